This design comes from an exercise in tuning for small area and a short achievable clock period on the open sky130 flow, not from production work. At most, simulation tests tie the RTL to the original design; equivalence was not proved. The runs stand in the order in which they began. Some may have run side by side, so a run need not build on the results above it, and the first need not be the original design. Some runs may be left out. An edit can pass the tests and still lose a function that they never use. Only the layout flow was run in runs 1 to 8, 14 to 16, 18, 20 to 32, 34 to 37, 41, 43 and 44; the RTL was not checked for function there. Power figures rest on the tool's default switching activity, not on a simulated workload.

==> design.v <==
module tod_core #(parameter TIME_WIDTH_SUB_NS=20, TIME_WIDTH_NS=32, TIME_WIDTH_SEC=48) (
    input clk,
    input rst_n,
    input set_init_time,  
    input set_offset_time,  
    input plus_offset_time,  
    input wire [TIME_WIDTH_SUB_NS-1:0] init_time_sub_ns,
    input wire [TIME_WIDTH_NS-1:0] init_time_ns,
    input wire [TIME_WIDTH_SEC-1:0] init_time_sec,
    input wire [TIME_WIDTH_SUB_NS-1:0] offset_time_sub_ns,
    input wire [TIME_WIDTH_NS-1:0] offset_time_ns,  
    input wire [TIME_WIDTH_SUB_NS-1:0] incr_time_sub_ns,
    input wire [TIME_WIDTH_NS-1:0] incr_time_ns,
    output reg [TIME_WIDTH_SUB_NS-1:0] time_sub_ns,
    output reg [TIME_WIDTH_NS-1:0] time_ns,
    output reg [TIME_WIDTH_SEC-1:0] time_sec
);
localparam W = TIME_WIDTH_SUB_NS + TIME_WIDTH_NS;    
localparam LW = TIME_WIDTH_SUB_NS + 9;                 
localparam HW = W - LW;                                
localparam [HW-1:0] KP = 23'd1953125;                  
localparam [HW-1:0] KM = -23'd1953125;
wire minus = set_offset_time & ~plus_offset_time;
wire [W-1:0] a = {time_ns, time_sub_ns};
wire [W-1:0] b = {incr_time_ns, incr_time_sub_ns};
wire [W-1:0] c = {W{set_offset_time}} & ({offset_time_ns, offset_time_sub_ns} ^ {W{minus}});
wire [W-1:0] x = a ^ b ^ c;
wire [W-1:0] y = {(a[W-2:0] & b[W-2:0]) | (a[W-2:0] & c[W-2:0]) | (b[W-2:0] & c[W-2:0]), 1'b0};
wire [LW-1:0] lo;
wire c9;
tod_add_lo u_lo (.a(x[LW-1:0]), .b(y[LW-1:0]), .cin(minus), .s(lo), .cout(c9));
wire [HW-1:0] xu = x[W-1:LW];
wire [HW-1:0] yu = y[W-1:LW];
wire [HW-1:0] xp = xu ^ yu ^ KP;
wire [HW-1:0] yp = {(xu[HW-2:0] & yu[HW-2:0]) | (xu[HW-2:0] & KP[HW-2:0]) | (yu[HW-2:0] & KP[HW-2:0]), 1'b0};
wire [HW-1:0] xm = xu ^ yu ^ KM;
wire [HW-1:0] ym = {(xu[HW-2:0] & yu[HW-2:0]) | (xu[HW-2:0] & KM[HW-2:0]) | (yu[HW-2:0] & KM[HW-2:0]), 1'b0};
wire [HW-1:0] u0, up, um;
wire co0, cop, com;
tod_add_hi u_h0 (.a(xu), .b(yu), .cin(c9), .s(u0), .cout(co0));
tod_add_hi u_hp (.a(xp), .b(yp), .cin(c9), .s(up), .cout(cop));
tod_add_hi u_hm (.a(xm), .b(ym), .cin(c9), .s(um), .cout(com));
wire sec_dec = u0[HW-1];                  
wire sec_adv = ~um[HW-1] & ~sec_dec;      
wire [HW-1:0] ns_hi = sec_dec ? up : (sec_adv ? um : u0);
wire [TIME_WIDTH_SEC-1:0] ones, zeros;
assign ones[0] = 1'b1;
assign zeros[0] = 1'b1;
genvar k;
generate for (k = 1; k < TIME_WIDTH_SEC; k = k + 1) begin : g_pre
    assign ones[k] = ones[k-1] & time_sec[k-1];
    assign zeros[k] = zeros[k-1] & ~time_sec[k-1];
end endgenerate
wire [TIME_WIDTH_SEC-1:0] sec_nxt = time_sec ^ (({TIME_WIDTH_SEC{sec_adv}} & ones) | ({TIME_WIDTH_SEC{sec_dec}} & zeros));
always @(posedge clk or negedge rst_n) begin
    if (!rst_n) begin
        time_sub_ns <= {TIME_WIDTH_SUB_NS{1'b0}};
        time_ns <= {TIME_WIDTH_NS{1'b0}};
        time_sec <= {TIME_WIDTH_SEC{1'b0}};
    end
    else if (set_init_time) begin
        time_sub_ns <= init_time_sub_ns;
        time_ns <= init_time_ns;
        time_sec <= init_time_sec;
    end
    else begin
        time_sub_ns <= lo[TIME_WIDTH_SUB_NS-1:0];
        time_ns <= {ns_hi, lo[LW-1:TIME_WIDTH_SUB_NS]};
        time_sec <= sec_nxt;
    end
end
endmodule
module tod_add_lo (input [28:0] a, input [28:0] b, input cin, output [28:0] s, output cout);
wire [29:0] g0 = {a & b, cin};
wire [29:0] p0 = {a ^ b, 1'b0};
wire g1_1 = g0[1] | (p0[1] & g0[0]);
wire p1_1 = p0[1] & p0[0];
wire g1_3 = g0[3] | (p0[3] & g0[2]);
wire p1_3 = p0[3] & p0[2];
wire g1_5 = g0[5] | (p0[5] & g0[4]);
wire p1_5 = p0[5] & p0[4];
wire g1_7 = g0[7] | (p0[7] & g0[6]);
wire p1_7 = p0[7] & p0[6];
wire g1_9 = g0[9] | (p0[9] & g0[8]);
wire p1_9 = p0[9] & p0[8];
wire g1_11 = g0[11] | (p0[11] & g0[10]);
wire p1_11 = p0[11] & p0[10];
wire g1_13 = g0[13] | (p0[13] & g0[12]);
wire p1_13 = p0[13] & p0[12];
wire g1_15 = g0[15] | (p0[15] & g0[14]);
wire p1_15 = p0[15] & p0[14];
wire g1_17 = g0[17] | (p0[17] & g0[16]);
wire p1_17 = p0[17] & p0[16];
wire g1_19 = g0[19] | (p0[19] & g0[18]);
wire p1_19 = p0[19] & p0[18];
wire g1_21 = g0[21] | (p0[21] & g0[20]);
wire p1_21 = p0[21] & p0[20];
wire g1_23 = g0[23] | (p0[23] & g0[22]);
wire p1_23 = p0[23] & p0[22];
wire g1_25 = g0[25] | (p0[25] & g0[24]);
wire p1_25 = p0[25] & p0[24];
wire g1_27 = g0[27] | (p0[27] & g0[26]);
wire p1_27 = p0[27] & p0[26];
wire g1_29 = g0[29] | (p0[29] & g0[28]);
wire p1_29 = p0[29] & p0[28];
wire g2_2 = g0[2] | (p0[2] & g1_1);
wire p2_2 = p0[2] & p1_1;
wire g2_3 = g1_3 | (p1_3 & g1_1);
wire p2_3 = p1_3 & p1_1;
wire g2_6 = g0[6] | (p0[6] & g1_5);
wire p2_6 = p0[6] & p1_5;
wire g2_7 = g1_7 | (p1_7 & g1_5);
wire p2_7 = p1_7 & p1_5;
wire g2_10 = g0[10] | (p0[10] & g1_9);
wire p2_10 = p0[10] & p1_9;
wire g2_11 = g1_11 | (p1_11 & g1_9);
wire p2_11 = p1_11 & p1_9;
wire g2_14 = g0[14] | (p0[14] & g1_13);
wire p2_14 = p0[14] & p1_13;
wire g2_15 = g1_15 | (p1_15 & g1_13);
wire p2_15 = p1_15 & p1_13;
wire g2_18 = g0[18] | (p0[18] & g1_17);
wire p2_18 = p0[18] & p1_17;
wire g2_19 = g1_19 | (p1_19 & g1_17);
wire p2_19 = p1_19 & p1_17;
wire g2_22 = g0[22] | (p0[22] & g1_21);
wire p2_22 = p0[22] & p1_21;
wire g2_23 = g1_23 | (p1_23 & g1_21);
wire p2_23 = p1_23 & p1_21;
wire g2_26 = g0[26] | (p0[26] & g1_25);
wire p2_26 = p0[26] & p1_25;
wire g2_27 = g1_27 | (p1_27 & g1_25);
wire p2_27 = p1_27 & p1_25;
wire g3_4 = g0[4] | (p0[4] & g2_3);
wire p3_4 = p0[4] & p2_3;
wire g3_5 = g1_5 | (p1_5 & g2_3);
wire p3_5 = p1_5 & p2_3;
wire g3_6 = g2_6 | (p2_6 & g2_3);
wire p3_6 = p2_6 & p2_3;
wire g3_7 = g2_7 | (p2_7 & g2_3);
wire p3_7 = p2_7 & p2_3;
wire g3_12 = g0[12] | (p0[12] & g2_11);
wire p3_12 = p0[12] & p2_11;
wire g3_13 = g1_13 | (p1_13 & g2_11);
wire p3_13 = p1_13 & p2_11;
wire g3_14 = g2_14 | (p2_14 & g2_11);
wire p3_14 = p2_14 & p2_11;
wire g3_15 = g2_15 | (p2_15 & g2_11);
wire p3_15 = p2_15 & p2_11;
wire g3_20 = g0[20] | (p0[20] & g2_19);
wire p3_20 = p0[20] & p2_19;
wire g3_21 = g1_21 | (p1_21 & g2_19);
wire p3_21 = p1_21 & p2_19;
wire g3_22 = g2_22 | (p2_22 & g2_19);
wire p3_22 = p2_22 & p2_19;
wire g3_23 = g2_23 | (p2_23 & g2_19);
wire p3_23 = p2_23 & p2_19;
wire g3_28 = g0[28] | (p0[28] & g2_27);
wire p3_28 = p0[28] & p2_27;
wire g3_29 = g1_29 | (p1_29 & g2_27);
wire p3_29 = p1_29 & p2_27;
wire g4_8 = g0[8] | (p0[8] & g3_7);
wire p4_8 = p0[8] & p3_7;
wire g4_9 = g1_9 | (p1_9 & g3_7);
wire p4_9 = p1_9 & p3_7;
wire g4_10 = g2_10 | (p2_10 & g3_7);
wire p4_10 = p2_10 & p3_7;
wire g4_11 = g2_11 | (p2_11 & g3_7);
wire p4_11 = p2_11 & p3_7;
wire g4_12 = g3_12 | (p3_12 & g3_7);
wire p4_12 = p3_12 & p3_7;
wire g4_13 = g3_13 | (p3_13 & g3_7);
wire p4_13 = p3_13 & p3_7;
wire g4_14 = g3_14 | (p3_14 & g3_7);
wire p4_14 = p3_14 & p3_7;
wire g4_15 = g3_15 | (p3_15 & g3_7);
wire p4_15 = p3_15 & p3_7;
wire g4_24 = g0[24] | (p0[24] & g3_23);
wire p4_24 = p0[24] & p3_23;
wire g4_25 = g1_25 | (p1_25 & g3_23);
wire p4_25 = p1_25 & p3_23;
wire g4_26 = g2_26 | (p2_26 & g3_23);
wire p4_26 = p2_26 & p3_23;
wire g4_27 = g2_27 | (p2_27 & g3_23);
wire p4_27 = p2_27 & p3_23;
wire g4_28 = g3_28 | (p3_28 & g3_23);
wire p4_28 = p3_28 & p3_23;
wire g4_29 = g3_29 | (p3_29 & g3_23);
wire p4_29 = p3_29 & p3_23;
wire g5_16 = g0[16] | (p0[16] & g4_15);
wire p5_16 = p0[16] & p4_15;
wire g5_17 = g1_17 | (p1_17 & g4_15);
wire p5_17 = p1_17 & p4_15;
wire g5_18 = g2_18 | (p2_18 & g4_15);
wire p5_18 = p2_18 & p4_15;
wire g5_19 = g2_19 | (p2_19 & g4_15);
wire p5_19 = p2_19 & p4_15;
wire g5_20 = g3_20 | (p3_20 & g4_15);
wire p5_20 = p3_20 & p4_15;
wire g5_21 = g3_21 | (p3_21 & g4_15);
wire p5_21 = p3_21 & p4_15;
wire g5_22 = g3_22 | (p3_22 & g4_15);
wire p5_22 = p3_22 & p4_15;
wire g5_23 = g3_23 | (p3_23 & g4_15);
wire p5_23 = p3_23 & p4_15;
wire g5_24 = g4_24 | (p4_24 & g4_15);
wire p5_24 = p4_24 & p4_15;
wire g5_25 = g4_25 | (p4_25 & g4_15);
wire p5_25 = p4_25 & p4_15;
wire g5_26 = g4_26 | (p4_26 & g4_15);
wire p5_26 = p4_26 & p4_15;
wire g5_27 = g4_27 | (p4_27 & g4_15);
wire p5_27 = p4_27 & p4_15;
wire g5_28 = g4_28 | (p4_28 & g4_15);
wire p5_28 = p4_28 & p4_15;
wire g5_29 = g4_29 | (p4_29 & g4_15);
wire p5_29 = p4_29 & p4_15;
wire [29:0] cy;
assign cy[0] = g0[0];
assign cy[1] = g1_1;
assign cy[2] = g2_2;
assign cy[3] = g2_3;
assign cy[4] = g3_4;
assign cy[5] = g3_5;
assign cy[6] = g3_6;
assign cy[7] = g3_7;
assign cy[8] = g4_8;
assign cy[9] = g4_9;
assign cy[10] = g4_10;
assign cy[11] = g4_11;
assign cy[12] = g4_12;
assign cy[13] = g4_13;
assign cy[14] = g4_14;
assign cy[15] = g4_15;
assign cy[16] = g5_16;
assign cy[17] = g5_17;
assign cy[18] = g5_18;
assign cy[19] = g5_19;
assign cy[20] = g5_20;
assign cy[21] = g5_21;
assign cy[22] = g5_22;
assign cy[23] = g5_23;
assign cy[24] = g5_24;
assign cy[25] = g5_25;
assign cy[26] = g5_26;
assign cy[27] = g5_27;
assign cy[28] = g5_28;
assign cy[29] = g5_29;
assign s = p0[29:1] ^ cy[28:0];
assign cout = cy[29];
endmodule
module tod_add_hi (input [22:0] a, input [22:0] b, input cin, output [22:0] s, output cout);
wire [23:0] g0 = {a & b, cin};
wire [23:0] p0 = {a ^ b, 1'b0};
wire g1_1 = g0[1] | (p0[1] & g0[0]);
wire p1_1 = p0[1] & p0[0];
wire g1_3 = g0[3] | (p0[3] & g0[2]);
wire p1_3 = p0[3] & p0[2];
wire g1_5 = g0[5] | (p0[5] & g0[4]);
wire p1_5 = p0[5] & p0[4];
wire g1_7 = g0[7] | (p0[7] & g0[6]);
wire p1_7 = p0[7] & p0[6];
wire g1_9 = g0[9] | (p0[9] & g0[8]);
wire p1_9 = p0[9] & p0[8];
wire g1_11 = g0[11] | (p0[11] & g0[10]);
wire p1_11 = p0[11] & p0[10];
wire g1_13 = g0[13] | (p0[13] & g0[12]);
wire p1_13 = p0[13] & p0[12];
wire g1_15 = g0[15] | (p0[15] & g0[14]);
wire p1_15 = p0[15] & p0[14];
wire g1_17 = g0[17] | (p0[17] & g0[16]);
wire p1_17 = p0[17] & p0[16];
wire g1_19 = g0[19] | (p0[19] & g0[18]);
wire p1_19 = p0[19] & p0[18];
wire g1_21 = g0[21] | (p0[21] & g0[20]);
wire p1_21 = p0[21] & p0[20];
wire g1_23 = g0[23] | (p0[23] & g0[22]);
wire p1_23 = p0[23] & p0[22];
wire g2_2 = g0[2] | (p0[2] & g1_1);
wire p2_2 = p0[2] & p1_1;
wire g2_3 = g1_3 | (p1_3 & g1_1);
wire p2_3 = p1_3 & p1_1;
wire g2_6 = g0[6] | (p0[6] & g1_5);
wire p2_6 = p0[6] & p1_5;
wire g2_7 = g1_7 | (p1_7 & g1_5);
wire p2_7 = p1_7 & p1_5;
wire g2_10 = g0[10] | (p0[10] & g1_9);
wire p2_10 = p0[10] & p1_9;
wire g2_11 = g1_11 | (p1_11 & g1_9);
wire p2_11 = p1_11 & p1_9;
wire g2_14 = g0[14] | (p0[14] & g1_13);
wire p2_14 = p0[14] & p1_13;
wire g2_15 = g1_15 | (p1_15 & g1_13);
wire p2_15 = p1_15 & p1_13;
wire g2_18 = g0[18] | (p0[18] & g1_17);
wire p2_18 = p0[18] & p1_17;
wire g2_19 = g1_19 | (p1_19 & g1_17);
wire p2_19 = p1_19 & p1_17;
wire g2_22 = g0[22] | (p0[22] & g1_21);
wire p2_22 = p0[22] & p1_21;
wire g2_23 = g1_23 | (p1_23 & g1_21);
wire p2_23 = p1_23 & p1_21;
wire g3_4 = g0[4] | (p0[4] & g2_3);
wire p3_4 = p0[4] & p2_3;
wire g3_5 = g1_5 | (p1_5 & g2_3);
wire p3_5 = p1_5 & p2_3;
wire g3_6 = g2_6 | (p2_6 & g2_3);
wire p3_6 = p2_6 & p2_3;
wire g3_7 = g2_7 | (p2_7 & g2_3);
wire p3_7 = p2_7 & p2_3;
wire g3_12 = g0[12] | (p0[12] & g2_11);
wire p3_12 = p0[12] & p2_11;
wire g3_13 = g1_13 | (p1_13 & g2_11);
wire p3_13 = p1_13 & p2_11;
wire g3_14 = g2_14 | (p2_14 & g2_11);
wire p3_14 = p2_14 & p2_11;
wire g3_15 = g2_15 | (p2_15 & g2_11);
wire p3_15 = p2_15 & p2_11;
wire g3_20 = g0[20] | (p0[20] & g2_19);
wire p3_20 = p0[20] & p2_19;
wire g3_21 = g1_21 | (p1_21 & g2_19);
wire p3_21 = p1_21 & p2_19;
wire g3_22 = g2_22 | (p2_22 & g2_19);
wire p3_22 = p2_22 & p2_19;
wire g3_23 = g2_23 | (p2_23 & g2_19);
wire p3_23 = p2_23 & p2_19;
wire g4_8 = g0[8] | (p0[8] & g3_7);
wire p4_8 = p0[8] & p3_7;
wire g4_9 = g1_9 | (p1_9 & g3_7);
wire p4_9 = p1_9 & p3_7;
wire g4_10 = g2_10 | (p2_10 & g3_7);
wire p4_10 = p2_10 & p3_7;
wire g4_11 = g2_11 | (p2_11 & g3_7);
wire p4_11 = p2_11 & p3_7;
wire g4_12 = g3_12 | (p3_12 & g3_7);
wire p4_12 = p3_12 & p3_7;
wire g4_13 = g3_13 | (p3_13 & g3_7);
wire p4_13 = p3_13 & p3_7;
wire g4_14 = g3_14 | (p3_14 & g3_7);
wire p4_14 = p3_14 & p3_7;
wire g4_15 = g3_15 | (p3_15 & g3_7);
wire p4_15 = p3_15 & p3_7;
wire g5_16 = g0[16] | (p0[16] & g4_15);
wire p5_16 = p0[16] & p4_15;
wire g5_17 = g1_17 | (p1_17 & g4_15);
wire p5_17 = p1_17 & p4_15;
wire g5_18 = g2_18 | (p2_18 & g4_15);
wire p5_18 = p2_18 & p4_15;
wire g5_19 = g2_19 | (p2_19 & g4_15);
wire p5_19 = p2_19 & p4_15;
wire g5_20 = g3_20 | (p3_20 & g4_15);
wire p5_20 = p3_20 & p4_15;
wire g5_21 = g3_21 | (p3_21 & g4_15);
wire p5_21 = p3_21 & p4_15;
wire g5_22 = g3_22 | (p3_22 & g4_15);
wire p5_22 = p3_22 & p4_15;
wire g5_23 = g3_23 | (p3_23 & g4_15);
wire p5_23 = p3_23 & p4_15;
wire [23:0] cy;
assign cy[0] = g0[0];
assign cy[1] = g1_1;
assign cy[2] = g2_2;
assign cy[3] = g2_3;
assign cy[4] = g3_4;
assign cy[5] = g3_5;
assign cy[6] = g3_6;
assign cy[7] = g3_7;
assign cy[8] = g4_8;
assign cy[9] = g4_9;
assign cy[10] = g4_10;
assign cy[11] = g4_11;
assign cy[12] = g4_12;
assign cy[13] = g4_13;
assign cy[14] = g4_14;
assign cy[15] = g4_15;
assign cy[16] = g5_16;
assign cy[17] = g5_17;
assign cy[18] = g5_18;
assign cy[19] = g5_19;
assign cy[20] = g5_20;
assign cy[21] = g5_21;
assign cy[22] = g5_22;
assign cy[23] = g5_23;
assign s = p0[23:1] ^ cy[22:0];
assign cout = cy[23];
endmodule
==> run.sh <==
#!/bin/bash
# synth_recipe.tcl (not shown) runs the flow's synth.tcl, then flattens the netlist and writes it again
# the make line also repeats each setting of config.mk as NAME=value (left out here)
make -C /OpenROAD-flow-scripts/flow DESIGN_CONFIG=/design/flow/config.mk WORK_HOME=/design/flow/orfs CLKGATE_MAP_FILE= SYNTH_SCRIPT=/design/flow/synth_recipe.tcl finish
==> config.mk <==
export PLATFORM = sky130hd
export DESIGN_NAME = tod_core
export DESIGN_NICKNAME = tod_core
export VERILOG_FILES = /design/flow/design.v
export SDC_FILE = /design/flow/constraint.sdc
export NUM_CORES = 4
export LEC_CHECK = 0
export CAP_MARGIN = 20
export CORE_MARGIN = 2
export CORE_UTILIZATION = 40
export SLEW_MARGIN = 20
==> constraint.sdc <==
create_clock -name core_clock -period 18.0 [get_ports {clk}]
set_input_delay 3.6000 -clock core_clock [delete_from_list [all_inputs] [get_ports {clk}]]
set_output_delay 3.6000 -clock core_clock [all_outputs]
set_load 0.01 [all_outputs]
==> results of run 1 <==
## Yosys cell counts (3+ instances only)
master / number / share of area (%)
o21bai_1: 4 / 0.25
nor2b_1: 10 / 0.51
and3_1: 13 / 0.67
o41ai_1: 3 / 0.22
fa_1: 78 / 13
nor3_1: 34 / 1.4
a211o_1: 3 / 0.22
or3_1: 12 / 0.61
nor3b_1: 5 / 0.31
o21ai_0: 97 / 4.0
a211oi_1: 18 / 1.1
a32oi_1: 3 / 0.22
nand4_1: 14 / 0.72
nand2_1: 167 / 5.1
nor4_2: 3 / 0.31
or4_4: 3 / 0.28
buf_1: 6 / 0.18
a21o_1: 20 / 1.2
xnor2_1: 100 / 7.2
a31o_2: 3 / 0.22
nand2b_1: 10 / 0.51
buf_6: 3 / 0.28
a22oi_1: 4 / 0.25
mux2_2: 7 / 0.65
and2_1: 7 / 0.36
ha_1: 116 / 12
nand3_1: 15 / 0.61
a41oi_1: 6 / 0.43
buf_2: 5 / 0.20
xor2_1: 64 / 4.6
nor2_1: 63 / 1.9
a21oi_1: 54 / 2.2
o31ai_1: 7 / 0.43
or4_1: 8 / 0.49
inv_1: 269 / 8.3
clkbuf_1: 38 / 1.2
a31oi_1: 16 / 0.82
and4_1: 6 / 0.43
nor4_1: 15 / 0.77
o211ai_1: 8 / 0.49
o21a_1: 21 / 1.3
dfrtp_1: 100 / 20
mux2i_1: 7 / 0.57
## cell families (layout without fill, tap and decap cells)
logic type               count (synthesis)  count (layout)  synth area share [%]
AO/OA/AOI/OAI                          296             296                  15.6
AND/OR/NAND/NOR                        395             395                  16.0
flip-flops                             100             100                  20.5
adder cells (fa/ha/maj)                194             194                  24.7
other                                    0               5                     0
buffers and inverters                  321             600                  10.1
multiplexers                            14              14                  1.22
XOR/XNOR                               165             165                  11.9
## area by class of cell
type | instances | area [sq um] | share of cell area (%)
diodes | 5 | 12.5 | 0.0786
clock buffers | 9 | 225 | 1.41
clock inverters | 7 | 67.6 | 0.424
inverters | 269 | 1010 | 6.34
multi-input cells | 1064 | 8490 | 53.3
flip-flops and latches | 100 | 2500 | 15.7
well taps | 390 | 488 | 3.06
repair buffers | 315 | 3130 | 19.6
## layer usage
layer  vias up  track usage, %  routed length (microns)
li1       5430               -                        -
met1      5183            30.3                    16100
met2       281            42.1                    17900
met3        48            3.97                     2020
met4         2            6.37                      844
met5         -               0                       13
## layout by cell type, fill, tap and decap left out, types with 14 or more instances in the layout
cell             count
xor2_1              64
clkdlybuf4s50_1    304
fa_1                78
a31oi_1             16
o21ai_0             97
nor2_1              63
a21oi_1             54
o21a_1              21
inv_1              269
nor4_1              15
a21o_1              20
nand3_1             15
nand4_1             14
xnor2_1            100
dfrtp_1            100
ha_1               116
nor3_1              34
nand2_1            167
a211oi_1            18
## worst max-delay path, stage by stage
cell and delay, ns:
buf_4 0.68, xnor2_1 0.20, nand2_1 0.09, fa_1 0.55
inv_1 0.05, ha_1 0.28, a211oi_1 0.09, o21ai_0 0.40
a41o_1 0.35, a21oi_1 0.14, o41ai_1 0.44, nor4_1 0.11
o41ai_1 0.64, o21a_1 0.22, o21ai_0 0.13, nor2b_1 0.18
fa_1 0.44, nand3b_1 0.24, a311oi_2 0.43, a31o_2 0.27
a21oi_2 0.11, or3_1 0.42, and3_1 0.22, buf_4 0.28
nor4_1 0.65, nand3_1 0.18, and3_1 0.24, o31ai_2 0.21
## flip-flops by register name, summed over array words and instances (netlist names)
register and count:
time_ns 32, time_sub_ns 20, time_sec 48
## worst min path at each step
stage,from,to,cells past startpoint
after floorplan,time_sec[47]$_DFF_PN0_,time_sec[47]$_DFF_PN0_,2
after global placement,time_sec[47]$_DFF_PN0_,time_sec[47]$_DFF_PN0_,2
after detailed placement,time_sec[47]$_DFF_PN0_,time_sec[47]$_DFF_PN0_,2
after CTS,time_sec[47]$_DFF_PN0_,time_sec[47]$_DFF_PN0_,2
after global routing,time_sec[47]$_DFF_PN0_,time_sec[47]$_DFF_PN0_,2
final,time_sec[47]$_DFF_PN0_,time_sec[47]$_DFF_PN0_,2
## metrics by stage
step | worst slack [ns] | area, sq um
after floorplan | 7.44 | 12200
after global placement | 6.09 | 15600
after detailed placement | 6.03 | 15600
after CTS | 6.38 | 15900
after global routing | 5.60 | 15900
final | 6.38 | 15900
==> impl_results.rst, run 1 <==
.. list-table::
   :header-rows: 1

   * - Metric
     - Value
   * - Via count of the first global-routing pass
     - 11400
   * - Post-synth EDFFs
     - 0
   * - Post-CTS Hold Buffers
     - 0
   * - Critical path start-end classification
     - in2reg
   * - Final estimated routing congestion in global placement
     - 0.901
   * - Resize count post-CTS
     - 0
   * - I/O pin count
     - 309
   * - Number of post-CTS setup repair buffers
     - 0
   * - Clock transition time at the flip-flop clock pins of the worst setup and hold paths
     - 0.08 ns
   * - Maximum clock insertion buffer count
     - 2
   * - Number of standard cells after synthesis
     - 1485
   * - Number of standard cells in the layout, taps in and fillers out
     - 2159
   * - Share of post-route cells with drive strength above 1
     - 3.17%
   * - RSZ-0062 raised after global routing
     - no
   * - Final hold vios
     - 0
   * - Transition time at the pin with the least slew margin
     - 0.919 ns
   * - Max-slew violation count
     - 0
   * - Post-placement cell count
     - 2138
   * - Area of the die
     - 31900 sq um
   * - Worst reg2reg path depth
     - 26
   * - Highest fanout seen on the critical path
     - 53
   * - Share of the core filled with cells in the final layout
     - 53.3%
   * - Req. time, crit path
     - 18.28 ns
   * - GRT Resource Usage Total
     - 23.9%
   * - Layout-stage area growth over the synthesis result
     - 30.4%
   * - Worst R2R Start
     - time_sub_ns[1]$_DFF_PN0_
   * - Final TNS setup
     - 0 ns
   * - Layout fillers
     - 2865
   * - End of the worst register-to-register path
     - time_sec[44]$_DFF_PN0_
   * - Number of distinct library cells after synthesis
     - 74
   * - Number of max-capacitance violations reported
     - 0
   * - Capturing element of the worst setup path
     - time_sec[44]$_DFF_PN0_
   * - Antenna violations before repair
     - 7
   * - Floorplan row count
     - 63
   * - Area of the mapped netlist
     - 12200 sq um
   * - Count of routing violations after the opening detailed-route iteration
     - 509
   * - Wire length of the first global-routing pass
     - 59600 microns
   * - # H-tree levels
     - 3
   * - Highest attainable clock frequency
     - 0.0861 GHz
   * - Fraction of synthesis flops using an asynchronous set or reset pin
     - 100%
   * - Number of warnings issued by yosys
     - 1
   * - Sequential cell area fraction in the yosys report
     - 20.5%
   * - Count of antenna-violating nets left after detailed routing
     - 0
   * - Average wire per cell in the routed design
     - 17.1 microns
   * - Clock root cell
     - clkbuf_16
   * - Avg Cell Area, Syn
     - 8.22 sq um
   * - Total clock buffers created by CTS
     - 9
   * - Run status
     - no timing/DRC/antenna violations
   * - Worst Setup SP
     - plus_offset_time
   * - Min-Delay Path Class
     - reg2reg
   * - Layout net count
     - 2162
   * - Flop and latch count out of synthesis
     - 100
   * - Critical path arrival
     - 11.90 ns
   * - Minimum setup slack among reg-to-reg paths
     - 10.15 ns
   * - Sum of net half-perimeters after detailed placement
     - 29100 microns
   * - Initial Utilization
     - 40.9%
   * - Drt first pass iters
     - 4
   * - Routed Wire Length
     - 36900 microns
   * - Global route overflow
     - 0
   * - Clock tree sinks
     - 100
   * - Die X
     - 179 microns
   * - Largest net degree at the start of global routing
     - 70
   * - Hold slack final
     - 0.620 ns
   * - Relative slew slack
     - 38.7%
   * - Count of buffers from port buffering
     - 308
   * - Finish-stage setup viols
     - 0
   * - Startpoint kind of the worst setup timing path
     - primary input
   * - Worst-Skew Late Latency
     - 0.37 ns
   * - Endpoint class of the critical path
     - flop
   * - Via density
     - 5.07
   * - Time the worst path needs with I/O delays and setup
     - 11.62 ns
   * - Routed via count
     - 10900
   * - Primary flip-flop cell chosen by synthesis mapping
     - dfrtp_1
   * - Y dimension of the die
     - 179 microns
   * - Worst Clk Skew
     - 0.0140 ns
   * - Part of the cycle the worst path needs
     - 64.6%
   * - Clock tree from TritonCTS
     - yes
   * - Core Area
     - 29900 sq um
   * - Remaining design rule violation count
     - 0
Power of run 1 is not shown: the default activity estimate is doubtful for this run.
==> inputs of run 2 (changes only) <==
--- a/design.v
+++ b/design.v
@@ -18,40 +18,31 @@
 localparam W = TIME_WIDTH_SUB_NS + TIME_WIDTH_NS;    
 localparam LW = TIME_WIDTH_SUB_NS + 9;                 
 localparam HW = W - LW;                                
-localparam [HW-1:0] KP = 23'd1953125;                  
-localparam [HW-1:0] KM = -23'd1953125;
+localparam SW = TIME_WIDTH_SEC;
 wire minus = set_offset_time & ~plus_offset_time;
-wire [W-1:0] a = {time_ns, time_sub_ns};
-wire [W-1:0] b = {incr_time_ns, incr_time_sub_ns};
-wire [W-1:0] c = {W{set_offset_time}} & ({offset_time_ns, offset_time_sub_ns} ^ {W{minus}});
-wire [W-1:0] x = a ^ b ^ c;
-wire [W-1:0] y = {(a[W-2:0] & b[W-2:0]) | (a[W-2:0] & c[W-2:0]) | (b[W-2:0] & c[W-2:0]), 1'b0};
+wire [W-1:0] x, y;
+tod_csa #(.W(W)) u_csa (
+    .a({time_ns, time_sub_ns}), .b({incr_time_ns, incr_time_sub_ns}),
+    .o({offset_time_ns, offset_time_sub_ns}), .en(set_offset_time), .neg(minus),
+    .x(x), .y(y));
 wire [LW-1:0] lo;
 wire c9;
 tod_add_lo u_lo (.a(x[LW-1:0]), .b(y[LW-1:0]), .cin(minus), .s(lo), .cout(c9));
-wire [HW-1:0] xu = x[W-1:LW];
-wire [HW-1:0] yu = y[W-1:LW];
-wire [HW-1:0] xp = xu ^ yu ^ KP;
-wire [HW-1:0] yp = {(xu[HW-2:0] & yu[HW-2:0]) | (xu[HW-2:0] & KP[HW-2:0]) | (yu[HW-2:0] & KP[HW-2:0]), 1'b0};
-wire [HW-1:0] xm = xu ^ yu ^ KM;
-wire [HW-1:0] ym = {(xu[HW-2:0] & yu[HW-2:0]) | (xu[HW-2:0] & KM[HW-2:0]) | (yu[HW-2:0] & KM[HW-2:0]), 1'b0};
+wire [HW-1:0] xp, yp, xm, ym;
+tod_kcsa #(.W(HW), .K(23'd1953125)) u_kp (.x(x[W-1:LW]), .y(y[W-1:LW]), .s(xp), .c(yp));
+tod_kcsa #(.W(HW), .K(-23'd1953125)) u_km (.x(x[W-1:LW]), .y(y[W-1:LW]), .s(xm), .c(ym));
 wire [HW-1:0] u0, up, um;
 wire co0, cop, com;
-tod_add_hi u_h0 (.a(xu), .b(yu), .cin(c9), .s(u0), .cout(co0));
+tod_add_hi u_h0 (.a(x[W-1:LW]), .b(y[W-1:LW]), .cin(c9), .s(u0), .cout(co0));
 tod_add_hi u_hp (.a(xp), .b(yp), .cin(c9), .s(up), .cout(cop));
 tod_add_hi u_hm (.a(xm), .b(ym), .cin(c9), .s(um), .cout(com));
-wire sec_dec = u0[HW-1];                  
-wire sec_adv = ~um[HW-1] & ~sec_dec;      
-wire [HW-1:0] ns_hi = sec_dec ? up : (sec_adv ? um : u0);
-wire [TIME_WIDTH_SEC-1:0] ones, zeros;
-assign ones[0] = 1'b1;
-assign zeros[0] = 1'b1;
-genvar k;
-generate for (k = 1; k < TIME_WIDTH_SEC; k = k + 1) begin : g_pre
-    assign ones[k] = ones[k-1] & time_sec[k-1];
-    assign zeros[k] = zeros[k-1] & ~time_sec[k-1];
-end endgenerate
-wire [TIME_WIDTH_SEC-1:0] sec_nxt = time_sec ^ (({TIME_WIDTH_SEC{sec_adv}} & ones) | ({TIME_WIDTH_SEC{sec_dec}} & zeros));
+wire [SW-1:0] ones, zeros;
+tod_secpre #(.W(SW)) u_pre (.v(time_sec), .ones(ones), .zeros(zeros));
+wire [HW-1:0] ns_hi_nxt;
+wire [SW-1:0] sec_nxt;
+tod_nxt #(.HW(HW), .SW(SW)) u_nxt (
+    .u0(u0), .up(up), .um(um), .sec(time_sec), .ones(ones), .zeros(zeros),
+    .ns_hi(ns_hi_nxt), .sec_nxt(sec_nxt));
 always @(posedge clk or negedge rst_n) begin
     if (!rst_n) begin
         time_sub_ns <= {TIME_WIDTH_SUB_NS{1'b0}};
@@ -65,11 +56,41 @@
     end
     else begin
         time_sub_ns <= lo[TIME_WIDTH_SUB_NS-1:0];
-        time_ns <= {ns_hi, lo[LW-1:TIME_WIDTH_SUB_NS]};
+        time_ns <= {ns_hi_nxt, lo[LW-1:TIME_WIDTH_SUB_NS]};
         time_sec <= sec_nxt;
     end
 end
 endmodule
+module tod_csa #(parameter W = 52) (
+    input [W-1:0] a, input [W-1:0] b, input [W-1:0] o, input en, input neg,
+    output [W-1:0] x, output [W-1:0] y);
+wire [W-1:0] c = {W{en}} & (o ^ {W{neg}});
+assign x = a ^ b ^ c;
+assign y = {(a[W-2:0] & b[W-2:0]) | (a[W-2:0] & c[W-2:0]) | (b[W-2:0] & c[W-2:0]), 1'b0};
+endmodule
+module tod_kcsa #(parameter W = 23, parameter [W-1:0] K = 0) (
+    input [W-1:0] x, input [W-1:0] y, output [W-1:0] s, output [W-1:0] c);
+assign s = x ^ y ^ K;
+assign c = {(x[W-2:0] & y[W-2:0]) | (x[W-2:0] & K[W-2:0]) | (y[W-2:0] & K[W-2:0]), 1'b0};
+endmodule
+module tod_secpre #(parameter W = 48) (input [W-1:0] v, output [W-1:0] ones, output [W-1:0] zeros);
+genvar k;
+assign ones[0] = 1'b1;
+assign zeros[0] = 1'b1;
+generate for (k = 1; k < W; k = k + 1) begin : g_pre
+    assign ones[k] = &v[k-1:0];
+    assign zeros[k] = ~|v[k-1:0];
+end endgenerate
+endmodule
+module tod_nxt #(parameter HW = 23, parameter SW = 48) (
+    input [HW-1:0] u0, input [HW-1:0] up, input [HW-1:0] um,
+    input [SW-1:0] sec, input [SW-1:0] ones, input [SW-1:0] zeros,
+    output [HW-1:0] ns_hi, output [SW-1:0] sec_nxt);
+wire dec = u0[HW-1];                
+wire adv = ~um[HW-1] & ~dec;        
+assign ns_hi = dec ? up : (adv ? um : u0);
+assign sec_nxt = sec ^ (({SW{adv}} & ones) | ({SW{dec}} & zeros));
+endmodule
 module tod_add_lo (input [28:0] a, input [28:0] b, input cin, output [28:0] s, output cout);
 wire [29:0] g0 = {a & b, cin};
 wire [29:0] p0 = {a ^ b, 1'b0};
@@ -250,8 +271,8 @@
 assign cout = cy[29];
 endmodule
 module tod_add_hi (input [22:0] a, input [22:0] b, input cin, output [22:0] s, output cout);
-wire [23:0] g0 = {a & b, cin};
-wire [23:0] p0 = {a ^ b, 1'b0};
+wire [22:0] g0 = a & b;
+wire [22:0] p0 = a ^ b;
 wire g1_1 = g0[1] | (p0[1] & g0[0]);
 wire p1_1 = p0[1] & p0[0];
 wire g1_3 = g0[3] | (p0[3] & g0[2]);
@@ -274,8 +295,6 @@
 wire p1_19 = p0[19] & p0[18];
 wire g1_21 = g0[21] | (p0[21] & g0[20]);
 wire p1_21 = p0[21] & p0[20];
-wire g1_23 = g0[23] | (p0[23] & g0[22]);
-wire p1_23 = p0[23] & p0[22];
 wire g2_2 = g0[2] | (p0[2] & g1_1);
 wire p2_2 = p0[2] & p1_1;
 wire g2_3 = g1_3 | (p1_3 & g1_1);
@@ -298,8 +317,6 @@
 wire p2_19 = p1_19 & p1_17;
 wire g2_22 = g0[22] | (p0[22] & g1_21);
 wire p2_22 = p0[22] & p1_21;
-wire g2_23 = g1_23 | (p1_23 & g1_21);
-wire p2_23 = p1_23 & p1_21;
 wire g3_4 = g0[4] | (p0[4] & g2_3);
 wire p3_4 = p0[4] & p2_3;
 wire g3_5 = g1_5 | (p1_5 & g2_3);
@@ -322,8 +339,6 @@
 wire p3_21 = p1_21 & p2_19;
 wire g3_22 = g2_22 | (p2_22 & g2_19);
 wire p3_22 = p2_22 & p2_19;
-wire g3_23 = g2_23 | (p2_23 & g2_19);
-wire p3_23 = p2_23 & p2_19;
 wire g4_8 = g0[8] | (p0[8] & g3_7);
 wire p4_8 = p0[8] & p3_7;
 wire g4_9 = g1_9 | (p1_9 & g3_7);
@@ -354,33 +369,31 @@
 wire p5_21 = p3_21 & p4_15;
 wire g5_22 = g3_22 | (p3_22 & g4_15);
 wire p5_22 = p3_22 & p4_15;
-wire g5_23 = g3_23 | (p3_23 & g4_15);
-wire p5_23 = p3_23 & p4_15;
 wire [23:0] cy;
-assign cy[0] = g0[0];
-assign cy[1] = g1_1;
-assign cy[2] = g2_2;
-assign cy[3] = g2_3;
-assign cy[4] = g3_4;
-assign cy[5] = g3_5;
-assign cy[6] = g3_6;
-assign cy[7] = g3_7;
-assign cy[8] = g4_8;
-assign cy[9] = g4_9;
-assign cy[10] = g4_10;
-assign cy[11] = g4_11;
-assign cy[12] = g4_12;
-assign cy[13] = g4_13;
-assign cy[14] = g4_14;
-assign cy[15] = g4_15;
-assign cy[16] = g5_16;
-assign cy[17] = g5_17;
-assign cy[18] = g5_18;
-assign cy[19] = g5_19;
-assign cy[20] = g5_20;
-assign cy[21] = g5_21;
-assign cy[22] = g5_22;
-assign cy[23] = g5_23;
-assign s = p0[23:1] ^ cy[22:0];
+assign cy[0] = cin;
+assign cy[1] = g0[0] | (p0[0] & cin);
+assign cy[2] = g1_1 | (p1_1 & cin);
+assign cy[3] = g2_2 | (p2_2 & cin);
+assign cy[4] = g2_3 | (p2_3 & cin);
+assign cy[5] = g3_4 | (p3_4 & cin);
+assign cy[6] = g3_5 | (p3_5 & cin);
+assign cy[7] = g3_6 | (p3_6 & cin);
+assign cy[8] = g3_7 | (p3_7 & cin);
+assign cy[9] = g4_8 | (p4_8 & cin);
+assign cy[10] = g4_9 | (p4_9 & cin);
+assign cy[11] = g4_10 | (p4_10 & cin);
+assign cy[12] = g4_11 | (p4_11 & cin);
+assign cy[13] = g4_12 | (p4_12 & cin);
+assign cy[14] = g4_13 | (p4_13 & cin);
+assign cy[15] = g4_14 | (p4_14 & cin);
+assign cy[16] = g4_15 | (p4_15 & cin);
+assign cy[17] = g5_16 | (p5_16 & cin);
+assign cy[18] = g5_17 | (p5_17 & cin);
+assign cy[19] = g5_18 | (p5_18 & cin);
+assign cy[20] = g5_19 | (p5_19 & cin);
+assign cy[21] = g5_20 | (p5_20 & cin);
+assign cy[22] = g5_21 | (p5_21 & cin);
+assign cy[23] = g5_22 | (p5_22 & cin);
+assign s = p0 ^ cy[22:0];
 assign cout = cy[23];
 endmodule
--- a/config.mk
+++ b/config.mk
@@ -9,3 +9,4 @@
 export CORE_MARGIN = 2
 export CORE_UTILIZATION = 40
 export SLEW_MARGIN = 20
+export SYNTH_HIERARCHICAL = 1
==> run 2 against run 1 <==
Still clean; via count is 25% higher; worst setup slack lost 0.81 ns; maximum frequency fell by 6.5%; routed wire length increased by 19%; register-to-register slack better by 0.42 ns; worst hold slack improved by 0.22 ns; utilization decreased by 4.3 points; critical path depth shrank 1; synthesized cell count rose by 25%.
==> impl_results.rst, run 2 <==
.. list-table::
   :header-rows: 1

   * - Metric
     - Value
   * - Run status
     - no timing/DRC/antenna violations
   * - Number of standard cells after synthesis
     - 1853 (+25%)
   * - RSZ-0062 raised after global routing
     - no
   * - Final TNS setup
     - 0 ns (unchanged)
   * - Clock tree from TritonCTS
     - yes
   * - Crit. path cell count
     - 27 (-3.6%)
   * - Critical path arrival
     - 12.69 ns (+0.79 ns)
   * - Finish-stage setup viols
     - 0 (unchanged)
   * - Wire length the detailed router placed on met1
     - 19700 microns (+22%)
   * - Via density
     - 5.22 (+3.0%)
   * - Relative slew slack
     - 27.0% (-12 points)
   * - Sum of net half-perimeters after detailed placement
     - 34000 microns (+17%)
   * - Clock root cell
     - clkbuf_16
   * - Drt first pass iters
     - 5 (+1)
   * - # H-tree levels
     - 3 (unchanged)
   * - Via count of the first global-routing pass
     - 13600 (+19%)
   * - Clock tree sinks
     - 100 (unchanged)
   * - End of the worst register-to-register path
     - time_sec[6]$_DFF_PN0_
   * - Hold-critical path endpoint
     - time_sec[47]$_DFF_PN0_
   * - Highest fanout seen on the critical path
     - 113 (+110%)
   * - Register bank with the most flops
     - time_sec
   * - Worst reg2reg path depth
     - 22 (-15%)
   * - Commonest cells after routing, fill and taps aside
     - 350 x inv_1, 305 x clkdlybuf4s50_1, 141 x ha_1
   * - Total clock buffers created by CTS
     - 9 (unchanged)
   * - Layout net count
     - 2508 (+16%)
   * - Highest attainable clock frequency
     - 0.0804 GHz (-6.5%)
   * - Transition time at the pin with the least slew margin
     - 1.09 ns (+0.176 ns)
   * - Antenna violations before repair
     - 3 (-4)
   * - Floorplan row count
     - 73 (+16%)
   * - Die X
     - 204 microns (+14%)
   * - Number of max-capacitance violations reported
     - 0 (unchanged)
   * - Initial Utilization
     - 40.3% (-0.57 points)
   * - Min-Delay Path Class
     - reg2reg
   * - Maximum clock insertion buffer count
     - 2 (unchanged)
   * - Resize count post-CTS
     - 0 (unchanged)
   * - Minimum setup slack among reg-to-reg paths
     - 10.57 ns (+0.42 ns)
   * - Final hold vios
     - 0 (unchanged)
   * - GRT Resource Usage Total
     - 21.3% (-2.6 points)
   * - Time the worst path needs with I/O delays and setup
     - 12.43 ns (+0.810 ns)
   * - Max-slew violation count
     - 0 (unchanged)
   * - Core Area
     - 39500 sq um (+32%)
   * - Critical path start-end classification
     - in2reg
   * - Slowest stage cell, crit path
     - buf_4
   * - Wire length of the first global-routing pass
     - 71300 microns (+20%)
   * - Endpoint class of the critical path
     - flop
   * - Average wire per cell in the routed design
     - 16.7 microns (-2.6%)
   * - Worst Clk Skew
     - 0.0166 ns (+0.00265 ns)
   * - Worst R2R Start
     - time_ns[0]$_DFF_PN0_
   * - Leading cell type in the layout, fill and taps excluded
     - inv_1
   * - Clock transition time at the flip-flop clock pins of the worst setup and hold paths
     - 0.08 ns (about the same)
   * - Global route overflow
     - 0 (unchanged)
   * - Final estimated routing congestion in global placement
     - 0.865 (-4.0%)
   * - Count of routing violations after the opening detailed-route iteration
     - 738 (+45%)
   * - Highest Signal Layer
     - met5
   * - Req. time, crit path
     - 18.26 ns (-0.02 ns)
   * - Number of buffers and inverters on the critical path
     - 6 (+3)
   * - Routed length on met3
     - 2280 microns (+13%)
   * - Worst-Skew Late Latency
     - 0.39 ns (+0.02 ns)
   * - Avg Cell Area, Syn
     - 8.60 sq um (+4.6%)
   * - Gate family responsible for the most delay along the worst path
     - compound AO/OA/AOI/OAI gates
   * - Startpoint kind of the worst setup timing path
     - primary input
   * - Area of the mapped netlist
     - 15900 sq um (+31%)
   * - Layout-stage area growth over the synthesis result
     - 21.5%
   * - Post-CTS Hold Buffers
     - 0 (unchanged)
   * - Routed Wire Length
     - 43800 microns (+19%)
   * - Y dimension of the die
     - 204 microns (+14%)
   * - Number of warnings issued by yosys
     - 7 (+6)
   * - Largest net degree at the start of global routing
     - 114 (+63%)
   * - Share of post-route cells with drive strength above 1
     - 9.89% (+6.7 points)
   * - Registers with the highest flip-flop counts
     - time_sec x48, time_ns x32, time_sub_ns x20
   * - Routed via count
     - 13700 (+25%)
[run 2: worst max path at each step]
stage / startpoint / end / slack, ns
floorplan: set_offset_time / time_sec[7]$_DFF_PN0_ / 9.33
global placement: set_offset_time / time_sec[3]$_DFF_PN0_ / 5.58
detailed placement: set_offset_time / time_sec[5]$_DFF_PN0_ / 5.24
CTS: set_offset_time / time_sec[3]$_DFF_PN0_ / 5.64
global route: set_offset_time / time_sec[8]$_DFF_PN0_ / 4.79
finish: set_offset_time / time_sec[6]$_DFF_PN0_ / 5.57
[run 2: cell type report]
cell class | instances | area [sq um]
fillers | 3758 | 20200
clock buffers | 11 | 243
flip-flops and latches | 100 | 2500
well taps | 525 | 657
diodes | 2 | 5.00
clock inverters | 4 | 48.8
inverters | 350 | 1310
multi-input cells | 1323 | 11500
repair buffers | 315 | 3130
[run 2: layer usage]
metal  vias up  GRT usage, %
met5         -             0
met2       300          36.2
met4         2          5.03
met1      6535          27.7
met3        41          4.23
li1       6850             -
[run 2: worst min-delay path: cells and delay by family (launching register included)]
kind / cells / cell delay (ns)
compound gates: 2 / 0.27
flops: 1 / 0.39
mux: 1 / 0.16
[run 2: stage by stage]
stage / hold WS, ns / instance area, sq um / setup slack [ns] / utilization [%] / cells
final: 0.844 / 19400 / 5.57 / 49.0 / 2630
after global routing: 0.895 / 19400 / 4.79 / 49.0 / 2630
after CTS: 0.855 / 19400 / 5.64 / 49.0 / 2628
after detailed placement: 0.835 / 19100 / 5.24 / 48.2 / 2613
after global placement: 0.797 / 19100 / 5.58 / 48.2 / 2613
after floorplan: 0.831 / 15900 / 9.33 / - / 1854
Power of run 2 is not shown: the default activity estimate is doubtful for this run.
==> inputs of run 3 (changes only) <==
==> flow/run.sh (new file) <==
#!/bin/bash
# The standard layout, with the port buffers made from the smallest buffer cell
# instead of the one buffer_ports picks by default. Each step's output goes to a log here.
set -euo pipefail
bash standard.sh "BUFFER_PORTS_ARGS=-buffer_cell sky130_fd_sc_hd__buf_1" finish > standard.log 2>&1
==> standard.sh (new file) <==
#!/bin/bash
# synth_recipe.tcl (not shown) runs the flow's synth.tcl, then flattens the netlist and writes it again
# the make line also repeats each setting of config.mk as NAME=value (left out here)
make -C /OpenROAD-flow-scripts/flow DESIGN_CONFIG=/design/flow/config.mk WORK_HOME=/design/flow/orfs CLKGATE_MAP_FILE= SYNTH_SCRIPT=/design/flow/synth_recipe.tcl "${@:-finish}"
removed: run.sh
==> run 3 against run 2 <==
Flip-flop and latch count did not move; still clean on timing, DRC and antenna; critical endpoint is now time_sec[9]$_DFF_PN0_; global-route usage is 0.66 points lower; worst setup slack gained 0.50 ns; sequential share of layout area is 1.4 points higher; critical path depth shrank 1; design area decreased by 9.9%; die area unchanged.
==> impl_results.rst, run 3 <==
.. list-table::
   :header-rows: 1

   * - Metric
     - Value
   * - Number of flip-flops under the largest register name
     - 48
   * - Transition time at the pin with the least slew margin
     - 1.04 ns (-0.0596 ns)
   * - Largest net degree at the start of global routing
     - 117 (+2.6%)
   * - Resize count post-CTS
     - 0 (unchanged)
   * - Remaining design rule violation count
     - 0
   * - Time the worst path needs with I/O delays and setup
     - 11.93 ns (-0.496 ns)
   * - Avg Cell Area, Syn
     - 8.60 sq um (unchanged)
   * - Area of the mapped netlist
     - 15900 sq um (unchanged)
   * - Maximum clock insertion buffer count
     - 2 (unchanged)
   * - Layout-stage area growth over the synthesis result
     - 9.54%
   * - Leading cell type in the layout, fill and taps excluded
     - inv_1
   * - Wire length of the first global-routing pass
     - 68500 microns (-3.8%)
   * - Number of buffers and inverters on the critical path
     - 5 (-1)
   * - Final hold vios
     - 0 (unchanged)
   * - Routed via count
     - 13800 (+0.41%)
   * - Commonest cells after routing, fill and taps aside
     - 350 x inv_1, 305 x buf_1, 141 x ha_1
   * - Total clock buffers created by CTS
     - 9 (unchanged)
   * - Clock tree sinks
     - 100 (unchanged)
   * - Registers with the highest flip-flop counts
     - time_sec x48, time_ns x32, time_sub_ns x20
   * - Worst Clk Skew
     - 0.0127 ns (-0.00395 ns)
   * - Relative slew slack
     - 31.0% (+4.0 points)
   * - Post-CTS Hold Buffers
     - 0 (unchanged)
   * - Count of buffers from port buffering
     - 308
   * - Area of the die
     - 41500 sq um
   * - Y dimension of the die
     - 204 microns (unchanged)
   * - I/O pin count
     - 309
   * - Highest attainable clock frequency
     - 0.0838 GHz (+4.2%)
   * - Number of post-CTS setup repair buffers
     - 0
   * - Gate family responsible for the most delay along the worst path
     - compound AO/OA/AOI/OAI gates
   * - Slowest stage cell, crit path
     - buf_4
   * - Highest fanout seen on the critical path
     - 116 (+2.7%)
   * - Startpoint kind of the worst setup timing path
     - primary input
   * - Worst-Skew Late Latency
     - 0.40 ns (about the same)
   * - Routed Wire Length
     - 43000 microns (-1.8%)
   * - Drt first pass iters
     - 5 (unchanged)
   * - Global route overflow
     - 0 (unchanged)
   * - Die X
     - 204 microns (unchanged)
   * - Critical path start-end classification
     - in2reg
   * - RSZ-0062 raised after global routing
     - no
   * - Sum of net half-perimeters after detailed placement
     - 33500 microns (-1.4%)
   * - Via density
     - 5.24 (+0.41%)
   * - Cell repeated most along the worst path
     - a21oi_1
   * - Critical path arrival
     - 12.22 ns (-0.47 ns)
   * - Antenna violations before repair
     - 2 (-1)
   * - Average wire per cell in the routed design
     - 16.4 microns (-1.8%)
   * - Number of standard cells after synthesis
     - 1853 (unchanged)
   * - Req. time, crit path
     - 18.28 ns (+0.02 ns)
   * - Final TNS setup
     - 0 ns (unchanged)
   * - Via count of the first global-routing pass
     - 13500 (-0.63%)
   * - Run status
     - no timing/DRC/antenna violations
   * - Part of the cycle the worst path needs
     - 66.3%
   * - Clock transition time at the flip-flop clock pins of the worst setup and hold paths
     - 0.08 ns (about the same)
   * - Max-slew violation count
     - 0 (unchanged)
   * - Clock tree from TritonCTS
     - yes
   * - Share of post-route cells with drive strength above 1
     - 9.98% (+0.086 points)
   * - Max stage delay on crit path
     - 0.86 ns
   * - Min-Delay Path Class
     - reg2reg
   * - Core Area
     - 39500 sq um (unchanged)
   * - Minimum setup slack among reg-to-reg paths
     - 11.01 ns (+0.44 ns)
   * - Final estimated routing congestion in global placement
     - 0.840 (-2.9%)
   * - Layout net count
     - 2509 (+0.040%)
   * - Finish-stage setup viols
     - 0 (unchanged)
   * - Count of routing violations after the opening detailed-route iteration
     - 701 (-5.0%)
   * - Diodes inserted
     - 0 (-2)
   * - Clock root cell
     - clkbuf_16
   * - GRT Resource Usage Total
     - 20.6% (-0.66 points)
   * - Endpoint class of the critical path
     - flop
   * - Initial Utilization
     - 40.3% (unchanged)
   * - Floorplan row count
     - 73 (unchanged)
   * - Number of max-capacitance violations reported
     - 0 (unchanged)
   * - # H-tree levels
     - 3 (unchanged)
   * - Count of antenna-violating nets left after detailed routing
     - 0
   * - Register bank with the most flops
     - time_sec
   * - Number of warnings issued by yosys
     - 7 (unchanged)
[run 3: changes by cell type in the layout (fill, tap and decap cells not counted), moves of 2 or more]
cell             delta
buf_1             +305
clkbuf_4            +2
clkdlybuf4s50_1   -305
diode_2             -2
clkinvlp_4          +2
[run 3: metrics by stage]
step	hold slack [ns]	instances	instance area, sq um	util (%)	worst slack (ns)
after floorplan	0.831	1854	15900	-	9.33
after global placement	0.817	2614	17200	43.4	5.86
after detailed placement	0.834	2614	17200	43.4	5.72
after CTS	0.855	2630	17500	44.1	6.13
after global routing	0.891	2630	17500	44.1	5.58
final	0.852	2630	17500	44.1	6.07
[run 3: per-layer routing]
| metal | share of wire [%] | global-route usage [%] | routed length, microns |
|---|---|---|---|
| met4 | 2.8 | 7.53 | 1210 |
| met2 | 48 | 34.8 | 20500 |
| met5 | 0.030 | 0 | 13 |
| met1 | 45 | 25.5 | 19200 |
| met3 | 5.0 | 4.87 | 2160 |
[run 3: area by class of cell]
cell class,instances,area [sq um]
fill,4011,22100
multi-input combinational,1323,11500
sequential,100,2500
inverter,350,1310
timing repair buffer,316,1220
tap,525,657
clock buffer,10,229
clock inverter,6,63.8
[run 3: worst paths after layout]
kind                                           start  depth (start not counted)                  endpoint
max                                  set_offset_time                         26     time_sec[9]$_DFF_PN0_
min                           time_sec[47]$_DFF_PN0_                          3    time_sec[47]$_DFF_PN0_
max reg2reg                time_sub_ns[16]$_DFF_PN0_                         21     time_sec[9]$_DFF_PN0_
min reg2reg                   time_sec[47]$_DFF_PN0_                          3    time_sec[47]$_DFF_PN0_
max in group asynchronous                      rst_n                          2    time_sec[27]$_DFF_PN0_
min in group asynchronous                      rst_n                          1  time_sub_ns[7]$_DFF_PN0_
[run 3: tightest hold or removal path: stages, from the launching register on]
cell	delay, ns
dfrtp_1	0.39
a21oi_1	0.06
a211oi_2	0.21
mux2_4	0.15
Power of run 3 is not shown: the default activity estimate is doubtful for this run.
==> inputs of run 4 (changes only) <==
==> flow/run.sh (replaced) <==
#!/bin/bash
# The standard layout, with the port buffers made from the smallest buffer cell
# instead of the one buffer_ports picks by default. Each step's output goes to a log here.
set -euo pipefail
bash standard.sh "BUFFER_PORTS_ARGS=-buffer_cell sky130_fd_sc_hd__buf_1" SETUP_SLACK_MARGIN=11 finish > standard.log 2>&1
==> run 4 against run 3 <==
Synthesized area stayed put; register-to-register slack improved by 1.8 ns; maximum frequency rose by 36%; sequential share of layout area decreased by 2.2 points; utilization increased by 8.2 points; clock skew is 0.0055 ns higher; worst hold slack better by 0.028 ns; worst setup slack improved by 3.2 ns; critical path depth up 6; routed wire length up 29%; cell count grew 4.3%; largest cell class unchanged.
==> impl_results.rst, run 4 <==
.. list-table::
   :header-rows: 1

   * - Metric
     - Value
   * - # H-tree levels
     - 3 (unchanged)
   * - Initial Utilization
     - 40.3% (unchanged)
   * - Critical path start-end classification
     - in2reg
   * - Placed Instance Area
     - 17500 sq um (+1.7%)
   * - Via density
     - 5.52 (+5.3%)
   * - Maximum clock insertion buffer count
     - 2 (unchanged)
   * - Worst R2R Start
     - time_sub_ns[6]$_DFF_PN0_
   * - Total clock buffers created by CTS
     - 9 (unchanged)
   * - Worst Clk Skew
     - 0.0182 ns (+0.00554 ns)
   * - Register bank with the most flops
     - time_sec
   * - Layout net count
     - 2620 (+4.4%)
   * - Leading cell type in the layout, fill and taps excluded
     - inv_1
   * - Part of the cycle the worst path needs
     - 48.7% (-18 points)
   * - Wire length of the first global-routing pass
     - 83700 microns (+22%)
   * - Number of standard cells in the layout, taps in and fillers out
     - 2743 (+4.3%)
   * - Post-placement cell count
     - 2614 (unchanged)
   * - Worst-Skew Late Latency
     - 0.41 ns (about the same)
   * - Highest fanout seen on the critical path
     - 8 (-93%)
   * - Y dimension of the die
     - 204 microns (unchanged)
   * - Clock tree from TritonCTS
     - yes
   * - Max-slew violation count
     - 0 (unchanged)
   * - Final hold vios
     - 0 (unchanged)
   * - Area of the mapped netlist
     - 15900 sq um (unchanged)
   * - Max stage delay on crit path
     - 0.53 ns (-0.33 ns)
   * - Drt first pass iters
     - 6 (+1)
   * - Share of post-route cells with drive strength above 1
     - 21.4% (+11 points)
   * - Time the worst path needs with I/O delays and setup
     - 8.77 ns (-3.16 ns)
   * - Finish-stage setup viols
     - 0 (unchanged)
   * - Routed via count
     - 15100 (+9.8%)
   * - Slowest stage cell, crit path
     - fa_1
   * - Clock tree sinks
     - 100 (unchanged)
   * - End of the worst register-to-register path
     - time_sec[2]$_DFF_PN0_
   * - Die X
     - 204 microns (unchanged)
   * - Area of the die
     - 41500 sq um (unchanged)
   * - Post-CTS Hold Buffers
     - 0 (unchanged)
   * - Registers with the highest flip-flop counts
     - time_sec x48, time_ns x32, time_sub_ns x20
   * - Minimum setup slack among reg-to-reg paths
     - 12.86 ns (+1.85 ns)
   * - Count of buffers from port buffering
     - 308 (unchanged)
   * - Worst Setup SP
     - set_offset_time
   * - Antenna violations before repair
     - 6 (+4)
   * - Min-Delay Path Class
     - reg2reg
   * - Count of antenna-violating nets left after detailed routing
     - 0 (unchanged)
   * - Routed Wire Length
     - 55700 microns (+29%)
   * - Endpoint class of the critical path
     - flop
   * - Final estimated routing congestion in global placement
     - 0.906 (+7.8%)
   * - Average wire per cell in the routed design
     - 20.3 microns (+24%)
   * - Transition time at the pin with the least slew margin
     - 1.10 ns (+0.0633 ns)
   * - Via count of the first global-routing pass
     - 15200 (+12%)
   * - Number of max-capacitance violations reported
     - 0 (unchanged)
   * - Req. time, crit path
     - 18.29 ns (about the same)
   * - Total non-filler cell area in the finished layout
     - 20700 sq um (+19%)
   * - Cell repeated most along the worst path
     - buf_12
   * - Run status
     - no timing/DRC/antenna violations
   * - Final TNS setup
     - 0 ns (unchanged)
   * - Clock transition time at the flip-flop clock pins of the worst setup and hold paths
     - 0.08 ns (about the same)
   * - Startpoint kind of the worst setup timing path
     - primary input
   * - GRT Resource Usage Total
     - 26.2% (+5.5 points)
   * - Clock root cell
     - clkbuf_16
   * - Count of routing violations after the opening detailed-route iteration
     - 849 (+21%)
   * - Layout-stage area growth over the synthesis result
     - 29.9%
   * - Number of flip-flops under the largest register name
     - 48 (unchanged)
   * - Number of standard cells after synthesis
     - 1853 (unchanged)
   * - Layout fillers
     - 3630 (-9.5%)
   * - Core Area
     - 39500 sq um (unchanged)
   * - Commonest cells after routing, fill and taps aside
     - 347 x inv_1, 305 x buf_1, 129 x ha_1
   * - Largest net degree at the start of global routing
     - 52 (-56%)
   * - Avg Cell Area, Syn
     - 8.60 sq um (unchanged)
   * - Worst reg2reg path depth
     - 24 (+14%)
   * - Remaining design rule violation count
     - 0 (unchanged)
   * - Share of the core filled with cells in the final layout
     - 52.3% (+8.2 points)
   * - Floorplan row count
     - 73 (unchanged)
run 4: metrics by stage:
stage	setup WS [ns]	hold slack (ns)
finish	9.23	0.880
floorplan	9.71	0.832
detailed placement	5.61	0.832
CTS	9.26	0.864
global route	9.05	0.911
global placement	5.84	0.799
run 4: per-layer routing:
metal / share of wire [%] / wire length, microns / track usage (%)
met5: 0.070 / 39 / 0
met4: 4.0 / 2240 / 11.4
met3: 6.9 / 3870 / 6.01
met2: 48 / 26500 / 43.9
met1: 41 / 23100 / 32.0
run 4: what timing repair did:
| item | 4_1_cts | 5_1_grt |
|---|---|---|
| gates cloned | 31 | 8 |
| pin swaps | 65 | 59 |
| gates resized for setup | 170 | 82 |
| setup endpoints to repair | 99 | 83 |
| buffers inserted | 59 | 13 |
run 4: how the worst min path moves through the flow:
| stage | from | endpoint |
|---|---|---|
| after floorplan | time_sec[47]$_DFF_PN0_ | time_sec[47]$_DFF_PN0_ |
| after global placement | time_sec[47]$_DFF_PN0_ | time_sec[47]$_DFF_PN0_ |
| after detailed placement | time_sec[47]$_DFF_PN0_ | time_sec[47]$_DFF_PN0_ |
| after CTS | time_sec[47]$_DFF_PN0_ | time_sec[47]$_DFF_PN0_ |
| after global routing | time_sec[47]$_DFF_PN0_ | time_sec[47]$_DFF_PN0_ |
| final | time_sec[47]$_DFF_PN0_ | time_sec[47]$_DFF_PN0_ |
run 4: critical path, delay by kind of cell:
family | cells | cell delay [ns]
compound gates | 13 | 2.07
buf+inv | 11 | 1.42
fa+ha+maj | 2 | 0.80
simple gates | 4 | 0.68
mux | 1 | 0.28
xor+xnor | 1 | 0.15
run 4: layout make-up:
type                    count  area [sq um]  share of cell area (%)
diodes                      3          7.51                  0.0363
clock buffers              11           253                    1.22
clock inverters             4          31.3                   0.151
inverters                 350          1310                    6.35
multi-input cells        1325         12900                    62.2
flip-flops and latches    100          2500                    12.1
well taps                 525           657                    3.17
repair buffers            425          3060                    14.8
Power of run 4 is not shown: default switching activity piles up to over one toggle a cycle in this logic, so the estimate is an artifact.
==> inputs of run 5 (changes only) <==
==> flow/run.sh (replaced) <==
#!/bin/bash
# The standard layout, with the port buffers made from the smallest buffer cell
# instead of the one buffer_ports picks by default. Each step's output goes to a log here.
set -euo pipefail
bash standard.sh "BUFFER_PORTS_ARGS=-buffer_cell sky130_fd_sc_hd__buf_1" SETUP_SLACK_MARGIN=8 finish > standard.log 2>&1
==> run 5 against run 4 <==
Via count down 8.0%; design area shrank 15%; utilization down 7.8 points; critical path depth shrank 6; global-route usage down 5.4 points; synthesized cell count is the same; non-clock buffer count decreased by 104; critical endpoint is now time_sec[24]$_DFF_PN0_.
==> impl_results.rst, run 5 <==
.. list-table::
   :header-rows: 1

   * - Metric
     - Value
   * - Run status
     - no timing/DRC/antenna violations
   * - Area of the mapped netlist
     - 15900 sq um (unchanged)
   * - Number of max-capacitance violations reported
     - 0 (unchanged)
   * - Total clock buffers created by CTS
     - 9 (unchanged)
   * - Wire length the detailed router placed on met1
     - 19900 microns (-14%)
   * - Count of routing violations after the opening detailed-route iteration
     - 771 (-9.2%)
   * - Worst-Skew Late Latency
     - 0.40 ns (about the same)
   * - Highest fanout seen on the critical path
     - 53 (+45)
   * - Routed wire length on met2
     - 21200 microns (-20%)
   * - Via density
     - 5.28 (-4.3%)
   * - Final estimated routing congestion in global placement
     - 0.840 (-7.2%)
   * - Antenna violations before repair
     - 2 (-4)
   * - Hold-critical path endpoint
     - time_sec[47]$_DFF_PN0_
   * - Endpoint class of the critical path
     - flop
   * - Startpoint kind of the worst setup timing path
     - primary input
   * - Worst Clk Skew
     - 0.0110 ns (-0.00723 ns)
   * - Met2 Use GR
     - 35.0% (-8.9 points)
   * - Maximum clock insertion buffer count
     - 2 (unchanged)
   * - Minimum setup slack among reg-to-reg paths
     - 12.31 ns (-0.55 ns)
   * - Drt first pass iters
     - 5 (-1)
   * - Y dimension of the die
     - 204 microns (unchanged)
   * - Routed length on met3
     - 2210 microns (-43%)
   * - Area occupied by registers
     - 2500 sq um (unchanged)
   * - Floorplan row count
     - 73 (unchanged)
   * - Remaining design rule violation count
     - 0 (unchanged)
   * - Met1 track utilization from global routing
     - 25.9% (-6.1 points)
   * - Finish-stage setup viols
     - 0 (unchanged)
   * - Req. time, crit path
     - 18.33 ns (+0.04 ns)
   * - Clock tree from TritonCTS
     - yes
   * - Routed Wire Length
     - 44500 microns (-20%)
   * - Busiest layer in global routing
     - met2
   * - Core Area
     - 39500 sq um (unchanged)
   * - Area of the die
     - 41500 sq um (unchanged)
   * - Layout net count
     - 2515 (-4.0%)
   * - Critical path start-end classification
     - in2reg
   * - Hold path startpoint
     - time_sec[47]$_DFF_PN0_
   * - Avg Cell Area, Syn
     - 8.60 sq um (unchanged)
   * - Transition time at the pin with the least slew margin
     - 0.979 ns (-0.120 ns)
   * - GRT Resource Usage Total
     - 20.8% (-5.4 points)
   * - Part of the cycle the worst path needs
     - 53.6% (+4.9 points)
   * - Leading cell type in the layout, fill and taps excluded
     - inv_1
   * - Routed via count
     - 13900 (-8.0%)
   * - Clock root cell
     - clkbuf_16
   * - Largest net degree at the start of global routing
     - 117 (+130%)
   * - Die X
     - 204 microns (unchanged)
   * - Count of buffers from port buffering
     - 308 (unchanged)
   * - Min-Delay Path Class
     - reg2reg
   * - # H-tree levels
     - 3 (unchanged)
   * - Register bank with the most flops
     - time_sec
   * - Number of standard cells after synthesis
     - 1853 (unchanged)
   * - Wire length of the first global-routing pass
     - 69000 microns (-18%)
   * - Count of antenna-violating nets left after detailed routing
     - 0 (unchanged)
   * - Final TNS setup
     - 0 ns (unchanged)
   * - Clock transition time at the flip-flop clock pins of the worst setup and hold paths
     - 0.08 ns (about the same)
   * - Layout fillers
     - 3994 (+10%)
   * - End of the worst register-to-register path
     - time_sec[24]$_DFF_PN0_
   * - Layout-stage area growth over the synthesis result
     - 10.6%
   * - Worst R2R Start
     - time_sub_ns[16]$_DFF_PN0_
   * - Share of post-route cells with drive strength above 1
     - 10.5% (-11 points)
   * - Worst reg2reg path depth
     - 21 (-13%)
   * - Clock tree sinks
     - 100 (unchanged)
   * - Average wire per cell in the routed design
     - 16.9 microns (-17%)
   * - Time the worst path needs with I/O delays and setup
     - 9.65 ns (+0.881 ns)
   * - Max-slew violation count
     - 0 (unchanged)
   * - Highest Signal Layer
     - met5
   * - Global routing met3 resource utilization
     - 4.83% (-1.2 points)
   * - Registers with the highest flip-flop counts
     - time_sec x48, time_ns x32, time_sub_ns x20
   * - Number of flip-flops under the largest register name
     - 48 (unchanged)
   * - Commonest cells after routing, fill and taps aside
     - 350 x inv_1, 305 x buf_1, 141 x ha_1
   * - Multi-input combinational cell area
     - 11500 sq um (-11%)
   * - Highest attainable clock frequency
     - 0.104 GHz
run 5: final cells by class:
type / count / share of cell area (%)
Clock buffer: 10 / 1.30
Clock inverter: 6 / 0.362
Inverter: 350 / 7.45
Multi-Input combinational cell: 1324 / 65.3
Sequential cell: 100 / 14.2
Tap cell: 525 / 3.73
Timing Repair Buffer: 321 / 7.66
run 5: worst max-delay path, stage by stage:
cell and delay (ns):
clkbuf_2 0.11, buf_12 0.25, nor2b_4 0.26, buf_12 0.27
xor2_1 0.17, nand2_1 0.08, fa_1 0.50, inv_1 0.05
ha_1 0.35, a21oi_1 0.18, o21ai_0 0.20, a211oi_1 0.44
o21ai_0 0.16, a21oi_1 0.18, o31ai_2 0.10, a21o_1 0.26
a21oi_1 0.25, o21bai_2 0.14, o21ai_1 0.32, a21oi_1 0.17
o31ai_1 0.49, a31oi_4 0.21, clkbuf_16 0.26, or3b_1 0.43
a211oi_2 0.24, mux2_4 0.18
run 5: per-stage QoR:
stage,util [%],area (sq um),setup WS [ns],hold slack (ns),instances
floorplan,-,15900,9.33,0.831,1854
global placement,43.4,17200,5.86,0.817,2614
detailed placement,43.4,17200,5.72,0.834,2614
CTS,44.3,17500,8.01,0.855,2634
global route,44.6,17600,7.95,0.891,2636
finish,44.6,17600,8.35,0.849,2636
run 5: worst max-delay path by stage:
stage / start / to / slack [ns] / depth (start not counted)
2_1_floorplan: set_offset_time / time_sec[7]$_DFF_PN0_ / 9.33 / 26
3_3_place_gp: set_offset_time / time_sec[13]$_DFF_PN0_ / 5.86 / 26
5_1_grt: set_offset_time / time_sec[31]$_DFF_PN0_ / 7.95 / 26
4_1_cts: set_offset_time / time_sec[28]$_DFF_PN0_ / 8.01 / 26
3_5_place_dp: set_offset_time / time_sec[24]$_DFF_PN0_ / 5.72 / 26
6_report: set_offset_time / time_sec[24]$_DFF_PN0_ / 8.35 / 26
run 5: timing repair:
item / CTS / global route
setup endpoints to repair: 71 / 71
buffers inserted: 3 / 0
cloned: 1 / 2
hold buffers: 0 / 0
resized for setup: 11 / 20
Power of run 5 is not shown: the default activity estimate is doubtful for this run.
==> inputs of run 6 (changes only) <==
==> design.v: back to that of run 1 <==
==> flow/run.sh (replaced) <==
#!/bin/bash
# The standard layout (standard.sh), with two changes to how it is made:
# - the port buffers use the smallest buffer cell instead of buffer_ports' default;
# - repair_timing works towards a setup slack of 8 ns at the design's clock period.
# The output of every step goes to standard.log here (ORFS's own per-step logs stay in orfs/logs).
set -euo pipefail
bash standard.sh "BUFFER_PORTS_ARGS=-buffer_cell sky130_fd_sc_hd__buf_1" SETUP_SLACK_MARGIN=8 finish > standard.log 2>&1
--- a/config.mk
+++ b/config.mk
@@ -9,4 +9,3 @@
 export CORE_MARGIN = 2
 export CORE_UTILIZATION = 40
 export SLEW_MARGIN = 20
-export SYNTH_HIERARCHICAL = 1
==> run 6 against run 5 <==
Routed wire length fell by 18%; first-iteration DRC count decreased by 24%; critical path depth increased by 3; worst hold slack got worse by 0.19 ns; sequential share of layout area rose by 3.0 points; worst setup slack lost 0.099 ns; critical path type unchanged; critical endpoint is now time_sec[8]$_DFF_PN0_.
==> impl_results.rst, run 6 <==
.. list-table::
   :header-rows: 1

   * - Metric
     - Value
   * - Run status
     - no timing/DRC/antenna violations
   * - Wire length the detailed router placed on met1
     - 16700 microns (-16%)
   * - Largest net degree at the start of global routing
     - 79 (-32%)
   * - Maximum clock insertion buffer count
     - 2 (unchanged)
   * - Final estimated routing congestion in global placement
     - 0.866 (+3.1%)
   * - Time the worst path needs with I/O delays and setup
     - 9.75 ns (+0.0987 ns)
   * - Total clock buffers created by CTS
     - 9 (unchanged)
   * - Layout-stage area growth over the synthesis result
     - 19.3%
   * - Number of max-capacitance violations reported
     - 0 (unchanged)
   * - Via density
     - 5.12 (-3.1%)
   * - Layout fillers
     - 3018 (-24%)
   * - # H-tree levels
     - 3 (unchanged)
   * - Drt first pass iters
     - 5 (unchanged)
   * - Remaining design rule violation count
     - 0 (unchanged)
   * - Leading cell type in the layout, fill and taps excluded
     - buf_1
   * - Highest fanout seen on the critical path
     - 17 (-68%)
   * - Min-Delay Path Class
     - reg2reg
   * - Clock root cell
     - clkbuf_16
   * - Gate family responsible for the most delay along the worst path
     - compound AO/OA/AOI/OAI gates
   * - Slowest stage cell, crit path
     - fa_2
   * - Clock tree from TritonCTS
     - yes
   * - Number of flip-flops under the largest register name
     - 48 (unchanged)
   * - Transition time at the pin with the least slew margin
     - 0.899 ns (-0.0799 ns)
   * - Commonest cells after routing, fill and taps aside
     - 304 x buf_1, 269 x inv_1, 167 x nand2_1
   * - Number of buffers and inverters on the critical path
     - 4 (-1)
   * - Resize count post-CTS
     - 27 (+16)
   * - Max stage delay on crit path
     - 0.52 ns (+0.02 ns)
   * - Registers with the highest flip-flop counts
     - time_sec x48, time_ns x32, time_sub_ns x20
   * - Count of antenna-violating nets left after detailed routing
     - 0 (unchanged)
   * - Post-CTS Hold Buffers
     - 0 (unchanged)
   * - Layout net count
     - 2187 (-13%)
   * - Routed wire length on met2
     - 17400 microns (-18%)
   * - Req. time, crit path
     - 18.30 ns (-0.03 ns)
   * - Part of the cycle the worst path needs
     - 54.2% (+0.55 points)
   * - Routed length on met3
     - 1740 microns (-21%)
   * - Multi-input combinational cell area
     - 8710 sq um (-24%)
   * - Area occupied by registers
     - 2500 sq um (unchanged)
   * - Highest Signal Layer
     - met4
   * - Startpoint kind of the worst setup timing path
     - primary input
   * - Minimum setup slack among reg-to-reg paths
     - 11.72 ns (-0.59 ns)
   * - Wire length of the first global-routing pass
     - 56500 microns (-18%)
   * - Routed via count
     - 11200 (-20%)
   * - Number of post-CTS setup repair buffers
     - 8 (+5)
   * - Y dimension of the die
     - 179 microns (-12%)
   * - Cells taking the most area after synthesis
     - dfrtp_1 20%, fa_1 13%, ha_1 12%
   * - Area of the die
     - 31900 sq um (-23%)
   * - Share of post-route cells with drive strength above 1
     - 6.04% (-4.5 points)
   * - Sum of net half-perimeters after detailed placement
     - 28300 microns
   * - Final TNS setup
     - 0 ns (unchanged)
   * - Number of standard cells after synthesis
     - 1485 (-20%)
   * - Cell repeated most along the worst path
     - a21oi_4
   * - Core Area
     - 29900 sq um (-24%)
   * - Register bank with the most flops
     - time_sec
   * - Clock transition time at the flip-flop clock pins of the worst setup and hold paths
     - 0.08 ns (about the same)
   * - Avg Cell Area, Syn
     - 8.22 sq um (-4.4%)
   * - Routed Wire Length
     - 36600 microns (-18%)
   * - Finish-stage setup viols
     - 0 (unchanged)
   * - Worst-Skew Late Latency
     - 0.37 ns (-0.03 ns)
   * - Count of routing violations after the opening detailed-route iteration
     - 585 (-24%)
   * - Antenna violations before repair
     - 0 (-2)
   * - Clock tree sinks
     - 100 (unchanged)
   * - Floorplan row count
     - 63 (-14%)
   * - Die X
     - 179 microns (-12%)
   * - Highest attainable clock frequency
     - 0.103 GHz (-1.0%)
   * - GRT Resource Usage Total
     - 22.5% (+1.7 points)
   * - Endpoint class of the critical path
     - flop
   * - Count of buffers from port buffering
     - 308 (unchanged)
   * - Area of the mapped netlist
     - 12200 sq um (-23%)
   * - Critical path start-end classification
     - in2reg
   * - Worst Clk Skew
     - 0.00977 ns (-0.00123 ns)
   * - Average wire per cell in the routed design
     - 16.8 microns (-0.57%)
==> run 6: worst min-delay path: stages (launching register included) <==
cell,delay (ns)
dfrtp_1,0.40
xor2_1,0.09
o21ai_1,0.12
==> run 6: logic make-up (layout without fill, tap and decap cells) <==
logic type	count (synthesis)	in the layout	share of synthesized area, %
simple gates	395	396	16.0
buf+inv	321	624	10.1
compound gates	296	296	15.6
fa+ha+maj	194	194	24.7
xor+xnor	165	165	11.9
flops	100	100	20.5
mux	14	14	1.22
other cells	0	1	0
==> run 6: layout make-up <==
cell class                      instances  share of cell area [%]
Sequential cell                       100                    17.2
Clock inverter                          6                   0.567
Multi-Input combinational cell       1065                    59.8
Clock buffer                           10                    1.64
Antenna cell                            1                  0.0172
Timing Repair Buffer                  339                    10.5
Tap cell                              390                    3.35
Inverter                              269                    6.93
==> run 6: final timing paths <==
| path | startpoint | endpoint | cells past startpoint |
|---|---|---|---|
| worst max-delay path | plus_offset_time | time_sec[8]$_DFF_PN0_ | 29 |
| worst min-delay path | time_sec[29]$_DFF_PN0_ | time_sec[29]$_DFF_PN0_ | 2 |
| worst max register to register | time_sub_ns[2]$_DFF_PN0_ | time_sec[8]$_DFF_PN0_ | 26 |
| worst min register to register | time_sec[29]$_DFF_PN0_ | time_sec[29]$_DFF_PN0_ | 2 |
| max in group asynchronous | rst_n | time_ns[20]$_DFF_PN0_ | 2 |
| min in group asynchronous | rst_n | time_ns[1]$_DFF_PN0_ | 1 |
==> run 6: per-layer routing <==
layer  vias up  GRT usage [%]
li1       5498              -
met1      5319           30.0
met2       299           38.2
met3        43           2.93
met4         0           6.54
met5         -              0
==> run 6: through the flow <==
stage | utilization (%) | instances | worst slack (ns) | instance area, sq um | hold WS, ns
after floorplan | - | 1485 | 8.04 | 12200 | 0.624
after global placement | 46.0 | 2140 | 6.18 | 13700 | 0.595
after detailed placement | 46.0 | 2140 | 6.08 | 13700 | 0.640
after CTS | 47.9 | 2165 | 8.08 | 14300 | 0.657
after global routing | 48.7 | 2179 | 7.95 | 14600 | 0.710
final | 48.7 | 2180 | 8.25 | 14600 | 0.658
Power of run 6 is not shown: the default activity estimate is doubtful for this run.
==> inputs of run 7 (changes only) <==
--- a/config.mk
+++ b/config.mk
@@ -7,5 +7,5 @@
 export LEC_CHECK = 0
 export CAP_MARGIN = 20
 export CORE_MARGIN = 2
-export CORE_UTILIZATION = 40
+export CORE_UTILIZATION = 60
 export SLEW_MARGIN = 20
==> run 7 against run 6 <==
Still clean; first-iteration DRC count is 11% lower; maximum frequency is 0.14% lower; design area is 2.7% lower; routed wire length is 7.0% lower; non-clock buffer count is 12 lower; register-to-register slack worse by 0.25 ns; worst hold slack worse by 0.0096 ns; global-route usage is 8.9 points higher; sequential share of layout area is 0.47 points higher; utilization is 22 points higher; clock skew is 0.0033 ns higher; flip-flop and latch count stayed put; highest routed layer is now met5.
==> impl_results.rst, run 7 <==
.. list-table::
   :header-rows: 1

   * - Metric
     - Value
   * - Run status
     - no timing/DRC/antenna violations
   * - GRT Resource Usage Total
     - 31.5% (+8.9 points)
   * - Highest fanout seen on the critical path
     - 36 (+19)
   * - Clock tree sinks
     - 100 (unchanged)
   * - Register bank with the most flops
     - time_sec
   * - Main combinational cell family by area after synthesis
     - adder cells
   * - Area of the mapped netlist
     - 12200 sq um (unchanged)
   * - Drt first pass iters
     - 4 (-1)
   * - Startpoint kind of the worst setup timing path
     - primary input
   * - Maximum clock insertion buffer count
     - 2 (unchanged)
   * - Avg Cell Area, Syn
     - 8.22 sq um (unchanged)
   * - Time the worst path needs with I/O delays and setup
     - 9.76 ns (+0.0135 ns)
   * - Basic-gate share of the synthesized area counting and, or, nand and nor cells
     - 16.0% (unchanged)
   * - Via density
     - 5.48 (+7.0%)
   * - Y dimension of the die
     - 147 microns (-18%)
   * - Hold slack final
     - 0.648 ns (-0.00955 ns)
   * - Fraction of synthesized cell area in xor and xnor cells
     - 11.9% (unchanged)
   * - Share of post-route cells with drive strength above 1
     - 4.90% (-1.1 points)
   * - Min-Delay Path Class
     - reg2reg
   * - Commonest cells after routing, fill and taps aside
     - 304 x buf_1, 269 x inv_1, 167 x nand2_1
   * - Share of cell area taken by muxes after synthesis
     - 1.22% (unchanged)
   * - Clock tree from TritonCTS
     - yes
   * - Sum of net half-perimeters after detailed placement
     - 25400 microns (-10%)
   * - Average wire per cell in the routed design
     - 16.6 microns (-0.87%)
   * - Worst-Skew Late Latency
     - 0.37 ns (about the same)
   * - Layout fillers
     - 1755 (-42%)
   * - Clock root cell
     - clkbuf_16
   * - Highest attainable clock frequency
     - 0.102 GHz (-0.14%)
   * - Number of max-capacitance violations reported
     - 0 (unchanged)
   * - Diodes inserted
     - 0 (-1)
   * - Placed Instance Area
     - 13600 sq um (-1.3%)
   * - Req. time, crit path
     - 18.25 ns (-0.05 ns)
   * - Total non-filler cell area in the finished layout
     - 14200 sq um (-2.7%)
   * - Antenna violations before repair
     - 1 (+1)
   * - Layout net count
     - 2174 (-0.59%)
   * - Finish-stage setup viols
     - 0 (unchanged)
   * - Final TNS setup
     - 0 ns (unchanged)
   * - Remaining design rule violation count
     - 0 (unchanged)
   * - Count of buffers from port buffering
     - 308 (unchanged)
   * - Worst Setup SP
     - set_offset_time
   * - Routed Wire Length
     - 34000 microns (-7.0%)
   * - Synth Area in Compound Gates
     - 15.6% (unchanged)
   * - Hold path startpoint
     - time_sec[32]$_DFF_PN0_
   * - Die X
     - 147 microns (-18%)
   * - Share of synthesized cell area in full adder, half adder and majority cells
     - 24.7% (unchanged)
   * - Layout-stage area growth over the synthesis result
     - 16.1%
   * - Count of antenna-violating nets left after detailed routing
     - 0 (unchanged)
   * - Transition time at the pin with the least slew margin
     - 0.995 ns (+0.0963 ns)
   * - Final estimated routing congestion in global placement
     - 0.864 (-0.23%)
run 7: cell counts after synthesis:
No cell type changed its count.
run 7: stage by stage:
step,worst slack [ns],instances
global route,8.01,2046
floorplan,8.04,1485
detailed placement,6.28,2017
global placement,6.46,2017
finish,8.24,2046
CTS,7.95,2041
run 7: critical path: stages:
cell and delay (ns):
clkbuf_4 0.19, buf_12 0.17, nand2_1 0.08, fa_1 0.48, inv_1 0.04, ha_1 0.31
o21ai_0 0.13, o21ai_1 0.20, a41o_1 0.26, a21oi_2 0.10, o41ai_2 0.30, nor4_2 0.09
o41ai_2 0.41, o21a_1 0.24, o21ai_1 0.11, nor2b_1 0.18, fa_2 0.41, nand3b_1 0.22
a311oi_2 0.31, a31o_2 0.26, a21oi_2 0.11, or3_4 0.42, and3_2 0.24, buf_12 0.20
and2_4 0.20, and2_1 0.15, or4_1 0.46, o211a_1 0.12
run 7: what timing repair did:
item / CTS / global route
gates cloned: 2 / 2
endpoints found under the setup margin: 71 / 66
hold endpoints to repair: 0 / 0
setup buffers: 6 / 3
resized for setup: 16 / 22
pin swaps: 7 / 9
run 7: final timing paths:
kind | depth (start not counted) | slack (ns) | end
hold reg to reg | 2 | 0.65 | time_sec[32]$_DFF_PN0_
max in group asynchronous | 2 | 13.42 | time_sec[41]$_DFF_PN0_
setup / recovery | 28 | 8.24 | time_sec[43]$_DFF_PN0_
hold / removal | 2 | 0.65 | time_sec[32]$_DFF_PN0_
setup reg to reg | 26 | 11.47 | time_sec[43]$_DFF_PN0_
min in group asynchronous | 1 | 3.27 | time_ns[19]$_DFF_PN0_
run 7: area by class of cell:
type                            instances  area (sq um)  area share [%]
Clock buffer                            9           225            1.59
Sequential cell                       100          2500            17.7
Inverter                              269          1010            7.12
Tap cell                              270           338            2.38
Timing Repair Buffer                  327          1430            10.1
Multi-Input combinational cell       1064          8610            60.7
Clock inverter                          7          67.6           0.477
run 7: layer usage:
layer  routed length (microns)  track usage (%)  part of all wire [%]  up-vias
met3                      2080             4.47                   6.1       57
met2                     16300             53.6                    48      360
met5                        12                0                 0.035        -
met1                     14800             41.8                    44     5329
met4                       871             9.56                   2.6        2
li1                          -                -                     -     5461
Power of run 7 is not shown: the default activity estimate is doubtful for this run.
==> inputs of run 8 (changes only) <==
==> flow/run.sh (replaced) <==
#!/bin/bash
# The standard layout (standard.sh), with three changes to how it is made:
# - synthesis maps the logic with flow/abc.script (an area-oriented ABC script; see flow/synth.tcl);
# - the port buffers use the smallest buffer cell instead of buffer_ports' default;
# - repair_timing works towards a setup slack of 8 ns at the design's clock period.
# The output of every step goes to standard.log here (ORFS's own per-step logs stay in orfs/logs).
set -euo pipefail
export FLOW_ABC_SCRIPT=$PWD/flow/abc.script
bash standard.sh SYNTH_SCRIPT=$PWD/flow/synth.tcl "BUFFER_PORTS_ARGS=-buffer_cell sky130_fd_sc_hd__buf_1" SETUP_SLACK_MARGIN=8 finish > standard.log 2>&1
==> flow/abc.script (new file) <==
&get -n
&st
&dch
&nf -a
&put
==> flow/synth.tcl (new file) <==
# synth_recipe.tcl (the standard synthesis) with one change: ABC maps with
# flow/abc.script in place of ORFS's abc_speed.script. Everything else,
# including the register names and cells, is as in the standard synthesis.
proc synth {args} { yosys synth -nofsm -noshare {*}$args }
proc abc {args} {
  set i [lsearch -exact $args -script]
  if { $i >= 0 } {
    set args [lreplace $args [expr {$i + 1}] [expr {$i + 1}] $::env(FLOW_ABC_SCRIPT)]
  }
  yosys abc {*}$args
}
source $::env(SCRIPTS_DIR)/synth.tcl
# left out here: clear keep_hierarchy, flatten, clean up, hide names made inside functions, write 1_2_yosys.v
--- a/config.mk
+++ b/config.mk
@@ -7,5 +7,5 @@
 export LEC_CHECK = 0
 export CAP_MARGIN = 20
 export CORE_MARGIN = 2
-export CORE_UTILIZATION = 60
+export CORE_UTILIZATION = 40
 export SLEW_MARGIN = 20
==> run 8 against run 7 <==
Largest cell class unchanged; flip-flop and latch count unchanged; worst hold slack worse by 0.033 ns; first-iteration DRC count up 1.2%; worst setup slack worse by 0.062 ns; synthesized area down 6.7%; highest routed layer is now met4; sequential share of layout area down 0.22 points; utilization down 19 points; register-to-register slack about the same; clock skew up 0.0063 ns; cell count up 5.1%; synthesized cell count down 6.3%; die area up 39%.
==> impl_results.rst, run 8 <==
.. list-table::
   :header-rows: 1

   * - Metric
     - Value
   * - Via density
     - 5.04 (-8.0%)
   * - Maximum clock insertion buffer count
     - 2 (unchanged)
   * - Antenna violations before repair
     - 0 (-1)
   * - Layout-stage area growth over the synthesis result
     - 26.1%
   * - Routed Wire Length
     - 35400 microns (+4.0%)
   * - Clock tree sinks
     - 100 (unchanged)
   * - Clock transition time at the flip-flop clock pins of the worst setup and hold paths
     - 0.08 ns
   * - RSZ-0062 raised after global routing
     - yes
   * - Cell repeated most along the worst path
     - nand2_2
   * - Y dimension of the die
     - 173 microns (+18%)
   * - Count of buffers from port buffering
     - 308 (unchanged)
   * - Multi-input combinational cell area
     - 8290 sq um (-3.7%)
   * - Clock root cell
     - clkbuf_16
   * - Max stage delay on crit path
     - 0.51 ns (+0.03 ns)
   * - Area of the die
     - 29800 sq um
   * - Share of post-route cells with drive strength above 1
     - 7.33% (+2.4 points)
   * - Slowest stage cell, crit path
     - fa_1
   * - Final estimated routing congestion in global placement
     - 0.868 (+0.43%)
   * - Worst Setup SP
     - set_offset_time
   * - Req. time, crit path
     - 18.27 ns (+0.02 ns)
   * - Count of antenna-violating nets left after detailed routing
     - 0 (unchanged)
   * - Clock tree from TritonCTS
     - yes
   * - Area of the mapped netlist
     - 11400 sq um (-6.7%)
   * - Diodes inserted
     - 0 (unchanged)
   * - Registers with the highest flip-flop counts
     - time_sec x48, time_ns x32, time_sub_ns x20
   * - Worst-Skew Late Latency
     - 0.37 ns (about the same)
   * - Sum of net half-perimeters after detailed placement
     - 25700 microns (+0.90%)
   * - Met1 track utilization from global routing
     - 31.2% (-11 points)
   * - Routed via count
     - 10800
   * - Layout fillers
     - 2792 (+59%)
   * - Post-synth top area share
     - 22.0%
   * - Total clock buffers created by CTS
     - 9
   * - Global routing met3 resource utilization
     - 2.02% (-2.4 points)
   * - Register bank with the most flops
     - time_sec
   * - Transition time at the pin with the least slew margin
     - 0.895 ns (-0.100 ns)
   * - Commonest cells after routing, fill and taps aside
     - 304 x buf_1, 270 x clkinv_1, 180 x nand2_1
   * - GRT Resource Usage Total
     - 23.3% (-8.2 points)
   * - Time the worst path needs with I/O delays and setup
     - 9.83 ns (+0.0623 ns)
   * - Met2 Use GR
     - 40.2% (-13 points)
   * - Average wire per cell in the routed design
     - 16.4 microns (-1.1%)
   * - Highest Signal Layer
     - met4
   * - Number of flip-flops under the largest register name
     - 48
   * - Post-CTS Hold Buffers
     - 0
   * - Number of max-capacitance violations reported
     - 0 (unchanged)
   * - Busiest layer in global routing
     - met2
   * - Min-Delay Path Class
     - reg2reg
   * - Remaining design rule violation count
     - 0 (unchanged)
   * - Critical path start-end classification
     - in2reg
   * - Relative slew slack
     - 39.9%
   * - Part of the cycle the worst path needs
     - 54.6%
   * - Startpoint kind of the worst setup timing path
     - primary input
   * - Layout net count
     - 2171 (-0.14%)
   * - Highest attainable clock frequency
     - 0.102 GHz (-0.63%)
   * - Wire length the detailed router placed on met1
     - 16000 microns (+8.0%)
   * - Number of buffers and inverters on the critical path
     - 5 (+1)
   * - Flop and latch count out of synthesis
     - 100
   * - Routed wire length on met2
     - 17100 microns (+4.9%)
   * - Drt first pass iters
     - 5 (+1)
   * - Highest fanout seen on the critical path
     - 14 (-61%)
   * - Hold path startpoint
     - time_sec[47]$_DFF_PN0_
   * - Avg Cell Area, Syn
     - 8.19 sq um (-0.44%)
   * - Largest net degree at the start of global routing
     - 93
   * - Routed length on met3
     - 1510 microns (-27%)
   * - Die X
     - 173 microns (+18%)
   * - Finish-stage setup viols
     - 0 (unchanged)
   * - Run status
     - no timing/DRC/antenna violations
   * - Final TNS setup
     - 0 ns (unchanged)
   * - Area occupied by registers
     - 2500 sq um (unchanged)
   * - Gate family responsible for the most delay along the worst path
     - simple AND/OR/NAND/NOR gates
   * - Worst Clk Skew
     - 0.0194 ns
   * - Max-slew violation count
     - 0
[run 8: changes by cell type in the layout (fill, tap and decap cells not counted), moves of 18 or more]
cell and delta:
o21ai_0 +23, buf_4 +34, o21a_1 -18, inv_1 -269, clkinv_1 +270, xor2_1 -23
a21oi_1 +22, nor2_1 -18, xnor2_1 +22
[run 8: timing repair]
item,in CTS,in global routing
endpoints found under the setup margin,71,61
gates cloned,5,2
pin swaps,20,39
gates resized for setup,39,38
setup buffers,23,20
[run 8: per-stage QoR]
stage	area [sq um]	setup WS, ns	cells	hold WS, ns	utilization (%)
final	14400	8.17	2151	0.616	51.4
after global routing	14400	7.88	2151	0.645	51.4
after CTS	13900	8.00	2129	0.580	49.9
after detailed placement	13200	5.81	2085	0.565	47.1
after global placement	13200	6.05	2085	0.561	47.1
after floorplan	11500	7.97	1391	0.585	-
[run 8: worst paths after layout]
check / end / slack, ns / depth (start not counted)
min in group asynchronous: time_sub_ns[19]$_DFF_PN0_ / 3.19 / 1
worst max-delay path: time_sec[45]$_DFF_PN0_ / 8.17 / 35
worst min register to register: time_sec[47]$_DFF_PN0_ / 0.62 / 2
worst min-delay path: time_sec[47]$_DFF_PN0_ / 0.62 / 2
max in group asynchronous: time_sec[45]$_DFF_PN0_ / 13.69 / 2
worst max register to register: time_sec[45]$_DFF_PN0_ / 11.46 / 33
[run 8: cell families (layout without fill, tap and decap cells)]
| logic type | Yosys count | after routing | synth area share (%) |
|---|---|---|---|
| AO/OA/AOI/OAI | 289 | 289 | 14.6 |
| multiplexers | 4 | 4 | 0.385 |
| flip-flops | 100 | 100 | 22.0 |
| adder cells (fa/ha/maj) | 194 | 194 | 26.5 |
| AND/OR/NAND/NOR | 359 | 361 | 14.4 |
| XOR/XNOR | 170 | 170 | 13.1 |
| buffers and inverters | 275 | 655 | 9.07 |
[run 8: layout make-up]
cell class	count	area share, %
Clock buffer	10	1.60
Clock inverter	6	0.357
Inverter	275	7.21
Multi-Input combinational cell	1018	57.7
Sequential cell	100	17.4
Tap cell	378	3.30
Timing Repair Buffer	364	12.4
Power of run 8 is not shown: the default activity estimate is doubtful for this run.
## Run 9: large edit since run 8, in outline
design.v: 386 -> 316 lines; modules unchanged: 1
  tod_add_lo: edited, 179 -> 139 lines, not shown
  tod_add_hi: edited, 135 -> 105 lines, not shown
==> run 9 against run 8 <==
Via count increased by 1.1%; die area increased by 3.7%; cell count increased by 1.3%; synthesized area increased by 3.8%; clock-buffer cell count unchanged; global-route usage decreased by 0.34 points; worst setup slack improved by 0.46 ns; register-to-register slack improved by 1.1 ns; first-iteration DRC count decreased by 8.4%; flip-flop and latch count unchanged; non-clock buffer count decreased by 46; utilization decreased by 3.4 points; critical path type unchanged; largest cell class unchanged.
==> impl_results.rst, run 9 <==
.. list-table::
   :header-rows: 1

   * - Metric
     - Value
   * - Minimum setup slack among reg-to-reg paths
     - 12.55 ns (+1.09 ns)
   * - Average wire per cell in the routed design
     - 16.0 microns (-3.0%)
   * - Run status
     - no timing/DRC/antenna violations
   * - Maximum clock insertion buffer count
     - 2 (unchanged)
   * - Wire length the detailed router placed on met1
     - 15500 microns (-3.1%)
   * - Post-synth EDFFs
     - 0
   * - Transition time at the pin with the least slew margin
     - 1.06 ns (+0.168 ns)
   * - Max stage delay on crit path
     - 0.80 ns (+0.29 ns)
   * - Area of the mapped netlist
     - 11800 sq um (+3.8%)
   * - Relative slew slack
     - 29.2% (-11 points)
   * - Clock tree sinks
     - 100 (unchanged)
   * - Min-Delay Path Class
     - reg2reg
   * - Register bank with the most flops
     - time_sec
   * - Clock transition time at the flip-flop clock pins of the worst setup and hold paths
     - 0.08 ns (about the same)
   * - RSZ-0062 raised after global routing
     - no
   * - Area of the die
     - 30900 sq um (+3.7%)
   * - # H-tree levels
     - 3
   * - Y dimension of the die
     - 176 microns (+1.8%)
   * - Layout fillers
     - 2991 (+7.1%)
   * - Count of buffers from port buffering
     - 308 (unchanged)
   * - Max-slew violation count
     - 0 (unchanged)
   * - Flop and latch count out of synthesis
     - 100 (unchanged)
   * - Routed via count
     - 11000 (+1.1%)
   * - Count of antenna-violating nets left after detailed routing
     - 0 (unchanged)
   * - Die X
     - 176 microns (+1.8%)
   * - Number of flip-flops under the largest register name
     - 48 (unchanged)
   * - Highest attainable clock frequency
     - 0.107 GHz (+4.9%)
   * - Number of standard cells in the layout, taps in and fillers out
     - 2180 (+1.3%)
   * - Registers with the highest flip-flop counts
     - time_sec x48, time_ns x32, time_sub_ns x20
   * - Post-placement cell count
     - 2163 (+3.7%)
   * - Layout-stage area growth over the synthesis result
     - 17.1%
   * - Number of max-capacitance violations reported
     - 0 (unchanged)
   * - Number of instances on the worst hold path
     - 2 (unchanged)
   * - Remaining design rule violation count
     - 0 (unchanged)
   * - Final estimated routing congestion in global placement
     - 0.876 (+0.91%)
   * - Post-CTS Hold Buffers
     - 0 (unchanged)
   * - Multi-input combinational cell area
     - 8260 sq um (-0.27%)
   * - Finish-stage setup viols
     - 0 (unchanged)
   * - Slowest stage cell, crit path
     - clkbuf_4
   * - Req. time, crit path
     - 18.21 ns (-0.06 ns)
   * - Total clock buffers created by CTS
     - 9 (unchanged)
   * - Cells taking the most area after synthesis
     - dfrtp_1 21%, fa_1 13%, ha_1 12%
   * - Worst-Skew Late Latency
     - 0.36 ns (about the same)
   * - PnR worst setup slack
     - 8.63 ns (+0.459 ns)
   * - Routed Wire Length
     - 34800 microns (-1.7%)
   * - Startpoint kind of the worst setup timing path
     - primary input
   * - Sum of net half-perimeters after detailed placement
     - 27600 microns (+7.4%)
   * - Post-synth top area share
     - 21.2% (-0.80 points)
   * - Worst Clk Skew
     - 0.0131 ns (-0.00634 ns)
   * - Via density
     - 5.03 (-0.23%)
   * - Final TNS setup
     - 0 ns (unchanged)
   * - Largest net degree at the start of global routing
     - 102 (+9.7%)
   * - Antenna violations before repair
     - 2 (+2)
   * - Highest Signal Layer
     - met5
   * - Routed wire length on met2
     - 16200 microns (-5.0%)
   * - Hold path startpoint
     - time_sec[46]$_DFF_PN0_
   * - Resize count post-CTS
     - 0 (-100%)
   * - Clock root cell
     - clkbuf_16
   * - Critical path start-end classification
     - in2reg
   * - Share of post-route cells with drive strength above 1
     - 1.73% (-5.6 points)
   * - Highest fanout seen on the critical path
     - 54 (+40)
   * - Drt first pass iters
     - 5 (unchanged)
   * - Number of buffers and inverters on the critical path
     - 3 (-2)
   * - Worst reg2reg path depth
     - 16 (-52%)
   * - Area occupied by registers
     - 2500 sq um (unchanged)
   * - GRT Resource Usage Total
     - 22.9% (-0.34 points)
   * - Commonest cells after routing, fill and taps aside
     - 304 x buf_1, 281 x clkinv_1, 197 x nand2_1
   * - Hold-critical path endpoint
     - time_sec[46]$_DFF_PN0_
   * - Fraction of synthesis flops using an asynchronous set or reset pin
     - 100%
   * - Part of the cycle the worst path needs
     - 52.0% (-2.6 points)
   * - Layout net count
     - 2191 (+0.92%)
[run 9: cell count changes in the layout (fill, tap and decap cells not counted), sizes merged, moves of 8 or more]
cell,change
xnor2,+11
nor2b,+9
o21ai,-8
xor2,-14
nand2,+11
a21oi,+24
mux2,+13
buf,-42
clkinv,+10
[run 9: kinds of logic (layout without fill, tap and decap cells)]
group / count (synthesis) / after routing / synth area share [%]
AND/OR/NAND/NOR: 388 / 388 / 15.0
AO/OA/AOI/OAI: 314 / 314 / 15.6
buffers and inverters: 281 / 615 / 8.93
adder cells (fa/ha/maj): 192 / 192 / 25.2
XOR/XNOR: 167 / 167 / 12.4
flip-flops: 100 / 100 / 21.2
multiplexers: 19 / 19 / 1.78
other: 0 / 1 / 0
[run 9: worst max path at each step]
stage	from	end	slack, ns	cells after the start
global placement	plus_offset_time	time_ns[26]$_DFF_PN0_	8.28	19
floorplan	offset_time_ns[20]	time_ns[27]$_DFF_PN0_	9.90	17
finish	plus_offset_time	time_ns[10]$_DFF_PN0_	8.63	18
detailed placement	plus_offset_time	time_ns[26]$_DFF_PN0_	8.19	19
CTS	plus_offset_time	time_ns[26]$_DFF_PN0_	8.55	19
global route	plus_offset_time	time_ns[27]$_DFF_PN0_	8.12	20
[run 9: metrics by stage]
stage | cell area (sq um) | hold WS [ns]
4_1_cts | 13800 | 0.641
5_1_grt | 13800 | 0.661
3_3_place_gp | 13500 | 0.613
6_report | 13800 | 0.646
2_1_floorplan | 11800 | 0.618
3_5_place_dp | 13500 | 0.623
[run 9: area by class of cell]
cell class                      count  share of cell area [%]
Antenna cell                        1                  0.0181
Clock buffer                       10                    1.66
Clock inverter                      6                   0.407
Inverter                          281                    7.63
Multi-Input combinational cell   1080                    59.7
Sequential cell                   100                    18.1
Tap cell                          384                    3.47
Timing Repair Buffer              318                    8.99
[run 9: metal layers]
layer / vias up / GRT usage (%)
met2: 332 / 39.1
met5: - / 0
met1: 5116 / 29.8
met4: 2 / 4.72
met3: 33 / 5.26
li1: 5477 / -
Power of run 9 is not shown: the default activity estimate is doubtful for this run.
==> inputs of run 10 (changes only) <==
--- a/flow/run.sh
+++ b/flow/run.sh
@@ -1,6 +1,6 @@
 #!/bin/bash
 # The standard layout (standard.sh), with three changes to how it is made:
-# - synthesis maps the logic with flow/abc.script (an area-oriented ABC script; see flow/synth.tcl);
+# - synthesis maps all logic with flow/abc.script, an area-oriented ABC script (see flow/synth.tcl);
 # - the port buffers use the smallest buffer cell instead of buffer_ports' default;
 # - repair_timing works towards a setup slack of 8 ns at the design's clock period.
 # The output of every step goes to standard.log here (ORFS's own per-step logs stay in orfs/logs).
==> flow/synth.tcl (replaced) <==
# synth_recipe.tcl (the standard synthesis) with two changes: ABC maps with
# flow/abc.script in place of ORFS's abc_speed.script, and full and half adders
# are not extracted into fa/ha cells first (ABC maps that logic with the rest).
# Everything else, including the register names and cells, is as in the
# standard synthesis.
proc synth {args} { yosys synth -nofsm -noshare {*}$args }
proc extract_fa {args} { }
proc abc {args} {
  set i [lsearch -exact $args -script]
  if { $i >= 0 } {
    set args [lreplace $args [expr {$i + 1}] [expr {$i + 1}] $::env(FLOW_ABC_SCRIPT)]
  }
  yosys abc {*}$args
}
source $::env(SCRIPTS_DIR)/synth.tcl
# left out here: clear keep_hierarchy, flatten, clean up, hide names made inside functions, write 1_2_yosys.v
==> run 10 against run 9 <==
Utilization is 0.060 points lower; via count is 8.7% higher; maximum frequency is 2.0% lower; critical path type unchanged; non-clock buffer count stayed put; sequential share of layout area is 0.83 points higher; flip-flop and latch count stayed put; critical endpoint is now time_sec[17]$_DFF_PN0_; worst setup slack worse by 0.19 ns; first-iteration DRC count is 30% higher; critical path depth is 3 higher; routed wire length is 2.7% higher; still clean; register-to-register slack worse by 1.2 ns; cell count is 1.9% higher.
==> impl_results.rst, run 10 <==
.. list-table::
   :header-rows: 1

   * - Metric
     - Value
   * - Run status
     - no timing/DRC/antenna violations
   * - Transition time at the pin with the least slew margin
     - 0.880 ns (-0.183 ns)
   * - Area of the mapped netlist
     - 11100 sq um (-5.7%)
   * - Slowest stage cell, crit path
     - buf_4
   * - Remaining design rule violation count
     - 0 (unchanged)
   * - Maximum clock insertion buffer count
     - 2 (unchanged)
   * - Wire length the detailed router placed on met1
     - 16200 microns (+4.5%)
   * - Via density
     - 5.36 (+6.6%)
   * - Register bank with the most flops
     - time_sec
   * - Layout fillers
     - 2888 (-3.4%)
   * - Hold slack final
     - 0.593 ns (-0.0528 ns)
   * - GRT Resource Usage Total
     - 23.9% (+0.95 points)
   * - Startpoint kind of the worst setup timing path
     - primary input
   * - Registers with the highest flip-flop counts
     - time_sec x48, time_ns x32, time_sub_ns x20
   * - Clock tree sinks
     - 100 (unchanged)
   * - Count of buffers from port buffering
     - 308 (unchanged)
   * - Highest attainable clock frequency
     - 0.105 GHz (-2.0%)
   * - Number of max-capacitance violations reported
     - 0 (unchanged)
   * - Commonest cells after routing, fill and taps aside
     - 304 x buf_1, 223 x nand2_1, 217 x xnor2_1
   * - Largest net degree at the start of global routing
     - 93 (-8.8%)
   * - Average wire per cell in the routed design
     - 16.1 microns (+0.74%)
   * - Final TNS setup
     - 0 ns (unchanged)
   * - Part of the cycle the worst path needs
     - 53.1% (+1.1 points)
   * - Sum of net half-perimeters after detailed placement
     - 27000 microns (-2.2%)
   * - Routed Wire Length
     - 35700 microns (+2.7%)
   * - Die X
     - 171 microns (-2.8%)
   * - Max stage delay on crit path
     - 0.44 ns (-0.36 ns)
   * - Worst-Skew Late Latency
     - 0.38 ns (+0.02 ns)
   * - Min-Delay Path Class
     - reg2reg
   * - Post-synth EDFFs
     - 0 (unchanged)
   * - Post-synth top area share
     - 22.5% (+1.3 points)
   * - Area of the die
     - 29200 sq um (-5.6%)
   * - Number of flip-flops under the largest register name
     - 48 (unchanged)
   * - Highest Signal Layer
     - met5
   * - Layout net count
     - 2047 (-6.6%)
   * - Total clock buffers created by CTS
     - 9 (unchanged)
   * - Y dimension of the die
     - 171 microns (-2.8%)
   * - Count of antenna-violating nets left after detailed routing
     - 0 (unchanged)
   * - Final estimated routing congestion in global placement
     - 0.881 (+0.64%)
   * - # H-tree levels
     - 3 (unchanged)
   * - Antenna violations before repair
     - 3 (+1)
   * - Req. time, crit path
     - 18.26 ns (+0.05 ns)
   * - Max-slew violation count
     - 0 (unchanged)
   * - Worst Clk Skew
     - 0.0153 ns (+0.00219 ns)
   * - Highest fanout seen on the critical path
     - 53 (-1.9%)
   * - Routed via count
     - 11900 (+8.7%)
   * - Clock transition time at the flip-flop clock pins of the worst setup and hold paths
     - 0.09 ns (about the same)
   * - Finish-stage setup viols
     - 0 (unchanged)
   * - Drt first pass iters
     - 5 (unchanged)
[run 10: final cells by class]
type / instances / area (sq um) / area share [%]
multi-input combinational: 1365 / 8510 / 64.4
sequential: 100 / 2500 / 18.9
clock inverter: 7 / 87.6 / 0.662
antenna: 1 / 2.50 / 0.0189
clock buffer: 9 / 225 / 1.70
timing repair buffer: 318 / 1260 / 9.51
tap: 378 / 473 / 3.58
inverter: 44 / 165 / 1.25
[run 10: through the flow]
stage	area, sq um	std cells	worst slack, ns
floorplan	11100	1509	8.22
global placement	12900	2205	7.60
detailed placement	12900	2205	7.43
CTS	13200	2221	8.05
global route	13200	2221	7.99
finish	13200	2222	8.44
[run 10: what timing repair did]
item                       4_1_cts  5_1_grt
hold buffers                     0        0
gates resized for setup          1        6
gates cloned                     0        0
setup endpoints to repair       24       68
[run 10: per-layer routing]
| layer | track usage (%) | vias to the layer above |
|---|---|---|
| met5 | 0 | - |
| li1 | - | 5990 |
| met2 | 40.6 | 400 |
| met3 | 5.78 | 38 |
| met1 | 30.5 | 5478 |
| met4 | 5.67 | 4 |
[run 10: cell families after synthesis]
kind of cell / Yosys count / share of synthesized area, %
AO/OA/AOI/OAI: 423 / 22.9
buffers and inverters: 44 / 1.48
AND/OR/NAND/NOR: 597 / 25.7
adder cells (fa/ha/maj): 20 / 1.80
XOR/XNOR: 321 / 25.2
flip-flops: 100 / 22.5
multiplexers: 4 / 0.393
[run 10: tightest hold or removal path, cell delays in order, from the launching register on]
cell and delay [ns]:
dfrtp_1 0.38, xnor2_1 0.12, o21ai_0 0.06
[run 10: final timing paths]
kind / from / to / slack, ns / cells past startpoint
max in group asynchronous: rst_n / time_ns[11]$_DFF_PN0_ / 13.44 / 2
min in group asynchronous: rst_n / time_sec[44]$_DFF_PN0_ / 3.27 / 1
hold / removal: time_sec[47]$_DFF_PN0_ / time_sec[47]$_DFF_PN0_ / 0.59 / 2
setup reg to reg: time_sec[0]$_DFF_PN0_ / time_sec[47]$_DFF_PN0_ / 11.39 / 18
setup / recovery: set_offset_time / time_sec[17]$_DFF_PN0_ / 8.44 / 21
hold reg to reg: time_sec[47]$_DFF_PN0_ / time_sec[47]$_DFF_PN0_ / 0.59 / 2
Power of run 10 is not shown: the default activity estimate is doubtful for this run.
==> inputs of run 11 (changes only) <==
==> flow/run.sh (replaced) <==
#!/bin/bash
# The standard layout (standard.sh), with three changes to how it is made:
# - synthesis maps all logic with flow/abc.script, an area-oriented ABC script (see flow/synth.tcl);
# - the port buffers use the smallest buffer cell instead of buffer_ports' default;
# - repair_timing works towards a setup slack of 11 ns at the design's clock period.
# The output of every step goes to standard.log here (ORFS's own per-step logs stay in orfs/logs).
set -euo pipefail
export FLOW_ABC_SCRIPT=$PWD/flow/abc.script
bash standard.sh SYNTH_SCRIPT=$PWD/flow/synth.tcl "BUFFER_PORTS_ARGS=-buffer_cell sky130_fd_sc_hd__buf_1" SETUP_SLACK_MARGIN=11 finish > standard.log 2>&1
==> run 11 against run 10 <==
Highest routed layer is now met4; via count increased by 6.9%; utilization is 9.9 points higher; largest cell class unchanged; critical path depth rose by 2; worst setup slack improved by 1.8 ns; still clean on timing, DRC and antenna; maximum frequency increased by 24%.
==> impl_results.rst, run 11 <==
.. list-table::
   :header-rows: 1

   * - Metric
     - Value
   * - Hold path startpoint
     - time_sec[27]$_DFF_PN0_
   * - End of the worst register-to-register path
     - time_sec[47]$_DFF_PN0_
   * - Startpoint kind of the worst setup timing path
     - primary input
   * - Initial Utilization
     - 40.3%
   * - Flop and latch count out of synthesis
     - 100
   * - Average wire per cell in the routed design
     - 18.3 microns (+14%)
   * - Clock transition time at the flip-flop clock pins of the worst setup and hold paths
     - 0.09 ns (about the same)
   * - Count of antenna-violating nets left after detailed routing
     - 0 (unchanged)
   * - Layout net count
     - 2151 (+5.1%)
   * - Highest Signal Layer
     - met4
   * - Highest attainable clock frequency
     - 0.129 GHz (+24%)
   * - Routed via count
     - 12700 (+6.9%)
   * - Post-synth top area share
     - 22.5% (unchanged)
   * - Multi-input combinational cell area
     - 10000 sq um (+18%)
   * - Top cell types by occurrence after synthesis
     - 223 x nand2_1, 219 x xnor2_1, 162 x o21ai_0
   * - Worst-Skew Late Latency
     - 0.37 ns (about the same)
   * - Run status
     - no timing/DRC/antenna violations
   * - Global routing met3 resource utilization
     - 5.81% (+0.023 points)
   * - Min-Delay Path Class
     - reg2reg
   * - Sum of net half-perimeters after detailed placement
     - 26900 microns (-0.19%)
   * - Y dimension of the die
     - 171 microns (unchanged)
   * - Post-placement cell count
     - 2202 (-0.14%)
   * - Die X
     - 171 microns (unchanged)
   * - Largest net degree at the start of global routing
     - 101 (+8.6%)
   * - Layout fillers
     - 2577 (-11%)
   * - Count of buffers from port buffering
     - 308 (unchanged)
   * - Clock tree sinks
     - 100 (unchanged)
   * - Endpoint class of the critical path
     - flop
   * - Area of the die
     - 29200 sq um (unchanged)
   * - Register bank with the most flops
     - time_sec
   * - # H-tree levels
     - 3 (unchanged)
   * - Final TNS setup
     - 0 ns (unchanged)
   * - Met2 Use GR
     - 47.3% (+6.7 points)
   * - Antenna violations before repair
     - 1 (-2)
   * - Busiest layer in global routing
     - met2
   * - Highest fanout seen on the critical path
     - 7 (-87%)
   * - Minimum setup slack among reg-to-reg paths
     - 10.59 ns (-0.80 ns)
   * - Count of routing violations after the opening detailed-route iteration
     - 651
   * - Req. time, crit path
     - 18.25 ns (about the same)
   * - Area occupied by registers
     - 2500 sq um (unchanged)
   * - Max-slew violation count
     - 0 (unchanged)
   * - Worst R2R Start
     - time_sec[0]$_DFF_PN0_
   * - Post-synth EDFFs
     - 0 (unchanged)
   * - Time the worst path needs with I/O delays and setup
     - 7.73 ns
   * - Routed Wire Length
     - 42500 microns (+19%)
   * - Commonest cells after routing, fill and taps aside
     - 304 x buf_1, 213 x nand2_1, 190 x xnor2_1
   * - Part of the cycle the worst path needs
     - 43.0% (-10 points)
   * - Number of flip-flops under the largest register name
     - 48 (unchanged)
   * - GRT Resource Usage Total
     - 28.2% (+4.3 points)
   * - Layout-stage area growth over the synthesis result
     - 43.4%
   * - Post-CTS Hold Buffers
     - 0 (unchanged)
   * - Met1 track utilization from global routing
     - 35.5% (+5.0 points)
   * - Total clock buffers created by CTS
     - 9 (unchanged)
   * - Worst Clk Skew
     - 0.0142 ns (-0.00108 ns)
   * - Registers with the highest flip-flop counts
     - time_sec x48, time_ns x32, time_sub_ns x20
   * - Number of max-capacitance violations reported
     - 0 (unchanged)
   * - Worst reg2reg path depth
     - 18 (unchanged)
   * - Maximum clock insertion buffer count
     - 2 (unchanged)
   * - Finish-stage setup viols
     - 0 (unchanged)
   * - Via density
     - 5.47 (+2.1%)
   * - Remaining design rule violation count
     - 0 (unchanged)
   * - Transition time at the pin with the least slew margin
     - 1.02 ns (+0.137 ns)
   * - Number of standard cells in the layout, taps in and fillers out
     - 2327 (+4.7%)
   * - Final estimated routing congestion in global placement
     - 0.914 (+3.7%)
   * - Drt first pass iters
     - 5 (unchanged)
   * - Area of the mapped netlist
     - 11100 sq um (unchanged)
   * - Cells taking the most area after synthesis
     - dfrtp_1 22%, xnor2_1 17%, xor2_1 8.0%
   * - Routed wire length on met2
     - 19800 microns
   * - Capturing element of the worst setup path
     - time_sec[17]$_DFF_PN0_
   * - Worst Setup SP
     - plus_offset_time
   * - Wire length the detailed router placed on met1
     - 18200 microns (+13%)
run 11: worst min-delay path by stage:
stage                     cells past startpoint                endpoint
after detailed placement                      2  time_sec[27]$_DFF_PN0_
final                                         2  time_sec[27]$_DFF_PN0_
after floorplan                               2  time_sec[47]$_DFF_PN0_
after global placement                        2  time_sec[27]$_DFF_PN0_
after global routing                          2  time_sec[30]$_DFF_PN0_
after CTS                                     2  time_sec[47]$_DFF_PN0_
run 11: kinds of logic after synthesis:
kind of cell | share of synthesized area [%]
AOI/OAI and AO/OA | 22.9
DFF | 22.5
buffers and inverters | 1.48
muxes | 0.393
adders and majority gates | 1.80
xor gates and xnor gates | 25.2
and+or+nand+nor | 25.7
run 11: metrics by stage:
stage	setup slack, ns	hold WS [ns]	area, sq um	utilization, %
after floorplan	10.07	0.607	11300	-
after global placement	7.97	0.592	13000	47.0
after detailed placement	7.89	0.596	13000	47.0
after CTS	10.36	0.614	15100	54.5
after global routing	10.12	0.660	16000	57.8
final	10.27	0.622	16000	57.8
run 11: what timing repair did:
| action | 4_1_cts | 5_1_grt |
|---|---|---|
| cloned | 22 | 1 |
| pin swaps | 60 | 58 |
| endpoints found under the setup margin | 85 | 75 |
| buffers inserted | 57 | 27 |
| resized for setup | 200 | 160 |
run 11: cell type report:
class                      count  share of cell area [%]
antenna                        2                  0.0313
clock buffer                   9                    1.41
clock inverter                 7                   0.658
inverter                      44                    1.07
multi-input combinational   1376                    62.8
sequential                   100                    15.7
tap                          378                    2.96
timing repair buffer         411                    15.4
run 11: critical path, stage by stage:
cell	delay [ns]
clkbuf_16	0.14
buf_16	0.15
buf_12	0.15
xor2_4	0.16
o31a_1	0.26
or3_4	0.36
and2_4	0.18
a32o_2	0.28
a22oi_2	0.20
nand2_1	0.12
a211oi_2	0.22
nor2_1	0.09
nor4_2	0.26
o31ai_4	0.13
a31o_4	0.30
xnor2_4	0.18
buf_12	0.18
buf_12	0.14
or3_4	0.34
nor2_4	0.11
a21oi_2	0.04
xnor2_1	0.12
mux2_4	0.25
Power of run 11 is not shown: the default activity estimate is doubtful for this run.
==> inputs of run 12 (changes only) <==
==> flow/run.sh (replaced) <==
#!/bin/bash
# The standard layout (standard.sh), with three changes to how it is made:
# - synthesis maps all logic with flow/abc.script, an area-oriented ABC script (see flow/synth.tcl);
# - the port buffers use the smallest buffer cell instead of buffer_ports' default;
# - repair_timing works towards a setup slack of 10 ns at the design's clock period.
# The output of every step goes to standard.log here (ORFS's own per-step logs stay in orfs/logs).
set -euo pipefail
export FLOW_ABC_SCRIPT=$PWD/flow/abc.script
bash standard.sh SYNTH_SCRIPT=$PWD/flow/synth.tcl "BUFFER_PORTS_ARGS=-buffer_cell sky130_fd_sc_hd__buf_1" SETUP_SLACK_MARGIN=10 finish > standard.log 2>&1
==> run 12 against run 11 <==
Clock skew is 0.0042 ns lower; synthesized area stayed put; design area is 13% lower; cell count is 3.5% lower; worst hold slack worse by 0.012 ns; first-iteration DRC count is 17% lower; global-route usage is 3.0 points lower; utilization is 7.4 points lower; worst setup slack worse by 0.12 ns; register-to-register slack better by 0.80 ns; via count is 5.1% lower; maximum frequency is 1.5% lower.
==> impl_results.rst, run 12 <==
.. list-table::
   :header-rows: 1

   * - Metric
     - Value
   * - Min-Delay Path Class
     - reg2reg
   * - Number of buffers and inverters on the critical path
     - 4 (-1)
   * - Max stage delay on crit path
     - 0.38 ns (+0.02 ns)
   * - Worst-Skew Late Latency
     - 0.37 ns (about the same)
   * - Count of antenna-violating nets left after detailed routing
     - 0 (unchanged)
   * - Layout-stage area growth over the synthesis result
     - 25.0%
   * - Routed via count
     - 12100 (-5.1%)
   * - Hold path startpoint
     - time_sec[47]$_DFF_PN0_
   * - Number of instances on the worst hold path
     - 2 (unchanged)
   * - GRT Resource Usage Total
     - 25.2% (-3.0 points)
   * - Via density
     - 5.38 (-1.7%)
   * - Remaining design rule violation count
     - 0 (unchanged)
   * - # H-tree levels
     - 3 (unchanged)
   * - Placed Instance Area
     - 12900 sq um (-0.42%)
   * - Area of the die
     - 29200 sq um (unchanged)
   * - Antenna violations before repair
     - 2 (+1)
   * - End of the worst register-to-register path
     - time_sec[47]$_DFF_PN0_
   * - Worst R2R Start
     - time_sec[0]$_DFF_PN0_
   * - Cells taking the most area after synthesis
     - dfrtp_1 22%, xnor2_1 17%, xor2_1 8.0%
   * - Initial Utilization
     - 40.3% (unchanged)
   * - Time the worst path needs with I/O delays and setup
     - 7.85 ns (+0.117 ns)
   * - Slowest stage cell, crit path
     - maj3_1
   * - Flop and latch count out of synthesis
     - 100 (unchanged)
   * - Y dimension of the die
     - 171 microns (unchanged)
   * - Drt first pass iters
     - 7 (+2)
   * - Run status
     - no timing/DRC/antenna violations
   * - Part of the cycle the worst path needs
     - 43.6% (+0.65 points)
   * - Area of the mapped netlist
     - 11100 sq um (unchanged)
   * - Layout net count
     - 2071 (-3.7%)
   * - Cell repeated most along the worst path
     - buf_12
   * - Total non-filler cell area in the finished layout
     - 13900 sq um (-13%)
   * - Worst Clk Skew
     - 0.00994 ns (-0.00423 ns)
   * - Post-synth top area share
     - 22.5% (unchanged)
   * - Commonest cells after routing, fill and taps aside
     - 304 x buf_1, 221 x nand2_1, 213 x xnor2_1
   * - Minimum setup slack among reg-to-reg paths
     - 11.39 ns (+0.80 ns)
   * - Count of routing violations after the opening detailed-route iteration
     - 538 (-17%)
   * - Finish-stage setup viols
     - 0 (unchanged)
   * - Routed Wire Length
     - 37600 microns (-12%)
   * - Largest net degree at the start of global routing
     - 103 (+2.0%)
   * - Number of max-capacitance violations reported
     - 0 (unchanged)
   * - Average wire per cell in the routed design
     - 16.7 microns (-8.4%)
   * - Gate family responsible for the most delay along the worst path
     - compound AO/OA/AOI/OAI gates
   * - Count of buffers from port buffering
     - 308 (unchanged)
   * - Clock transition time at the flip-flop clock pins of the worst setup and hold paths
     - 0.08 ns (about the same)
   * - Top cell types by occurrence after synthesis
     - 223 x nand2_1, 219 x xnor2_1, 162 x o21ai_0
   * - Startpoint kind of the worst setup timing path
     - primary input
   * - Transition time at the pin with the least slew margin
     - 0.933 ns (-0.0838 ns)
   * - Worst Setup SP
     - plus_offset_time
   * - Post-synth EDFFs
     - 0 (unchanged)
## run 12: cell types whose count changed in the layout (fill, tap and decap cells not counted), sizes merged
| cell | previous run | this run |
|---|---|---|
| clkinvlp | 1 | 2 |
| bufinv | 2 | 0 |
| buf | 402 | 330 |
| and2 | 44 | 40 |
| diode | 2 | 1 |
| nand2 | 226 | 223 |
| a31oi | 36 | 35 |
| bufbuf | 3 | 4 |
## run 12: how the worst max path moves through the flow
stage,end,cells after the start
finish,time_sec[17]$_DFF_PN0_,22
global route,time_sec[17]$_DFF_PN0_,22
CTS,time_ns[21]$_DFF_PN0_,20
detailed placement,time_sec[47]$_DFF_PN0_,20
global placement,time_sec[47]$_DFF_PN0_,21
floorplan,time_sec[17]$_DFF_PN0_,17
## run 12: layer usage
| metal | vias to the layer above | part of all wire, % | global-route usage, % |
|---|---|---|---|
| met2 | 312 | 46 | 42.1 |
| met3 | 66 | 6.1 | 4.44 |
| met1 | 5655 | 44 | 32.8 |
| met4 | 2 | 3.2 | 8.84 |
| li1 | 6047 | - | - |
| met5 | - | 0.035 | 0 |
## run 12: logic make-up after synthesis
group,after synthesis,share of synthesized area [%]
AO/OA/AOI/OAI,423,22.9
XOR/XNOR,321,25.2
adder cells (fa/ha/maj),20,1.80
buffers and inverters,44,1.48
flip-flops,100,22.5
multiplexers,4,0.393
AND/OR/NAND/NOR,597,25.7
## run 12: cell type report
cell class	instances	area (sq um)
repair buffers	339	1660
fillers	2847	13700
inverters	44	168
multi-input cells	1368	8830
well taps	378	473
flip-flops and latches	100	2500
clock buffers	10	229
diodes	1	2.50
clock inverters	6	52.6
## run 12: per-stage QoR
stage               util [%]  instances  setup WS (ns)  hold WS, ns
global placement        46.8       2203           8.05        0.600
floorplan                  -       1509          10.00        0.607
finish                  50.4       2246          10.15        0.610
CTS                     49.6       2235          10.00        0.608
global route            50.4       2246           9.98        0.626
detailed placement      46.8       2203           7.91        0.601
## run 12: what timing repair did
item | in CTS | in global routing
gates resized for setup | 46 | 33
gates cloned | 8 | 2
endpoints found under the setup margin | 71 | 70
pin swaps | 5 | 10
buffers inserted | 8 | 8
Power of run 12 is not shown: the default activity estimate is doubtful for this run.
==> inputs of run 13 (changes only) <==
--- a/config.mk
+++ b/config.mk
@@ -7,5 +7,5 @@
 export LEC_CHECK = 0
 export CAP_MARGIN = 20
 export CORE_MARGIN = 2
-export CORE_UTILIZATION = 40
+export CORE_UTILIZATION = 60
 export SLEW_MARGIN = 20
==> run 13 against run 12 <==
First-iteration DRC count rose by 55%; register-to-register slack worse by 0.10 ns; still clean; critical path type unchanged; cell count shrank 6.9%; worst setup slack got worse by 0.074 ns.
==> impl_results.rst, run 13 <==
.. list-table::
   :header-rows: 1

   * - Metric
     - Value
   * - Startpoint kind of the worst setup timing path
     - primary input
   * - Total non-filler cell area in the finished layout
     - 13500 sq um (-3.0%)
   * - Largest net degree at the start of global routing
     - 95 (-7.8%)
   * - Number of instances on the worst hold path
     - 2 (unchanged)
   * - Most used standard cell by instance count after synthesis
     - nand2_1
   * - PnR worst setup slack
     - 10.08 ns (-0.0743 ns)
   * - Primary flip-flop cell chosen by synthesis mapping
     - dfrtp_1
   * - Met2 Use GR
     - 57.3% (+15 points)
   * - # H-tree levels
     - 3 (unchanged)
   * - Routed via count
     - 12300 (+2.2%)
   * - Highest Signal Layer
     - met4
   * - Area of the mapped netlist
     - 11100 sq um (unchanged)
   * - Pre-CTS setup slack
     - 8.28 ns (+0.371 ns)
   * - Count of routing violations after the opening detailed-route iteration
     - 834 (+55%)
   * - Layout net count
     - 2065 (-0.29%)
   * - Avg Cell Area, Syn
     - 7.38 sq um
   * - Initial Utilization
     - 61.6% (+21 points)
   * - Routed wire length on met2
     - 16500 microns (-5.1%)
   * - Post-synth EDFFs
     - 0 (unchanged)
   * - Routed length on met3
     - 3120 microns (+37%)
   * - Sum of net half-perimeters after detailed placement
     - 24300 microns
   * - Min-Delay Path Class
     - reg2reg
   * - Time the worst path needs with I/O delays and setup
     - 7.92 ns (+0.0743 ns)
   * - Finish-stage setup viols
     - 0 (unchanged)
   * - Y dimension of the die
     - 140 microns (-18%)
   * - Routed Wire Length
     - 35900 microns (-4.4%)
   * - Worst Clk Skew
     - 0.00968 ns (-0.000258 ns)
   * - Die X
     - 140 microns
   * - Post-placement cell count
     - 2052 (-6.9%)
   * - Count of antenna-violating nets left after detailed routing
     - 0 (unchanged)
   * - Transition time at the pin with the least slew margin
     - 1.04 ns (+0.112 ns)
   * - Clock tree sinks
     - 100
   * - Max-slew violation count
     - 0
   * - Run status
     - no timing/DRC/antenna violations
   * - Total clock buffers created by CTS
     - 9
   * - Antenna violations before repair
     - 1 (-1)
   * - Count of buffers from port buffering
     - 308 (unchanged)
   * - Remaining design rule violation count
     - 0 (unchanged)
   * - Average wire per cell in the routed design
     - 17.2 microns (+2.6%)
   * - Commonest cells after routing, fill and taps aside
     - 304 x buf_1, 219 x nand2_1, 214 x xnor2_1
   * - Part of the cycle the worst path needs
     - 44.0% (+0.41 points)
   * - Global route overflow
     - 0
   * - Endpoint class of the critical path
     - flop
   * - Share of the core filled with cells in the final layout
     - 74.7% (+24 points)
   * - Number of distinct library cells after synthesis
     - 52
   * - Number of max-capacitance violations reported
     - 0 (unchanged)
   * - Fraction of synthesis flops using an asynchronous set or reset pin
     - 100%
   * - Layout-stage area growth over the synthesis result
     - 21.3%
   * - Req. time, crit path
     - 18.22 ns
   * - Worst-Skew Late Latency
     - 0.37 ns (about the same)
   * - Placed Instance Area
     - 12700 sq um (-1.6%)
   * - Hold slack final
     - 0.593 ns (-0.0177 ns)
   * - Final estimated routing congestion in global placement
     - 0.925
   * - Drt first pass iters
     - 5 (-2)
   * - Critical path arrival
     - 8.15 ns
   * - Flop and latch count out of synthesis
     - 100 (unchanged)
   * - Met1 track utilization from global routing
     - 43.4% (+11 points)
   * - I/O pin count
     - 309
   * - Post-synth top area share
     - 22.5% (unchanged)
   * - Busiest layer in global routing
     - met2
   * - Via density
     - 5.90 (+9.7%)
   * - Area of the die
     - 19700 sq um (-33%)
   * - Maximum clock insertion buffer count
     - 2
   * - Wire length the detailed router placed on met1
     - 14900 microns (-10%)
   * - Number of flip-flops under the largest register name
     - 48
   * - Number of standard cells in the layout, taps in and fillers out
     - 2092 (-6.9%)
   * - GRT Resource Usage Total
     - 34.3% (+9.1 points)
   * - Clock transition time at the flip-flop clock pins of the worst setup and hold paths
     - 0.08 ns (about the same)
   * - Cells taking the most area after synthesis
     - dfrtp_1 22%, xnor2_1 17%, xor2_1 8.0%
   * - Top cell types by occurrence after synthesis
     - 223 x nand2_1, 219 x xnor2_1, 162 x o21ai_0
   * - Global routing met3 resource utilization
     - 7.21% (+2.8 points)
==> run 13: cells by family (layout without fill, tap and decap cells) <==
kind of cell | count (synthesis) | after routing | share of synthesized area [%]
flops | 100 | 100 | 22.5
fa+ha+maj | 20 | 20 | 1.80
buf+inv | 44 | 392 | 1.48
xor+xnor | 321 | 321 | 25.2
compound gates | 423 | 424 | 22.9
simple gates | 597 | 600 | 25.7
mux | 4 | 4 | 0.393
other cells | 0 | 2 | 0
==> run 13: layout make-up <==
type | instances | area [sq um]
Clock buffer | 10 | 239
Antenna cell | 2 | 5.00
Tap cell | 229 | 287
Inverter | 44 | 168
Multi-Input combinational cell | 1369 | 8780
Timing Repair Buffer | 332 | 1480
Clock inverter | 6 | 46.3
Sequential cell | 100 | 2500
Fill cell | 1550 | 4580
==> run 13: repair_timing <==
action | CTS | global route
endpoints found under the setup margin | 71 | 70
cloned | 4 | 5
resized for setup | 22 | 39
setup buffers | 4 | 9
hold buffers | 0 | 0
pin swaps | 4 | 5
hold endpoints to repair | 0 | 0
==> run 13: final timing paths <==
check	startpoint	endpoint	slack [ns]
max	plus_offset_time	time_sec[47]$_DFF_PN0_	10.08
min	time_sec[47]$_DFF_PN0_	time_sec[47]$_DFF_PN0_	0.59
max reg2reg	time_sec[0]$_DFF_PN0_	time_sec[47]$_DFF_PN0_	11.29
min reg2reg	time_sec[47]$_DFF_PN0_	time_sec[47]$_DFF_PN0_	0.59
max in group asynchronous	rst_n	time_sec[37]$_DFF_PN0_	13.43
min in group asynchronous	rst_n	time_sub_ns[18]$_DFF_PN0_	3.25
==> run 13: worst max-delay path, stage by stage <==
cell and delay [ns]:
clkbuf_16 0.19, xor2_1 0.20, o31a_1 0.33, or3_1 0.42, nand2_2 0.17, xnor2_1 0.14, a31oi_1 0.27, o221ai_1 0.21
a311o_1 0.42, a21boi_0 0.30, o22ai_1 0.12, o21bai_2 0.26, a31oi_1 0.26, xnor2_2 0.15, buf_4 0.20, nand2_4 0.24
o31ai_1 0.39, xnor2_1 0.16, o21ai_0 0.08
Power of run 13 is not shown: the default activity estimate is doubtful for this run.
==> inputs of run 14 (changes only) <==
--- a/design.v
+++ b/design.v
@@ -234,83 +234,105 @@
 wire p1_19 = p0[19] & p0[18];
 wire g1_21 = g0[21] | (p0[21] & g0[20]);
 wire p1_21 = p0[21] & p0[20];
+wire g2_2 = g0[2] | (p0[2] & g1_1);
+wire p2_2 = p0[2] & p1_1;
 wire g2_3 = g1_3 | (p1_3 & g1_1);
 wire p2_3 = p1_3 & p1_1;
+wire g2_6 = g0[6] | (p0[6] & g1_5);
+wire p2_6 = p0[6] & p1_5;
 wire g2_7 = g1_7 | (p1_7 & g1_5);
 wire p2_7 = p1_7 & p1_5;
+wire g2_10 = g0[10] | (p0[10] & g1_9);
+wire p2_10 = p0[10] & p1_9;
 wire g2_11 = g1_11 | (p1_11 & g1_9);
 wire p2_11 = p1_11 & p1_9;
+wire g2_14 = g0[14] | (p0[14] & g1_13);
+wire p2_14 = p0[14] & p1_13;
 wire g2_15 = g1_15 | (p1_15 & g1_13);
 wire p2_15 = p1_15 & p1_13;
+wire g2_18 = g0[18] | (p0[18] & g1_17);
+wire p2_18 = p0[18] & p1_17;
 wire g2_19 = g1_19 | (p1_19 & g1_17);
 wire p2_19 = p1_19 & p1_17;
+wire g2_22 = g0[22] | (p0[22] & g1_21);
+wire p2_22 = p0[22] & p1_21;
+wire g3_4 = g0[4] | (p0[4] & g2_3);
+wire p3_4 = p0[4] & p2_3;
+wire g3_5 = g1_5 | (p1_5 & g2_3);
+wire p3_5 = p1_5 & p2_3;
+wire g3_6 = g2_6 | (p2_6 & g2_3);
+wire p3_6 = p2_6 & p2_3;
 wire g3_7 = g2_7 | (p2_7 & g2_3);
 wire p3_7 = p2_7 & p2_3;
+wire g3_12 = g0[12] | (p0[12] & g2_11);
+wire p3_12 = p0[12] & p2_11;
+wire g3_13 = g1_13 | (p1_13 & g2_11);
+wire p3_13 = p1_13 & p2_11;
+wire g3_14 = g2_14 | (p2_14 & g2_11);
+wire p3_14 = p2_14 & p2_11;
 wire g3_15 = g2_15 | (p2_15 & g2_11);
 wire p3_15 = p2_15 & p2_11;
+wire g3_20 = g0[20] | (p0[20] & g2_19);
+wire p3_20 = p0[20] & p2_19;
+wire g3_21 = g1_21 | (p1_21 & g2_19);
+wire p3_21 = p1_21 & p2_19;
+wire g3_22 = g2_22 | (p2_22 & g2_19);
+wire p3_22 = p2_22 & p2_19;
+wire g4_8 = g0[8] | (p0[8] & g3_7);
+wire p4_8 = p0[8] & p3_7;
+wire g4_9 = g1_9 | (p1_9 & g3_7);
+wire p4_9 = p1_9 & p3_7;
+wire g4_10 = g2_10 | (p2_10 & g3_7);
+wire p4_10 = p2_10 & p3_7;
+wire g4_11 = g2_11 | (p2_11 & g3_7);
+wire p4_11 = p2_11 & p3_7;
+wire g4_12 = g3_12 | (p3_12 & g3_7);
+wire p4_12 = p3_12 & p3_7;
+wire g4_13 = g3_13 | (p3_13 & g3_7);
+wire p4_13 = p3_13 & p3_7;
+wire g4_14 = g3_14 | (p3_14 & g3_7);
+wire p4_14 = p3_14 & p3_7;
 wire g4_15 = g3_15 | (p3_15 & g3_7);
 wire p4_15 = p3_15 & p3_7;
-wire g5_11 = g2_11 | (p2_11 & g3_7);
-wire p5_11 = p2_11 & p3_7;
+wire g5_16 = g0[16] | (p0[16] & g4_15);
+wire p5_16 = p0[16] & p4_15;
+wire g5_17 = g1_17 | (p1_17 & g4_15);
+wire p5_17 = p1_17 & p4_15;
+wire g5_18 = g2_18 | (p2_18 & g4_15);
+wire p5_18 = p2_18 & p4_15;
 wire g5_19 = g2_19 | (p2_19 & g4_15);
 wire p5_19 = p2_19 & p4_15;
-wire g6_5 = g1_5 | (p1_5 & g2_3);
-wire p6_5 = p1_5 & p2_3;
-wire g6_9 = g1_9 | (p1_9 & g3_7);
-wire p6_9 = p1_9 & p3_7;
-wire g6_13 = g1_13 | (p1_13 & g5_11);
-wire p6_13 = p1_13 & p5_11;
-wire g6_17 = g1_17 | (p1_17 & g4_15);
-wire p6_17 = p1_17 & p4_15;
-wire g6_21 = g1_21 | (p1_21 & g5_19);
-wire p6_21 = p1_21 & p5_19;
-wire g7_2 = g0[2] | (p0[2] & g1_1);
-wire p7_2 = p0[2] & p1_1;
-wire g7_4 = g0[4] | (p0[4] & g2_3);
-wire p7_4 = p0[4] & p2_3;
-wire g7_6 = g0[6] | (p0[6] & g6_5);
-wire p7_6 = p0[6] & p6_5;
-wire g7_8 = g0[8] | (p0[8] & g3_7);
-wire p7_8 = p0[8] & p3_7;
-wire g7_10 = g0[10] | (p0[10] & g6_9);
-wire p7_10 = p0[10] & p6_9;
-wire g7_12 = g0[12] | (p0[12] & g5_11);
-wire p7_12 = p0[12] & p5_11;
-wire g7_14 = g0[14] | (p0[14] & g6_13);
-wire p7_14 = p0[14] & p6_13;
-wire g7_16 = g0[16] | (p0[16] & g4_15);
-wire p7_16 = p0[16] & p4_15;
-wire g7_18 = g0[18] | (p0[18] & g6_17);
-wire p7_18 = p0[18] & p6_17;
-wire g7_20 = g0[20] | (p0[20] & g5_19);
-wire p7_20 = p0[20] & p5_19;
-wire g7_22 = g0[22] | (p0[22] & g6_21);
-wire p7_22 = p0[22] & p6_21;
+wire g5_20 = g3_20 | (p3_20 & g4_15);
+wire p5_20 = p3_20 & p4_15;
+wire g5_21 = g3_21 | (p3_21 & g4_15);
+wire p5_21 = p3_21 & p4_15;
+wire g5_22 = g3_22 | (p3_22 & g4_15);
+wire p5_22 = p3_22 & p4_15;
 wire [23:0] cy;
 assign cy[0] = cin;
 assign cy[1] = g0[0] | (p0[0] & cin);
 assign cy[2] = g1_1 | (p1_1 & cin);
-assign cy[3] = g7_2 | (p7_2 & cin);
+assign cy[3] = g2_2 | (p2_2 & cin);
 assign cy[4] = g2_3 | (p2_3 & cin);
-assign cy[5] = g7_4 | (p7_4 & cin);
-assign cy[6] = g6_5 | (p6_5 & cin);
-assign cy[7] = g7_6 | (p7_6 & cin);
+assign cy[5] = g3_4 | (p3_4 & cin);
+assign cy[6] = g3_5 | (p3_5 & cin);
+assign cy[7] = g3_6 | (p3_6 & cin);
 assign cy[8] = g3_7 | (p3_7 & cin);
-assign cy[9] = g7_8 | (p7_8 & cin);
-assign cy[10] = g6_9 | (p6_9 & cin);
-assign cy[11] = g7_10 | (p7_10 & cin);
-assign cy[12] = g5_11 | (p5_11 & cin);
-assign cy[13] = g7_12 | (p7_12 & cin);
-assign cy[14] = g6_13 | (p6_13 & cin);
-assign cy[15] = g7_14 | (p7_14 & cin);
+assign cy[9] = g4_8 | (p4_8 & cin);
+assign cy[10] = g4_9 | (p4_9 & cin);
+assign cy[11] = g4_10 | (p4_10 & cin);
+assign cy[12] = g4_11 | (p4_11 & cin);
+assign cy[13] = g4_12 | (p4_12 & cin);
+assign cy[14] = g4_13 | (p4_13 & cin);
+assign cy[15] = g4_14 | (p4_14 & cin);
 assign cy[16] = g4_15 | (p4_15 & cin);
-assign cy[17] = g7_16 | (p7_16 & cin);
-assign cy[18] = g6_17 | (p6_17 & cin);
-assign cy[19] = g7_18 | (p7_18 & cin);
+assign cy[17] = g5_16 | (p5_16 & cin);
+assign cy[18] = g5_17 | (p5_17 & cin);
+assign cy[19] = g5_18 | (p5_18 & cin);
 assign cy[20] = g5_19 | (p5_19 & cin);
-assign cy[21] = g7_20 | (p7_20 & cin);
-assign cy[22] = g6_21 | (p6_21 & cin);
-assign cy[23] = g7_22 | (p7_22 & cin);
+assign cy[21] = g5_20 | (p5_20 & cin);
+assign cy[22] = g5_21 | (p5_21 & cin);
+assign cy[23] = g5_22 | (p5_22 & cin);
 assign s = p0 ^ cy[22:0];
 assign cout = cy[23];
 endmodule
--- a/config.mk
+++ b/config.mk
@@ -7,5 +7,5 @@
 export LEC_CHECK = 0
 export CAP_MARGIN = 20
 export CORE_MARGIN = 2
-export CORE_UTILIZATION = 60
+export CORE_UTILIZATION = 40
 export SLEW_MARGIN = 20
==> run 14 against run 13 <==
Maximum frequency rose by 2.3%; routed wire length rose by 1.3%; worst hold slack improved by 0.032 ns.
==> impl_results.rst, run 14 <==
.. list-table::
   :header-rows: 1

   * - Metric
     - Value
   * - Run status
     - no timing/DRC/antenna violations
   * - Endpoint class of the critical path
     - flop
   * - Max stage delay on crit path
     - 0.43 ns (about the same)
   * - Slowest stage cell, crit path
     - a2111o_1
   * - Post-synth EDFFs
     - 0 (unchanged)
   * - Number of standard cells in the layout, taps in and fillers out
     - 2180 (+4.2%)
   * - Number of flip-flops under the largest register name
     - 48 (unchanged)
   * - Clock tree sinks
     - 100 (unchanged)
   * - Routed via count
     - 11700 (-5.2%)
   * - Transition time at the pin with the least slew margin
     - 1.03 ns (-0.00994 ns)
   * - Global route overflow
     - 0 (unchanged)
   * - Max-slew violation count
     - 0 (unchanged)
   * - Share of cell area taken by muxes after synthesis
     - 0.0915% (-0.30 points)
   * - Main combinational cell family by area after synthesis
     - XOR/XNOR gates
   * - Global routing met3 resource utilization
     - 5.13% (-2.1 points)
   * - Worst-Skew Late Latency
     - 0.37 ns (about the same)
   * - Antenna violations before repair
     - 4 (+3)
   * - I/O pin count
     - 309 (unchanged)
   * - Count of antenna-violating nets left after detailed routing
     - 0 (unchanged)
   * - Layout net count
     - 2040 (-1.2%)
   * - # H-tree levels
     - 3 (unchanged)
   * - Met1 track utilization from global routing
     - 32.1% (-11 points)
   * - Total clock buffers created by CTS
     - 9 (unchanged)
   * - Most used standard cell by instance count after synthesis
     - xnor2_1
   * - Post-placement cell count
     - 2147 (+4.6%)
   * - Finish-stage setup viols
     - 0 (unchanged)
   * - Synth Area in Compound Gates
     - 22.3% (-0.56 points)
   * - Largest net degree at the start of global routing
     - 97 (+2.1%)
   * - Fraction of synthesis flops using an asynchronous set or reset pin
     - 100% (unchanged)
   * - Worst R2R Start
     - time_sec[0]$_DFF_PN0_
   * - PnR worst setup slack
     - 10.25 ns (+0.175 ns)
   * - Area of the die
     - 28700 sq um (+46%)
   * - GRT Resource Usage Total
     - 24.9% (-9.3 points)
   * - Share of synthesized cell area in full adder, half adder and majority cells
     - 1.01% (-0.79 points)
   * - Flop and latch count out of synthesis
     - 100 (unchanged)
   * - Avg Cell Area, Syn
     - 7.34 sq um (-0.60%)
   * - Y dimension of the die
     - 169 microns (+21%)
   * - Average wire per cell in the routed design
     - 16.7 microns (-2.8%)
   * - Cell-by-cell trace of the critical path
     - clkbuf_8 -> buf_16 -> xnor2_1 -> nand2_1 -> xnor2_2 -> xor2_1 -> or2_0 -> o22ai_1 -> a2111o_1 -> a31o_2 -> a31o_4 -> a31oi_4 -> o21a_4 -> o21ai_4 -> xnor2_4 -> buf_12 -> nand2b_4 -> or3_1 -> o21ai_0 -> xnor2_1 -> o21ai_0
   * - Die X
     - 169 microns (+21%)
   * - Critical path arrival
     - 7.96 ns (-0.19 ns)
   * - Layout fillers
     - 2742 (+77%)
   * - Share of the core filled with cells in the final layout
     - 49.8% (-25 points)
   * - Routed Wire Length
     - 36400 microns (+1.3%)
   * - Number of buffers and inverters on the critical path
     - 3 (+1)
   * - Sum of net half-perimeters after detailed placement
     - 26400 microns (+8.9%)
   * - Maximum clock insertion buffer count
     - 2 (unchanged)
   * - Fraction of synthesized cell area in xor and xnor cells
     - 27.0% (+1.7 points)
   * - Busiest layer in global routing
     - met2
-- run 14: cell count changes after synthesis, moves of 10 or more --
| cell | previous run | this run |
|---|---|---|
| a31oi_1 | 35 | 25 |
| and2_0 | 37 | 23 |
| nor2_1 | 116 | 164 |
| o21ai_0 | 162 | 151 |
| xnor2_1 | 219 | 233 |
-- run 14: cells by family (layout without fill, tap and decap cells) --
group           Yosys count  after routing
buf+inv                  36            379
other cells               0              3
compound gates          402            403
fa+ha+maj                11             11
flops                   100            100
xor+xnor                337            337
simple gates            604            605
mux                       1              1
-- run 14: path summary, 6_finish.rpt --
check | slack (ns) | cells past startpoint | endpoint
hold reg to reg | 0.63 | 2 | time_sec[41]$_DFF_PN0_
min in group asynchronous | 3.28 | 1 | time_sec[12]$_DFF_PN0_
hold / removal | 0.63 | 2 | time_sec[41]$_DFF_PN0_
max in group asynchronous | 13.46 | 2 | time_ns[23]$_DFF_PN0_
setup reg to reg | 12.55 | 18 | time_sec[47]$_DFF_PN0_
setup / recovery | 10.25 | 21 | time_sec[41]$_DFF_PN0_
-- run 14: through the flow --
step | instance area [sq um] | hold slack [ns]
after floorplan | 11000 | 0.611
after global placement | 12600 | 0.581
after detailed placement | 12600 | 0.592
after CTS | 13200 | 0.618
after global routing | 13400 | 0.669
final | 13400 | 0.625
-- run 14: layer usage --
metal	vias up	routed length, microns
li1	5923	-
met4	2	891
met3	58	2500
met2	374	16700
met1	5344	16300
met5	-	18
-- run 14: layout make-up --
cell class,instances,area (sq um),share of cell area (%)
clock buffer,10,239,1.78
clock inverter,6,53.8,0.402
multi-input combinational,1357,8550,63.8
sequential,100,2500,18.7
tap,341,427,3.19
inverter,36,136,1.02
antenna,3,7.51,0.0561
timing repair buffer,327,1480,11.0
-- run 14: timing repair --
item | 4_1_cts | 5_1_grt
endpoints found under the setup margin | 71 | 70
gates resized for setup | 31 | 29
buffers inserted | 1 | 7
pin swaps | 1 | 8
cloned | 4 | 2
hold buffers | 0 | 0
-- run 14: worst reg2reg max path, delay by kind of cell (launching register included) --
| kind | cells | cell delay (ns) |
|---|---|---|
| compound gates | 2 | 0.23 |
| xor+xnor | 1 | 0.16 |
| simple gates | 15 | 4.37 |
| flops | 1 | 0.55 |
Power of run 14 is not shown: the default activity estimate is doubtful for this run.
==> inputs of run 15 (changes only) <==
--- a/design.v
+++ b/design.v
@@ -48,8 +48,8 @@
 assign zeros[0] = 1'b1;
 genvar k;
 generate for (k = 1; k < TIME_WIDTH_SEC; k = k + 1) begin : g_pre
-    assign ones[k] = ones[k-1] & time_sec[k-1];
-    assign zeros[k] = zeros[k-1] & ~time_sec[k-1];
+    assign ones[k] = &time_sec[k-1:0];
+    assign zeros[k] = ~|time_sec[k-1:0];
 end endgenerate
 wire [TIME_WIDTH_SEC-1:0] sec_nxt = time_sec ^ (({TIME_WIDTH_SEC{sec_adv}} & ones) | ({TIME_WIDTH_SEC{sec_dec}} & zeros));
 always @(posedge clk or negedge rst_n) begin
==> run 15 against run 14 <==
Worst hold slack lost 0.023 ns; clock-buffer cell count grew 1; critical path type unchanged; highest routed layer unchanged; clock skew shrank 0.0037 ns.
==> impl_results.rst, run 15 <==
.. list-table::
   :header-rows: 1

   * - Metric
     - Value
   * - Run status
     - no timing/DRC/antenna violations
   * - Layout fillers
     - 2991 (+9.1%)
   * - Antenna violations before repair
     - 7 (+3)
   * - Met1 track utilization from global routing
     - 34.4% (+2.3 points)
   * - Slowest stage cell, crit path
     - or4_1
   * - Global routing met3 resource utilization
     - 6.65% (+1.5 points)
   * - Most area-hungry cell class in the final design
     - multi-input combinational cells
   * - Transition time at the pin with the least slew margin
     - 1.03 ns (-0.00224 ns)
   * - Busiest layer in global routing
     - met2
   * - Routed length on met3
     - 3650 microns (+46%)
   * - Post-synth EDFFs
     - 0 (unchanged)
   * - Area occupied by registers
     - 2500 sq um (unchanged)
   * - Die X
     - 176 microns (+3.8%)
   * - Multi-input combinational cell area
     - 9730 sq um (+14%)
   * - Max stage delay on crit path
     - 0.51 ns (+0.08 ns)
   * - Most used standard cell by instance count after synthesis
     - xnor2_1
   * - Wire length the detailed router placed on met1
     - 18400 microns (+13%)
   * - Routed via count
     - 13300 (+14%)
   * - Routed wire length on met2
     - 19100 microns (+14%)
   * - GRT Resource Usage Total
     - 26.2% (+1.3 points)
   * - Number of ordinary inverters in the final layout
     - 24 (-33%)
   * - Number of standard cells in the layout, taps in and fillers out
     - 2332 (+7.0%)
   * - Avg Cell Area, Syn
     - 7.43 sq um (+1.3%)
   * - Proportion of final cell area spent on non-clock buffers
     - 11.7% (+0.66 points)
   * - # H-tree levels
     - 3 (unchanged)
   * - Critical path arrival
     - 8.07 ns (+0.11 ns)
   * - Clock buffer count in the final layout
     - 11 (+1)
   * - Average wire per cell in the routed design
     - 18.0 microns (+7.7%)
   * - Max-slew violation count
     - 0 (unchanged)
   * - Sequential portion of the cell area
     - 16.8% (-1.9 points)
   * - Number of sequential cells
     - 100 (unchanged)
   * - Inserted tap cell count
     - 384 (+13%)
   * - Sum of net half-perimeters after detailed placement
     - 29400 microns (+11%)
   * - Finish-stage setup viols
     - 0 (unchanged)
   * - Share of cell area taken by multi-input logic gates
     - 65.5% (+1.6 points)
   * - Multi-Input Combinational
     - 1463 (+7.8%)
   * - Global route overflow
     - 0 (unchanged)
   * - Clock tree sinks
     - 100 (unchanged)
   * - Number of buffers and inverters on the critical path
     - 4 (+1)
   * - Post-placement cell count
     - 2290 (+6.7%)
   * - Cell-by-cell trace of the critical path
     - clkbuf_16 -> buf_16 -> xnor2_2 -> and3_1 -> nor3_2 -> maj3_1 -> a31oi_1 -> o21ai_2 -> a311o_2 -> a311o_1 -> a211oi_4 -> o31a_4 -> o21ai_4 -> xnor2_4 -> buf_12 -> buf_12 -> or4_1 -> a31o_1 -> o22a_1
   * - Layout net count
     - 2151 (+5.4%)
   * - Total clock buffers created by CTS
     - 9 (unchanged)
   * - Area fraction of clock buffers and clock inverters
     - 2.13% (-0.057 points)
   * - Routed Wire Length
     - 41900 microns (+15%)
   * - Maximum clock insertion buffer count
     - 2 (unchanged)
   * - Area of the die
     - 30900 sq um (+7.7%)
   * - I/O pin count
     - 309 (unchanged)
   * - Y dimension of the die
     - 176 microns (+3.8%)
-- run 15: cell count changes in the layout (fill, tap and decap cells not counted), moves of 24 or more --
| cell | before | now |
|---|---|---|
| or2_0 | 19 | 43 |
| nand2_1 | 223 | 165 |
| o21ai_0 | 142 | 115 |
| nor2_1 | 163 | 129 |
| xnor2_1 | 227 | 181 |
| o22a_1 | 9 | 34 |
| nor3_1 | 25 | 56 |
| a31o_1 | 3 | 32 |
-- run 15: logic make-up after synthesis --
group / Yosys count / synth area share (%)
simple gates: 659 / 27.8
compound gates: 506 / 27.9
xor+xnor: 279 / 20.7
flops: 100 / 21.2
buf+inv: 24 / 0.764
fa+ha+maj: 17 / 1.44
mux: 2 / 0.191
-- run 15: repair_timing --
item	in CTS	in global routing
setup endpoints to repair	71	71
resized for setup	57	49
pin swaps	9	11
cloned	5	1
buffers inserted	11	8
-- run 15: worst register-to-register path: stages (launching register included) --
cell,delay [ns]
dfrtp_1,0.50
or4_1,0.63
or4_1,0.44
or2_0,0.34
or4_1,0.56
or3_1,0.42
nand2b_1,0.22
or4_1,0.46
or3_1,0.41
or4b_1,0.57
or4_1,0.61
or4_1,0.62
or3_1,0.40
or3_1,0.34
a31o_1,0.22
o22a_1,0.15
-- run 15: per-stage QoR --
step | hold slack, ns | util (%) | area [sq um] | setup WS (ns)
2_1_floorplan | 0.606 | - | 12000 | 9.83
3_3_place_gp | 0.570 | 47.6 | 13700 | 7.85
3_5_place_dp | 0.580 | 47.6 | 13700 | 7.62
4_1_cts | 0.591 | 50.5 | 14600 | 10.00
5_1_grt | 0.651 | 51.5 | 14900 | 9.98
6_report | 0.602 | 51.5 | 14900 | 10.20
-- run 15: final timing paths --
kind,slack (ns),cells after the start,end,start
min in group asynchronous,3.23,1,time_sub_ns[3]$_DFF_PN0_,rst_n
max reg2reg,11.02,15,time_sec[45]$_DFF_PN0_,time_sec[1]$_DFF_PN0_
min,0.60,2,time_sec[19]$_DFF_PN0_,time_sec[19]$_DFF_PN0_
max,10.20,19,time_sec[18]$_DFF_PN0_,plus_offset_time
min reg2reg,0.60,2,time_sec[19]$_DFF_PN0_,time_sec[19]$_DFF_PN0_
max in group asynchronous,13.41,2,time_sec[35]$_DFF_PN0_,rst_n
Power of run 15 is not shown: the default activity estimate is doubtful for this run.
==> inputs of run 16 (changes only) <==
--- a/design.v
+++ b/design.v
@@ -48,8 +48,8 @@
 assign zeros[0] = 1'b1;
 genvar k;
 generate for (k = 1; k < TIME_WIDTH_SEC; k = k + 1) begin : g_pre
-    assign ones[k] = &time_sec[k-1:0];
-    assign zeros[k] = ~|time_sec[k-1:0];
+    assign ones[k] = ones[k-1] & time_sec[k-1];
+    assign zeros[k] = zeros[k-1] & ~time_sec[k-1];
 end endgenerate
 wire [TIME_WIDTH_SEC-1:0] sec_nxt = time_sec ^ (({TIME_WIDTH_SEC{sec_adv}} & ones) | ({TIME_WIDTH_SEC{sec_dec}} & zeros));
 always @(posedge clk or negedge rst_n) begin
==> flow/abc.script (replaced) <==
strash
dch
amap
==> run 16 against run 15 <==
Sequential share of layout area shrank 0.13 points; non-clock buffer count grew 137; synthesized area shrank 14%; clock-buffer cell count shrank 2; critical path depth grew 39; first-iteration DRC count grew 30%; cell count grew 4.6%; maximum frequency shrank 28%.
==> impl_results.rst, run 16 <==
.. list-table::
   :header-rows: 1

   * - Metric
     - Value
   * - Basic-gate share of the synthesized area counting and, or, nand and nor cells
     - 29.6% (+1.9 points)
   * - Multi-Input Combinational
     - 1372 (-6.2%)
   * - Worst-Skew Late Latency
     - 0.37 ns
   * - Commonest cells after routing, fill and taps aside
     - 313 x nor2_1, 303 x buf_1, 236 x nand2_1
   * - Global route overflow
     - 0 (unchanged)
   * - Run status
     - no timing/DRC/antenna violations
   * - Slowest stage cell, crit path
     - o211ai_1
   * - GRT Resource Usage Total
     - 31.8% (+5.7 points)
   * - Fraction of synthesized cell area in xor and xnor cells
     - 0.0859% (-21 points)
   * - Clock transition time at the flip-flop clock pins of the worst setup and hold paths
     - 0.09 ns
   * - Area occupied by registers
     - 2500 sq um (about the same)
   * - Total clock buffers created by CTS
     - 9 (unchanged)
   * - Clock buffer count in the final layout
     - 9 (-2)
   * - Final estimated routing congestion in global placement
     - 0.941
   * - Layout fillers
     - 2325 (-22%)
   * - Die X
     - 164 microns (-6.9%)
   * - Maximum clock insertion buffer count
     - 2 (unchanged)
   * - Number of distinct library cells after synthesis
     - 37
   * - Share of cell area taken by multi-input logic gates
     - 54.8% (-11 points)
   * - Most used standard cell by instance count after synthesis
     - nor2_1
   * - Placed Instance Area
     - 11900 sq um (-13%)
   * - Sum of net half-perimeters after detailed placement
     - 27000 microns (-8.2%)
   * - Number of post-CTS setup repair buffers
     - 138 (+127)
   * - Transition time at the pin with the least slew margin
     - 1.12 ns (+0.0848 ns)
   * - Finish-stage setup viols
     - 0 (unchanged)
   * - Routed Wire Length
     - 45400 microns (+8.4%)
   * - Most area-hungry cell class in the final design
     - multi-input combinational cells
   * - Clock tree sinks
     - 100 (unchanged)
   * - Proportion of final cell area spent on non-clock buffers
     - 18.9% (+7.2 points)
   * - Flop and latch count out of synthesis
     - 100
   * - Sequential portion of the cell area
     - 16.7% (-0.13 points)
   * - Primary flip-flop cell chosen by synthesis mapping
     - dfrtp_1
   * - Resize count post-CTS
     - 120 (+110%)
   * - Startpoint kind of the worst setup timing path
     - primary input
   * - Antenna violations before repair
     - 2 (-5)
   * - Via count of the first global-routing pass
     - 13000
   * - Max stage delay on crit path
     - 0.38 ns (-0.13 ns)
   * - Post-CTS Hold Buffers
     - 0
   * - Share of cell area taken by muxes after synthesis
     - 0% (-0.19 points)
   * - Average wire per cell in the routed design
     - 18.6 microns (+3.6%)
   * - Number of warnings issued by yosys
     - 1
   * - Fraction of synthesis flops using an asynchronous set or reset pin
     - 100%
   * - Initial Utilization
     - 40.6%
   * - Routed via count
     - 14200 (+6.7%)
   * - Relative slew slack
     - 25.5%
   * - Part of the cycle the worst path needs
     - 59.8%
   * - Main combinational cell family by area after synthesis
     - compound AO/OA/AOI/OAI gates
   * - Number of sequential cells
     - 100 (unchanged)
   * - Layout net count
     - 2311 (+7.4%)
   * - Avg Cell Area, Syn
     - 6.36 sq um (-14%)
   * - Area of the die
     - 26800 sq um (-13%)
   * - Share of synthesized cell area in full adder, half adder and majority cells
     - 0% (-1.4 points)
   * - Area fraction of clock buffers and clock inverters
     - 2.16% (+0.032 points)
   * - Clock root cell
     - clkbuf_16
   * - Total non-filler cell area in the finished layout
     - 15000 sq um (+0.83%)
   * - Req. time, crit path
     - 18.26 ns
   * - Multi-input combinational cell area
     - 8210 sq um (-16%)
   * - Number of ordinary inverters in the final layout
     - 138 (+480%)
   * - Synth Area in Compound Gates
     - 41.0% (+13 points)
   * - Y dimension of the die
     - 164 microns (-6.9%)
   * - I/O pin count
     - 309 (unchanged)
   * - Critical path arrival
     - 11.03 ns (+2.96 ns)
   * - Endpoint class of the critical path
     - flop
   * - Inserted tap cell count
     - 330 (-14%)
   * - Max-slew violation count
     - 0 (unchanged)
   * - Count of buffers from port buffering
     - 308
   * - Share of post-route cells with drive strength above 1
     - 16.3%
   * - Share of the core filled with cells in the final layout
     - 59.7% (+8.2 points)
   * - Post-synth EDFFs
     - 0 (unchanged)
   * - # H-tree levels
     - 3 (unchanged)
   * - Number of standard cells after synthesis
     - 1602
==> run 16: cell types whose count changed after synthesis, moves of 41 or more <==
cell	previous run	this run
xor2_1	79	0
o21ai_0	132	235
nor2_1	131	327
o32a_1	1	47
nand2_1	170	239
xnor2_1	200	1
nor3_1	63	22
nand3_1	49	6
clkinv_1	24	130
==> run 16: final timing paths <==
kind | startpoint | endpoint | slack, ns | cells after the start
worst min-delay path | time_sec[47]$_DFF_PN0_ | time_sec[47]$_DFF_PN0_ | 0.57 | 3
worst min register to register | time_sec[47]$_DFF_PN0_ | time_sec[47]$_DFF_PN0_ | 0.57 | 3
min in group asynchronous | rst_n | time_sec[41]$_DFF_PN0_ | 3.35 | 1
max in group asynchronous | rst_n | time_sub_ns[18]$_DFF_PN0_ | 13.41 | 2
worst max register to register | time_sec[0]$_DFF_PN0_ | time_sec[46]$_DFF_PN0_ | 7.71 | 29
worst max-delay path | plus_offset_time | time_sub_ns[6]$_DFF_PN0_ | 7.23 | 58
==> run 16: stage by stage <==
stage	hold slack, ns	setup WS (ns)	cells
2_1_floorplan	0.597	7.18	1602
3_3_place_gp	0.560	5.72	2245
3_5_place_dp	0.581	5.53	2245
4_1_cts	0.584	8.13	2412
5_1_grt	0.633	7.06	2437
6_report	0.570	7.23	2439
==> run 16: worst max-delay path: cells and delay by family <==
kind / cells / cell delay, ns
buffers and inverters: 43 / 5.39
AND/OR/NAND/NOR: 5 / 0.72
AO/OA/AOI/OAI: 10 / 1.29
==> run 16: cell families after synthesis <==
kind of cell	Yosys count
AO/OA/AOI/OAI	657
XOR/XNOR	1
buffers and inverters	130
flip-flops	100
AND/OR/NAND/NOR	714
==> run 16: metal layers <==
layer	GRT usage [%]	routed length [microns]	vias up	part of all wire [%]
li1	-	-	6944	-
met1	38.3	18000	6397	40
met4	13.8	2010	2	4.4
met5	0	13	-	0.029
met2	53.4	20600	695	45
met3	8.43	4800	177	11
==> run 16: report_power, final <==
group | internal [mW] | leakage [nW] | switching, mW
clock network | 0.123 | 0.156 | 0.106
logic | 0.888 | 4.11 | 1.32
registers | 0.285 | 1.15 | 0.0657
total | 1.30 | 5.42 | 1.49
==> inputs of run 17 (changes only) <==
==> design.v: back to that of run 9 <==
==> flow/run.sh (replaced) <==
#!/bin/bash
# The standard layout (standard.sh), with three changes to how it is made:
# - synthesis maps all logic with flow/abc.script, an area-oriented ABC script (see flow/synth.tcl);
# - the port buffers use the smallest buffer cell instead of buffer_ports' default;
# - repair_timing works towards a setup slack of 10.5 ns at the design's clock period.
# The output of every step goes to standard.log here (ORFS's own per-step logs stay in orfs/logs).
set -euo pipefail
export FLOW_ABC_SCRIPT=$PWD/flow/abc.script
bash standard.sh SYNTH_SCRIPT=$PWD/flow/synth.tcl "BUFFER_PORTS_ARGS=-buffer_cell sky130_fd_sc_hd__buf_1" SETUP_SLACK_MARGIN=10.5 finish > standard.log 2>&1
==> flow/abc.script (replaced) <==
&get -n
&st
&dch
&nf -a
&put
==> run 17 against run 16 <==
Synthesized area grew 9.3%; maximum frequency increased by 42%; still clean on timing, DRC and antenna; utilization down 4.1 points; register-to-register slack gained 3.2 ns; design area is 2.4% higher; die area rose by 9.0%.
==> impl_results.rst, run 17 <==
.. list-table::
   :header-rows: 1

   * - Metric
     - Value
   * - Run status
     - no timing/DRC/antenna violations
   * - Y dimension of the die
     - 171 microns (+4.4%)
   * - Post-synth top area share
     - 22.5%
   * - Commonest cells after routing, fill and taps aside
     - 304 x buf_1, 215 x nand2_1, 183 x xnor2_1
   * - Wire length the detailed router placed on met1
     - 17800 microns (-0.91%)
   * - Routed Wire Length
     - 41300 microns (-9.0%)
   * - Post-synth EDFFs
     - 0 (unchanged)
   * - I/O pin count
     - 309 (unchanged)
   * - Highest Signal Layer
     - met4
   * - Fraction of synthesis flops using an asynchronous set or reset pin
     - 100% (unchanged)
   * - Number of standard cells after synthesis
     - 1509 (-5.8%)
   * - Max-slew violation count
     - 0 (unchanged)
   * - Count of buffers from port buffering
     - 308 (unchanged)
   * - Number of buffers and inverters on the critical path
     - 3 (-93%)
   * - Area of the die
     - 29200 sq um (+9.0%)
   * - Clock tree sinks
     - 100 (unchanged)
   * - Gate family responsible for the most delay along the worst path
     - compound AO/OA/AOI/OAI gates
   * - Busiest layer in global routing
     - met2
   * - Crit. path cell count
     - 21 (-64%)
   * - Sum of net half-perimeters after detailed placement
     - 25800 microns (-4.3%)
   * - # H-tree levels
     - 3 (unchanged)
   * - Routed wire length on met2
     - 19200 microns (-6.8%)
   * - Critical path arrival
     - 7.87 ns (-3.16 ns)
   * - Relative slew slack
     - 38.8% (+13 points)
   * - Part of the cycle the worst path needs
     - 42.3% (-18 points)
   * - Share of the core filled with cells in the final layout
     - 55.6% (-4.1 points)
   * - Pre-CTS setup slack
     - 8.23 ns (+2.70 ns)
   * - Finish-stage setup viols
     - 0 (unchanged)
   * - Via density
     - 5.45
   * - Max stage delay on crit path
     - 0.38 ns (about the same)
   * - Total clock buffers created by CTS
     - 9 (unchanged)
   * - Final estimated routing congestion in global placement
     - 0.850 (-9.6%)
   * - Initial Utilization
     - 40.3% (-0.29 points)
   * - Layout net count
     - 2118 (-8.4%)
   * - Transition time at the pin with the least slew margin
     - 0.918 ns (-0.199 ns)
   * - Number of instances on the worst hold path
     - 2 (-1)
   * - Die X
     - 171 microns (+4.4%)
   * - GRT Resource Usage Total
     - 26.8% (-5.0 points)
   * - Worst-Skew Late Latency
     - 0.37 ns (about the same)
   * - Clock tree from TritonCTS
     - yes
   * - Clock transition time at the flip-flop clock pins of the worst setup and hold paths
     - 0.08 ns (about the same)
   * - Met2 Use GR
     - 45.1% (-8.3 points)
   * - PnR worst setup slack
     - 10.39 ns (+3.16 ns)
   * - Endpoint class of the critical path
     - flop
   * - Maximum clock insertion buffer count
     - 2 (unchanged)
   * - Flop and latch count out of synthesis
     - 100 (unchanged)
   * - Share of post-route cells with drive strength above 1
     - 14.8% (-1.5 points)
   * - Critical path start-end classification
     - in2reg
   * - Worst reg2reg path depth
     - 18 (-38%)
   * - Highest attainable clock frequency
     - 0.131 GHz
   * - Avg Cell Area, Syn
     - 7.38 sq um (+16%)
   * - Global routing met3 resource utilization
     - 5.57% (-2.9 points)
   * - Global route overflow
     - 0 (unchanged)
   * - Clock root cell
     - clkbuf_16
   * - Slowest stage cell, crit path
     - or3_4
   * - Startpoint kind of the worst setup timing path
     - primary input
   * - Sequential cell area fraction in the yosys report
     - 22.5%
   * - Antenna violations before repair
     - 4 (+2)
   * - Number of warnings issued by yosys
     - 1 (unchanged)
   * - Count of antenna-violating nets left after detailed routing
     - 0
   * - Post-CTS Hold Buffers
     - 0 (unchanged)
   * - Routed via count
     - 12500 (-12%)
   * - Req. time, crit path
     - 18.26 ns (about the same)
   * - Via count of the first global-routing pass
     - 11800 (-9.5%)
   * - Most used standard cell by instance count after synthesis
     - nand2_1
   * - Routed length on met3
     - 2950 microns (-38%)
   * - Average wire per cell in the routed design
     - 18.0 microns (-3.3%)
   * - Met1 track utilization from global routing
     - 33.7% (-4.6 points)
   * - Primary flip-flop cell chosen by synthesis mapping
     - dfrtp_1
   * - Minimum setup slack among reg-to-reg paths
     - 10.95 ns (+3.24 ns)
   * - Number of distinct library cells after synthesis
     - 52 (+41%)
==> run 17: metrics by stage <==
step | hold slack (ns) | instances | area [sq um]
finish | 0.590 | 2296 | 15400
global placement | 0.569 | 2202 | 13000
detailed placement | 0.584 | 2202 | 13000
CTS | 0.597 | 2263 | 14400
global route | 0.597 | 2296 | 15400
floorplan | 0.607 | 1509 | 11300
==> run 17: final timing paths <==
kind                                             start                      to
worst min-delay path            time_sec[47]$_DFF_PN0_  time_sec[47]$_DFF_PN0_
worst max-delay path                  plus_offset_time  time_sec[17]$_DFF_PN0_
min in group asynchronous                        rst_n    time_ns[1]$_DFF_PN0_
worst min register to register  time_sec[47]$_DFF_PN0_  time_sec[47]$_DFF_PN0_
worst max register to register   time_sec[0]$_DFF_PN0_  time_sec[47]$_DFF_PN0_
max in group asynchronous                        rst_n   time_ns[17]$_DFF_PN0_
==> run 17: cell families (layout without fill, tap and decap cells) <==
kind of cell	count (synthesis)	after routing	share of synthesized area (%)
simple gates	597	604	25.7
mux	4	4	0.393
other cells	0	4	0
compound gates	423	424	22.9
flops	100	100	22.5
xor+xnor	321	321	25.2
buf+inv	44	441	1.48
fa+ha+maj	20	20	1.80
==> run 17: worst register-to-register path: stages (launching register included) <==
cell and delay, ns:
dfrtp_1 0.53, or3_1 0.46, nand4bb_1 0.26, nor4b_1 0.52
and4b_1 0.31, nand4bb_1 0.17, or4b_1 0.55, or4_1 0.54
or4_1 0.47, nor3_1 0.25, nand2b_1 0.16, or4_1 0.49
or4_1 0.57, or4_1 0.51, or3_1 0.38, or4_4 0.43
o31ai_2 0.08, xnor2_1 0.15, o21ai_1 0.07
==> run 17: repair_timing <==
item                       CTS  global route
gates cloned                15             4
setup buffers               30            25
pin swaps                   34            43
setup endpoints to repair   74            70
gates resized for setup    126           140
==> run 17: layout make-up <==
class | instances | area, sq um
sequential | 100 | 2500
clock buffer | 9 | 225
fill | 2723 | 12300
timing repair buffer | 381 | 2130
multi-input combinational | 1373 | 9720
inverter | 44 | 170
tap | 378 | 473
clock inverter | 7 | 130
antenna | 4 | 10.0
Power of run 17 is not shown: the default activity estimate is doubtful for this run.
==> inputs of run 18 (changes only) <==
==> design.v: back to that of run 14 <==
==> flow/run.sh (replaced) <==
#!/bin/bash
# The standard layout (standard.sh), with three changes to how it is made:
# - synthesis maps all logic with flow/abc.script, an area-oriented ABC script (see flow/synth.tcl);
# - the port buffers use the smallest buffer cell instead of buffer_ports' default;
# - repair_timing works towards a setup slack of 10 ns at the design's clock period.
# The output of every step goes to standard.log here (ORFS's own per-step logs stay in orfs/logs).
set -euo pipefail
export FLOW_ABC_SCRIPT=$PWD/flow/abc.script
bash standard.sh SYNTH_SCRIPT=$PWD/flow/synth.tcl "BUFFER_PORTS_ARGS=-buffer_cell sky130_fd_sc_hd__buf_1" SETUP_SLACK_MARGIN=10 finish > standard.log 2>&1
==> flow/abc.script (replaced) <==
strash
&get -n
&fraig -x
&put
scorr
dc2
strash
&get -n
&dch -f
&nf
&put
==> run 18 against run 17 <==
Clock skew grew 0.0029 ns; worst setup slack lost 8.4 ns; register-to-register slack lost 6.1 ns; critical endpoint is now time_sec[47]$_DFF_PN0_.
==> impl_results.rst, run 18 <==
.. list-table::
   :header-rows: 1

   * - Metric
     - Value
   * - Run status
     - no timing/DRC/antenna violations
   * - Clock tree sinks
     - 100 (unchanged)
   * - Post-synth top area share
     - 24.1% (+1.7 points)
   * - Y dimension of the die
     - 165 microns (-3.5%)
   * - Avg Cell Area, Syn
     - 7.20 sq um (-2.4%)
   * - Primary flip-flop cell chosen by synthesis mapping
     - dfrtp_1
   * - RSZ-0062 raised after global routing
     - yes
   * - Placed Instance Area
     - 12400 sq um (-4.3%)
   * - Endpoint class of the critical path
     - flop
   * - Max stage delay on crit path
     - 0.35 ns (-0.03 ns)
   * - Total clock buffers created by CTS
     - 9 (unchanged)
   * - Critical path start-end classification
     - in2reg
   * - Internal cell power
     - 1.44 mW
   * - Number of instances on the worst hold path
     - 2 (unchanged)
   * - Count of buffers from port buffering
     - 308 (unchanged)
   * - Slowest stage cell, crit path
     - maj3_2
   * - Power dissipated in sequential cells
     - 0.393 mW
   * - Via count of the first global-routing pass
     - 10900 (-7.7%)
   * - Most used standard cell by instance count after synthesis
     - nand2_1
   * - Share of post-route cells with drive strength above 1
     - 15.7% (+0.92 points)
   * - Crit. path cell count
     - 54 (+160%)
   * - Clock transition time at the flip-flop clock pins of the worst setup and hold paths
     - 0.09 ns (about the same)
   * - Layout net count
     - 2089 (-1.4%)
   * - Post-CTS Hold Buffers
     - 0 (unchanged)
   * - Number of post-CTS setup repair buffers
     - 66 (+120%)
   * - Finish-stage setup viols
     - 0 (unchanged)
   * - Routed via count
     - 11400 (-8.8%)
   * - Sequential cell area fraction in the yosys report
     - 24.1% (+1.7 points)
   * - Startpoint kind of the worst setup timing path
     - primary input
   * - GRT Resource Usage Total
     - 24.6% (-2.2 points)
   * - Layout-stage area growth over the synthesis result
     - 39.2%
   * - Via density
     - 5.14 (-5.6%)
   * - Critical path arrival
     - 16.34 ns (+8.47 ns)
   * - Global route overflow
     - 0 (unchanged)
   * - Final estimated routing congestion in global placement
     - 0.874 (+2.7%)
   * - Area of the die
     - 27200 sq um (-6.8%)
   * - Sum of net half-perimeters after detailed placement
     - 24600 microns (-4.7%)
   * - Worst-Skew Late Latency
     - 0.36 ns (about the same)
   * - I/O pin count
     - 309 (unchanged)
   * - Number of standard cells after synthesis
     - 1439 (-4.6%)
   * - Clock root cell
     - clkbuf_16
   * - Worst reg2reg path depth
     - 53 (+35)
   * - Total non-filler cell area in the finished layout
     - 14400 sq um (-6.1%)
   * - # H-tree levels
     - 3 (unchanged)
   * - Number of buffers and inverters on the critical path
     - 1 (-2)
   * - Flop and latch count out of synthesis
     - 100 (unchanged)
   * - Routed Wire Length
     - 34900 microns (-16%)
   * - Part of the cycle the worst path needs
     - 89.2% (+47 points)
   * - Relative slew slack
     - 33.1% (-5.7 points)
   * - Clock tree from TritonCTS
     - yes
   * - Pre-CTS setup slack
     - 0.282 ns (-7.94 ns)
   * - Number of distinct library cells after synthesis
     - 56 (+7.7%)
   * - Initial Utilization
     - 40.9% (+0.61 points)
   * - Remaining design rule violation count
     - 0
   * - Commonest cells after routing, fill and taps aside
     - 302 x buf_1, 290 x nand2_1, 218 x xnor2_1
   * - Max-slew violation count
     - 0 (unchanged)
   * - Post-synth EDFFs
     - 0 (unchanged)
   * - Highest attainable clock frequency
     - 0.0623 GHz (-53%)
   * - PnR worst setup slack
     - 1.95 ns (-8.44 ns)
   * - Average wire per cell in the routed design
     - 15.7 microns (-13%)
   * - Die X
     - 165 microns (-3.5%)
   * - Req. time, crit path
     - 18.29 ns (+0.03 ns)
   * - Clk power
     - 0.216 mW
   * - Fraction of synthesis flops using an asynchronous set or reset pin
     - 100% (unchanged)
   * - Largest area contributor in the netlist
     - dfrtp_1
   * - Antenna violations before repair
     - 2 (-2)
   * - Gate family responsible for the most delay along the worst path
     - compound AO/OA/AOI/OAI gates
   * - Number of warnings issued by yosys
     - 1 (unchanged)
   * - Count of antenna-violating nets left after detailed routing
     - 0 (unchanged)
   * - Transition time at the pin with the least slew margin
     - 1.00 ns (+0.0845 ns)
   * - Cells taking the most area after synthesis
     - dfrtp_1 24%, xnor2_1 20%, nand2_1 11%
-- run 18: cell count changes after synthesis, sizes merged, moves of 16 or more --
cell / change
a21oi: -32
a31oi: -25
and3: -19
clkinv: +25
nand2: +79
nor2: +59
o21ai: -49
or3: -16
xor2: -60
-- run 18: area by class of cell --
cell class	count	area, sq um
Fill cell	2443	10900
Sequential cell	100	2500
Tap cell	330	413
Clock buffer	10	229
Clock inverter	6	77.6
Inverter	69	259
Multi-Input combinational cell	1272	8750
Timing Repair Buffer	428	2190
Antenna cell	3	7.51
-- run 18: metrics by stage --
step	hold WS, ns	power [mW]	util (%)	instances
2_1_floorplan	0.595	1.78	-	1439
3_3_place_gp	0.563	2.17	49.0	2082
3_5_place_dp	0.568	2.18	49.0	2082
4_1_cts	0.583	2.64	53.7	2165
5_1_grt	0.613	3.11	56.9	2215
6_report	0.587	2.87	57.0	2218
-- run 18: metal layers --
| metal | up-vias | GRT usage, % | share of wire [%] |
|---|---|---|---|
| li1 | 5775 | - | - |
| met5 | - | 0 | 0 |
| met3 | 56 | 4.50 | 5.7 |
| met4 | 0 | 7.94 | 2.6 |
| met1 | 5289 | 31.7 | 44 |
| met2 | 288 | 41.6 | 48 |
-- run 18: final timing paths --
path / end / slack [ns] / startpoint
setup / recovery: time_sec[47]$_DFF_PN0_ / 1.95 / plus_offset_time
hold / removal: time_sec[47]$_DFF_PN0_ / 0.59 / time_sec[47]$_DFF_PN0_
setup reg to reg: time_sec[47]$_DFF_PN0_ / 4.81 / time_sub_ns[0]$_DFF_PN0_
hold reg to reg: time_sec[47]$_DFF_PN0_ / 0.59 / time_sec[47]$_DFF_PN0_
max in group asynchronous: time_sec[45]$_DFF_PN0_ / 13.42 / rst_n
min in group asynchronous: time_sec[12]$_DFF_PN0_ / 3.38 / rst_n
-- run 18: cell families after synthesis --
group | after synthesis | share of synthesized area, %
multiplexers | 18 | 1.92
flip-flops | 100 | 24.1
AND/OR/NAND/NOR | 661 | 28.4
adder cells (fa/ha/maj) | 16 | 1.55
XOR/XNOR | 274 | 23.3
buffers and inverters | 69 | 2.50
AO/OA/AOI/OAI | 301 | 18.2
==> inputs of run 19 (changes only) <==
==> design.v: back to that of run 9 <==
==> flow/run.sh (replaced) <==
#!/bin/bash
# The standard layout (standard.sh), with three changes to how it is made:
# - synthesis maps all logic with flow/abc.script, an area-oriented ABC script (see flow/synth.tcl);
# - the port buffers use the smallest buffer cell instead of buffer_ports' default;
# - repair_timing works towards a setup slack of 9.5 ns at the design's clock period.
# The output of every step goes to standard.log here (ORFS's own per-step logs stay in orfs/logs).
set -euo pipefail
export FLOW_ABC_SCRIPT=$PWD/flow/abc.script
bash standard.sh SYNTH_SCRIPT=$PWD/flow/synth.tcl "BUFFER_PORTS_ARGS=-buffer_cell sky130_fd_sc_hd__buf_1" SETUP_SLACK_MARGIN=9.5 finish > standard.log 2>&1
==> flow/abc.script (replaced) <==
&get -n
&st
&dch
&nf -a
&put
==> run 19 against run 18 <==
Via count grew 4.8%; worst setup slack gained 7.8 ns; synthesized area grew 7.5%; critical path type unchanged; critical endpoint is now time_sec[17]$_DFF_PN0_.
==> impl_results.rst, run 19 <==
.. list-table::
   :header-rows: 1

   * - Metric
     - Value
   * - Run status
     - no timing/DRC/antenna violations
   * - Transition time at the pin with the least slew margin
     - 0.912 ns (-0.0905 ns)
   * - Via density
     - 5.35 (+4.0%)
   * - Highest attainable clock frequency
     - 0.121 GHz (+95%)
   * - Die X
     - 171 microns (+3.6%)
   * - Share of cell area taken by muxes after synthesis
     - 0.393% (-1.5 points)
   * - Y dimension of the die
     - 171 microns (+3.6%)
   * - Clock transition time at the flip-flop clock pins of the worst setup and hold paths
     - 0.08 ns (about the same)
   * - Initial Utilization
     - 40.3% (-0.61 points)
   * - Max-slew violation count
     - 0 (unchanged)
   * - Total clock buffers created by CTS
     - 9 (unchanged)
   * - Post-synth top area share
     - 22.5% (-1.7 points)
   * - Synth Area in Compound Gates
     - 22.9% (+4.6 points)
   * - Number of standard cells after synthesis
     - 1509 (+4.9%)
   * - Clock tree sinks
     - 100 (unchanged)
   * - Layout fillers
     - 2902 (+19%)
   * - Antenna violations before repair
     - 7 (+5)
   * - Global route overflow
     - 0 (unchanged)
   * - Slowest stage cell, crit path
     - or3_1
   * - Clock root cell
     - clkbuf_16
   * - Area of the die
     - 29200 sq um (+7.3%)
   * - RSZ-0062 raised after global routing
     - no
   * - Commonest cells after routing, fill and taps aside
     - 304 x buf_1, 221 x nand2_1, 217 x xnor2_1
   * - Sum of net half-perimeters after detailed placement
     - 26100 microns (+6.1%)
   * - Routed via count
     - 12000 (+4.8%)
   * - Endpoint class of the critical path
     - flop
   * - Max stage delay on crit path
     - 0.40 ns (+0.05 ns)
   * - Finish-stage setup viols
     - 0 (unchanged)
   * - Flop and latch count out of synthesis
     - 100 (unchanged)
   * - Share of synthesized cell area in full adder, half adder and majority cells
     - 1.80% (+0.25 points)
   * - Routed Wire Length
     - 36400 microns (+4.3%)
   * - Most used standard cell by instance count after synthesis
     - nand2_1
   * - # H-tree levels
     - 3 (unchanged)
   * - Clock tree from TritonCTS
     - yes
   * - Count of antenna-violating nets left after detailed routing
     - 0 (unchanged)
   * - Count of buffers from port buffering
     - 308 (unchanged)
   * - Worst-Skew Late Latency
     - 0.37 ns (about the same)
   * - Layout-stage area growth over the synthesis result
     - 21.2%
   * - I/O pin count
     - 309 (unchanged)
   * - Critical path arrival
     - 8.49 ns (-7.85 ns)
   * - Multi-input combinational cell area
     - 8610 sq um (-1.6%)
   * - Critical path start-end classification
     - in2reg
   * - Average wire per cell in the routed design
     - 16.3 microns (+3.5%)
   * - Fraction of synthesis flops using an asynchronous set or reset pin
     - 100% (unchanged)
   * - Avg Cell Area, Syn
     - 7.38 sq um (+2.5%)
   * - Main combinational cell family by area after synthesis
     - simple AND/OR/NAND/NOR gates
   * - Via count of the first global-routing pass
     - 11300 (+3.8%)
   * - Pre-CTS setup slack
     - 7.46 ns (+7.18 ns)
   * - Post-CTS Hold Buffers
     - 0 (unchanged)
-- run 19: cell count changes after synthesis, moves of 16 or more --
| cell | change |
|---|---|
| xor2_1 | +60 |
| a31oi_1 | +25 |
| nor2_1 | -59 |
| clkinv_1 | -25 |
| a21oi_1 | +32 |
| nand2_1 | -79 |
| o21ai_0 | +49 |
| or3_1 | +16 |
| and3_1 | +19 |
-- run 19: routing by layer --
layer / vias to the layer above / GRT usage [%] / part of all wire, %
met1: 5459 / 31.8 / 45
met2: 415 / 39.4 / 44
li1: 6023 / - / -
met3: 54 / 6.18 / 9.0
met4: 4 / 6.30 / 1.7
met5: - / 0 / 0.074
-- run 19: final timing paths --
kind	startpoint	end	slack [ns]	cells past startpoint
worst max-delay path	set_offset_time	time_sec[17]$_DFF_PN0_	9.75	21
worst min-delay path	time_sec[33]$_DFF_PN0_	time_sec[33]$_DFF_PN0_	0.63	2
worst max register to register	time_sec[0]$_DFF_PN0_	time_sec[47]$_DFF_PN0_	11.31	18
worst min register to register	time_sec[33]$_DFF_PN0_	time_sec[33]$_DFF_PN0_	0.63	2
max in group asynchronous	rst_n	time_sub_ns[19]$_DFF_PN0_	13.45	2
min in group asynchronous	rst_n	time_sec[11]$_DFF_PN0_	3.35	1
-- run 19: area by class of cell --
| class | count | area share [%] |
|---|---|---|
| multi-input combinational | 1366 | 63.8 |
| clock inverter | 7 | 0.732 |
| tap | 378 | 3.50 |
| clock buffer | 9 | 1.67 |
| inverter | 44 | 1.23 |
| sequential | 100 | 18.5 |
| timing repair buffer | 326 | 10.4 |
| antenna | 5 | 0.0927 |
-- run 19: critical path, delay by kind of cell --
kind / cells / cell delay, ns
multiplexers: 1 / 0.30
adder cells (fa/ha/maj): 1 / 0.40
XOR/XNOR: 2 / 0.26
buffers and inverters: 4 / 0.97
AO/OA/AOI/OAI: 9 / 1.83
AND/OR/NAND/NOR: 4 / 1.06
-- run 19: through the flow --
step                      hold WS [ns]  utilization, %  instances  instance area, sq um
after floorplan                  0.607               -       1509                 11200
after global placement           0.610            46.6       2202                 12900
after detailed placement         0.623            46.6       2202                 12900
after CTS                        0.641            48.4       2223                 13400
after global routing             0.669            48.8       2231                 13500
final                            0.635            48.9       2235                 13500
Power of run 19 is not shown: the default activity estimate is doubtful for this run.
==> inputs of run 20 (changes only) <==
==> design.v: back to that of run 14 <==
==> flow/run.sh (replaced) <==
#!/bin/bash
# The standard layout (standard.sh), with three changes to how it is made:
# - synthesis maps all logic with flow/abc.script, an area-oriented ABC script (see flow/synth.tcl);
# - the port buffers use the smallest buffer cell instead of buffer_ports' default;
# - repair_timing works towards a setup slack of 10 ns at the design's clock period.
# The output of every step goes to standard.log here (ORFS's own per-step logs stay in orfs/logs).
set -euo pipefail
export FLOW_ABC_SCRIPT=$PWD/flow/abc.script
bash standard.sh SYNTH_SCRIPT=$PWD/flow/synth.tcl "BUFFER_PORTS_ARGS=-buffer_cell sky130_fd_sc_hd__buf_1" SETUP_SLACK_MARGIN=10 finish > standard.log 2>&1
==> flow/abc.script (replaced) <==
&get -n
&st
&dch
&nf
&st
&syn2
&if -g -K 6
&synch2
&nf
&st
&syn2
&if -g -K 6
&synch2
&nf
&st
&syn2
&if -g -K 6
&synch2
&nf
&st
&syn2
&if -g -K 6
&synch2
&nf
&st
&syn2
&if -g -K 6
&synch2
&nf
&put
buffer -c
topo
stime -c
upsize -c
dnsize -c
==> run 20 against run 19 <==
Sequential share of layout area shrank 4.9 points; cell count is 28% higher; non-clock buffer count grew 54; clock-buffer cell count is 1 higher; global-route usage grew 3.9 points; critical path type unchanged.
==> impl_results.rst, run 20 <==
.. list-table::
   :header-rows: 1

   * - Metric
     - Value
   * - Run status
     - no timing/DRC/antenna violations
   * - Crit. path cell count
     - 19 (-9.5%)
   * - Startpoint kind of the worst setup timing path
     - primary input
   * - Count of buffers from port buffering
     - 308 (unchanged)
   * - Total clock buffers created by CTS
     - 9 (unchanged)
   * - Die X
     - 197 microns (+15%)
   * - Clock tree sinks
     - 100 (unchanged)
   * - Finish-stage setup viols
     - 0 (unchanged)
   * - Post-placement cell count
     - 2786 (+27%)
   * - End of the worst register-to-register path
     - time_ns[11]$_DFF_PN0_
   * - Y dimension of the die
     - 197 microns (+15%)
   * - Worst R2R Start
     - time_ns[4]$_DFF_PN0_
   * - Number of standard cells in the layout, taps in and fillers out
     - 2869 (+28%)
   * - Busiest layer in global routing
     - met2
   * - Clock root cell
     - clkbuf_16
   * - Placed Instance Area
     - 16200 sq um (+26%)
   * - Max stage delay on crit path
     - 0.63 ns (+0.23 ns)
   * - Avg Cell Area, Syn
     - 7.08 sq um (-4.0%)
   * - Multi-input combinational cell area
     - 12800 sq um (+49%)
   * - Capturing element of the worst setup path
     - time_ns[11]$_DFF_PN0_
   * - Highest attainable clock frequency
     - 0.125 GHz (+3.4%)
   * - Worst-Skew Late Latency
     - 0.39 ns (+0.02 ns)
   * - Number of flip-flops under the largest register name
     - 48
   * - Number of buffers and inverters on the critical path
     - 3 (-1)
   * - Flop and latch count out of synthesis
     - 100 (unchanged)
   * - Clock tree from TritonCTS
     - yes
   * - Most used standard cell by instance count after synthesis
     - nand2_1
   * - Drt first pass iters
     - 6
   * - Transition time at the pin with the least slew margin
     - 1.33 ns (+0.413 ns)
   * - Slowest stage cell, crit path
     - o41a_4
   * - Post-synth top area share
     - 16.8% (-5.6 points)
   * - Layout fillers
     - 3685 (+27%)
   * - Area of the die
     - 38700 sq um (+33%)
   * - Wire length of the first global-routing pass
     - 86500 microns
   * - Post-CTS Hold Buffers
     - 0 (unchanged)
   * - Count of antenna-violating nets left after detailed routing
     - 0 (unchanged)
   * - Number of standard cells after synthesis
     - 2097 (+39%)
   * - RSZ-0062 raised after global routing
     - yes
   * - Clock transition time at the flip-flop clock pins of the worst setup and hold paths
     - 0.09 ns (about the same)
   * - Commonest cells after routing, fill and taps aside
     - 304 x buf_1, 293 x nand2_1, 186 x nor2_1
   * - Average wire per cell in the routed design
     - 20.3 microns (+24%)
   * - Fraction of synthesis flops using an asynchronous set or reset pin
     - 100% (unchanged)
   * - Global routing met3 resource utilization
     - 4.04% (-2.1 points)
   * - Critical path arrival
     - 8.25 ns (-0.24 ns)
   * - Met2 Use GR
     - 45.7% (+6.3 points)
   * - Max-slew violation count
     - 0 (unchanged)
   * - Minimum setup slack among reg-to-reg paths
     - 13.08 ns (+1.77 ns)
   * - Layout-stage area growth over the synthesis result
     - 23.6%
   * - Met1 track utilization from global routing
     - 37.7% (+5.9 points)
   * - Share of the core filled with cells in the final layout
     - 50.1% (+1.3 points)
   * - Antenna violations before repair
     - 3 (-4)
   * - Via density
     - 6.04 (+13%)
   * - Final hold vios
     - 0
   * - Routed via count
     - 17300 (+45%)
   * - # H-tree levels
     - 3 (unchanged)
   * - Sum of net half-perimeters after detailed placement
     - 40500 microns (+55%)
   * - Final estimated routing congestion in global placement
     - 0.926
   * - Worst Setup SP
     - plus_offset_time
   * - Via count of the first global-routing pass
     - 16000 (+42%)
   * - Initial Utilization
     - 40.6% (+0.26 points)
   * - Worst reg2reg path depth
     - 17 (-1)
   * - Min-Delay Path Class
     - reg2reg
   * - Gate family responsible for the most delay along the worst path
     - compound AO/OA/AOI/OAI gates
   * - Routed Wire Length
     - 58100 microns (+60%)
   * - Global route overflow
     - 0 (unchanged)
   * - Cells taking the most area after synthesis
     - dfrtp_1 17%, xnor2_1 11%, nand2_1 7.6%
   * - Critical path start-end classification
     - in2reg
   * - Endpoint class of the critical path
     - flop
   * - Total non-filler cell area in the finished layout
     - 18400 sq um (+36%)
   * - Relative slew slack
     - 11.3%
   * - I/O pin count
     - 309 (unchanged)
==> run 20: repair_timing <==
item,in CTS,in global routing
gates cloned,7,6
hold endpoints to repair,0,0
setup buffers,19,33
setup endpoints to repair,71,67
gates resized for setup,76,136
pin swaps,19,53
==> run 20: layout make-up <==
cell class	instances	area share, %
Clock inverter	6	0.348
Inverter	31	0.675
Multi-Input combinational cell	1872	69.8
Antenna cell	2	0.0273
Clock buffer	10	1.30
Sequential cell	100	13.6
Tap cell	468	3.19
Timing Repair Buffer	380	11.0
==> run 20: worst min-delay path by stage <==
stage,start,to,depth (start not counted)
2_1_floorplan,time_sec[47]$_DFF_PN0_,time_sec[47]$_DFF_PN0_,2
3_3_place_gp,time_sec[47]$_DFF_PN0_,time_sec[47]$_DFF_PN0_,2
3_5_place_dp,time_sec[47]$_DFF_PN0_,time_sec[47]$_DFF_PN0_,2
4_1_cts,time_sec[47]$_DFF_PN0_,time_sec[47]$_DFF_PN0_,2
5_1_grt,time_sec[15]$_DFF_PN0_,time_sec[15]$_DFF_PN0_,2
6_report,time_sec[16]$_DFF_PN0_,time_sec[16]$_DFF_PN0_,2
==> run 20: kinds of logic (layout without fill, tap and decap cells) <==
| group | after synthesis | after routing | synth area share [%] |
|---|---|---|---|
| adder cells (fa/ha/maj) | 31 | 31 | 2.12 |
| buffers and inverters | 129 | 427 | 4.06 |
| XOR/XNOR | 267 | 269 | 16.1 |
| flip-flops | 100 | 100 | 16.8 |
| AO/OA/AOI/OAI | 657 | 658 | 30.0 |
| multiplexers | 35 | 35 | 2.46 |
| other | 0 | 2 | 0 |
| AND/OR/NAND/NOR | 878 | 879 | 28.4 |
==> run 20: metrics by stage <==
| stage | hold WS [ns] | worst slack (ns) |
|---|---|---|
| finish | 0.629 | 10.03 |
| global placement | 0.601 | 8.11 |
| detailed placement | 0.620 | 7.97 |
| CTS | 0.638 | 10.01 |
| global route | 0.658 | 9.86 |
| floorplan | 0.620 | 10.19 |
==> run 20: routing by layer <==
metal  up-vias  wire (microns)
met5         -              13
met3        91            4550
met1      8195           24700
li1       8295               -
met4         2            1730
met2       748           27100
Power of run 20 is not shown: the default activity estimate is doubtful for this run.
==> inputs of run 21 (changes only) <==
==> flow/abc.script (replaced) <==
&get -n
&st
&syn2
&dch
&nf -a
&put
==> run 21 against run 20 <==
Worst setup slack got worse by 1.4 ns; maximum frequency down 15%; sequential share of layout area rose by 2.7 points; die area decreased by 26%; global-route usage is 3.3 points lower; first-iteration DRC count fell by 56%; routed wire length down 36%; synthesized area decreased by 27%; critical path type unchanged; critical endpoint is now time_sec[47]$_DFF_PN0_; largest cell class unchanged.
==> impl_results.rst, run 21 <==
.. list-table::
   :header-rows: 1

   * - Metric
     - Value
   * - Crit. path cell count
     - 28 (+9)
   * - Clock tree from TritonCTS
     - yes
   * - Hold path startpoint
     - time_sec[47]$_DFF_PN0_
   * - Proportion of final cell area spent on non-clock buffers
     - 15.2% (+4.2 points)
   * - Layout fillers
     - 2597 (-30%)
   * - Multi-Input Combinational
     - 1373 (-27%)
   * - Number of flip-flops under the largest register name
     - 48 (unchanged)
   * - Drt first pass iters
     - 5 (-1)
   * - Total clock buffers created by CTS
     - 9 (unchanged)
   * - Number of standard cells after synthesis
     - 1493 (-29%)
   * - Routed via count
     - 12100 (-30%)
   * - Worst-Skew Late Latency
     - 0.37 ns (-0.02 ns)
   * - Relative slew slack
     - 35.6% (+24 points)
   * - Clock tree sinks
     - 100 (unchanged)
   * - Highest attainable clock frequency
     - 0.106 GHz (-15%)
   * - Flop and latch count out of synthesis
     - 100 (unchanged)
   * - Critical path arrival
     - 9.71 ns (+1.46 ns)
   * - Hold slack final
     - 0.591 ns (-0.0380 ns)
   * - Area fraction of clock buffers and clock inverters
     - 1.87% (+0.22 points)
   * - PnR worst setup slack
     - 8.58 ns (-1.44 ns)
   * - Final estimated routing congestion in global placement
     - 0.882 (-4.7%)
   * - Placed Instance Area
     - 12700 sq um (-22%)
   * - Gate family responsible for the most delay along the worst path
     - simple AND/OR/NAND/NOR gates
   * - Antenna violations before repair
     - 1 (-2)
   * - Max stage delay on crit path
     - 0.41 ns (-0.22 ns)
   * - Initial Utilization
     - 40.5% (-0.076 points)
   * - Layout-stage area growth over the synthesis result
     - 40.8%
   * - Number of instances on the worst hold path
     - 2 (unchanged)
   * - Number of ordinary inverters in the final layout
     - 20 (-35%)
   * - Wire length of the first global-routing pass
     - 56600 microns (-35%)
   * - Worst R2R Start
     - time_sub_ns[15]$_DFF_PN0_
   * - Critical path start-end classification
     - in2reg
   * - Count of antenna-violating nets left after detailed routing
     - 0 (unchanged)
   * - Clock transition time at the flip-flop clock pins of the worst setup and hold paths
     - 0.08 ns (about the same)
   * - Finish-stage setup viols
     - 0 (unchanged)
   * - Multi-input combinational cell area
     - 9660 sq um (-25%)
   * - Routed Wire Length
     - 37300 microns (-36%)
   * - Number of sequential cells
     - 100 (unchanged)
   * - Post-placement cell count
     - 2150 (-23%)
   * - Share of the core filled with cells in the final layout
     - 57.0% (+6.9 points)
   * - Most used standard cell by instance count after synthesis
     - nand2_1
   * - Die X
     - 169 microns (-14%)
   * - Global route overflow
     - 0 (unchanged)
   * - Via density
     - 5.33 (-12%)
   * - RSZ-0062 raised after global routing
     - yes
   * - Slowest stage cell, crit path
     - nor4_4
   * - Via count of the first global-routing pass
     - 11300 (-30%)
   * - Fraction of synthesis flops using an asynchronous set or reset pin
     - 100% (unchanged)
   * - Avg Cell Area, Syn
     - 7.27 sq um (+2.6%)
   * - Sum of net half-perimeters after detailed placement
     - 25700 microns (-37%)
   * - Count of buffers from port buffering
     - 308 (unchanged)
   * - Commonest cells after routing, fill and taps aside
     - 304 x buf_1, 261 x nand2_1, 191 x nor2_1
   * - Share of cell area taken by multi-input logic gates
     - 63.2% (-6.6 points)
   * - Inserted tap cell count
     - 341 (-27%)
   * - Area of the die
     - 28500 sq um (-26%)
   * - Max-slew violation count
     - 0 (unchanged)
   * - Number of standard cells in the layout, taps in and fillers out
     - 2269 (-21%)
   * - Post-synth top area share
     - 23.1% (+6.2 points)
   * - Y dimension of the die
     - 169 microns (-14%)
   * - Pre-CTS setup slack
     - 6.58 ns (-1.40 ns)
   * - Sequential portion of the cell area
     - 16.4% (+2.7 points)
   * - Average wire per cell in the routed design
     - 16.5 microns (-19%)
   * - Startpoint kind of the worst setup timing path
     - primary input
   * - Run status
     - no timing/DRC/antenna violations
   * - Number of buffers and inverters on the critical path
     - 4 (+1)
   * - # H-tree levels
     - 3 (unchanged)
   * - Clock buffer count in the final layout
     - 9 (-1)
   * - I/O pin count
     - 309 (unchanged)
   * - Clock root cell
     - clkbuf_16
   * - Total non-filler cell area in the finished layout
     - 15300 sq um (-17%)
   * - Endpoint class of the critical path
     - flop
## run 21: changes by cell type after synthesis, sizes merged, moves of 20 or more
cell / previous run / this run
o21ai: 203 / 132
nand2: 304 / 280
clkbuf: 55 / 0
buf: 43 / 0
nor3: 64 / 24
a31oi: 42 / 11
or2: 40 / 15
clkinv: 0 / 20
nand3: 64 / 22
xor2: 82 / 119
and2: 55 / 22
inv: 31 / 0
and3: 33 / 9
## run 21: tightest hold or removal path, stage by stage, from the launching register on
cell,delay (ns)
dfrtp_1,0.40
o21ai_0,0.08
a31oi_1,0.08
## run 21: path summary, 6_finish.rpt
kind / endpoint / slack, ns
max in group asynchronous: time_sec[0]$_DFF_PN0_ / 13.47
min in group asynchronous: time_sec[39]$_DFF_PN0_ / 3.40
worst max-delay path: time_sec[47]$_DFF_PN0_ / 8.58
worst max register to register: time_sec[47]$_DFF_PN0_ / 11.60
worst min register to register: time_sec[47]$_DFF_PN0_ / 0.59
worst min-delay path: time_sec[47]$_DFF_PN0_ / 0.59
## run 21: logic make-up (layout without fill, tap and decap cells)
| logic type | after synthesis | in the layout | synth area share (%) |
|---|---|---|---|
| AO/OA/AOI/OAI | 346 | 346 | 19.1 |
| other | 0 | 1 | 0 |
| AND/OR/NAND/NOR | 659 | 659 | 26.8 |
| buffers and inverters | 20 | 454 | 0.692 |
| multiplexers | 19 | 19 | 1.87 |
| XOR/XNOR | 322 | 322 | 26.0 |
| adder cells (fa/ha/maj) | 27 | 27 | 2.49 |
| flip-flops | 100 | 100 | 23.1 |
## run 21: timing repair
| action | 4_1_cts | 5_1_grt |
|---|---|---|
| cloned | 5 | 1 |
| pin swaps | 54 | 103 |
| hold buffers | 0 | 0 |
| hold endpoints to repair | 0 | 0 |
| setup endpoints to repair | 71 | 65 |
| resized for setup | 135 | 183 |
| buffers inserted | 47 | 50 |
## run 21: layer usage
layer / part of all wire [%] / GRT usage (%) / vias up
met2: 49 / 43.1 / 305
met4: 2.1 / 6.93 / 0
met3: 4.1 / 2.50 / 43
met1: 45 / 32.5 / 5697
met5: 0 / 0 / -
li1: - / - / 6056
Power of run 21 is not shown: the default activity estimate is doubtful for this run.
==> inputs of run 22 (changes only) <==
--- a/design.v
+++ b/design.v
@@ -31,18 +31,17 @@
 tod_add_lo u_lo (.a(x[LW-1:0]), .b(y[LW-1:0]), .cin(minus), .s(lo), .cout(c9));
 wire [HW-1:0] xu = x[W-1:LW];
 wire [HW-1:0] yu = y[W-1:LW];
-wire [HW-1:0] xp = xu ^ yu ^ KP;
-wire [HW-1:0] yp = {(xu[HW-2:0] & yu[HW-2:0]) | (xu[HW-2:0] & KP[HW-2:0]) | (yu[HW-2:0] & KP[HW-2:0]), 1'b0};
-wire [HW-1:0] xm = xu ^ yu ^ KM;
-wire [HW-1:0] ym = {(xu[HW-2:0] & yu[HW-2:0]) | (xu[HW-2:0] & KM[HW-2:0]) | (yu[HW-2:0] & KM[HW-2:0]), 1'b0};
-wire [HW-1:0] u0, up, um;
-wire co0, cop, com;
+wire low = minus & ({1'b0, time_ns[31:28]} + {1'b0, incr_time_ns[31:28]} <= {1'b0, offset_time_ns[31:28]});
+wire [HW-1:0] ks = low ? KP : KM;         
+wire [HW-1:0] xk = xu ^ yu ^ ks;
+wire [HW-1:0] yk = {(xu[HW-2:0] & yu[HW-2:0]) | (xu[HW-2:0] & ks[HW-2:0]) | (yu[HW-2:0] & ks[HW-2:0]), 1'b0};
+wire [HW-1:0] u0, uk;
+wire co0, cok;
 tod_add_hi u_h0 (.a(xu), .b(yu), .cin(c9), .s(u0), .cout(co0));
-tod_add_hi u_hp (.a(xp), .b(yp), .cin(c9), .s(up), .cout(cop));
-tod_add_hi u_hm (.a(xm), .b(ym), .cin(c9), .s(um), .cout(com));
-wire sec_dec = u0[HW-1];                  
-wire sec_adv = ~um[HW-1] & ~sec_dec;      
-wire [HW-1:0] ns_hi = sec_dec ? up : (sec_adv ? um : u0);
+tod_add_hi u_hk (.a(xk), .b(yk), .cin(c9), .s(uk), .cout(cok));
+wire sec_dec = low & u0[HW-1];            
+wire sec_adv = ~low & ~uk[HW-1];          
+wire [HW-1:0] ns_hi = (sec_dec | sec_adv) ? uk : u0;
 wire [TIME_WIDTH_SEC-1:0] ones, zeros;
 assign ones[0] = 1'b1;
 assign zeros[0] = 1'b1;
==> flow/abc.script (replaced) <==
&get -n
&st
&dch
&nf -a
&put
==> run 22 against run 21 <==
Critical path type unchanged; worst setup slack better by 1.5 ns; maximum frequency up 19%; global-route usage down 0.97 points; utilization down 4.4 points; synthesized cell count down 3.8%; non-clock buffer count down 85; via count down 5.5%; design area down 10%; routed wire length down 5.5%; cell count down 6.0%.
==> impl_results.rst, run 22 <==
.. list-table::
   :header-rows: 1

   * - Metric
     - Value
   * - Fraction of synthesis flops using an asynchronous set or reset pin
     - 100% (unchanged)
   * - Global route overflow
     - 0 (unchanged)
   * - Multi-input combinational cell area
     - 8760 sq um (-9.3%)
   * - Number of sequential cells
     - 100 (unchanged)
   * - Routed Wire Length
     - 35300 microns (-5.5%)
   * - Wire length of the first global-routing pass
     - 54400 microns (-3.8%)
   * - Core Area
     - 26100 sq um
   * - Proportion of final cell area spent on non-clock buffers
     - 11.7% (-3.5 points)
   * - Sum of net half-perimeters after detailed placement
     - 24600 microns (-4.0%)
   * - Multi-Input Combinational
     - 1312 (-4.4%)
   * - GRT Resource Usage Total
     - 23.8%
   * - Count of antenna-violating nets left after detailed routing
     - 0 (unchanged)
   * - Layout-stage area growth over the synthesis result
     - 29.4%
   * - Via count of the first global-routing pass
     - 10800 (-4.2%)
   * - Number of max-capacitance violations reported
     - 0
   * - Post-synth top area share
     - 23.6% (+0.55 points)
   * - Placed Instance Area
     - 12500 sq um (-1.3%)
   * - Number of instances on the worst hold path
     - 2 (unchanged)
   * - Commonest cells after routing, fill and taps aside
     - 302 x buf_1, 242 x nand2_1, 231 x xnor2_1
   * - Die X
     - 167 microns (-1.1%)
   * - Antenna violations before repair
     - 6 (+5)
   * - Drt first pass iters
     - 5 (unchanged)
   * - Finish-stage setup viols
     - 0 (unchanged)
   * - Clock buffer count in the final layout
     - 9 (unchanged)
   * - Area of the die
     - 27800 sq um (-2.3%)
   * - Max stage delay on crit path
     - 0.57 ns (+0.16 ns)
   * - Number of standard cells after synthesis
     - 1437 (-3.8%)
   * - Floorplan row count
     - 59
   * - Final estimated routing congestion in global placement
     - 0.828 (-6.2%)
   * - Routed via count
     - 11400 (-5.5%)
   * - Number of buffers and inverters on the critical path
     - 4 (unchanged)
   * - I/O pin count
     - 309 (unchanged)
   * - Run status
     - no timing/DRC/antenna violations
   * - Area fraction of clock buffers and clock inverters
     - 2.13% (+0.26 points)
   * - Most used standard cell by instance count after synthesis
     - xnor2_1
   * - Max-slew violation count
     - 0 (unchanged)
   * - Inserted tap cell count
     - 335 (-1.8%)
   * - Number of flip-flops under the largest register name
     - 48 (unchanged)
   * - Average wire per cell in the routed design
     - 16.6 microns (+0.62%)
   * - Via density
     - 5.36 (+0.55%)
   * - Endpoint class of the critical path
     - flop
   * - Total clock buffers created by CTS
     - 9 (unchanged)
   * - Share of cell area taken by multi-input logic gates
     - 63.9% (+0.66 points)
   * - Layout fillers
     - 2589 (-0.31%)
   * - Avg Cell Area, Syn
     - 7.38 sq um (+1.5%)
   * - Layout net count
     - 1998
   * - Highest attainable clock frequency
     - 0.126 GHz (+19%)
   * - Crit. path cell count
     - 21 (-25%)
   * - Count of buffers from port buffering
     - 308 (unchanged)
   * - Worst-Skew Late Latency
     - 0.36 ns (about the same)
   * - Initial Utilization
     - 40.7% (+0.18 points)
   * - Clock root cell
     - clkbuf_16
   * - Gate family responsible for the most delay along the worst path
     - simple AND/OR/NAND/NOR gates
   * - Diodes inserted
     - 3
   * - # H-tree levels
     - 3 (unchanged)
   * - Critical path start-end classification
     - in2reg
   * - RSZ-0062 raised after global routing
     - yes
   * - Startpoint kind of the worst setup timing path
     - primary input
   * - Number of ordinary inverters in the final layout
     - 32 (+60%)
   * - Clock tree from TritonCTS
     - yes
   * - Clock transition time at the flip-flop clock pins of the worst setup and hold paths
     - 0.09 ns (about the same)
   * - Sequential portion of the cell area
     - 18.2% (+1.9 points)
   * - Total non-filler cell area in the finished layout
     - 13700 sq um (-10%)
   * - Flop and latch count out of synthesis
     - 100 (unchanged)
   * - Relative slew slack
     - 36.1% (+0.45 points)
   * - Slowest stage cell, crit path
     - or4b_4
   * - Post-CTS Hold Buffers
     - 0 (unchanged)
   * - Y dimension of the die
     - 167 microns (-1.1%)
   * - Clock tree sinks
     - 100 (unchanged)
   * - Leading cell type in the layout, fill and taps excluded
     - buf_1
   * - Critical path arrival
     - 8.12 ns (-1.59 ns)
[run 22: cell count changes after synthesis, moves of 14 or more]
cell | previous run | this run
a21oi_1 | 99 | 80
maj3_1 | 27 | 13
nand2_1 | 280 | 245
nor2_1 | 205 | 135
o21a_1 | 7 | 28
o21ai_0 | 132 | 152
o32ai_1 | 0 | 18
xnor2_1 | 203 | 247
xor2_1 | 119 | 75
[run 22: timing repair]
action | in CTS | in global routing
endpoints found under the setup margin | 70 | 69
pin swaps | 3 | 23
hold endpoints to repair | 0 | 0
setup buffers | 8 | 6
gates cloned | 5 | 7
resized for setup | 32 | 76
[run 22: metal layers]
layer | GRT usage [%] | wire length [microns] | share of wire, %
met3 | 5.73 | 2570 | 7.3
met4 | 4.91 | 452 | 1.3
met5 | 0 | 57 | 0.16
met2 | 38.6 | 15900 | 45
met1 | 32.2 | 16300 | 46
[run 22: cells by family after synthesis]
family / after synthesis / synth area share (%)
AOI/OAI and AO/OA: 377 / 21.6
DFF: 100 / 23.6
muxes: 3 / 0.307
adders and majority gates: 13 / 1.23
buffers and inverters: 32 / 1.13
and+or+nand+nor: 590 / 25.5
xor gates and xnor gates: 322 / 26.6
[run 22: through the flow]
stage               hold slack [ns]  worst slack [ns]  util (%)  instances
finish                        0.607             10.09      52.6       2132
CTS                           0.589              9.99      50.5       2116
global route                  0.608              9.92      52.6       2131
detailed placement            0.578              8.45      48.1       2087
floorplan                     0.614              9.05         -       1437
global placement              0.575              8.55      48.1       2087
[run 22: worst paths after layout]
check / from / end / slack (ns)
worst max register to register: time_sec[0]$_DFF_PN0_ / time_sec[47]$_DFF_PN0_ / 10.72
worst min-delay path: time_sec[9]$_DFF_PN0_ / time_sec[9]$_DFF_PN0_ / 0.61
worst max-delay path: incr_time_ns[28] / time_sec[21]$_DFF_PN0_ / 10.09
min in group asynchronous: rst_n / time_ns[8]$_DFF_PN0_ / 3.41
max in group asynchronous: rst_n / time_sub_ns[0]$_DFF_PN0_ / 13.41
worst min register to register: time_sec[9]$_DFF_PN0_ / time_sec[9]$_DFF_PN0_ / 0.61
Power of run 22 is not shown: the default activity estimate is doubtful for this run.
--- run 23: outline of the changes from run 22 ---
design.v: 337 -> 355 lines; modules unchanged: 1
  tod_add_lo: edited, 139 -> 179 lines, not shown
  tod_add_hi: edited, 127 -> 105 lines, not shown
==> flow/abc.script (replaced) <==
&get -n
&st
&dch -f
&nf -a
&put
==> run 23 against run 22 <==
Non-clock buffer count grew 17; via count grew 3.0%; still clean; critical path depth shrank 1; die area decreased by 1.0%; flip-flop and latch count is the same; maximum frequency increased by 1.0%; worst setup slack better by 0.081 ns; design area is 1.6% lower.
==> impl_results.rst, run 23 <==
.. list-table::
   :header-rows: 1

   * - Metric
     - Value
   * - Global route overflow
     - 0 (unchanged)
   * - Proportion of final cell area spent on non-clock buffers
     - 12.6% (+0.93 points)
   * - Layout net count
     - 2021 (+1.2%)
   * - Number of standard cells after synthesis
     - 1444 (+0.49%)
   * - Busiest layer in global routing
     - met2
   * - Clock root cell
     - clkbuf_16
   * - Count of buffers from port buffering
     - 308 (unchanged)
   * - Number of sequential cells
     - 100 (unchanged)
   * - Area fraction of clock buffers and clock inverters
     - 2.08% (-0.048 points)
   * - Fraction of synthesis flops using an asynchronous set or reset pin
     - 100% (unchanged)
   * - Drt first pass iters
     - 5 (unchanged)
   * - Initial Utilization
     - 40.5% (-0.19 points)
   * - Worst-Skew Late Latency
     - 0.36 ns (about the same)
   * - Number of ordinary inverters in the final layout
     - 33 (+3.1%)
   * - Inserted tap cell count
     - 335 (unchanged)
   * - # H-tree levels
     - 3 (unchanged)
   * - Max stage delay on crit path
     - 0.43 ns (-0.14 ns)
   * - Clock tree from TritonCTS
     - yes
   * - Core Area
     - 25900 sq um (-0.57%)
   * - Multi-Input Combinational
     - 1317 (+0.38%)
   * - Routed via count
     - 11800 (+3.0%)
   * - Commonest cells after routing, fill and taps aside
     - 302 x buf_1, 252 x nand2_1, 185 x xnor2_1
   * - Via density
     - 5.47 (+2.0%)
   * - Floorplan row count
     - 59 (unchanged)
   * - Highest Signal Layer
     - met4
   * - Leading cell type in the layout, fill and taps excluded
     - buf_1
   * - Routed wire length on met2
     - 17000 microns (+7.2%)
   * - Clock transition time at the flip-flop clock pins of the worst setup and hold paths
     - 0.09 ns (about the same)
   * - Number of flip-flops under the largest register name
     - 48 (unchanged)
   * - Count of antenna-violating nets left after detailed routing
     - 0 (unchanged)
   * - Highest fanout seen on the critical path
     - 13
   * - Req. time, crit path
     - 18.20 ns
   * - Sequential portion of the cell area
     - 18.5% (+0.30 points)
   * - Endpoint class of the critical path
     - flop
   * - Antenna violations before repair
     - 1 (-5)
   * - Max-slew violation count
     - 0 (unchanged)
   * - Routed length on met3
     - 2310 microns (-10%)
   * - Clock tree sinks
     - 100 (unchanged)
   * - Run status
     - no timing/DRC/antenna violations
   * - Highest attainable clock frequency
     - 0.128 GHz (+1.0%)
   * - Flop and latch count out of synthesis
     - 100 (unchanged)
   * - Y dimension of the die
     - 166 microns (-0.51%)
   * - Maximum clock insertion buffer count
     - 2
   * - Finish-stage setup viols
     - 0 (unchanged)
   * - Critical path start-end classification
     - in2reg
   * - Number of max-capacitance violations reported
     - 0 (unchanged)
   * - Wire length of the first global-routing pass
     - 55600 microns (+2.1%)
   * - Sum of net half-perimeters after detailed placement
     - 25400 microns (+3.3%)
   * - Die X
     - 166 microns (-0.51%)
   * - GRT Resource Usage Total
     - 24.6% (+0.84 points)
   * - RSZ-0062 raised after global routing
     - yes
   * - Via count of the first global-routing pass
     - 10800 (+0.44%)
   * - Most used standard cell by instance count after synthesis
     - nand2_1
   * - Diodes inserted
     - 0 (-3)
   * - Average wire per cell in the routed design
     - 17.0 microns (+2.6%)
   * - Global routing met3 resource utilization
     - 5.12% (-0.60 points)
   * - Share of cell area taken by multi-input logic gates
     - 62.7% (-1.1 points)
   * - Slowest stage cell, crit path
     - a311oi_2
   * - Critical path arrival
     - 8.03 ns (-0.09 ns)
   * - Post-CTS Hold Buffers
     - 0 (unchanged)
   * - Startpoint kind of the worst setup timing path
     - primary input
   * - Wire length the detailed router placed on met1
     - 16500 microns (+0.63%)
   * - Met1 track utilization from global routing
     - 32.6% (+0.45 points)
   * - Avg Cell Area, Syn
     - 7.26 sq um (-1.5%)
   * - Area of the mapped netlist
     - 10500 sq um
   * - I/O pin count
     - 309 (unchanged)
   * - Layout fillers
     - 2642 (+2.0%)
   * - Final estimated routing congestion in global placement
     - 0.855 (+3.3%)
   * - Met2 Use GR
     - 40.1% (+1.5 points)
   * - Routed Wire Length
     - 36600 microns (+3.6%)
   * - Multi-input combinational cell area
     - 8470 sq um (-3.4%)
## run 23: cell types whose count changed in the layout (fill, tap and decap cells not counted), moves of 13 or more
cell	previous run	this run
xnor2_1	231	185
nor2b_1	11	24
a31oi_1	11	28
o21ai_1	52	10
buf_4	11	29
o21ai_0	97	160
## run 23: logic make-up after synthesis
family	count (synthesis)	share of synthesized area, %
muxes	1	0.0954
DFF	100	23.9
xor gates and xnor gates	280	23.4
buffers and inverters	33	1.18
and+or+nand+nor	619	27.6
AOI/OAI and AO/OA	399	22.8
adders and majority gates	12	1.15
## run 23: stage by stage
step	hold WS [ns]	cells	util [%]	worst slack, ns	area [sq um]
global placement	0.575	2093	47.1	8.13	12200
floorplan	0.607	1444	-	10.02	10600
global route	0.643	2152	52.1	9.88	13500
finish	0.600	2152	52.1	10.17	13500
detailed placement	0.583	2093	47.1	7.79	12200
CTS	0.601	2138	50.1	10.01	13000
## run 23: final timing paths
check / startpoint / to / slack [ns] / depth (start not counted)
worst min-delay path: time_sec[47]$_DFF_PN0_ / time_sec[47]$_DFF_PN0_ / 0.60 / 2
worst max-delay path: incr_time_ns[29] / time_sec[20]$_DFF_PN0_ / 10.17 / 20
max in group asynchronous: rst_n / time_ns[8]$_DFF_PN0_ / 13.49 / 2
min in group asynchronous: rst_n / time_sec[19]$_DFF_PN0_ / 3.38 / 1
worst max register to register: time_sec[0]$_DFF_PN0_ / time_sec[47]$_DFF_PN0_ / 10.75 / 18
worst min register to register: time_sec[47]$_DFF_PN0_ / time_sec[47]$_DFF_PN0_ / 0.60 / 2
## run 23: worst max-delay path: cells and delay by family
| kind | cells | cell delay, ns |
|---|---|---|
| AND/OR/NAND/NOR | 5 | 1.07 |
| buffers and inverters | 2 | 0.34 |
| XOR/XNOR | 3 | 0.53 |
| AO/OA/AOI/OAI | 10 | 2.49 |
## run 23: timing repair
| action | 4_1_cts | 5_1_grt |
|---|---|---|
| gates cloned | 6 | 5 |
| setup endpoints to repair | 71 | 70 |
| endpoints found under the hold margin | 0 | 0 |
| gates resized for setup | 48 | 71 |
| pin swaps | 15 | 19 |
| setup buffers | 23 | 9 |
Power of run 23 is not shown: the default activity estimate is doubtful for this run.
==> inputs of run 24 (changes only) <==
==> design.v: back to that of run 22 <==
==> run 24 against run 23 <==
Cell count did not move; global-route usage fell by 0.36 points; via count fell by 1.2%; maximum frequency rose by 1.1%; critical path type unchanged; routed wire length fell by 0.49%; register-to-register slack improved by 0.36 ns; sequential share of layout area rose by 0.22 points; still clean on timing, DRC and antenna; flip-flop and latch count did not move; first-iteration DRC count rose by 21%.
==> impl_results.rst, run 24 <==
.. list-table::
   :header-rows: 1

   * - Metric
     - Value
   * - Run status
     - no timing/DRC/antenna violations
   * - Worst-Skew Late Latency
     - 0.37 ns (about the same)
   * - Most used standard cell by instance count after synthesis
     - nand2_1
   * - Y dimension of the die
     - 167 microns (+0.64%)
   * - Hold path startpoint
     - time_sec[40]$_DFF_PN0_
   * - Maximum clock insertion buffer count
     - 2 (unchanged)
   * - Highest fanout seen on the critical path
     - 20 (+7)
   * - Avg Cell Area, Syn
     - 7.30 sq um (+0.55%)
   * - Clock root cell
     - clkbuf_16
   * - Routed via count
     - 11600 (-1.2%)
   * - Basic-gate share of the synthesized area counting and, or, nand and nor cells
     - 27.2% (-0.40 points)
   * - Core Area
     - 26100 sq um (+0.57%)
   * - Via density
     - 5.41 (-1.2%)
   * - Worst reg2reg path depth
     - 18 (unchanged)
   * - Number of buffers and inverters on the critical path
     - 3 (+1)
   * - Minimum setup slack among reg-to-reg paths
     - 11.11 ns (+0.36 ns)
   * - Pre-CTS setup slack
     - 8.08 ns (+0.295 ns)
   * - Share of cell area taken by muxes after synthesis
     - 0.200% (+0.10 points)
   * - Flop and latch count out of synthesis
     - 100 (unchanged)
   * - Main combinational cell family by area after synthesis
     - simple AND/OR/NAND/NOR gates
   * - Share of synthesized cell area in full adder, half adder and majority cells
     - 0.848% (-0.30 points)
   * - Number of standard cells after synthesis
     - 1455 (+0.76%)
   * - # H-tree levels
     - 3 (unchanged)
   * - Final estimated routing congestion in global placement
     - 0.889 (+4.0%)
   * - Req. time, crit path
     - 18.23 ns (+0.03 ns)
   * - Initial Utilization
     - 40.8% (+0.30 points)
   * - Total non-filler cell area in the finished layout
     - 13300 sq um (-1.2%)
   * - Floorplan row count
     - 59 (unchanged)
   * - Clock tree sinks
     - 100 (unchanged)
   * - Clock tree from TritonCTS
     - yes
   * - Worst Setup SP
     - plus_offset_time
   * - Highest attainable clock frequency
     - 0.129 GHz (+1.1%)
   * - Hold-critical path endpoint
     - time_sec[40]$_DFF_PN0_
   * - Count of buffers from port buffering
     - 308 (unchanged)
   * - Fraction of synthesis flops using an asynchronous set or reset pin
     - 100% (unchanged)
   * - Drt first pass iters
     - 5 (unchanged)
   * - Leading cell type in the layout, fill and taps excluded
     - buf_1
   * - Antenna violations before repair
     - 4 (+3)
   * - Count of antenna-violating nets left after detailed routing
     - 0 (unchanged)
   * - Layout net count
     - 2019 (-0.099%)
   * - Gate family responsible for the most delay along the worst path
     - compound AO/OA/AOI/OAI gates
   * - Commonest cells after routing, fill and taps aside
     - 302 x buf_1, 262 x nand2_1, 217 x xnor2_1
   * - Endpoint class of the critical path
     - flop
   * - Routed Wire Length
     - 36400 microns (-0.49%)
   * - Die X
     - 167 microns (+0.64%)
   * - Fraction of synthesized cell area in xor and xnor cells
     - 24.3% (+0.93 points)
   * - Slowest stage cell, crit path
     - or2_2
   * - Global route overflow
     - 0 (unchanged)
   * - Average wire per cell in the routed design
     - 16.9 microns (-0.49%)
## run 24: cell types whose count changed in the layout (fill, tap and decap cells not counted), sizes merged, moves of 10 or more
| cell | previous run | this run |
|---|---|---|
| xnor2 | 206 | 229 |
| o32ai | 1 | 22 |
| nor2 | 126 | 110 |
| buf | 344 | 331 |
| a31oi | 33 | 23 |
| nand2 | 257 | 267 |
| nand2b | 31 | 41 |
## run 24: worst min-delay path: stages (launching register included)
cell and delay, ns:
dfrtp_1 0.39, xnor2_1 0.12, o21ai_0 0.07
## run 24: routing by layer
| layer | wire (microns) | vias to the layer above | share of wire, % | global-route usage, % |
|---|---|---|---|---|
| li1 | - | 5863 | - | - |
| met1 | 15700 | 5395 | 43 | 30.4 |
| met2 | 17300 | 333 | 48 | 41.3 |
| met3 | 2650 | 44 | 7.3 | 6.25 |
| met4 | 721 | 4 | 2.0 | 6.41 |
| met5 | 27 | - | 0.074 | 0 |
## run 24: logic make-up (layout without fill, tap and decap cells)
| family | Yosys count | in the layout |
|---|---|---|
| AOI/OAI and AO/OA | 397 | 397 |
| other | 0 | 2 |
| and+or+nand+nor | 617 | 625 |
| adders and majority gates | 9 | 9 |
| xor gates and xnor gates | 295 | 295 |
| DFF | 100 | 100 |
| buffers and inverters | 35 | 387 |
| muxes | 2 | 2 |
## run 24: repair_timing
| action | 4_1_cts | 5_1_grt |
|---|---|---|
| buffers inserted | 11 | 10 |
| pin swaps | 7 | 10 |
| gates cloned | 5 | 5 |
| resized for setup | 32 | 62 |
| endpoints found under the setup margin | 71 | 70 |
## run 24: area by class of cell
| cell class | count | area (sq um) |
|---|---|---|
| clock buffers | 9 | 225 |
| repair buffers | 336 | 1500 |
| inverters | 35 | 135 |
| clock inverters | 7 | 76.3 |
| multi-input cells | 1328 | 8470 |
| well taps | 335 | 419 |
| diodes | 2 | 5.00 |
| flip-flops and latches | 100 | 2500 |
| fillers | 2665 | 12700 |
## run 24: per-stage QoR
stage | util, % | std cells | hold WS (ns)
floorplan | - | 1455 | 0.614
global placement | 47.2 | 2103 | 0.588
detailed placement | 47.2 | 2103 | 0.602
CTS | 49.4 | 2135 | 0.618
global route | 51.2 | 2151 | 0.641
finish | 51.2 | 2152 | 0.616
Power of run 24 is not shown: the default activity estimate is doubtful for this run.
==> inputs of run 25 (changes only) <==
--- a/design.v
+++ b/design.v
@@ -31,17 +31,18 @@
 tod_add_lo u_lo (.a(x[LW-1:0]), .b(y[LW-1:0]), .cin(minus), .s(lo), .cout(c9));
 wire [HW-1:0] xu = x[W-1:LW];
 wire [HW-1:0] yu = y[W-1:LW];
-wire low = minus & ({1'b0, time_ns[31:28]} + {1'b0, incr_time_ns[31:28]} <= {1'b0, offset_time_ns[31:28]});
-wire [HW-1:0] ks = low ? KP : KM;         
-wire [HW-1:0] xk = xu ^ yu ^ ks;
-wire [HW-1:0] yk = {(xu[HW-2:0] & yu[HW-2:0]) | (xu[HW-2:0] & ks[HW-2:0]) | (yu[HW-2:0] & ks[HW-2:0]), 1'b0};
-wire [HW-1:0] u0, uk;
-wire co0, cok;
+wire [HW-1:0] xp = xu ^ yu ^ KP;
+wire [HW-1:0] yp = {(xu[HW-2:0] & yu[HW-2:0]) | (xu[HW-2:0] & KP[HW-2:0]) | (yu[HW-2:0] & KP[HW-2:0]), 1'b0};
+wire [HW-1:0] xm = xu ^ yu ^ KM;
+wire [HW-1:0] ym = {(xu[HW-2:0] & yu[HW-2:0]) | (xu[HW-2:0] & KM[HW-2:0]) | (yu[HW-2:0] & KM[HW-2:0]), 1'b0};
+wire [HW-1:0] u0, up, um;
+wire co0, cop, com;
 tod_add_hi u_h0 (.a(xu), .b(yu), .cin(c9), .s(u0), .cout(co0));
-tod_add_hi u_hk (.a(xk), .b(yk), .cin(c9), .s(uk), .cout(cok));
-wire sec_dec = low & u0[HW-1];            
-wire sec_adv = ~low & ~uk[HW-1];          
-wire [HW-1:0] ns_hi = (sec_dec | sec_adv) ? uk : u0;
+tod_add_hi u_hp (.a(xp), .b(yp), .cin(c9), .s(up), .cout(cop));
+tod_add_hi u_hm (.a(xm), .b(ym), .cin(c9), .s(um), .cout(com));
+wire sec_dec = u0[HW-1];                  
+wire sec_adv = ~um[HW-1] & ~sec_dec;      
+wire [HW-1:0] ns_hi = sec_dec ? up : (sec_adv ? um : u0);
 wire [TIME_WIDTH_SEC-1:0] ones, zeros;
 assign ones[0] = 1'b1;
 assign zeros[0] = 1'b1;
@@ -50,21 +51,24 @@
     assign ones[k] = ones[k-1] & time_sec[k-1];
     assign zeros[k] = zeros[k-1] & ~time_sec[k-1];
 end endgenerate
-wire [TIME_WIDTH_SEC-1:0] sec_nxt = time_sec ^ (({TIME_WIDTH_SEC{sec_adv}} & ones) | ({TIME_WIDTH_SEC{sec_dec}} & zeros));
+wire ld = set_init_time;
+wire adv_n = sec_adv & ~ld;
+wire dec_n = sec_dec & ~ld;
+wire [TIME_WIDTH_SEC-1:0] sec_q = ld ? init_time_sec : time_sec;
+wire [TIME_WIDTH_SEC-1:0] sec_nxt = sec_q ^ (({TIME_WIDTH_SEC{adv_n}} & ones) | ({TIME_WIDTH_SEC{dec_n}} & zeros));
+wire use_p = sec_dec & ~ld;
+wire use_m = sec_adv & ~ld;
+wire use_0 = ~sec_dec & ~sec_adv & ~ld;
+wire [HW-1:0] ns_hi_nxt = ({HW{use_p}} & up) | ({HW{use_m}} & um) | ({HW{use_0}} & u0) | ({HW{ld}} & init_time_ns[TIME_WIDTH_NS-1:9]);
 always @(posedge clk or negedge rst_n) begin
     if (!rst_n) begin
         time_sub_ns <= {TIME_WIDTH_SUB_NS{1'b0}};
         time_ns <= {TIME_WIDTH_NS{1'b0}};
         time_sec <= {TIME_WIDTH_SEC{1'b0}};
     end
-    else if (set_init_time) begin
-        time_sub_ns <= init_time_sub_ns;
-        time_ns <= init_time_ns;
-        time_sec <= init_time_sec;
-    end
     else begin
-        time_sub_ns <= lo[TIME_WIDTH_SUB_NS-1:0];
-        time_ns <= {ns_hi, lo[LW-1:TIME_WIDTH_SUB_NS]};
+        time_sub_ns <= ld ? init_time_sub_ns : lo[TIME_WIDTH_SUB_NS-1:0];
+        time_ns <= {ns_hi_nxt, ld ? init_time_ns[8:0] : lo[LW-1:TIME_WIDTH_SUB_NS]};
         time_sec <= sec_nxt;
     end
 end
==> flow/abc.script (replaced) <==
&get -n
&st
&dch
&nf -a
&put
--- a/config.mk
+++ b/config.mk
@@ -8,4 +8,5 @@
 export CAP_MARGIN = 20
 export CORE_MARGIN = 2
 export CORE_UTILIZATION = 40
+export CTS_BUF_LIST = sky130_fd_sc_hd__clkbuf_4 sky130_fd_sc_hd__clkbuf_8
 export SLEW_MARGIN = 20
==> run 25 against run 24 <==
Non-clock buffer count decreased by 6; worst hold slack improved by 0.0062 ns; flip-flop and latch count unchanged; still clean.
==> impl_results.rst, run 25 <==
.. list-table::
   :header-rows: 1

   * - Metric
     - Value
   * - Share of synthesized cell area in full adder, half adder and majority cells
     - 1.72% (+0.88 points)
   * - Primary flip-flop cell chosen by synthesis mapping
     - dfrtp_1
   * - Flop and latch count out of synthesis
     - 100 (unchanged)
   * - Endpoint class of the critical path
     - flop
   * - Standby leakage power
     - 4.87 nW
   * - Transition time at the pin with the least slew margin
     - 0.823 ns
   * - Remaining design rule violation count
     - 0
   * - Floorplan row count
     - 60 (+1.7%)
   * - Fraction of synthesized cell area in xor and xnor cells
     - 25.6% (+1.3 points)
   * - Highest fanout seen on the critical path
     - 14 (-30%)
   * - Maximum clock insertion buffer count
     - 2 (unchanged)
   * - Hold path startpoint
     - time_sec[47]$_DFF_PN0_
   * - Pre-CTS setup slack
     - 8.46 ns (+0.373 ns)
   * - Relative slew slack
     - 45.1%
   * - Cell repeated most along the worst path
     - a21oi_1
   * - Critical path arrival
     - 8.03 ns
   * - Commonest cells after routing, fill and taps aside
     - 304 x buf_1, 203 x xnor2_1, 188 x nand2_1
   * - Most used standard cell by instance count after synthesis
     - xnor2_1
   * - Number of max-capacitance violations reported
     - 0
   * - Core Area
     - 27000 sq um (+3.7%)
   * - Y dimension of the die
     - 170 microns (+1.9%)
   * - Leading cell type in the layout, fill and taps excluded
     - buf_1
   * - Basic-gate share of the synthesized area counting and, or, nand and nor cells
     - 24.5% (-2.7 points)
   * - RSZ-0062 raised after global routing
     - no
   * - Count of antenna-violating nets left after detailed routing
     - 0 (unchanged)
   * - Req. time, crit path
     - 18.28 ns (+0.05 ns)
   * - Share of post-route cells with drive strength above 1
     - 3.99%
   * - Final hold vios
     - 0
   * - Die X
     - 170 microns (+1.9%)
   * - Global route overflow
     - 0 (unchanged)
   * - Via density
     - 5.47 (+1.2%)
   * - Clock tree sinks
     - 100 (unchanged)
   * - Largest area contributor in the netlist
     - dfrtp_1
   * - Initial Utilization
     - 40.8% (+0.059 points)
   * - Worst reg2reg path depth
     - 17 (-1)
   * - Final TNS setup
     - 0 ns
   * - Time the worst path needs with I/O delays and setup
     - 7.76 ns
   * - Critical path start-end classification
     - in2reg
   * - Share of cell area taken by muxes after synthesis
     - 4.45% (+4.3 points)
   * - Total non-filler cell area in the finished layout
     - 13300 sq um (-0.44%)
   * - Largest net degree at the start of global routing
     - 95
   * - Routed Wire Length
     - 36100 microns (-0.95%)
   * - Worst-Skew Late Latency
     - 0.40 ns (+0.03 ns)
   * - Clock root cell
     - clkbuf_8
   * - Routed via count
     - 11600 (-0.15%)
   * - Sequential cell area fraction in the yosys report
     - 22.7%
   * - Highest attainable clock frequency
     - 0.129 GHz (-0.19%)
   * - Layout net count
     - 1985 (-1.7%)
   * - Slowest stage cell, crit path
     - a21oi_1
   * - Main combinational cell family by area after synthesis
     - XOR/XNOR gates
   * - Worst Setup SP
     - plus_offset_time
   * - Number of standard cells in the layout, taps in and fillers out
     - 2123 (-1.3%)
   * - Average wire per cell in the routed design
     - 17.0 microns (+0.40%)
   * - Run status
     - no timing/DRC/antenna violations
   * - # H-tree levels
     - 3 (unchanged)
   * - Cell-by-cell trace of the critical path
     - clkbuf_4 -> buf_16 -> xnor2_1 -> nand3_1 -> and3b_1 -> maj3_1 -> a21oi_1 -> o21a_1 -> o21a_1 -> o21ai_2 -> a21oi_1 -> o31ai_2 -> buf_2 -> a21oi_1 -> clkinv_1 -> a21oi_1 -> xor2_1 -> o22ai_1 -> a221o_1
   * - Avg Cell Area, Syn
     - 7.70 sq um (+5.5%)
   * - Antenna violations before repair
     - 3 (-1)
   * - GRT Resource Usage Total
     - 23.8%
   * - Worst Clk Skew
     - 0.0166 ns
   * - Post-placement cell count
     - 2092 (-0.52%)
   * - Count of buffers from port buffering
     - 308 (unchanged)
   * - Number of standard cells after synthesis
     - 1433 (-1.5%)
   * - Fraction of synthesis flops using an asynchronous set or reset pin
     - 100% (unchanged)
   * - Drt first pass iters
     - 6 (+1)
   * - Placed Instance Area
     - 12700 sq um
   * - Post-synth top area share
     - 22.7%
   * - I/O pin count
     - 309
   * - Clock tree from TritonCTS
     - yes
   * - Top cell types by occurrence after synthesis
     - 207 x xnor2_1, 191 x nand2_1, 129 x nor2_1
   * - Final estimated routing congestion in global placement
     - 0.893 (+0.44%)
run 25: metrics by stage:
step                total power, mW  hold slack (ns)  utilization [%]
floorplan                      1.88            0.637                -
global placement               2.34            0.598             47.1
detailed placement             2.36            0.600             47.1
CTS                            2.58            0.630             48.3
global route                   2.92            0.668             49.1
finish                         2.67            0.622             49.1
run 25: cell families (layout without fill, tap and decap cells):
group / count (synthesis) / after routing
AO/OA/AOI/OAI: 342 / 342
adder cells (fa/ha/maj): 19 / 19
other: 0 / 1
multiplexers: 49 / 49
buffers and inverters: 36 / 382
AND/OR/NAND/NOR: 564 / 566
flip-flops: 100 / 100
XOR/XNOR: 323 / 323
run 25: final cells by class:
class | instances | area, sq um
Fill cell | 2786 | 13800
Antenna cell | 1 | 2.50
Sequential cell | 100 | 2500
Timing Repair Buffer | 330 | 1420
Multi-Input combinational cell | 1299 | 8580
Clock buffer | 10 | 131
Clock inverter | 6 | 72.6
Inverter | 36 | 139
Tap cell | 341 | 427
run 25: timing repair:
item,CTS,global route
pin swaps,1,6
buffers inserted,4,5
cloned,1,4
resized for setup,18,31
setup endpoints to repair,71,70
hold buffers,0,0
run 25: path summary, 6_finish.rpt:
path                                             to  slack, ns
min in group asynchronous    time_sec[39]$_DFF_PN0_       3.25
max                           time_ns[19]$_DFF_PN0_      10.24
min reg2reg                  time_sec[47]$_DFF_PN0_       0.62
max in group asynchronous  time_sub_ns[0]$_DFF_PN0_      13.44
min                          time_sec[47]$_DFF_PN0_       0.62
max reg2reg                  time_sec[47]$_DFF_PN0_      11.24
run 25: layer usage:
layer	share of wire, %	track usage [%]
met1	44	29.1
met2	47	41.8
met3	7.8	5.77
met4	1.4	5.98
met5	0.036	0
run 25: critical path, delay by kind of cell:
family / cells / cell delay (ns)
adders and majority gates: 1 / 0.40
buffers and inverters: 4 / 0.81
AOI/OAI and AO/OA: 10 / 2.47
and+or+nand+nor: 2 / 0.34
xor gates and xnor gates: 2 / 0.41
run 25: power by group:
group	internal [mW]	switching, mW
sequential	0.307	0.0891
clock	0.0675	0.0958
combinational	0.850	1.27
==> inputs of run 26 (changes only) <==
--- a/design.v
+++ b/design.v
@@ -51,24 +51,21 @@
     assign ones[k] = ones[k-1] & time_sec[k-1];
     assign zeros[k] = zeros[k-1] & ~time_sec[k-1];
 end endgenerate
-wire ld = set_init_time;
-wire adv_n = sec_adv & ~ld;
-wire dec_n = sec_dec & ~ld;
-wire [TIME_WIDTH_SEC-1:0] sec_q = ld ? init_time_sec : time_sec;
-wire [TIME_WIDTH_SEC-1:0] sec_nxt = sec_q ^ (({TIME_WIDTH_SEC{adv_n}} & ones) | ({TIME_WIDTH_SEC{dec_n}} & zeros));
-wire use_p = sec_dec & ~ld;
-wire use_m = sec_adv & ~ld;
-wire use_0 = ~sec_dec & ~sec_adv & ~ld;
-wire [HW-1:0] ns_hi_nxt = ({HW{use_p}} & up) | ({HW{use_m}} & um) | ({HW{use_0}} & u0) | ({HW{ld}} & init_time_ns[TIME_WIDTH_NS-1:9]);
+wire [TIME_WIDTH_SEC-1:0] sec_nxt = time_sec ^ (({TIME_WIDTH_SEC{sec_adv}} & ones) | ({TIME_WIDTH_SEC{sec_dec}} & zeros));
 always @(posedge clk or negedge rst_n) begin
     if (!rst_n) begin
         time_sub_ns <= {TIME_WIDTH_SUB_NS{1'b0}};
         time_ns <= {TIME_WIDTH_NS{1'b0}};
         time_sec <= {TIME_WIDTH_SEC{1'b0}};
     end
+    else if (set_init_time) begin
+        time_sub_ns <= init_time_sub_ns;
+        time_ns <= init_time_ns;
+        time_sec <= init_time_sec;
+    end
     else begin
-        time_sub_ns <= ld ? init_time_sub_ns : lo[TIME_WIDTH_SUB_NS-1:0];
-        time_ns <= {ns_hi_nxt, ld ? init_time_ns[8:0] : lo[LW-1:TIME_WIDTH_SUB_NS]};
+        time_sub_ns <= lo[TIME_WIDTH_SUB_NS-1:0];
+        time_ns <= {ns_hi, lo[LW-1:TIME_WIDTH_SUB_NS]};
         time_sec <= sec_nxt;
     end
 end
--- a/config.mk
+++ b/config.mk
@@ -7,6 +7,6 @@
 export LEC_CHECK = 0
 export CAP_MARGIN = 20
 export CORE_MARGIN = 2
-export CORE_UTILIZATION = 40
+export CORE_UTILIZATION = 55
 export CTS_BUF_LIST = sky130_fd_sc_hd__clkbuf_4 sky130_fd_sc_hd__clkbuf_8
 export SLEW_MARGIN = 20
==> run 26 against run 25 <==
Still clean on timing, DRC and antenna; sequential share of layout area increased by 0.33 points; via count increased by 1.2%; clock skew increased by 0.00080 ns; synthesized cell count increased by 4.0%; critical path depth unchanged; global-route usage increased by 6.9 points; die area decreased by 27%; first-iteration DRC count increased by 32%.
==> impl_results.rst, run 26 <==
.. list-table::
   :header-rows: 1

   * - Metric
     - Value
   * - Run status
     - no timing/DRC/antenna violations
   * - Post-placement cell count
     - 2072 (-0.96%)
   * - Hold slack final
     - 0.610 ns (-0.0121 ns)
   * - Clock tree from TritonCTS
     - yes
   * - Most used standard cell by instance count after synthesis
     - xnor2_1
   * - Routed via count
     - 11800 (+1.2%)
   * - Highest attainable clock frequency
     - 0.130 GHz (+0.90%)
   * - Global route overflow
     - 0 (unchanged)
   * - Drt first pass iters
     - 5 (-1)
   * - Number of buffers and inverters on the critical path
     - 3 (-1)
   * - Clock root cell
     - clkbuf_8
   * - End of the worst register-to-register path
     - time_sec[47]$_DFF_PN0_
   * - Leading cell type in the layout, fill and taps excluded
     - buf_1
   * - Commonest cells after routing, fill and taps aside
     - 304 x buf_1, 230 x xnor2_1, 224 x nand2_1
   * - Die X
     - 145 microns (-15%)
   * - Remaining design rule violation count
     - 0 (unchanged)
   * - Top cell types by occurrence after synthesis
     - 233 x xnor2_1, 225 x nand2_1, 164 x nor2_1
   * - Cell-by-cell trace of the critical path
     - clkbuf_2 -> buf_12 -> nand2_1 -> xnor2_1 -> xor2_1 -> o31a_1 -> nor3_1 -> a2111o_1 -> a31o_2 -> a31o_2 -> a31oi_4 -> o21a_2 -> o21ai_4 -> xnor2_4 -> buf_8 -> or3_1 -> o21ai_0 -> xnor2_1 -> o21ai_0
   * - Layout fillers
     - 1810 (-35%)
   * - Fraction of synthesis flops using an asynchronous set or reset pin
     - 100% (unchanged)
   * - Post-synth top area share
     - 22.9% (+0.21 points)
   * - Via density
     - 5.61 (+2.5%)
   * - # H-tree levels
     - 3 (unchanged)
   * - Minimum setup slack among reg-to-reg paths
     - 12.32 ns (+1.08 ns)
   * - Highest fanout seen on the critical path
     - 42 (+28)
   * - Total non-filler cell area in the finished layout
     - 13000 sq um (-1.7%)
   * - Critical path start-end classification
     - in2reg
   * - Worst reg2reg path depth
     - 18 (+1)
   * - Worst-Skew Late Latency
     - 0.40 ns (about the same)
   * - Placed Instance Area
     - 12600 sq um (-1.3%)
   * - Count of antenna-violating nets left after detailed routing
     - 0 (unchanged)
   * - Relative slew slack
     - 29.5% (-16 points)
   * - Critical path arrival
     - 7.93 ns (-0.10 ns)
   * - Transition time at the pin with the least slew margin
     - 1.05 ns (+0.227 ns)
   * - Req. time, crit path
     - 18.24 ns (-0.04 ns)
   * - Flop and latch count out of synthesis
     - 100 (unchanged)
   * - Diodes inserted
     - 0 (-1)
   * - Layout net count
     - 2037 (+2.6%)
   * - Clock tree sinks
     - 100 (unchanged)
   * - Fraction of synthesized cell area in xor and xnor cells
     - 27.0% (+1.4 points)
   * - Final estimated routing congestion in global placement
     - 0.910 (+1.9%)
   * - Worst Setup SP
     - set_offset_time
   * - Routed Wire Length
     - 33200 microns (-8.0%)
   * - Initial Utilization
     - 56.2% (+15 points)
   * - Share of post-route cells with drive strength above 1
     - 3.22% (-0.77 points)
   * - Worst Clk Skew
     - 0.0174 ns (+0.000798 ns)
   * - Main combinational cell family by area after synthesis
     - XOR/XNOR gates
   * - Final TNS setup
     - 0 ns (unchanged)
   * - Share of the core filled with cells in the final layout
     - 67.0% (+18 points)
==> run 26: changes by cell type in the layout (fill, tap and decap cells not counted), moves of 9 or more <==
cell,before,now
a221oi_1,11,2
nand2_1,188,224
o22a_1,0,9
and2_0,36,23
nor2_1,128,163
a32oi_1,10,1
o21ai_0,87,143
mux2i_1,48,1
xnor2_1,203,230
xor2_1,114,102
a21oi_1,74,88
==> run 26: worst min-delay path: stages, from the launching register on <==
cell	delay (ns)
dfrtp_1	0.37
xor2_1	0.07
o21ai_0	0.14
==> run 26: how the worst min path moves through the flow <==
stage / start / endpoint / cells past startpoint
floorplan: time_sec[47]$_DFF_PN0_ / time_sec[47]$_DFF_PN0_ / 2
global placement: time_sec[47]$_DFF_PN0_ / time_sec[47]$_DFF_PN0_ / 2
detailed placement: time_sec[47]$_DFF_PN0_ / time_sec[47]$_DFF_PN0_ / 2
CTS: time_sec[47]$_DFF_PN0_ / time_sec[47]$_DFF_PN0_ / 2
global route: time_sec[47]$_DFF_PN0_ / time_sec[47]$_DFF_PN0_ / 2
finish: time_sec[47]$_DFF_PN0_ / time_sec[47]$_DFF_PN0_ / 2
==> run 26: cell type report <==
cell class	instances	area, sq um	share of cell area (%)
inverter	36	138	1.06
tap	265	332	2.54
timing repair buffer	325	1390	10.7
multi-input combinational	1356	8460	64.8
clock buffer	9	124	0.950
clock inverter	7	98.8	0.758
sequential	100	2500	19.2
==> run 26: logic make-up after synthesis <==
group,count (synthesis)
flops,100
buf+inv,36
simple gates,604
xor+xnor,337
compound gates,402
fa+ha+maj,11
mux,1
==> run 26: routing by layer <==
metal | vias to the layer above | global-route usage [%] | wire length (microns)
met2 | 398 | 52.7 | 15600
met3 | 41 | 5.19 | 2530
met5 | - | 0 | 0
met4 | 0 | 8.96 | 648
met1 | 5433 | 39.6 | 14400
li1 | 5895 | - | -
==> run 26: timing repair <==
| item | 4_1_cts | 5_1_grt |
|---|---|---|
| hold endpoints to repair | 0 | 0 |
| hold buffers | 0 | 0 |
| gates resized for setup | 22 | 20 |
| endpoints found under the setup margin | 71 | 69 |
| pin swaps | 3 | 2 |
| buffers inserted | 5 | 2 |
| gates cloned | 2 | 1 |
Power of run 26 is not shown: the default activity estimate is doubtful for this run.
==> run 27: too many edits to list; what changed since run 26 <==
design.v: 338 -> 317 lines; modules unchanged: 1
  tod_core: edited, 72 -> 73 lines, not shown
  tod_add_hi: edited, 127 -> 105 lines, not shown
==> flow/abc.script (replaced) <==
&get -n
&st
&dch -f
&nf -a
&put
==> run 27 against run 26 <==
Routed wire length down 1.3%; synthesized cell count shrank 9.5%; first-iteration DRC count increased by 0.30%; global-route usage fell by 0.21 points; clock skew about the same; die area shrank 3.2%.
==> impl_results.rst, run 27 <==
.. list-table::
   :header-rows: 1

   * - Metric
     - Value
   * - Routed via count
     - 11100 (-5.5%)
   * - Hold slack final
     - 0.634 ns (+0.0248 ns)
   * - Highest attainable clock frequency
     - 0.129 GHz (-0.79%)
   * - Highest fanout seen on the critical path
     - 21 (-50%)
   * - Highest Signal Layer
     - met4
   * - Critical path arrival
     - 8.04 ns (+0.11 ns)
   * - Met2 Use GR
     - 50.1% (-2.6 points)
   * - Number of instances on the worst hold path
     - 2 (unchanged)
   * - Cell-by-cell trace of the critical path
     - clkbuf_8 -> xnor2_1 -> a21oi_1 -> nand3b_1 -> maj3_1 -> o21ai_0 -> a21o_1 -> a31oi_2 -> o21ai_1 -> a21oi_2 -> o31a_1 -> o41ai_2 -> xnor2_1 -> nand2_1 -> nor2_1 -> buf_4 -> a32oi_1 -> xor2_1
   * - Most used standard cell by instance count after synthesis
     - xnor2_1
   * - Clock tree sinks
     - 100 (unchanged)
   * - Routed Wire Length
     - 32700 microns (-1.3%)
   * - Req. time, crit path
     - 18.29 ns (+0.05 ns)
   * - Clock tree from TritonCTS
     - yes
   * - Transition time at the pin with the least slew margin
     - 0.981 ns (-0.0689 ns)
   * - Number of buffers and inverters on the critical path
     - 2 (-1)
   * - Drt first pass iters
     - 5 (unchanged)
   * - Main combinational cell family by area after synthesis
     - XOR/XNOR gates
   * - Run status
     - no timing/DRC/antenna violations
   * - Layout net count
     - 1898 (-6.8%)
   * - Die X
     - 143 microns (-1.6%)
   * - Relative slew slack
     - 34.6% (+5.1 points)
   * - Global route overflow
     - 0 (unchanged)
   * - Routed wire length on met2
     - 15100 microns (-3.4%)
   * - Top cell types by occurrence after synthesis
     - 214 x xnor2_1, 194 x nand2_1, 107 x nor2_1
   * - Layout fillers
     - 1703 (-5.9%)
   * - Resize count post-CTS
     - 23 (+4.5%)
   * - Flop and latch count out of synthesis
     - 100 (unchanged)
   * - Critical path start-end classification
     - in2reg
   * - Fraction of synthesized cell area in xor and xnor cells
     - 25.2% (-1.7 points)
   * - Remaining design rule violation count
     - 0 (unchanged)
   * - Met1 track utilization from global routing
     - 41.0% (+1.4 points)
   * - Post-synth EDFFs
     - 0
   * - Global routing met3 resource utilization
     - 4.43% (-0.76 points)
   * - Fraction of synthesis flops using an asynchronous set or reset pin
     - 100% (unchanged)
   * - # H-tree levels
     - 3 (unchanged)
   * - Worst Setup SP
     - plus_offset_time
   * - Busiest layer in global routing
     - met2
   * - Count of antenna-violating nets left after detailed routing
     - 0 (unchanged)
   * - Clock root cell
     - clkbuf_8
   * - Number of post-CTS setup repair buffers
     - 1 (-4)
   * - Post-CTS Hold Buffers
     - 0 (unchanged)
   * - End of the worst register-to-register path
     - time_sec[47]$_DFF_PN0_
   * - Leading cell type in the layout, fill and taps excluded
     - buf_1
   * - Routed length on met3
     - 2380 microns (-5.8%)
   * - Share of post-route cells with drive strength above 1
     - 5.02% (+1.8 points)
   * - Worst Clk Skew
     - 0.0169 ns (-0.000469 ns)
   * - Via density
     - 5.76 (+2.7%)
   * - Post-synth top area share
     - 23.7% (+0.79 points)
run 27: cell types whose count changed after synthesis, moves of 13 or more:
cell,change
o22ai_1,-14
a21oi_1,-26
nor2_1,-57
a22oi_1,+23
a21o_1,-13
xor2_1,-16
xnor2_1,-19
mux2i_1,+47
o21ai_0,-54
nand2_1,-31
run 27: worst min-delay path, delay by kind of cell (launching register included):
family	cells	cell delay (ns)
muxes	1	0.08
xor gates and xnor gates	1	0.16
DFF	1	0.37
run 27: final cells by class:
cell class	count	area [sq um]	share of cell area, %
antenna	3	7.51	0.0585
clock buffer	10	138	1.07
inverter	27	106	0.828
timing repair buffer	325	1420	11.0
tap	234	293	2.28
sequential	100	2500	19.5
multi-input combinational	1226	8310	64.7
clock inverter	6	63.8	0.497
run 27: kinds of logic (layout without fill, tap and decap cells):
| logic type | count (synthesis) | count (layout) |
|---|---|---|
| AO/OA/AOI/OAI | 322 | 324 |
| buffers and inverters | 27 | 368 |
| multiplexers | 48 | 48 |
| XOR/XNOR | 303 | 303 |
| other | 0 | 3 |
| adder cells (fa/ha/maj) | 21 | 21 |
| flip-flops | 100 | 100 |
| AND/OR/NAND/NOR | 528 | 530 |
run 27: per-stage QoR:
stage          std cells  utilization [%]  total power [mW]  cell area (sq um)
2_1_floorplan       1349                -              1.73              10600
3_3_place_gp        1899             64.7              2.10              12100
3_5_place_dp        1899             64.7              2.13              12100
4_1_cts             1918             66.6              2.32              12500
5_1_grt             1930             68.4              2.63              12800
6_report            1931             68.4              2.43              12800
run 27: worst min path at each step:
stage	from	endpoint	slack, ns
6_report	time_sec[47]$_DFF_PN0_	time_sec[47]$_DFF_PN0_	0.63
5_1_grt	time_sec[47]$_DFF_PN0_	time_sec[47]$_DFF_PN0_	0.69
4_1_cts	time_sec[47]$_DFF_PN0_	time_sec[47]$_DFF_PN0_	0.63
3_5_place_dp	time_sec[47]$_DFF_PN0_	time_sec[47]$_DFF_PN0_	0.60
3_3_place_gp	time_sec[47]$_DFF_PN0_	time_sec[47]$_DFF_PN0_	0.59
2_1_floorplan	time_sec[47]$_DFF_PN0_	time_sec[47]$_DFF_PN0_	0.64
==> inputs of run 28 (changes only) <==
--- a/design.v
+++ b/design.v
@@ -235,83 +235,105 @@
 wire p1_19 = p0[19] & p0[18];
 wire g1_21 = g0[21] | (p0[21] & g0[20]);
 wire p1_21 = p0[21] & p0[20];
+wire g2_2 = g0[2] | (p0[2] & g1_1);
+wire p2_2 = p0[2] & p1_1;
 wire g2_3 = g1_3 | (p1_3 & g1_1);
 wire p2_3 = p1_3 & p1_1;
+wire g2_6 = g0[6] | (p0[6] & g1_5);
+wire p2_6 = p0[6] & p1_5;
 wire g2_7 = g1_7 | (p1_7 & g1_5);
 wire p2_7 = p1_7 & p1_5;
+wire g2_10 = g0[10] | (p0[10] & g1_9);
+wire p2_10 = p0[10] & p1_9;
 wire g2_11 = g1_11 | (p1_11 & g1_9);
 wire p2_11 = p1_11 & p1_9;
+wire g2_14 = g0[14] | (p0[14] & g1_13);
+wire p2_14 = p0[14] & p1_13;
 wire g2_15 = g1_15 | (p1_15 & g1_13);
 wire p2_15 = p1_15 & p1_13;
+wire g2_18 = g0[18] | (p0[18] & g1_17);
+wire p2_18 = p0[18] & p1_17;
 wire g2_19 = g1_19 | (p1_19 & g1_17);
 wire p2_19 = p1_19 & p1_17;
+wire g2_22 = g0[22] | (p0[22] & g1_21);
+wire p2_22 = p0[22] & p1_21;
+wire g3_4 = g0[4] | (p0[4] & g2_3);
+wire p3_4 = p0[4] & p2_3;
+wire g3_5 = g1_5 | (p1_5 & g2_3);
+wire p3_5 = p1_5 & p2_3;
+wire g3_6 = g2_6 | (p2_6 & g2_3);
+wire p3_6 = p2_6 & p2_3;
 wire g3_7 = g2_7 | (p2_7 & g2_3);
 wire p3_7 = p2_7 & p2_3;
+wire g3_12 = g0[12] | (p0[12] & g2_11);
+wire p3_12 = p0[12] & p2_11;
+wire g3_13 = g1_13 | (p1_13 & g2_11);
+wire p3_13 = p1_13 & p2_11;
+wire g3_14 = g2_14 | (p2_14 & g2_11);
+wire p3_14 = p2_14 & p2_11;
 wire g3_15 = g2_15 | (p2_15 & g2_11);
 wire p3_15 = p2_15 & p2_11;
+wire g3_20 = g0[20] | (p0[20] & g2_19);
+wire p3_20 = p0[20] & p2_19;
+wire g3_21 = g1_21 | (p1_21 & g2_19);
+wire p3_21 = p1_21 & p2_19;
+wire g3_22 = g2_22 | (p2_22 & g2_19);
+wire p3_22 = p2_22 & p2_19;
+wire g4_8 = g0[8] | (p0[8] & g3_7);
+wire p4_8 = p0[8] & p3_7;
+wire g4_9 = g1_9 | (p1_9 & g3_7);
+wire p4_9 = p1_9 & p3_7;
+wire g4_10 = g2_10 | (p2_10 & g3_7);
+wire p4_10 = p2_10 & p3_7;
+wire g4_11 = g2_11 | (p2_11 & g3_7);
+wire p4_11 = p2_11 & p3_7;
+wire g4_12 = g3_12 | (p3_12 & g3_7);
+wire p4_12 = p3_12 & p3_7;
+wire g4_13 = g3_13 | (p3_13 & g3_7);
+wire p4_13 = p3_13 & p3_7;
+wire g4_14 = g3_14 | (p3_14 & g3_7);
+wire p4_14 = p3_14 & p3_7;
 wire g4_15 = g3_15 | (p3_15 & g3_7);
 wire p4_15 = p3_15 & p3_7;
-wire g5_11 = g2_11 | (p2_11 & g3_7);
-wire p5_11 = p2_11 & p3_7;
+wire g5_16 = g0[16] | (p0[16] & g4_15);
+wire p5_16 = p0[16] & p4_15;
+wire g5_17 = g1_17 | (p1_17 & g4_15);
+wire p5_17 = p1_17 & p4_15;
+wire g5_18 = g2_18 | (p2_18 & g4_15);
+wire p5_18 = p2_18 & p4_15;
 wire g5_19 = g2_19 | (p2_19 & g4_15);
 wire p5_19 = p2_19 & p4_15;
-wire g6_5 = g1_5 | (p1_5 & g2_3);
-wire p6_5 = p1_5 & p2_3;
-wire g6_9 = g1_9 | (p1_9 & g3_7);
-wire p6_9 = p1_9 & p3_7;
-wire g6_13 = g1_13 | (p1_13 & g5_11);
-wire p6_13 = p1_13 & p5_11;
-wire g6_17 = g1_17 | (p1_17 & g4_15);
-wire p6_17 = p1_17 & p4_15;
-wire g6_21 = g1_21 | (p1_21 & g5_19);
-wire p6_21 = p1_21 & p5_19;
-wire g7_2 = g0[2] | (p0[2] & g1_1);
-wire p7_2 = p0[2] & p1_1;
-wire g7_4 = g0[4] | (p0[4] & g2_3);
-wire p7_4 = p0[4] & p2_3;
-wire g7_6 = g0[6] | (p0[6] & g6_5);
-wire p7_6 = p0[6] & p6_5;
-wire g7_8 = g0[8] | (p0[8] & g3_7);
-wire p7_8 = p0[8] & p3_7;
-wire g7_10 = g0[10] | (p0[10] & g6_9);
-wire p7_10 = p0[10] & p6_9;
-wire g7_12 = g0[12] | (p0[12] & g5_11);
-wire p7_12 = p0[12] & p5_11;
-wire g7_14 = g0[14] | (p0[14] & g6_13);
-wire p7_14 = p0[14] & p6_13;
-wire g7_16 = g0[16] | (p0[16] & g4_15);
-wire p7_16 = p0[16] & p4_15;
-wire g7_18 = g0[18] | (p0[18] & g6_17);
-wire p7_18 = p0[18] & p6_17;
-wire g7_20 = g0[20] | (p0[20] & g5_19);
-wire p7_20 = p0[20] & p5_19;
-wire g7_22 = g0[22] | (p0[22] & g6_21);
-wire p7_22 = p0[22] & p6_21;
+wire g5_20 = g3_20 | (p3_20 & g4_15);
+wire p5_20 = p3_20 & p4_15;
+wire g5_21 = g3_21 | (p3_21 & g4_15);
+wire p5_21 = p3_21 & p4_15;
+wire g5_22 = g3_22 | (p3_22 & g4_15);
+wire p5_22 = p3_22 & p4_15;
 wire [23:0] cy;
 assign cy[0] = cin;
 assign cy[1] = g0[0] | (p0[0] & cin);
 assign cy[2] = g1_1 | (p1_1 & cin);
-assign cy[3] = g7_2 | (p7_2 & cin);
+assign cy[3] = g2_2 | (p2_2 & cin);
 assign cy[4] = g2_3 | (p2_3 & cin);
-assign cy[5] = g7_4 | (p7_4 & cin);
-assign cy[6] = g6_5 | (p6_5 & cin);
-assign cy[7] = g7_6 | (p7_6 & cin);
+assign cy[5] = g3_4 | (p3_4 & cin);
+assign cy[6] = g3_5 | (p3_5 & cin);
+assign cy[7] = g3_6 | (p3_6 & cin);
 assign cy[8] = g3_7 | (p3_7 & cin);
-assign cy[9] = g7_8 | (p7_8 & cin);
-assign cy[10] = g6_9 | (p6_9 & cin);
-assign cy[11] = g7_10 | (p7_10 & cin);
-assign cy[12] = g5_11 | (p5_11 & cin);
-assign cy[13] = g7_12 | (p7_12 & cin);
-assign cy[14] = g6_13 | (p6_13 & cin);
-assign cy[15] = g7_14 | (p7_14 & cin);
+assign cy[9] = g4_8 | (p4_8 & cin);
+assign cy[10] = g4_9 | (p4_9 & cin);
+assign cy[11] = g4_10 | (p4_10 & cin);
+assign cy[12] = g4_11 | (p4_11 & cin);
+assign cy[13] = g4_12 | (p4_12 & cin);
+assign cy[14] = g4_13 | (p4_13 & cin);
+assign cy[15] = g4_14 | (p4_14 & cin);
 assign cy[16] = g4_15 | (p4_15 & cin);
-assign cy[17] = g7_16 | (p7_16 & cin);
-assign cy[18] = g6_17 | (p6_17 & cin);
-assign cy[19] = g7_18 | (p7_18 & cin);
+assign cy[17] = g5_16 | (p5_16 & cin);
+assign cy[18] = g5_17 | (p5_17 & cin);
+assign cy[19] = g5_18 | (p5_18 & cin);
 assign cy[20] = g5_19 | (p5_19 & cin);
-assign cy[21] = g7_20 | (p7_20 & cin);
-assign cy[22] = g6_21 | (p6_21 & cin);
-assign cy[23] = g7_22 | (p7_22 & cin);
+assign cy[21] = g5_20 | (p5_20 & cin);
+assign cy[22] = g5_21 | (p5_21 & cin);
+assign cy[23] = g5_22 | (p5_22 & cin);
 assign s = p0 ^ cy[22:0];
 assign cout = cy[23];
 endmodule
==> run 28 against run 27 <==
Still clean on timing, DRC and antenna; maximum frequency decreased by 0.48%; die area increased by 0.30%; non-clock buffer count is 1 lower; largest cell class unchanged; highest routed layer unchanged.
==> impl_results.rst, run 28 <==
.. list-table::
   :header-rows: 1

   * - Metric
     - Value
   * - Area of the die
     - 20400 sq um
   * - Count of buffers from port buffering
     - 308
   * - Hold-critical path endpoint
     - time_sec[39]$_DFF_PN0_
   * - Core Area
     - 18800 sq um
   * - Wire length of the first global-routing pass
     - 46900 microns
   * - Critical path start-end classification
     - in2reg
   * - Number of instances on the worst hold path
     - 2 (unchanged)
   * - Most used standard cell by instance count after synthesis
     - nand2_1
   * - Routed via count
     - 10900 (-1.5%)
   * - Highest attainable clock frequency
     - 0.128 GHz (-0.48%)
   * - I/O pin count
     - 309
   * - Layout fillers
     - 1736 (+1.9%)
   * - Count of antenna-violating nets left after detailed routing
     - 0 (unchanged)
   * - Req. time, crit path
     - 18.29 ns (about the same)
   * - Post-synth EDFFs
     - 0 (unchanged)
   * - Post-synth top area share
     - 23.6% (-0.073 points)
   * - End of the worst register-to-register path
     - time_sec[46]$_DFF_PN0_
   * - Busiest layer in global routing
     - met2
   * - Top cell types by occurrence after synthesis
     - 179 x nand2_1, 171 x xnor2_1, 111 x o21ai_0
   * - Die X
     - 143 microns (+0.15%)
   * - Worst Clk Skew
     - 0.0178 ns (+0.000893 ns)
   * - Global routing met3 resource utilization
     - 4.80% (+0.37 points)
   * - Area occupied by registers
     - 2500 sq um (unchanged)
   * - Highest fanout seen on the critical path
     - 27 (+29%)
   * - Layout net count
     - 1911 (+0.68%)
   * - Highest Signal Layer
     - met4
   * - Clock tree from TritonCTS
     - yes
   * - Leading cell type in the layout, fill and taps excluded
     - buf_1
   * - Multi-input combinational cell area
     - 8270 sq um (-0.47%)
   * - # H-tree levels
     - 3 (unchanged)
   * - Routed wire length on met2
     - 14500 microns (-3.6%)
   * - Hold path startpoint
     - time_sec[39]$_DFF_PN0_
   * - Clock transition time at the flip-flop clock pins of the worst setup and hold paths
     - 0.12 ns
   * - Met1 track utilization from global routing
     - 35.7% (-5.3 points)
   * - Share of post-route cells with drive strength above 1
     - 4.16% (-0.86 points)
   * - Layout-stage area growth over the synthesis result
     - 20.4%
   * - Via density
     - 5.57 (-3.3%)
   * - Worst reg2reg path depth
     - 17
   * - Wire length the detailed router placed on met1
     - 13200 microns
   * - Commonest cells after routing, fill and taps aside
     - 304 x buf_1, 178 x nand2_1, 166 x xnor2_1
   * - Clock tree sinks
     - 100 (unchanged)
   * - Remaining design rule violation count
     - 0 (unchanged)
   * - Drt first pass iters
     - 5 (unchanged)
   * - Count of routing violations after the opening detailed-route iteration
     - 606
   * - Fraction of synthesis flops using an asynchronous set or reset pin
     - 100% (unchanged)
   * - Routed length on met3
     - 2000 microns (-16%)
   * - Post-CTS Hold Buffers
     - 0 (unchanged)
   * - Clock root cell
     - clkbuf_8
   * - Startpoint kind of the worst setup timing path
     - primary input
   * - Transition time at the pin with the least slew margin
     - 0.899 ns (-0.0820 ns)
   * - Pwr Density
     - 180 nW/um^2
   * - Worst Setup SP
     - plus_offset_time
   * - Relative slew slack
     - 40.1% (+5.5 points)
   * - Number of max-capacitance violations reported
     - 0
   * - Final hold vios
     - 0
   * - Min-Delay Path Class
     - reg2reg
   * - Largest area contributor in the netlist
     - dfrtp_1
   * - Routed Wire Length
     - 30200 microns (-7.9%)
   * - Run status
     - no timing/DRC/antenna violations
   * - Diodes inserted
     - 0 (-3)
   * - Endpoint class of the critical path
     - flop
   * - Flop and latch count out of synthesis
     - 100 (unchanged)
   * - Critical path arrival
     - 8.07 ns (+0.03 ns)
   * - Number of standard cells after synthesis
     - 1365
   * - Total clock buffers created by CTS
     - 9
   * - Capturing element of the worst setup path
     - time_sec[15]$_DFF_PN0_
   * - Global route overflow
     - 0 (unchanged)
   * - Met2 Use GR
     - 49.9% (-0.23 points)
   * - Hold slack final
     - 0.627 ns (-0.00756 ns)
   * - Antenna violations before repair
     - 0
   * - Worst R2R Start
     - time_sec[0]$_DFF_PN0_
run 28: what timing repair did:
| action | 4_1_cts | 5_1_grt |
|---|---|---|
| resized for setup | 20 | 18 |
| setup buffers | 1 | 6 |
| gates cloned | 2 | 1 |
| endpoints found under the setup margin | 71 | 70 |
| endpoints found under the hold margin | 0 | 0 |
| pin swaps | 2 | 6 |
run 28: worst max-delay path, stage by stage:
cell,delay (ns)
clkbuf_4,0.16
buf_16,0.21
xnor2_2,0.21
a21oi_1,0.11
nand3b_1,0.21
maj3_1,0.41
maj3_1,0.44
o21ai_2,0.24
a21oi_2,0.15
o21ai_2,0.19
a21oi_1,0.15
o31a_4,0.46
o311ai_4,0.34
xnor2_2,0.22
nor2_4,0.24
nand2_4,0.16
nor3_1,0.29
a41oi_2,0.07
xor2_1,0.18
run 28: cell families after synthesis:
group                    Yosys count  share of synthesized area [%]
AND/OR/NAND/NOR                  545                           25.7
AO/OA/AOI/OAI                    353                           20.8
flip-flops                       100                           23.6
XOR/XNOR                         280                           23.3
adder cells (fa/ha/maj)           11                           1.04
multiplexers                      49                           4.62
buffers and inverters             27                          0.956
run 28: through the flow:
stage | util [%] | cell area (sq um) | setup slack, ns | cells | power (mW)
final | 67.8 | 12800 | 10.21 | 1967 | 2.30
after global routing | 67.8 | 12800 | 9.96 | 1967 | 2.51
after CTS | 67.0 | 12600 | 9.98 | 1960 | 2.23
after detailed placement | 65.2 | 12300 | 8.48 | 1941 | 2.04
after global placement | 65.2 | 12300 | 8.62 | 1941 | 2.02
after floorplan | - | 10700 | 10.00 | 1365 | 1.65
run 28: layout make-up:
class,instances,area share (%)
Timing Repair Buffer,324,10.8
Multi-Input combinational cell,1240,64.8
Clock buffer,10,1.08
Clock inverter,6,0.402
Sequential cell,100,19.6
Inverter,27,0.793
Tap cell,260,2.55
run 28: power breakdown:
part           switching [mW]  internal [mW]  leakage (nW)
sequential             0.0870          0.306          1.18
combinational            1.04          0.720          3.52
clock                  0.0952         0.0566        0.0943
==> inputs of run 29 (changes only) <==
==> design.v: back to that of run 14 <==
==> flow/abc.script (replaced) <==
&get -n
&st
&dch
&nf -a
&put
--- a/config.mk
+++ b/config.mk
@@ -9,4 +9,5 @@
 export CORE_MARGIN = 2
 export CORE_UTILIZATION = 55
 export CTS_BUF_LIST = sky130_fd_sc_hd__clkbuf_4 sky130_fd_sc_hd__clkbuf_8
+export PLACE_DENSITY = 0.75
 export SLEW_MARGIN = 20
==> run 29 against run 28 <==
Still clean on timing, DRC and antenna; critical path depth increased by 1; sequential share of layout area decreased by 0.37 points; utilization decreased by 0.92 points; synthesized area increased by 3.1%; first-iteration DRC count increased by 23%; flip-flop and latch count unchanged; global-route usage increased by 3.3 points; non-clock buffer count increased by 2; worst hold slack got worse by 0.014 ns.
==> impl_results.rst, run 29 <==
.. list-table::
   :header-rows: 1

   * - Metric
     - Value
   * - Run status
     - no timing/DRC/antenna violations
   * - Slowest stage cell, crit path
     - a211oi_2
   * - Highest Signal Layer
     - met5
   * - Busiest layer in global routing
     - met2
   * - Clock tree from TritonCTS
     - yes
   * - Layout-stage area growth over the synthesis result
     - 19.1%
   * - Number of standard cells in the layout, taps in and fillers out
     - 2098 (+6.7%)
   * - Via density
     - 5.70 (+2.5%)
   * - Global routing met3 resource utilization
     - 6.35% (+1.6 points)
   * - Highest attainable clock frequency
     - 0.129 GHz (+0.47%)
   * - # H-tree levels
     - 3 (unchanged)
   * - Clock tree sinks
     - 100 (unchanged)
   * - Wire length the detailed router placed on met1
     - 14500 microns (+10%)
   * - Core Area
     - 19500 sq um (+3.4%)
   * - Number of buffers and inverters on the critical path
     - 2 (unchanged)
   * - Gate family responsible for the most delay along the worst path
     - compound AO/OA/AOI/OAI gates
   * - Count of buffers from port buffering
     - 308 (unchanged)
   * - Routed via count
     - 12000 (+9.3%)
   * - Transition time at the pin with the least slew margin
     - 0.989 ns (+0.0904 ns)
   * - Largest area contributor in the netlist
     - dfrtp_1
   * - Basic-gate share of the synthesized area counting and, or, nand and nor cells
     - 25.5% (-0.23 points)
   * - Routed Wire Length
     - 34300 microns (+14%)
   * - Antenna violations before repair
     - 1 (+1)
   * - Share of post-route cells with drive strength above 1
     - 3.11% (-1.0 points)
   * - Post-synth EDFFs
     - 0 (unchanged)
   * - Met2 Use GR
     - 54.2% (+4.3 points)
   * - Share of the core filled with cells in the final layout
     - 66.9% (-0.92 points)
   * - Cell-by-cell trace of the critical path
     - buf_12 -> buf_16 -> xnor2_1 -> nand2_1 -> xnor2_1 -> xor2_2 -> o31a_1 -> nor3_1 -> a2111o_1 -> a31o_2 -> a31o_2 -> a31oi_4 -> o21ai_4 -> a211oi_2 -> nor4_2 -> or2_0 -> maj3_1 -> xnor2_1 -> o22ai_1 -> o22a_1
   * - Wire length of the first global-routing pass
     - 55200 microns (+18%)
   * - Count of routing violations after the opening detailed-route iteration
     - 743 (+23%)
   * - Die X
     - 145 microns (+1.5%)
   * - Highest fanout seen on the critical path
     - 21 (-22%)
   * - Synth Area in Compound Gates
     - 22.3% (+1.5 points)
   * - Routed wire length on met2
     - 16000 microns (+11%)
   * - Req. time, crit path
     - 18.29 ns (about the same)
   * - Startpoint kind of the worst setup timing path
     - primary input
   * - Global route overflow
     - 0 (unchanged)
   * - Drt first pass iters
     - 6 (+1)
   * - Count of antenna-violating nets left after detailed routing
     - 0 (unchanged)
   * - Layout net count
     - 2038 (+6.6%)
   * - Total clock buffers created by CTS
     - 9 (unchanged)
   * - Share of synthesized cell area in full adder, half adder and majority cells
     - 1.01% (-0.031 points)
   * - Post-placement cell count
     - 2073 (+6.8%)
   * - Critical path arrival
     - 8.04 ns (-0.03 ns)
   * - Post-synth top area share
     - 22.9% (-0.72 points)
   * - Endpoint class of the critical path
     - flop
   * - Number of standard cells after synthesis
     - 1491 (+9.2%)
   * - Min-Delay Path Class
     - reg2reg
   * - Fraction of synthesis flops using an asynchronous set or reset pin
     - 100% (unchanged)
-- run 29: cell types whose count changed after synthesis, sizes merged, moves of 13 or more --
cell	change
nor2	+69
xnor2	+62
mux2i	-48
nand2	+46
o21ai	+40
a22oi	-30
and3	-18
a21oi	+15
and2	-15
o22ai	+14
or2	-13
or3	-13
-- run 29: path summary, 6_finish.rpt --
kind	from	endpoint	slack, ns	cells past startpoint
hold reg to reg	time_sec[47]$_DFF_PN0_	time_sec[47]$_DFF_PN0_	0.61	2
setup reg to reg	time_sec[0]$_DFF_PN0_	time_sec[47]$_DFF_PN0_	12.46	18
hold / removal	time_sec[47]$_DFF_PN0_	time_sec[47]$_DFF_PN0_	0.61	2
setup / recovery	plus_offset_time	time_ns[20]$_DFF_PN0_	10.25	20
min in group asynchronous	rst_n	time_sub_ns[9]$_DFF_PN0_	3.23	1
max in group asynchronous	rst_n	time_sec[19]$_DFF_PN0_	13.47	2
-- run 29: timing repair --
action,4_1_cts,5_1_grt
gates resized for setup,29,12
setup endpoints to repair,71,69
hold endpoints to repair,0,0
pin swaps,2,6
gates cloned,2,1
buffers inserted,0,7
hold buffers,0,0
-- run 29: through the flow --
step / setup slack (ns) / area (sq um)
after floorplan: 10.09 / 11000
after global placement: 8.43 / 12600
after detailed placement: 8.20 / 12600
after CTS: 10.04 / 12900
after global routing: 9.98 / 13000
final: 10.25 / 13000
-- run 29: logic make-up (layout without fill, tap and decap cells) --
kind of cell / after synthesis / in the layout
xor+xnor: 337 / 337
buf+inv: 36 / 377
flops: 100 / 100
mux: 1 / 1
compound gates: 402 / 402
fa+ha+maj: 11 / 11
simple gates: 604 / 605
-- run 29: layout make-up --
type,count,area [sq um]
clock inverters,5,60.1
repair buffers,326,1420
well taps,265,332
fillers,1809,6440
inverters,36,135
multi-input cells,1356,8440
flip-flops and latches,100,2500
clock buffers,10,138
-- run 29: tightest hold or removal path, cell delays in order (launching register included) --
cell	delay [ns]
dfrtp_1	0.38
xor2_1	0.07
o21ai_0	0.14
Power of run 29 is not shown: the default activity estimate is doubtful for this run.
==> inputs of run 30 (changes only) <==
--- a/flow/run.sh
+++ b/flow/run.sh
@@ -6,4 +6,4 @@
 # The output of every step goes to standard.log here (ORFS's own per-step logs stay in orfs/logs).
 set -euo pipefail
 export FLOW_ABC_SCRIPT=$PWD/flow/abc.script
-bash standard.sh SYNTH_SCRIPT=$PWD/flow/synth.tcl "BUFFER_PORTS_ARGS=-buffer_cell sky130_fd_sc_hd__buf_1" SETUP_SLACK_MARGIN=10 finish > standard.log 2>&1
+bash standard.sh SYNTH_SCRIPT=$PWD/flow/synth.tcl "BUFFER_PORTS_ARGS=-buffer_cell sky130_fd_sc_hd__buf_1" SETUP_SLACK_MARGIN=10 "REMOVE_ABC_BUFFERS=1" finish > standard.log 2>&1
--- a/config.mk
+++ b/config.mk
@@ -9,5 +9,4 @@
 export CORE_MARGIN = 2
 export CORE_UTILIZATION = 55
 export CTS_BUF_LIST = sky130_fd_sc_hd__clkbuf_4 sky130_fd_sc_hd__clkbuf_8
-export PLACE_DENSITY = 0.75
 export SLEW_MARGIN = 20
==> run 30 against run 29 <==
Clock skew up 0.0048 ns; non-clock buffer count rose by 5; utilization grew 1.4 points; worst setup slack worse by 0.081 ns; largest cell class unchanged; design area up 2.1%; cell count rose by 0.33%; critical path depth unchanged; routed wire length increased by 1.2%; maximum frequency decreased by 1.0%; synthesized cell count unchanged; register-to-register slack got worse by 0.05 ns; global-route usage decreased by 0.59 points.
==> impl_results.rst, run 30 <==
.. list-table::
   :header-rows: 1

   * - Metric
     - Value
   * - Min-Delay Path Class
     - reg2reg
   * - # H-tree levels
     - 3 (unchanged)
   * - Average wire per cell in the routed design
     - 16.5 microns
   * - Layout fillers
     - 1779 (-1.7%)
   * - Share of post-route cells with drive strength above 1
     - 4.18% (+1.1 points)
   * - Count of routing violations after the opening detailed-route iteration
     - 754 (+1.5%)
   * - Via count of the first global-routing pass
     - 11200
   * - Post-synth top area share
     - 22.9% (unchanged)
   * - Non-clock buffer count
     - 331 (+1.5%)
   * - Multi-input combinational cell area
     - 8540 sq um (+1.1%)
   * - Highest Signal Layer
     - met4
   * - Routed length on met3
     - 3080 microns
   * - Wire length the detailed router placed on met1
     - 14800 microns (+1.9%)
   * - Minimum setup slack among reg-to-reg paths
     - 12.41 ns (-0.05 ns)
   * - Primary flip-flop cell chosen by synthesis mapping
     - dfrtp_1
   * - Count of buffers from port buffering
     - 308 (unchanged)
   * - Highest attainable clock frequency
     - 0.128 GHz (-1.0%)
   * - Clock tree from TritonCTS
     - yes
   * - Routed Wire Length
     - 34800 microns (+1.2%)
   * - Sequential portion of the cell area
     - 18.8% (-0.39 points)
   * - Time the worst path needs with I/O delays and setup
     - 7.83 ns
   * - End of the worst register-to-register path
     - time_sec[47]$_DFF_PN0_
   * - Post-synth EDFFs
     - 0 (unchanged)
   * - Drt first pass iters
     - 6 (unchanged)
   * - Multi-Input Combinational
     - 1357 (+0.074%)
   * - Floorplan row count
     - 51
   * - Via density
     - 5.65 (-1.0%)
   * - Highest fanout seen on the critical path
     - 14 (-33%)
   * - Worst reg2reg path depth
     - 18 (unchanged)
   * - Proportion of final cell area spent on non-clock buffers
     - 11.4% (+0.51 points)
   * - Endpoint class of the critical path
     - flop
   * - Area fraction of clock buffers and clock inverters
     - 2.05% (+0.53 points)
   * - Antenna violations before repair
     - 0 (-1)
   * - Worst R2R Start
     - time_sec[0]$_DFF_PN0_
   * - Fraction of synthesis flops using an asynchronous set or reset pin
     - 100% (unchanged)
   * - Clock buffer count in the final layout
     - 12 (+2)
   * - Register bank with the most flops
     - time_sec
   * - Run status
     - no timing/DRC/antenna violations
   * - Most area-hungry cell class in the final design
     - multi-input combinational cells
   * - Final hold vios
     - 0
   * - Initial Utilization
     - 56.2%
   * - Req. time, crit path
     - 18.27 ns (-0.02 ns)
   * - Area occupied by registers
     - 2500 sq um (unchanged)
   * - Number of standard cells after synthesis
     - 1491 (unchanged)
   * - Core Area
     - 19500 sq um (unchanged)
   * - Inserted tap cell count
     - 265 (unchanged)
   * - Transition time at the pin with the least slew margin
     - 0.909 ns (-0.0804 ns)
   * - Final TNS setup
     - 0 ns
   * - Critical path arrival
     - 8.10 ns (+0.06 ns)
   * - Number of instances on the worst hold path
     - 2 (unchanged)
   * - Hold-critical path endpoint
     - time_sec[47]$_DFF_PN0_
   * - Routed wire length on met2
     - 16200 microns (+0.80%)
   * - Wire length of the first global-routing pass
     - 54400 microns (-1.5%)
   * - Largest area contributor in the netlist
     - dfrtp_1
   * - Critical path start-end classification
     - in2reg
   * - Final estimated routing congestion in global placement
     - 0.923
   * - Post-CTS Hold Buffers
     - 0 (unchanged)
   * - Startpoint kind of the worst setup timing path
     - primary input
   * - Largest net degree at the start of global routing
     - 104
   * - Total clock buffers created by CTS
     - 9 (unchanged)
   * - Count of antenna-violating nets left after detailed routing
     - 0 (unchanged)
   * - Routed via count
     - 11900 (-0.67%)
   * - Clock tree sinks
     - 100 (unchanged)
   * - Hold path startpoint
     - time_sec[47]$_DFF_PN0_
   * - Share of cell area taken by multi-input logic gates
     - 64.2% (-0.61 points)
   * - Layout-stage area growth over the synthesis result
     - 21.6%
   * - Layout net count
     - 2044 (+0.29%)
   * - Number of sequential cells
     - 100 (unchanged)
   * - Global route overflow
     - 0 (unchanged)
   * - Die X
     - 145 microns (unchanged)
   * - Number of ordinary inverters in the final layout
     - 36 (unchanged)
run 30: cell counts after synthesis:
No cell type changed its count.
run 30: critical path: stages:
cell and delay, ns:
clkbuf_4 0.19, buf_16 0.20, xnor2_1 0.14, nand2_1 0.13, xnor2_2 0.20, xor2_1 0.24
or2_0 0.18, o22ai_1 0.14, a2111o_1 0.44, a31o_2 0.28, a31o_2 0.26, a31oi_4 0.21
o21ai_2 0.11, buf_4 0.18, a21boi_0 0.66, nor2_1 0.13, a21o_1 0.23, xnor2_1 0.14
nor2_1 0.06, o32a_1 0.34
run 30: kinds of logic after synthesis:
logic type	synth area share, %
buffers and inverters	1.24
adder cells (fa/ha/maj)	1.01
AND/OR/NAND/NOR	25.5
multiplexers	0.0915
XOR/XNOR	27.0
flip-flops	22.9
AO/OA/AOI/OAI	22.3
run 30: metal layers:
metal | global-route usage [%] | vias up
met5 | 0 | -
met4 | 8.71 | 0
met3 | 6.57 | 53
met2 | 52.4 | 449
met1 | 40.4 | 5467
li1 | - | 5919
run 30: timing repair:
item                                   CTS  global route
cloned                                   3             5
resized for setup                       30            31
setup endpoints to repair               71            69
endpoints found under the hold margin    0             0
pin swaps                                3             4
setup buffers                            2             7
run 30: worst max-delay path by stage:
stage	startpoint	end
5_1_grt	plus_offset_time	time_ns[24]$_DFF_PN0_
6_report	plus_offset_time	time_ns[19]$_DFF_PN0_
3_5_place_dp	set_offset_time	time_ns[17]$_DFF_PN0_
3_3_place_gp	set_offset_time	time_ns[17]$_DFF_PN0_
4_1_cts	plus_offset_time	time_sec[26]$_DFF_PN0_
2_1_floorplan	offset_time_sub_ns[9]	time_sec[26]$_DFF_PN0_
run 30: stage by stage:
step | util [%] | cells | area, sq um | worst slack [ns] | hold slack [ns]
finish | 68.3 | 2105 | 13300 | 10.17 | 0.609
global route | 68.3 | 2105 | 13300 | 9.90 | 0.658
CTS | 66.8 | 2093 | 13000 | 10.00 | 0.609
detailed placement | 64.3 | 2072 | 12500 | 7.99 | 0.580
global placement | 64.3 | 2072 | 12500 | 8.18 | 0.573
floorplan | - | 1491 | 10900 | 8.48 | 0.611
Power of run 30 is not shown: the default activity estimate is doubtful for this run.
==> run 31: too many edits to list; what changed since run 30 <==
design.v: 338 -> 316 lines; modules unchanged: 1
  tod_core: edited, 72 -> 72 lines, not shown
  tod_add_hi: edited, 127 -> 105 lines, not shown
==> flow/run.sh (replaced) <==
#!/bin/bash
# The standard layout (standard.sh), with three changes to how it is made:
# - synthesis maps all logic with flow/abc.script, an area-oriented ABC script (see flow/synth.tcl);
# - the port buffers use the smallest buffer cell instead of buffer_ports' default;
# - repair_timing works towards a setup slack of 9.8 ns at the design's clock period.
# The output of every step goes to standard.log here (ORFS's own per-step logs stay in orfs/logs).
set -euo pipefail
export FLOW_ABC_SCRIPT=$PWD/flow/abc.script
bash standard.sh SYNTH_SCRIPT=$PWD/flow/synth.tcl "BUFFER_PORTS_ARGS=-buffer_cell sky130_fd_sc_hd__buf_1" SETUP_SLACK_MARGIN=9.8 finish > standard.log 2>&1
==> flow/abc.script (replaced) <==
&get -n
&st
&dch -f
&nf -a
&put
==> run 31 against run 30 <==
Synthesized area shrank 3.3%; first-iteration DRC count decreased by 28%; clock-buffer cell count down 1; synthesized cell count fell by 9.5%; die area fell by 3.2%; design area is 5.5% lower; cell count shrank 8.7%; register-to-register slack got worse by 1.9 ns; global-route usage fell by 2.5 points; worst setup slack lost 0.094 ns; via count down 9.6%; non-clock buffer count is 10 lower; largest cell class unchanged.
==> impl_results.rst, run 31 <==
.. list-table::
   :header-rows: 1

   * - Metric
     - Value
   * - Run status
     - no timing/DRC/antenna violations
   * - Highest fanout seen on the critical path
     - 27 (+13)
   * - Min-Delay Path Class
     - reg2reg
   * - Largest net degree at the start of global routing
     - 69 (-34%)
   * - Worst reg2reg path depth
     - 17 (-1)
   * - Count of antenna-violating nets left after detailed routing
     - 0 (unchanged)
   * - Sequential cell area fraction in the yosys report
     - 23.7%
   * - Startpoint kind of the worst setup timing path
     - primary input
   * - Number of standard cells in the layout, taps in and fillers out
     - 1922 (-8.7%)
   * - Layout-stage area growth over the synthesis result
     - 18.8%
   * - Hold-critical path endpoint
     - time_sec[39]$_DFF_PN0_
   * - Hold path startpoint
     - time_sec[39]$_DFF_PN0_
   * - Highest attainable clock frequency
     - 0.126 GHz (-1.2%)
   * - Final TNS setup
     - 0 ns (unchanged)
   * - Via density
     - 5.59 (-0.97%)
   * - Clock tree sinks
     - 100 (unchanged)
   * - Clock transition time at the flip-flop clock pins of the worst setup and hold paths
     - 0.11 ns
   * - Global route overflow
     - 0 (unchanged)
   * - Cells taking the most area after synthesis
     - dfrtp_1 24%, xnor2_1 18%, xor2_1 7.3%
   * - Drt first pass iters
     - 5 (-1)
   * - Wire length of the first global-routing pass
     - 47300 microns (-13%)
   * - Total clock buffers created by CTS
     - 9 (unchanged)
   * - Clock tree from TritonCTS
     - yes
   * - Hold slack final
     - 0.624 ns (+0.0155 ns)
   * - Core Area
     - 18800 sq um (-3.6%)
   * - Via count of the first global-routing pass
     - 10000 (-11%)
   * - Number of instances on the worst hold path
     - 2 (unchanged)
   * - Share of post-route cells with drive strength above 1
     - 3.32% (-0.87 points)
   * - Placed Instance Area
     - 12100 sq um (-3.0%)
   * - PnR worst setup slack
     - 10.08 ns (-0.0944 ns)
   * - Minimum setup slack among reg-to-reg paths
     - 10.53 ns (-1.88 ns)
   * - Worst Setup SP
     - plus_offset_time
   * - # H-tree levels
     - 3 (unchanged)
   * - Count of routing violations after the opening detailed-route iteration
     - 541 (-28%)
   * - Count of buffers from port buffering
     - 308 (unchanged)
   * - Antenna violations before repair
     - 0 (unchanged)
   * - Layout fillers
     - 1707 (-4.0%)
   * - Final estimated routing congestion in global placement
     - 0.862 (-6.6%)
   * - Largest area contributor in the netlist
     - dfrtp_1
   * - Primary flip-flop cell chosen by synthesis mapping
     - dfrtp_1
   * - Switching portion of total power
     - 52.6%
   * - Total non-filler cell area in the finished layout
     - 12600 sq um (-5.5%)
   * - Transition time at the pin with the least slew margin
     - 1.00 ns (+0.0950 ns)
   * - Req. time, crit path
     - 18.24 ns (-0.03 ns)
   * - Finish-stage setup viols
     - 0
   * - Post-synth EDFFs
     - 0 (unchanged)
   * - Layout net count
     - 1892 (-7.4%)
   * - Average wire per cell in the routed design
     - 15.8 microns (-4.2%)
   * - Initial Utilization
     - 56.3% (+0.14 points)
   * - Pwr Density
     - 188 nW/um^2
   * - Post-synth top area share
     - 23.7% (+0.79 points)
   * - Fraction of synthesis flops using an asynchronous set or reset pin
     - 100% (unchanged)
   * - Register bank with the most flops
     - time_sec
   * - Routed via count
     - 10700 (-9.6%)
   * - Max-slew violation count
     - 0
   * - Pre-CTS setup slack
     - 8.62 ns (+0.630 ns)
   * - End of the worst register-to-register path
     - time_sec[47]$_DFF_PN0_
   * - Max VDD drop
     - 117 uV
   * - Critical path start-end classification
     - in2reg
   * - I/O pin count
     - 309
   * - Die X
     - 143 microns (-1.6%)
   * - Critical path arrival
     - 8.17 ns (+0.07 ns)
   * - Number of standard cells after synthesis
     - 1349 (-9.5%)
   * - Endpoint class of the critical path
     - flop
   * - Worst R2R Start
     - time_sec[0]$_DFF_PN0_
   * - Routed Wire Length
     - 30400 microns (-12%)
   * - Floorplan row count
     - 50 (-2.0%)
   * - Time the worst path needs with I/O delays and setup
     - 7.92 ns (+0.0944 ns)
   * - Capturing element of the worst setup path
     - time_ns[30]$_DFF_PN0_
   * - Post-placement cell count
     - 1903 (-8.2%)
   * - Final hold vios
     - 0 (unchanged)
-- run 31: changes by cell type after synthesis, moves of 11 or more --
cell / previous run / this run
a21o_1: 18 / 5
a21oi_1: 88 / 62
a22oi_1: 10 / 33
mux2i_1: 1 / 48
nand2_1: 225 / 194
nor2_1: 164 / 107
o211ai_1: 15 / 4
o21ai_0: 151 / 97
o22ai_1: 14 / 0
o31ai_1: 7 / 18
xnor2_1: 233 / 214
xor2_1: 104 / 88
-- run 31: stage by stage --
step	util, %	power (mW)
after CTS	66.1	2.30
after floorplan	-	1.72
after global placement	64.7	2.10
after detailed placement	64.7	2.12
after global routing	66.9	2.57
final	66.9	2.36
-- run 31: worst max-delay path, cell delays in order --
cell      delay [ns]
clkbuf_4        0.18
buf_16          0.21
xnor2_2         0.17
and3_1          0.17
or3_1           0.39
maj3_1          0.36
o31ai_1         0.10
a21o_1          0.21
a31oi_2         0.20
o21ai_1         0.22
a21oi_1         0.17
o31a_2          0.49
o41ai_2         0.39
xnor2_1         0.13
nand2_1         0.15
nor2_1          0.13
nor2_1          0.65
o21ai_0         0.23
-- run 31: layout make-up --
class,count,area (sq um),area share (%)
Tap cell,234,293,2.33
Sequential cell,100,2500,19.9
Clock buffer,11,145,1.16
Timing Repair Buffer,321,1340,10.7
Clock inverter,5,61.3,0.488
Inverter,27,104,0.827
Multi-Input combinational cell,1224,8120,64.6
-- run 31: kinds of logic after synthesis --
logic type / Yosys count / synth area share [%]
multiplexers: 48 / 4.54
AO/OA/AOI/OAI: 322 / 19.5
AND/OR/NAND/NOR: 528 / 24.1
XOR/XNOR: 303 / 25.2
flip-flops: 100 / 23.7
adder cells (fa/ha/maj): 21 / 1.99
buffers and inverters: 27 / 0.958
-- run 31: layer usage --
metal  part of all wire, %  GRT usage (%)
met1                    44           36.4
met2                    47           49.8
met3                   6.4           4.96
met4                   2.0           8.65
met5                     0              0
-- run 31: what timing repair did --
action,CTS,global route
hold endpoints to repair,0,0
gates resized for setup,12,26
setup endpoints to repair,70,70
hold buffers,0,0
gates cloned,0,3
pin swaps,0,1
setup buffers,0,0
--- run 32: outline of the changes from run 31 ---
design.v: 316 -> 531 lines; modules unchanged: 0
  tod_core: edited, 72 -> 81 lines, not shown
  tod_add_lo: edited, 139 -> 193 lines, not shown
  tod_add_hi: edited, 105 -> 239 lines, not shown
  tod_aoi21: new, 3 lines, not shown
  tod_oai21: new, 3 lines, not shown
  tod_nand2: new, 3 lines, not shown
  tod_nor2: new, 3 lines
  tod_aoi22: new, 3 lines, not shown
  tod_aoi222: new, 3 lines, not shown
==> module tod_nor2 as of run 32 <==
module tod_nor2 (input a, input b, output y);
assign y = ~(a | b);
endmodule
==> flow/run.sh (replaced) <==
#!/bin/bash
# The standard layout (standard.sh), with three changes to how it is made:
# - synthesis maps all logic with flow/abc.script, an area-oriented ABC script (see flow/synth.tcl);
# - the port buffers use the smallest buffer cell instead of buffer_ports' default;
# - repair_timing works towards a setup slack of 10 ns at the design's clock period.
# The output of every step goes to standard.log here (ORFS's own per-step logs stay in orfs/logs).
set -euo pipefail
export FLOW_ABC_SCRIPT=$PWD/flow/abc.script
bash standard.sh SYNTH_SCRIPT=$PWD/flow/synth.tcl "BUFFER_PORTS_ARGS=-buffer_cell sky130_fd_sc_hd__buf_1" SETUP_SLACK_MARGIN=10 "SYNTH_KEEP_MODULES=tod_aoi21 tod_oai21 tod_nand2 tod_nor2 tod_aoi22 tod_aoi222" finish > standard.log 2>&1
==> run 32 against run 31 <==
Still clean; clock skew up 0.0043 ns; design area up 0.47%; global-route usage increased by 0.89 points; worst setup slack better by 0.20 ns; critical path type is now reg2reg; largest power group unchanged; highest routed layer unchanged.
==> impl_results.rst, run 32 <==
.. list-table::
   :header-rows: 1

   * - Metric
     - Value
   * - Run status
     - no timing/DRC/antenna violations
   * - Average wire per cell in the routed design
     - 15.2 microns (-3.9%)
   * - Finish-stage setup viols
     - 0 (unchanged)
   * - Share of post-route cells with drive strength above 1
     - 4.57% (+1.3 points)
   * - Largest area contributor in the netlist
     - dfrtp_1
   * - Minimum setup slack among reg-to-reg paths
     - 10.27 ns (-0.26 ns)
   * - Die X
     - 142 microns (-0.61%)
   * - Total clock buffers created by CTS
     - 9 (unchanged)
   * - Post-synth EDFFs
     - 0 (unchanged)
   * - Startpoint kind of the worst setup timing path
     - flop
   * - Via count of the first global-routing pass
     - 10400 (+3.9%)
   * - Met2 Use GR
     - 52.2% (+2.4 points)
   * - Max-slew violation count
     - 0 (unchanged)
   * - Cell repeated most along the worst path
     - or4_1
   * - Total non-filler cell area in the finished layout
     - 12600 sq um (+0.47%)
   * - Layout fillers
     - 1732 (+1.5%)
   * - Global routing met3 resource utilization
     - 5.06% (+0.099 points)
   * - Number of buffers and inverters on the critical path
     - 0 (-2)
   * - Number of standard cells after synthesis
     - 1443 (+7.0%)
   * - Hold path startpoint
     - time_sec[43]$_DFF_PN0_
   * - Post-synth top area share
     - 24.0% (+0.30 points)
   * - Layout net count
     - 1998 (+5.6%)
   * - Max stage delay on crit path
     - 0.58 ns (-0.07 ns)
   * - Floorplan row count
     - 50 (unchanged)
   * - Primary flip-flop cell chosen by synthesis mapping
     - dfrtp_1
   * - Drt first pass iters
     - 6 (+1)
   * - Count of buffers from port buffering
     - 308 (unchanged)
   * - Sequential cell area fraction in the yosys report
     - 24.0% (+0.30 points)
   * - Wire length of the first global-routing pass
     - 48500 microns (+2.6%)
   * - Layout-stage area growth over the synthesis result
     - 20.9%
   * - Cells taking the most area after synthesis
     - dfrtp_1 24%, xnor2_1 17%, nand2_1 11%
   * - Count of antenna-violating nets left after detailed routing
     - 0 (unchanged)
   * - Final hold vios
     - 0 (unchanged)
   * - Switching portion of total power
     - 54.7% (+2.1 points)
   * - Number of instances on the worst hold path
     - 2 (unchanged)
   * - Routed via count
     - 11100 (+3.0%)
   * - Initial Utilization
     - 56.0% (-0.33 points)
   * - Clock tree from TritonCTS
     - yes
   * - Highest fanout seen on the critical path
     - 6 (-78%)
   * - Req. time, crit path
     - 18.27 ns (+0.03 ns)
   * - Final TNS setup
     - 0 ns (unchanged)
   * - Cell-by-cell trace of the critical path
     - or4_4 -> nor4_4 -> or4b_4 -> nor4_2 -> nand2b_1 -> or4_1 -> or4_1 -> or4_1 -> or4_4 -> or4_1 -> or4_1 -> or4_1 -> or4_1 -> or4_4 -> or4_4 -> nor4_1 -> a22oi_1 -> xor2_1
   * - Pwr Density
     - 187 nW/um^2 (-0.36%)
   * - Antenna violations before repair
     - 2 (+2)
   * - Highest attainable clock frequency
     - 0.129 GHz (+2.5%)
   * - Hold-critical path endpoint
     - time_sec[43]$_DFF_PN0_
   * - Core Area
     - 18600 sq um (-0.67%)
   * - Transition time at the pin with the least slew margin
     - 0.797 ns (-0.207 ns)
   * - I/O pin count
     - 309 (unchanged)
-- run 32: cell count changes after synthesis, moves of 23 or more --
cell / change
a31oi_1: -24
nand2_1: +113
a222oi_1: +23
clkinv_1: +49
o21ai_0: +84
-- run 32: cell type report --
type	count	area (sq um)	area share (%)
timing repair buffer	327	1410	11.2
clock buffer	9	124	0.982
tap	234	293	2.32
inverter	76	287	2.27
sequential	100	2500	19.8
antenna	1	2.50	0.0198
multi-input combinational	1275	7950	63.0
clock inverter	7	48.8	0.387
-- run 32: metrics by stage --
step | worst slack [ns] | util, % | std cells | hold slack [ns]
finish | 10.27 | 67.7 | 2029 | 0.677
CTS | 10.01 | 66.5 | 2020 | 0.661
global placement | 7.76 | 64.4 | 1995 | 0.621
global route | 9.99 | 67.7 | 2028 | 0.705
floorplan | 10.02 | - | 1447 | 0.618
detailed placement | 7.83 | 64.5 | 1996 | 0.636
-- run 32: cell families after synthesis --
| family | count (synthesis) | synth area share (%) |
|---|---|---|
| simple gates | 589 | 25.2 |
| compound gates | 322 | 17.8 |
| xor+xnor | 305 | 25.6 |
| flops | 100 | 24.0 |
| buf+inv | 77 | 2.80 |
| mux | 48 | 4.60 |
| fa+ha+maj | 1 | 0.0959 |
| other cells | 1 | 0.0359 |
-- run 32: worst max path at each step --
stage | cells after the start | endpoint | start | slack, ns
after floorplan | 20 | time_sec[0]$_DFF_PN0_ | incr_time_ns[28] | 10.02
after global placement | 21 | time_sec[8]$_DFF_PN0_ | plus_offset_time | 7.76
after detailed placement | 20 | time_sec[19]$_DFF_PN0_ | plus_offset_time | 7.83
after CTS | 18 | time_sec[47]$_DFF_PN0_ | time_sec[2]$_DFF_PN0_ | 10.01
after global routing | 25 | time_ns[21]$_DFF_PN0_ | plus_offset_time | 9.99
final | 18 | time_sec[47]$_DFF_PN0_ | time_sec[2]$_DFF_PN0_ | 10.27
-- run 32: routing by layer --
layer,part of all wire [%],vias up
li1,-,5605
met1,43,5087
met2,48,350
met3,6.6,34
met4,1.7,0
met5,0,-
-- run 32: timing repair --
item / in CTS / in global routing
gates resized for setup: 32 / 38
pin swaps: 5 / 5
cloned: 5 / 1
setup endpoints to repair: 71 / 71
buffers inserted: 3 / 7
==> run 33: too many edits to list; what changed since run 32 <==
design.v: 531 -> 627 lines; modules unchanged: 8
  tod_add_lo: edited, 193 -> 289 lines, not shown
==> flow/run.sh (replaced) <==
#!/bin/bash
# The standard layout (standard.sh), with three changes to how it is made:
# - synthesis maps all logic with flow/abc.script, an area-oriented ABC script (see flow/synth.tcl);
# - the port buffers use the smallest buffer cell instead of buffer_ports' default;
# - repair_timing works towards a setup slack of 10.5 ns at the design's clock period.
# The output of every step goes to standard.log here (ORFS's own per-step logs stay in orfs/logs).
set -euo pipefail
export FLOW_ABC_SCRIPT=$PWD/flow/abc.script
bash standard.sh SYNTH_SCRIPT=$PWD/flow/synth.tcl "BUFFER_PORTS_ARGS=-buffer_cell sky130_fd_sc_hd__buf_1" SETUP_SLACK_MARGIN=10.5 "SYNTH_KEEP_MODULES=tod_aoi21 tod_oai21 tod_nand2 tod_nor2 tod_aoi22 tod_aoi222" finish > standard.log 2>&1
==> flow/abc.script (replaced) <==
&get -n
&st
&dch
&nf -a
&put
==> run 33 against run 32 <==
Utilization rose by 2.5 points; critical endpoint unchanged; cell count rose by 5.3%; routed wire length rose by 6.6%.
==> impl_results.rst, run 33 <==
.. list-table::
   :header-rows: 1

   * - Metric
     - Value
   * - Drt first pass iters
     - 5 (-1)
   * - Routed Wire Length
     - 32900 microns
   * - Fraction of synthesized cell area in xor and xnor cells
     - 28.2% (+2.6 points)
   * - Share of the core filled with cells in the final layout
     - 70.2% (+2.5 points)
   * - Flop and latch count out of synthesis
     - 100
   * - Floorplan row count
     - 51 (+2.0%)
   * - Layout fillers
     - 1724 (-0.46%)
   * - Number of standard cells in the layout, taps in and fillers out
     - 2137 (+5.3%)
   * - Sequential cell area fraction in the yosys report
     - 23.1% (-0.85 points)
   * - Primary flip-flop cell chosen by synthesis mapping
     - dfrtp_1
   * - Hold-critical path endpoint
     - time_sec[47]$_DFF_PN0_
   * - Clock transition time at the flip-flop clock pins of the worst setup and hold paths
     - 0.12 ns
   * - Hold slack final
     - 0.615 ns (-0.0623 ns)
   * - Initial Utilization
     - 55.8% (-0.21 points)
   * - Run status
     - no timing/DRC/antenna violations
   * - Post-placement cell count
     - 2070 (+3.7%)
   * - Wire length of the first global-routing pass
     - 49900 microns (+2.8%)
   * - Finish-stage setup viols
     - 0 (unchanged)
   * - Transition time at the pin with the least slew margin
     - 0.842 ns (+0.0452 ns)
   * - Min-Delay Path Class
     - reg2reg
   * - Most used standard cell by instance count after synthesis
     - nor2_1
   * - Clock tree from TritonCTS
     - yes
   * - Final hold vios
     - 0 (unchanged)
   * - Core Area
     - 19400 sq um (+4.1%)
   * - Leading cell type in the layout, fill and taps excluded
     - buf_1
   * - Layout-stage area growth over the synthesis result
     - 25.9%
   * - Share of cell area taken by muxes after synthesis
     - 4.44% (-0.16 points)
   * - Cells taking the most area after synthesis
     - dfrtp_1 23%, xnor2_1 15%, xor2_1 13%
   * - Total clock buffers created by CTS
     - 9 (unchanged)
   * - Highest attainable clock frequency
     - 0.137 GHz (+6.1%)
   * - Basic-gate share of the synthesized area counting and, or, nand and nor cells
     - 21.6% (-3.6 points)
   * - Startpoint kind of the worst setup timing path
     - flop
   * - Clock root cell
     - clkbuf_8
   * - Worst reg2reg path depth
     - 18
   * - Post-synth EDFFs
     - 0 (unchanged)
   * - Number of instances on the worst hold path
     - 2 (unchanged)
   * - Time the worst path needs with I/O delays and setup
     - 7.28 ns
   * - Antenna violations before repair
     - 1 (-1)
   * - Minimum setup slack among reg-to-reg paths
     - 10.72 ns (+0.44 ns)
   * - Multi-input combinational cell area
     - 8420 sq um (+5.9%)
   * - Max-slew violation count
     - 0 (unchanged)
   * - Global route overflow
     - 0
   * - Number of standard cells after synthesis
     - 1486 (+3.0%)
   * - Number of flip-flops under the largest register name
     - 48
   * - I/O pin count
     - 309 (unchanged)
   * - Register bank with the most flops
     - time_sec
   * - Routed via count
     - 11500 (+3.8%)
   * - Req. time, crit path
     - 18.29 ns (+0.02 ns)
   * - Area occupied by registers
     - 2500 sq um (about the same)
   * - Layout net count
     - 2075 (+3.9%)
   * - Main combinational cell family by area after synthesis
     - XOR/XNOR gates
   * - PnR worst setup slack
     - 10.72 ns (+0.445 ns)
   * - Final TNS setup
     - 0 ns (unchanged)
   * - Total non-filler cell area in the finished layout
     - 13600 sq um (+8.0%)
   * - Hold path startpoint
     - time_sec[47]$_DFF_PN0_
   * - Largest area contributor in the netlist
     - dfrtp_1
   * - Average wire per cell in the routed design
     - 15.4 microns (+1.3%)
   * - Sum of net half-perimeters after detailed placement
     - 22100 microns
   * - Top cell types by occurrence after synthesis
     - 212 x nor2_1, 184 x xnor2_1, 177 x nand2_1
   * - Post-synth top area share
     - 23.1% (-0.85 points)
   * - Share of post-route cells with drive strength above 1
     - 9.14% (+4.6 points)
   * - Endpoint class of the critical path
     - flop
   * - Synth Area in Compound Gates
     - 18.9% (+1.2 points)
   * - Via count of the first global-routing pass
     - 10400 (-0.52%)
   * - Count of antenna-violating nets left after detailed routing
     - 0 (unchanged)
   * - Pre-CTS setup slack
     - 8.57 ns (+0.742 ns)
   * - Share of synthesized cell area in full adder, half adder and majority cells
     - 0% (-0.096 points)
   * - Worst Clk Skew
     - 0.0213 ns
   * - Count of buffers from port buffering
     - 308 (unchanged)
   * - Die X
     - 144 microns (+1.8%)
   * - Highest fanout seen on the critical path
     - 4 (-2)
run 33: changes by cell type in the layout (fill, tap and decap cells not counted), sizes merged, moves of 20 or more:
cell / previous run / this run
nor2b: 29 / 1
o21ai: 181 / 144
nor2: 131 / 214
buf: 323 / 356
nand2: 307 / 177
nand2b: 12 / 45
clkinv: 80 / 106
xor2: 105 / 164
a21oi: 67 / 137
or2: 29 / 9
run 33: critical path, cell delays in order, from the launching register on:
cell and delay (ns):
dfrtp_1 0.43, or4_4 0.56, nor4_4 0.20, or4b_4 0.54, nor4_4 0.19, nand2b_1 0.16, or4_4 0.47, or4_4 0.45
or4_4 0.46, or4_4 0.47, or4_4 0.45, or4_4 0.45, or4_4 0.45, or4_4 0.46, or4_4 0.46, or4_4 0.48
nor4_4 0.17, a22oi_1 0.11, xor2_1 0.17
run 33: area by class of cell:
class / count / area share, %
multi-input cells: 1288 / 61.8
flip-flops and latches: 100 / 18.4
repair buffers: 362 / 13.1
inverters: 105 / 2.96
well taps: 265 / 2.43
clock buffers: 9 / 0.909
clock inverters: 7 / 0.413
diodes: 1 / 0.0184
run 33: how the worst max path moves through the flow:
stage / startpoint / end / slack, ns / cells past startpoint
after floorplan: incr_time_ns[29] / time_sec[0]$_DFF_PN0_ / 10.51 / 20
after global placement: plus_offset_time / time_sec[45]$_DFF_PN0_ / 8.64 / 19
after detailed placement: plus_offset_time / time_ns[12]$_DFF_PN0_ / 8.57 / 20
after CTS: plus_offset_time / time_ns[15]$_DFF_PN0_ / 10.50 / 23
after global routing: plus_offset_time / time_sec[7]$_DFF_PN0_ / 10.42 / 23
final: time_sec[3]$_DFF_PN0_ / time_sec[47]$_DFF_PN0_ / 10.72 / 18
run 33: layer usage:
metal	share of wire, %	track usage [%]
met5	0	0
met4	1.8	7.92
met3	7.7	5.53
met2	47	50.9
met1	43	38.5
run 33: timing repair:
action                     4_1_cts  5_1_grt
buffers inserted                21       20
resized for setup               57       74
setup endpoints to repair       71       71
cloned                           6        3
pin swaps                       18       28
Power of run 33 is not shown: the default activity estimate is doubtful for this run.
--- run 34: outline of the changes from run 33 ---
design.v: 627 -> 557 lines; modules unchanged: 6
  tod_core: edited, 81 -> 99 lines, not shown
  tod_add_lo: edited, 289 -> 193 lines, not shown
  tod_add_hi: edited, 239 -> 241 lines, not shown
  tod_mux2: new, 3 lines, not shown
  tod_xnor2: new, 3 lines, not shown
==> flow/run.sh (replaced) <==
#!/bin/bash
# The standard layout (standard.sh), with three changes to how it is made:
# - synthesis maps all logic with flow/abc.script, an area-oriented ABC script (see flow/synth.tcl);
# - the port buffers use the smallest buffer cell instead of buffer_ports' default;
# - repair_timing works towards a setup slack of 10 ns at the design's clock period.
# - extra ORFS settings: "SYNTH_KEEP_MODULES=tod_aoi21 tod_oai21 tod_nand2 tod_nor2 tod_aoi22 tod_aoi222 tod_xnor2 tod_mux2" (SYNTH_KEEP_MODULES keeps the one-gate blocks of
#   rtl/tod_core.v apart in synthesis, so each maps to one library gate).
# The output of every step goes to standard.log here (ORFS's own per-step logs stay in orfs/logs).
set -euo pipefail
export FLOW_ABC_SCRIPT=$PWD/flow/abc.script
bash standard.sh SYNTH_SCRIPT=$PWD/flow/synth.tcl "BUFFER_PORTS_ARGS=-buffer_cell sky130_fd_sc_hd__buf_1" SETUP_SLACK_MARGIN=10 "SYNTH_KEEP_MODULES=tod_aoi21 tod_oai21 tod_nand2 tod_nor2 tod_aoi22 tod_aoi222 tod_xnor2 tod_mux2" finish > standard.log 2>&1
==> flow/abc.script (replaced) <==
&get -n
&st
&dch -f
&nf -a
&put
--- a/config.mk
+++ b/config.mk
@@ -8,5 +8,4 @@
 export CAP_MARGIN = 20
 export CORE_MARGIN = 2
 export CORE_UTILIZATION = 55
-export CTS_BUF_LIST = sky130_fd_sc_hd__clkbuf_4 sky130_fd_sc_hd__clkbuf_8
 export SLEW_MARGIN = 20
==> run 34 against run 33 <==
Die area decreased by 2.4%; register-to-register slack worse by 0.34 ns; design area fell by 4.6%; worst setup slack got worse by 0.55 ns; first-iteration DRC count grew 53%; clock skew is 0.010 ns lower; maximum frequency shrank 7.0%; worst hold slack got worse by 0.012 ns; utilization is 1.0 points lower; critical path type is now in2reg; largest cell class unchanged.
==> impl_results.rst, run 34 <==
.. list-table::
   :header-rows: 1

   * - Metric
     - Value
   * - Run status
     - no timing/DRC/antenna violations
   * - Die X
     - 143 microns (-1.2%)
   * - Startpoint kind of the worst setup timing path
     - primary input
   * - Share of synthesized cell area in full adder, half adder and majority cells
     - 0% (unchanged)
   * - Total non-filler cell area in the finished layout
     - 13000 sq um (-4.6%)
   * - Worst Clk Skew
     - 0.0113 ns (-0.0100 ns)
   * - Share of post-route cells with drive strength above 1
     - 6.56% (-2.6 points)
   * - Leading cell type in the layout, fill and taps excluded
     - buf_1
   * - Endpoint class of the critical path
     - flop
   * - Number of standard cells after synthesis
     - 1472 (-0.94%)
   * - I/O pin count
     - 309 (unchanged)
   * - Flop and latch count out of synthesis
     - 100 (unchanged)
   * - Register bank with the most flops
     - time_sec
   * - Routed length on met3
     - 2550 microns (+0.35%)
   * - Share of cell area taken by muxes after synthesis
     - 5.40% (+0.96 points)
   * - Floorplan row count
     - 50 (-2.0%)
   * - Min-Delay Path Class
     - reg2reg
   * - Clock tree from TritonCTS
     - yes
   * - Primary flip-flop cell chosen by synthesis mapping
     - dfrtp_1
   * - Routed Wire Length
     - 34100 microns (+3.5%)
   * - PnR worst setup slack
     - 10.17 ns (-0.549 ns)
   * - Global route overflow
     - 0 (unchanged)
   * - Antenna violations before repair
     - 1 (unchanged)
   * - Clock root cell
     - clkbuf_16
   * - Final hold vios
     - 0 (unchanged)
   * - Sum of net half-perimeters after detailed placement
     - 24200 microns (+9.7%)
   * - Synth Area in Compound Gates
     - 18.4% (-0.51 points)
   * - Post-synth top area share
     - 23.7% (+0.58 points)
   * - Basic-gate share of the synthesized area counting and, or, nand and nor cells
     - 26.9% (+5.3 points)
   * - Highest Signal Layer
     - met4
   * - Clock transition time at the flip-flop clock pins of the worst setup and hold paths
     - 0.08 ns (-0.04 ns)
   * - Post-synth EDFFs
     - 0 (unchanged)
   * - Highest attainable clock frequency
     - 0.128 GHz (-7.0%)
   * - Hold slack final
     - 0.603 ns (-0.0117 ns)
   * - Time the worst path needs with I/O delays and setup
     - 7.83 ns (+0.549 ns)
   * - Layout-stage area growth over the synthesis result
     - 23.0%
   * - Share of the core filled with cells in the final layout
     - 69.2% (-1.0 points)
   * - Routed wire length on met2
     - 16000 microns (+2.7%)
   * - Number of flip-flops under the largest register name
     - 48 (unchanged)
   * - Max-slew violation count
     - 0 (unchanged)
   * - Largest area contributor in the netlist
     - dfrtp_1
   * - Core Area
     - 18800 sq um (-3.3%)
   * - Finish-stage setup viols
     - 0 (unchanged)
   * - Highest fanout seen on the critical path
     - 14 (+10)
   * - Diodes inserted
     - 0 (-1)
   * - Req. time, crit path
     - 18.23 ns (-0.06 ns)
   * - Wire length the detailed router placed on met1
     - 14800 microns (+4.3%)
   * - Count of antenna-violating nets left after detailed routing
     - 0 (unchanged)
   * - Routed via count
     - 11500 (+0.087%)
==> run 34: cell types whose count changed after synthesis, sizes merged, moves of 32 or more <==
cell / change
xor2: -87
clkinv: -32
nand2: +53
o21ai: +58
nor2b: +83
a21oi: -68
==> run 34: layer usage <==
| layer | GRT usage (%) | vias up |
|---|---|---|
| met5 | 0 | - |
| met4 | 9.07 | 0 |
| met3 | 4.00 | 47 |
| met2 | 53.0 | 452 |
| met1 | 42.9 | 5295 |
| li1 | - | 5710 |
==> run 34: worst max-delay path: stages <==
cell and delay [ns]:
buf_2 0.25, buf_12 0.22, nand2b_4 0.12, buf_12 0.16, xnor2_1 0.12, nand2_1 0.12
o21ai_1 0.29, xor2_2 0.24, xnor2_1 0.16, nor2_1 0.09, nor2_1 0.19, nand2_1 0.13
nor2_2 0.21, nand2_1 0.16, nor2_2 0.23, nand2_1 0.14, o21ai_4 0.25, mux2_4 0.44
or2_4 0.35, a222oi_1 0.41, clkinv_1 0.14
==> run 34: worst paths after layout <==
check                                             to                    from  slack (ns)
hold / removal                time_sec[47]$_DFF_PN0_  time_sec[47]$_DFF_PN0_        0.60
hold reg to reg               time_sec[47]$_DFF_PN0_  time_sec[47]$_DFF_PN0_        0.60
setup reg to reg              time_sec[47]$_DFF_PN0_   time_sec[3]$_DFF_PN0_       10.38
max in group asynchronous  time_sub_ns[12]$_DFF_PN0_                   rst_n       13.46
min in group asynchronous      time_ns[19]$_DFF_PN0_                   rst_n        3.35
setup / recovery               time_ns[31]$_DFF_PN0_         set_offset_time       10.17
==> run 34: layout make-up <==
class	instances	area, sq um
multi-input combinational	1305	8190
fill	1701	5780
sequential	100	2500
timing repair buffer	334	1420
tap	234	293
inverter	73	277
clock buffer	9	225
clock inverter	7	86.3
==> run 34: what timing repair did <==
| action | in CTS | in global routing |
|---|---|---|
| cloned | 3 | 2 |
| buffers inserted | 9 | 10 |
| pin swaps | 2 | 7 |
| gates resized for setup | 51 | 63 |
| endpoints found under the setup margin | 71 | 27 |
==> run 34: power breakdown <==
group          switching [mW]  total (mW)  leakage, nW  internal, mW
clock                   0.111       0.212        0.151         0.101
combinational            1.13        1.89         3.59         0.760
sequential             0.0867       0.392         1.18         0.305
total                    1.33        2.50         4.93          1.17
--- run 35: outline of the changes from run 34 ---
design.v: 557 -> 629 lines; modules unchanged: 6
  tod_core: edited, 99 -> 83 lines, not shown
  tod_add_lo: edited, 193 -> 289 lines, not shown
  tod_add_hi: edited, 241 -> 239 lines, not shown
  removed: tod_mux2, tod_xnor2
==> flow/run.sh (replaced) <==
#!/bin/bash
# The standard layout (standard.sh), with three changes to how it is made:
# - synthesis maps all logic with flow/abc.script, an area-oriented ABC script (see flow/synth.tcl);
# - the port buffers use the smallest buffer cell instead of buffer_ports' default;
# - repair_timing works towards a setup slack of 10.5 ns at the design's clock period.
# - extra ORFS settings: "SYNTH_KEEP_MODULES=tod_aoi21 tod_oai21 tod_nand2 tod_nor2 tod_aoi22 tod_aoi222" (SYNTH_KEEP_MODULES keeps the one-gate blocks of
#   rtl/tod_core.v apart in synthesis, so each maps to one library gate).
# The output of every step goes to standard.log here (ORFS's own per-step logs stay in orfs/logs).
set -euo pipefail
export FLOW_ABC_SCRIPT=$PWD/flow/abc.script
bash standard.sh SYNTH_SCRIPT=$PWD/flow/synth.tcl "BUFFER_PORTS_ARGS=-buffer_cell sky130_fd_sc_hd__buf_1" SETUP_SLACK_MARGIN=10.5 "SYNTH_KEEP_MODULES=tod_aoi21 tod_oai21 tod_nand2 tod_nor2 tod_aoi22 tod_aoi222" finish > standard.log 2>&1
==> flow/abc.script (replaced) <==
&get -n
&st
&dch
&nf -a
&put
==> run 35 against run 34 <==
Register-to-register slack improved by 0.27 ns; global-route usage decreased by 0.87 points; maximum frequency increased by 6.2%; critical path depth unchanged; critical endpoint is now time_ns[28]$_DFF_PN0_; highest routed layer unchanged.
==> impl_results.rst, run 35 <==
.. list-table::
   :header-rows: 1

   * - Metric
     - Value
   * - Highest fanout seen on the critical path
     - 13 (-1)
   * - Core Area
     - 19400 sq um (+3.4%)
   * - Clock tree from TritonCTS
     - yes
   * - Final hold vios
     - 0 (unchanged)
   * - Share of post-route cells with drive strength above 1
     - 9.60% (+3.0 points)
   * - Worst Clk Skew
     - 0.0149 ns (+0.00359 ns)
   * - Die X
     - 145 microns (+1.4%)
   * - Min-Delay Path Class
     - reg2reg
   * - Layout-stage area growth over the synthesis result
     - 28.3%
   * - Global route overflow
     - 0 (unchanged)
   * - Slowest stage cell, crit path
     - a222oi_1
   * - Highest attainable clock frequency
     - 0.136 GHz (+6.2%)
   * - Number of flip-flops under the largest register name
     - 48 (unchanged)
   * - Met1 track utilization from global routing
     - 40.2% (-2.8 points)
   * - Busiest layer in global routing
     - met2
   * - Share of the core filled with cells in the final layout
     - 71.9% (+2.6 points)
   * - Largest area contributor in the netlist
     - dfrtp_1
   * - Floorplan row count
     - 51 (+2.0%)
   * - Register bank with the most flops
     - time_sec
   * - I/O pin count
     - 309 (unchanged)
   * - Routed via count
     - 12100 (+5.0%)
   * - Met2 Use GR
     - 51.2% (-1.9 points)
   * - Wire length the detailed router placed on met1
     - 15200 microns (+2.8%)
   * - Highest Signal Layer
     - met4
   * - Flop and latch count out of synthesis
     - 100 (unchanged)
   * - Antenna violations before repair
     - 1 (unchanged)
   * - Clock transition time at the flip-flop clock pins of the worst setup and hold paths
     - 0.08 ns (about the same)
   * - Leading cell type in the layout, fill and taps excluded
     - buf_1
   * - Gate family responsible for the most delay along the worst path
     - compound AO/OA/AOI/OAI gates
   * - Routed length on met3
     - 3150 microns (+24%)
   * - End of the worst register-to-register path
     - time_sec[47]$_DFF_PN0_
   * - Sum of net half-perimeters after detailed placement
     - 23900 microns (-1.6%)
   * - Post-synth top area share
     - 23.0% (-0.66 points)
   * - Count of antenna-violating nets left after detailed routing
     - 0 (unchanged)
   * - Startpoint kind of the worst setup timing path
     - primary input
   * - Routed wire length on met2
     - 16800 microns (+4.9%)
   * - Run status
     - no timing/DRC/antenna violations
   * - Number of buffers and inverters on the critical path
     - 2 (-2)
   * - Req. time, crit path
     - 18.22 ns (about the same)
   * - Post-synth EDFFs
     - 0 (unchanged)
   * - Clock root cell
     - clkbuf_16
   * - Endpoint class of the critical path
     - flop
   * - Max-slew violation count
     - 0 (unchanged)
   * - Global routing met3 resource utilization
     - 7.62% (+3.6 points)
   * - Cell-by-cell trace of the critical path
     - clkbuf_16 -> xnor2_1 -> nand2_1 -> xnor2_2 -> and2_4 -> or2_4 -> xnor2_2 -> o21ai_2 -> o21ai_2 -> a21oi_4 -> o21ai_4 -> a21oi_4 -> o21ai_2 -> a21oi_1 -> o21ai_1 -> xor2_1 -> xnor2_2 -> nand2b_4 -> a21oi_4 -> a222oi_1 -> clkinv_1
   * - Primary flip-flop cell chosen by synthesis mapping
     - dfrtp_1
   * - Time the worst path needs with I/O delays and setup
     - 7.38 ns (-0.454 ns)
   * - Hold path startpoint
     - time_sec[47]$_DFF_PN0_
   * - Final TNS setup
     - 0 ns
-- run 35: cell types whose count changed in the layout (fill, tap and decap cells not counted), moves of 9 or more --
cell      before  now
nand2_1      230  213
o21ai_1       13   25
xnor2_1      187  170
nand2b_1      15   25
nor2_2         6   15
buf_4         22   36
clkinv_1      72  108
xor2_1        73  113
nor2b_1       84   27
a21oi_1       61   70
-- run 35: per-stage QoR --
stage	hold slack (ns)	area, sq um	instances	worst slack [ns]
finish	0.656	13900	2183	10.62
global route	0.675	13900	2182	10.41
CTS	0.641	13200	2148	10.50
detailed placement	0.622	12500	2118	7.93
global placement	0.612	12500	2116	8.14
floorplan	0.618	10900	1538	10.35
-- run 35: worst max-delay path by stage --
| stage | from | end | slack, ns | depth (start not counted) |
|---|---|---|---|---|
| after CTS | set_offset_time | time_ns[9]$_DFF_PN0_ | 10.50 | 21 |
| after detailed placement | plus_offset_time | time_ns[30]$_DFF_PN0_ | 7.93 | 16 |
| after global routing | plus_offset_time | time_ns[28]$_DFF_PN0_ | 10.41 | 21 |
| final | plus_offset_time | time_ns[28]$_DFF_PN0_ | 10.62 | 21 |
| after floorplan | incr_time_ns[29] | time_sec[0]$_DFF_PN0_ | 10.35 | 18 |
| after global placement | plus_offset_time | time_ns[30]$_DFF_PN0_ | 8.14 | 16 |
-- run 35: cells by family (layout without fill, tap and decap cells) --
kind of cell              Yosys count  after routing  synth area share [%]
xor gates and xnor gates          302            302                  24.5
DFF                               100            100                  23.0
buffers and inverters             112            486                  3.91
AOI/OAI and AO/OA                 362            364                  19.0
muxes                              48             48                  4.42
and+or+nand+nor                   609            612                  25.1
other                               1              6                0.0345
-- run 35: cell type report --
type | count | area, sq um
Timing Repair Buffer | 359 | 1760
Fill cell | 1687 | 5460
Clock buffer | 9 | 225
Antenna cell | 1 | 2.50
Multi-Input combinational cell | 1331 | 8570
Inverter | 111 | 427
Tap cell | 265 | 332
Clock inverter | 7 | 115
Sequential cell | 100 | 2500
-- run 35: timing repair --
item                       CTS  global route
gates cloned                 4             8
resized for setup           48           136
buffers inserted            10            26
pin swaps                    9            35
hold endpoints to repair     0             0
setup endpoints to repair   71            71
Power of run 35 is not shown: the default activity estimate is doubtful for this run.
==> inputs of run 36 (changes only) <==
==> design.v: back to that of run 34 <==
==> flow/run.sh (replaced) <==
#!/bin/bash
# The standard layout (standard.sh), with three changes to how it is made:
# - synthesis maps all logic with flow/abc.script, an area-oriented ABC script (see flow/synth.tcl);
# - the port buffers use the smallest buffer cell instead of buffer_ports' default;
# - repair_timing works towards a setup slack of 10.5 ns at the design's clock period.
# - extra ORFS settings: "SYNTH_KEEP_MODULES=tod_aoi21 tod_oai21 tod_nand2 tod_nor2 tod_aoi22 tod_aoi222 tod_xnor2 tod_mux2" (SYNTH_KEEP_MODULES keeps the one-gate blocks of
#   rtl/tod_core.v apart in synthesis, so each maps to one library gate).
# The output of every step goes to standard.log here (ORFS's own per-step logs stay in orfs/logs).
set -euo pipefail
export FLOW_ABC_SCRIPT=$PWD/flow/abc.script
bash standard.sh SYNTH_SCRIPT=$PWD/flow/synth.tcl "BUFFER_PORTS_ARGS=-buffer_cell sky130_fd_sc_hd__buf_1" SETUP_SLACK_MARGIN=10.5 "SYNTH_KEEP_MODULES=tod_aoi21 tod_oai21 tod_nand2 tod_nor2 tod_aoi22 tod_aoi222 tod_xnor2 tod_mux2" finish > standard.log 2>&1
==> flow/abc.script (replaced) <==
&get -n
&st
&dch -f
&nf -a
&put
==> run 36 against run 35 <==
Global-route usage rose by 1.6 points; clock skew fell by 0.0015 ns; register-to-register slack got worse by 0.02 ns; via count fell by 2.3%; maximum frequency barely moved; cell count fell by 3.7%; design area fell by 0.46%; worst hold slack got worse by 0.018 ns; routed wire length fell by 0.43%; clock-buffer cell count did not move; utilization rose by 2.1 points; critical path type unchanged; highest routed layer is now met5.
==> impl_results.rst, run 36 <==
.. list-table::
   :header-rows: 1

   * - Metric
     - Value
   * - Top cell types by occurrence after synthesis
     - 230 x nand2_1, 207 x nor2_1, 202 x o21ai_0
   * - Layout fillers
     - 1572 (-6.8%)
   * - Pre-CTS setup slack
     - 8.52 ns (+0.592 ns)
   * - Leading cell type in the layout, fill and taps excluded
     - buf_1
   * - Min-Delay Path Class
     - reg2reg
   * - Cell-by-cell trace of the critical path
     - buf_6 -> buf_12 -> nand2b_4 -> buf_12 -> buf_16 -> xnor2_2 -> nand2_1 -> xnor2_2 -> xor2_2 -> xnor2_2 -> nor2_2 -> nor2_2 -> a21oi_2 -> o21ai_4 -> a21oi_4 -> o21ai_4 -> a21oi_2 -> o21ai_4 -> mux2_4 -> or2_4 -> a222oi_1 -> clkinv_1
   * - Die X
     - 143 microns (-1.4%)
   * - Clock root cell
     - clkbuf_16
   * - Number of post-CTS setup repair buffers
     - 26 (+16)
   * - Resize count post-CTS
     - 66 (+38%)
   * - Hold slack final
     - 0.638 ns (-0.0184 ns)
   * - Relative contribution of sequential cells to total power
     - 14.3%
   * - Final TNS setup
     - 0 ns (unchanged)
   * - Max-slew violation count
     - 0 (unchanged)
   * - Routed via count
     - 11800 (-2.3%)
   * - Startpoint kind of the worst setup timing path
     - primary input
   * - Final hold vios
     - 0 (unchanged)
   * - Power in combinational cells
     - 2.11 mW
   * - Number of flip-flops under the largest register name
     - 48 (unchanged)
   * - Number of buffers and inverters on the critical path
     - 5 (+3)
   * - Highest fanout seen on the critical path
     - 8 (-5)
   * - Register bank with the most flops
     - time_sec
   * - Largest area contributor in the netlist
     - dfrtp_1
   * - Highest attainable clock frequency
     - 0.135 GHz (about the same)
   * - Global route overflow
     - 0 (unchanged)
   * - Post-synth EDFFs
     - 0 (unchanged)
   * - Floorplan row count
     - 50 (-2.0%)
   * - Hold path startpoint
     - time_sec[47]$_DFF_PN0_
   * - Flop and latch count out of synthesis
     - 100 (unchanged)
   * - Clock tree from TritonCTS
     - yes
   * - Primary flip-flop cell chosen by synthesis mapping
     - dfrtp_1
   * - Endpoint class of the critical path
     - flop
   * - Clock transition time at the flip-flop clock pins of the worst setup and hold paths
     - 0.08 ns (about the same)
   * - Multi-input combinational cell area
     - 8610 sq um (+0.47%)
   * - Slowest stage cell, crit path
     - a222oi_1
   * - Count of antenna-violating nets left after detailed routing
     - 0 (unchanged)
   * - Antenna violations before repair
     - 2 (+1)
   * - Worst Clk Skew
     - 0.0134 ns (-0.00150 ns)
   * - PnR worst setup slack
     - 10.62 ns (-0.00280 ns)
   * - Share of post-route cells with drive strength above 1
     - 12.6% (+3.0 points)
   * - Run status
     - no timing/DRC/antenna violations
   * - # H-tree levels
     - 3
   * - Sum of net half-perimeters after detailed placement
     - 24100 microns (+0.86%)
   * - Standby leakage power
     - 5.37 nW
   * - Time the worst path needs with I/O delays and setup
     - 7.38 ns (+0.00280 ns)
   * - Area occupied by registers
     - 2510 sq um (about the same)
   * - Gate family responsible for the most delay along the worst path
     - compound AO/OA/AOI/OAI gates
   * - Req. time, crit path
     - 18.23 ns (about the same)
   * - I/O pin count
     - 309 (unchanged)
## run 36: changes by cell type in the layout (fill, tap and decap cells not counted), moves of 9 or more
cell / previous run / this run
xor2_2: 0 / 9
clkinv_1: 108 / 71
buf_4: 36 / 58
o21ai_0: 168 / 145
nor2_2: 15 / 25
xor2_1: 113 / 68
nand2b_1: 25 / 15
nor2b_1: 27 / 82
nand2_1: 213 / 222
nor2_1: 199 / 177
a21oi_1: 70 / 58
## run 36: area by class of cell
type | instances | share of cell area [%]
clock inverter | 7 | 0.676
timing repair buffer | 376 | 13.4
antenna | 1 | 0.0180
sequential | 100 | 18.1
inverter | 73 | 2.00
tap | 234 | 2.11
clock buffer | 9 | 1.62
multi-input combinational | 1302 | 62.1
## run 36: metrics by stage
step,instance area (sq um),cells
after CTS,13100,2067
after floorplan,10700,1476
after global routing,13900,2101
final,13900,2102
after global placement,12200,2021
after detailed placement,12200,2021
## run 36: worst paths after layout
kind	depth (start not counted)	end
max in group asynchronous	2	time_ns[29]$_DFF_PN0_
max	22	time_ns[23]$_DFF_PN0_
min	2	time_sec[47]$_DFF_PN0_
max reg2reg	18	time_sec[47]$_DFF_PN0_
min reg2reg	2	time_sec[47]$_DFF_PN0_
min in group asynchronous	1	time_ns[24]$_DFF_PN0_
## run 36: kinds of logic (layout without fill, tap and decap cells)
kind of cell | after synthesis | after routing | synth area share [%]
AND/OR/NAND/NOR | 623 | 623 | 26.9
AO/OA/AOI/OAI | 342 | 342 | 18.4
multiplexers | 56 | 56 | 5.40
buffers and inverters | 74 | 465 | 2.67
flip-flops | 100 | 100 | 23.7
other | 1 | 6 | 0.0355
XOR/XNOR | 276 | 276 | 22.9
## run 36: Yosys stat by module, one instance, submodules excluded
module	cell area, sq um	copies in the design
tod_aoi21	5.00	66
tod_aoi22	7.51	48
tod_core	7780	1
tod_nand2	3.75	80
tod_aoi222	10.0	23
tod_oai21	5.00	152
tod_nor2	3.75	66
tod_xnor2	8.76	52
tod_mux2	11.3	8
## run 36: layer usage
metal / track usage [%] / routed length [microns]
met5: 0 / 11
met4: 9.33 / 888
met3: 5.59 / 3110
met2: 53.1 / 16600
met1: 44.0 / 15000
==> inputs of run 37 (changes only) <==
==> design.v: back to that of run 32 <==
==> flow/run.sh (replaced) <==
#!/bin/bash
# The standard layout (standard.sh), with three changes to how it is made:
# - synthesis maps all logic with flow/abc.script, an area-oriented ABC script (see flow/synth.tcl);
# - the port buffers use the smallest buffer cell instead of buffer_ports' default;
# - repair_timing works towards a setup slack of 10 ns at the design's clock period.
# - extra ORFS settings: "SYNTH_KEEP_MODULES=tod_aoi21 tod_oai21 tod_nand2 tod_nor2 tod_aoi22 tod_aoi222" (SYNTH_KEEP_MODULES keeps the one-gate blocks of
#   rtl/tod_core.v apart in synthesis, so each maps to one library gate).
# The output of every step goes to standard.log here (ORFS's own per-step logs stay in orfs/logs).
set -euo pipefail
export FLOW_ABC_SCRIPT=$PWD/flow/abc.script
bash standard.sh SYNTH_SCRIPT=$PWD/flow/synth.tcl "BUFFER_PORTS_ARGS=-buffer_cell sky130_fd_sc_hd__buf_1" SETUP_SLACK_MARGIN=10 "SYNTH_KEEP_MODULES=tod_aoi21 tod_oai21 tod_nand2 tod_nor2 tod_aoi22 tod_aoi222" finish > standard.log 2>&1
--- a/config.mk
+++ b/config.mk
@@ -7,5 +7,5 @@
 export LEC_CHECK = 0
 export CAP_MARGIN = 20
 export CORE_MARGIN = 2
-export CORE_UTILIZATION = 55
+export CORE_UTILIZATION = 70
 export SLEW_MARGIN = 20
==> run 37 against run 36 <==
Clock power is 8% lower; flip-flop and latch count is the same; critical path depth rose by 4; global-route usage rose by 7.5 points.
==> impl_results.rst, run 37 <==
.. list-table::
   :header-rows: 1

   * - Metric
     - Value
   * - Run status
     - no timing/DRC/antenna violations
   * - Highest fanout seen on the critical path
     - 9 (+1)
   * - Wire length of the first global-routing pass
     - 52200 microns
   * - Critical path arrival
     - 8.40 ns
   * - Endpoint class of the critical path
     - flop
   * - Floorplan row count
     - 44 (-12%)
   * - Avg Cell Area, Syn
     - 7.24 sq um
   * - Clock tree sinks
     - 100
   * - Highest attainable clock frequency
     - 0.122 GHz (-9.9%)
   * - Number of post-CTS setup repair buffers
     - 2 (-92%)
   * - Sum of net half-perimeters after detailed placement
     - 22400 microns (-6.9%)
   * - Busiest layer in global routing
     - met2
   * - Largest area contributor in the netlist
     - dfrtp_1
   * - Placed Instance Area
     - 11900 sq um (-2.4%)
   * - Min-Delay Path Class
     - reg2reg
   * - Die X
     - 126 microns (-12%)
   * - Basic-gate share of the synthesized area counting and, or, nand and nor cells
     - 25.2% (-1.7 points)
   * - Standby leakage power
     - 4.90 nW (-8.8%)
   * - Share of post-route cells with drive strength above 1
     - 5.20% (-7.4 points)
   * - Number of buffers and inverters on the critical path
     - 4 (-1)
   * - Slowest stage cell, crit path
     - a222oi_1
   * - I/O pin count
     - 309 (unchanged)
   * - Power in combinational cells
     - 2.01 mW (-5%)
   * - Flop and latch count out of synthesis
     - 100 (unchanged)
   * - Register bank with the most flops
     - time_sec
   * - Share of cell area taken by muxes after synthesis
     - 4.60% (-0.80 points)
   * - Sequential cell area fraction in the yosys report
     - 24.0%
   * - Post-synth EDFFs
     - 0 (unchanged)
   * - Global routing met3 resource utilization
     - 7.69% (+2.1 points)
   * - Global route overflow
     - 0 (unchanged)
   * - Routed via count
     - 12500 (+5.7%)
   * - Startpoint kind of the worst setup timing path
     - primary input
   * - Count of antenna-violating nets left after detailed routing
     - 0 (unchanged)
   * - Clock transition time at the flip-flop clock pins of the worst setup and hold paths
     - 0.08 ns (about the same)
   * - Primary flip-flop cell chosen by synthesis mapping
     - dfrtp_1
   * - Met1 track utilization from global routing
     - 46.0% (+2.0 points)
   * - Layout-stage area growth over the synthesis result
     - 22.1%
   * - Number of flip-flops under the largest register name
     - 48 (unchanged)
   * - Time the worst path needs with I/O delays and setup
     - 8.19 ns (+0.811 ns)
   * - # H-tree levels
     - 3 (unchanged)
   * - Fraction of synthesized cell area in xor and xnor cells
     - 25.6% (+2.7 points)
   * - Final hold vios
     - 0 (unchanged)
   * - Routed length on met3
     - 3920 microns (+26%)
   * - Highest Signal Layer
     - met4
   * - Req. time, crit path
     - 18.21 ns (-0.02 ns)
   * - Number of standard cells after synthesis
     - 1443
   * - PnR worst setup slack
     - 9.81 ns (-0.811 ns)
   * - Total non-filler cell area in the finished layout
     - 12700 sq um (-8.1%)
   * - Via density
     - 6.26
   * - Relative contribution of sequential cells to total power
     - 15.0% (+0.7 points)
   * - Gate family responsible for the most delay along the worst path
     - compound AO/OA/AOI/OAI gates
   * - Synth Area in Compound Gates
     - 17.8% (-0.68 points)
   * - Antenna violations before repair
     - 0 (-2)
   * - Met2 Use GR
     - 68.8% (+16 points)
   * - Worst Clk Skew
     - 0.0116 ns (-0.00175 ns)
   * - Hold path startpoint
     - time_sec[47]$_DFF_PN0_
   * - Remaining design rule violation count
     - 0
   * - Main combinational cell family by area after synthesis
     - XOR/XNOR gates
   * - Post-synth top area share
     - 24.0%
   * - Clock root cell
     - clkbuf_16
   * - Pre-CTS setup slack
     - 8.07 ns (-0.455 ns)
   * - Resize count post-CTS
     - 28 (-58%)
   * - Top cell types by occurrence after synthesis
     - 307 x nand2_1, 200 x xnor2_1, 181 x o21ai_0
   * - Final TNS setup
     - 0 ns (unchanged)
   * - Max-slew violation count
     - 0 (unchanged)
   * - Routed wire length on met2
     - 17000 microns (+2.4%)
   * - Commonest cells after routing, fill and taps aside
     - 304 x nand2_1, 304 x buf_1, 195 x xnor2_1
   * - Share of synthesized cell area in full adder, half adder and majority cells
     - 0.0959% (+0.096 points)
   * - Wire length the detailed router placed on met1
     - 13000 microns (-14%)
   * - Diodes inserted
     - 0 (-1)
   * - Clock tree from TritonCTS
     - yes
==> run 37: changes by cell type in the layout (fill, tap and decap cells not counted), moves of 13 or more <==
cell	delta
nand2_1	+82
nor2_1	-56
nor2b_1	-54
xor2_1	+37
buf_4	-33
o21ai_0	+28
or2_0	+28
o21ai_1	-27
xnor2_1	+24
nor2_2	-21
xnor2_2	-21
o21ai_2	-13
==> run 37: per-stage QoR <==
stage / hold slack (ns) / std cells / power (mW)
6_report: 0.618 / 1992 / 2.60
5_1_grt: 0.650 / 1992 / 2.76
4_1_cts: 0.618 / 1967 / 2.37
3_5_place_dp: 0.601 / 1943 / 2.08
3_3_place_gp: 0.568 / 1943 / 2.02
2_1_floorplan: 0.618 / 1447 / 1.68
==> run 37: logic make-up after synthesis <==
kind of cell,Yosys count
buffers and inverters,77
AO/OA/AOI/OAI,322
multiplexers,48
flip-flops,100
other,1
XOR/XNOR,305
AND/OR/NAND/NOR,589
adder cells (fa/ha/maj),1
==> run 37: final timing paths <==
kind | endpoint | slack (ns) | depth (start not counted)
worst min register to register | time_sec[47]$_DFF_PN0_ | 0.62 | 2
worst min-delay path | time_sec[47]$_DFF_PN0_ | 0.62 | 2
min in group asynchronous | time_sec[14]$_DFF_PN0_ | 3.19 | 1
worst max-delay path | time_ns[30]$_DFF_PN0_ | 9.81 | 26
worst max register to register | time_sec[47]$_DFF_PN0_ | 10.15 | 18
max in group asynchronous | time_ns[6]$_DFF_PN0_ | 13.45 | 2
==> run 37: final cells by class <==
cell class                 instances  area (sq um)
clock buffer                      10           229
clock inverter                     6          58.8
fill                             859          1790
inverter                          76           287
multi-input combinational       1277          7940
sequential                       100          2500
tap                              184           230
timing repair buffer             339          1500
==> run 37: per-module statistics from Yosys (local to each module, per instance) <==
| module | times used | cell area (sq um) | cells |
|---|---|---|---|
| tod_nand2 | 28 | 3.75 | 1 |
| tod_aoi21 | 66 | 5.00 | 1 |
| tod_core | 1 | 8660 | 1111 |
| tod_aoi22 | 48 | 7.51 | 1 |
| tod_oai21 | 101 | 5.00 | 1 |
| tod_nor2 | 66 | 3.75 | 1 |
| tod_aoi222 | 23 | 10.0 | 1 |
==> inputs of run 38 (changes only) <==
--- a/design.v
+++ b/design.v
@@ -31,7 +31,9 @@
 tod_add_lo u_lo (.a(x[LW-1:0]), .b(y[LW-1:0]), .cin(minus), .s(lo), .cout(c9));
 wire [HW-1:0] xu = x[W-1:LW];
 wire [HW-1:0] yu = y[W-1:LW];
-wire low = minus & ({1'b0, time_ns[29:28]} + {1'b0, incr_time_ns[29:28]} <= {1'b0, offset_time_ns[29:28]});
+wire [1:0] ib = incr_time_ns[29:28];
+wire [1:0] io = offset_time_ns[29:28];
+wire low = minus & (time_ns[29] ? ({1'b0, ib} + 3'd2 <= {1'b0, io}) : (ib <= io));
 wire [HW-1:0] ks = low ? KP : KM;         
 wire [HW-1:0] xk = xu ^ yu ^ ks;
 wire [HW-1:0] yk = {(xu[HW-2:0] & yu[HW-2:0]) | (xu[HW-2:0] & ks[HW-2:0]) | (yu[HW-2:0] & ks[HW-2:0]), 1'b0};
@@ -82,7 +84,7 @@
 module tod_add_lo (input [28:0] a, input [28:0] b, input cin, output [28:0] s, output cout);
 wire [28:0] p = a ^ b;
 wire [28:0] gn = ~(a & b);
-wire [28:0] pn = ~(a ^ b);
+wire [28:0] pn = ~(a | b);    
 wire w1 = ~cin;
 wire w2;
 tod_oai21 uw2 (.a1(pn[0]), .a2(w1), .b1(gn[0]), .y(w2));
@@ -275,7 +277,7 @@
 module tod_add_hi (input [22:0] a, input [22:0] b, input cin, output [22:0] s, output cout);
 wire [22:0] p = a ^ b;
 wire [22:0] gn = ~(a & b);
-wire [22:0] pn = ~(a ^ b);
+wire [22:0] pn = ~(a | b);    
 wire w1;
 tod_oai21 uw1 (.a1(pn[1]), .a2(gn[0]), .b1(gn[1]), .y(w1));
 wire w2;
==> flow/run.sh (replaced) <==
#!/bin/bash
# The standard layout (standard.sh), with three changes to how it is made:
# - synthesis maps all logic with flow/abc.script, an area-oriented ABC script (see flow/synth.tcl);
# - the port buffers use the smallest buffer cell instead of buffer_ports' default;
# - repair_timing works towards a setup slack of 10.25 ns at the design's clock period.
# - extra ORFS settings: "SYNTH_KEEP_MODULES=tod_aoi21 tod_oai21 tod_nand2 tod_nor2 tod_aoi22 tod_aoi222" (SYNTH_KEEP_MODULES keeps the one-gate blocks of
#   rtl/tod_core.v apart in synthesis, so each maps to one library gate).
# The output of every step goes to standard.log here (ORFS's own per-step logs stay in orfs/logs).
set -euo pipefail
export FLOW_ABC_SCRIPT=$PWD/flow/abc.script
bash standard.sh SYNTH_SCRIPT=$PWD/flow/synth.tcl "BUFFER_PORTS_ARGS=-buffer_cell sky130_fd_sc_hd__buf_1" SETUP_SLACK_MARGIN=10.25 "SYNTH_KEEP_MODULES=tod_aoi21 tod_oai21 tod_nand2 tod_nor2 tod_aoi22 tod_aoi222" finish > standard.log 2>&1
--- a/config.mk
+++ b/config.mk
@@ -7,5 +7,5 @@
 export LEC_CHECK = 0
 export CAP_MARGIN = 20
 export CORE_MARGIN = 2
-export CORE_UTILIZATION = 70
+export CORE_UTILIZATION = 55
 export SLEW_MARGIN = 20
==> run 38 against run 37 <==
Still clean; global-route usage shrank 9.8 points; power decreased by 8.9%; sequential power about the same; cell count increased by 2.1%; first-iteration DRC count is 54% lower; flip-flop and latch count unchanged; worst setup slack better by 0.65 ns; synthesized cell count increased by 0.83%; maximum frequency up 8.6%; register-to-register slack improved by 0.31 ns; largest cell class unchanged; highest routed layer is now met5.
==> impl_results.rst, run 38 <==
.. list-table::
   :header-rows: 1

   * - Metric
     - Value
   * - Highest fanout seen on the critical path
     - 6 (-3)
   * - Register bank with the most flops
     - time_sec
   * - Routed via count
     - 11200 (-10%)
   * - Number of buffers and inverters on the critical path
     - 0 (-4)
   * - Pre-CTS setup slack
     - 9.01 ns (+0.939 ns)
   * - Minimum setup slack among reg-to-reg paths
     - 10.46 ns (+0.31 ns)
   * - Flop and latch count out of synthesis
     - 100 (unchanged)
   * - Max-slew violation count
     - 0 (unchanged)
   * - Clock tree from TritonCTS
     - yes
   * - Number of ordinary inverters in the final layout
     - 99 (+30%)
   * - Number of instances on the worst hold path
     - 2 (unchanged)
   * - Wire length of the first global-routing pass
     - 49000 microns (-6.1%)
   * - Fraction of synthesized cell area in xor and xnor cells
     - 22.1% (-3.5 points)
   * - Post-synth EDFFs
     - 0 (unchanged)
   * - Run status
     - no timing/DRC/antenna violations
   * - Endpoint class of the critical path
     - flop
   * - Via density
     - 5.50 (-12%)
   * - Area fraction of clock buffers and clock inverters
     - 2.59% (+0.33 points)
   * - Critical path arrival
     - 7.79 ns (-0.61 ns)
   * - Highest attainable clock frequency
     - 0.133 GHz (+8.6%)
   * - Share of cell area taken by multi-input logic gates
     - 61.8% (-0.54 points)
   * - Commonest cells after routing, fill and taps aside
     - 304 x buf_1, 234 x nand2_1, 191 x xnor2_1
   * - Clock tree sinks
     - 100 (unchanged)
   * - Non-clock buffer count
     - 323 (-4.7%)
   * - Post-synth top area share
     - 23.9% (-0.057 points)
   * - Slowest stage cell, crit path
     - or4_4
   * - Avg Cell Area, Syn
     - 7.19 sq um (-0.59%)
   * - Gate family responsible for the most delay along the worst path
     - simple AND/OR/NAND/NOR gates
   * - Relative contribution of sequential cells to total power
     - 16.4% (+1.4 points)
   * - Primary flip-flop cell chosen by synthesis mapping
     - dfrtp_1
   * - Largest area contributor in the netlist
     - dfrtp_1
   * - Sequential cell area fraction in the yosys report
     - 23.9% (-0.057 points)
   * - Remaining design rule violation count
     - 0 (unchanged)
   * - Top cell types by occurrence after synthesis
     - 235 x nand2_1, 192 x xnor2_1, 187 x o21ai_0
   * - Inserted tap cell count
     - 234 (+27%)
   * - PnR worst setup slack
     - 10.46 ns (+0.649 ns)
   * - Area occupied by registers
     - 2500 sq um (unchanged)
   * - I/O pin count
     - 309 (unchanged)
   * - Share of cell area taken by muxes after synthesis
     - 4.59% (-0.011 points)
   * - Most area-hungry cell class in the final design
     - multi-input combinational cells
   * - Number of standard cells after synthesis
     - 1455 (+0.83%)
   * - Count of antenna-violating nets left after detailed routing
     - 0 (unchanged)
   * - Share of synthesized cell area in full adder, half adder and majority cells
     - 1.34% (+1.2 points)
   * - Clock buffer count in the final layout
     - 9 (-1)
   * - Sum of net half-perimeters after detailed placement
     - 22800 microns (+1.9%)
   * - Placed Instance Area
     - 12100 sq um (+1.4%)
   * - Time the worst path needs with I/O delays and setup
     - 7.54 ns (-0.649 ns)
   * - Final TNS setup
     - 0 ns (unchanged)
   * - Main combinational cell family by area after synthesis
     - simple AND/OR/NAND/NOR gates
-- run 38: changes by cell type after synthesis, sizes merged, moves of 21 or more --
| cell | before | now |
|---|---|---|
| nand2 | 307 | 235 |
| xor2 | 105 | 72 |
| nor2 | 127 | 157 |
| a21oi | 67 | 95 |
| clkinv | 76 | 99 |
| nor2b | 29 | 50 |
-- run 38: timing repair --
item / CTS / global route
buffers inserted: 3 / 0
endpoints found under the hold margin: 0 / 0
endpoints found under the setup margin: 71 / 71
gates resized for setup: 18 / 49
cloned: 0 / 1
pin swaps: 1 / 3
-- run 38: worst max-delay path by stage --
stage | to | slack (ns) | startpoint | cells after the start
finish | time_sec[47]$_DFF_PN0_ | 10.46 | time_sec[2]$_DFF_PN0_ | 18
global route | time_ns[23]$_DFF_PN0_ | 10.22 | plus_offset_time | 23
detailed placement | time_ns[11]$_DFF_PN0_ | 9.01 | plus_offset_time | 19
CTS | time_sec[5]$_DFF_PN0_ | 10.27 | plus_offset_time | 20
global placement | time_ns[28]$_DFF_PN0_ | 9.17 | plus_offset_time | 19
floorplan | time_sec[0]$_DFF_PN0_ | 10.22 | incr_time_ns[29] | 17
-- run 38: metrics by stage --
| stage | utilization, % | std cells | hold slack [ns] |
|---|---|---|---|
| floorplan | - | 1459 | 0.618 |
| global placement | 64.6 | 2011 | 0.595 |
| detailed placement | 64.6 | 2011 | 0.592 |
| CTS | 66.9 | 2030 | 0.606 |
| global route | 67.7 | 2031 | 0.647 |
| finish | 67.7 | 2033 | 0.603 |
-- run 38: cells by family (layout without fill, tap and decap cells) --
kind of cell,after synthesis,count (layout)
other cells,1,7
buf+inv,100,438
fa+ha+maj,14,14
compound gates,356,356
simple gates,572,572
mux,48,48
xor+xnor,264,264
flops,100,100
-- run 38: layer usage --
| metal | up-vias | share of wire (%) | track usage (%) |
|---|---|---|---|
| li1 | 5646 | - | - |
| met4 | 4 | 3.2 | 10.4 |
| met1 | 5127 | 43 | 37.5 |
| met2 | 340 | 46 | 50.7 |
| met5 | - | 0.087 | 0 |
| met3 | 56 | 7.6 | 7.74 |
==> inputs of run 39 (changes only) <==
==> flow/run.sh (replaced) <==
#!/bin/bash
# The standard layout (standard.sh), with three changes to how it is made:
# - synthesis maps all logic with flow/abc.script, an area-oriented ABC script (see flow/synth.tcl);
# - the port buffers use the smallest buffer cell instead of buffer_ports' default;
# - repair_timing works towards a setup slack of 10.35 ns at the design's clock period.
# - extra ORFS settings: "SYNTH_KEEP_MODULES=tod_aoi21 tod_oai21 tod_nand2 tod_nor2 tod_aoi22 tod_aoi222" (SYNTH_KEEP_MODULES keeps the one-gate blocks of
#   rtl/tod_core.v apart in synthesis, so each maps to one library gate).
# The output of every step goes to standard.log here (ORFS's own per-step logs stay in orfs/logs).
set -euo pipefail
export FLOW_ABC_SCRIPT=$PWD/flow/abc.script
bash standard.sh SYNTH_SCRIPT=$PWD/flow/synth.tcl "BUFFER_PORTS_ARGS=-buffer_cell sky130_fd_sc_hd__buf_1" SETUP_SLACK_MARGIN=10.35 "SYNTH_KEEP_MODULES=tod_aoi21 tod_oai21 tod_nand2 tod_nor2 tod_aoi22 tod_aoi222" finish > standard.log 2>&1
==> run 39 against run 38 <==
Clock skew rose by 0.00090 ns; critical endpoint is now time_ns[15]$_DFF_PN0_; worst setup slack improved by 0.11 ns; die area did not move.
==> impl_results.rst, run 39 <==
.. list-table::
   :header-rows: 1

   * - Metric
     - Value
   * - Share of post-route cells with drive strength above 1
     - 9.71%
   * - Placed Instance Area
     - 12100 sq um (about the same)
   * - Hold slack final
     - 0.625 ns (+0.0215 ns)
   * - Primary flip-flop cell chosen by synthesis mapping
     - dfrtp_1
   * - Floorplan row count
     - 50
   * - Max stage delay on crit path
     - 0.40 ns
   * - Number of warnings issued by yosys
     - 1
   * - Crit. path cell count
     - 24 (+6)
   * - Relative contribution of combinational cells to total power
     - 77.1%
   * - Final hold vios
     - 0
   * - Clock tree from TritonCTS
     - yes
   * - Part of the cycle the worst path needs
     - 41.3%
   * - Largest area contributor in the netlist
     - dfrtp_1
   * - Count of antenna-violating nets left after detailed routing
     - 0 (unchanged)
   * - Relative contribution of sequential cells to total power
     - 14.8% (-1.6 points)
   * - Capturing element of the worst setup path
     - time_ns[15]$_DFF_PN0_
   * - Sequential cell area fraction in the yosys report
     - 23.9% (unchanged)
   * - Post-synth top area share
     - 23.9% (unchanged)
   * - Fraction of synthesized cell area in xor and xnor cells
     - 22.1% (unchanged)
   * - Register bank with the most flops
     - time_sec
   * - Count of buffers from port buffering
     - 308
   * - Time the worst path needs with I/O delays and setup
     - 7.44 ns (-0.106 ns)
   * - Avg Cell Area, Syn
     - 7.19 sq um (unchanged)
   * - Worst Clk Skew
     - 0.0121 ns
   * - Area occupied by registers
     - 2500 sq um (unchanged)
   * - Routed via count
     - 11500 (+2.8%)
   * - Share of synthesized cell area in full adder, half adder and majority cells
     - 1.34% (unchanged)
   * - Run status
     - no timing/DRC/antenna violations
   * - Layout fillers
     - 1658
   * - Hold path startpoint
     - time_sec[47]$_DFF_PN0_
   * - Power dissipated in sequential cells
     - 0.387 mW
   * - Highest attainable clock frequency
     - 0.134 GHz (+1.4%)
   * - Max-slew violation count
     - 0 (unchanged)
   * - Area of the mapped netlist
     - 10500 sq um
   * - Number of standard cells after synthesis
     - 1455 (unchanged)
   * - Sum of net half-perimeters after detailed placement
     - 22600 microns (-0.97%)
   * - Registers with the highest flip-flop counts
     - time_sec x48, time_ns x32, time_sub_ns x20
   * - Number of buffers and inverters on the critical path
     - 7 (+7)
   * - Startpoint kind of the worst setup timing path
     - primary input
   * - End of the worst register-to-register path
     - time_sec[47]$_DFF_PN0_
   * - Wire length of the first global-routing pass
     - 50200 microns (+2.4%)
   * - Flop and latch count out of synthesis
     - 100 (unchanged)
   * - Share of cell area taken by muxes after synthesis
     - 4.59% (unchanged)
   * - Clock root cell
     - clkbuf_16
   * - Minimum setup slack among reg-to-reg paths
     - 10.61 ns (+0.15 ns)
   * - Post-synth EDFFs
     - 0 (unchanged)
   * - Main combinational cell family by area after synthesis
     - simple AND/OR/NAND/NOR gates
   * - Final TNS setup
     - 0 ns (unchanged)
   * - Y dimension of the die
     - 142 microns
   * - Top cell types by occurrence after synthesis
     - 235 x nand2_1, 192 x xnor2_1, 187 x o21ai_0
   * - Clock transition time at the flip-flop clock pins of the worst setup and hold paths
     - 0.08 ns
   * - Worst Setup SP
     - plus_offset_time
   * - Total non-filler cell area in the finished layout
     - 13400 sq um
   * - Via density
     - 5.55 (+0.95%)
   * - Number of flip-flops under the largest register name
     - 48
   * - Relative slew slack
     - 48.7%
   * - Remaining design rule violation count
     - 0 (unchanged)
   * - Endpoint class of the critical path
     - flop
   * - Highest fanout seen on the critical path
     - 14 (+8)
   * - Critical path arrival
     - 7.69 ns (-0.10 ns)
   * - Clock tree sinks
     - 100 (unchanged)
   * - # H-tree levels
     - 3
   * - Share of the core filled with cells in the final layout
     - 71.4% (+3.7 points)
   * - Commonest cells after routing, fill and taps aside
     - 304 x buf_1, 228 x nand2_1, 179 x xnor2_1
   * - Antenna violations before repair
     - 1
   * - Gate family responsible for the most delay along the worst path
     - compound AO/OA/AOI/OAI gates
   * - Max VDD drop
     - 98.5 uV
   * - Total clock buffers created by CTS
     - 9
   * - Critical path start-end classification
     - in2reg
   * - I/O pin count
     - 309 (unchanged)
   * - Slowest stage cell, crit path
     - a222oi_1
## run 39: cell counts after synthesis
No cell type changed its count.
## run 39: per-stage QoR
step / setup WS [ns] / instances
6_report: 10.56 / 2070
5_1_grt: 10.34 / 2068
4_1_cts: 10.37 / 2034
3_5_place_dp: 8.58 / 2010
3_3_place_gp: 8.78 / 2010
2_1_floorplan: 10.28 / 1459
## run 39: metal layers
layer,global-route usage [%],vias up,part of all wire (%)
li1,-,5737,-
met2,52.7,444,48
met1,39.8,5262,41
met4,9.00,0,2.1
met5,0,-,0
met3,6.93,41,8.9
## run 39: cell type report
type,count,area share (%)
timing repair buffer,353,12.5
antenna,2,0.0375
multi-input combinational,1265,61.3
tap,234,2.19
clock inverter,7,0.684
clock buffer,9,1.69
timing repair inverter,1,0.0655
sequential,100,18.7
inverter,99,2.89
## run 39: worst min-delay path by stage
stage / to / slack (ns) / cells after the start
2_1_floorplan: time_sec[47]$_DFF_PN0_ / 0.62 / 2
3_3_place_gp: time_sec[47]$_DFF_PN0_ / 0.61 / 2
3_5_place_dp: time_sec[47]$_DFF_PN0_ / 0.61 / 2
4_1_cts: time_sec[47]$_DFF_PN0_ / 0.63 / 2
5_1_grt: time_sec[47]$_DFF_PN0_ / 0.64 / 2
6_report: time_sec[47]$_DFF_PN0_ / 0.62 / 2
## run 39: logic make-up after synthesis
logic type,count (synthesis)
XOR/XNOR,264
AND/OR/NAND/NOR,572
buffers and inverters,100
other,1
adder cells (fa/ha/maj),14
AO/OA/AOI/OAI,356
multiplexers,48
flip-flops,100
## run 39: timing repair
item	4_1_cts	5_1_grt
cloned	6	6
hold buffers	0	0
resized for setup	40	126
setup buffers	2	28
endpoints found under the setup margin	71	71
pin swaps	5	38
## run 39: worst register-to-register path, stage by stage, from the launching register on
cell	delay (ns)
dfrtp_1	0.45
or4_4	0.58
nor4_4	0.20
or4b_4	0.54
nor4_4	0.21
nand2b_1	0.18
or4_4	0.47
or4_4	0.47
or4_4	0.46
or4_4	0.47
or4_4	0.46
or4_4	0.46
or4_4	0.46
or4_4	0.47
or4_4	0.46
or4_4	0.47
nor4_2	0.18
a22oi_1	0.12
xor2_1	0.18
==> inputs of run 40 (changes only) <==
==> flow/run.sh (replaced) <==
#!/bin/bash
# The standard layout (standard.sh), with three changes to how it is made:
# - synthesis maps all logic with flow/abc.script, an area-oriented ABC script (see flow/synth.tcl);
# - the port buffers use the smallest buffer cell instead of buffer_ports' default;
# - repair_timing works towards a setup slack of 10.15 ns at the design's clock period.
# - extra ORFS settings: "SYNTH_KEEP_MODULES=tod_aoi21 tod_oai21 tod_nand2 tod_nor2 tod_aoi22 tod_aoi222" (SYNTH_KEEP_MODULES keeps the one-gate blocks of
#   rtl/tod_core.v apart in synthesis, so each maps to one library gate).
# The output of every step goes to standard.log here (ORFS's own per-step logs stay in orfs/logs).
set -euo pipefail
export FLOW_ABC_SCRIPT=$PWD/flow/abc.script
bash standard.sh SYNTH_SCRIPT=$PWD/flow/synth.tcl "BUFFER_PORTS_ARGS=-buffer_cell sky130_fd_sc_hd__buf_1" SETUP_SLACK_MARGIN=10.15 "SYNTH_KEEP_MODULES=tod_aoi21 tod_oai21 tod_nand2 tod_nor2 tod_aoi22 tod_aoi222" finish > standard.log 2>&1
==> run 40 against run 39 <==
Via count decreased by 2.5%; clock-buffer cell count unchanged; sequential power about the same; critical path type unchanged; largest cell class unchanged; synthesized area unchanged; routed wire length decreased by 5.5%; utilization decreased by 3.6 points; clock skew increased by 0.0027 ns; cell count decreased by 1.8%; design area decreased by 5.1%; worst hold slack got worse by 0.016 ns; die area unchanged.
==> impl_results.rst, run 40 <==
.. list-table::
   :header-rows: 1

   * - Metric
     - Value
   * - Hold path startpoint
     - time_sec[47]$_DFF_PN0_
   * - Share of the core filled with cells in the final layout
     - 67.8% (-3.6 points)
   * - Sum of net half-perimeters after detailed placement
     - 22700 microns (+0.32%)
   * - Number of buffers and inverters on the critical path
     - 4 (-3)
   * - Count of antenna-violating nets left after detailed routing
     - 0 (unchanged)
   * - Max stage delay on crit path
     - 0.39 ns (about the same)
   * - Remaining design rule violation count
     - 0 (unchanged)
   * - Startpoint kind of the worst setup timing path
     - primary input
   * - Number of warnings issued by yosys
     - 1 (unchanged)
   * - Share of post-route cells with drive strength above 1
     - 4.39% (-5.3 points)
   * - Flop and latch count out of synthesis
     - 100 (unchanged)
   * - Total non-filler cell area in the finished layout
     - 12700 sq um (-5.1%)
   * - Via density
     - 5.51 (-0.72%)
   * - Antenna violations before repair
     - 2 (+1)
   * - Count of buffers from port buffering
     - 308 (unchanged)
   * - Sequential cell area fraction in the yosys report
     - 23.9% (unchanged)
   * - Number of flip-flops under the largest register name
     - 48 (unchanged)
   * - Register bank with the most flops
     - time_sec
   * - Primary flip-flop cell chosen by synthesis mapping
     - dfrtp_1
   * - Clock transition time at the flip-flop clock pins of the worst setup and hold paths
     - 0.08 ns (about the same)
   * - Number of standard cells in the layout, taps in and fillers out
     - 2033 (-1.8%)
   * - Relative slew slack
     - 35.4% (-13 points)
   * - Pre-CTS setup slack
     - 8.73 ns (+0.152 ns)
   * - Highest fanout seen on the critical path
     - 23 (+9)
   * - Area of the mapped netlist
     - 10500 sq um (unchanged)
   * - Time the worst path needs with I/O delays and setup
     - 7.62 ns (+0.178 ns)
   * - Placed Instance Area
     - 12100 sq um (+0.12%)
   * - Critical path start-end classification
     - in2reg
   * - Critical path arrival
     - 7.85 ns (+0.16 ns)
   * - Routed via count
     - 11200 (-2.5%)
   * - Number of instances on the worst hold path
     - 2 (unchanged)
   * - Total clock buffers created by CTS
     - 9 (unchanged)
   * - Endpoint class of the critical path
     - flop
   * - I/O pin count
     - 309 (unchanged)
   * - Part of the cycle the worst path needs
     - 42.3% (+0.99 points)
   * - Run status
     - no timing/DRC/antenna violations
   * - Top cell types by occurrence after synthesis
     - 235 x nand2_1, 192 x xnor2_1, 187 x o21ai_0
   * - Max VDD drop
     - 86.7 uV (-12%)
   * - Slowest stage cell, crit path
     - a222oi_1
   * - Largest area contributor in the netlist
     - dfrtp_1
   * - Minimum setup slack among reg-to-reg paths
     - 10.45 ns (-0.16 ns)
   * - Y dimension of the die
     - 142 microns (unchanged)
   * - Registers with the highest flip-flop counts
     - time_sec x48, time_ns x32, time_sub_ns x20
   * - Number of standard cells after synthesis
     - 1455 (unchanged)
   * - Post-synth top area share
     - 23.9% (unchanged)
   * - Hold slack final
     - 0.609 ns (-0.0164 ns)
   * - Worst Clk Skew
     - 0.0148 ns (+0.00266 ns)
   * - Hold-critical path endpoint
     - time_sec[47]$_DFF_PN0_
   * - Relative contribution of sequential cells to total power
     - 16.3% (+1.5 points)
[run 40: per-module statistics from Yosys, one instance, submodules excluded]
module      cells  area (sq um)  times used  flops+latches
tod_core     1123          8690           1            100
tod_aoi222      1          10.0          23              0
tod_aoi22       1          7.51          48              0
tod_aoi21       1          5.00          66              0
tod_oai21       1          5.00         101              0
tod_nand2       1          3.75          28              0
tod_nor2        1          3.75          66              0
[run 40: cell families after synthesis]
logic type	after synthesis	synth area share (%)
AND/OR/NAND/NOR	572	25.0
AO/OA/AOI/OAI	356	19.4
XOR/XNOR	264	22.1
flip-flops	100	23.9
buffers and inverters	100	3.62
multiplexers	48	4.59
adder cells (fa/ha/maj)	14	1.34
other	1	0.0358
[run 40: how the worst max path moves through the flow]
stage                          start                endpoint  slack (ns)  depth (start not counted)
2_1_floorplan       incr_time_ns[29]   time_sec[0]$_DFF_PN0_       10.14                         17
3_3_place_gp        plus_offset_time  time_sec[28]$_DFF_PN0_        8.55                         21
3_5_place_dp        plus_offset_time   time_ns[14]$_DFF_PN0_        8.73                         19
4_1_cts        time_sec[2]$_DFF_PN0_  time_sec[47]$_DFF_PN0_       10.18                         18
5_1_grt             plus_offset_time   time_ns[29]$_DFF_PN0_       10.10                         23
6_report            plus_offset_time   time_ns[29]$_DFF_PN0_       10.38                         23
[run 40: timing repair]
action / CTS / global route
setup endpoints to repair: 71 / 71
gates cloned: 2 / 1
buffers inserted: 2 / 1
pin swaps: 3 / 6
gates resized for setup: 25 / 43
[run 40: final cells by class]
| type | instances | area [sq um] |
|---|---|---|
| fillers | 1737 | 6020 |
| well taps | 234 | 293 |
| flip-flops and latches | 100 | 2500 |
| multi-input cells | 1261 | 7820 |
| clock buffers | 9 | 225 |
| repair buffers | 322 | 1380 |
| diodes | 1 | 2.50 |
| inverters | 99 | 387 |
| clock inverters | 7 | 77.6 |
[run 40: metal layers]
layer  vias to the layer above  track usage (%)  part of all wire (%)
li1                       5651                -                     -
met1                      5127             39.0                    43
met2                       362             51.4                    48
met3                        56             5.59                   7.0
met4                         2             10.1                   2.5
met5                         -                0                 0.041
==> inputs of run 41 (changes only) <==
--- a/design.v
+++ b/design.v
@@ -31,9 +31,7 @@
 tod_add_lo u_lo (.a(x[LW-1:0]), .b(y[LW-1:0]), .cin(minus), .s(lo), .cout(c9));
 wire [HW-1:0] xu = x[W-1:LW];
 wire [HW-1:0] yu = y[W-1:LW];
-wire [1:0] ib = incr_time_ns[29:28];
-wire [1:0] io = offset_time_ns[29:28];
-wire low = minus & (time_ns[29] ? ({1'b0, ib} + 3'd2 <= {1'b0, io}) : (ib <= io));
+wire low = minus & ({1'b0, time_ns[29:28]} + {1'b0, incr_time_ns[29:28]} <= {1'b0, offset_time_ns[29:28]});
 wire [HW-1:0] ks = low ? KP : KM;         
 wire [HW-1:0] xk = xu ^ yu ^ ks;
 wire [HW-1:0] yk = {(xu[HW-2:0] & yu[HW-2:0]) | (xu[HW-2:0] & ks[HW-2:0]) | (yu[HW-2:0] & ks[HW-2:0]), 1'b0};
@@ -84,7 +82,7 @@
 module tod_add_lo (input [28:0] a, input [28:0] b, input cin, output [28:0] s, output cout);
 wire [28:0] p = a ^ b;
 wire [28:0] gn = ~(a & b);
-wire [28:0] pn = ~(a | b);    
+wire [28:0] pn = ~(a ^ b);
 wire w1 = ~cin;
 wire w2;
 tod_oai21 uw2 (.a1(pn[0]), .a2(w1), .b1(gn[0]), .y(w2));
@@ -277,7 +275,7 @@
 module tod_add_hi (input [22:0] a, input [22:0] b, input cin, output [22:0] s, output cout);
 wire [22:0] p = a ^ b;
 wire [22:0] gn = ~(a & b);
-wire [22:0] pn = ~(a | b);    
+wire [22:0] pn = ~(a ^ b);
 wire w1;
 tod_oai21 uw1 (.a1(pn[1]), .a2(gn[0]), .b1(gn[1]), .y(w1));
 wire w2;
==> flow/run.sh (replaced) <==
#!/bin/bash
# The standard layout (standard.sh), with three changes to how it is made:
# - synthesis maps all logic with flow/abc.script, an area-oriented ABC script (see flow/synth.tcl);
# - the port buffers use the smallest buffer cell instead of buffer_ports' default;
# - repair_timing works towards a setup slack of 10 ns at the design's clock period.
# - extra ORFS settings: "SYNTH_KEEP_MODULES=tod_aoi21 tod_oai21 tod_nand2 tod_nor2 tod_aoi22 tod_aoi222" (SYNTH_KEEP_MODULES keeps the one-gate blocks of
#   rtl/tod_core.v apart in synthesis, so each maps to one library gate).
# The output of every step goes to standard.log here (ORFS's own per-step logs stay in orfs/logs).
set -euo pipefail
export FLOW_ABC_SCRIPT=$PWD/flow/abc.script
bash standard.sh SYNTH_SCRIPT=$PWD/flow/synth.tcl "BUFFER_PORTS_ARGS=-buffer_cell sky130_fd_sc_hd__buf_1" SETUP_SLACK_MARGIN=10 "SYNTH_KEEP_MODULES=tod_aoi21 tod_oai21 tod_nand2 tod_nor2 tod_aoi22 tod_aoi222" finish > standard.log 2>&1
==> run 41 against run 40 <==
Via count decreased by 0.89%; highest routed layer is now met4; combinational power up 3%; first-iteration DRC count fell by 2.9%; clock skew rose by 0.0026 ns; largest power group unchanged; worst setup slack got worse by 0.11 ns.
==> impl_results.rst, run 41 <==
.. list-table::
   :header-rows: 1

   * - Metric
     - Value
   * - Share of post-route cells with drive strength above 1
     - 4.94% (+0.55 points)
   * - I/O pin count
     - 309 (unchanged)
   * - Post-synth top area share
     - 24.0% (+0.057 points)
   * - Antenna violations before repair
     - 2 (unchanged)
   * - Basic-gate share of the synthesized area counting and, or, nand and nor cells
     - 25.2% (+0.12 points)
   * - Clock transition time at the flip-flop clock pins of the worst setup and hold paths
     - 0.08 ns (about the same)
   * - Startpoint kind of the worst setup timing path
     - flop
   * - Area of the mapped netlist
     - 10400 sq um (-0.24%)
   * - End of the worst register-to-register path
     - time_sec[47]$_DFF_PN0_
   * - Sequential cell area fraction in the yosys report
     - 24.0% (+0.057 points)
   * - Flop and latch count out of synthesis
     - 100 (unchanged)
   * - Capturing element of the worst setup path
     - time_sec[47]$_DFF_PN0_
   * - Transition time at the pin with the least slew margin
     - 0.776 ns
   * - Hold path startpoint
     - time_sec[43]$_DFF_PN0_
   * - Relative contribution of sequential cells to total power
     - 16.0% (-0.3 points)
   * - Sum of net half-perimeters after detailed placement
     - 22000 microns (-3.0%)
   * - Clock power share
     - 8.1%
   * - Critical path arrival
     - 7.96 ns (+0.11 ns)
   * - Switching component of the power
     - 1.30 mW
   * - Endpoint class of the critical path
     - flop
   * - Share of synthesized cell area in full adder, half adder and majority cells
     - 0.0959% (-1.2 points)
   * - Average wire per cell in the routed design
     - 15.2 microns
   * - Largest area contributor in the netlist
     - dfrtp_1
   * - Fraction of synthesized cell area in xor and xnor cells
     - 25.6% (+3.5 points)
   * - Run status
     - no timing/DRC/antenna violations
   * - Min-Delay Path Class
     - reg2reg
   * - Worst R2R Start
     - time_sec[2]$_DFF_PN0_
   * - Maximum clock insertion buffer count
     - 2
   * - Total clock buffers created by CTS
     - 9 (unchanged)
   * - Routed via count
     - 11100 (-0.89%)
   * - Pre-CTS setup slack
     - 7.83 ns (-0.903 ns)
   * - Final hold vios
     - 0
   * - Primary flip-flop cell chosen by synthesis mapping
     - dfrtp_1
   * - Largest net degree at the start of global routing
     - 60
   * - Register bank with the most flops
     - time_sec
   * - Y dimension of the die
     - 142 microns (-0.12%)
   * - Minimum setup slack among reg-to-reg paths
     - 10.27 ns (-0.18 ns)
   * - Hold slack final
     - 0.662 ns (+0.0539 ns)
   * - Time the worst path needs with I/O delays and setup
     - 7.73 ns (+0.114 ns)
   * - Critical path start-end classification
     - reg2reg
   * - Worst Clk Skew
     - 0.0174 ns (+0.00262 ns)
   * - Die X
     - 142 microns
   * - Global route overflow
     - 0
   * - # H-tree levels
     - 3
   * - Share of cell area taken by muxes after synthesis
     - 4.60% (+0.011 points)
   * - Via count of the first global-routing pass
     - 10400
   * - Number of standard cells after synthesis
     - 1443 (-0.82%)
   * - Via density
     - 5.45 (-0.99%)
   * - Main combinational cell family by area after synthesis
     - XOR/XNOR gates
   * - PnR worst setup slack
     - 10.27 ns
   * - Highest fanout seen on the critical path
     - 6 (-74%)
   * - Number of distinct library cells after synthesis
     - 28
   * - Worst Setup SP
     - time_sec[2]$_DFF_PN0_
   * - Layout net count
     - 2004
   * - Number of warnings issued by yosys
     - 1 (unchanged)
   * - Count of buffers from port buffering
     - 308 (unchanged)
   * - Number of flip-flops under the largest register name
     - 48 (unchanged)
   * - Registers with the highest flip-flop counts
     - time_sec x48, time_ns x32, time_sub_ns x20
   * - Relative slew slack
     - 48.3% (+13 points)
   * - Hold-critical path endpoint
     - time_sec[43]$_DFF_PN0_
   * - Part of the cycle the worst path needs
     - 42.9% (+0.63 points)
   * - Number of instances on the worst hold path
     - 2 (unchanged)
   * - Synth Area in Compound Gates
     - 17.8% (-1.6 points)
   * - Top cell types by occurrence after synthesis
     - 307 x nand2_1, 200 x xnor2_1, 181 x o21ai_0
   * - Count of antenna-violating nets left after detailed routing
     - 0 (unchanged)
   * - Switching portion of total power
     - 53.8%
   * - Final TNS setup
     - 0 ns
   * - Max VDD drop
     - 90.2 uV (+4.1%)
   * - Post-CTS Hold Buffers
     - 0
   * - Clock tree from TritonCTS
     - yes
   * - Remaining design rule violation count
     - 0 (unchanged)
[run 41: cell types whose count changed in the layout (fill, tap and decap cells not counted), moves of 6 or more]
cell / previous run / this run
a21oi_1: 83 / 59
buf_4: 7 / 20
clkinv_1: 96 / 75
maj3_1: 14 / 1
nand2_1: 234 / 305
nand2b_1: 23 / 11
nand3_1: 9 / 3
nor2_1: 151 / 119
nor2b_1: 50 / 28
o21ai_0: 176 / 168
or2_0: 9 / 27
xnor2_1: 188 / 196
xor2_1: 72 / 104
[run 41: worst max-delay path: stages (launching register included)]
cell,delay (ns)
dfrtp_1,0.44
or4_4,0.58
nor4_4,0.20
or4b_4,0.54
nor4_2,0.21
nand2b_1,0.17
or4_1,0.49
or4_1,0.50
or4_1,0.51
or4_4,0.48
or4_1,0.49
or4_1,0.49
or4_1,0.50
or4_1,0.51
or4_4,0.48
or4_4,0.46
nor4_1,0.22
a22oi_1,0.13
xor2_1,0.18
[run 41: timing repair]
action	4_1_cts	5_1_grt
buffers inserted	2	15
endpoints found under the setup margin	71	71
pin swaps	6	7
resized for setup	33	39
cloned	4	1
[run 41: routing by layer]
metal / wire (microns) / global-route usage (%) / share of wire (%) / vias up
met5: 0 / 0 / 0 / -
met4: 676 / 9.68 / 2.2 / 0
met3: 2100 / 5.30 / 6.8 / 47
met2: 14800 / 51.7 / 48 / 351
met1: 13400 / 36.8 / 43 / 5099
li1: - / - / - / 5601
[run 41: per-stage QoR]
stage / std cells / util [%] / total power [mW] / area, sq um
after detailed placement: 1996 / 64.5 / 2.08 / 12000
after global placement: 1995 / 64.4 / 2.04 / 12000
after CTS: 2018 / 66.9 / 2.34 / 12500
after global routing: 2034 / 68.4 / 2.65 / 12800
final: 2035 / 68.4 / 2.42 / 12800
after floorplan: 1447 / - / 1.68 / 10500
[run 41: cell type report]
cell class,count,area [sq um]
multi-input cells,1274,7950
fillers,1709,5880
flip-flops and latches,100,2500
repair buffers,334,1450
well taps,234,293
inverters,76,287
clock buffers,9,225
clock inverters,7,48.8
diodes,1,2.50
==> inputs of run 42 (changes only) <==
--- a/design.v
+++ b/design.v
@@ -31,7 +31,9 @@
 tod_add_lo u_lo (.a(x[LW-1:0]), .b(y[LW-1:0]), .cin(minus), .s(lo), .cout(c9));
 wire [HW-1:0] xu = x[W-1:LW];
 wire [HW-1:0] yu = y[W-1:LW];
-wire low = minus & ({1'b0, time_ns[29:28]} + {1'b0, incr_time_ns[29:28]} <= {1'b0, offset_time_ns[29:28]});
+wire [1:0] ib = incr_time_ns[29:28];
+wire [1:0] io = offset_time_ns[29:28];
+wire low = minus & (time_ns[29] ? ({1'b0, ib} + 3'd2 <= {1'b0, io}) : (ib <= io));
 wire [HW-1:0] ks = low ? KP : KM;         
 wire [HW-1:0] xk = xu ^ yu ^ ks;
 wire [HW-1:0] yk = {(xu[HW-2:0] & yu[HW-2:0]) | (xu[HW-2:0] & ks[HW-2:0]) | (yu[HW-2:0] & ks[HW-2:0]), 1'b0};
@@ -82,7 +84,7 @@
 module tod_add_lo (input [28:0] a, input [28:0] b, input cin, output [28:0] s, output cout);
 wire [28:0] p = a ^ b;
 wire [28:0] gn = ~(a & b);
-wire [28:0] pn = ~(a ^ b);
+wire [28:0] pn = ~(a | b);    
 wire w1 = ~cin;
 wire w2;
 tod_oai21 uw2 (.a1(pn[0]), .a2(w1), .b1(gn[0]), .y(w2));
@@ -275,7 +277,7 @@
 module tod_add_hi (input [22:0] a, input [22:0] b, input cin, output [22:0] s, output cout);
 wire [22:0] p = a ^ b;
 wire [22:0] gn = ~(a & b);
-wire [22:0] pn = ~(a ^ b);
+wire [22:0] pn = ~(a | b);    
 wire w1;
 tod_oai21 uw1 (.a1(pn[1]), .a2(gn[0]), .b1(gn[1]), .y(w1));
 wire w2;
==> flow/run.sh (replaced) <==
#!/bin/bash
# The standard layout (standard.sh), with three changes to how it is made:
# - synthesis maps all logic with flow/abc.script, an area-oriented ABC script (see flow/synth.tcl);
# - the port buffers use the smallest buffer cell instead of buffer_ports' default;
# - repair_timing works towards a setup slack of 10.25 ns at the design's clock period.
# - extra ORFS settings: "SYNTH_KEEP_MODULES=tod_aoi21 tod_oai21 tod_nand2 tod_nor2 tod_aoi22 tod_aoi222" (SYNTH_KEEP_MODULES keeps the one-gate blocks of
#   rtl/tod_core.v apart in synthesis, so each maps to one library gate).
# The output of every step goes to standard.log here (ORFS's own per-step logs stay in orfs/logs).
set -euo pipefail
export FLOW_ABC_SCRIPT=$PWD/flow/abc.script
bash standard.sh SYNTH_SCRIPT=$PWD/flow/synth.tcl "BUFFER_PORTS_ARGS=-buffer_cell sky130_fd_sc_hd__buf_1" SETUP_SLACK_MARGIN=10.25 "SYNTH_KEEP_MODULES=tod_aoi21 tod_oai21 tod_nand2 tod_nor2 tod_aoi22 tod_aoi222" finish > standard.log 2>&1
--- a/config.mk
+++ b/config.mk
@@ -7,5 +7,5 @@
 export LEC_CHECK = 0
 export CAP_MARGIN = 20
 export CORE_MARGIN = 2
-export CORE_UTILIZATION = 55
+export CORE_UTILIZATION = 65
 export SLEW_MARGIN = 20
==> run 42 against run 41 <==
Still clean; routed wire length up 6.7%; clock skew down 0.0039 ns; flip-flop and latch count unchanged; sequential power about the same; sequential share of layout area down 0.32 points; clock-buffer cell count unchanged; via count up 6.1%; worst setup slack better by 0.16 ns; synthesized area up 0.24%; register-to-register slack better by 0.24 ns; cell count down 0.25%; utilization up 14 points; highest routed layer is now met5.
==> impl_results.rst, run 42 <==
.. list-table::
   :header-rows: 1

   * - Metric
     - Value
   * - Run status
     - no timing/DRC/antenna violations
   * - Time the worst path needs with I/O delays and setup
     - 7.57 ns (-0.161 ns)
   * - Post-synth top area share
     - 23.9% (-0.057 points)
   * - Maximum clock insertion buffer count
     - 2 (unchanged)
   * - Y dimension of the die
     - 131 microns (-7.7%)
   * - Placed Instance Area
     - 12100 sq um (+0.19%)
   * - Register bank with the most flops
     - time_sec
   * - Number of warnings issued by yosys
     - 1 (unchanged)
   * - Total clock buffers created by CTS
     - 9 (unchanged)
   * - I/O pin count
     - 309 (unchanged)
   * - Part of the cycle the worst path needs
     - 42.0% (-0.89 points)
   * - Post-CTS Hold Buffers
     - 0 (unchanged)
   * - Clock buffer count in the final layout
     - 9 (unchanged)
   * - Area occupied by registers
     - 2500 sq um (unchanged)
   * - Min-Delay Path Class
     - reg2reg
   * - Multi-input combinational cell area
     - 8010 sq um (+0.76%)
   * - Layout net count
     - 2017 (+0.65%)
   * - Count of buffers from port buffering
     - 308 (unchanged)
   * - Share of cell area taken by multi-input logic gates
     - 61.7% (-0.55 points)
   * - Highest fanout seen on the critical path
     - 24 (+18)
   * - Inserted tap cell count
     - 216 (-7.7%)
   * - Via density
     - 5.80 (+6.4%)
   * - Clock power share
     - 8.4% (+0.3 points)
   * - Sequential cell area fraction in the yosys report
     - 23.9% (-0.057 points)
   * - Sum of net half-perimeters after detailed placement
     - 22400 microns (+1.7%)
   * - Global route overflow
     - 0 (unchanged)
   * - Number of ordinary inverters in the final layout
     - 99 (+30%)
   * - Largest net degree at the start of global routing
     - 78 (+30%)
   * - Multi-Input Combinational
     - 1263 (-0.86%)
   * - Largest area contributor in the netlist
     - dfrtp_1
   * - Layout fillers
     - 1142 (-33%)
   * - Critical path arrival
     - 7.81 ns (-0.15 ns)
   * - Worst Clk Skew
     - 0.0135 ns (-0.00389 ns)
   * - Sequential portion of the cell area
     - 19.3% (-0.32 points)
   * - # H-tree levels
     - 3 (unchanged)
   * - Remaining design rule violation count
     - 0 (unchanged)
   * - Share of post-route cells with drive strength above 1
     - 6.84% (+1.9 points)
   * - Max stage delay on crit path
     - 0.52 ns (-0.06 ns)
   * - Slowest stage cell, crit path
     - nor2_4
   * - Final TNS setup
     - 0 ns (unchanged)
   * - Endpoint class of the critical path
     - flop
   * - Average wire per cell in the routed design
     - 16.3 microns (+6.9%)
   * - Proportion of final cell area spent on non-clock buffers
     - 11.5% (+0.076 points)
   * - Relative slew slack
     - 48.2% (-0.085 points)
   * - Switching portion of total power
     - 53.2% (-0.65 points)
   * - Hold slack final
     - 0.646 ns (-0.0166 ns)
   * - Cell-by-cell trace of the critical path
     - buf_4 -> bufbuf_16 -> xnor2_1 -> nand2_1 -> xnor2_1 -> or2_0 -> nand2_1 -> xnor2_1 -> nand2_1 -> o21ai_0 -> a21oi_1 -> o21ai_4 -> a21oi_2 -> o21ai_2 -> a21oi_2 -> o21ai_1 -> xnor2_1 -> xnor2_1 -> nand2b_4 -> nor2_4 -> a22oi_1 -> xor2_1
   * - Registers with the highest flip-flop counts
     - time_sec x48, time_ns x32, time_sub_ns x20
   * - Routed via count
     - 11800 (+6.1%)
-- run 42: per-stage QoR --
step                      cells  utilization, %
after floorplan            1459               -
after global placement     1991            76.1
after detailed placement   1991            76.1
after CTS                  2015            79.6
after global routing       2029            81.9
final                      2030            82.0
-- run 42: timing repair --
item / 4_1_cts / 5_1_grt
resized for setup: 29 / 76
buffers inserted: 2 / 12
endpoints found under the setup margin: 71 / 71
pin swaps: 5 / 13
cloned: 6 / 2
-- run 42: critical path, delay by kind of cell --
family,cells,cell delay (ns)
AOI/OAI and AO/OA,8,1.31
xor gates and xnor gates,6,1.06
buffers and inverters,2,0.51
and+or+nand+nor,6,1.32
-- run 42: worst paths after layout --
kind / startpoint / depth (start not counted) / end / slack [ns]
worst max-delay path: plus_offset_time / 22 / time_sec[44]$_DFF_PN0_ / 10.43
worst min-delay path: time_sec[47]$_DFF_PN0_ / 2 / time_sec[47]$_DFF_PN0_ / 0.65
worst max register to register: time_sec[2]$_DFF_PN0_ / 18 / time_sec[47]$_DFF_PN0_ / 10.51
worst min register to register: time_sec[47]$_DFF_PN0_ / 2 / time_sec[47]$_DFF_PN0_ / 0.65
max in group asynchronous: rst_n / 2 / time_ns[20]$_DFF_PN0_ / 13.74
min in group asynchronous: rst_n / 1 / time_sec[0]$_DFF_PN0_ / 3.17
-- run 42: per-layer routing --
layer  routed length, microns  vias up  share of wire (%)  global-route usage, %
met3                     3080       78                9.3                   7.49
met5                       12        -              0.036                      0
li1                         -     5693                  -                      -
met1                    13200     5428                 40                   44.2
met4                     1030        2                3.1                   14.0
met2                    15700      579                 48                   63.1
-- run 42: cell families (layout without fill, tap and decap cells) --
| family | count (synthesis) | count (layout) | share of synthesized area [%] |
|---|---|---|---|
| AO/OA/AOI/OAI | 356 | 357 | 19.4 |
| XOR/XNOR | 264 | 264 | 22.1 |
| adder cells (fa/ha/maj) | 14 | 14 | 1.34 |
| multiplexers | 48 | 48 | 4.59 |
| flip-flops | 100 | 100 | 23.9 |
| buffers and inverters | 100 | 450 | 3.62 |
| AND/OR/NAND/NOR | 572 | 575 | 25.0 |
| other | 1 | 6 | 0.0358 |
==> inputs of run 43 (changes only) <==
--- a/design.v
+++ b/design.v
@@ -24,8 +24,9 @@
 wire [W-1:0] a = {time_ns, time_sub_ns};
 wire [W-1:0] b = {incr_time_ns, incr_time_sub_ns};
 wire [W-1:0] c = {W{set_offset_time}} & ({offset_time_ns, offset_time_sub_ns} ^ {W{minus}});
-wire [W-1:0] x = a ^ b ^ c;
-wire [W-1:0] y = {(a[W-2:0] & b[W-2:0]) | (a[W-2:0] & c[W-2:0]) | (b[W-2:0] & c[W-2:0]), 1'b0};
+wire [W-1:0] x, ym;
+tod_csa u_csa (.a(a), .b(b), .c(c), .s(x), .co(ym));
+wire [W-1:0] y = {ym[W-2:0], 1'b0};
 wire [LW-1:0] lo;
 wire c9;
 tod_add_lo u_lo (.a(x[LW-1:0]), .b(y[LW-1:0]), .cin(minus), .s(lo), .cout(c9));
@@ -81,6 +82,10 @@
     end
 end
 endmodule
+module tod_csa (input [51:0] a, input [51:0] b, input [51:0] c, output [51:0] s, output [51:0] co);
+assign s = a ^ b ^ c;
+assign co = (a & b) | (a & c) | (b & c);
+endmodule
 module tod_add_lo (input [28:0] a, input [28:0] b, input cin, output [28:0] s, output cout);
 wire [28:0] p = a ^ b;
 wire [28:0] gn = ~(a & b);
==> flow/run.sh (replaced) <==
#!/bin/bash
# The standard layout (standard.sh), with three changes to how it is made:
# - synthesis maps all logic with flow/abc.script, an area-oriented ABC script (see flow/synth.tcl);
# - the port buffers use the smallest buffer cell instead of buffer_ports' default;
# - repair_timing works towards a setup slack of 10.25 ns at the design's clock period.
# - extra ORFS settings: "SYNTH_KEEP_MODULES=tod_aoi21 tod_oai21 tod_nand2 tod_nor2 tod_aoi22 tod_aoi222 tod_csa" (SYNTH_KEEP_MODULES keeps the one-gate blocks of
#   rtl/tod_core.v apart in synthesis, so each maps to one library gate).
# The output of every step goes to standard.log here (ORFS's own per-step logs stay in orfs/logs).
set -euo pipefail
export FLOW_ABC_SCRIPT=$PWD/flow/abc.script
bash standard.sh SYNTH_SCRIPT=$PWD/flow/synth.tcl "BUFFER_PORTS_ARGS=-buffer_cell sky130_fd_sc_hd__buf_1" SETUP_SLACK_MARGIN=10.25 "SYNTH_KEEP_MODULES=tod_aoi21 tod_oai21 tod_nand2 tod_nor2 tod_aoi22 tod_aoi222 tod_csa" finish > standard.log 2>&1
--- a/flow/synth.tcl
+++ b/flow/synth.tcl
@@ -1,10 +1,11 @@
 # synth_recipe.tcl (the standard synthesis) with two changes: ABC maps with
 # flow/abc.script in place of ORFS's abc_speed.script, and full and half adders
-# are not extracted into fa/ha cells first (ABC maps that logic with the rest).
+# are extracted into fa/ha cells only in the carry-save block tod_csa (ABC
+# maps the adders' logic elsewhere with the rest).
 # Everything else, including the register names and cells, is as in the
 # standard synthesis.
 proc synth {args} { yosys synth -nofsm -noshare {*}$args }
-proc extract_fa {args} { }
+proc extract_fa {args} { yosys extract_fa {*}$args tod_csa }
 proc abc {args} {
   set i [lsearch -exact $args -script]
   if { $i >= 0 } {
--- a/config.mk
+++ b/config.mk
@@ -7,5 +7,5 @@
 export LEC_CHECK = 0
 export CAP_MARGIN = 20
 export CORE_MARGIN = 2
-export CORE_UTILIZATION = 65
+export CORE_UTILIZATION = 55
 export SLEW_MARGIN = 20
==> run 43 against run 42 <==
Die area up 12%; flip-flop and latch count is the same; worst hold slack improved by 0.0022 ns; maximum frequency increased by 0.40%; first-iteration DRC count fell by 33%; critical endpoint is now time_ns[13]$_DFF_PN0_; highest routed layer is now met4.
==> impl_results.rst, run 43 <==
.. list-table::
   :header-rows: 1

   * - Metric
     - Value
   * - Final estimated routing congestion in global placement
     - 0.874
   * - Pre-CTS setup slack
     - 8.76 ns
   * - Diodes inserted
     - 0
   * - Flop and latch count out of synthesis
     - 100
   * - Worst reg2reg path depth
     - 18 (unchanged)
   * - Post-placement cell count
     - 1805 (-9.3%)
   * - Highest fanout seen on the critical path
     - 14 (-42%)
   * - Layout-stage area growth over the synthesis result
     - 26.9%
   * - Number of flip-flops under the largest register name
     - 48
   * - Req. time, crit path
     - 18.25 ns
   * - Via count of the first global-routing pass
     - 9736
   * - Share of the core filled with cells in the final layout
     - 70.7% (-11 points)
   * - Total non-filler cell area in the finished layout
     - 12600 sq um
   * - Sum of net half-perimeters after detailed placement
     - 21100 microns (-5.5%)
   * - I/O pin count
     - 309 (unchanged)
   * - Placed Instance Area
     - 11600 sq um (-3.5%)
   * - Global route overflow
     - 0 (unchanged)
   * - Number of standard cells in the layout, taps in and fillers out
     - 1845 (-9.1%)
   * - Post-synth EDFFs
     - 0
   * - Worst R2R Start
     - time_sec[3]$_DFF_PN0_
   * - Y dimension of the die
     - 138 microns (+5.8%)
   * - Leading cell type in the layout, fill and taps excluded
     - buf_1
   * - Run status
     - no timing/DRC/antenna violations
   * - Cell-by-cell trace of the critical path
     - clkbuf_4 -> buf_12 -> o21ai_0 -> a21oi_1 -> fa_2 -> xor2_2 -> xor2_1 -> nor2_2 -> o21ai_2 -> a21oi_4 -> o21ai_4 -> a21oi_4 -> o21ai_2 -> a21oi_1 -> o21ai_1 -> xor2_1 -> xnor2_2 -> a21oi_4 -> buf_4 -> nor2b_4 -> a222oi_1 -> clkinv_1
   * - Register bank with the most flops
     - time_sec
   * - Routed via count
     - 10500 (-11%)
   * - Endpoint class of the critical path
     - flop
   * - Average wire per cell in the routed design
     - 16.8 microns (+3.6%)
   * - Count of buffers from port buffering
     - 308 (unchanged)
   * - Largest net degree at the start of global routing
     - 83 (+6.4%)
   * - Clock root cell
     - clkbuf_16
   * - Commonest cells after routing, fill and taps aside
     - 304 x buf_1, 178 x o21ai_0, 128 x nor2_1
   * - Total clock buffers created by CTS
     - 9 (unchanged)
   * - Sequential cell area fraction in the yosys report
     - 25.2% (+1.3 points)
   * - Hold slack final
     - 0.648 ns (+0.00224 ns)
   * - Min-Delay Path Class
     - reg2reg
   * - # H-tree levels
     - 3 (unchanged)
   * - Post-CTS Hold Buffers
     - 0 (unchanged)
   * - Cell repeated most along the worst path
     - a21oi_4
   * - Final hold vios
     - 0
   * - End of the worst register-to-register path
     - time_sec[47]$_DFF_PN0_
   * - Max-slew violation count
     - 0
   * - Hold-critical path endpoint
     - time_sec[47]$_DFF_PN0_
   * - PnR worst setup slack
     - 10.46 ns
   * - Max stage delay on crit path
     - 0.52 ns (about the same)
   * - Slowest stage cell, crit path
     - fa_2
   * - Highest attainable clock frequency
     - 0.133 GHz
   * - Post-synth top area share
     - 25.2% (+1.3 points)
   * - Hold path startpoint
     - time_sec[47]$_DFF_PN0_
   * - Remaining design rule violation count
     - 0 (unchanged)
   * - Gate family responsible for the most delay along the worst path
     - compound AO/OA/AOI/OAI gates
   * - Worst Clk Skew
     - 0.0167 ns (+0.00321 ns)
   * - Time the worst path needs with I/O delays and setup
     - 7.54 ns (-0.0299 ns)
   * - Critical path arrival
     - 7.79 ns (-0.02 ns)
   * - Layout net count
     - 1872 (-7.2%)
   * - Registers with the highest flip-flop counts
     - time_sec x48, time_ns x32, time_sub_ns x20
   * - Share of post-route cells with drive strength above 1
     - 9.34% (+2.5 points)
   * - Minimum setup slack among reg-to-reg paths
     - 10.48 ns (-0.03 ns)
   * - Number of buffers and inverters on the critical path
     - 4 (+2)
   * - Maximum clock insertion buffer count
     - 2 (unchanged)
   * - Startpoint kind of the worst setup timing path
     - primary input
   * - Via density
     - 5.69 (-2.0%)
   * - Avg Cell Area, Syn
     - 7.90 sq um
   * - Number of warnings issued by yosys
     - 1 (unchanged)
   * - Largest area contributor in the netlist
     - dfrtp_1
   * - Final TNS setup
     - 0 ns (unchanged)
   * - Number of instances on the worst hold path
     - 2 (unchanged)
   * - Core Area
     - 17800 sq um
   * - Drt first pass iters
     - 6
   * - Part of the cycle the worst path needs
     - 41.9% (-0.17 points)
   * - Relative slew slack
     - 29.4% (-19 points)
run 43: timing repair:
item | in CTS | in global routing
cloned | 5 | 3
setup endpoints to repair | 71 | 71
buffers inserted | 2 | 14
gates resized for setup | 24 | 92
pin swaps | 3 | 29
run 43: layout make-up:
cell class              count  area (sq um)
repair buffers            333          1430
clock inverters             7           105
fillers                  1541          5230
repair inverters            2          27.5
well taps                 229           287
flip-flops and latches    100          2500
multi-input cells        1089          7710
clock buffers               9           225
inverters                  76           315
run 43: how the worst max path moves through the flow:
| stage | startpoint | to | slack (ns) | cells after the start |
|---|---|---|---|---|
| after global routing | time_sec[3]$_DFF_PN0_ | time_sec[47]$_DFF_PN0_ | 10.18 | 18 |
| after detailed placement | plus_offset_time | time_sec[40]$_DFF_PN0_ | 8.76 | 18 |
| after CTS | plus_offset_time | time_ns[17]$_DFF_PN0_ | 10.25 | 22 |
| after global placement | plus_offset_time | time_sec[38]$_DFF_PN0_ | 8.84 | 18 |
| final | set_offset_time | time_ns[13]$_DFF_PN0_ | 10.46 | 22 |
| after floorplan | plus_offset_time | time_sec[10]$_DFF_PN0_ | 10.25 | 19 |
run 43: cells by family after synthesis:
kind of cell / synth area share [%]
muxes: 4.83
AOI/OAI and AO/OA: 22.4
other: 0.0377
adders and majority gates: 10.5
DFF: 25.2
buffers and inverters: 2.95
and+or+nand+nor: 19.1
xor gates and xnor gates: 15.0
run 43: per-module statistics from Yosys (local to each module, per instance):
module	flops+latches	copies in the design
tod_oai21	0	101
tod_aoi22	0	48
tod_csa	0	1
tod_nor2	0	66
tod_aoi21	0	66
tod_aoi222	0	23
tod_core	100	1
tod_nand2	0	28
run 43: metal layers:
layer  GRT usage, %  vias up  wire, microns
met5              0        -              0
met4           11.4        0            890
met3           5.75       60           2430
met2           49.5      413          14500
met1           41.5     4906          13200
li1               -     5112              -
Power of run 43 is not shown: the default activity estimate is doubtful for this run.
==> inputs of run 44 (changes only) <==
==> flow/run.sh (replaced) <==
#!/bin/bash
# The standard layout (standard.sh), with three changes to how it is made:
# - synthesis maps all logic with flow/abc.script, an area-oriented ABC script (see flow/synth.tcl);
# - the port buffers use the smallest buffer cell instead of buffer_ports' default;
# - repair_timing works towards a setup slack of 10.5 ns at the design's clock period.
# - extra ORFS settings: "SYNTH_KEEP_MODULES=tod_aoi21 tod_oai21 tod_nand2 tod_nor2 tod_aoi22 tod_aoi222 tod_csa" (SYNTH_KEEP_MODULES keeps the one-gate blocks of
#   rtl/tod_core.v apart in synthesis, so each maps to one library gate).
# The output of every step goes to standard.log here (ORFS's own per-step logs stay in orfs/logs).
set -euo pipefail
export FLOW_ABC_SCRIPT=$PWD/flow/abc.script
bash standard.sh SYNTH_SCRIPT=$PWD/flow/synth.tcl "BUFFER_PORTS_ARGS=-buffer_cell sky130_fd_sc_hd__buf_1" SETUP_SLACK_MARGIN=10.5 "SYNTH_KEEP_MODULES=tod_aoi21 tod_oai21 tod_nand2 tod_nor2 tod_aoi22 tod_aoi222 tod_csa" finish > standard.log 2>&1
==> run 44 against run 43 <==
Global-route usage is 0.29 points higher; synthesized area stayed put; flip-flop and latch count stayed put; non-clock buffer count is 13 higher; sequential share of layout area is 0.90 points lower; clock-buffer cell count is 1 higher; die area stayed put; critical path type unchanged.
==> impl_results.rst, run 44 <==
.. list-table::
   :header-rows: 1

   * - Metric
     - Value
   * - Global route overflow
     - 0 (unchanged)
   * - Main combinational cell family by area after synthesis
     - compound AO/OA/AOI/OAI gates
   * - Sequential cell area fraction in the yosys report
     - 25.2% (unchanged)
   * - Part of the cycle the worst path needs
     - 41.2% (-0.69 points)
   * - Min-Delay Path Class
     - reg2reg
   * - Average wire per cell in the routed design
     - 17.7 microns (+5.0%)
   * - Number of buffers and inverters on the critical path
     - 4 (unchanged)
   * - Hold slack final
     - 0.613 ns (-0.0355 ns)
   * - Total clock buffers created by CTS
     - 9 (unchanged)
   * - Routed via count
     - 10700 (+2.0%)
   * - Layout-stage area growth over the synthesis result
     - 33.1%
   * - Synth Area in Compound Gates
     - 22.4% (unchanged)
   * - Via count of the first global-routing pass
     - 9620 (-1.2%)
   * - Hold path startpoint
     - time_sec[47]$_DFF_PN0_
   * - Commonest cells after routing, fill and taps aside
     - 304 x buf_1, 151 x o21ai_0, 123 x nand2_1
   * - Run status
     - no timing/DRC/antenna violations
   * - Gate family responsible for the most delay along the worst path
     - compound AO/OA/AOI/OAI gates
   * - Max stage delay on crit path
     - 0.48 ns (-0.04 ns)
   * - Sum of net half-perimeters after detailed placement
     - 21500 microns (+1.6%)
   * - Minimum setup slack among reg-to-reg paths
     - 10.68 ns (+0.20 ns)
   * - Final hold vios
     - 0 (unchanged)
   * - PnR worst setup slack
     - 10.59 ns (+0.125 ns)
   * - Post-placement cell count
     - 1805 (unchanged)
   * - Register bank with the most flops
     - time_sec
   * - Endpoint class of the critical path
     - flop
   * - Via density
     - 5.75 (+1.1%)
   * - Share of synthesized cell area in full adder, half adder and majority cells
     - 10.5% (unchanged)
   * - Leading cell type in the layout, fill and taps excluded
     - buf_1
   * - Clock root cell
     - clkbuf_16
   * - Registers with the highest flip-flop counts
     - time_sec x48, time_ns x32, time_sub_ns x20
   * - Remaining design rule violation count
     - 0 (unchanged)
   * - Highest fanout seen on the critical path
     - 7 (-7)
   * - Hold-critical path endpoint
     - time_sec[47]$_DFF_PN0_
   * - Maximum clock insertion buffer count
     - 2 (unchanged)
   * - # H-tree levels
     - 3 (unchanged)
   * - I/O pin count
     - 309 (unchanged)
   * - Avg Cell Area, Syn
     - 7.90 sq um (unchanged)
   * - Largest area contributor in the netlist
     - dfrtp_1
   * - Critical path arrival
     - 7.65 ns (-0.14 ns)
   * - Startpoint kind of the worst setup timing path
     - primary input
   * - Share of cell area taken by muxes after synthesis
     - 4.83% (unchanged)
   * - Fraction of synthesized cell area in xor and xnor cells
     - 15.0% (unchanged)
   * - Final TNS setup
     - 0 ns (unchanged)
   * - Number of warnings issued by yosys
     - 1 (unchanged)
   * - Worst R2R Start
     - time_sec[3]$_DFF_PN0_
   * - Final estimated routing congestion in global placement
     - 0.884 (+1.1%)
   * - Post-CTS Hold Buffers
     - 0 (unchanged)
   * - Basic-gate share of the synthesized area counting and, or, nand and nor cells
     - 19.1% (unchanged)
   * - Layout net count
     - 1888 (+0.85%)
[run 44: cell types whose count changed in the layout (fill, tap and decap cells not counted), sizes merged]
cell | previous run | this run
clkinvlp | 1 | 2
clkbuf | 14 | 16
nor2b | 37 | 38
buf | 328 | 340
[run 44: final cells by class]
type | count | area [sq um]
timing repair inverter | 4 | 73.8
timing repair buffer | 346 | 1620
multi-input combinational | 1090 | 8090
sequential | 100 | 2500
clock inverter | 6 | 95.1
inverter | 76 | 315
clock buffer | 10 | 239
tap | 229 | 287
fill | 1445 | 4620
[run 44: per-stage QoR]
stage	util, %	cell area [sq um]
floorplan	-	10100
global route	74.1	13200
global placement	65.3	11600
finish	74.1	13200
CTS	68.7	12300
detailed placement	65.3	11600
[run 44: cells by family after synthesis]
family / after synthesis
AOI/OAI and AO/OA: 397
DFF: 100
other: 1
adders and majority gates: 52
muxes: 48
buffers and inverters: 77
and+or+nand+nor: 413
xor gates and xnor gates: 170
[run 44: Yosys stat by module, one instance, submodules excluded]
module      cell area [sq um]  flip-flops and latches  times used  cells inside
tod_core                 7120                     100           1           874
tod_csa                  1040                       0           1            52
tod_aoi222               10.0                       0          23             1
tod_aoi22                7.51                       0          48             1
tod_aoi21                5.00                       0          66             1
tod_oai21                5.00                       0         101             1
tod_nand2                3.75                       0          28             1
tod_nor2                 3.75                       0          66             1
[run 44: worst max-delay path by stage]
| stage | start | end | slack (ns) | depth (start not counted) |
|---|---|---|---|---|
| after floorplan | plus_offset_time | time_sec[10]$_DFF_PN0_ | 10.27 | 19 |
| after global placement | plus_offset_time | time_ns[28]$_DFF_PN0_ | 8.74 | 19 |
| after detailed placement | plus_offset_time | time_ns[28]$_DFF_PN0_ | 8.72 | 19 |
| after CTS | time_sec[1]$_DFF_PN0_ | time_sec[47]$_DFF_PN0_ | 10.51 | 18 |
| after global routing | plus_offset_time | time_ns[12]$_DFF_PN0_ | 10.40 | 22 |
| final | plus_offset_time | time_ns[12]$_DFF_PN0_ | 10.59 | 23 |
[run 44: layer usage]
metal	vias up	share of wire, %	global-route usage [%]
met4	0	2.4	8.16
met5	-	0	0
met3	53	7.7	5.26
met2	463	48	51.5
met1	5050	42	42.4
li1	5136	-	-
Power of run 44 is not shown: the default activity estimate is doubtful for this run.
==> inputs of run 45 (changes only) <==
--- a/design.v
+++ b/design.v
@@ -24,9 +24,8 @@
 wire [W-1:0] a = {time_ns, time_sub_ns};
 wire [W-1:0] b = {incr_time_ns, incr_time_sub_ns};
 wire [W-1:0] c = {W{set_offset_time}} & ({offset_time_ns, offset_time_sub_ns} ^ {W{minus}});
-wire [W-1:0] x, ym;
-tod_csa u_csa (.a(a), .b(b), .c(c), .s(x), .co(ym));
-wire [W-1:0] y = {ym[W-2:0], 1'b0};
+wire [W-1:0] x = a ^ b ^ c;
+wire [W-1:0] y = {(a[W-2:0] & b[W-2:0]) | (a[W-2:0] & c[W-2:0]) | (b[W-2:0] & c[W-2:0]), 1'b0};
 wire [LW-1:0] lo;
 wire c9;
 tod_add_lo u_lo (.a(x[LW-1:0]), .b(y[LW-1:0]), .cin(minus), .s(lo), .cout(c9));
@@ -82,10 +81,6 @@
     end
 end
 endmodule
-module tod_csa (input [51:0] a, input [51:0] b, input [51:0] c, output [51:0] s, output [51:0] co);
-assign s = a ^ b ^ c;
-assign co = (a & b) | (a & c) | (b & c);
-endmodule
 module tod_add_lo (input [28:0] a, input [28:0] b, input cin, output [28:0] s, output cout);
 wire [28:0] p = a ^ b;
 wire [28:0] gn = ~(a & b);
==> flow/run.sh (replaced) <==
#!/bin/bash
# The standard layout (standard.sh), with three changes to how it is made:
# - synthesis maps all logic with flow/abc.script, an area-oriented ABC script (see flow/synth.tcl);
# - the port buffers use the smallest buffer cell instead of buffer_ports' default;
# - repair_timing works towards a setup slack of 10.25 ns at the design's clock period.
# - extra ORFS settings: "SYNTH_KEEP_MODULES=tod_aoi21 tod_oai21 tod_nand2 tod_nor2 tod_aoi22 tod_aoi222" (SYNTH_KEEP_MODULES keeps the one-gate blocks of
#   rtl/tod_core.v apart in synthesis, so each maps to one library gate).
# The output of every step goes to standard.log here (ORFS's own per-step logs stay in orfs/logs).
set -euo pipefail
export FLOW_ABC_SCRIPT=$PWD/flow/abc.script
bash standard.sh SYNTH_SCRIPT=$PWD/flow/synth.tcl "BUFFER_PORTS_ARGS=-buffer_cell sky130_fd_sc_hd__buf_1" SETUP_SLACK_MARGIN=10.25 "SYNTH_KEEP_MODULES=tod_aoi21 tod_oai21 tod_nand2 tod_nor2 tod_aoi22 tod_aoi222" finish > standard.log 2>&1
==> flow/synth.tcl (replaced) <==
# synth_recipe.tcl (the standard synthesis) with two changes: ABC maps with
# flow/abc.script in place of ORFS's abc_speed.script, and full and half adders
# are not extracted into fa/ha cells first (ABC maps that logic with the rest).
# Everything else, including the register names and cells, is as in the
# standard synthesis.
proc synth {args} { yosys synth -nofsm -noshare {*}$args }
proc extract_fa {args} { }
proc abc {args} {
  set i [lsearch -exact $args -script]
  if { $i >= 0 } {
    set args [lreplace $args [expr {$i + 1}] [expr {$i + 1}] $::env(FLOW_ABC_SCRIPT)]
  }
  yosys abc {*}$args
}
source $::env(SCRIPTS_DIR)/synth.tcl
# left out here: clear keep_hierarchy, flatten, clean up, hide names made inside functions, write 1_2_yosys.v
--- a/config.mk
+++ b/config.mk
@@ -7,5 +7,5 @@
 export LEC_CHECK = 0
 export CAP_MARGIN = 20
 export CORE_MARGIN = 2
-export CORE_UTILIZATION = 55
+export CORE_UTILIZATION = 50
 export SLEW_MARGIN = 20
==> run 45 against run 44 <==
Critical path type unchanged; register-to-register slack worse by 0.10 ns; critical endpoint is now time_ns[29]$_DFF_PN0_; clock skew up 0.0018 ns; sequential share of layout area up 0.48 points; design area down 2.6%; utilization down 11 points.
==> impl_results.rst, run 45 <==
.. list-table::
   :header-rows: 1

   * - Metric
     - Value
   * - Final hold vios
     - 0 (unchanged)
   * - Maximum clock insertion buffer count
     - 2 (unchanged)
   * - Clock root cell
     - clkbuf_16
   * - Via count of the first global-routing pass
     - 10500 (+8.8%)
   * - Largest area contributor in the netlist
     - dfrtp_1
   * - Average wire per cell in the routed design
     - 15.6 microns (-12%)
   * - Registers with the highest flip-flop counts
     - time_sec x48, time_ns x32, time_sub_ns x20
   * - Total clock buffers created by CTS
     - 9 (unchanged)
   * - Highest fanout seen on the critical path
     - 23 (+16)
   * - Sum of net half-perimeters after detailed placement
     - 23500 microns (+9.3%)
   * - Critical path arrival
     - 7.72 ns (+0.07 ns)
   * - Met2 Use GR
     - 48.4% (-3.1 points)
   * - Y dimension of the die
     - 149 microns
   * - Max stage delay on crit path
     - 0.38 ns (-0.10 ns)
   * - Basic-gate share of the synthesized area counting and, or, nand and nor cells
     - 25.0% (+5.9 points)
   * - Routed length on met3
     - 2540 microns (+0.67%)
   * - Routed via count
     - 11000 (+3.2%)
   * - Via density
     - 5.32 (-7.5%)
   * - Main combinational cell family by area after synthesis
     - simple AND/OR/NAND/NOR gates
   * - Part of the cycle the worst path needs
     - 41.6% (+0.46 points)
   * - Final estimated routing congestion in global placement
     - 0.875 (-0.97%)
   * - Wire length the detailed router placed on met1
     - 14000 microns (+2.1%)
   * - Run status
     - no timing/DRC/antenna violations
   * - Synth Area in Compound Gates
     - 19.4% (-3.0 points)
   * - Number of warnings issued by yosys
     - 1 (unchanged)
   * - Worst-Skew Late Latency
     - 0.37 ns
   * - Minimum setup slack among reg-to-reg paths
     - 10.58 ns (-0.10 ns)
   * - Share of the core filled with cells in the final layout
     - 63.3% (-11 points)
   * - Busiest layer in global routing
     - met2
   * - Min-Delay Path Class
     - reg2reg
   * - Fraction of synthesis flops using an asynchronous set or reset pin
     - 100%
   * - Startpoint kind of the worst setup timing path
     - primary input
   * - Remaining design rule violation count
     - 0 (unchanged)
   * - Commonest cells after routing, fill and taps aside
     - 304 x buf_1, 233 x nand2_1, 190 x xnor2_1
   * - Fraction of synthesized cell area in xor and xnor cells
     - 22.1% (+7.1 points)
   * - Number of standard cells after synthesis
     - 1455
   * - Leading cell type in the layout, fill and taps excluded
     - buf_1
   * - Avg Cell Area, Syn
     - 7.19 sq um (-9.0%)
   * - Worst Setup SP
     - incr_time_ns[29]
   * - I/O pin count
     - 309 (unchanged)
   * - Capturing element of the worst setup path
     - time_ns[29]$_DFF_PN0_
   * - Sequential cell area fraction in the yosys report
     - 23.9% (-1.3 points)
   * - Post-CTS Hold Buffers
     - 0 (unchanged)
   * - Register bank with the most flops
     - time_sec
   * - Share of synthesized cell area in full adder, half adder and majority cells
     - 1.34% (-9.1 points)
   * - Final TNS setup
     - 0 ns (unchanged)
   * - Highest Signal Layer
     - met4
   * - Endpoint class of the critical path
     - flop
   * - Routed wire length on met2
     - 15200 microns (-4.0%)
[run 45: critical path, delay by kind of cell]
family	cells	cell delay, ns
buffers and inverters	4	0.73
and+or+nand+nor	2	0.59
xor gates and xnor gates	3	0.55
AOI/OAI and AO/OA	12	2.24
[run 45: metrics by stage]
stage / hold WS (ns) / setup slack, ns / area, sq um / power [mW] / instances
floorplan: 0.618 / 10.22 / 10600 / 1.68 / 1459
global placement: 0.601 / 8.49 / 12100 / 2.05 / 2043
detailed placement: 0.607 / 8.64 / 12200 / 2.09 / 2045
CTS: 0.626 / 10.26 / 12700 / 2.38 / 2068
global route: 0.679 / 10.20 / 12900 / 2.68 / 2074
finish: 0.629 / 10.50 / 12900 / 2.44 / 2076
[run 45: final cells by class]
type	count	area [sq um]
Clock inverter	7	118
Clock buffer	9	225
Multi-Input combinational cell	1262	7890
Tap cell	270	338
Antenna cell	3	7.51
Timing Repair Buffer	326	1420
Sequential cell	100	2500
Fill cell	1979	7480
Inverter	99	385
[run 45: how the worst min path moves through the flow]
stage / to / startpoint / slack [ns] / cells after the start
6_report: time_sec[47]$_DFF_PN0_ / time_sec[47]$_DFF_PN0_ / 0.63 / 2
5_1_grt: time_sec[47]$_DFF_PN0_ / time_sec[47]$_DFF_PN0_ / 0.68 / 2
4_1_cts: time_sec[47]$_DFF_PN0_ / time_sec[47]$_DFF_PN0_ / 0.63 / 2
3_5_place_dp: time_sec[47]$_DFF_PN0_ / time_sec[47]$_DFF_PN0_ / 0.61 / 2
3_3_place_gp: time_sec[47]$_DFF_PN0_ / time_sec[47]$_DFF_PN0_ / 0.60 / 2
2_1_floorplan: time_sec[47]$_DFF_PN0_ / time_sec[47]$_DFF_PN0_ / 0.62 / 2
[run 45: timing repair]
item / CTS / global route
cloned: 2 / 2
buffers inserted: 5 / 3
pin swaps: 3 / 7
gates resized for setup: 28 / 52
endpoints found under the setup margin: 71 / 71
[run 45: report_power, final]
part | switching (mW) | internal (mW)
registers | 0.0840 | 0.306
logic | 1.09 | 0.733
clock network | 0.106 | 0.126
total | 1.28 | 1.17
==> inputs of run 46 (changes only) <==
--- a/config.mk
+++ b/config.mk
@@ -7,5 +7,5 @@
 export LEC_CHECK = 0
 export CAP_MARGIN = 20
 export CORE_MARGIN = 2
-export CORE_UTILIZATION = 50
+export CORE_UTILIZATION = 60
 export SLEW_MARGIN = 20
==> run 46 against run 45 <==
Still clean on timing, DRC and antenna; synthesized cell count is the same; first-iteration DRC count grew 4.7%; design area shrank 1.3%; utilization grew 11 points; worst setup slack gained 0.031 ns; register-to-register slack lost 0.05 ns; largest power group unchanged.
==> impl_results.rst, run 46 <==
.. list-table::
   :header-rows: 1

   * - Metric
     - Value
   * - Wire length the detailed router placed on met1
     - 12700 microns (-8.9%)
   * - Maximum clock insertion buffer count
     - 2 (unchanged)
   * - Commonest cells after routing, fill and taps aside
     - 304 x buf_1, 235 x nand2_1, 191 x xnor2_1
   * - Final estimated routing congestion in global placement
     - 0.912 (+4.2%)
   * - Sum of net half-perimeters after detailed placement
     - 22800 microns (-2.7%)
   * - Area of the die
     - 18500 sq um
   * - Share of synthesized cell area in full adder, half adder and majority cells
     - 1.34% (unchanged)
   * - Run status
     - no timing/DRC/antenna violations
   * - Resize count post-CTS
     - 21 (-25%)
   * - Min-Delay Path Class
     - reg2reg
   * - Startpoint kind of the worst setup timing path
     - primary input
   * - Total non-filler cell area in the finished layout
     - 12700 sq um (-1.3%)
   * - Gate family responsible for the most delay along the worst path
     - simple AND/OR/NAND/NOR gates
   * - Routed length on met3
     - 2720 microns (+7.3%)
   * - Critical path arrival
     - 7.70 ns (-0.02 ns)
   * - Basic-gate share of the synthesized area counting and, or, nand and nor cells
     - 25.0% (unchanged)
   * - Total clock buffers created by CTS
     - 9 (unchanged)
   * - Y dimension of the die
     - 136 microns (-8.5%)
   * - Fraction of synthesis flops using an asynchronous set or reset pin
     - 100% (unchanged)
   * - Highest attainable clock frequency
     - 0.134 GHz
   * - Floorplan row count
     - 48
   * - Endpoint class of the critical path
     - flop
   * - GRT Resource Usage Total
     - 32.2%
   * - Via density
     - 5.62 (+5.6%)
   * - Fraction of synthesized cell area in xor and xnor cells
     - 22.1% (unchanged)
   * - Average wire per cell in the routed design
     - 15.5 microns (-0.58%)
   * - Transition time at the pin with the least slew margin
     - 0.965 ns
   * - Max VDD drop
     - 116 uV
   * - Number of warnings issued by yosys
     - 1 (unchanged)
   * - Share of post-route cells with drive strength above 1
     - 4.67%
   * - Placed Instance Area
     - 12100 sq um (-0.52%)
   * - Remaining design rule violation count
     - 0 (unchanged)
   * - Highest Signal Layer
     - met5
   * - Number of instances on the worst hold path
     - 2 (unchanged)
   * - Largest area contributor in the netlist
     - dfrtp_1
   * - Leading cell type in the layout, fill and taps excluded
     - buf_1
   * - Post-CTS Hold Buffers
     - 0 (unchanged)
   * - Busiest layer in global routing
     - met2
   * - Number of buffers and inverters on the critical path
     - 4 (unchanged)
   * - Worst-Skew Late Latency
     - 0.37 ns (about the same)
   * - Sequential cell area fraction in the yosys report
     - 23.9% (unchanged)
   * - I/O pin count
     - 309 (unchanged)
   * - Avg Cell Area, Syn
     - 7.19 sq um (unchanged)
   * - Synth Area in Compound Gates
     - 19.4% (unchanged)
   * - Met1 track utilization from global routing
     - 39.1%
   * - Wire length of the first global-routing pass
     - 47800 microns
   * - Final hold vios
     - 0 (unchanged)
   * - Highest fanout seen on the critical path
     - 23 (unchanged)
   * - Number of standard cells after synthesis
     - 1455 (unchanged)
   * - Cell repeated most along the worst path
     - nand2_1
   * - Via count of the first global-routing pass
     - 10200 (-2.5%)
   * - Max stage delay on crit path
     - 0.43 ns (+0.05 ns)
   * - Routed via count
     - 11400 (+3.0%)
   * - Worst reg2reg path depth
     - 18
   * - Core Area
     - 17200 sq um
   * - Part of the cycle the worst path needs
     - 41.5% (-0.17 points)
   * - Register bank with the most flops
     - time_sec
   * - Main combinational cell family by area after synthesis
     - simple AND/OR/NAND/NOR gates
   * - Registers with the highest flip-flop counts
     - time_sec x48, time_ns x32, time_sub_ns x20
   * - Final TNS setup
     - 0 ns (unchanged)
   * - Relative slew slack
     - 35.6%
   * - Routed wire length on met2
     - 14900 microns (-2.2%)
   * - Met2 Use GR
     - 55.1% (+6.8 points)
   * - Clock root cell
     - clkbuf_16
   * - Layout fillers
     - 1453 (-27%)
   * - Pwr Density
     - 188 nW/um^2
   * - Number of post-CTS setup repair buffers
     - 4 (-1)
   * - Clock tree sinks
     - 100
   * - Crit. path cell count
     - 24 (+14%)
   * - Count of buffers from port buffering
     - 308
   * - Most used standard cell by instance count after synthesis
     - nand2_1
==> run 46: worst paths after layout <==
path | start | to | slack, ns
hold reg to reg | time_sec[47]$_DFF_PN0_ | time_sec[47]$_DFF_PN0_ | 0.63
setup / recovery | plus_offset_time | time_ns[31]$_DFF_PN0_ | 10.53
max in group asynchronous | rst_n | time_sec[16]$_DFF_PN0_ | 13.47
min in group asynchronous | rst_n | time_sec[4]$_DFF_PN0_ | 3.20
setup reg to reg | time_sec[2]$_DFF_PN0_ | time_sec[47]$_DFF_PN0_ | 10.53
hold / removal | time_sec[47]$_DFF_PN0_ | time_sec[47]$_DFF_PN0_ | 0.63
==> run 46: per-stage QoR <==
step	hold slack [ns]	setup WS [ns]	total power, mW	utilization (%)	std cells
6_report	0.633	10.53	2.38	74.0	2026
5_1_grt	0.662	10.22	2.60	74.0	2025
4_1_cts	0.634	10.25	2.32	73.1	2021
3_5_place_dp	0.606	8.85	2.07	70.4	2001
3_3_place_gp	0.596	8.75	2.03	70.2	1999
2_1_floorplan	0.618	10.22	1.68	-	1459
==> run 46: power by group <==
| group | leakage, nW | total, mW | internal [mW] | switching (mW) |
|---|---|---|---|---|
| sequential | 1.18 | 0.389 | 0.306 | 0.0829 |
| combinational | 3.45 | 1.78 | 0.719 | 1.06 |
| clock | 0.148 | 0.212 | 0.111 | 0.101 |
==> run 46: layout make-up <==
| class | instances | area, sq um | share of cell area, % |
|---|---|---|---|
| clock inverters | 6 | 82.6 | 0.650 |
| flip-flops and latches | 100 | 2500 | 19.7 |
| repair buffers | 325 | 1400 | 11.0 |
| well taps | 225 | 282 | 2.21 |
| inverters | 99 | 385 | 3.03 |
| multi-input cells | 1260 | 7830 | 61.6 |
| clock buffers | 10 | 229 | 1.80 |
| diodes | 1 | 2.50 | 0.0197 |
==> run 46: modules after synthesis, one instance, submodules excluded <==
module / flip-flops and latches / cells
tod_aoi22: 0 / 1
tod_nor2: 0 / 1
tod_core: 100 / 1123
tod_aoi222: 0 / 1
tod_aoi21: 0 / 1
tod_oai21: 0 / 1
tod_nand2: 0 / 1
==> inputs of run 47 (changes only) <==
--- a/config.mk
+++ b/config.mk
@@ -7,5 +7,6 @@
 export LEC_CHECK = 0
 export CAP_MARGIN = 20
 export CORE_MARGIN = 2
-export CORE_UTILIZATION = 60
+export CORE_UTILIZATION = 55
+export GPL_TIMING_DRIVEN = 0
 export SLEW_MARGIN = 20
==> run 47 against run 46 <==
Critical path depth decreased by 3; clock power grew 5%; register-to-register slack got worse by 0.02 ns; critical path type unchanged.
==> impl_results.rst, run 47 <==
.. list-table::
   :header-rows: 1

   * - Metric
     - Value
   * - Relative contribution of combinational cells to total power
     - 76.1% (+1.3 points)
   * - Post-placement cell count
     - 2017 (+0.80%)
   * - Wire length of the first global-routing pass
     - 49400 microns (+3.2%)
   * - Wire length the detailed router placed on met1
     - 13400 microns (+4.8%)
   * - Hold path startpoint
     - time_sec[9]$_DFF_PN0_
   * - Total clock buffers created by CTS
     - 9 (unchanged)
   * - Fraction of synthesis flops using an asynchronous set or reset pin
     - 100% (unchanged)
   * - Routed wire length on met2
     - 15200 microns (+1.7%)
   * - Commonest cells after routing, fill and taps aside
     - 304 x buf_1, 231 x nand2_1, 191 x xnor2_1
   * - Met1 track utilization from global routing
     - 38.2% (-0.82 points)
   * - Hold slack final
     - 0.643 ns (+0.00999 ns)
   * - Area of the die
     - 20100 sq um (+8.8%)
   * - Worst-Skew Late Latency
     - 0.38 ns (about the same)
   * - Most used standard cell by instance count after synthesis
     - nand2_1
   * - Final estimated routing congestion in global placement
     - 0.936 (+2.7%)
   * - Clock tree sinks
     - 100 (unchanged)
   * - Switching component of the power
     - 1.34 mW (+7.3%)
   * - Startpoint kind of the worst setup timing path
     - primary input
   * - Pwr Density
     - 193 nW/um^2 (+2.8%)
   * - Count of antenna-violating nets left after detailed routing
     - 0
   * - Worst reg2reg path depth
     - 18 (unchanged)
   * - Highest fanout seen on the critical path
     - 15 (-35%)
   * - Worst R2R Start
     - time_sec[2]$_DFF_PN0_
   * - Floorplan row count
     - 50 (+4.2%)
   * - PnR worst setup slack
     - 10.38 ns (-0.151 ns)
   * - Tot Pwr
     - 2.55 mW (+6.9%)
   * - Internal cell power
     - 1.21 mW (+6.4%)
   * - Y dimension of the die
     - 142 microns (+4.3%)
   * - Number of instances on the worst hold path
     - 2 (unchanged)
   * - Capturing element of the worst setup path
     - time_ns[31]$_DFF_PN0_
   * - Relative slew slack
     - 57.5% (+22 points)
   * - Minimum setup slack among reg-to-reg paths
     - 10.51 ns (-0.02 ns)
   * - Share of post-route cells with drive strength above 1
     - 6.69% (+2.0 points)
   * - Max stage delay on crit path
     - 0.37 ns (-0.06 ns)
   * - Share of the core filled with cells in the final layout
     - 70.6% (-3.4 points)
   * - Average wire per cell in the routed design
     - 15.5 microns (+0.12%)
   * - Registers with the highest flip-flop counts
     - time_sec x48, time_ns x32, time_sub_ns x20
   * - Global route overflow
     - 0
   * - Leading cell type in the layout, fill and taps excluded
     - buf_1
   * - Highest attainable clock frequency
     - 0.131 GHz (-2.0%)
   * - Via count of the first global-routing pass
     - 10300 (+0.83%)
   * - Largest area contributor in the netlist
     - dfrtp_1
   * - Total non-filler cell area in the finished layout
     - 13200 sq um (+3.9%)
   * - Count of buffers from port buffering
     - 308 (unchanged)
   * - Sequential cell area fraction in the yosys report
     - 23.9% (unchanged)
   * - Register bank with the most flops
     - time_sec
   * - Pre-CTS setup slack
     - 8.48 ns (-0.373 ns)
   * - Number of warnings issued by yosys
     - 1 (unchanged)
   * - Clock transition time at the flip-flop clock pins of the worst setup and hold paths
     - 0.08 ns
   * - Routed via count
     - 11300 (-0.51%)
   * - Number of buffers and inverters on the critical path
     - 5 (+1)
   * - Busiest layer in global routing
     - met2
   * - Final TNS setup
     - 0 ns (unchanged)
   * - Met2 Use GR
     - 51.3% (-3.9 points)
   * - Number of standard cells in the layout, taps in and fillers out
     - 2060 (+1.7%)
   * - Hold-critical path endpoint
     - time_sec[9]$_DFF_PN0_
   * - GRT Resource Usage Total
     - 30.5% (-1.7 points)
   * - Critical path arrival
     - 7.83 ns (+0.13 ns)
   * - Sum of net half-perimeters after detailed placement
     - 23000 microns (+0.91%)
   * - Part of the cycle the worst path needs
     - 42.3% (+0.84 points)
   * - Run status
     - no timing/DRC/antenna violations
   * - Clock power share
     - 8.8% (about the same)
   * - Via density
     - 5.50 (-2.2%)
   * - Routed length on met3
     - 2500 microns (-8.1%)
   * - Remaining design rule violation count
     - 0 (unchanged)
   * - Avg Cell Area, Syn
     - 7.19 sq um (unchanged)
   * - Core Area
     - 18700 sq um (+8.9%)
   * - Post-CTS Hold Buffers
     - 0 (unchanged)
   * - I/O pin count
     - 309 (unchanged)
   * - Clock root cell
     - clkbuf_16
   * - Endpoint class of the critical path
     - flop
-- run 47: repair_timing --
item / 4_1_cts / 5_1_grt
endpoints found under the setup margin: 71 / 71
resized for setup: 33 / 56
gates cloned: 5 / 0
setup buffers: 6 / 14
pin swaps: 6 / 13
-- run 47: Yosys stat by module (local to each module, per instance) --
| module | area [sq um] | flip-flops and latches | cells inside | times used |
|---|---|---|---|---|
| tod_core | 8690 | 100 | 1123 | 1 |
| tod_aoi222 | 10.0 | 0 | 1 | 23 |
| tod_aoi22 | 7.51 | 0 | 1 | 48 |
| tod_aoi21 | 5.00 | 0 | 1 | 66 |
| tod_oai21 | 5.00 | 0 | 1 | 101 |
| tod_nand2 | 3.75 | 0 | 1 | 28 |
| tod_nor2 | 3.75 | 0 | 1 | 66 |
-- run 47: final cells by class --
class	instances	area (sq um)
sequential	100	2500
buffer	1	7.51
timing repair buffer	345	1720
inverter	99	389
multi-input combinational	1263	7970
antenna	2	5.00
clock inverter	7	103
tap	234	293
clock buffer	9	225
fill	1594	5490
-- run 47: worst register-to-register path, cell delays in order (launching register included) --
cell and delay (ns):
dfrtp_1 0.44, or4_4 0.57, nor4_4 0.22, or4b_4 0.55, nor4_4 0.19, nand2b_1 0.16, or4_4 0.46, or4_4 0.46
or4_1 0.50, or4_4 0.48, or4_1 0.48, or4_1 0.51, or4_4 0.47, or4_1 0.48, or4_4 0.47, or4_4 0.46
nor4_1 0.18, a22oi_1 0.12, xor2_1 0.18
-- run 47: kinds of logic (layout without fill, tap and decap cells) --
family	Yosys count	in the layout	synth area share (%)
compound gates	356	357	19.4
xor+xnor	264	264	22.1
fa+ha+maj	14	14	1.34
buf+inv	100	461	3.62
flops	100	100	23.9
simple gates	572	575	25.0
other cells	1	7	0.0358
mux	48	48	4.59
-- run 47: power groups by stage --
stage | registers (mW) | clock network [mW] | logic, mW
after CTS | 0.385 | 0.226 | 1.84
after global routing | 0.398 | 0.233 | 2.14
final | 0.386 | 0.223 | 1.94
after detailed placement | 0.386 | 0 | 1.70
after global placement | 0.384 | 0 | 1.65
after floorplan | 0.408 | 0 | 1.27
==> inputs of run 48 (changes only) <==
--- a/design.v
+++ b/design.v
@@ -24,8 +24,9 @@
 wire [W-1:0] a = {time_ns, time_sub_ns};
 wire [W-1:0] b = {incr_time_ns, incr_time_sub_ns};
 wire [W-1:0] c = {W{set_offset_time}} & ({offset_time_ns, offset_time_sub_ns} ^ {W{minus}});
-wire [W-1:0] x = a ^ b ^ c;
-wire [W-1:0] y = {(a[W-2:0] & b[W-2:0]) | (a[W-2:0] & c[W-2:0]) | (b[W-2:0] & c[W-2:0]), 1'b0};
+wire [W-1:0] x, ym;
+tod_csa u_csa (.a(a), .b(b), .c(c), .s(x), .co(ym));
+wire [W-1:0] y = {ym[W-2:0], 1'b0};
 wire [LW-1:0] lo;
 wire c9;
 tod_add_lo u_lo (.a(x[LW-1:0]), .b(y[LW-1:0]), .cin(minus), .s(lo), .cout(c9));
@@ -39,10 +40,9 @@
 wire [HW-1:0] yk = {(xu[HW-2:0] & yu[HW-2:0]) | (xu[HW-2:0] & ks[HW-2:0]) | (yu[HW-2:0] & ks[HW-2:0]), 1'b0};
 wire [HW-1:0] u0, uk;
 wire co0, cok;
-tod_add_hi u_h0 (.a(xu), .b(yu), .cin(c9), .s(u0), .cout(co0));
-tod_add_hi u_hk (.a(xk), .b(yk), .cin(c9), .s(uk), .cout(cok));
-wire sec_dec = low & u0[HW-1];            
-wire sec_adv = ~low & ~uk[HW-1];          
+wire p0m, c0m, pkm, ckm;                   
+tod_add_hi u_h0 (.a(xu), .b(yu), .cin(c9), .s(u0), .cout(co0), .pm(p0m), .cm(c0m));
+tod_add_hi u_hk (.a(xk), .b(yk), .cin(c9), .s(uk), .cout(cok), .pm(pkm), .cm(ckm));
 wire [TIME_WIDTH_SEC-1:0] ones, zeros;
 assign ones[0] = 1'b1;
 assign zeros[0] = 1'b1;
@@ -51,21 +51,28 @@
     assign ones[k] = ones[k-1] & time_sec[k-1];
     assign zeros[k] = zeros[k-1] & ~time_sec[k-1];
 end endgenerate
+localparam NC = 4;
 wire ld = set_init_time;
-wire adv_n = sec_adv & ~ld;
-wire dec_n = sec_dec & ~ld;
+wire e_adv = ~low & ~ld;
+wire e_dec = low & ~ld;
+wire [NC-1:0] adv_n, dec_n, use_k, use_0;
+genvar r;
+generate for (r = 0; r < NC; r = r + 1) begin : g_flag
+    tod_mux2 u_a (.a(e_adv & ~pkm), .b(e_adv & pkm), .s(ckm), .y(adv_n[r]));
+    tod_mux2 u_d (.a(e_dec & p0m), .b(e_dec & ~p0m), .s(c0m), .y(dec_n[r]));
+    assign use_k[r] = adv_n[r] | dec_n[r];
+    assign use_0[r] = ~(adv_n[r] | dec_n[r] | ld);
+end endgenerate
 wire [TIME_WIDTH_SEC-1:0] sec_q = ld ? init_time_sec : time_sec;
 wire [TIME_WIDTH_SEC-1:0] sec_tn;        
 genvar j;
 generate for (j = 0; j < TIME_WIDTH_SEC; j = j + 1) begin : g_sfin
-    tod_aoi22 u_t (.a1(adv_n), .a2(ones[j]), .b1(dec_n), .b2(zeros[j]), .y(sec_tn[j]));
+    tod_aoi22 u_t (.a1(adv_n[j % NC]), .a2(ones[j]), .b1(dec_n[j % NC]), .b2(zeros[j]), .y(sec_tn[j]));
 end endgenerate
 wire [TIME_WIDTH_SEC-1:0] sec_nxt = ~(sec_q ^ sec_tn);
-wire use_k = (sec_dec | sec_adv) & ~ld;
-wire use_0 = ~(sec_dec | sec_adv) & ~ld;
 wire [HW-1:0] ns_hi_n;
 generate for (j = 0; j < HW; j = j + 1) begin : g_nfin
-    tod_aoi222 u_m (.a1(use_k), .a2(uk[j]), .b1(use_0), .b2(u0[j]), .c1(ld), .c2(init_time_ns[9+j]), .y(ns_hi_n[j]));
+    tod_aoi222 u_m (.a1(use_k[j % NC]), .a2(uk[j]), .b1(use_0[j % NC]), .b2(u0[j]), .c1(ld), .c2(init_time_ns[9+j]), .y(ns_hi_n[j]));
 end endgenerate
 wire [HW-1:0] ns_hi_nxt = ~ns_hi_n;
 always @(posedge clk or negedge rst_n) begin
@@ -81,6 +88,10 @@
     end
 end
 endmodule
+module tod_csa (input [51:0] a, input [51:0] b, input [51:0] c, output [51:0] s, output [51:0] co);
+assign s = a ^ b ^ c;
+assign co = (a & b) | (a & c) | (b & c);
+endmodule
 module tod_add_lo (input [28:0] a, input [28:0] b, input cin, output [28:0] s, output cout);
 wire [28:0] p = a ^ b;
 wire [28:0] gn = ~(a & b);
@@ -274,7 +285,7 @@
 assign s = p ^ cy[28:0];
 assign cout = cy[29];
 endmodule
-module tod_add_hi (input [22:0] a, input [22:0] b, input cin, output [22:0] s, output cout);
+module tod_add_hi (input [22:0] a, input [22:0] b, input cin, output [22:0] s, output cout, output pm, output cm);
 wire [22:0] p = a ^ b;
 wire [22:0] gn = ~(a & b);
 wire [22:0] pn = ~(a | b);    
@@ -512,6 +523,8 @@
 assign cy[23] = ~w110;
 assign s = p ^ cy[22:0];
 assign cout = cy[23];
+assign pm = p[22];
+assign cm = cy[22];
 endmodule
 module tod_aoi21 (input a1, input a2, input b1, output y);
 assign y = ~((a1 & a2) | b1);
@@ -525,6 +538,12 @@
 module tod_nor2 (input a, input b, output y);
 assign y = ~(a | b);
 endmodule
+module tod_mux2 (input a, input b, input s, output y);
+assign y = s ? b : a;
+endmodule
+module tod_xnor2 (input a, input b, output y);
+assign y = ~(a ^ b);
+endmodule
 module tod_aoi22 (input a1, input a2, input b1, input b2, output y);
 assign y = ~((a1 & a2) | (b1 & b2));
 endmodule
==> flow/run.sh (replaced) <==
#!/bin/bash
# The standard layout (standard.sh), with three changes to how it is made:
# - synthesis maps all logic with flow/abc.script, an area-oriented ABC script (see flow/synth.tcl);
# - the port buffers use the smallest buffer cell instead of buffer_ports' default;
# - repair_timing works towards a setup slack of 10.25 ns at the design's clock period.
# - extra ORFS settings: "SYNTH_KEEP_MODULES=tod_aoi21 tod_oai21 tod_nand2 tod_nor2 tod_aoi22 tod_aoi222 tod_csa tod_mux2" (SYNTH_KEEP_MODULES keeps the one-gate blocks of
#   rtl/tod_core.v apart in synthesis, so each maps to one library gate).
# The output of every step goes to standard.log here (ORFS's own per-step logs stay in orfs/logs).
set -euo pipefail
export FLOW_ABC_SCRIPT=$PWD/flow/abc.script
bash standard.sh SYNTH_SCRIPT=$PWD/flow/synth.tcl "BUFFER_PORTS_ARGS=-buffer_cell sky130_fd_sc_hd__buf_1" SETUP_SLACK_MARGIN=10.25 "SYNTH_KEEP_MODULES=tod_aoi21 tod_oai21 tod_nand2 tod_nor2 tod_aoi22 tod_aoi222 tod_csa tod_mux2" finish > standard.log 2>&1
--- a/flow/synth.tcl
+++ b/flow/synth.tcl
@@ -1,10 +1,11 @@
 # synth_recipe.tcl (the standard synthesis) with two changes: ABC maps with
 # flow/abc.script in place of ORFS's abc_speed.script, and full and half adders
-# are not extracted into fa/ha cells first (ABC maps that logic with the rest).
+# are extracted into fa/ha cells only in the carry-save block tod_csa (ABC
+# maps the adders' logic elsewhere with the rest).
 # Everything else, including the register names and cells, is as in the
 # standard synthesis.
 proc synth {args} { yosys synth -nofsm -noshare {*}$args }
-proc extract_fa {args} { }
+proc extract_fa {args} { yosys extract_fa {*}$args tod_csa }
 proc abc {args} {
   set i [lsearch -exact $args -script]
   if { $i >= 0 } {
--- a/config.mk
+++ b/config.mk
@@ -8,5 +8,4 @@
 export CAP_MARGIN = 20
 export CORE_MARGIN = 2
 export CORE_UTILIZATION = 55
-export GPL_TIMING_DRIVEN = 0
 export SLEW_MARGIN = 20
==> run 48 against run 47 <==
Still clean; clock skew fell by 0.014 ns; critical path depth down 2; clock-buffer cell count is 1 higher; routed wire length shrank 1.0%; cell count decreased by 10%.
==> impl_results.rst, run 48 <==
.. list-table::
   :header-rows: 1

   * - Metric
     - Value
   * - Run status
     - no timing/DRC/antenna violations
   * - Final estimated routing congestion in global placement
     - 0.899 (-3.9%)
   * - Total clock buffers created by CTS
     - 9 (unchanged)
   * - Number of post-CTS setup repair buffers
     - 3 (-3)
   * - I/O pin count
     - 309 (unchanged)
   * - Number of instances on the worst hold path
     - 2 (unchanged)
   * - Layout fillers
     - 1561 (-2.1%)
   * - Main combinational cell family by area after synthesis
     - compound AO/OA/AOI/OAI gates
   * - Y dimension of the die
     - 139 microns (-1.8%)
   * - Minimum setup slack among reg-to-reg paths
     - 10.49 ns (-0.02 ns)
   * - Critical path arrival
     - 7.79 ns (-0.04 ns)
   * - Clock transition time at the flip-flop clock pins of the worst setup and hold paths
     - 0.08 ns (about the same)
   * - Relative slew slack
     - 39.2% (-18 points)
   * - Core Area
     - 18000 sq um (-4.0%)
   * - Count of buffers from port buffering
     - 308 (unchanged)
   * - Largest area contributor in the netlist
     - dfrtp_1
   * - Highest attainable clock frequency
     - 0.132 GHz (+0.60%)
   * - Synth Area in Compound Gates
     - 22.0% (+2.6 points)
   * - Sequential cell area fraction in the yosys report
     - 24.8% (+0.89 points)
   * - Post-placement cell count
     - 1822 (-9.7%)
   * - Final TNS setup
     - 0 ns (unchanged)
   * - Diodes inserted
     - 0 (-2)
   * - Share of synthesized cell area in full adder, half adder and majority cells
     - 10.3% (+9.0 points)
   * - Average wire per cell in the routed design
     - 17.1 microns (+10%)
   * - Remaining design rule violation count
     - 0 (unchanged)
   * - Commonest cells after routing, fill and taps aside
     - 304 x buf_1, 190 x o21ai_0, 144 x nor2_1
   * - Global route overflow
     - 0 (unchanged)
   * - Pwr Density
     - 213 nW/um^2 (+10%)
   * - Hold path startpoint
     - time_sec[47]$_DFF_PN0_
   * - Fraction of synthesized cell area in xor and xnor cells
     - 14.8% (-7.3 points)
   * - Total non-filler cell area in the finished layout
     - 12400 sq um (-6.3%)
   * - Basic-gate share of the synthesized area counting and, or, nand and nor cells
     - 19.5% (-5.5 points)
   * - Max stage delay on crit path
     - 0.50 ns (+0.13 ns)
   * - Hold-critical path endpoint
     - time_sec[47]$_DFF_PN0_
   * - Worst-Skew Late Latency
     - 0.36 ns (-0.02 ns)
   * - Fraction of synthesis flops using an asynchronous set or reset pin
     - 100% (unchanged)
   * - Routed via count
     - 10500 (-7.5%)
   * - Worst reg2reg path depth
     - 18 (unchanged)
   * - Highest fanout seen on the critical path
     - 26 (+11)
   * - Count of antenna-violating nets left after detailed routing
     - 0 (unchanged)
   * - Registers with the highest flip-flop counts
     - time_sec x48, time_ns x32, time_sub_ns x20
   * - Startpoint kind of the worst setup timing path
     - primary input
   * - Post-CTS Hold Buffers
     - 0 (unchanged)
   * - Endpoint class of the critical path
     - flop
   * - Resize count post-CTS
     - 52 (+58%)
   * - Number of standard cells in the layout, taps in and fillers out
     - 1852 (-10%)
   * - Number of buffers and inverters on the critical path
     - 3 (-2)
   * - Share of cell area taken by muxes after synthesis
     - 5.65% (+1.1 points)
   * - Sum of net half-perimeters after detailed placement
     - 23100 microns (+0.17%)
run 48: metrics by stage:
step	setup WS (ns)	hold WS [ns]
6_report	10.43	0.606
2_1_floorplan	10.26	0.618
3_3_place_gp	8.20	0.573
4_1_cts	10.22	0.610
5_1_grt	10.18	0.648
3_5_place_dp	8.08	0.588
run 48: how the worst max path moves through the flow:
stage,from,end,slack [ns]
floorplan,plus_offset_time,time_ns[10]$_DFF_PN0_,10.26
global placement,set_offset_time,time_ns[19]$_DFF_PN0_,8.20
detailed placement,set_offset_time,time_ns[19]$_DFF_PN0_,8.08
CTS,plus_offset_time,time_ns[22]$_DFF_PN0_,10.22
global route,plus_offset_time,time_ns[19]$_DFF_PN0_,10.18
finish,plus_offset_time,time_ns[19]$_DFF_PN0_,10.43
run 48: logic make-up after synthesis:
logic type / count (synthesis)
simple gates: 426
compound gates: 396
flops: 100
other cells: 1
buf+inv: 77
xor+xnor: 170
fa+ha+maj: 52
mux: 56
run 48: final cells by class:
cell class | instances | area (sq um) | share of cell area, %
inverter | 76 | 300 | 2.43
tap | 229 | 287 | 2.31
clock buffer | 10 | 239 | 1.93
timing repair buffer | 324 | 1300 | 10.5
clock inverter | 6 | 58.8 | 0.475
sequential | 100 | 2500 | 20.2
multi-input combinational | 1105 | 7660 | 61.9
timing repair inverter | 2 | 31.3 | 0.253
run 48: where the power goes:
group	total [mW]	switching, mW	internal [mW]
clock	0.197	0.0964	0.101
sequential	0.399	0.0913	0.307
combinational	2.04	1.20	0.833
run 48: modules after synthesis (local to each module, per instance):
module	area (sq um)	cells	times used	flip-flops and latches
tod_csa	1040	52	1	0
tod_mux2	11.3	1	8	0
tod_aoi222	10.0	1	23	0
tod_oai21	5.00	1	101	0
tod_nor2	3.75	1	66	0
tod_core	7180	886	1	100
tod_aoi22	7.51	1	48	0
tod_nand2	3.75	1	28	0
tod_aoi21	5.00	1	66	0
run 48: metal layers:
layer | up-vias | share of wire, % | track usage, %
met4 | 0 | 1.6 | 8.13
met3 | 32 | 7.0 | 3.85
met1 | 4890 | 43 | 44.9
met5 | - | 0 | 0
li1 | 5146 | - | -
met2 | 406 | 48 | 52.3
==> inputs of run 49 (changes only) <==
==> flow/run.sh (replaced) <==
#!/bin/bash
# The standard layout (standard.sh), with three changes to how it is made:
# - synthesis maps all logic with flow/abc.script, an area-oriented ABC script (see flow/synth.tcl);
# - the port buffers use the smallest buffer cell instead of buffer_ports' default;
# - repair_timing works towards a setup slack of 10.5 ns at the design's clock period.
# - extra ORFS settings: "SYNTH_KEEP_MODULES=tod_aoi21 tod_oai21 tod_nand2 tod_nor2 tod_aoi22 tod_aoi222 tod_csa tod_mux2" (SYNTH_KEEP_MODULES keeps the one-gate blocks of
#   rtl/tod_core.v apart in synthesis, so each maps to one library gate).
# The output of every step goes to standard.log here (ORFS's own per-step logs stay in orfs/logs).
set -euo pipefail
export FLOW_ABC_SCRIPT=$PWD/flow/abc.script
bash standard.sh SYNTH_SCRIPT=$PWD/flow/synth.tcl "BUFFER_PORTS_ARGS=-buffer_cell sky130_fd_sc_hd__buf_1" SETUP_SLACK_MARGIN=10.5 "SYNTH_KEEP_MODULES=tod_aoi21 tod_oai21 tod_nand2 tod_nor2 tod_aoi22 tod_aoi222 tod_csa tod_mux2" finish > standard.log 2>&1
==> run 49 against run 48 <==
Still clean on timing, DRC and antenna; synthesized cell count stayed put; worst hold slack better by 0.0030 ns; worst setup slack improved by 0.16 ns; via count increased by 4.0%; design area increased by 4.0%; register-to-register slack gained 0.30 ns; maximum frequency increased by 2.1%; non-clock buffer count is 12 higher; cell count up 0.76%; routed wire length grew 5.8%; synthesized area did not move; global-route usage grew 1.3 points; critical path type unchanged; highest routed layer unchanged.
==> impl_results.rst, run 49 <==
.. list-table::
   :header-rows: 1

   * - Metric
     - Value
   * - Area occupied by registers
     - 2500 sq um (about the same)
   * - Worst Setup SP
     - plus_offset_time
   * - Global route overflow
     - 0 (unchanged)
   * - Minimum setup slack among reg-to-reg paths
     - 10.79 ns (+0.30 ns)
   * - Busiest layer in global routing
     - met2
   * - Worst reg2reg path depth
     - 18 (unchanged)
   * - Average wire per cell in the routed design
     - 17.9 microns (+5.0%)
   * - Total clock buffers created by CTS
     - 9 (unchanged)
   * - Final estimated routing congestion in global placement
     - 0.879 (-2.2%)
   * - Endpoint class of the critical path
     - flop
   * - Routed length on met3
     - 2400 microns (+8.8%)
   * - Registers with the highest flip-flop counts
     - time_sec x48, time_ns x32, time_sub_ns x20
   * - Highest Signal Layer
     - met4
   * - Count of buffers from port buffering
     - 308 (unchanged)
   * - Max stage delay on crit path
     - 0.51 ns (about the same)
   * - Routed via count
     - 10900 (+4.0%)
   * - Remaining design rule violation count
     - 0 (unchanged)
   * - Final TNS setup
     - 0 ns (unchanged)
   * - I/O pin count
     - 309 (unchanged)
   * - Number of buffers and inverters on the critical path
     - 3 (unchanged)
   * - Y dimension of the die
     - 139 microns (unchanged)
   * - Post-placement cell count
     - 1822 (unchanged)
   * - Sequential cell area fraction in the yosys report
     - 24.8% (unchanged)
   * - Primary flip-flop cell chosen by synthesis mapping
     - dfrtp_1
   * - Startpoint kind of the worst setup timing path
     - primary input
   * - Number of standard cells in the layout, taps in and fillers out
     - 1866 (+0.76%)
   * - Sum of net half-perimeters after detailed placement
     - 23600 microns (+2.3%)
   * - Commonest cells after routing, fill and taps aside
     - 304 x buf_1, 173 x o21ai_0, 130 x nor2_1
   * - Flop and latch count out of synthesis
     - 100
   * - Total non-filler cell area in the finished layout
     - 12900 sq um (+4.0%)
   * - Global routing met3 resource utilization
     - 4.96% (+1.1 points)
   * - Highest fanout seen on the critical path
     - 26 (unchanged)
   * - Layout fillers
     - 1530 (-2.0%)
   * - Capturing element of the worst setup path
     - time_ns[15]$_DFF_PN0_
   * - Clock transition time at the flip-flop clock pins of the worst setup and hold paths
     - 0.08 ns (about the same)
   * - Met2 Use GR
     - 54.3% (+2.0 points)
   * - Met1 track utilization from global routing
     - 44.5% (-0.39 points)
   * - Worst-Skew Late Latency
     - 0.36 ns (about the same)
   * - Core Area
     - 18000 sq um (unchanged)
   * - Multi-input combinational cell area
     - 7970 sq um (+4.1%)
   * - Fraction of synthesis flops using an asynchronous set or reset pin
     - 100% (unchanged)
   * - Relative slew slack
     - 41.7% (+2.5 points)
   * - Largest area contributor in the netlist
     - dfrtp_1
   * - Run status
     - no timing/DRC/antenna violations
   * - Top cell types by occurrence after synthesis
     - 204 x o21ai_0, 157 x nor2_1, 135 x nand2_1
   * - Post-CTS Hold Buffers
     - 0 (unchanged)
   * - Final hold vios
     - 0
   * - Wire length the detailed router placed on met1
     - 13800 microns (+0.76%)
   * - Count of antenna-violating nets left after detailed routing
     - 0 (unchanged)
==> run 49: worst min-delay path by stage <==
stage | end | cells after the start | from | slack [ns]
floorplan | time_sec[47]$_DFF_PN0_ | 2 | time_sec[47]$_DFF_PN0_ | 0.62
global placement | time_sec[47]$_DFF_PN0_ | 2 | time_sec[47]$_DFF_PN0_ | 0.57
detailed placement | time_sec[47]$_DFF_PN0_ | 2 | time_sec[47]$_DFF_PN0_ | 0.59
CTS | time_sec[47]$_DFF_PN0_ | 2 | time_sec[47]$_DFF_PN0_ | 0.61
global route | time_sec[47]$_DFF_PN0_ | 2 | time_sec[47]$_DFF_PN0_ | 0.64
finish | time_sec[47]$_DFF_PN0_ | 2 | time_sec[47]$_DFF_PN0_ | 0.61
==> run 49: through the flow <==
stage          setup WS [ns]  hold slack [ns]  utilization (%)
6_report               10.59            0.609             71.7
5_1_grt                10.39            0.641             71.7
4_1_cts                10.49            0.611             68.5
3_5_place_dp            8.30            0.593             64.8
3_3_place_gp            8.47            0.570             64.8
2_1_floorplan          10.51            0.618                -
==> run 49: layout make-up <==
| type | instances | share of cell area, % |
|---|---|---|
| clock buffers | 9 | 1.75 |
| inverters | 76 | 2.33 |
| multi-input cells | 1105 | 61.9 |
| diodes | 1 | 0.0194 |
| well taps | 229 | 2.23 |
| flip-flops and latches | 100 | 19.5 |
| repair inverters | 3 | 0.554 |
| repair buffers | 336 | 11.0 |
| clock inverters | 7 | 0.709 |
==> run 49: kinds of logic after synthesis <==
family	Yosys count	share of synthesized area, %
AOI/OAI and AO/OA	396	22.0
xor gates and xnor gates	170	14.8
adders and majority gates	52	10.3
buffers and inverters	77	2.90
DFF	100	24.8
muxes	56	5.65
other	1	0.0372
and+or+nand+nor	426	19.5
==> run 49: what timing repair did <==
| action | CTS | global route |
|---|---|---|
| gates cloned | 2 | 1 |
| buffers inserted | 7 | 17 |
| pin swaps | 5 | 26 |
| setup endpoints to repair | 71 | 71 |
| gates resized for setup | 72 | 111 |
Power of run 49 is not shown: the default activity estimate is doubtful for this run.
==> inputs of run 50 (changes only) <==
==> design.v: back to that of run 38 <==
==> flow/run.sh (replaced) <==
#!/bin/bash
# The standard layout (standard.sh), with three changes to how it is made:
# - synthesis maps all logic with flow/abc.script, an area-oriented ABC script (see flow/synth.tcl);
# - the port buffers use the smallest buffer cell instead of buffer_ports' default;
# - repair_timing works towards a setup slack of 10.25 ns at the design's clock period.
# - extra ORFS settings: "SYNTH_KEEP_MODULES=tod_aoi21 tod_oai21 tod_nand2 tod_nor2 tod_aoi22 tod_aoi222" (SYNTH_KEEP_MODULES keeps the one-gate blocks of
#   rtl/tod_core.v apart in synthesis, so each maps to one library gate).
# The output of every step goes to standard.log here (ORFS's own per-step logs stay in orfs/logs).
set -euo pipefail
export FLOW_ABC_SCRIPT=$PWD/flow/abc.script
bash standard.sh SYNTH_SCRIPT=$PWD/flow/synth.tcl "BUFFER_PORTS_ARGS=-buffer_cell sky130_fd_sc_hd__buf_1" SETUP_SLACK_MARGIN=10.25 "SYNTH_KEEP_MODULES=tod_aoi21 tod_oai21 tod_nand2 tod_nor2 tod_aoi22 tod_aoi222" finish > standard.log 2>&1
==> flow/synth.tcl (replaced) <==
# synth_recipe.tcl (the standard synthesis) with two changes: ABC maps with
# flow/abc.script in place of ORFS's abc_speed.script, and full and half adders
# are not extracted into fa/ha cells first (ABC maps that logic with the rest).
# Everything else, including the register names and cells, is as in the
# standard synthesis.
proc synth {args} { yosys synth -nofsm -noshare {*}$args }
proc extract_fa {args} { }
proc abc {args} {
  set i [lsearch -exact $args -script]
  if { $i >= 0 } {
    set args [lreplace $args [expr {$i + 1}] [expr {$i + 1}] $::env(FLOW_ABC_SCRIPT)]
  }
  yosys abc {*}$args
}
source $::env(SCRIPTS_DIR)/synth.tcl
# left out here: clear keep_hierarchy, flatten, clean up, hide names made inside functions, write 1_2_yosys.v
--- a/config.mk
+++ b/config.mk
@@ -8,4 +8,5 @@
 export CAP_MARGIN = 20
 export CORE_MARGIN = 2
 export CORE_UTILIZATION = 55
+export GPL_ROUTABILITY_DRIVEN = 0
 export SLEW_MARGIN = 20
==> run 50 against run 49 <==
Largest cell class unchanged; worst hold slack gained 0.046 ns; design area shrank 0.50%; flip-flop and latch count is the same; non-clock buffer count shrank 7; critical path type unchanged; still clean; cell count grew 9.3%; routed wire length shrank 5.7%; first-iteration DRC count shrank 13%; synthesized cell count grew 14%; synthesized area grew 3.7%.
==> impl_results.rst, run 50 <==
.. list-table::
   :header-rows: 1

   * - Metric
     - Value
   * - Cells taking the most area after synthesis
     - dfrtp_1 24%, xnor2_1 16%, o21ai_0 8.9%
   * - Number of standard cells in the layout, taps in and fillers out
     - 2040 (+9.3%)
   * - Highest attainable clock frequency
     - 0.133 GHz
   * - Sum of net half-perimeters after detailed placement
     - 23100 microns (-2.1%)
   * - Highest fanout seen on the critical path
     - 23 (-12%)
   * - Startpoint kind of the worst setup timing path
     - primary input
   * - Clock tree from TritonCTS
     - yes
   * - Final hold vios
     - 0 (unchanged)
   * - PnR worst setup slack
     - 10.49 ns (-0.0939 ns)
   * - Largest area contributor in the netlist
     - dfrtp_1
   * - Routed via count
     - 11300 (+3.3%)
   * - Remaining design rule violation count
     - 0 (unchanged)
   * - Slowest stage cell, crit path
     - a222oi_1
   * - Clk power
     - 0.220 mW
   * - Clock tree sinks
     - 100
   * - Y dimension of the die
     - 142 microns (+1.8%)
   * - Power dissipated in sequential cells
     - 0.388 mW
   * - Count of routing violations after the opening detailed-route iteration
     - 743
   * - Worst-Skew Late Latency
     - 0.36 ns (about the same)
   * - Max-slew violation count
     - 0
   * - Standby leakage power
     - 4.85 nW
   * - Clock power share
     - 9.2%
   * - Count of antenna-violating nets left after detailed routing
     - 0 (unchanged)
   * - Primary flip-flop cell chosen by synthesis mapping
     - dfrtp_1
   * - Area of the die
     - 20100 sq um
   * - Post-CTS Hold Buffers
     - 0 (unchanged)
   * - I/O pin count
     - 309 (unchanged)
   * - Average wire per cell in the routed design
     - 15.5 microns (-14%)
   * - Flop and latch count out of synthesis
     - 100 (unchanged)
   * - Transition time at the pin with the least slew margin
     - 0.885 ns
   * - Sequential cell area fraction in the yosys report
     - 23.9% (-0.89 points)
   * - # H-tree levels
     - 3
   * - Max VDD drop
     - 84.4 uV
   * - Share of post-route cells with drive strength above 1
     - 5.05%
   * - Total non-filler cell area in the finished layout
     - 12800 sq um (-0.50%)
   * - Req. time, crit path
     - 18.23 ns
   * - Global route overflow
     - 0 (unchanged)
   * - Run status
     - no timing/DRC/antenna violations
   * - Clock transition time at the flip-flop clock pins of the worst setup and hold paths
     - 0.08 ns (about the same)
   * - Total clock buffers created by CTS
     - 9 (unchanged)
   * - Top cell types by occurrence after synthesis
     - 235 x nand2_1, 192 x xnor2_1, 187 x o21ai_0
   * - Wire length of the first global-routing pass
     - 49200 microns
   * - Number of standard cells after synthesis
     - 1455
   * - Registers with the highest flip-flop counts
     - time_sec x48, time_ns x32, time_sub_ns x20
   * - Pre-CTS setup slack
     - 8.45 ns (+0.152 ns)
   * - Number of buffers and inverters on the critical path
     - 4 (+1)
   * - Hold slack final
     - 0.654 ns (+0.0456 ns)
   * - Number of distinct library cells after synthesis
     - 28
   * - Layout fillers
     - 1697 (+11%)
   * - Die X
     - 142 microns
   * - Number of flip-flops under the largest register name
     - 48
   * - Fraction of synthesis flops using an asynchronous set or reset pin
     - 100% (unchanged)
   * - Pwr Density
     - 188 nW/um^2
   * - Max stage delay on crit path
     - 0.41 ns (-0.10 ns)
   * - Share of the core filled with cells in the final layout
     - 68.5% (-3.2 points)
   * - Commonest cells after routing, fill and taps aside
     - 304 x buf_1, 233 x nand2_1, 189 x xnor2_1
   * - Relative slew slack
     - 41.0% (-0.68 points)
   * - Count of buffers from port buffering
     - 308 (unchanged)
   * - Final TNS setup
     - 0 ns (unchanged)
   * - Placed Instance Area
     - 12100 sq um
   * - Endpoint class of the critical path
     - flop
   * - Post-placement cell count
     - 2011 (+10%)
   * - Largest net degree at the start of global routing
     - 64
   * - Area of the mapped netlist
     - 10500 sq um
   * - Clock root cell
     - clkbuf_16
   * - Maximum clock insertion buffer count
     - 2
   * - Core Area
     - 18700 sq um (+4.1%)
   * - Relative contribution of sequential cells to total power
     - 16.1%
   * - Switching portion of total power
     - 52.5%
   * - Layout-stage area growth over the synthesis result
     - 22.4%
   * - Worst Clk Skew
     - 0.00991 ns
[run 50: path summary, 6_finish.rpt]
path / startpoint / to / slack (ns) / cells past startpoint
worst max-delay path: plus_offset_time / time_ns[29]$_DFF_PN0_ / 10.49 / 23
worst min-delay path: time_sec[47]$_DFF_PN0_ / time_sec[47]$_DFF_PN0_ / 0.65 / 2
worst max register to register: time_sec[2]$_DFF_PN0_ / time_sec[47]$_DFF_PN0_ / 10.57 / 18
worst min register to register: time_sec[47]$_DFF_PN0_ / time_sec[47]$_DFF_PN0_ / 0.65 / 2
max in group asynchronous: rst_n / time_sec[45]$_DFF_PN0_ / 13.43 / 2
min in group asynchronous: rst_n / time_ns[16]$_DFF_PN0_ / 3.26 / 1
[run 50: layout make-up]
cell class | count | area, sq um | share of cell area, %
antenna | 3 | 7.51 | 0.0586
clock buffer | 10 | 239 | 1.87
clock inverter | 6 | 88.8 | 0.693
inverter | 99 | 389 | 3.04
multi-input combinational | 1259 | 7840 | 61.2
sequential | 100 | 2500 | 19.5
tap | 234 | 293 | 2.29
timing repair buffer | 329 | 1450 | 11.3
[run 50: metal layers]
| layer | GRT usage, % | routed length (microns) | up-vias |
|---|---|---|---|
| met5 | 0 | 13 | - |
| met4 | 9.32 | 720 | 2 |
| met3 | 6.46 | 2390 | 52 |
| met2 | 51.1 | 14700 | 376 |
| met1 | 38.6 | 13700 | 5153 |
| li1 | - | - | 5668 |
[run 50: logic make-up after synthesis]
logic type | after synthesis | synth area share, %
AOI/OAI and AO/OA | 356 | 19.4
xor gates and xnor gates | 264 | 22.1
adders and majority gates | 14 | 1.34
buffers and inverters | 100 | 3.62
DFF | 100 | 23.9
muxes | 48 | 4.59
other | 1 | 0.0358
and+or+nand+nor | 572 | 25.0
[run 50: tightest hold or removal path, delay by kind of cell (launching register included)]
kind | cells | cell delay [ns]
XOR/XNOR | 1 | 0.13
flip-flops | 1 | 0.39
multiplexers | 1 | 0.10
[run 50: timing repair]
action                                  in CTS  in global routing
resized for setup                           20                 43
cloned                                       1                  1
setup buffers                                5                  3
endpoints found under the setup margin      71                 71
pin swaps                                    4                  5
==> inputs of run 51 (changes only) <==
==> design.v: back to that of run 48 <==
==> flow/run.sh (replaced) <==
#!/bin/bash
# The standard layout (standard.sh), changed only in how the layout is made:
# - synthesis (flow/synth.tcl) maps the logic with flow/abc.script, an
#   area-oriented ABC script, and keeps the one-gate blocks of rtl/tod_core.v,
#   the carry-save block tod_csa and the 2:1 muxes apart (SYNTH_KEEP_MODULES), so
#   each maps to its own library cells and the adders keep their depth;
# - the port buffers use the smallest buffer cell instead of buffer_ports' default;
set -euo pipefail
export FLOW_ABC_SCRIPT=$PWD/flow/abc.script
bash standard.sh SYNTH_SCRIPT=$PWD/flow/synth.tcl "BUFFER_PORTS_ARGS=-buffer_cell sky130_fd_sc_hd__buf_1" SETUP_SLACK_MARGIN=10.25 "SYNTH_KEEP_MODULES=tod_aoi21 tod_oai21 tod_nand2 tod_nor2 tod_aoi22 tod_aoi222 tod_csa tod_mux2" finish > standard.log 2>&1
--- a/flow/synth.tcl
+++ b/flow/synth.tcl
@@ -1,10 +1,11 @@
 # synth_recipe.tcl (the standard synthesis) with two changes: ABC maps with
 # flow/abc.script in place of ORFS's abc_speed.script, and full and half adders
-# are not extracted into fa/ha cells first (ABC maps that logic with the rest).
+# are extracted into fa/ha cells only in the carry-save block tod_csa (ABC
+# maps the adders' logic elsewhere with the rest).
 # Everything else, including the register names and cells, is as in the
 # standard synthesis.
 proc synth {args} { yosys synth -nofsm -noshare {*}$args }
-proc extract_fa {args} { }
+proc extract_fa {args} { yosys extract_fa {*}$args tod_csa }
 proc abc {args} {
   set i [lsearch -exact $args -script]
   if { $i >= 0 } {
--- a/config.mk
+++ b/config.mk
@@ -8,5 +8,4 @@
 export CAP_MARGIN = 20
 export CORE_MARGIN = 2
 export CORE_UTILIZATION = 55
-export GPL_ROUTABILITY_DRIVEN = 0
 export SLEW_MARGIN = 20
==> run 51 against run 50 <==
Still clean; synthesized area down 3.6%; non-clock buffer count down 5; flip-flop and latch count did not move; critical path depth down 4; power increased by 9.3%; synthesized cell count shrank 12%; worst hold slack got worse by 0.049 ns; die area fell by 3.5%; sequential share of layout area grew 0.69 points; maximum frequency is 0.84% lower; design area down 3.4%; critical endpoint is now time_ns[19]$_DFF_PN0_; largest power group unchanged.
==> impl_results.rst, run 51 <==
.. list-table::
   :header-rows: 1

   * - Metric
     - Value
   * - Primary flip-flop cell chosen by synthesis mapping
     - dfrtp_1
   * - Post-CTS Hold Buffers
     - 0 (unchanged)
   * - Number of flip-flops under the largest register name
     - 48 (unchanged)
   * - Number of standard cells after synthesis
     - 1278 (-12%)
   * - Routed via count
     - 10500 (-6.9%)
   * - Sum of net half-perimeters after detailed placement
     - 23100 microns (-0.15%)
   * - Relative slew slack
     - 39.2% (-1.9 points)
   * - Hold slack final
     - 0.606 ns (-0.0486 ns)
   * - Count of antenna-violating nets left after detailed routing
     - 0 (unchanged)
   * - Largest area contributor in the netlist
     - dfrtp_1
   * - Final TNS setup
     - 0 ns (unchanged)
   * - Cells taking the most area after synthesis
     - dfrtp_1 25%, fa_1 10%, o21ai_0 10%
   * - Clock tree from TritonCTS
     - yes
   * - Post-placement cell count
     - 1822 (-9.4%)
   * - Minimum setup slack among reg-to-reg paths
     - 10.49 ns (-0.08 ns)
   * - Worst R2R Start
     - time_sec[2]$_DFF_PN0_
   * - Transition time at the pin with the least slew margin
     - 0.913 ns (+0.0280 ns)
   * - Number of instances on the worst hold path
     - 2 (unchanged)
   * - Crit. path cell count
     - 19 (-17%)
   * - Top cell types by occurrence after synthesis
     - 204 x o21ai_0, 157 x nor2_1, 135 x nand2_1
   * - Flop and latch count out of synthesis
     - 100 (unchanged)
   * - Slowest stage cell, crit path
     - fa_1
   * - Number of distinct library cells after synthesis
     - 27 (-3.6%)
   * - Clock transition time at the flip-flop clock pins of the worst setup and hold paths
     - 0.08 ns (about the same)
   * - Core Area
     - 18000 sq um (-4.0%)
   * - Max stage delay on crit path
     - 0.50 ns (+0.09 ns)
   * - PnR worst setup slack
     - 10.43 ns (-0.0637 ns)
   * - Resize count post-CTS
     - 52 (+160%)
   * - Number of buffers and inverters on the critical path
     - 3 (-1)
   * - Sequential cell area fraction in the yosys report
     - 24.8% (+0.89 points)
   * - Number of post-CTS setup repair buffers
     - 3 (-2)
   * - I/O pin count
     - 309 (unchanged)
   * - Run status
     - no timing/DRC/antenna violations
   * - Total clock buffers created by CTS
     - 9 (unchanged)
   * - Remaining design rule violation count
     - 0 (unchanged)
   * - Worst Setup SP
     - plus_offset_time
   * - Clock root cell
     - clkbuf_16
   * - Pwr Density
     - 213 nW/um^2 (+13%)
   * - Area of the mapped netlist
     - 10100 sq um (-3.6%)
   * - Registers with the highest flip-flop counts
     - time_sec x48, time_ns x32, time_sub_ns x20
   * - Count of routing violations after the opening detailed-route iteration
     - 855 (+15%)
   * - Y dimension of the die
     - 139 microns (-1.8%)
   * - Max-slew violation count
     - 0 (unchanged)
   * - Share of the core filled with cells in the final layout
     - 68.9% (+0.42 points)
   * - Share of post-route cells with drive strength above 1
     - 6.65% (+1.6 points)
   * - Worst reg2reg path depth
     - 18 (unchanged)
   * - Area of the die
     - 19400 sq um (-3.5%)
   * - Die X
     - 139 microns (-1.8%)
   * - Number of standard cells in the layout, taps in and fillers out
     - 1852 (-9.2%)
-- run 51: cell types whose count changed in the layout (fill, tap and decap cells not counted), moves of 7 or more --
cell and delta:
nand3_1 -9, or2_0 -10, fa_1 +52, nor2b_1 -14, a21oi_1 +24, xnor2_1 -100, maj3_1 -14, nand2_1 -100
mux2_4 +8, clkinv_1 -22, nand2b_1 -7, o21ai_0 +16
-- run 51: cell type report --
cell class              count  area (sq um)
well taps                 229           287
flip-flops and latches    100          2500
clock buffers              10           239
repair buffers            324          1300
fillers                  1561          5590
repair inverters            2          31.3
clock inverters             6          58.8
inverters                  76           300
multi-input cells        1105          7660
-- run 51: power by group --
part	leakage [nW]	switching, mW	internal, mW
combinational	3.31	1.20	0.833
sequential	1.18	0.0913	0.307
clock	0.148	0.0964	0.101
total	4.63	1.39	1.24
-- run 51: how the worst min path moves through the flow --
stage                           startpoint                endpoint  slack (ns)
finish              time_sec[47]$_DFF_PN0_  time_sec[47]$_DFF_PN0_        0.61
global route        time_sec[47]$_DFF_PN0_  time_sec[47]$_DFF_PN0_        0.65
CTS                 time_sec[47]$_DFF_PN0_  time_sec[47]$_DFF_PN0_        0.61
global placement    time_sec[47]$_DFF_PN0_  time_sec[47]$_DFF_PN0_        0.57
floorplan           time_sec[47]$_DFF_PN0_  time_sec[47]$_DFF_PN0_        0.62
detailed placement  time_sec[47]$_DFF_PN0_  time_sec[47]$_DFF_PN0_        0.59
-- run 51: tightest hold or removal path, stage by stage, from the launching register on --
cell	delay, ns
dfrtp_1	0.35
mux2i_1	0.08
xor2_1	0.13
-- run 51: routing by layer --
| metal | GRT usage, % | up-vias | share of wire, % |
|---|---|---|---|
| met2 | 52.3 | 406 | 48 |
| met3 | 3.85 | 32 | 7.0 |
| li1 | - | 5146 | - |
| met5 | 0 | - | 0 |
| met1 | 44.9 | 4890 | 43 |
| met4 | 8.13 | 0 | 1.6 |
-- run 51: logic make-up after synthesis --
group | Yosys count | synth area share (%)
buf+inv | 77 | 2.90
flops | 100 | 24.8
simple gates | 426 | 19.5
xor+xnor | 170 | 14.8
compound gates | 396 | 22.0
mux | 56 | 5.65
other cells | 1 | 0.0372
fa+ha+maj | 52 | 10.3
==> inputs of run 52 (changes only) <==
==> flow/run.sh (replaced) <==
#!/bin/bash
# The standard layout (standard.sh), with three changes to how it is made:
# - synthesis maps all logic with flow/abc.script, an area-oriented ABC script (see flow/synth.tcl);
# - the port buffers use the smallest buffer cell instead of buffer_ports' default;
# - repair_timing works towards a setup slack of 10.35 ns at the design's clock period.
# - extra ORFS settings: "SYNTH_KEEP_MODULES=tod_aoi21 tod_oai21 tod_nand2 tod_nor2 tod_aoi22 tod_aoi222 tod_csa tod_mux2" (SYNTH_KEEP_MODULES keeps the one-gate blocks of
#   rtl/tod_core.v apart in synthesis, so each maps to one library gate).
# The output of every step goes to standard.log here (ORFS's own per-step logs stay in orfs/logs).
set -euo pipefail
export FLOW_ABC_SCRIPT=$PWD/flow/abc.script
bash standard.sh SYNTH_SCRIPT=$PWD/flow/synth.tcl "BUFFER_PORTS_ARGS=-buffer_cell sky130_fd_sc_hd__buf_1" SETUP_SLACK_MARGIN=10.35 "SYNTH_KEEP_MODULES=tod_aoi21 tod_oai21 tod_nand2 tod_nor2 tod_aoi22 tod_aoi222 tod_csa tod_mux2" finish > standard.log 2>&1
==> run 52 against run 51 <==
Clock skew hardly changed; die area stayed put; synthesized area stayed put; critical path type unchanged; critical path depth stayed put; cell count stayed put; largest power group unchanged; flip-flop and latch count stayed put; largest cell class unchanged; routed wire length is 2.1% higher; maximum frequency is 1.4% higher; worst hold slack worse by 0.0071 ns; utilization is 0.29 points higher.
==> impl_results.rst, run 52 <==
.. list-table::
   :header-rows: 1

   * - Metric
     - Value
   * - Top cell types by occurrence after synthesis
     - 204 x o21ai_0, 157 x nor2_1, 135 x nand2_1
   * - Die X
     - 139 microns (unchanged)
   * - Post-synth top area share
     - 24.8%
   * - Clock transition time at the flip-flop clock pins of the worst setup and hold paths
     - 0.08 ns (about the same)
   * - Routed wire length on met2
     - 15400 microns (+1.0%)
   * - Resize count post-CTS
     - 63 (+21%)
   * - Max stage delay on crit path
     - 0.54 ns (+0.04 ns)
   * - Hold slack final
     - 0.599 ns (-0.00705 ns)
   * - Relative slew slack
     - 33.9% (-5.2 points)
   * - Number of standard cells in the layout, taps in and fillers out
     - 1852 (unchanged)
   * - Multi-input combinational cell area
     - 7700 sq um (+0.54%)
   * - Area of the die
     - 19400 sq um (unchanged)
   * - Post-CTS Hold Buffers
     - 0 (unchanged)
   * - Clock tree sinks
     - 100
   * - Post-placement cell count
     - 1821 (-0.055%)
   * - Pwr Density
     - 214 nW/um^2 (+0.83%)
   * - Count of routing violations after the opening detailed-route iteration
     - 835 (-2.3%)
   * - Highest fanout seen on the critical path
     - 26
   * - Share of post-route cells with drive strength above 1
     - 7.09% (+0.43 points)
   * - I/O pin count
     - 309 (unchanged)
   * - Commonest cells after routing, fill and taps aside
     - 304 x buf_1, 186 x o21ai_0, 142 x nor2_1
   * - Remaining design rule violation count
     - 0 (unchanged)
   * - Clock tree from TritonCTS
     - yes
   * - Avg Cell Area, Syn
     - 7.89 sq um
   * - Total clock buffers created by CTS
     - 9 (unchanged)
   * - Transition time at the pin with the least slew margin
     - 0.991 ns (+0.0781 ns)
   * - Highest attainable clock frequency
     - 0.134 GHz
   * - Share of the core filled with cells in the final layout
     - 69.2% (+0.29 points)
   * - Number of flip-flops under the largest register name
     - 48 (unchanged)
   * - Area occupied by registers
     - 2500 sq um (unchanged)
   * - Count of antenna-violating nets left after detailed routing
     - 0 (unchanged)
   * - Gate family responsible for the most delay along the worst path
     - compound AO/OA/AOI/OAI gates
   * - Number of warnings issued by yosys
     - 1
   * - Final TNS setup
     - 0 ns (unchanged)
   * - Tot Pwr
     - 2.67 mW
   * - Cells taking the most area after synthesis
     - dfrtp_1 25%, fa_1 10%, o21ai_0 10%
   * - Largest area contributor in the netlist
     - dfrtp_1
   * - Highest Signal Layer
     - met4
   * - Placed Instance Area
     - 11600 sq um
   * - Number of post-CTS setup repair buffers
     - 4 (+1)
   * - Critical path start-end classification
     - in2reg
   * - Post-synth EDFFs
     - 0
   * - Wire length the detailed router placed on met1
     - 13800 microns (+0.38%)
   * - Final estimated routing congestion in global placement
     - 0.927
   * - Worst Clk Skew
     - 0.0116 ns
   * - Y dimension of the die
     - 139 microns (unchanged)
   * - Sum of net half-perimeters after detailed placement
     - 23500 microns (+1.9%)
   * - Number of distinct library cells after synthesis
     - 27 (unchanged)
   * - Area of the mapped netlist
     - 10100 sq um (unchanged)
   * - Run status
     - no timing/DRC/antenna violations
   * - Registers with the highest flip-flop counts
     - time_sec x48, time_ns x32, time_sub_ns x20
   * - GRT Resource Usage Total
     - 32.2%
   * - Routed length on met3
     - 2470 microns (+12%)
   * - Via count of the first global-routing pass
     - 9794
   * - Startpoint kind of the worst setup timing path
     - primary input
   * - Core Area
     - 18000 sq um (unchanged)
   * - Routed via count
     - 10700 (+1.9%)
   * - Layout fillers
     - 1580 (+1.2%)
   * - Part of the cycle the worst path needs
     - 41.5%
   * - Sequential cell area fraction in the yosys report
     - 24.8% (unchanged)
   * - Wire length of the first global-routing pass
     - 50300 microns
   * - Worst-Skew Late Latency
     - 0.36 ns
   * - Max-slew violation count
     - 0 (unchanged)
   * - Primary flip-flop cell chosen by synthesis mapping
     - dfrtp_1
   * - Diodes inserted
     - 0
   * - Slowest stage cell, crit path
     - fa_1
   * - Number of buffers and inverters on the critical path
     - 3 (unchanged)
   * - Clock root cell
     - clkbuf_16
   * - Number of standard cells after synthesis
     - 1278 (unchanged)
   * - PnR worst setup slack
     - 10.53 ns (+0.101 ns)
   * - Flop and latch count out of synthesis
     - 100 (unchanged)
-- run 52: Yosys stat by module, one instance, submodules excluded --
module | cells | times used | cell area (sq um)
tod_nor2 | 1 | 66 | 3.75
tod_aoi22 | 1 | 48 | 7.51
tod_oai21 | 1 | 101 | 5.00
tod_nand2 | 1 | 28 | 3.75
tod_mux2 | 1 | 8 | 11.3
tod_aoi222 | 1 | 23 | 10.0
tod_core | 886 | 1 | 7180
tod_aoi21 | 1 | 66 | 5.00
tod_csa | 52 | 1 | 1040
-- run 52: cell type report --
cell class / instances / share of cell area (%)
Clock inverter: 6 / 0.453
Timing Repair inverter: 2 / 0.262
Multi-Input combinational cell: 1105 / 61.9
Tap cell: 229 / 2.30
Inverter: 76 / 2.42
Timing Repair Buffer: 324 / 10.7
Clock buffer: 10 / 1.84
Sequential cell: 100 / 20.1
-- run 52: layer usage --
metal | global-route usage (%) | vias up
li1 | - | 5160
met1 | 44.4 | 5026
met2 | 52.9 | 437
met3 | 4.65 | 48
met4 | 9.41 | 0
met5 | 0 | -
-- run 52: report_power, final --
part / internal [mW] / total, mW / switching (mW)
clock network: 0.0971 / 0.196 / 0.0993
logic: 0.851 / 2.07 / 1.22
registers: 0.307 / 0.400 / 0.0926
-- run 52: cells by family (layout without fill, tap and decap cells) --
family	after synthesis	after routing	share of synthesized area, %
other cells	1	5	0.0372
xor+xnor	170	170	14.8
simple gates	426	426	19.5
compound gates	396	396	22.0
fa+ha+maj	52	52	10.3
buf+inv	77	418	2.90
flops	100	100	24.8
mux	56	56	5.65
-- run 52: final timing paths --
kind,from,endpoint,slack [ns],depth (start not counted)
max,plus_offset_time,time_ns[19]$_DFF_PN0_,10.53,19
min,time_sec[47]$_DFF_PN0_,time_sec[47]$_DFF_PN0_,0.60,2
max reg2reg,time_sec[2]$_DFF_PN0_,time_sec[47]$_DFF_PN0_,10.60,18
min reg2reg,time_sec[47]$_DFF_PN0_,time_sec[47]$_DFF_PN0_,0.60,2
max in group asynchronous,rst_n,time_sec[1]$_DFF_PN0_,13.41,2
min in group asynchronous,rst_n,time_ns[20]$_DFF_PN0_,3.31,1
==> inputs of run 53 (changes only) <==
==> flow/run.sh (replaced) <==
#!/bin/bash
# The standard layout (standard.sh), with three changes to how it is made:
# - synthesis maps all logic with flow/abc.script, an area-oriented ABC script (see flow/synth.tcl);
# - the port buffers use the smallest buffer cell instead of buffer_ports' default;
# - repair_timing works towards a setup slack of 10.15 ns at the design's clock period.
# - extra ORFS settings: "SYNTH_KEEP_MODULES=tod_aoi21 tod_oai21 tod_nand2 tod_nor2 tod_aoi22 tod_aoi222 tod_csa tod_mux2" (SYNTH_KEEP_MODULES keeps the one-gate blocks of
#   rtl/tod_core.v apart in synthesis, so each maps to one library gate).
# The output of every step goes to standard.log here (ORFS's own per-step logs stay in orfs/logs).
set -euo pipefail
export FLOW_ABC_SCRIPT=$PWD/flow/abc.script
bash standard.sh SYNTH_SCRIPT=$PWD/flow/synth.tcl "BUFFER_PORTS_ARGS=-buffer_cell sky130_fd_sc_hd__buf_1" SETUP_SLACK_MARGIN=10.15 "SYNTH_KEEP_MODULES=tod_aoi21 tod_oai21 tod_nand2 tod_nor2 tod_aoi22 tod_aoi222 tod_csa tod_mux2" finish > standard.log 2>&1
==> run 53 against run 52 <==
Still clean; sequential power is essentially flat; clock skew grew 0.0019 ns; maximum frequency shrank 2.4%; flip-flop and latch count is the same; clock power grew 8%; power shrank 1.4%; synthesized area is the same; non-clock buffer count shrank 7; global-route usage shrank 0.26 points.
==> impl_results.rst, run 53 <==
.. list-table::
   :header-rows: 1

   * - Metric
     - Value
   * - Capturing element of the worst setup path
     - time_ns[11]$_DFF_PN0_
   * - Worst Clk Skew
     - 0.0135 ns (+0.00187 ns)
   * - Part of the cycle the worst path needs
     - 42.5% (+1.0 points)
   * - Max-slew violation count
     - 0 (unchanged)
   * - Primary flip-flop cell chosen by synthesis mapping
     - dfrtp_1
   * - Max stage delay on crit path
     - 0.57 ns (+0.03 ns)
   * - Run status
     - no timing/DRC/antenna violations
   * - Count of routing violations after the opening detailed-route iteration
     - 841 (+0.72%)
   * - Internal cell power
     - 1.24 mW (-1.3%)
   * - Wire length the detailed router placed on met1
     - 13600 microns (-1.6%)
   * - Clock tree from TritonCTS
     - yes
   * - Switching component of the power
     - 1.39 mW (-1.4%)
   * - Post-placement cell count
     - 1822 (+0.055%)
   * - Registers with the highest flip-flop counts
     - time_sec x48, time_ns x32, time_sub_ns x20
   * - Highest Signal Layer
     - met4
   * - Clock tree sinks
     - 100 (unchanged)
   * - Tot Pwr
     - 2.63 mW (-1.4%)
   * - Cells taking the most area after synthesis
     - dfrtp_1 25%, fa_1 10%, o21ai_0 10%
   * - Area occupied by registers
     - 2500 sq um (about the same)
   * - Number of flip-flops under the largest register name
     - 48 (unchanged)
   * - Relative contribution of sequential cells to total power
     - 15.1% (about the same)
   * - Share of the core filled with cells in the final layout
     - 68.7% (-0.47 points)
   * - Met1 track utilization from global routing
     - 44.0% (-0.37 points)
   * - Startpoint kind of the worst setup timing path
     - primary input
   * - Diodes inserted
     - 0 (unchanged)
   * - Share of post-route cells with drive strength above 1
     - 6.25% (-0.84 points)
   * - Highest attainable clock frequency
     - 0.131 GHz (-2.4%)
   * - Post-CTS Hold Buffers
     - 0 (unchanged)
   * - Post-synth top area share
     - 24.8% (unchanged)
   * - Y dimension of the die
     - 139 microns (unchanged)
   * - Slowest stage cell, crit path
     - fa_1
   * - Worst reg2reg path depth
     - 18 (unchanged)
   * - Relative slew slack
     - 33.7% (-0.21 points)
   * - Area of the die
     - 19400 sq um (unchanged)
   * - Crit. path cell count
     - 19 (unchanged)
   * - Number of instances on the worst hold path
     - 2 (unchanged)
   * - Multi-input combinational cell area
     - 7670 sq um (-0.39%)
   * - Routed length on met3
     - 2480 microns (+0.32%)
   * - Clock power share
     - 8.0% (+0.6 points)
   * - Relative contribution of combinational cells to total power
     - 76.8% (-0.8 points)
   * - Routed wire length on met2
     - 14900 microns (-2.8%)
   * - Worst Setup SP
     - plus_offset_time
   * - Minimum setup slack among reg-to-reg paths
     - 10.46 ns (-0.14 ns)
   * - Sum of net half-perimeters after detailed placement
     - 23100 microns (-1.7%)
   * - Worst R2R Start
     - time_sec[1]$_DFF_PN0_
   * - Largest area contributor in the netlist
     - dfrtp_1
   * - Layout fillers
     - 1596 (+1.0%)
   * - Gate family responsible for the most delay along the worst path
     - compound AO/OA/AOI/OAI gates
   * - Core Area
     - 18000 sq um (unchanged)
[run 53: power groups by stage]
| stage | Sequential [mW] | Combinational (mW) | Clock [mW] |
|---|---|---|---|
| floorplan | 0.413 | 1.37 | 0 |
| global placement | 0.399 | 1.80 | 0 |
| detailed placement | 0.399 | 1.81 | 0 |
| CTS | 0.397 | 1.88 | 0.215 |
| global route | 0.411 | 2.23 | 0.222 |
| finish | 0.398 | 2.02 | 0.211 |
[run 53: logic make-up (layout without fill, tap and decap cells)]
kind of cell             count (synthesis)  after routing  share of synthesized area [%]
flip-flops                             100            100                           24.8
AO/OA/AOI/OAI                          396            396                           22.0
adder cells (fa/ha/maj)                 52             52                           10.3
multiplexers                            56             56                           5.65
buffers and inverters                   77            411                           2.90
XOR/XNOR                               170            170                           14.8
AND/OR/NAND/NOR                        426            426                           19.5
other                                    1              5                         0.0372
[run 53: worst min path at each step]
stage / startpoint / to / slack [ns]
6_report: time_sec[47]$_DFF_PN0_ / time_sec[47]$_DFF_PN0_ / 0.61
5_1_grt: time_sec[47]$_DFF_PN0_ / time_sec[47]$_DFF_PN0_ / 0.64
4_1_cts: time_sec[47]$_DFF_PN0_ / time_sec[47]$_DFF_PN0_ / 0.61
3_5_place_dp: time_sec[47]$_DFF_PN0_ / time_sec[47]$_DFF_PN0_ / 0.60
3_3_place_gp: time_sec[47]$_DFF_PN0_ / time_sec[47]$_DFF_PN0_ / 0.57
2_1_floorplan: time_sec[47]$_DFF_PN0_ / time_sec[47]$_DFF_PN0_ / 0.62
[run 53: Yosys stat by module (local to each module, per instance)]
module | cells inside | cell area, sq um
tod_aoi222 | 1 | 10.0
tod_nor2 | 1 | 3.75
tod_aoi21 | 1 | 5.00
tod_nand2 | 1 | 3.75
tod_oai21 | 1 | 5.00
tod_csa | 52 | 1040
tod_aoi22 | 1 | 7.51
tod_mux2 | 1 | 11.3
tod_core | 886 | 7180
[run 53: layout make-up]
type | instances | area share [%]
Tap cell | 229 | 2.32
Clock inverter | 5 | 0.537
Inverter | 76 | 2.42
Clock buffer | 11 | 1.97
Timing Repair Buffer | 317 | 10.1
Sequential cell | 100 | 20.3
Timing Repair inverter | 2 | 0.253
Multi-Input combinational cell | 1105 | 62.1
==> inputs of run 54 (changes only) <==
==> flow/run.sh (replaced) <==
#!/bin/bash
# The standard layout (standard.sh), with three changes to how it is made:
# - synthesis maps all logic with flow/abc.script, an area-oriented ABC script (see flow/synth.tcl);
# - the port buffers use the smallest buffer cell instead of buffer_ports' default;
# - repair_timing works towards a setup slack of 10.35 ns at the design's clock period.
# - extra ORFS settings: "SYNTH_KEEP_MODULES=tod_aoi21 tod_oai21 tod_nand2 tod_nor2 tod_aoi22 tod_aoi222 tod_csa tod_mux2" (SYNTH_KEEP_MODULES keeps the one-gate blocks of
#   rtl/tod_core.v apart in synthesis, so each maps to one library gate).
# The output of every step goes to standard.log here (ORFS's own per-step logs stay in orfs/logs).
set -euo pipefail
export FLOW_ABC_SCRIPT=$PWD/flow/abc.script
bash standard.sh SYNTH_SCRIPT=$PWD/flow/synth.tcl "BUFFER_PORTS_ARGS=-buffer_cell sky130_fd_sc_hd__buf_1" SETUP_SLACK_MARGIN=10.35 "SYNTH_KEEP_MODULES=tod_aoi21 tod_oai21 tod_nand2 tod_nor2 tod_aoi22 tod_aoi222 tod_csa tod_mux2" finish > standard.log 2>&1
--- a/config.mk
+++ b/config.mk
@@ -7,5 +7,5 @@
 export LEC_CHECK = 0
 export CAP_MARGIN = 20
 export CORE_MARGIN = 2
-export CORE_UTILIZATION = 55
+export CORE_UTILIZATION = 60
 export SLEW_MARGIN = 20
==> run 54 against run 53 <==
First-iteration DRC count grew 2.4%; die area decreased by 8.1%; critical endpoint is now time_ns[14]$_DFF_PN0_; synthesized cell count unchanged; critical path depth fell by 2; synthesized area is the same; critical path type unchanged; sequential share of layout area is 0.23 points lower; clock-buffer cell count shrank 1; utilization is 6.9 points higher; still clean on timing, DRC and antenna; worst hold slack lost 0.012 ns; via count is 2.4% higher; register-to-register slack improved by 0.13 ns.
==> impl_results.rst, run 54 <==
.. list-table::
   :header-rows: 1

   * - Metric
     - Value
   * - Run status
     - no timing/DRC/antenna violations
   * - Layout fillers
     - 1306 (-18%)
   * - Via density
     - 5.86
   * - Hold slack final
     - 0.601 ns
   * - Relative slew slack
     - 33.1% (-0.64 points)
   * - Transition time at the pin with the least slew margin
     - 1.00 ns
   * - Most used standard cell by instance count after synthesis
     - o21ai_0
   * - Number of standard cells in the layout, taps in and fillers out
     - 1850
   * - Share of post-route cells with drive strength above 1
     - 7.91% (+1.7 points)
   * - Initial Utilization
     - 61.1%
   * - Slowest stage cell, crit path
     - fa_1
   * - Gate family responsible for the most delay along the worst path
     - compound AO/OA/AOI/OAI gates
   * - Placed Instance Area
     - 11600 sq um
   * - Routed via count
     - 10800
   * - Via count of the first global-routing pass
     - 10000
   * - Sum of net half-perimeters after detailed placement
     - 22900 microns (-0.82%)
   * - Share of the core filled with cells in the final layout
     - 75.6% (+6.9 points)
   * - Time the worst path needs with I/O delays and setup
     - 7.53 ns
   * - Final TNS setup
     - 0 ns
   * - Req. time, crit path
     - 18.21 ns
   * - Clock tree sinks
     - 100 (unchanged)
   * - Global route overflow
     - 0
   * - Worst-Skew Late Latency
     - 0.36 ns
   * - Top cell types by occurrence after synthesis
     - 204 x o21ai_0, 157 x nor2_1, 135 x nand2_1
   * - Highest fanout seen on the critical path
     - 13
   * - Area of the die
     - 17900 sq um (-8.1%)
   * - Total non-filler cell area in the finished layout
     - 12500 sq um
   * - Highest attainable clock frequency
     - 0.133 GHz (+1.7%)
   * - Drt first pass iters
     - 6
   * - Cell-by-cell trace of the critical path
     - buf_8 -> clkinv_8 -> o21ai_0 -> a21oi_1 -> fa_1 -> nand2_1 -> o21ai_1 -> a21oi_2 -> o21ai_2 -> a21oi_2 -> o21ai_2 -> a21oi_1 -> o21ai_4 -> mux2_4 -> or2_4 -> a222oi_1 -> clkinv_1
   * - Avg Cell Area, Syn
     - 7.89 sq um
   * - # H-tree levels
     - 3
   * - PnR worst setup slack
     - 10.47 ns
   * - Clock tree from TritonCTS
     - yes
   * - RSZ-0062 raised after global routing
     - yes
   * - Core Area
     - 16500 sq um (-8.0%)
   * - Layout net count
     - 1886
   * - Worst Clk Skew
     - 0.0133 ns (-0.000198 ns)
   * - Routed Wire Length
     - 31900 microns
   * - Critical path arrival
     - 7.74 ns
   * - Post-placement cell count
     - 1813 (-0.49%)
   * - Fraction of synthesis flops using an asynchronous set or reset pin
     - 100%
   * - Final estimated routing congestion in global placement
     - 0.954
   * - Total clock buffers created by CTS
     - 9
   * - Average wire per cell in the routed design
     - 17.3 microns
   * - Floorplan row count
     - 47
   * - Diodes inserted
     - 0 (unchanged)
   * - Max-slew violation count
     - 0 (unchanged)
   * - Finish-stage setup viols
     - 0
   * - Post-synth top area share
     - 24.8% (unchanged)
   * - Startpoint kind of the worst setup timing path
     - primary input
   * - Maximum clock insertion buffer count
     - 2
   * - Post-CTS Hold Buffers
     - 0 (unchanged)
   * - Part of the cycle the worst path needs
     - 41.8% (-0.72 points)
   * - Registers with the highest flip-flop counts
     - time_sec x48, time_ns x32, time_sub_ns x20
   * - Area of the mapped netlist
     - 10100 sq um
   * - Post-synth EDFFs
     - 0
   * - Cells taking the most area after synthesis
     - dfrtp_1 25%, fa_1 10%, o21ai_0 10%
   * - Largest area contributor in the netlist
     - dfrtp_1
   * - Largest net degree at the start of global routing
     - 70
   * - Primary flip-flop cell chosen by synthesis mapping
     - dfrtp_1
   * - Number of max-capacitance violations reported
     - 0
   * - Area occupied by registers
     - 2500 sq um (about the same)
   * - Number of flip-flops under the largest register name
     - 48 (unchanged)
   * - Y dimension of the die
     - 134 microns (-4.1%)
   * - Final hold vios
     - 0
   * - Multi-input combinational cell area
     - 7720 sq um (+0.64%)
   * - Die X
     - 134 microns
   * - Endpoint class of the critical path
     - flop
   * - Count of routing violations after the opening detailed-route iteration
     - 861 (+2.4%)
   * - Max stage delay on crit path
     - 0.57 ns (about the same)
[run 54: cell counts after synthesis]
Identical to the previous run, type by type.
[run 54: area by class of cell]
cell class                      count  area share, %
Clock buffer                       10           1.83
Clock inverter                      6          0.471
Inverter                           76           2.40
Multi-Input combinational cell   1105           61.8
Sequential cell                   100           20.0
Tap cell                          220           2.20
Timing Repair Buffer              330           10.9
Timing Repair inverter              3          0.441
[run 54: what timing repair did]
item                       in CTS  in global routing
gates resized for setup        69                 52
gates cloned                    2                  1
pin swaps                       5                  8
setup endpoints to repair      71                 27
setup buffers                   7                 11
[run 54: cell families (layout without fill, tap and decap cells)]
| kind of cell | after synthesis | count (layout) | synth area share, % |
|---|---|---|---|
| AND/OR/NAND/NOR | 426 | 426 | 19.5 |
| adder cells (fa/ha/maj) | 52 | 52 | 10.3 |
| AO/OA/AOI/OAI | 396 | 396 | 22.0 |
| flip-flops | 100 | 100 | 24.8 |
| buffers and inverters | 77 | 425 | 2.90 |
| multiplexers | 56 | 56 | 5.65 |
| other | 1 | 5 | 0.0372 |
| XOR/XNOR | 170 | 170 | 14.8 |
[run 54: layer usage]
layer | global-route usage, % | routed length (microns)
met1 | 45.4 | 12900
met2 | 57.0 | 15100
met3 | 5.94 | 2780
met4 | 15.7 | 1220
met5 | 0 | 0
[run 54: final timing paths]
kind	startpoint	to	slack [ns]	cells after the start
max in group asynchronous	rst_n	time_sec[1]$_DFF_PN0_	13.48	2
hold reg to reg	time_sec[47]$_DFF_PN0_	time_sec[47]$_DFF_PN0_	0.60	2
setup reg to reg	time_sec[3]$_DFF_PN0_	time_sec[47]$_DFF_PN0_	10.59	18
min in group asynchronous	rst_n	time_sub_ns[2]$_DFF_PN0_	3.34	1
setup / recovery	plus_offset_time	time_ns[14]$_DFF_PN0_	10.47	17
hold / removal	time_sec[47]$_DFF_PN0_	time_sec[47]$_DFF_PN0_	0.60	2
Power of run 54 is not shown: the default activity estimate is doubtful for this run.
==> inputs of run 55 (changes only) <==
==> flow/run.sh (replaced) <==
#!/bin/bash
# The standard layout (standard.sh), with three changes to how it is made:
# - synthesis maps all logic with flow/abc.script, an area-oriented ABC script (see flow/synth.tcl);
# - the port buffers use the smallest buffer cell instead of buffer_ports' default;
# - repair_timing works towards a setup slack of 10.45 ns at the design's clock period.
# - extra ORFS settings: "SYNTH_KEEP_MODULES=tod_aoi21 tod_oai21 tod_nand2 tod_nor2 tod_aoi22 tod_aoi222 tod_csa tod_mux2" (SYNTH_KEEP_MODULES keeps the one-gate blocks of
#   rtl/tod_core.v apart in synthesis, so each maps to one library gate).
# The output of every step goes to standard.log here (ORFS's own per-step logs stay in orfs/logs).
set -euo pipefail
export FLOW_ABC_SCRIPT=$PWD/flow/abc.script
bash standard.sh SYNTH_SCRIPT=$PWD/flow/synth.tcl "BUFFER_PORTS_ARGS=-buffer_cell sky130_fd_sc_hd__buf_1" SETUP_SLACK_MARGIN=10.45 "SYNTH_KEEP_MODULES=tod_aoi21 tod_oai21 tod_nand2 tod_nor2 tod_aoi22 tod_aoi222 tod_csa tod_mux2" finish > standard.log 2>&1
--- a/config.mk
+++ b/config.mk
@@ -7,5 +7,5 @@
 export LEC_CHECK = 0
 export CAP_MARGIN = 20
 export CORE_MARGIN = 2
-export CORE_UTILIZATION = 60
+export CORE_UTILIZATION = 55
 export SLEW_MARGIN = 20
==> run 55 against run 54 <==
Still clean on timing, DRC and antenna; non-clock buffer count grew 11; register-to-register slack gained 0.03 ns; die area grew 8.8%; worst setup slack gained 0.15 ns; cell count grew 1.1%; maximum frequency grew 2.0%; design area grew 3.4%; flip-flop and latch count is the same; critical endpoint is now time_sec[47]$_DFF_PN0_.
==> impl_results.rst, run 55 <==
.. list-table::
   :header-rows: 1

   * - Metric
     - Value
   * - Top cell types by occurrence after synthesis
     - 204 x o21ai_0, 157 x nor2_1, 135 x nand2_1
   * - End of the worst register-to-register path
     - time_sec[47]$_DFF_PN0_
   * - Sum of net half-perimeters after detailed placement
     - 23100 microns (+0.82%)
   * - Via density
     - 5.78 (-1.4%)
   * - Share of post-route cells with drive strength above 1
     - 11.3% (+3.4 points)
   * - Number of flip-flops under the largest register name
     - 48 (unchanged)
   * - Run status
     - no timing/DRC/antenna violations
   * - Transition time at the pin with the least slew margin
     - 0.864 ns (-0.140 ns)
   * - Worst R2R Start
     - time_sec[2]$_DFF_PN0_
   * - Time the worst path needs with I/O delays and setup
     - 7.38 ns (-0.145 ns)
   * - Drt first pass iters
     - 6 (unchanged)
   * - Critical path arrival
     - 7.62 ns (-0.12 ns)
   * - Highest attainable clock frequency
     - 0.135 GHz (+2.0%)
   * - Largest net degree at the start of global routing
     - 59 (-16%)
   * - Capturing element of the worst setup path
     - time_sec[47]$_DFF_PN0_
   * - Global route overflow
     - 0 (unchanged)
   * - Worst Clk Skew
     - 0.0125 ns (-0.000778 ns)
   * - Final TNS setup
     - 0 ns (unchanged)
   * - RSZ-0062 raised after global routing
     - yes
   * - Post-synth top area share
     - 24.8% (unchanged)
   * - Cell-by-cell trace of the critical path
     - or4_4 -> nor4_4 -> or4b_4 -> nor4_4 -> nand2b_1 -> or4_1 -> or4_4 -> or4_4 -> or4_4 -> or4_4 -> or4_4 -> or4_4 -> or4_4 -> or4_4 -> or4_4 -> nor4_1 -> a22oi_1 -> xor2_1
   * - Max-slew violation count
     - 0 (unchanged)
   * - Minimum setup slack among reg-to-reg paths
     - 10.62 ns (+0.03 ns)
   * - Primary flip-flop cell chosen by synthesis mapping
     - dfrtp_1
   * - PnR worst setup slack
     - 10.62 ns (+0.145 ns)
   * - Number of standard cells in the layout, taps in and fillers out
     - 1871 (+1.1%)
   * - Most used standard cell by instance count after synthesis
     - o21ai_0
   * - Total clock buffers created by CTS
     - 9 (unchanged)
   * - Die X
     - 139 microns (+4.3%)
   * - Cells taking the most area after synthesis
     - dfrtp_1 25%, fa_1 10%, o21ai_0 10%
   * - Max stage delay on crit path
     - 0.58 ns (about the same)
   * - Avg Cell Area, Syn
     - 7.89 sq um (unchanged)
   * - Startpoint kind of the worst setup timing path
     - flop
   * - Routed via count
     - 10800 (-0.32%)
   * - Highest fanout seen on the critical path
     - 6 (-7)
   * - Layout net count
     - 1897 (+0.58%)
   * - Worst-Skew Late Latency
     - 0.36 ns (about the same)
   * - Part of the cycle the worst path needs
     - 41.0% (-0.81 points)
   * - Total non-filler cell area in the finished layout
     - 12900 sq um (+3.4%)
   * - Number of max-capacitance violations reported
     - 0 (unchanged)
   * - Final estimated routing congestion in global placement
     - 0.904 (-5.3%)
   * - Count of routing violations after the opening detailed-route iteration
     - 749 (-13%)
   * - Fraction of synthesis flops using an asynchronous set or reset pin
     - 100% (unchanged)
   * - Clock tree from TritonCTS
     - yes
   * - Core Area
     - 18000 sq um (+8.7%)
   * - # H-tree levels
     - 3 (unchanged)
   * - Finish-stage setup viols
     - 0 (unchanged)
   * - Endpoint class of the critical path
     - flop
   * - Relative slew slack
     - 42.4% (+9.3 points)
[run 55: how the worst min path moves through the flow]
stage / from / cells after the start / to / slack, ns
2_1_floorplan: time_sec[47]$_DFF_PN0_ / 2 / time_sec[47]$_DFF_PN0_ / 0.62
3_3_place_gp: time_sec[47]$_DFF_PN0_ / 2 / time_sec[47]$_DFF_PN0_ / 0.57
3_5_place_dp: time_sec[47]$_DFF_PN0_ / 2 / time_sec[47]$_DFF_PN0_ / 0.59
4_1_cts: time_sec[47]$_DFF_PN0_ / 2 / time_sec[47]$_DFF_PN0_ / 0.61
5_1_grt: time_sec[47]$_DFF_PN0_ / 2 / time_sec[47]$_DFF_PN0_ / 0.62
6_report: time_sec[47]$_DFF_PN0_ / 2 / time_sec[47]$_DFF_PN0_ / 0.60
[run 55: metal layers]
layer | vias up | track usage, % | wire, microns
met5 | - | 0 | 0
met4 | 0 | 10.0 | 827
met3 | 55 | 4.75 | 2420
met2 | 467 | 55.8 | 16400
met1 | 5115 | 44.1 | 14100
li1 | 5174 | - | -
[run 55: cells by family after synthesis]
family                     Yosys count  synth area share, %
DFF                                100                 24.8
other                                1               0.0372
xor gates and xnor gates           170                 14.8
and+or+nand+nor                    426                 19.5
buffers and inverters               77                 2.90
adders and majority gates           52                 10.3
AOI/OAI and AO/OA                  396                 22.0
muxes                               56                 5.65
[run 55: what timing repair did]
item / 4_1_cts / 5_1_grt
endpoints found under the setup margin: 71 / 61
pin swaps: 8 / 36
resized for setup: 71 / 118
buffers inserted: 8 / 17
cloned: 3 / 3
[run 55: critical path, delay by kind of cell (launching register included)]
family | cells | cell delay, ns
flip-flops | 1 | 0.45
XOR/XNOR | 1 | 0.19
AND/OR/NAND/NOR | 16 | 6.45
AO/OA/AOI/OAI | 1 | 0.18
[run 55: area by class of cell]
cell class / count / area, sq um / area share (%)
antenna: 1 / 2.50 / 0.0194
clock buffer: 9 / 225 / 1.74
clock inverter: 7 / 67.6 / 0.523
inverter: 76 / 300 / 2.33
multi-input combinational: 1105 / 7980 / 61.8
sequential: 100 / 2500 / 19.4
tap: 229 / 287 / 2.22
timing repair buffer: 341 / 1500 / 11.6
timing repair inverter: 3 / 50.0 / 0.388
Power of run 55 is not shown: the default activity estimate is doubtful for this run.
==> inputs of run 56 (changes only) <==
==> flow/run.sh (replaced) <==
#!/bin/bash
# The standard layout (standard.sh), changed only in how the layout is made:
# - synthesis (flow/synth.tcl) maps the logic with flow/abc.script, an
#   area-oriented ABC script, and keeps the one-gate blocks of rtl/tod_core.v,
#   the carry-save block tod_csa and the 2:1 muxes apart (SYNTH_KEEP_MODULES), so
#   each maps to its own library cells and the adders keep their depth;
# - the port buffers use the smallest buffer cell instead of buffer_ports' default;
set -euo pipefail
export FLOW_ABC_SCRIPT=$PWD/flow/abc.script
bash standard.sh SYNTH_SCRIPT=$PWD/flow/synth.tcl "BUFFER_PORTS_ARGS=-buffer_cell sky130_fd_sc_hd__buf_1" SETUP_SLACK_MARGIN=10.35 "SYNTH_KEEP_MODULES=tod_aoi21 tod_oai21 tod_nand2 tod_nor2 tod_aoi22 tod_aoi222 tod_csa tod_mux2" finish > standard.log 2>&1
==> run 56 against run 55 <==
Maximum frequency is 1.2% lower; sequential share of layout area is 0.76 points higher; die area stayed put; non-clock buffer count is 17 lower; synthesized area stayed put; via count is 1.3% lower; clock-buffer cell count is 1 higher; synthesized cell count stayed put; worst setup slack worse by 0.089 ns; global-route usage is 0.80 points lower; first-iteration DRC count is 11% higher; flip-flop and latch count stayed put; largest cell class unchanged; highest routed layer unchanged.
==> impl_results.rst, run 56 <==
.. list-table::
   :header-rows: 1

   * - Metric
     - Value
   * - Fraction of synthesis flops using an asynchronous set or reset pin
     - 100% (unchanged)
   * - Relative slew slack
     - 33.9% (-8.5 points)
   * - End of the worst register-to-register path
     - time_sec[47]$_DFF_PN0_
   * - Minimum setup slack among reg-to-reg paths
     - 10.60 ns (-0.02 ns)
   * - Routed via count
     - 10700 (-1.3%)
   * - Number of buffers and inverters on the critical path
     - 3 (+3)
   * - Total clock buffers created by CTS
     - 9 (unchanged)
   * - # H-tree levels
     - 3 (unchanged)
   * - Primary flip-flop cell chosen by synthesis mapping
     - dfrtp_1
   * - Via density
     - 5.76 (-0.28%)
   * - Top cell types by occurrence after synthesis
     - 204 x o21ai_0, 157 x nor2_1, 135 x nand2_1
   * - Count of routing violations after the opening detailed-route iteration
     - 835 (+11%)
   * - Share of synthesized cell area in full adder, half adder and majority cells
     - 10.3% (unchanged)
   * - Time the worst path needs with I/O delays and setup
     - 7.47 ns (+0.0891 ns)
   * - Crit. path cell count
     - 19 (+1)
   * - Drt first pass iters
     - 8 (+2)
   * - Highest fanout seen on the critical path
     - 26 (+20)
   * - Max-slew violation count
     - 0 (unchanged)
   * - Diodes inserted
     - 0 (-1)
   * - Number of instances on the worst hold path
     - 2 (unchanged)
   * - Cells taking the most area after synthesis
     - dfrtp_1 25%, fa_1 10%, o21ai_0 10%
   * - Largest net degree at the start of global routing
     - 81 (+37%)
   * - Hold path startpoint
     - time_sec[47]$_DFF_PN0_
   * - Cell-by-cell trace of the critical path
     - buf_6 -> clkinv_8 -> o21ai_0 -> a21oi_1 -> fa_1 -> xor2_1 -> xnor2_1 -> nor2_1 -> o21ai_0 -> a21oi_1 -> o21ai_4 -> a21oi_4 -> o21ai_2 -> a21oi_2 -> o21ai_4 -> mux2_4 -> or2_4 -> a222oi_1 -> clkinv_1
   * - Die X
     - 139 microns (unchanged)
   * - Endpoint class of the critical path
     - flop
   * - Synth Area in Compound Gates
     - 22.0% (unchanged)
   * - Worst Clk Skew
     - 0.0116 ns (-0.000897 ns)
   * - Number of flip-flops under the largest register name
     - 48 (unchanged)
   * - Most used standard cell by instance count after synthesis
     - o21ai_0
   * - Basic-gate share of the synthesized area counting and, or, nand and nor cells
     - 19.5% (unchanged)
   * - Worst-Skew Late Latency
     - 0.36 ns (about the same)
   * - Post-synth top area share
     - 24.8% (unchanged)
   * - Final estimated routing congestion in global placement
     - 0.927 (+2.6%)
   * - Startpoint kind of the worst setup timing path
     - primary input
   * - Final TNS setup
     - 0 ns (unchanged)
   * - Gate family responsible for the most delay along the worst path
     - compound AO/OA/AOI/OAI gates
   * - Transition time at the pin with the least slew margin
     - 0.991 ns (+0.127 ns)
   * - Sum of net half-perimeters after detailed placement
     - 23500 microns (+1.7%)
   * - Highest attainable clock frequency
     - 0.134 GHz (-1.2%)
   * - Clock tree from TritonCTS
     - yes
   * - Number of post-CTS setup repair buffers
     - 4 (-4)
   * - RSZ-0062 raised after global routing
     - yes
   * - Finish-stage setup viols
     - 0 (unchanged)
   * - Run status
     - no timing/DRC/antenna violations
   * - Layout net count
     - 1879 (-0.95%)
   * - Fraction of synthesized cell area in xor and xnor cells
     - 14.8% (unchanged)
   * - Part of the cycle the worst path needs
     - 41.5% (+0.50 points)
   * - Core Area
     - 18000 sq um (unchanged)
-- run 56: cell counts after synthesis --
Identical to the previous run, type by type.
-- run 56: worst max-delay path by stage --
stage	to
3_3_place_gp	time_ns[19]$_DFF_PN0_
3_5_place_dp	time_ns[19]$_DFF_PN0_
6_report	time_ns[19]$_DFF_PN0_
2_1_floorplan	time_ns[10]$_DFF_PN0_
5_1_grt	time_ns[15]$_DFF_PN0_
4_1_cts	time_ns[19]$_DFF_PN0_
-- run 56: layout make-up --
cell class	count	area [sq um]
clock buffers	10	229
repair inverters	2	32.5
well taps	229	287
fillers	1580	5530
clock inverters	6	56.3
inverters	76	300
repair buffers	324	1330
flip-flops and latches	100	2500
multi-input cells	1105	7700
-- run 56: per-stage QoR --
| step | instance area (sq um) | std cells | setup slack (ns) | hold WS [ns] | total power, mW |
|---|---|---|---|---|---|
| final | 12400 | 1852 | 10.53 | 0.599 | 2.67 |
| after global routing | 12400 | 1852 | 10.30 | 0.623 | 2.88 |
| after floorplan | 10200 | 1282 | 10.36 | 0.618 | 1.79 |
| after detailed placement | 11600 | 1821 | 7.96 | 0.587 | 2.23 |
| after CTS | 12200 | 1843 | 10.36 | 0.606 | 2.54 |
| after global placement | 11600 | 1821 | 8.21 | 0.569 | 2.19 |
-- run 56: report_power, final --
group          switching [mW]  total (mW)  internal [mW]  leakage (nW)
logic                    1.22        2.07          0.851          3.33
registers              0.0926       0.400          0.307          1.18
clock network          0.0993       0.196         0.0971         0.137
total                    1.41        2.67           1.25          4.65
-- run 56: worst register-to-register path, stage by stage, from the launching register on --
cell	delay [ns]
dfrtp_1	0.43
or4_4	0.57
nor4_4	0.19
or4b_4	0.54
nor4_4	0.18
nand2b_1	0.15
or4_4	0.47
or4_4	0.46
or4_4	0.46
or4_1	0.49
or4_4	0.47
or4_1	0.49
or4_4	0.48
or4_4	0.45
or4_4	0.46
or4_4	0.46
nor4_1	0.18
a22oi_1	0.16
xor2_1	0.19
-- run 56: layer usage --
metal	wire length, microns	up-vias	global-route usage [%]
met5	0	-	0
met4	698	0	9.41
met3	2470	48	4.65
met2	15400	437	52.9
met1	13800	5026	44.4
li1	-	5160	-

## re-timing with driven ports
No port has a modelled driver above. Below, the same layouts with a new extraction and two added sets of constraints.
Step 1, drivers: a clkbuf_16 drives clk and a buf_2 each remaining input, both assumed.
Step 2 times the ports against the registers' clock, not the clock port: input delays grow and output delays shrink by t, the midpoint of the rising clock arrivals with the driver on.
a / b / c = ideal ports / drivers / drivers and shift; a / b = the first two.
| run | t (ns) | slack for setup (ns) | worst setup path after step 2 | pins driven straight from the clock port |
|---|---|---|---|---|
| run 1 | 0.414 | 6.380 / 6.403 / 5.989 | input to register | 1 |
| run 2 | 0.432 | 5.570 / 5.603 / 5.171 | input to register | 1 |
| run 3 | 0.441 | 6.066 / 6.092 / 5.652 | input to register | 1 |
| run 4 | 0.453 | 9.229 / 9.234 / 8.781 | input to register | 1 |
| run 5 | 0.442 | 8.348 / 8.374 / 7.933 | input to register | 1 |
| run 6 | 0.416 | 8.249 / 8.254 / 7.837 | input to register | 1 |
| run 7 | 0.410 | 8.236 / 8.105 / 7.695 | input to register | 1 |
| run 8 | 0.416 | 8.173 / 8.176 / 7.760 | input to register | 1 |
| run 9 | 0.406 | 8.633 / 8.657 / 8.250 | input to register | 1 |
| run 10 | 0.423 | 8.438 / 8.464 / 8.040 | input to register | 1 |
| run 11 | 0.412 | 10.269 / 10.277 / 9.864 | input to register | 1 |
| run 12 | 0.413 | 10.152 / 10.101 / 9.688 | input to register | 1 |
| run 13 | 0.411 | 10.078 / 9.981 / 9.569 | input to register | 1 |
| run 14 | 0.408 | 10.253 / 10.262 / 9.853 | input to register | 1 |
| run 15 | 0.409 | 10.196 / 10.181 / 9.772 | input to register | 1 |
| run 16 | 0.416 | 7.229 / 7.185 / 6.768 | input to register | 1 |
| run 17 | 0.408 | 10.389 / 10.390 / 9.981 | input to register | 1 |
| run 18 | 0.399 | 1.947 / 1.865 / 1.466 | input to register | 1 |
| run 19 | 0.406 | 9.752 / 9.738 / 9.331 | input to register | 1 |
| run 20 | 0.439 | 10.025 / 9.963 / 9.524 | input to register | 1 |
| run 21 | 0.406 | 8.581 / 8.587 / 8.181 | input to register | 1 |
| run 22 | 0.398 | 10.094 / 10.085 / 9.687 | input to register | 1 |
| run 23 | 0.398 | 10.175 / 10.132 / 9.734 | input to register | 1 |
| run 24 | 0.404 | 10.259 / 10.254 / 9.850 | input to register | 1 |
| run 25 | 0.434 | 10.244 / 10.268 / 9.834 | input to register | 1 |
| run 26 | 0.432 | 10.313 / 10.326 / 9.893 | input to register | 1 |
| run 27 | 0.453 | 10.252 / 10.269 / 9.817 | input to register | 1 |
| run 28 | 0.430 | 10.214 / 10.235 / 9.804 | input to register | 1 |
| run 29 | 0.439 | 10.251 / 10.224 / 9.785 | input to register | 1 |
| run 30 | 0.430 | 10.170 / 10.186 / 9.756 | input to register | 1 |
| run 31 | 0.441 | 10.075 / 10.098 / 9.657 | input to register | 1 |
| run 32 | 0.425 | 10.272 / 10.229 / 9.804 | input to register | 1 |
| run 33 | 0.434 | 10.716 / 10.716 / 10.296 | input to register | 1 |
| run 34 | 0.404 | 10.167 / 10.192 / 9.788 | input to register | 1 |
| run 35 | 0.407 | 10.622 / 10.525 / 10.117 | input to register | 1 |
| run 36 | 0.409 | 10.619 / 10.631 / 10.229 | input to register | 1 |
| run 37 | 0.409 | 9.808 / 9.774 / 9.364 | input to register | 1 |
| run 38 | 0.405 | 10.457 / 10.457 / 10.097 | input to register | 1 |
| run 39 | 0.415 | 10.562 / 10.584 / 10.169 | input to register | 1 |
| run 40 | 0.413 | 10.385 / 10.353 / 9.940 | input to register | 1 |
| run 41 | 0.401 | 10.271 / 10.200 / 9.799 | input to register | 1 |
| run 42 | 0.411 | 10.431 / 10.449 / 10.038 | input to register | 1 |
| run 43 | 0.407 | 10.461 / 10.483 / 10.077 | input to register | 1 |
| run 44 | 0.398 | 10.586 / 10.547 / 10.149 | input to register | 1 |
| run 45 | 0.408 | 10.503 / 10.513 / 10.104 | input to register | 1 |
| run 46 | 0.402 | 10.534 / 10.534 / 10.136 | input to register | 1 |
| run 47 | 0.414 | 10.383 / 10.382 / 9.968 | input to register | 1 |
| run 48 | 0.402 | 10.428 / 10.437 / 10.035 | input to register | 1 |
| run 49 | 0.404 | 10.586 / 10.561 / 10.157 | input to register | 1 |
| run 50 | 0.405 | 10.492 / 10.511 / 10.106 | input to register | 1 |
| run 51 | 0.402 | 10.428 / 10.437 / 10.035 | input to register | 1 |
| run 52 | 0.402 | 10.530 / 10.535 / 10.133 | input to register | 1 |
| run 53 | 0.404 | 10.343 / 10.351 / 9.947 | input to register | 1 |
| run 54 | 0.400 | 10.474 / 10.468 / 10.068 | input to register | 1 |
| run 55 | 0.404 | 10.619 / 10.619 / 10.229 | input to register | 1 |
| run 56 | 0.402 | 10.530 / 10.535 / 10.133 | input to register | 1 |
After both steps every run listed still meets setup and hold. The setup slack of run 7, which loses most, moves by -0.131 ns with the drivers and by -0.541 ns with both steps.
